Context: an optimization exercise on an open-source flow, tuned for small area and a short achievable clock period. The choices shown serve that exercise and are no tape-out recipe.
Where RTL was checked, it was by simulation tests only, not by an equivalence proof against the original.
Runs are listed by start time; runs that overlapped did not see each other's results, and the first one shown may already differ from the original design.
Some runs may be left out. An edit can pass the tests and still lose a function that they never use.
For runs 5 to 15, 21, 22 and 25, only the layout was checked, not whether the RTL still works.

==> flow/design.v <==
module XORmessage(a,m,b);
input [63:0] a;
input [63:0] m;
output[63:0] b;
assign b = a ^ m;
endmodule
module GS(a3,a2,a1,a0,sbox_type,
          b3,b2,b1,b0);
input  a3,a2,a1,a0,sbox_type;
output b3,b2,b1,b0;
nand (a0_a2,a0,a2);
xnor (t1,a1,a0_a2);
nand (t1_a3,t1,a3);
xnor (t0,a0,t1_a3);
nor  (t0_t1,t0,t1);
xnor (t2,a2,t0_t1);
xnor (t3,a3,t2);
xnor (s1,t1,t3);
nand (t0_s1,t0,s1);
xnor (s2,t2,t0_s1);
buf  (b3,t0);
buf  (b1,s1);
buf  (b2,s2);
xor  (b0,t3,sbox_type);
endmodule
module SubCells(a0,a1,a2,a3,sbox_type,
                b0,b1,b2,b3);
input [15:0] a0,a1,a2,a3;
input        sbox_type;
output[15:0] b0,b1,b2,b3;
GS u15(a3[15],a2[15],a1[15],a0[15],sbox_type,b3[15],b2[15],b1[15],b0[15]);
GS u14(a3[14],a2[14],a1[14],a0[14],sbox_type,b3[14],b2[14],b1[14],b0[14]);
GS u13(a3[13],a2[13],a1[13],a0[13],sbox_type,b3[13],b2[13],b1[13],b0[13]);
GS u12(a3[12],a2[12],a1[12],a0[12],sbox_type,b3[12],b2[12],b1[12],b0[12]);
GS u11(a3[11],a2[11],a1[11],a0[11],sbox_type,b3[11],b2[11],b1[11],b0[11]);
GS u10(a3[10],a2[10],a1[10],a0[10],sbox_type,b3[10],b2[10],b1[10],b0[10]);
GS u09(a3[ 9],a2[ 9],a1[ 9],a0[ 9],sbox_type,b3[ 9],b2[ 9],b1[ 9],b0[ 9]);
GS u08(a3[ 8],a2[ 8],a1[ 8],a0[ 8],sbox_type,b3[ 8],b2[ 8],b1[ 8],b0[ 8]);
GS u07(a3[ 7],a2[ 7],a1[ 7],a0[ 7],sbox_type,b3[ 7],b2[ 7],b1[ 7],b0[ 7]);
GS u06(a3[ 6],a2[ 6],a1[ 6],a0[ 6],sbox_type,b3[ 6],b2[ 6],b1[ 6],b0[ 6]);
GS u05(a3[ 5],a2[ 5],a1[ 5],a0[ 5],sbox_type,b3[ 5],b2[ 5],b1[ 5],b0[ 5]);
GS u04(a3[ 4],a2[ 4],a1[ 4],a0[ 4],sbox_type,b3[ 4],b2[ 4],b1[ 4],b0[ 4]);
GS u03(a3[ 3],a2[ 3],a1[ 3],a0[ 3],sbox_type,b3[ 3],b2[ 3],b1[ 3],b0[ 3]);
GS u02(a3[ 2],a2[ 2],a1[ 2],a0[ 2],sbox_type,b3[ 2],b2[ 2],b1[ 2],b0[ 2]);
GS u01(a3[ 1],a2[ 1],a1[ 1],a0[ 1],sbox_type,b3[ 1],b2[ 1],b1[ 1],b0[ 1]);
GS u00(a3[ 0],a2[ 0],a1[ 0],a0[ 0],sbox_type,b3[ 0],b2[ 0],b1[ 0],b0[ 0]);
endmodule
module PermBits(a0,a1,a2,a3,
                b0,b1,b2,b3);
input [15:0] a0,a1,a2,a3;
output[15:0] b0,b1,b2,b3;
assign b0[0] = a0[0];
assign b0[12] = a0[1];
assign b0[8] = a0[2];
assign b0[4] = a0[3];
assign b0[1] = a0[4];
assign b0[13] = a0[5];
assign b0[9] = a0[6];
assign b0[5] = a0[7];
assign b0[2] = a0[8];
assign b0[14] = a0[9];
assign b0[10] = a0[10];
assign b0[6] = a0[11];
assign b0[3] = a0[12];
assign b0[15] = a0[13];
assign b0[11] = a0[14];
assign b0[7] = a0[15];
assign b1[4] = a1[0];
assign b1[0] = a1[1];
assign b1[12] = a1[2];
assign b1[8] = a1[3];
assign b1[5] = a1[4];
assign b1[1] = a1[5];
assign b1[13] = a1[6];
assign b1[9] = a1[7];
assign b1[6] = a1[8];
assign b1[2] = a1[9];
assign b1[14] = a1[10];
assign b1[10] = a1[11];
assign b1[7] = a1[12];
assign b1[3] = a1[13];
assign b1[15] = a1[14];
assign b1[11] = a1[15];
assign b2[8] = a2[0];
assign b2[4] = a2[1];
assign b2[0] = a2[2];
assign b2[12] = a2[3];
assign b2[9] = a2[4];
assign b2[5] = a2[5];
assign b2[1] = a2[6];
assign b2[13] = a2[7];
assign b2[10] = a2[8];
assign b2[6] = a2[9];
assign b2[2] = a2[10];
assign b2[14] = a2[11];
assign b2[11] = a2[12];
assign b2[7] = a2[13];
assign b2[3] = a2[14];
assign b2[15] = a2[15];
assign b3[12] = a3[0];
assign b3[8] = a3[1];
assign b3[4] = a3[2];
assign b3[0] = a3[3];
assign b3[13] = a3[4];
assign b3[9] = a3[5];
assign b3[5] = a3[6];
assign b3[1] = a3[7];
assign b3[14] = a3[8];
assign b3[10] = a3[9];
assign b3[6] = a3[10];
assign b3[2] = a3[11];
assign b3[15] = a3[12];
assign b3[11] = a3[13];
assign b3[7] = a3[14];
assign b3[3] = a3[15];
endmodule
module AddRoundKey(a0,a1,a2,a3,
                   key,
                   rc,
                   b0,b1,b2,b3);
input [15:0] a0,a1,a2,a3;
input [31:0] key;
input [5:0]  rc;
output[15:0] b0,b1,b2,b3;
assign b0 = a0 ^ key[15:0];
assign b1 = a1 ^ key[31:16];
assign b2 = a2;
assign b3[15]   = a3[15] ^ 1'b1;
assign b3[14:6] = a3[14:6];
assign b3[5:0]  = a3[5:0] ^ rc;
endmodule
module RoundFunction(a,
                     key,
                     rc,
                     sbox_type,
                     b);
input [63:0] a;
input [31:0] key;
input [5:0]  rc;
input        sbox_type;
output[63:0] b;
wire [15:0] a0,a1,a2,a3;
wire [15:0] s0,s1,s2,s3;
wire [15:0] p0,p1,p2,p3;
wire [15:0] b0,b1,b2,b3;
assign a0 = {a[60],a[56],a[52],a[48],a[44],a[40],a[36],a[32],a[28],a[24],a[20],a[16],a[12],a[8] ,a[4],a[0]};
assign a1 = {a[61],a[57],a[53],a[49],a[45],a[41],a[37],a[33],a[29],a[25],a[21],a[17],a[13],a[9] ,a[5],a[1]};
assign a2 = {a[62],a[58],a[54],a[50],a[46],a[42],a[38],a[34],a[30],a[26],a[22],a[18],a[14],a[10],a[6],a[2]};
assign a3 = {a[63],a[59],a[55],a[51],a[47],a[43],a[39],a[35],a[31],a[27],a[23],a[19],a[15],a[11],a[7],a[3]};
SubCells sc0(a0,a1,a2,a3,
             sbox_type,
             s0,s1,s2,s3);
PermBits pm0(s0,s1,s2,s3,
             p0,p1,p2,p3);
AddRoundKey ak0(p0,p1,p2,p3,
                key,
                rc,
                b0,b1,b2,b3);
assign b={b3[15],b2[15],b1[15],b0[15],
          b3[14],b2[14],b1[14],b0[14],
          b3[13],b2[13],b1[13],b0[13],
          b3[12],b2[12],b1[12],b0[12],
          b3[11],b2[11],b1[11],b0[11],
          b3[10],b2[10],b1[10],b0[10],
          b3[9] ,b2[9] ,b1[9] ,b0[9] ,
          b3[8] ,b2[8] ,b1[8] ,b0[8] ,
          b3[7] ,b2[7] ,b1[7] ,b0[7] ,
          b3[6] ,b2[6] ,b1[6] ,b0[6] ,
          b3[5] ,b2[5] ,b1[5] ,b0[5] ,
          b3[4] ,b2[4] ,b1[4] ,b0[4] ,
          b3[3] ,b2[3] ,b1[3] ,b0[3] ,
          b3[2] ,b2[2] ,b1[2] ,b0[2] ,
          b3[1] ,b2[1] ,b1[1] ,b0[1] ,
          b3[0] ,b2[0] ,b1[0] ,b0[0] };
endmodule
module LFSR(clk,rst,LFSR_out);
input        clk,rst;
output [5:0] LFSR_out;
reg  [5:0] LFSR_out_r;
wire [5:0] LFSR_out_w;
assign LFSR_out_w[5] = LFSR_out_r[4];
assign LFSR_out_w[4] = LFSR_out_r[3];
assign LFSR_out_w[3] = LFSR_out_r[2];
assign LFSR_out_w[2] = LFSR_out_r[1];
assign LFSR_out_w[1] = LFSR_out_r[0];
assign LFSR_out_w[0] = LFSR_out_r[5] ^ LFSR_out_r[4] ^ 1'b1;
always @(posedge clk) begin
    if(rst) begin
        LFSR_out_r[5] <= 0;
        LFSR_out_r[4] <= 0;
        LFSR_out_r[3] <= 0;
        LFSR_out_r[2] <= 0;
        LFSR_out_r[1] <= 0;
        LFSR_out_r[0] <= 0;
    end
    else begin
        LFSR_out_r[5] <= LFSR_out_w[5];
        LFSR_out_r[4] <= LFSR_out_w[4];
        LFSR_out_r[3] <= LFSR_out_w[3];
        LFSR_out_r[2] <= LFSR_out_w[2];
        LFSR_out_r[1] <= LFSR_out_w[1];
        LFSR_out_r[0] <= LFSR_out_w[0];
    end
end
assign LFSR_out = LFSR_out_w;
endmodule
module KeyUpdate(a,
                 b);
input [127:0] a;
output[127:0] b;
wire [31:0] a0,a1,a2,a3;
wire [31:0] b0,b1,b2,b3;
assign a0 = a[31:0];
assign a1 = a[63:32];
assign a2 = a[95:64];
assign a3 = a[127:96];
assign b3[0] = a0[12];
assign b3[1] = a0[13];
assign b3[2] = a0[14];
assign b3[3] = a0[15];
assign b3[4] = a0[0];
assign b3[5] = a0[1];
assign b3[6] = a0[2];
assign b3[7] = a0[3];
assign b3[8] = a0[4];
assign b3[9] = a0[5];
assign b3[10] = a0[6];
assign b3[11] = a0[7];
assign b3[12] = a0[8];
assign b3[13] = a0[9];
assign b3[14] = a0[10];
assign b3[15] = a0[11];
assign b3[16] = a0[18];
assign b3[17] = a0[19];
assign b3[18] = a0[20];
assign b3[19] = a0[21];
assign b3[20] = a0[22];
assign b3[21] = a0[23];
assign b3[22] = a0[24];
assign b3[23] = a0[25];
assign b3[24] = a0[26];
assign b3[25] = a0[27];
assign b3[26] = a0[28];
assign b3[27] = a0[29];
assign b3[28] = a0[30];
assign b3[29] = a0[31];
assign b3[30] = a0[16];
assign b3[31] = a0[17];
assign b0 = a1;
assign b1 = a2;
assign b2 = a3;
assign b = {b3,b2,b1,b0};
endmodule
module LDMAC(clk,rst,
             load_s1,load_s2,
             load_k,
             load_m,
             din,
             dout,
             dout_valid,
             done);
input            clk,rst;
input            load_s1,load_s2;
output reg       load_k;
output reg       load_m;
input     [63:0] din;
output reg[63:0] dout;
output reg       dout_valid;
output reg       done;
reg [63:0]  s1;
reg [63:0]  s2;
reg [127:0] k_enc;
reg         sbox_type;
reg  [63:0] xmi;
wire [63:0] xmo;
reg  [63:0] rfi;
wire [63:0] rfo;
reg         rst_lfsr;
wire [5:0]  LFSR_out;
wire [127:0] kuo;
reg [2:0] state;
reg [4:0] cntr,cntr_limit;
reg       cntr_up;
reg [2:0] blok;
reg       blok_up;
always @(posedge clk) begin 
    if(rst) begin
        state <= 0;
    end
    else begin
        case(state)
        3'd0: state <= 4;                   
        3'd1: state <= (cntr_up) ? 5 : 1;   
        3'd2: state <= (cntr_up) ? 3 : 2;   
        3'd3: state <= (cntr_up) ? 6 : 3;   
        3'd4: state <= (blok_up) ? 2 : 1;   
        3'd5: state <= (cntr_up) ? 0 : 5;   
        3'd6: state <= (cntr_up) ? 7 : 6;   
        3'd7: state <= (cntr_up) ? 0 : 7;   
        default: state <= state;
        endcase
    end
end
always @(*) begin
    case(state)
    3'd1,3'd5: cntr_limit=13;
    3'd3,3'd7: cntr_limit=27;
    default  : cntr_limit=1;
    endcase
end
always @(*) begin
    cntr_up = (cntr==cntr_limit);
end
always @(posedge clk) begin
    case(state)
    3'd0,3'd4: cntr <=0;
    default  : cntr <= (~cntr_up) ? cntr+1 : 0;
    endcase
end
always @(*) begin
    blok_up = (blok==7);
end
always @(posedge clk) begin
    blok <= (rst) ? 0 : blok + (state==3'd4);
end
always @(posedge clk) begin 
    load_m <= (state==3'd4);
end
always @(*) begin  
    case(state)
    3'd2,3'd6: load_k = 1;
    default:   load_k = 0;
    endcase
end
always @(*) begin
    done       = ((state==3'd7) && cntr_up); 
    dout       = rfo;
    dout_valid = ((state==3'd3 || state==3'd7) && cntr_up); 
end
always @(posedge clk) begin
    if(load_s1) begin
        s1 <= din;
    end
    else begin
        case(state)
        3'd0     : s1 <= xmo;
        3'd1,3'd3: s1 <= rfo;
        default  : s1 <= s1;
        endcase
    end
end
always @(posedge clk) begin
    if(load_s2) begin
        s2 <= din;
    end
    else begin
        case(state)
        3'd4     : s2 <= xmo;
        3'd5,3'd7: s2 <= rfo;
        default  : s2 <= s2;
        endcase
    end
end
always @(posedge clk) begin 
    case(state)
    3'd2,3'd6: k_enc <= {k_enc[63:0],din};
    default  : k_enc <= kuo;
    endcase
end
reg [63:0] s1_s2;
always @(*) begin
    s1_s2 = (state[2]==1'b0) ? s1 : s2;
end
always @(*) begin
    xmi = s1_s2;
    rfi = s1_s2;
end
always @(*) begin
    case(state)
    3'd3,3'd7: sbox_type = 0;
    default  : sbox_type = 1;
    endcase
end
always @(*) begin
    case(state)
    3'd4    : rst_lfsr = 1;
    default : rst_lfsr = (cntr_up);
    endcase  
end
XORmessage xm0(xmi,
               din,
               xmo);
RoundFunction rf0(rfi,
                  (k_enc[31:0] & {32{~sbox_type}}),
                  LFSR_out,
                  sbox_type,
                  rfo);
LFSR lf0(clk,rst_lfsr,
         LFSR_out);
KeyUpdate ku0(k_enc,
              kuo);
endmodule
==> flow/run.sh <==
#!/bin/bash
# synth_recipe.tcl (not shown) runs the flow's synth.tcl, then flattens the netlist and writes it again
# the make line also repeats each setting of config.mk as NAME=value (left out here)
make -C /OpenROAD-flow-scripts/flow DESIGN_CONFIG=/design/flow/config.mk WORK_HOME=/design/flow/orfs CLKGATE_MAP_FILE= SYNTH_SCRIPT=/design/flow/synth_recipe.tcl finish
==> flow/config.mk <==
export PLATFORM = sky130hd
export DESIGN_NAME = LDMAC
export DESIGN_NICKNAME = LDMAC
export VERILOG_FILES = /design/flow/design.v
export SDC_FILE = /design/flow/constraint.sdc
export NUM_CORES = 4
export LEC_CHECK = 0
export CAP_MARGIN = 20
export CORE_MARGIN = 2
export CORE_UTILIZATION = 40
export SLEW_MARGIN = 20
==> flow/constraint.sdc <==
create_clock -name core_clock -period 5.0 [get_ports {clk}]
set_input_delay 1.0000 -clock core_clock [delete_from_list [all_inputs] [get_ports {clk}]]
set_output_delay 1.0000 -clock core_clock [all_outputs]
set_load 0.01 [all_outputs]
==> flow_summary.html, run 1 <==
<table>
<tr><th>Metric</th><th>Value</th></tr>
<tr><th colspan="2">Synthesis</th></tr>
<tr><td>Cell area after synthesis</td><td>0.0155 mm²</td></tr>
<tr><td>Synthesis Warnings</td><td>12</td></tr>
<tr><td>Most used DFF post-synth</td><td>sky130_fd_sc_hd__dfxtp_1</td></tr>
<tr><td>Count of distinct cell types in the synthesized netlist</td><td>56</td></tr>
<tr><td>Synth async-reset ratio</td><td>0</td></tr>
<tr><td>Post-synthesis average cell area</td><td>8.91 µm²</td></tr>
<tr><td>Number of enable-type register cells in the synthesized netlist</td><td>128</td></tr>
<tr><td>#FFs+latches synth</td><td>274</td></tr>
<tr><td>Gate count after technology mapping</td><td>1735</td></tr>
<tr><td>Part of the Yosys area used for sequential elements</td><td>0.438</td></tr>
<tr><th colspan="2">Critical path</th></tr>
<tr><td>Category of the critical setup timing path</td><td>reg -&gt; out</td></tr>
<tr><td>Endpoint class of the critical path</td><td>primary output</td></tr>
<tr><td>Worst EP required</td><td>4.00 ns</td></tr>
<tr><td>Highest fanout seen on the critical path</td><td>28</td></tr>
<tr><td>Critical path data arrival time</td><td>3.79 ns</td></tr>
<tr><td>Startpoint Class</td><td>flop</td></tr>
<tr><th colspan="2">Cells and area</th></tr>
<tr><td>Reg area</td><td>~0.0068 mm²</td></tr>
<tr><td>Diodes inserted</td><td>0</td></tr>
<tr><td>Area of the multi-input gates</td><td>0.00778 mm²</td></tr>
<tr><td>Number of nets in the finished design</td><td>1876</td></tr>
<tr><td>Synthesis-to-finish area growth</td><td>17.6%</td></tr>
<tr><td>Layout fillers</td><td>about 3600</td></tr>
<tr><td>Fraction of layout cells with a size suffix above 1</td><td>0.0897</td></tr>
<tr><th colspan="2">STA</th></tr>
<tr><td>Tmin final</td><td>4.79 ns</td></tr>
<tr><td>Endpoints failing setup</td><td>0</td></tr>
<tr><td>Slew at the pin with the worst max-slew slack</td><td>~1.1 ns</td></tr>
<tr><td>Slew Viols, Final</td><td>0</td></tr>
<tr><td>Final hold vios</td><td>0</td></tr>
<tr><td>Final worst clock skew</td><td>~0.018 ns</td></tr>
<tr><td>Tightest slew margin relative to the limit</td><td>0.274</td></tr>
<tr><td>Fraction of the cycle the final worst path needs</td><td>0.959</td></tr>
<tr><td>Highest achievable clock rate</td><td>209 MHz</td></tr>
<tr><td>Total negative slack for setup checks</td><td>0 ns</td></tr>
<tr><td>Unrepaired setup endpoints after global routing</td><td>false</td></tr>
<tr><th colspan="2">Global route</th></tr>
<tr><td>Number of global-route vias before repair</td><td>12225</td></tr>
<tr><td>First-pass GRT wire length</td><td>76.6 mm</td></tr>
<tr><td>GRT Util Overall</td><td>0.248</td></tr>
<tr><td>Pin count of the biggest net entering global routing</td><td>70</td></tr>
<tr><td>Grt total ovfl</td><td>0</td></tr>
<tr><td>Antenna violations before repair</td><td>0</td></tr>
<tr><th colspan="2">Floorplan</th></tr>
<tr><td>X dimension of the die</td><td>201 µm</td></tr>
<tr><td>Floorplan core area</td><td>between 0.03 and 0.04 mm²</td></tr>
<tr><td>I/O pin total</td><td>between 100 and 150</td></tr>
<tr><td>Area of the die</td><td>0.0402 mm²</td></tr>
<tr><td>Number of placement rows</td><td>71</td></tr>
<tr><td>Die extent in y</td><td>201 µm</td></tr>
<tr><td>Starting Density</td><td>0.408</td></tr>
<tr><th colspan="2">Drt</th></tr>
<tr><td>Number of routed nets with antenna violations</td><td>0</td></tr>
<tr><td>Met2 wire len</td><td>23.4 mm</td></tr>
<tr><td>Highest metal layer with signal wires</td><td>met4</td></tr>
<tr><td>Total Wirelength</td><td>51.3 mm</td></tr>
<tr><td>WL per Instance</td><td>between 20 and 25 µm</td></tr>
<tr><td>Routed length on met1</td><td>22.6 mm</td></tr>
<tr><td>Number of design-rule violations left by the first detailed-router iteration</td><td>1532</td></tr>
<tr><td>DRC violation count after routing</td><td>0</td></tr>
<tr><td>WL met3</td><td>about 4.0 mm</td></tr>
<tr><td>Iteration count of the initial detailed-routing pass</td><td>6</td></tr>
<tr><td>Detail-routed via count per cell</td><td>approximately 5.7</td></tr>
<tr><td>DR vias</td><td>13300</td></tr>
<tr><th colspan="2">Clock tree</th></tr>
<tr><td>Source-to-sink clock delay at the later pin of the worst-skew pair</td><td>0.51 ns</td></tr>
<tr><td>Resize count post-CTS</td><td>0</td></tr>
<tr><td>Count of hold-fix buffers inserted at cts</td><td>0</td></tr>
<tr><td>Buffer type at the clock tree root</td><td>sky130_fd_sc_hd__clkbuf_16</td></tr>
<tr><td>Inserted Clock Buffers</td><td>34</td></tr>
<tr><td>Maximum level of the CTS H-tree</td><td>2</td></tr>
<tr><td>Clock transition at the register clock pins on the worst setup and hold paths after CTS</td><td>0.06 ns</td></tr>
<tr><td>TritonCTS Sinks</td><td>274</td></tr>
<tr><td>Setup Fix Bufs, Post-CTS</td><td>0</td></tr>
<tr><td>Clock tree from TritonCTS</td><td>done</td></tr>
<tr><td>Longest Clk Path Bufs</td><td>3</td></tr>
<tr><th colspan="2">Place</th></tr>
<tr><td>Half-perimeter wire length after detailed placement</td><td>34.4 mm</td></tr>
<tr><td># port buffers</td><td>135</td></tr>
<tr><td>Global placer's final weighted congestion</td><td>0.839</td></tr>
<tr><th colspan="2">Job</th></tr>
<tr><td>Total of max-cap violations</td><td>0</td></tr>
<tr><th colspan="2">Run status</th></tr>
<tr><td>Status</td><td>no timing/DRC/antenna violations</td></tr>
<tr><th colspan="2">Hold path</th></tr>
<tr><td>Type of the tightest min-delay check</td><td>reg -&gt; reg</td></tr>
</table>
-- critical path, cell delays in order (launching register included) --
cell and delay (ns):
sky130_fd_sc_hd__dfxtp_4 0.85, sky130_fd_sc_hd__buf_4 0.34, sky130_fd_sc_hd__mux2i_1 0.59, sky130_fd_sc_hd__nand2b_1 0.18, sky130_fd_sc_hd__o211ai_2 0.33, sky130_fd_sc_hd__xor2_1 0.39
sky130_fd_sc_hd__inv_1 0.07, sky130_fd_sc_hd__clkdlybuf4s50_1 0.49
-- layer usage --
layer | track usage | vias up
met2 | 0.393 | 571
li1 | - | 6151
met1 | 0.358 | 6497
met4 | 0.0693 | 0
met3 | 0.0260 | 81
met5 | 0 | -
-- registers in the layout, indices dropped and copies added (netlist names) --
register / flops
blok: 3
cntr: 5
k_enc: 128
lf0.LFSR_out_r: 6
load_m: 1
s1: 64
s2: 64
state: 3
-- cells in the mapped netlist (all sizes together), types with 2 or more instances --
cell type / n / share of area
a21oi: 26 / 0.0084
o311ai: 10 / 0.0057
or4b: 6 / 0.0039
nand3: 5 / 0.0016
nor2: 120 / 0.029
a22oi: 118 / 0.057
buf: 52 / 0.027
mux2: 11 / 0.0080
a221oi: 3 / 0.0017
nand4b: 11 / 0.0062
nand2: 434 / 0.11
o311a: 2 / 0.0013
nor2b: 3 / 0.0012
nand2b: 19 / 0.0077
mux2i: 73 / 0.068
a211oi: 13 / 0.0076
dfxtp: 146 / 0.19
nor4b: 2 / 0.0011
o22ai: 4 / 0.0016
o32ai: 2 / 0.0011
o32a: 4 / 0.0026
o21ai: 140 / 0.045
o211ai: 7 / 0.0050
a21o: 119 / 0.058
and2: 8 / 0.0032
nor4: 4 / 0.0016
xor2: 14 / 0.0079
clkbuf: 72 / 0.017
nor3: 4 / 0.0013
edfxtp: 128 / 0.25
ha: 3 / 0.0024
inv: 74 / 0.018
xnor2: 88 / 0.050
-- worst paths after layout --
check | slack (ns) | to | startpoint | cells after the start
worst max-delay path | 0.21 | dout[23] | state[2] | 7
worst min-delay path | 0.41 | k_enc[66] | k_enc[98] | 2
worst max register to register | 1.81 | s2[39] | state[2] | 6
worst min register to register | 0.41 | k_enc[66] | k_enc[98] | 2
-- kinds of logic (layout without fill, tap and decap cells) --
| kind of cell | count (synthesis) | in the layout | synth area share |
|---|---|---|---|
| AO/OA/AOI/OAI | 452 | 452 | 0.198 |
| XOR/XNOR | 102 | 102 | 0.0578 |
| adder cells (fa/ha/maj) | 3 | 3 | 0.00243 |
| buffers and inverters | 198 | 292 | 0.0623 |
| flip-flops | 274 | 274 | 0.438 |
| multiplexers | 84 | 84 | 0.0762 |
| AND/OR/NAND/NOR | 622 | 622 | 0.166 |
-- stage by stage --
step           hold slack [ns]  area [µm²]  setup slack, ns  cells  utilization
2_1_floorplan            0.399       15500            0.448   1735            -
5_1_grt                  0.432       18200           0.0531   2340        0.480
4_1_cts                  0.417       18200            0.265   2340        0.480
3_5_place_dp             0.406       17000            0.785   2280        0.450
6_report                 0.412       18200            0.206   2340        0.480
3_3_place_gp             0.402       17000            0.819   2280        0.450
-- placed cells by master, fill, tap and decap left out, types with 6 or more instances in the layout --
cell                              Yosys  final
sky130_fd_sc_hd__a211oi_1             9      9
sky130_fd_sc_hd__a21o_1             119    118
sky130_fd_sc_hd__a21oi_1             26     26
sky130_fd_sc_hd__a22oi_1            118    118
sky130_fd_sc_hd__and2_1               7      7
sky130_fd_sc_hd__buf_4               25     20
sky130_fd_sc_hd__clkbuf_16            0     36
sky130_fd_sc_hd__clkbuf_8             0      6
sky130_fd_sc_hd__clkdlybuf4s50_1      0    133
sky130_fd_sc_hd__clkinv_2             0      7
sky130_fd_sc_hd__dfxtp_1            146    145
sky130_fd_sc_hd__edfxtp_1           128    128
sky130_fd_sc_hd__inv_1               74     73
sky130_fd_sc_hd__mux2_2              11     11
sky130_fd_sc_hd__mux2i_1             22     22
sky130_fd_sc_hd__mux2i_2             36     36
sky130_fd_sc_hd__mux2i_4             15     15
sky130_fd_sc_hd__nand2_1            432    430
sky130_fd_sc_hd__nand2b_1            19     17
sky130_fd_sc_hd__nand4b_1            11     11
sky130_fd_sc_hd__nor2_1             120    118
sky130_fd_sc_hd__o21ai_0            109    109
sky130_fd_sc_hd__o21ai_1             31     31
sky130_fd_sc_hd__o311ai_0            10     10
sky130_fd_sc_hd__xnor2_1             88     88
sky130_fd_sc_hd__xor2_1              14     14
-- layout make-up --
class	instances	area share
clock inverter	13	0.00792
tap	511	0.0352
inverter	74	0.0154
sequential	274	0.373
timing repair buffer	158	0.0854
multi-input combinational	1263	0.428
clock buffer	47	0.0552
Power of run 1 is not shown: the default activity estimate is doubtful for this run.
==> run 2, diff against run 1 <==
==> flow/design.v (replaced) <==
module XORmessage(a,m,b);
input [63:0] a;
input [63:0] m;
output[63:0] b;
assign b = a ^ m;
endmodule
module GS(a3,a2,a1,a0,sbox_type,
          b3,b2,b1,b0);
input  a3,a2,a1,a0,sbox_type;
output b3,b2,b1,b0;
nand (a0_a2,a0,a2);
xnor (t1,a1,a0_a2);
nand (t1_a3,t1,a3);
xnor (t0,a0,t1_a3);
nor  (t0_t1,t0,t1);
xnor (t2,a2,t0_t1);
xnor (t3,a3,t2);
xnor (s1,t1,t3);
nand (t0_s1,t0,s1);
xnor (s2,t2,t0_s1);
buf  (b3,t0);
buf  (b1,s1);
buf  (b2,s2);
xor  (b0,t3,sbox_type);
endmodule
module SubCells(a0,a1,a2,a3,sbox_type,
                b0,b1,b2,b3);
input [15:0] a0,a1,a2,a3;
input        sbox_type;
output[15:0] b0,b1,b2,b3;
GS u15(a3[15],a2[15],a1[15],a0[15],sbox_type,b3[15],b2[15],b1[15],b0[15]);
GS u14(a3[14],a2[14],a1[14],a0[14],sbox_type,b3[14],b2[14],b1[14],b0[14]);
GS u13(a3[13],a2[13],a1[13],a0[13],sbox_type,b3[13],b2[13],b1[13],b0[13]);
GS u12(a3[12],a2[12],a1[12],a0[12],sbox_type,b3[12],b2[12],b1[12],b0[12]);
GS u11(a3[11],a2[11],a1[11],a0[11],sbox_type,b3[11],b2[11],b1[11],b0[11]);
GS u10(a3[10],a2[10],a1[10],a0[10],sbox_type,b3[10],b2[10],b1[10],b0[10]);
GS u09(a3[ 9],a2[ 9],a1[ 9],a0[ 9],sbox_type,b3[ 9],b2[ 9],b1[ 9],b0[ 9]);
GS u08(a3[ 8],a2[ 8],a1[ 8],a0[ 8],sbox_type,b3[ 8],b2[ 8],b1[ 8],b0[ 8]);
GS u07(a3[ 7],a2[ 7],a1[ 7],a0[ 7],sbox_type,b3[ 7],b2[ 7],b1[ 7],b0[ 7]);
GS u06(a3[ 6],a2[ 6],a1[ 6],a0[ 6],sbox_type,b3[ 6],b2[ 6],b1[ 6],b0[ 6]);
GS u05(a3[ 5],a2[ 5],a1[ 5],a0[ 5],sbox_type,b3[ 5],b2[ 5],b1[ 5],b0[ 5]);
GS u04(a3[ 4],a2[ 4],a1[ 4],a0[ 4],sbox_type,b3[ 4],b2[ 4],b1[ 4],b0[ 4]);
GS u03(a3[ 3],a2[ 3],a1[ 3],a0[ 3],sbox_type,b3[ 3],b2[ 3],b1[ 3],b0[ 3]);
GS u02(a3[ 2],a2[ 2],a1[ 2],a0[ 2],sbox_type,b3[ 2],b2[ 2],b1[ 2],b0[ 2]);
GS u01(a3[ 1],a2[ 1],a1[ 1],a0[ 1],sbox_type,b3[ 1],b2[ 1],b1[ 1],b0[ 1]);
GS u00(a3[ 0],a2[ 0],a1[ 0],a0[ 0],sbox_type,b3[ 0],b2[ 0],b1[ 0],b0[ 0]);
endmodule
module PermBits(a0,a1,a2,a3,
                b0,b1,b2,b3);
input [15:0] a0,a1,a2,a3;
output[15:0] b0,b1,b2,b3;
assign b0[0] = a0[0];
assign b0[12] = a0[1];
assign b0[8] = a0[2];
assign b0[4] = a0[3];
assign b0[1] = a0[4];
assign b0[13] = a0[5];
assign b0[9] = a0[6];
assign b0[5] = a0[7];
assign b0[2] = a0[8];
assign b0[14] = a0[9];
assign b0[10] = a0[10];
assign b0[6] = a0[11];
assign b0[3] = a0[12];
assign b0[15] = a0[13];
assign b0[11] = a0[14];
assign b0[7] = a0[15];
assign b1[4] = a1[0];
assign b1[0] = a1[1];
assign b1[12] = a1[2];
assign b1[8] = a1[3];
assign b1[5] = a1[4];
assign b1[1] = a1[5];
assign b1[13] = a1[6];
assign b1[9] = a1[7];
assign b1[6] = a1[8];
assign b1[2] = a1[9];
assign b1[14] = a1[10];
assign b1[10] = a1[11];
assign b1[7] = a1[12];
assign b1[3] = a1[13];
assign b1[15] = a1[14];
assign b1[11] = a1[15];
assign b2[8] = a2[0];
assign b2[4] = a2[1];
assign b2[0] = a2[2];
assign b2[12] = a2[3];
assign b2[9] = a2[4];
assign b2[5] = a2[5];
assign b2[1] = a2[6];
assign b2[13] = a2[7];
assign b2[10] = a2[8];
assign b2[6] = a2[9];
assign b2[2] = a2[10];
assign b2[14] = a2[11];
assign b2[11] = a2[12];
assign b2[7] = a2[13];
assign b2[3] = a2[14];
assign b2[15] = a2[15];
assign b3[12] = a3[0];
assign b3[8] = a3[1];
assign b3[4] = a3[2];
assign b3[0] = a3[3];
assign b3[13] = a3[4];
assign b3[9] = a3[5];
assign b3[5] = a3[6];
assign b3[1] = a3[7];
assign b3[14] = a3[8];
assign b3[10] = a3[9];
assign b3[6] = a3[10];
assign b3[2] = a3[11];
assign b3[15] = a3[12];
assign b3[11] = a3[13];
assign b3[7] = a3[14];
assign b3[3] = a3[15];
endmodule
module AddRoundKey(a0,a1,a2,a3,
                   c,
                   b0,b1,b2,b3);
input [15:0] a0,a1,a2,a3;
input [63:0] c;
output[15:0] b0,b1,b2,b3;
genvar j;
generate
    for (j = 0; j < 16; j = j + 1) begin : g
        assign b0[j] = a0[j] ^ c[4*j];
        assign b1[j] = a1[j] ^ c[4*j+1];
        assign b2[j] = a2[j] ^ c[4*j+2];
        assign b3[j] = a3[j] ^ c[4*j+3];
    end
endgenerate
endmodule
module RoundFunction(a,
                     c,
                     b);
input [63:0] a;
input [63:0] c;
output[63:0] b;
wire [15:0] a0,a1,a2,a3;
wire [15:0] s0,s1,s2,s3;
wire [15:0] p0,p1,p2,p3;
wire [15:0] b0,b1,b2,b3;
genvar j;
generate
    for (j = 0; j < 16; j = j + 1) begin : g
        assign a0[j] = a[4*j];
        assign a1[j] = a[4*j+1];
        assign a2[j] = a[4*j+2];
        assign a3[j] = a[4*j+3];
        assign b[4*j]   = b0[j];
        assign b[4*j+1] = b1[j];
        assign b[4*j+2] = b2[j];
        assign b[4*j+3] = b3[j];
    end
endgenerate
SubCells sc0(a0,a1,a2,a3,
             1'b0,
             s0,s1,s2,s3);
PermBits pm0(s0,s1,s2,s3,
             p0,p1,p2,p3);
AddRoundKey ak0(p0,p1,p2,p3,
                c,
                b0,b1,b2,b3);
endmodule
module LFSR(clk,clr,r,rc);
input        clk,clr;
output reg [5:0] r;
output     [5:0] rc;
assign rc = {r[4:0], ~(r[5] ^ r[4])};
always @(posedge clk) begin
    r <= clr ? 6'd0 : rc;
end
endmodule
module KeyUpdate(a,
                 b);
input [127:0] a;
output[127:0] b;
wire [31:0] a0,a1,a2,a3;
wire [31:0] b0,b1,b2,b3;
assign a0 = a[31:0];
assign a1 = a[63:32];
assign a2 = a[95:64];
assign a3 = a[127:96];
assign b3[0] = a0[12];
assign b3[1] = a0[13];
assign b3[2] = a0[14];
assign b3[3] = a0[15];
assign b3[4] = a0[0];
assign b3[5] = a0[1];
assign b3[6] = a0[2];
assign b3[7] = a0[3];
assign b3[8] = a0[4];
assign b3[9] = a0[5];
assign b3[10] = a0[6];
assign b3[11] = a0[7];
assign b3[12] = a0[8];
assign b3[13] = a0[9];
assign b3[14] = a0[10];
assign b3[15] = a0[11];
assign b3[16] = a0[18];
assign b3[17] = a0[19];
assign b3[18] = a0[20];
assign b3[19] = a0[21];
assign b3[20] = a0[22];
assign b3[21] = a0[23];
assign b3[22] = a0[24];
assign b3[23] = a0[25];
assign b3[24] = a0[26];
assign b3[25] = a0[27];
assign b3[26] = a0[28];
assign b3[27] = a0[29];
assign b3[28] = a0[30];
assign b3[29] = a0[31];
assign b3[30] = a0[16];
assign b3[31] = a0[17];
assign b0 = a1;
assign b1 = a2;
assign b2 = a3;
assign b = {b3,b2,b1,b0};
endmodule
module LDMAC(clk,rst,
             load_s1,load_s2,
             load_k,
             load_m,
             din,
             dout,
             dout_valid,
             done);
input            clk,rst;
input            load_s1,load_s2;
output reg       load_k;
output reg       load_m;
input     [63:0] din;
output    [63:0] dout;
output reg       dout_valid;
output reg       done;
localparam [5:0] F12 = 6'd60;
localparam [5:0] F27 = 6'd5;
reg X1,X2,P1,P2,KA1,KB1,E1,KA2,KB2,E2;
reg fin;             
reg [2:0] blok;
wire blok_up = (blok == 3'd7);
wire [5:0] r, rc;
wire lfsr_clr = X2 | KA1 | KA2 | fin;
always @(posedge clk) begin
    if (rst) begin
        X1 <= 1'b1; X2 <= 1'b0; P1 <= 1'b0; P2 <= 1'b0;
        KA1 <= 1'b0; KB1 <= 1'b0; E1 <= 1'b0;
        KA2 <= 1'b0; KB2 <= 1'b0; E2 <= 1'b0;
    end
    else begin
        X1  <= (P2 | E2) & fin;
        X2  <= X1;
        P1  <= (X2 & ~blok_up) | (P1 & ~fin);
        P2  <= (P1 & fin) | (P2 & ~fin);
        KA1 <= X2 & blok_up;
        KB1 <= KA1;
        E1  <= KB1 | (E1 & ~fin);
        KA2 <= E1 & fin;
        KB2 <= KA2;
        E2  <= KB2 | (E2 & ~fin);
    end
end
wire last_p = ~rst & ~fin & (P1 | P2) & (r == F12);
wire last_e = ~rst & ~fin & (E1 | E2) & (r == F27);
always @(posedge clk) begin
    fin        <= last_p | last_e;
    dout_valid <= last_e;
    done       <= last_e & E2;
    load_k     <= ~rst & (KA1 | KA2 | (X2 & blok_up) | (E1 & fin));
    load_m     <= X2;
    blok       <= rst ? 3'd0 : blok + {2'd0, X2};
end
LFSR lf0(clk, lfsr_clr, r, rc);
reg  [127:0] k;
wire [127:0] kuo;
KeyUpdate ku0(k, kuo);
always @(posedge clk) begin
    if (KA1 | KB1 | KA2 | KB2) k <= {k[63:0], din};
    else                       k <= kuo;
end
wire        kb  = KB1 | KB2;
wire        enc = kb | E1 | E2;
wire [31:0] kw  = kb ? din[31:0] : k[63:32];
reg  [63:0] c;
integer j;
always @(*) begin
    for (j = 0; j < 16; j = j + 1) begin
        c[4*j]   = ~enc | kw[j];
        c[4*j+1] = enc & kw[16+j];
        c[4*j+2] = 1'b0;
        c[4*j+3] = (j == 15) ? 1'b1 : (j < 6) ? rc[j] : 1'b0;
    end
end
reg  [63:0] A, B;
wire [63:0] rfi, rfo;
wire s2A    = P2 | KA2 | KB2 | E2;                
wire mode_e = ~rst & (kb | ((E1 | E2) & ~fin));   
wire mode_p = ~rst & (P1 | P2) & ~fin;            
wire swap   = ~rst & fin;
wire swap_p = swap & (P1 | P2);
wire swap_e = swap & (E1 | E2);
wire m      = ~rst & (s2A ^ fin);                 
wire ld_a   = m ? load_s2 : load_s1;
wire ld_b   = m ? load_s1 : load_s2;
wire ld_r   = mode_e & (s2A ? load_s2 : load_s1);
wire xor_a  = rst | X1;
wire xor_b  = ~rst & X2;
assign rfi = ld_r ? din : A;
RoundFunction rf0(rfi, c, rfo);
always @(posedge clk) begin
    if (mode_e)      A <= rfo;
    else if (ld_a)   A <= din;
    else if (mode_p) A <= rfo;
    else if (swap)   A <= B;
    else if (xor_a)  A <= A ^ din;
end
always @(posedge clk) begin
    if (ld_b)        B <= din;
    else if (swap_p) B <= rfo;
    else if (swap_e) B <= A;
    else if (xor_b)  B <= B ^ din;
end
assign dout = A;
endmodule
==> flow_summary.html, run 2 <==
<table>
<tr><th>Metric</th><th>Value</th></tr>
<tr><th colspan="2">Hold path</th></tr>
<tr><td>Worst Hold End</td><td>load_m</td></tr>
<tr><td>Hold Path Stages</td><td>0</td></tr>
<tr><td>Hold path startpoint</td><td>X2</td></tr>
<tr><td>Type of the tightest min-delay check</td><td>reg -&gt; reg</td></tr>
<tr><th colspan="2">Floorplan</th></tr>
<tr><td>I/O pin total</td><td>136</td></tr>
<tr><td>Die extent in y</td><td>217 µm</td></tr>
<tr><td>Number of placement rows</td><td>77</td></tr>
<tr><td>Floorplan core area</td><td>0.0444 mm²</td></tr>
<tr><td>X dimension of the die</td><td>217 µm</td></tr>
<tr><td>Area of the die</td><td>about 0.047 mm²</td></tr>
<tr><td>Starting Density</td><td>0.408</td></tr>
<tr><th colspan="2">Global route</th></tr>
<tr><td>Antenna violations before repair</td><td>2</td></tr>
<tr><td>Pin count of the biggest net entering global routing</td><td>approximately 130</td></tr>
<tr><td>Grt total ovfl</td><td>0</td></tr>
<tr><td>First-pass GRT wire length</td><td>105 mm</td></tr>
<tr><td>GRT Util Overall</td><td>0.296</td></tr>
<tr><td>Number of global-route vias before repair</td><td>between 15000 and 20000</td></tr>
<tr><th colspan="2">Synthesis</th></tr>
<tr><td>Count of distinct cell types in the synthesized netlist</td><td>60</td></tr>
<tr><td>#FFs+latches synth</td><td>280</td></tr>
<tr><td>Leading area contributor after synthesis</td><td>sky130_fd_sc_hd__edfxtp_1</td></tr>
<tr><td>Top cells by area, synth</td><td>sky130_fd_sc_hd__edfxtp_1, sky130_fd_sc_hd__dfxtp_1, sky130_fd_sc_hd__mux2_2</td></tr>
<tr><td>Number of enable-type register cells in the synthesized netlist</td><td>128</td></tr>
<tr><td>Gate count after technology mapping</td><td>2047</td></tr>
<tr><td>Post-synthesis average cell area</td><td>8.85 µm²</td></tr>
<tr><td>Synthesis Warnings</td><td>12</td></tr>
<tr><td>Cell area after synthesis</td><td>about 0.018 mm²</td></tr>
<tr><td>Synth cell count leaders</td><td>sky130_fd_sc_hd__a21oi_1, sky130_fd_sc_hd__clkbuf_1, sky130_fd_sc_hd__nor2_1</td></tr>
<tr><td>Share of Yosys cell area claimed by the top area cell type</td><td>0.212</td></tr>
<tr><td>Cell with the most instances after synthesis</td><td>sky130_fd_sc_hd__a21oi_1</td></tr>
<tr><td>Part of the Yosys area used for sequential elements</td><td>0.380</td></tr>
<tr><td>Synth async-reset ratio</td><td>0</td></tr>
<tr><td>Most used DFF post-synth</td><td>sky130_fd_sc_hd__dfxtp_1</td></tr>
<tr><th colspan="2">Cells and area</th></tr>
<tr><td>Fraction of layout cells with a size suffix above 1</td><td>0.138</td></tr>
<tr><td>Layout fillers</td><td>roughly 4200</td></tr>
<tr><td>Highest-count cells in the layout ignoring fill and taps</td><td>sky130_fd_sc_hd__a21oi_1, sky130_fd_sc_hd__nor2_1, sky130_fd_sc_hd__dfxtp_1</td></tr>
<tr><td>Synthesis-to-finish area growth</td><td>15.9%</td></tr>
<tr><td>Post-Layout Inst Area</td><td>0.0210 mm²</td></tr>
<tr><td>Biggest regs</td><td>k x128, A x64, B x64</td></tr>
<tr><td>Largest register by flop count</td><td>k</td></tr>
<tr><td>Flip-flop count of the largest register after layout</td><td>approximately 130</td></tr>
<tr><td>Number of nets in the finished design</td><td>2103</td></tr>
<tr><td>Most frequent standard cell in the layout excluding fill and tap cells</td><td>sky130_fd_sc_hd__a21oi_1</td></tr>
<tr><th colspan="2">Drt</th></tr>
<tr><td>WL per Instance</td><td>26.9 µm</td></tr>
<tr><td>Number of design-rule violations left by the first detailed-router iteration</td><td>2073</td></tr>
<tr><td>Total Wirelength</td><td>between 70 and 80 mm</td></tr>
<tr><td>Number of routed nets with antenna violations</td><td>0</td></tr>
<tr><td>DRC violation count after routing</td><td>0</td></tr>
<tr><td>Iteration count of the initial detailed-routing pass</td><td>7</td></tr>
<tr><td>Detail-routed via count per cell</td><td>between 6 and 7</td></tr>
<tr><td>DR vias</td><td>16882</td></tr>
<tr><th colspan="2">STA</th></tr>
<tr><td>Final hold vios</td><td>0</td></tr>
<tr><td>Tmin final</td><td>3.69 ns</td></tr>
<tr><td>Final worst clock skew</td><td>0.0231 ns</td></tr>
<tr><td>Unrepaired setup endpoints after global routing</td><td>false</td></tr>
<tr><td>Total negative slack for setup checks</td><td>0 ns</td></tr>
<tr><td>Tightest slew margin relative to the limit</td><td>0.152</td></tr>
<tr><td>Endpoints failing setup</td><td>0</td></tr>
<tr><td>Slew Viols, Final</td><td>0</td></tr>
<tr><td>WHS</td><td>0.421 ns</td></tr>
<tr><td>Highest achievable clock rate</td><td>271 MHz</td></tr>
<tr><td>Fraction of the cycle the final worst path needs</td><td>0.738</td></tr>
<tr><td>Slew at the pin with the worst max-slew slack</td><td>1.26 ns</td></tr>
<tr><th colspan="2">Critical path</th></tr>
<tr><td>Slowest stage cell on the critical path</td><td>sky130_fd_sc_hd__nand3_4</td></tr>
<tr><td>Highest fanout seen on the critical path</td><td>35</td></tr>
<tr><td>Cells along the critical path</td><td>clkdlybuf4s50_1, buf_4, nand2b_1, nor2_1, nor2_1, nand3_4, buf_4</td></tr>
<tr><td>Depth of the worst register-to-register path</td><td>7</td></tr>
<tr><td>FF-to-FF setup slack</td><td>between 1 and 1.5 ns</td></tr>
<tr><td>Worst EP required</td><td>5.25 ns</td></tr>
<tr><td>Category of the critical setup timing path</td><td>in -&gt; reg</td></tr>
<tr><td>Number of buffers and inverters on the critical path</td><td>3</td></tr>
<tr><td>Startpoint Class</td><td>input pin</td></tr>
<tr><td>Biggest cell delay along the critical path</td><td>0.62 ns</td></tr>
<tr><td>Critical path data arrival time</td><td>between 3 and 4 ns</td></tr>
<tr><td>Largest delay share family, worst path</td><td>simple AND/OR/NAND/NOR gates</td></tr>
<tr><td>R2R Path End</td><td>B[57]</td></tr>
<tr><td>Endpoint class of the critical path</td><td>flop</td></tr>
<tr><th colspan="2">Clock tree</th></tr>
<tr><td>Inserted Clock Buffers</td><td>34</td></tr>
<tr><td>Longest Clk Path Bufs</td><td>3</td></tr>
<tr><td>Clock transition at the register clock pins on the worst setup and hold paths after CTS</td><td>around 0.06 ns</td></tr>
<tr><td>Setup Fix Bufs, Post-CTS</td><td>0</td></tr>
<tr><td>Clock tree from TritonCTS</td><td>done</td></tr>
<tr><td>TritonCTS Sinks</td><td>280</td></tr>
<tr><td>Resize count post-CTS</td><td>0</td></tr>
<tr><td>Buffer type at the clock tree root</td><td>sky130_fd_sc_hd__clkbuf_16</td></tr>
<tr><td>Count of hold-fix buffers inserted at cts</td><td>0</td></tr>
<tr><td>Maximum level of the CTS H-tree</td><td>2</td></tr>
<tr><td>Source-to-sink clock delay at the later pin of the worst-skew pair</td><td>0.54 ns</td></tr>
<tr><th colspan="2">Run status</th></tr>
<tr><td>Status</td><td>no timing/DRC/antenna violations</td></tr>
<tr><th colspan="2">Place</th></tr>
<tr><td># port buffers</td><td>135</td></tr>
<tr><td>Global placer's final weighted congestion</td><td>0.914</td></tr>
<tr><td>Half-perimeter wire length after detailed placement</td><td>47.4 mm</td></tr>
<tr><td>DP Area</td><td>0.0198 mm²</td></tr>
<tr><th colspan="2">Job</th></tr>
<tr><td>Total of max-cap violations</td><td>0</td></tr>
</table>
[run 2: changes by cell type in the layout (fill, tap and decap cells not counted), moves of 80 or more]
cell,delta
sky130_fd_sc_hd__nand2_1,-349
sky130_fd_sc_hd__a21oi_1,+183
sky130_fd_sc_hd__mux2_2,+123
sky130_fd_sc_hd__a21o_1,-118
sky130_fd_sc_hd__nor3b_1,+110
sky130_fd_sc_hd__a22oi_1,-98
sky130_fd_sc_hd__o211ai_1,+94
sky130_fd_sc_hd__nor2_1,+80
[run 2: how the worst max path moves through the flow]
stage | depth (start not counted) | slack (ns) | startpoint | to
after floorplan | 5 | 0.91 | rst | B[0]
after global placement | 7 | 0.85 | rst | B[12]
after detailed placement | 7 | 0.83 | rst | B[12]
after CTS | 7 | 1.38 | rst | B[10]
after global routing | 7 | 1.23 | rst | B[10]
final | 7 | 1.31 | rst | B[10]
[run 2: kinds of logic after synthesis]
group	count (synthesis)	synth area share
DFF	280	0.380
buffers and inverters	251	0.0550
xor gates and xnor gates	135	0.0691
and+or+nand+nor	548	0.158
adders and majority gates	4	0.00276
muxes	181	0.110
AOI/OAI and AO/OA	648	0.226
[run 2: cell type report]
cell class | count | area [µm²] | area share
Multi-Input combinational cell | 1516 | 10400 | 0.493
Clock buffer | 49 | 1050 | 0.0499
Inverter | 13 | 48.8 | 0.00232
Timing Repair Buffer | 186 | 1810 | 0.0862
Tap cell | 592 | 741 | 0.0353
Sequential cell | 280 | 6890 | 0.328
Antenna cell | 3 | 7.51 | 0.000358
Clock inverter | 13 | 106 | 0.00506
[run 2: per-layer routing]
metal  vias up  global-route usage  part of all wire  wire (µm)
met5         -                   0           0.00018         13
met4         2               0.126             0.041       2950
met2      1063               0.462              0.45      32100
li1       7508                   -                 -          -
met1      8156               0.403              0.40      28300
met3       153              0.0552              0.11       7980
[run 2: through the flow]
stage	setup slack, ns	std cells	utilization
6_report	1.31	2652	0.473
5_1_grt	1.23	2649	0.473
4_1_cts	1.38	2649	0.473
3_5_place_dp	0.835	2587	0.447
3_3_place_gp	0.845	2587	0.447
2_1_floorplan	0.912	2047	-
Power of run 2 is not shown: the default activity estimate is doubtful for this run.
==> run 3, diff against run 2 <==
--- a/flow/config.mk
+++ b/flow/config.mk
@@ -6,6 +6,8 @@
 export NUM_CORES = 4
 export LEC_CHECK = 0
+export ABC_CLOCK_PERIOD_IN_PS = 2000
 export CAP_MARGIN = 20
 export CORE_MARGIN = 2
 export CORE_UTILIZATION = 40
+export SETUP_SLACK_MARGIN = 2.8
 export SLEW_MARGIN = 20
==> flow_summary.html, run 3 <==
<table>
<tr><th>Metric</th><th>Value</th></tr>
<tr><th colspan="2">Run status</th></tr>
<tr><td>Status</td><td>no timing/DRC/antenna violations</td></tr>
<tr><th colspan="2">Clock tree</th></tr>
<tr><td>Buffer type at the clock tree root</td><td>sky130_fd_sc_hd__clkbuf_16</td></tr>
<tr><td>Source-to-sink clock delay at the later pin of the worst-skew pair</td><td>just under 0.6 ns</td></tr>
<tr><td>Inserted Clock Buffers</td><td>34</td></tr>
<tr><td>Count of hold-fix buffers inserted at cts</td><td>0</td></tr>
<tr><td>TritonCTS Sinks</td><td>280</td></tr>
<tr><td>Clock tree from TritonCTS</td><td>done</td></tr>
<tr><td>Clock transition at the register clock pins on the worst setup and hold paths after CTS</td><td>roughly 0.060 ns</td></tr>
<tr><td>Longest Clk Path Bufs</td><td>3</td></tr>
<tr><td>Maximum level of the CTS H-tree</td><td>2</td></tr>
<tr><th colspan="2">Drt</th></tr>
<tr><td>Total Wirelength</td><td>94.1 mm</td></tr>
<tr><td>Number of routed nets with antenna violations</td><td>0</td></tr>
<tr><td>Iteration count of the initial detailed-routing pass</td><td>8</td></tr>
<tr><td>Number of design-rule violations left by the first detailed-router iteration</td><td>3490</td></tr>
<tr><td>Detail-routed via count per cell</td><td>slightly below 7</td></tr>
<tr><td>DR vias</td><td>19968</td></tr>
<tr><td>WL per Instance</td><td>32.6 µm</td></tr>
<tr><td>DRC violation count after routing</td><td>0</td></tr>
<tr><th colspan="2">Cells and area</th></tr>
<tr><td>Reg area</td><td>slightly below 0.007 mm²</td></tr>
<tr><td>Flip-flop count of the largest register after layout</td><td>about 130</td></tr>
<tr><td>Layout fillers</td><td>3534</td></tr>
<tr><td>Biggest regs</td><td>k x128, A x64, B x64</td></tr>
<tr><td>Synthesis-to-finish area growth</td><td>42.3%</td></tr>
<tr><td>Most frequent standard cell in the layout excluding fill and tap cells</td><td>sky130_fd_sc_hd__nor2_1</td></tr>
<tr><td>Highest-count cells in the layout ignoring fill and taps</td><td>sky130_fd_sc_hd__nor2_1, sky130_fd_sc_hd__a21oi_1, sky130_fd_sc_hd__dfxtp_1</td></tr>
<tr><td>Number of nets in the finished design</td><td>2337</td></tr>
<tr><td>Largest register by flop count</td><td>k</td></tr>
<tr><td>Area of the multi-input gates</td><td>~0.012 mm²</td></tr>
<tr><td>Fraction of layout cells with a size suffix above 1</td><td>0.348</td></tr>
<tr><th colspan="2">Global route</th></tr>
<tr><td>Met3 routing resource usage after global routing</td><td>0.123</td></tr>
<tr><td>Global-route layer with the greatest usage</td><td>met2</td></tr>
<tr><td>Number of global-route vias before repair</td><td>17992</td></tr>
<tr><td>GRT Util Overall</td><td>0.355</td></tr>
<tr><td>Met1 track demand over resource</td><td>0.434</td></tr>
<tr><td>Grt total ovfl</td><td>0</td></tr>
<tr><td>Antenna violations before repair</td><td>9</td></tr>
<tr><td>First-pass GRT wire length</td><td>~120 mm</td></tr>
<tr><td>Routing usage on met2</td><td>0.511</td></tr>
<tr><td>Pin count of the biggest net entering global routing</td><td>73</td></tr>
<tr><th colspan="2">Critical path</th></tr>
<tr><td>Startpoint Class</td><td>flop</td></tr>
<tr><td>Critical path data arrival time</td><td>~3.2 ns</td></tr>
<tr><td>Slowest stage cell on the critical path</td><td>sky130_fd_sc_hd__o31ai_2</td></tr>
<tr><td>Number of buffers and inverters on the critical path</td><td>0</td></tr>
<tr><td>Category of the critical setup timing path</td><td>reg -&gt; reg</td></tr>
<tr><td>Endpoint class of the critical path</td><td>flop</td></tr>
<tr><td>Biggest cell delay along the critical path</td><td>1.04 ns</td></tr>
<tr><td>Highest fanout seen on the critical path</td><td>11</td></tr>
<tr><td>Largest delay share family, worst path</td><td>compound AO/OA/AOI/OAI gates</td></tr>
<tr><td>Cells along the critical path</td><td>or2_4, o31ai_2, o211ai_1, o2111ai_2, xnor2_2, o221ai_1</td></tr>
<tr><td>Worst EP required</td><td>5.31 ns</td></tr>
<tr><th colspan="2">Synthesis</th></tr>
<tr><td>#FFs+latches synth</td><td>280</td></tr>
<tr><td>Synthesis Warnings</td><td>12</td></tr>
<tr><td>Cell with the most instances after synthesis</td><td>sky130_fd_sc_hd__a21oi_1</td></tr>
<tr><td>Most used DFF post-synth</td><td>sky130_fd_sc_hd__dfxtp_1</td></tr>
<tr><td>Part of the Yosys area used for sequential elements</td><td>0.380</td></tr>
<tr><td>Count of distinct cell types in the synthesized netlist</td><td>60</td></tr>
<tr><td>Synth cell count leaders</td><td>sky130_fd_sc_hd__a21oi_1, sky130_fd_sc_hd__clkbuf_1, sky130_fd_sc_hd__nor2_1</td></tr>
<tr><td>Share of Yosys cell area claimed by the top area cell type</td><td>0.212</td></tr>
<tr><td>Number of enable-type register cells in the synthesized netlist</td><td>128</td></tr>
<tr><td>Top cells by area, synth</td><td>sky130_fd_sc_hd__edfxtp_1, sky130_fd_sc_hd__dfxtp_1, sky130_fd_sc_hd__mux2_2</td></tr>
<tr><td>Synth async-reset ratio</td><td>0</td></tr>
<tr><td>Gate count after technology mapping</td><td>2047</td></tr>
<tr><td>Leading area contributor after synthesis</td><td>sky130_fd_sc_hd__edfxtp_1</td></tr>
<tr><td>Post-synthesis average cell area</td><td>between 8 and 9 µm²</td></tr>
<tr><td>Cell area after synthesis</td><td>roughly 0.018 mm²</td></tr>
<tr><th colspan="2">Floorplan</th></tr>
<tr><td>X dimension of the die</td><td>217 µm</td></tr>
<tr><td>Die extent in y</td><td>217 µm</td></tr>
<tr><td>I/O pin total</td><td>136</td></tr>
<tr><td>Area of the die</td><td>~0.047 mm²</td></tr>
<tr><td>Number of placement rows</td><td>77</td></tr>
<tr><td>Floorplan core area</td><td>0.0444 mm²</td></tr>
<tr><td>Starting Density</td><td>0.408</td></tr>
<tr><th colspan="2">Place</th></tr>
<tr><td># port buffers</td><td>135</td></tr>
<tr><td>Global placer's final weighted congestion</td><td>0.854</td></tr>
<tr><td>Half-perimeter wire length after detailed placement</td><td>45.6 mm</td></tr>
<tr><th colspan="2">STA</th></tr>
<tr><td>Tightest slew margin relative to the limit</td><td>0.177</td></tr>
<tr><td>Final hold vios</td><td>0</td></tr>
<tr><td>Fraction of the cycle the final worst path needs</td><td>0.574</td></tr>
<tr><td>Final worst clock skew</td><td>around 0.019 ns</td></tr>
<tr><td>Endpoints failing setup</td><td>0</td></tr>
<tr><td>Unrepaired setup endpoints after global routing</td><td>true</td></tr>
<tr><td>Slew at the pin with the worst max-slew slack</td><td>1.23 ns</td></tr>
<tr><td>Highest achievable clock rate</td><td>349 MHz</td></tr>
<tr><td>Slew Viols, Final</td><td>0</td></tr>
<tr><td>Total negative slack for setup checks</td><td>0 ns</td></tr>
<tr><td>Tmin final</td><td>2.87 ns</td></tr>
<tr><th colspan="2">Hold path</th></tr>
<tr><td>Type of the tightest min-delay check</td><td>reg -&gt; reg</td></tr>
<tr><th colspan="2">Job</th></tr>
<tr><td>Total of max-cap violations</td><td>0</td></tr>
</table>
[run 3: layout make-up]
cell class	instances	share of cell area
Antenna cell	4	0.000388
Clock inverter	14	0.00466
Sequential cell	280	0.268
Timing Repair Buffer	415	0.192
Multi-Input combinational cell	1521	0.468
Inverter	13	0.00189
Tap cell	592	0.0287
Clock buffer	48	0.0363
[run 3: cell families after synthesis]
logic type	count (synthesis)	share of synthesized area
fa+ha+maj	4	0.00276
flops	280	0.380
simple gates	548	0.158
compound gates	648	0.226
xor+xnor	135	0.0691
mux	181	0.110
buf+inv	251	0.0550
[run 3: routing by layer]
| metal | routed length, µm | vias to the layer above |
|---|---|---|
| li1 | - | 8028 |
| met1 | 30900 | 9362 |
| met2 | 37600 | 1926 |
| met3 | 16100 | 648 |
| met4 | 9450 | 4 |
| met5 | 25 | - |
[run 3: final timing paths]
path,from,to,slack (ns),depth (start not counted)
worst max register to register,KB2,A[20],2.13,6
worst min-delay path,X2,load_m,0.42,0
worst max-delay path,KB2,A[20],2.13,6
worst min register to register,X2,load_m,0.42,0
[run 3: through the flow]
stage / setup slack, ns / std cells / utilization / hold WS [ns] / cell area [µm²]
after floorplan: 2.44 / 2047 / - / 0.380 / 18700
after global placement: 0.884 / 2576 / 0.449 / 0.414 / 19900
after detailed placement: 0.855 / 2576 / 0.449 / 0.420 / 19900
after CTS: 2.52 / 2823 / 0.545 / 0.428 / 24200
after global routing: 2.14 / 2883 / 0.580 / 0.444 / 25800
final: 2.13 / 2887 / 0.580 / 0.422 / 25800
[run 3: timing repair]
| action | 4_1_cts | 5_1_grt |
|---|---|---|
| setup endpoints to repair | 454 | 381 |
| pin swaps | 59 | 69 |
| gates cloned | 34 | 19 |
| resized for setup | 619 | 161 |
| setup buffers | 151 | 41 |
Power of run 3 is not shown: the default activity estimate is doubtful for this run.
==> run 4, diff against run 3 <==
--- a/flow/config.mk
+++ b/flow/config.mk
@@ -6,5 +6,4 @@
 export NUM_CORES = 4
 export LEC_CHECK = 0
-export ABC_CLOCK_PERIOD_IN_PS = 2000
 export CAP_MARGIN = 20
 export CORE_MARGIN = 2
==> flow_summary.html, run 4 <==
<table>
<tr><th>Metric</th><th>Value</th></tr>
<tr><th colspan="2">Run status</th></tr>
<tr><td>Status</td><td>no timing/DRC/antenna violations</td></tr>
<tr><th colspan="2">STA</th></tr>
<tr><td>Endpoints failing setup</td><td>0</td></tr>
<tr><td>Highest achievable clock rate</td><td>349 MHz</td></tr>
<tr><td>Slew at the pin with the worst max-slew slack</td><td>approximately 1.2 ns</td></tr>
<tr><td>Unrepaired setup endpoints after global routing</td><td>true</td></tr>
<tr><td>Tightest slew margin relative to the limit</td><td>0.177</td></tr>
<tr><td>Total negative slack for setup checks</td><td>0 ns</td></tr>
<tr><td>WHS</td><td>0.422 ns</td></tr>
<tr><td>Slew Viols, Final</td><td>0</td></tr>
<tr><td>Final hold vios</td><td>0</td></tr>
<tr><td>Tmin final</td><td>approximately 2.9 ns</td></tr>
<tr><td>Final worst clock skew</td><td>0.0188 ns</td></tr>
<tr><td>Fraction of the cycle the final worst path needs</td><td>0.574</td></tr>
<tr><th colspan="2">Synthesis</th></tr>
<tr><td>Share of Yosys cell area claimed by the top area cell type</td><td>0.212</td></tr>
<tr><td>Post-synthesis average cell area</td><td>8.85 µm²</td></tr>
<tr><td>Xor-xnor portion of the synthesized cell area</td><td>0.0691</td></tr>
<tr><td>Leading area contributor after synthesis</td><td>sky130_fd_sc_hd__edfxtp_1</td></tr>
<tr><td>Part of the Yosys area used for sequential elements</td><td>0.380</td></tr>
<tr><td>Synth async-reset ratio</td><td>0</td></tr>
<tr><td>Cell with the most instances after synthesis</td><td>sky130_fd_sc_hd__a21oi_1</td></tr>
<tr><td>Share of the synthesized area in compound gates (AO/OA/AOI/OAI)</td><td>0.226</td></tr>
<tr><td>Gate count after technology mapping</td><td>2047</td></tr>
<tr><td>Main combinational cell family by area after synthesis</td><td>compound AO/OA/AOI/OAI gates</td></tr>
<tr><td>Synth cell count leaders</td><td>sky130_fd_sc_hd__a21oi_1, sky130_fd_sc_hd__clkbuf_1, sky130_fd_sc_hd__nor2_1</td></tr>
<tr><td>#FFs+latches synth</td><td>280</td></tr>
<tr><td>Basic-gate share of the synthesized area counting and, or, nand and nor cells</td><td>0.158</td></tr>
<tr><td>Multiplexer share of the synthesized area</td><td>0.110</td></tr>
<tr><td>Synthesis Warnings</td><td>12</td></tr>
<tr><td>Synth Area in Adders</td><td>0.00276</td></tr>
<tr><td>Number of enable-type register cells in the synthesized netlist</td><td>128</td></tr>
<tr><td>Top cells by area, synth</td><td>sky130_fd_sc_hd__edfxtp_1, sky130_fd_sc_hd__dfxtp_1, sky130_fd_sc_hd__mux2_2</td></tr>
<tr><td>Most used DFF post-synth</td><td>sky130_fd_sc_hd__dfxtp_1</td></tr>
<tr><td>Cell area after synthesis</td><td>0.0181 mm²</td></tr>
<tr><td>Count of distinct cell types in the synthesized netlist</td><td>60</td></tr>
<tr><th colspan="2">Cells and area</th></tr>
<tr><td>Biggest regs</td><td>k x128, A x64, B x64</td></tr>
<tr><td>Number of nets in the finished design</td><td>about 2300</td></tr>
<tr><td>Layout fillers</td><td>3534</td></tr>
<tr><td>Most frequent standard cell in the layout excluding fill and tap cells</td><td>sky130_fd_sc_hd__nor2_1</td></tr>
<tr><td>Area of the multi-input gates</td><td>0.0121 mm²</td></tr>
<tr><td>Highest-count cells in the layout ignoring fill and taps</td><td>sky130_fd_sc_hd__nor2_1, sky130_fd_sc_hd__a21oi_1, sky130_fd_sc_hd__dfxtp_1</td></tr>
<tr><td>Flip-flop count of the largest register after layout</td><td>128</td></tr>
<tr><td>Synthesis-to-finish area growth</td><td>42.3%</td></tr>
<tr><td>Number of standard cells in the layout, taps in and fillers out</td><td>2887</td></tr>
<tr><td>Fraction of layout cells with a size suffix above 1</td><td>0.348</td></tr>
<tr><td>Reg area</td><td>0.00690 mm²</td></tr>
<tr><td>Largest register by flop count</td><td>k</td></tr>
<tr><th colspan="2">Critical path</th></tr>
<tr><td>Worst EP required</td><td>5.31 ns</td></tr>
<tr><td>Startpoint Class</td><td>flop</td></tr>
<tr><td>Endpoint class of the critical path</td><td>flop</td></tr>
<tr><td>Category of the critical setup timing path</td><td>reg -&gt; reg</td></tr>
<tr><td>Highest fanout seen on the critical path</td><td>11</td></tr>
<tr><td>Critical path data arrival time</td><td>3.18 ns</td></tr>
<tr><td>Depth of the worst register-to-register path</td><td>6</td></tr>
<tr><th colspan="2">Drt</th></tr>
<tr><td>WL per Instance</td><td>roughly 33 µm</td></tr>
<tr><td>Number of routed nets with antenna violations</td><td>0</td></tr>
<tr><td>DRC violation count after routing</td><td>0</td></tr>
<tr><td>DR vias</td><td>19968</td></tr>
<tr><td>Detail-routed via count per cell</td><td>6.92</td></tr>
<tr><td>Number of design-rule violations left by the first detailed-router iteration</td><td>3490</td></tr>
<tr><td>Total Wirelength</td><td>94.1 mm</td></tr>
<tr><td>Iteration count of the initial detailed-routing pass</td><td>8</td></tr>
<tr><th colspan="2">Global route</th></tr>
<tr><td>Grt total ovfl</td><td>0</td></tr>
<tr><td>Pin count of the biggest net entering global routing</td><td>73</td></tr>
<tr><td>Antenna violations before repair</td><td>9</td></tr>
<tr><td>Number of global-route vias before repair</td><td>17992</td></tr>
<tr><td>First-pass GRT wire length</td><td>123 mm</td></tr>
<tr><td>GRT Util Overall</td><td>0.355</td></tr>
<tr><th colspan="2">Floorplan</th></tr>
<tr><td>Die extent in y</td><td>217 µm</td></tr>
<tr><td>Starting Density</td><td>0.408</td></tr>
<tr><td>Floorplan core area</td><td>0.0444 mm²</td></tr>
<tr><td>Area of the die</td><td>about 0.047 mm²</td></tr>
<tr><td>Number of placement rows</td><td>between 70 and 80</td></tr>
<tr><td>X dimension of the die</td><td>217 µm</td></tr>
<tr><td>I/O pin total</td><td>136</td></tr>
<tr><th colspan="2">Job</th></tr>
<tr><td>Total of max-cap violations</td><td>0</td></tr>
<tr><th colspan="2">Clock tree</th></tr>
<tr><td>Source-to-sink clock delay at the later pin of the worst-skew pair</td><td>between 0.5 and 0.6 ns</td></tr>
<tr><td>Clock tree from TritonCTS</td><td>done</td></tr>
<tr><td>Longest Clk Path Bufs</td><td>3</td></tr>
<tr><td>Buffer type at the clock tree root</td><td>sky130_fd_sc_hd__clkbuf_16</td></tr>
<tr><td>Maximum level of the CTS H-tree</td><td>2</td></tr>
<tr><td>TritonCTS Sinks</td><td>280</td></tr>
<tr><td>Clock transition at the register clock pins on the worst setup and hold paths after CTS</td><td>0.06 ns</td></tr>
<tr><td>Inserted Clock Buffers</td><td>34</td></tr>
<tr><th colspan="2">Place</th></tr>
<tr><td># port buffers</td><td>135</td></tr>
<tr><td>Half-perimeter wire length after detailed placement</td><td>45.6 mm</td></tr>
<tr><td>Placed instance count</td><td>2576</td></tr>
<tr><td>Global placer's final weighted congestion</td><td>0.854</td></tr>
<tr><th colspan="2">Hold path</th></tr>
<tr><td>Type of the tightest min-delay check</td><td>reg -&gt; reg</td></tr>
<tr><td>Hold Path Stages</td><td>0</td></tr>
</table>
## run 4: cell counts in the layout (fill, tap and decap cells not counted)
No cell type changed its count.
## run 4: logic make-up after synthesis
logic type	Yosys count
AOI/OAI and AO/OA	648
and+or+nand+nor	548
DFF	280
buffers and inverters	251
muxes	181
xor gates and xnor gates	135
adders and majority gates	4
## run 4: area by class of cell
| type | instances | share of cell area |
|---|---|---|
| inverters | 13 | 0.00189 |
| repair buffers | 415 | 0.192 |
| multi-input cells | 1521 | 0.468 |
| well taps | 592 | 0.0287 |
| clock buffers | 48 | 0.0363 |
| diodes | 4 | 0.000388 |
| flip-flops and latches | 280 | 0.268 |
| clock inverters | 14 | 0.00466 |
## run 4: final timing paths
| check | startpoint | endpoint | slack, ns |
|---|---|---|---|
| worst max register to register | KB2 | A[20] | 2.13 |
| worst max-delay path | KB2 | A[20] | 2.13 |
| worst min register to register | X2 | load_m | 0.42 |
| worst min-delay path | X2 | load_m | 0.42 |
## run 4: critical path, cell delays in order, from the launching register on
cell                        delay, ns
sky130_fd_sc_hd__dfxtp_2         0.42
sky130_fd_sc_hd__or2_4           0.39
sky130_fd_sc_hd__o31ai_2         1.04
sky130_fd_sc_hd__o211ai_1        0.27
sky130_fd_sc_hd__o2111ai_2       0.19
sky130_fd_sc_hd__xnor2_2         0.15
sky130_fd_sc_hd__o221ai_1        0.14
## run 4: through the flow
| stage | cell area, µm² | setup slack [ns] | util |
|---|---|---|---|
| 5_1_grt | 25800 | 2.14 | 0.580 |
| 2_1_floorplan | 18700 | 2.44 | - |
| 4_1_cts | 24200 | 2.52 | 0.545 |
| 3_5_place_dp | 19900 | 0.855 | 0.449 |
| 3_3_place_gp | 19900 | 0.884 | 0.449 |
| 6_report | 25800 | 2.13 | 0.580 |
## run 4: layer usage
metal | part of all wire | track usage
met5 | 0.00027 | 0
met2 | 0.40 | 0.511
met3 | 0.17 | 0.123
met4 | 0.10 | 0.274
met1 | 0.33 | 0.434
## run 4: timing repair
item                       CTS  global route
resized for setup          619           161
pin swaps                   59            69
cloned                      34            19
hold buffers                 0             0
setup endpoints to repair  454           381
buffers inserted           151            41
Power of run 4 is not shown: the default activity estimate is doubtful for this run.
==> run 5, diff against run 4 <==
--- a/flow/design.v
+++ b/flow/design.v
@@ -294,31 +294,24 @@
 end
 reg  [63:0] A, B;
-wire [63:0] rfi, rfo;
-wire s2A    = P2 | KA2 | KB2 | E2;                
-wire mode_e = ~rst & (kb | ((E1 | E2) & ~fin));   
-wire mode_p = ~rst & (P1 | P2) & ~fin;            
-wire swap   = ~rst & fin;
-wire swap_p = swap & (P1 | P2);
-wire swap_e = swap & (E1 | E2);
-wire m      = ~rst & (s2A ^ fin);                 
-wire ld_a   = m ? load_s2 : load_s1;
-wire ld_b   = m ? load_s1 : load_s2;
-wire ld_r   = mode_e & (s2A ? load_s2 : load_s1);
-wire xor_a  = rst | X1;
-wire xor_b  = ~rst & X2;
-assign rfi = ld_r ? din : A;
-RoundFunction rf0(rfi, c, rfo);
+wire [63:0] a, rfo;
+wire s2A  = ~rst & (X2 | P2 | KA2 | KB2 | E2);     
+wire ldc  = s2A ? load_s2 : load_s1;               
+wire ldo  = s2A ? load_s1 : load_s2;               
+wire dx   = rst | X1 | X2;                         
+wire swp  = ~rst & (X1 | X2 | fin);                
+wire rnd  = ~rst & (kb | ((E1 | E2 | ((P1 | P2) & ~ldc)) & ~fin));
+wire bx   = ~rst & (X1 | X2 | ((E1 | E2) & fin));  
+wire bp   = ~rst & (P1 | P2) & fin;                
+assign a = ldc ? din : (dx ? A ^ din : A);
+RoundFunction rf0(a, c, rfo);
 always @(posedge clk) begin
-    if (mode_e)      A <= rfo;
-    else if (ld_a)   A <= din;
-    else if (mode_p) A <= rfo;
-    else if (swap)   A <= B;
-    else if (xor_a)  A <= A ^ din;
+    if (swp)      A <= ldo ? din : B;
+    else if (rnd) A <= rfo;
+    else          A <= a;
 end
 always @(posedge clk) begin
-    if (ld_b)        B <= din;
-    else if (swap_p) B <= rfo;
-    else if (swap_e) B <= A;
-    else if (xor_b)  B <= B ^ din;
+    if (bx | (bp & ldc)) B <= a;
+    else if (bp)         B <= rfo;
+    else if (ldo)        B <= din;
 end
 assign dout = A;
--- a/flow/config.mk
+++ b/flow/config.mk
@@ -9,4 +9,3 @@
 export CORE_MARGIN = 2
 export CORE_UTILIZATION = 40
-export SETUP_SLACK_MARGIN = 2.8
 export SLEW_MARGIN = 20
==> flow_summary.html, run 5 <==
<table>
<tr><th>Metric</th><th>Value</th></tr>
<tr><th colspan="2">Run status</th></tr>
<tr><td>Status</td><td>no timing/DRC/antenna violations</td></tr>
<tr><th colspan="2">Floorplan</th></tr>
<tr><td>Floorplan core area</td><td>0.0367 mm²</td></tr>
<tr><td>Area of the die</td><td>0.0390 mm²</td></tr>
<tr><td>Starting Density</td><td>0.408</td></tr>
<tr><td>Number of placement rows</td><td>70</td></tr>
<tr><td>I/O pin total</td><td>136</td></tr>
<tr><td>X dimension of the die</td><td>between 150 and 200 µm</td></tr>
<tr><td>Die extent in y</td><td>197 µm</td></tr>
<tr><th colspan="2">Synthesis</th></tr>
<tr><td>Cell with the most instances after synthesis</td><td>sky130_fd_sc_hd__dfxtp_1</td></tr>
<tr><td>Main combinational cell family by area after synthesis</td><td>compound AO/OA/AOI/OAI gates</td></tr>
<tr><td>Basic-gate share of the synthesized area counting and, or, nand and nor cells</td><td>0.104</td></tr>
<tr><td>Share of the synthesized area in compound gates (AO/OA/AOI/OAI)</td><td>0.255</td></tr>
<tr><td>Leading area contributor after synthesis</td><td>sky130_fd_sc_hd__dfxtp_1</td></tr>
<tr><td>Post-synthesis average cell area</td><td>9.35 µm²</td></tr>
<tr><td>Part of the Yosys area used for sequential elements</td><td>0.374</td></tr>
<tr><td>Synth async-reset ratio</td><td>0</td></tr>
<tr><td>Count of distinct cell types in the synthesized netlist</td><td>66</td></tr>
<tr><td>Number of enable-type register cells in the synthesized netlist</td><td>0</td></tr>
<tr><td>Top cells by area, synth</td><td>sky130_fd_sc_hd__dfxtp_1, sky130_fd_sc_hd__mux2_2, sky130_fd_sc_hd__mux2i_1</td></tr>
<tr><td>#FFs+latches synth</td><td>280</td></tr>
<tr><td>Multiplexer share of the synthesized area</td><td>0.162</td></tr>
<tr><td>Share of Yosys cell area claimed by the top area cell type</td><td>0.374</td></tr>
<tr><td>Gate count after technology mapping</td><td>1601</td></tr>
<tr><td>Synth Area in Adders</td><td>0.00334</td></tr>
<tr><td>Xor-xnor portion of the synthesized cell area</td><td>0.0583</td></tr>
<tr><td>Cell area after synthesis</td><td>~0.015 mm²</td></tr>
<tr><td>Synthesis Warnings</td><td>12</td></tr>
<tr><td>Most used DFF post-synth</td><td>sky130_fd_sc_hd__dfxtp_1</td></tr>
<tr><td>Synth cell count leaders</td><td>sky130_fd_sc_hd__dfxtp_1, sky130_fd_sc_hd__mux2_2, sky130_fd_sc_hd__nor2_1</td></tr>
<tr><th colspan="2">Drt</th></tr>
<tr><td>Routed length on met1</td><td>about 23 mm</td></tr>
<tr><td>Total Wirelength</td><td>53.1 mm</td></tr>
<tr><td>Met2 wire len</td><td>23.5 mm</td></tr>
<tr><td>WL per Instance</td><td>approximately 24 µm</td></tr>
<tr><td>DR vias</td><td>13228</td></tr>
<tr><td>DRC violation count after routing</td><td>0</td></tr>
<tr><td>Highest metal layer with signal wires</td><td>met4</td></tr>
<tr><td>WL met3</td><td>approximately 4.4 mm</td></tr>
<tr><td>Iteration count of the initial detailed-routing pass</td><td>6</td></tr>
<tr><td>Number of routed nets with antenna violations</td><td>0</td></tr>
<tr><td>Number of design-rule violations left by the first detailed-router iteration</td><td>about 1300</td></tr>
<tr><td>Detail-routed via count per cell</td><td>6.08</td></tr>
<tr><th colspan="2">Critical path</th></tr>
<tr><td>Category of the critical setup timing path</td><td>in -&gt; reg</td></tr>
<tr><td>Startpoint Class</td><td>input pin</td></tr>
<tr><td>Slowest stage cell on the critical path</td><td>sky130_fd_sc_hd__or3_4</td></tr>
<tr><td>Biggest cell delay along the critical path</td><td>0.70 ns</td></tr>
<tr><td>Endpoint class of the critical path</td><td>flop</td></tr>
<tr><td>Cells along the critical path</td><td>clkdlybuf4s50_1, or3_4, buf_4, o21ai_2, a21oi_4, o21ai_1, a32oi_1, mux2i_1, o311a_1</td></tr>
<tr><td>Critical path data arrival time</td><td>4.44 ns</td></tr>
<tr><td>Worst EP required</td><td>5.52 ns</td></tr>
<tr><td>Highest fanout seen on the critical path</td><td>63</td></tr>
<tr><th colspan="2">STA</th></tr>
<tr><td>Slew at the pin with the worst max-slew slack</td><td>about 1.2 ns</td></tr>
<tr><td>Endpoints failing setup</td><td>0</td></tr>
<tr><td>Fraction of the cycle the final worst path needs</td><td>0.783</td></tr>
<tr><td>Tmin final</td><td>between 3 and 4 ns</td></tr>
<tr><td>Tightest slew margin relative to the limit</td><td>0.215</td></tr>
<tr><td>Slew Viols, Final</td><td>0</td></tr>
<tr><td>Highest achievable clock rate</td><td>255 MHz</td></tr>
<tr><td>Final worst clock skew</td><td>0.0321 ns</td></tr>
<tr><td>Unrepaired setup endpoints after global routing</td><td>false</td></tr>
<tr><td>Total negative slack for setup checks</td><td>0 ns</td></tr>
<tr><td>Final hold vios</td><td>0</td></tr>
<tr><th colspan="2">Cells and area</th></tr>
<tr><td>Largest register by flop count</td><td>k</td></tr>
<tr><td>Synthesis-to-finish area growth</td><td>18.7%</td></tr>
<tr><td>Number of nets in the finished design</td><td>1758</td></tr>
<tr><td>Biggest regs</td><td>k x128, A x64, B x64</td></tr>
<tr><td>Layout fillers</td><td>3459</td></tr>
<tr><td>Area of the multi-input gates</td><td>0.00881 mm²</td></tr>
<tr><td>Highest-count cells in the layout ignoring fill and taps</td><td>sky130_fd_sc_hd__dfxtp_1, sky130_fd_sc_hd__mux2_2, sky130_fd_sc_hd__clkdlybuf4s50_1</td></tr>
<tr><td>Reg area</td><td>0.00561 mm²</td></tr>
<tr><td>Diodes inserted</td><td>0</td></tr>
<tr><td>Most frequent standard cell in the layout excluding fill and tap cells</td><td>sky130_fd_sc_hd__dfxtp_1</td></tr>
<tr><td>Fraction of layout cells with a size suffix above 1</td><td>0.188</td></tr>
<tr><td>Flip-flop count of the largest register after layout</td><td>128</td></tr>
<tr><th colspan="2">Place</th></tr>
<tr><td>Half-perimeter wire length after detailed placement</td><td>37.6 mm</td></tr>
<tr><td># port buffers</td><td>135</td></tr>
<tr><td>Global placer's final weighted congestion</td><td>0.899</td></tr>
<tr><th colspan="2">Job</th></tr>
<tr><td>Total of max-cap violations</td><td>0</td></tr>
<tr><th colspan="2">Clock tree</th></tr>
<tr><td>Inserted Clock Buffers</td><td>31</td></tr>
<tr><td>TritonCTS Sinks</td><td>280</td></tr>
<tr><td>Source-to-sink clock delay at the later pin of the worst-skew pair</td><td>0.59 ns</td></tr>
<tr><td>Setup Fix Bufs, Post-CTS</td><td>0</td></tr>
<tr><td>Buffer type at the clock tree root</td><td>sky130_fd_sc_hd__clkbuf_16</td></tr>
<tr><td>Count of hold-fix buffers inserted at cts</td><td>0</td></tr>
<tr><td>Clock transition at the register clock pins on the worst setup and hold paths after CTS</td><td>0.06 ns</td></tr>
<tr><td>Resize count post-CTS</td><td>0</td></tr>
<tr><td>Longest Clk Path Bufs</td><td>3</td></tr>
<tr><td>Maximum level of the CTS H-tree</td><td>1</td></tr>
<tr><td>Clock tree from TritonCTS</td><td>done</td></tr>
<tr><th colspan="2">Global route</th></tr>
<tr><td>Grt total ovfl</td><td>0</td></tr>
<tr><td>First-pass GRT wire length</td><td>78.1 mm</td></tr>
<tr><td>Number of global-route vias before repair</td><td>approximately 12000</td></tr>
<tr><td>GRT Util Overall</td><td>0.266</td></tr>
<tr><td>Antenna violations before repair</td><td>2</td></tr>
<tr><td>Pin count of the biggest net entering global routing</td><td>roughly 130</td></tr>
<tr><th colspan="2">Hold path</th></tr>
<tr><td>Type of the tightest min-delay check</td><td>reg -&gt; reg</td></tr>
</table>
[run 5: cell count changes in the layout (fill, tap and decap cells not counted), sizes merged, moves of 88 or more]
| cell | previous run | this run |
|---|---|---|
| buf | 323 | 38 |
| clkdlybuf4s50 | 6 | 135 |
| dfxtp | 152 | 280 |
| edfxtp | 128 | 0 |
| nor3b | 111 | 4 |
| nor2 | 200 | 104 |
| a21oi | 212 | 124 |
[run 5: final timing paths]
path	endpoint	start	slack (ns)	cells past startpoint
hold / removal	k[37]	k[69]	0.45	1
hold reg to reg	k[37]	k[69]	0.45	1
setup / recovery	A[7]	rst	1.09	9
setup reg to reg	A[7]	X2	1.63	9
[run 5: kinds of logic after synthesis]
kind of cell / Yosys count
multiplexers: 225
adder cells (fa/ha/maj): 4
buffers and inverters: 125
flip-flops: 280
AO/OA/AOI/OAI: 548
AND/OR/NAND/NOR: 335
XOR/XNOR: 84
[run 5: area by class of cell]
type	instances	share of cell area
multi-input cells	1196	0.496
well taps	468	0.0329
inverters	4	0.000844
flip-flops and latches	280	0.315
clock buffers	36	0.0458
clock inverters	19	0.0126
repair buffers	173	0.0970
[run 5: per-stage QoR]
step | utilization | cell area (µm²) | std cells | hold slack (ns) | worst slack, ns
6_report | 0.485 | 17800 | 2176 | 0.450 | 1.09
4_1_cts | 0.485 | 17800 | 2176 | 0.453 | 1.19
2_1_floorplan | - | 15000 | 1601 | 0.427 | 1.85
3_3_place_gp | 0.456 | 16700 | 2121 | 0.434 | 0.627
5_1_grt | 0.485 | 17800 | 2176 | 0.458 | 0.951
3_5_place_dp | 0.456 | 16700 | 2121 | 0.439 | 0.598
[run 5: worst max-delay path: cells and delay by family]
kind / cells / cell delay (ns)
AND/OR/NAND/NOR: 1 / 0.70
multiplexers: 1 / 0.26
buffers and inverters: 2 / 1.10
AO/OA/AOI/OAI: 5 / 1.31
[run 5: routing by layer]
layer,global-route usage,vias up
met2,0.410,591
met5,0,-
met3,0.0534,112
met4,0.126,0
li1,-,6160
met1,0.355,6365
Power of run 5 is not shown: the default activity estimate is doubtful for this run.
==> run 6, diff against run 5 <==
--- a/flow/config.mk
+++ b/flow/config.mk
@@ -9,3 +9,4 @@
 export CORE_MARGIN = 2
 export CORE_UTILIZATION = 40
+export SETUP_SLACK_MARGIN = 2.6
 export SLEW_MARGIN = 20
==> flow_summary.html, run 6 <==
<table>
<tr><th>Metric</th><th>Value</th></tr>
<tr><th colspan="2">Run status</th></tr>
<tr><td>Status</td><td>no timing/DRC/antenna violations</td></tr>
<tr><th colspan="2">Drt</th></tr>
<tr><td>Number of design-rule violations left by the first detailed-router iteration</td><td>2520</td></tr>
<tr><td>DR vias</td><td>16707</td></tr>
<tr><td>Total Wirelength</td><td>74.1 mm</td></tr>
<tr><td>Number of routed nets with antenna violations</td><td>0</td></tr>
<tr><td>DRC violation count after routing</td><td>0</td></tr>
<tr><td>Detail-routed via count per cell</td><td>between 6 and 7</td></tr>
<tr><td>WL per Instance</td><td>29.7 µm</td></tr>
<tr><td>Iteration count of the initial detailed-routing pass</td><td>7</td></tr>
<tr><th colspan="2">Synthesis</th></tr>
<tr><td>Share of Yosys cell area claimed by the top area cell type</td><td>0.374</td></tr>
<tr><td>Post-synthesis average cell area</td><td>9.35 µm²</td></tr>
<tr><td>Synthesis Warnings</td><td>12</td></tr>
<tr><td>Cell area after synthesis</td><td>0.0150 mm²</td></tr>
<tr><td>Part of the Yosys area used for sequential elements</td><td>0.374</td></tr>
<tr><td>Number of enable-type register cells in the synthesized netlist</td><td>0</td></tr>
<tr><td>Gate count after technology mapping</td><td>1601</td></tr>
<tr><td>Top cells by area, synth</td><td>sky130_fd_sc_hd__dfxtp_1, sky130_fd_sc_hd__mux2_2, sky130_fd_sc_hd__mux2i_1</td></tr>
<tr><td>Synth async-reset ratio</td><td>0</td></tr>
<tr><td>Leading area contributor after synthesis</td><td>sky130_fd_sc_hd__dfxtp_1</td></tr>
<tr><td>Count of distinct cell types in the synthesized netlist</td><td>66</td></tr>
<tr><td>Synth cell count leaders</td><td>sky130_fd_sc_hd__dfxtp_1, sky130_fd_sc_hd__mux2_2, sky130_fd_sc_hd__nor2_1</td></tr>
<tr><td>#FFs+latches synth</td><td>280</td></tr>
<tr><td>Cell with the most instances after synthesis</td><td>sky130_fd_sc_hd__dfxtp_1</td></tr>
<tr><td>Most used DFF post-synth</td><td>sky130_fd_sc_hd__dfxtp_1</td></tr>
<tr><th colspan="2">Critical path</th></tr>
<tr><td>Startpoint Class</td><td>flop</td></tr>
<tr><td>Slowest stage cell on the critical path</td><td>sky130_fd_sc_hd__o211ai_1</td></tr>
<tr><td>Category of the critical setup timing path</td><td>reg -&gt; reg</td></tr>
<tr><td>Dominant cell type by count on the critical path</td><td>sky130_fd_sc_hd__buf_4</td></tr>
<tr><td>Biggest cell delay along the critical path</td><td>0.70 ns</td></tr>
<tr><td>Endpoint class of the critical path</td><td>flop</td></tr>
<tr><td>Highest fanout seen on the critical path</td><td>6</td></tr>
<tr><td>Worst EP required</td><td>approximately 5.5 ns</td></tr>
<tr><td>Critical path data arrival time</td><td>3.72 ns</td></tr>
<tr><td>Cells along the critical path</td><td>nor3_4, mux2i_4, and2_4, buf_6, buf_12, buf_16, a21oi_4, buf_4, buf_4, o211ai_1, nor2_1, a221oi_2</td></tr>
<tr><th colspan="2">STA</th></tr>
<tr><td>Unrepaired setup endpoints after global routing</td><td>true</td></tr>
<tr><td>Slew at the pin with the worst max-slew slack</td><td>1.07 ns</td></tr>
<tr><td>Fraction of the cycle the final worst path needs</td><td>0.648</td></tr>
<tr><td>Final worst clock skew</td><td>approximately 0.031 ns</td></tr>
<tr><td>Tmin final</td><td>about 3.2 ns</td></tr>
<tr><td>Total negative slack for setup checks</td><td>0 ns</td></tr>
<tr><td>Final hold vios</td><td>0</td></tr>
<tr><td>Tightest slew margin relative to the limit</td><td>0.290</td></tr>
<tr><td>Slew Viols, Final</td><td>0</td></tr>
<tr><td>Highest achievable clock rate</td><td>309 MHz</td></tr>
<tr><td>Endpoints failing setup</td><td>0</td></tr>
<tr><th colspan="2">Hold path</th></tr>
<tr><td>Type of the tightest min-delay check</td><td>reg -&gt; reg</td></tr>
<tr><th colspan="2">Clock tree</th></tr>
<tr><td>Clock tree from TritonCTS</td><td>done</td></tr>
<tr><td>Clock transition at the register clock pins on the worst setup and hold paths after CTS</td><td>0.06 ns</td></tr>
<tr><td>Maximum level of the CTS H-tree</td><td>2</td></tr>
<tr><td>Source-to-sink clock delay at the later pin of the worst-skew pair</td><td>0.58 ns</td></tr>
<tr><td>TritonCTS Sinks</td><td>280</td></tr>
<tr><td>Inserted Clock Buffers</td><td>34</td></tr>
<tr><td>Buffer type at the clock tree root</td><td>sky130_fd_sc_hd__clkbuf_16</td></tr>
<tr><td>Longest Clk Path Bufs</td><td>3</td></tr>
<tr><th colspan="2">Place</th></tr>
<tr><td>Global placer's final weighted congestion</td><td>0.883</td></tr>
<tr><td># port buffers</td><td>around 140</td></tr>
<tr><td>Half-perimeter wire length after detailed placement</td><td>38.2 mm</td></tr>
<tr><th colspan="2">Cells and area</th></tr>
<tr><td>Highest-count cells in the layout ignoring fill and taps</td><td>sky130_fd_sc_hd__dfxtp_1, sky130_fd_sc_hd__buf_4, sky130_fd_sc_hd__mux2_2</td></tr>
<tr><td>Flip-flop count of the largest register after layout</td><td>128</td></tr>
<tr><td>Synthesis-to-finish area growth</td><td>63.6%</td></tr>
<tr><td>Number of nets in the finished design</td><td>2076</td></tr>
<tr><td>Most frequent standard cell in the layout excluding fill and tap cells</td><td>sky130_fd_sc_hd__dfxtp_1</td></tr>
<tr><td>Biggest regs</td><td>k x128, A x64, B x64</td></tr>
<tr><td>Fraction of layout cells with a size suffix above 1</td><td>0.500</td></tr>
<tr><td>Largest register by flop count</td><td>k</td></tr>
<tr><th colspan="2">Floorplan</th></tr>
<tr><td>I/O pin total</td><td>136</td></tr>
<tr><td>Number of placement rows</td><td>70</td></tr>
<tr><td>Die extent in y</td><td>197 µm</td></tr>
<tr><td>Area of the die</td><td>0.0390 mm²</td></tr>
<tr><td>Floorplan core area</td><td>0.0367 mm²</td></tr>
<tr><td>X dimension of the die</td><td>about 200 µm</td></tr>
<tr><td>Starting Density</td><td>0.408</td></tr>
<tr><th colspan="2">Global route</th></tr>
<tr><td>Grt total ovfl</td><td>0</td></tr>
<tr><td>Pin count of the biggest net entering global routing</td><td>65</td></tr>
<tr><td>GRT Util Overall</td><td>0.328</td></tr>
<tr><td>First-pass GRT wire length</td><td>95.4 mm</td></tr>
<tr><td>Antenna violations before repair</td><td>0</td></tr>
<tr><td>Number of global-route vias before repair</td><td>~15000</td></tr>
<tr><th colspan="2">Job</th></tr>
<tr><td>Total of max-cap violations</td><td>0</td></tr>
</table>
[run 6: cell counts after synthesis]
No cell type changed its count.
[run 6: cell type report]
class                           instances  area, µm²
Inverter                                4       15.0
Tap cell                              468        586
Antenna cell                            1       2.50
Multi-Input combinational cell       1197      11500
Fill cell                            2526      12200
Clock buffer                           48       1010
Timing Repair Buffer                  487       5400
Sequential cell                       280       5700
Clock inverter                         14        249
[run 6: repair_timing]
action / CTS / global route
endpoints found under the setup margin: 195 / 259
buffers inserted: 188 / 95
pin swaps: 131 / 166
resized for setup: 453 / 242
hold buffers: 0 / 0
gates cloned: 18 / 11
[run 6: worst max-delay path: cells and delay by family (launching register included)]
family	cells	cell delay [ns]
mux	1	0.35
simple gates	3	0.66
compound gates	3	1.01
buf+inv	5	0.75
flops	1	0.36
[run 6: cells by family (layout without fill, tap and decap cells)]
kind of cell    count (synthesis)  in the layout  synth area share
fa+ha+maj                       4              4           0.00334
simple gates                  335            336             0.104
compound gates                548            548             0.255
xor+xnor                       84             84            0.0583
mux                           225            225             0.162
other cells                     0              1                 0
buf+inv                       125            553            0.0434
flops                         280            280             0.374
[run 6: worst paths after layout]
kind              slack [ns]   from    end  depth (start not counted)
setup / recovery        1.76    KA2  B[18]                         12
hold / removal          0.45  k[65]  k[33]                          1
setup reg to reg        1.76    KA2  B[18]                         12
hold reg to reg         0.45  k[65]  k[33]                          1
[run 6: metal layers]
metal	global-route usage	wire length [µm]	vias to the layer above
li1	-	-	6833
met3	0.0705	9530	456
met5	0	0	-
met2	0.502	31500	1450
met4	0.211	6290	0
met1	0.419	26800	7968
[run 6: through the flow]
stage,hold slack (ns),setup slack (ns),cell area (µm²),utilization,cells
6_report,0.450,1.76,24500,0.668,2499
5_1_grt,0.457,1.76,24500,0.668,2498
4_1_cts,0.453,2.21,22200,0.606,2392
3_5_place_dp,0.440,0.815,17300,0.470,2124
3_3_place_gp,0.435,0.822,17300,0.470,2124
2_1_floorplan,0.427,1.94,15500,-,1601
Power of run 6 is not shown: the default activity estimate is doubtful for this run.
==> run 7, diff against run 6 <==
--- a/flow/config.mk
+++ b/flow/config.mk
@@ -11,2 +11,3 @@
 export SETUP_SLACK_MARGIN = 2.6
 export SLEW_MARGIN = 20
+export TNS_END_PERCENT = 0
==> flow_summary.html, run 7 <==
<table>
<tr><th>Metric</th><th>Value</th></tr>
<tr><th colspan="2">Synthesis</th></tr>
<tr><td>Leading area contributor after synthesis</td><td>sky130_fd_sc_hd__dfxtp_1</td></tr>
<tr><td>Part of the Yosys area used for sequential elements</td><td>0.374</td></tr>
<tr><td>Post-synthesis average cell area</td><td>9.35 µm²</td></tr>
<tr><td>Share of Yosys cell area claimed by the top area cell type</td><td>0.374</td></tr>
<tr><td>Count of distinct cell types in the synthesized netlist</td><td>66</td></tr>
<tr><td>Most used DFF post-synth</td><td>sky130_fd_sc_hd__dfxtp_1</td></tr>
<tr><td>Synthesis Warnings</td><td>12</td></tr>
<tr><td>Top cells by area, synth</td><td>sky130_fd_sc_hd__dfxtp_1, sky130_fd_sc_hd__mux2_2, sky130_fd_sc_hd__mux2i_1</td></tr>
<tr><td>Synth cell count leaders</td><td>sky130_fd_sc_hd__dfxtp_1, sky130_fd_sc_hd__mux2_2, sky130_fd_sc_hd__nor2_1</td></tr>
<tr><td>Synth async-reset ratio</td><td>0</td></tr>
<tr><td>Number of enable-type register cells in the synthesized netlist</td><td>0</td></tr>
<tr><td>Cell with the most instances after synthesis</td><td>sky130_fd_sc_hd__dfxtp_1</td></tr>
<tr><td>Cell area after synthesis</td><td>about 0.015 mm²</td></tr>
<tr><td>Gate count after technology mapping</td><td>1601</td></tr>
<tr><td>#FFs+latches synth</td><td>280</td></tr>
<tr><th colspan="2">STA</th></tr>
<tr><td>Slew Viols, Final</td><td>0</td></tr>
<tr><td>Highest achievable clock rate</td><td>343 MHz</td></tr>
<tr><td>Final hold vios</td><td>0</td></tr>
<tr><td>Fraction of the cycle the final worst path needs</td><td>0.584</td></tr>
<tr><td>Tightest slew margin relative to the limit</td><td>0.373</td></tr>
<tr><td>Final worst clock skew</td><td>0.0198 ns</td></tr>
<tr><td>Endpoints failing setup</td><td>0</td></tr>
<tr><td>Unrepaired setup endpoints after global routing</td><td>true</td></tr>
<tr><td>Slew at the pin with the worst max-slew slack</td><td>between 0.9 and 1 ns</td></tr>
<tr><td>Total negative slack for setup checks</td><td>0 ns</td></tr>
<tr><td>Tmin final</td><td>2.92 ns</td></tr>
<tr><th colspan="2">Drt</th></tr>
<tr><td>Number of routed nets with antenna violations</td><td>0</td></tr>
<tr><td>Total Wirelength</td><td>56.9 mm</td></tr>
<tr><td>DRC violation count after routing</td><td>0</td></tr>
<tr><td>WL per Instance</td><td>between 20 and 30 µm</td></tr>
<tr><td>Iteration count of the initial detailed-routing pass</td><td>7</td></tr>
<tr><td>DR vias</td><td>14058</td></tr>
<tr><td>Detail-routed via count per cell</td><td>a little over 6</td></tr>
<tr><td>Number of design-rule violations left by the first detailed-router iteration</td><td>1844</td></tr>
<tr><th colspan="2">Clock tree</th></tr>
<tr><td>TritonCTS Sinks</td><td>280</td></tr>
<tr><td>Longest Clk Path Bufs</td><td>3</td></tr>
<tr><td>Clock tree from TritonCTS</td><td>done</td></tr>
<tr><td>Maximum level of the CTS H-tree</td><td>1</td></tr>
<tr><td>Count of hold-fix buffers inserted at cts</td><td>0</td></tr>
<tr><td>Inserted Clock Buffers</td><td>31</td></tr>
<tr><td>Source-to-sink clock delay at the later pin of the worst-skew pair</td><td>between 0.5 and 0.6 ns</td></tr>
<tr><td>Buffer type at the clock tree root</td><td>sky130_fd_sc_hd__clkbuf_16</td></tr>
<tr><td>Clock transition at the register clock pins on the worst setup and hold paths after CTS</td><td>0.06 ns</td></tr>
<tr><th colspan="2">Critical path</th></tr>
<tr><td>Critical path data arrival time</td><td>around 3.4 ns</td></tr>
<tr><td>Startpoint Class</td><td>input pin</td></tr>
<tr><td>Highest fanout seen on the critical path</td><td>8</td></tr>
<tr><td>Category of the critical setup timing path</td><td>in -&gt; reg</td></tr>
<tr><td>Beginning of the critical path</td><td>rst</td></tr>
<tr><td>Endpoint class of the critical path</td><td>flop</td></tr>
<tr><td>Startpoint of the worst-slack reg-to-reg timing path</td><td>KB2</td></tr>
<tr><td>Worst EP required</td><td>5.50 ns</td></tr>
<tr><th colspan="2">Cells and area</th></tr>
<tr><td>Layout fillers</td><td>3312</td></tr>
<tr><td>Synthesis-to-finish area growth</td><td>26.8%</td></tr>
<tr><td>Largest register by flop count</td><td>k</td></tr>
<tr><td>Fraction of layout cells with a size suffix above 1</td><td>0.249</td></tr>
<tr><td>Most frequent standard cell in the layout excluding fill and tap cells</td><td>sky130_fd_sc_hd__dfxtp_1</td></tr>
<tr><td>Number of nets in the finished design</td><td>1837</td></tr>
<tr><td>Biggest regs</td><td>k x128, A x64, B x64</td></tr>
<tr><td>Flip-flop count of the largest register after layout</td><td>128</td></tr>
<tr><td>Highest-count cells in the layout ignoring fill and taps</td><td>sky130_fd_sc_hd__dfxtp_1, sky130_fd_sc_hd__mux2_2, sky130_fd_sc_hd__clkdlybuf4s50_1</td></tr>
<tr><th colspan="2">Place</th></tr>
<tr><td># port buffers</td><td>135</td></tr>
<tr><td>Global placer's final weighted congestion</td><td>0.902</td></tr>
<tr><td>Half-perimeter wire length after detailed placement</td><td>~37 mm</td></tr>
<tr><th colspan="2">Run status</th></tr>
<tr><td>Status</td><td>no timing/DRC/antenna violations</td></tr>
<tr><th colspan="2">Global route</th></tr>
<tr><td>Antenna violations before repair</td><td>2</td></tr>
<tr><td>First-pass GRT wire length</td><td>83.6 mm</td></tr>
<tr><td>Grt total ovfl</td><td>0</td></tr>
<tr><td>Number of global-route vias before repair</td><td>12969</td></tr>
<tr><td>GRT Util Overall</td><td>0.283</td></tr>
<tr><td>Pin count of the biggest net entering global routing</td><td>65</td></tr>
<tr><th colspan="2">Floorplan</th></tr>
<tr><td>Area of the die</td><td>between 0.03 and 0.04 mm²</td></tr>
<tr><td>Die extent in y</td><td>~200 µm</td></tr>
<tr><td>Number of placement rows</td><td>70</td></tr>
<tr><td>I/O pin total</td><td>136</td></tr>
<tr><td>Starting Density</td><td>0.408</td></tr>
<tr><td>X dimension of the die</td><td>around 200 µm</td></tr>
<tr><td>Floorplan core area</td><td>0.0367 mm²</td></tr>
<tr><th colspan="2">Job</th></tr>
<tr><td>Total of max-cap violations</td><td>0</td></tr>
<tr><th colspan="2">Hold path</th></tr>
<tr><td>Type of the tightest min-delay check</td><td>reg -&gt; reg</td></tr>
<tr><td>Hold path startpoint</td><td>k[89]</td></tr>
</table>
run 7: cell count changes in the layout (fill, tap and decap cells not counted), moves of 29 or more:
cell	delta
sky130_fd_sc_hd__o21ai_2	-42
sky130_fd_sc_hd__o21ai_0	+64
sky130_fd_sc_hd__buf_12	-29
sky130_fd_sc_hd__buf_6	-77
sky130_fd_sc_hd__nand3_1	+31
sky130_fd_sc_hd__xnor2_1	+30
sky130_fd_sc_hd__a31oi_4	-35
sky130_fd_sc_hd__a31oi_1	+51
sky130_fd_sc_hd__nand3_2	-29
sky130_fd_sc_hd__clkdlybuf4s50_1	+68
sky130_fd_sc_hd__buf_4	-102
sky130_fd_sc_hd__dlygate4sd2_1	-65
sky130_fd_sc_hd__dfxtp_1	+55
sky130_fd_sc_hd__dfxtp_2	-48
run 7: cell type report:
cell class	instances	area [µm²]	share of cell area
Antenna cell	1	2.50	0.000132
Clock buffer	44	895	0.0471
Clock inverter	13	155	0.00817
Inverter	4	15.0	0.000791
Multi-Input combinational cell	1200	9160	0.482
Sequential cell	280	5610	0.296
Tap cell	468	586	0.0308
Timing Repair Buffer	248	2560	0.135
run 7: logic make-up (layout without fill, tap and decap cells):
logic type,after synthesis,count (layout),synth area share
XOR/XNOR,84,84,0.0583
adder cells (fa/ha/maj),4,4,0.00334
multiplexers,225,225,0.162
AND/OR/NAND/NOR,335,339,0.104
buffers and inverters,125,309,0.0434
other,0,1,0
AO/OA/AOI/OAI,548,548,0.255
flip-flops,280,280,0.374
run 7: critical path, stage by stage:
cell                      delay [ns]
sky130_fd_sc_hd__buf_12         0.11
sky130_fd_sc_hd__buf_8          0.12
sky130_fd_sc_hd__nor2b_4        0.14
sky130_fd_sc_hd__mux2i_4        0.09
sky130_fd_sc_hd__buf_12         0.16
sky130_fd_sc_hd__and2_4         0.24
sky130_fd_sc_hd__buf_4          0.17
sky130_fd_sc_hd__buf_16         0.15
sky130_fd_sc_hd__a21oi_4        0.31
sky130_fd_sc_hd__nand2_1        0.14
sky130_fd_sc_hd__a32oi_2        0.23
sky130_fd_sc_hd__buf_4          0.19
sky130_fd_sc_hd__mux2i_1        0.19
sky130_fd_sc_hd__o311a_1        0.16
run 7: final timing paths:
kind	depth (start not counted)	end	slack (ns)
hold reg to reg	1	k[57]	0.45
hold / removal	1	k[57]	0.45
setup / recovery	14	A[7]	2.08
setup reg to reg	11	B[46]	2.12
run 7: per-stage QoR:
step / worst slack [ns] / hold WS, ns / std cells / area, µm² / util
after floorplan: 1.92 / 0.427 / 1601 / 15000 / -
after global placement: 0.742 / 0.434 / 2119 / 16700 / 0.456
after detailed placement: 0.698 / 0.439 / 2119 / 16700 / 0.456
after CTS: 2.14 / 0.449 / 2240 / 18700 / 0.510
after global routing: 2.04 / 0.460 / 2257 / 19000 / 0.517
final: 2.08 / 0.452 / 2258 / 19000 / 0.517
run 7: what timing repair did:
action,CTS,global route
setup buffers,54,15
gates cloned,10,1
pin swaps,17,12
resized for setup,73,26
endpoints found under the setup margin,196,197
run 7: metal layers:
metal  global-route usage  up-vias  part of all wire
li1                     -     6328                 -
met1                0.385     6855              0.42
met2                0.444      738              0.44
met3               0.0403      137             0.091
met4                0.131        0             0.051
met5                    0        -                 0
Power of run 7 is not shown: the default activity estimate is doubtful for this run.
==> run 8, diff against run 7 <==
--- a/flow/config.mk
+++ b/flow/config.mk
@@ -9,5 +9,5 @@
 export CORE_MARGIN = 2
 export CORE_UTILIZATION = 40
-export SETUP_SLACK_MARGIN = 2.6
+export SETUP_SLACK_MARGIN = 3.2
 export SLEW_MARGIN = 20
 export TNS_END_PERCENT = 0
==> flow_summary.html, run 8 <==
<table>
<tr><th>Metric</th><th>Value</th></tr>
<tr><th colspan="2">Cells and area</th></tr>
<tr><td>Number of nets in the finished design</td><td>1837</td></tr>
<tr><td>Fraction of layout cells with a size suffix above 1</td><td>0.249</td></tr>
<tr><td>Largest register by flop count</td><td>k</td></tr>
<tr><td>Highest-count cells in the layout ignoring fill and taps</td><td>sky130_fd_sc_hd__dfxtp_1, sky130_fd_sc_hd__mux2_2, sky130_fd_sc_hd__clkdlybuf4s50_1</td></tr>
<tr><td>Flip-flop count of the largest register after layout</td><td>about 130</td></tr>
<tr><td>Biggest regs</td><td>k x128, A x64, B x64</td></tr>
<tr><td>Synthesis-to-finish area growth</td><td>26.8%</td></tr>
<tr><td>Most frequent standard cell in the layout excluding fill and tap cells</td><td>sky130_fd_sc_hd__dfxtp_1</td></tr>
<tr><th colspan="2">STA</th></tr>
<tr><td>Unrepaired setup endpoints after global routing</td><td>true</td></tr>
<tr><td>Final worst clock skew</td><td>0.0198 ns</td></tr>
<tr><td>Total negative slack for setup checks</td><td>0 ns</td></tr>
<tr><td>WHS</td><td>0.452 ns</td></tr>
<tr><td>Highest achievable clock rate</td><td>343 MHz</td></tr>
<tr><td>Tmin final</td><td>2.92 ns</td></tr>
<tr><td>Endpoints failing setup</td><td>0</td></tr>
<tr><td>Fraction of the cycle the final worst path needs</td><td>0.584</td></tr>
<tr><td>Slew Viols, Final</td><td>0</td></tr>
<tr><td>Final hold vios</td><td>0</td></tr>
<tr><td>Slew at the pin with the worst max-slew slack</td><td>0.938 ns</td></tr>
<tr><td>Tightest slew margin relative to the limit</td><td>0.373</td></tr>
<tr><th colspan="2">Critical path</th></tr>
<tr><td>Category of the critical setup timing path</td><td>in -&gt; reg</td></tr>
<tr><td>R2R Path End</td><td>B[46]</td></tr>
<tr><td>Critical path data arrival time</td><td>3.42 ns</td></tr>
<tr><td>FF-to-FF setup slack</td><td>2.12 ns</td></tr>
<tr><td>Cells along the critical path</td><td>buf_12, buf_8, nor2b_4, mux2i_4, buf_12, and2_4, buf_4, buf_16, a21oi_4, nand2_1, a32oi_2, buf_4, mux2i_1, o311a_1</td></tr>
<tr><td>Biggest cell delay along the critical path</td><td>0.31 ns</td></tr>
<tr><td>Worst EP required</td><td>5.50 ns</td></tr>
<tr><td>Endpoint class of the critical path</td><td>flop</td></tr>
<tr><td>Startpoint Class</td><td>input pin</td></tr>
<tr><td>Depth of the worst register-to-register path</td><td>11</td></tr>
<tr><td>Slowest stage cell on the critical path</td><td>sky130_fd_sc_hd__a21oi_4</td></tr>
<tr><td>Highest fanout seen on the critical path</td><td>8</td></tr>
<tr><td>Startpoint of the worst-slack reg-to-reg timing path</td><td>KB2</td></tr>
<tr><th colspan="2">Synthesis</th></tr>
<tr><td>Top cells by area, synth</td><td>sky130_fd_sc_hd__dfxtp_1, sky130_fd_sc_hd__mux2_2, sky130_fd_sc_hd__mux2i_1</td></tr>
<tr><td>Most used DFF post-synth</td><td>sky130_fd_sc_hd__dfxtp_1</td></tr>
<tr><td>Count of distinct cell types in the synthesized netlist</td><td>66</td></tr>
<tr><td>Gate count after technology mapping</td><td>~1600</td></tr>
<tr><td>Synth async-reset ratio</td><td>0</td></tr>
<tr><td>Synth cell count leaders</td><td>sky130_fd_sc_hd__dfxtp_1, sky130_fd_sc_hd__mux2_2, sky130_fd_sc_hd__nor2_1</td></tr>
<tr><td>Cell with the most instances after synthesis</td><td>sky130_fd_sc_hd__dfxtp_1</td></tr>
<tr><td>Part of the Yosys area used for sequential elements</td><td>0.374</td></tr>
<tr><td>#FFs+latches synth</td><td>280</td></tr>
<tr><td>Share of Yosys cell area claimed by the top area cell type</td><td>0.374</td></tr>
<tr><td>Number of enable-type register cells in the synthesized netlist</td><td>0</td></tr>
<tr><td>Cell area after synthesis</td><td>0.0150 mm²</td></tr>
<tr><td>Synthesis Warnings</td><td>12</td></tr>
<tr><td>Leading area contributor after synthesis</td><td>sky130_fd_sc_hd__dfxtp_1</td></tr>
<tr><td>Post-synthesis average cell area</td><td>9.35 µm²</td></tr>
<tr><th colspan="2">Drt</th></tr>
<tr><td>Total Wirelength</td><td>56.9 mm</td></tr>
<tr><td>DRC violation count after routing</td><td>0</td></tr>
<tr><td>Number of routed nets with antenna violations</td><td>0</td></tr>
<tr><td>DR vias</td><td>14058</td></tr>
<tr><td>Detail-routed via count per cell</td><td>6.23</td></tr>
<tr><td>Number of design-rule violations left by the first detailed-router iteration</td><td>1844</td></tr>
<tr><td>Iteration count of the initial detailed-routing pass</td><td>7</td></tr>
<tr><td>WL per Instance</td><td>25.2 µm</td></tr>
<tr><th colspan="2">Place</th></tr>
<tr><td># port buffers</td><td>between 100 and 150</td></tr>
<tr><td>Global placer's final weighted congestion</td><td>0.902</td></tr>
<tr><td>Half-perimeter wire length after detailed placement</td><td>37.0 mm</td></tr>
<tr><th colspan="2">Clock tree</th></tr>
<tr><td>Clock tree from TritonCTS</td><td>done</td></tr>
<tr><td>Source-to-sink clock delay at the later pin of the worst-skew pair</td><td>0.58 ns</td></tr>
<tr><td>Longest Clk Path Bufs</td><td>3</td></tr>
<tr><td>TritonCTS Sinks</td><td>280</td></tr>
<tr><td>Maximum level of the CTS H-tree</td><td>1</td></tr>
<tr><td>Clock transition at the register clock pins on the worst setup and hold paths after CTS</td><td>0.06 ns</td></tr>
<tr><td>Inserted Clock Buffers</td><td>31</td></tr>
<tr><td>Buffer type at the clock tree root</td><td>sky130_fd_sc_hd__clkbuf_16</td></tr>
<tr><th colspan="2">Hold path</th></tr>
<tr><td>Type of the tightest min-delay check</td><td>reg -&gt; reg</td></tr>
<tr><td>Hold Path Stages</td><td>1</td></tr>
<tr><td>Worst Hold End</td><td>k[57]</td></tr>
<tr><td>Hold path startpoint</td><td>k[89]</td></tr>
<tr><th colspan="2">Job</th></tr>
<tr><td>Total of max-cap violations</td><td>0</td></tr>
<tr><th colspan="2">Global route</th></tr>
<tr><td>Grt total ovfl</td><td>0</td></tr>
<tr><td>First-pass GRT wire length</td><td>approximately 84 mm</td></tr>
<tr><td>Pin count of the biggest net entering global routing</td><td>65</td></tr>
<tr><td>Antenna violations before repair</td><td>2</td></tr>
<tr><td>GRT Util Overall</td><td>0.283</td></tr>
<tr><td>Number of global-route vias before repair</td><td>12969</td></tr>
<tr><th colspan="2">Floorplan</th></tr>
<tr><td>Starting Density</td><td>0.408</td></tr>
<tr><td>I/O pin total</td><td>136</td></tr>
<tr><td>Number of placement rows</td><td>70</td></tr>
<tr><td>Area of the die</td><td>0.0390 mm²</td></tr>
<tr><td>Floorplan core area</td><td>0.0367 mm²</td></tr>
<tr><td>X dimension of the die</td><td>197 µm</td></tr>
<tr><td>Die extent in y</td><td>around 200 µm</td></tr>
<tr><th colspan="2">Run status</th></tr>
<tr><td>Status</td><td>no timing/DRC/antenna violations</td></tr>
</table>
[run 8: repair_timing]
item / CTS / global route
hold buffers: 0 / 0
cloned: 10 / 1
pin swaps: 17 / 12
setup buffers: 54 / 15
gates resized for setup: 73 / 26
endpoints found under the setup margin: 327 / 324
[run 8: critical path, delay by kind of cell]
kind	cells	cell delay, ns
AO/OA/AOI/OAI	3	0.70
AND/OR/NAND/NOR	3	0.52
multiplexers	2	0.28
buffers and inverters	6	0.90
[run 8: layout make-up]
cell class              count  area [µm²]
repair buffers            248        2560
inverters                   4        15.0
clock buffers              44         895
multi-input cells        1200        9160
flip-flops and latches    280        5610
fillers                  3312       17700
diodes                      1        2.50
clock inverters            13         155
well taps                 468         586
[run 8: logic make-up (layout without fill, tap and decap cells)]
| family | Yosys count | in the layout | synth area share |
|---|---|---|---|
| AOI/OAI and AO/OA | 548 | 548 | 0.255 |
| xor gates and xnor gates | 84 | 84 | 0.0583 |
| buffers and inverters | 125 | 309 | 0.0434 |
| and+or+nand+nor | 335 | 339 | 0.104 |
| other | 0 | 1 | 0 |
| DFF | 280 | 280 | 0.374 |
| adders and majority gates | 4 | 4 | 0.00334 |
| muxes | 225 | 225 | 0.162 |
[run 8: per-layer routing]
layer / up-vias / global-route usage / routed length, µm
met5: - / 0 / 0
met4: 0 / 0.131 / 2880
met3: 137 / 0.0403 / 5170
met2: 738 / 0.444 / 25200
met1: 6855 / 0.385 / 23600
li1: 6328 / - / -
[run 8: worst max path at each step]
stage	startpoint	endpoint	slack (ns)	depth (start not counted)
after global placement	load_s1	A[26]	0.74	10
after global routing	KB2	B[3]	2.04	10
final	rst	A[7]	2.08	14
after detailed placement	load_s1	A[26]	0.70	10
after CTS	KB2	A[12]	2.14	10
after floorplan	rst	A[15]	1.92	11
[run 8: stage by stage]
stage          worst slack (ns)  cells  utilization  cell area [µm²]
2_1_floorplan              1.92   1601            -            15000
3_3_place_gp              0.742   2119        0.456            16700
3_5_place_dp              0.698   2119        0.456            16700
4_1_cts                    2.14   2240        0.510            18700
5_1_grt                    2.04   2257        0.517            19000
6_report                   2.08   2258        0.517            19000
Power of run 8 is not shown: the default activity estimate is doubtful for this run.
==> run 9, diff against run 8 <==
--- a/flow/config.mk
+++ b/flow/config.mk
@@ -8,6 +8,6 @@
 export CAP_MARGIN = 20
 export CORE_MARGIN = 2
-export CORE_UTILIZATION = 40
-export SETUP_SLACK_MARGIN = 3.2
+export CORE_UTILIZATION = 60
+export SETUP_SLACK_MARGIN = 2.6
 export SLEW_MARGIN = 20
 export TNS_END_PERCENT = 0
==> flow_summary.html, run 9 <==
<table>
<tr><th>Metric</th><th>Value</th></tr>
<tr><th colspan="2">STA</th></tr>
<tr><td>Tightest slew margin relative to the limit</td><td>0.445</td></tr>
<tr><td>Final hold vios</td><td>0</td></tr>
<tr><td>Highest achievable clock rate</td><td>345 MHz</td></tr>
<tr><td>Endpoints failing setup</td><td>0</td></tr>
<tr><td>Slew Viols, Final</td><td>0</td></tr>
<tr><td>Unrepaired setup endpoints after global routing</td><td>true</td></tr>
<tr><td>Tmin final</td><td>2.90 ns</td></tr>
<tr><td>Total negative slack for setup checks</td><td>0 ns</td></tr>
<tr><td>Final worst clock skew</td><td>~0.014 ns</td></tr>
<tr><td>Slew at the pin with the worst max-slew slack</td><td>0.833 ns</td></tr>
<tr><td>Fraction of the cycle the final worst path needs</td><td>0.580</td></tr>
<tr><th colspan="2">Synthesis</th></tr>
<tr><td>Part of the Yosys area used for sequential elements</td><td>0.374</td></tr>
<tr><td>Synthesis Warnings</td><td>12</td></tr>
<tr><td>Synth Area in Adders</td><td>0.00334</td></tr>
<tr><td>Basic-gate share of the synthesized area counting and, or, nand and nor cells</td><td>0.104</td></tr>
<tr><td>Top cells by area, synth</td><td>sky130_fd_sc_hd__dfxtp_1, sky130_fd_sc_hd__mux2_2, sky130_fd_sc_hd__mux2i_1</td></tr>
<tr><td>Most used DFF post-synth</td><td>sky130_fd_sc_hd__dfxtp_1</td></tr>
<tr><td>Cell with the most instances after synthesis</td><td>sky130_fd_sc_hd__dfxtp_1</td></tr>
<tr><td>Post-synthesis average cell area</td><td>9.35 µm²</td></tr>
<tr><td>Share of Yosys cell area claimed by the top area cell type</td><td>0.374</td></tr>
<tr><td>Number of enable-type register cells in the synthesized netlist</td><td>0</td></tr>
<tr><td>Cell area after synthesis</td><td>0.0150 mm²</td></tr>
<tr><td>Synth async-reset ratio</td><td>0</td></tr>
<tr><td>Main combinational cell family by area after synthesis</td><td>compound AO/OA/AOI/OAI gates</td></tr>
<tr><td>Leading area contributor after synthesis</td><td>sky130_fd_sc_hd__dfxtp_1</td></tr>
<tr><td>#FFs+latches synth</td><td>280</td></tr>
<tr><td>Count of distinct cell types in the synthesized netlist</td><td>66</td></tr>
<tr><td>Xor-xnor portion of the synthesized cell area</td><td>0.0583</td></tr>
<tr><td>Multiplexer share of the synthesized area</td><td>0.162</td></tr>
<tr><td>Synth cell count leaders</td><td>sky130_fd_sc_hd__dfxtp_1, sky130_fd_sc_hd__mux2_2, sky130_fd_sc_hd__nor2_1</td></tr>
<tr><td>Gate count after technology mapping</td><td>1601</td></tr>
<tr><td>Share of the synthesized area in compound gates (AO/OA/AOI/OAI)</td><td>0.255</td></tr>
<tr><th colspan="2">Critical path</th></tr>
<tr><td>Beginning of the critical path</td><td>load_s2</td></tr>
<tr><td>Startpoint Class</td><td>input pin</td></tr>
<tr><td>Worst EP required</td><td>5.42 ns</td></tr>
<tr><td>Critical path data arrival time</td><td>3.32 ns</td></tr>
<tr><td>Endpoint class of the critical path</td><td>flop</td></tr>
<tr><td>Category of the critical setup timing path</td><td>in -&gt; reg</td></tr>
<tr><td>Startpoint of the worst-slack reg-to-reg timing path</td><td>X2</td></tr>
<tr><td>Highest fanout seen on the critical path</td><td>13</td></tr>
<tr><th colspan="2">Cells and area</th></tr>
<tr><td>Highest-count cells in the layout ignoring fill and taps</td><td>sky130_fd_sc_hd__dfxtp_1, sky130_fd_sc_hd__mux2_2, sky130_fd_sc_hd__clkdlybuf4s50_1</td></tr>
<tr><td>Number of standard cells in the layout, taps in and fillers out</td><td>2149</td></tr>
<tr><td>Flip-flop count of the largest register after layout</td><td>approximately 130</td></tr>
<tr><td>Largest register by flop count</td><td>k</td></tr>
<tr><td>Fraction of layout cells with a size suffix above 1</td><td>0.275</td></tr>
<tr><td>Number of nets in the finished design</td><td>1874</td></tr>
<tr><td>Synthesis-to-finish area growth</td><td>29.8%</td></tr>
<tr><td>Most frequent standard cell in the layout excluding fill and tap cells</td><td>sky130_fd_sc_hd__dfxtp_1</td></tr>
<tr><td>Biggest regs</td><td>k x128, A x64, B x64</td></tr>
<tr><td>Layout fillers</td><td>1611</td></tr>
<tr><th colspan="2">Drt</th></tr>
<tr><td>Highest metal layer with signal wires</td><td>met5</td></tr>
<tr><td>Total Wirelength</td><td>57.4 mm</td></tr>
<tr><td>Met2 wire len</td><td>24.2 mm</td></tr>
<tr><td>Number of routed nets with antenna violations</td><td>0</td></tr>
<tr><td>DR vias</td><td>14827</td></tr>
<tr><td>Number of design-rule violations left by the first detailed-router iteration</td><td>2277</td></tr>
<tr><td>DRC violation count after routing</td><td>0</td></tr>
<tr><td>Iteration count of the initial detailed-routing pass</td><td>6</td></tr>
<tr><td>Detail-routed via count per cell</td><td>6.90</td></tr>
<tr><td>Routed length on met1</td><td>21.1 mm</td></tr>
<tr><td>WL per Instance</td><td>roughly 27 µm</td></tr>
<tr><td>WL met3</td><td>7.58 mm</td></tr>
<tr><th colspan="2">Global route</th></tr>
<tr><td>First-pass GRT wire length</td><td>84.8 mm</td></tr>
<tr><td>Pin count of the biggest net entering global routing</td><td>65</td></tr>
<tr><td>GRT Util Overall</td><td>0.423</td></tr>
<tr><td>Antenna violations before repair</td><td>2</td></tr>
<tr><td>Grt total ovfl</td><td>0</td></tr>
<tr><td>Number of global-route vias before repair</td><td>13844</td></tr>
<tr><th colspan="2">Floorplan</th></tr>
<tr><td>Die extent in y</td><td>162 µm</td></tr>
<tr><td>Floorplan core area</td><td>0.0244 mm²</td></tr>
<tr><td>Number of placement rows</td><td>57</td></tr>
<tr><td>Starting Density</td><td>0.614</td></tr>
<tr><td>Area of the die</td><td>roughly 0.026 mm²</td></tr>
<tr><td>X dimension of the die</td><td>162 µm</td></tr>
<tr><td>I/O pin total</td><td>136</td></tr>
<tr><th colspan="2">Place</th></tr>
<tr><td>Half-perimeter wire length after detailed placement</td><td>34.6 mm</td></tr>
<tr><td>Placed instance count</td><td>1974</td></tr>
<tr><td># port buffers</td><td>135</td></tr>
<tr><td>Global placer's final weighted congestion</td><td>~0.93</td></tr>
<tr><th colspan="2">Hold path</th></tr>
<tr><td>Hold path startpoint</td><td>k[68]</td></tr>
<tr><td>Type of the tightest min-delay check</td><td>reg -&gt; reg</td></tr>
<tr><th colspan="2">Clock tree</th></tr>
<tr><td>Buffer type at the clock tree root</td><td>sky130_fd_sc_hd__clkbuf_16</td></tr>
<tr><td>Inserted Clock Buffers</td><td>29</td></tr>
<tr><td>Longest Clk Path Bufs</td><td>3</td></tr>
<tr><td>Clock tree from TritonCTS</td><td>done</td></tr>
<tr><td>Maximum level of the CTS H-tree</td><td>1</td></tr>
<tr><td>TritonCTS Sinks</td><td>280</td></tr>
<tr><td>Clock transition at the register clock pins on the worst setup and hold paths after CTS</td><td>0.06 ns</td></tr>
<tr><td>Source-to-sink clock delay at the later pin of the worst-skew pair</td><td>0.57 ns</td></tr>
<tr><th colspan="2">Run status</th></tr>
<tr><td>Status</td><td>no timing/DRC/antenna violations</td></tr>
<tr><th colspan="2">Job</th></tr>
<tr><td>Total of max-cap violations</td><td>0</td></tr>
</table>
[run 9: worst max-delay path, stage by stage]
cell and delay, ns:
sky130_fd_sc_hd__clkdlybuf4s15_2 0.21, sky130_fd_sc_hd__nor2b_4 0.14, sky130_fd_sc_hd__a22oi_2 0.14, sky130_fd_sc_hd__buf_4 0.18
sky130_fd_sc_hd__nand2_1 0.20, sky130_fd_sc_hd__a21oi_4 0.45, sky130_fd_sc_hd__nand2_1 0.58, sky130_fd_sc_hd__nor2_1 0.33
sky130_fd_sc_hd__a221oi_1 0.08
[run 9: path summary, 6_finish.rpt]
check	end	slack [ns]	cells after the start
setup / recovery	B[42]	2.10	9
hold / removal	k[36]	0.45	1
setup reg to reg	A[63]	2.12	13
hold reg to reg	k[36]	0.45	1
[run 9: cell type report]
cell class / instances / area, µm² / share of cell area
multi-input combinational: 1200 / 9300 / 0.479
tap: 324 / 405 / 0.0209
clock inverter: 13 / 199 / 0.0102
antenna: 1 / 2.50 / 0.000129
timing repair buffer: 287 / 3040 / 0.157
inverter: 4 / 15.0 / 0.000773
clock buffer: 40 / 857 / 0.0441
sequential: 280 / 5610 / 0.289
[run 9: logic make-up (layout without fill, tap and decap cells)]
logic type,count (synthesis),in the layout
compound gates,548,548
simple gates,335,339
flops,280,280
mux,225,225
buf+inv,125,344
xor+xnor,84,84
fa+ha+maj,4,4
other cells,0,1
[run 9: repair_timing]
action / in CTS / in global routing
hold buffers: 0 / 0
pin swaps: 46 / 16
resized for setup: 103 / 21
buffers inserted: 84 / 20
setup endpoints to repair: 195 / 221
gates cloned: 17 / 0
[run 9: per-stage QoR]
| step | util | setup WS [ns] | cell area (µm²) | hold WS, ns |
|---|---|---|---|---|
| after CTS | 0.786 | 2.16 | 19200 | 0.452 |
| after detailed placement | 0.680 | 0.876 | 16600 | 0.439 |
| after global placement | 0.680 | 0.945 | 16600 | 0.434 |
| after global routing | 0.797 | 2.04 | 19400 | 0.467 |
| final | 0.797 | 2.10 | 19400 | 0.449 |
| after floorplan | - | 1.92 | 15000 | 0.427 |
[run 9: per-layer routing]
| metal | up-vias | track usage |
|---|---|---|
| li1 | 6404 | - |
| met1 | 6981 | 0.554 |
| met2 | 1134 | 0.630 |
| met3 | 306 | 0.102 |
| met4 | 2 | 0.260 |
| met5 | - | 0 |
Power of run 9 is not shown: the default activity estimate is doubtful for this run.
==> run 10, diff against run 9 <==
==> flow/flow/run.sh (new file) <==
#!/bin/bash
set -euo pipefail
export BUFFER_PORTS_ARGS="-buffer_cell sky130_fd_sc_hd__buf_2"
bash standard.sh > standard_flow.log 2>&1
==> flow/standard.sh (new file) <==
#!/bin/bash
# synth_recipe.tcl (not shown) runs the flow's synth.tcl, then flattens the netlist and writes it again
# the make line also repeats each setting of config.mk as NAME=value (left out here)
make -C /OpenROAD-flow-scripts/flow DESIGN_CONFIG=/design/flow/config.mk WORK_HOME=/design/flow/orfs CLKGATE_MAP_FILE= SYNTH_SCRIPT=/design/flow/synth_recipe.tcl "${@:-finish}"
--- a/flow/config.mk
+++ b/flow/config.mk
@@ -8,5 +8,5 @@
 export CAP_MARGIN = 20
 export CORE_MARGIN = 2
-export CORE_UTILIZATION = 60
+export CORE_UTILIZATION = 40
 export SETUP_SLACK_MARGIN = 2.6
 export SLEW_MARGIN = 20
removed: flow/run.sh
==> flow_summary.html, run 10 <==
<table>
<tr><th>Metric</th><th>Value</th></tr>
<tr><th colspan="2">Synthesis</th></tr>
<tr><td>Post-synthesis average cell area</td><td>9.35 µm²</td></tr>
<tr><td>Leading area contributor after synthesis</td><td>sky130_fd_sc_hd__dfxtp_1</td></tr>
<tr><td>Part of the Yosys area used for sequential elements</td><td>0.374</td></tr>
<tr><td>Top cells by area, synth</td><td>sky130_fd_sc_hd__dfxtp_1, sky130_fd_sc_hd__mux2_2, sky130_fd_sc_hd__mux2i_1</td></tr>
<tr><td>Synth cell count leaders</td><td>sky130_fd_sc_hd__dfxtp_1, sky130_fd_sc_hd__mux2_2, sky130_fd_sc_hd__nor2_1</td></tr>
<tr><td>Most used DFF post-synth</td><td>sky130_fd_sc_hd__dfxtp_1</td></tr>
<tr><td>Cell area after synthesis</td><td>0.0150 mm²</td></tr>
<tr><td>#FFs+latches synth</td><td>280</td></tr>
<tr><td>Synthesis Warnings</td><td>12</td></tr>
<tr><td>Count of distinct cell types in the synthesized netlist</td><td>between 60 and 70</td></tr>
<tr><td>Cell with the most instances after synthesis</td><td>sky130_fd_sc_hd__dfxtp_1</td></tr>
<tr><td>Synth async-reset ratio</td><td>0</td></tr>
<tr><td>Number of enable-type register cells in the synthesized netlist</td><td>0</td></tr>
<tr><td>Share of Yosys cell area claimed by the top area cell type</td><td>0.374</td></tr>
<tr><td>Gate count after technology mapping</td><td>1601</td></tr>
<tr><th colspan="2">Job</th></tr>
<tr><td>Total of max-cap violations</td><td>0</td></tr>
<tr><th colspan="2">Hold path</th></tr>
<tr><td>Type of the tightest min-delay check</td><td>reg -&gt; reg</td></tr>
<tr><td>Worst Hold End</td><td>k[87]</td></tr>
<tr><td>Hold Path Stages</td><td>1</td></tr>
<tr><td>Hold path startpoint</td><td>k[119]</td></tr>
<tr><th colspan="2">Critical path</th></tr>
<tr><td>Biggest cell delay along the critical path</td><td>~0.49 ns</td></tr>
<tr><td>FF-to-FF setup slack</td><td>2.24 ns</td></tr>
<tr><td>Startpoint of the worst-slack reg-to-reg timing path</td><td>X2</td></tr>
<tr><td>Startpoint Class</td><td>input pin</td></tr>
<tr><td>Slowest stage cell on the critical path</td><td>sky130_fd_sc_hd__xnor3_2</td></tr>
<tr><td>Depth of the worst register-to-register path</td><td>10</td></tr>
<tr><td>Largest delay share family, worst path</td><td>compound AO/OA/AOI/OAI gates</td></tr>
<tr><td>R2R Path End</td><td>A[15]</td></tr>
<tr><td>Beginning of the critical path</td><td>load_s2</td></tr>
<tr><td>Cells along the critical path</td><td>buf_4, nor2b_4, a22oi_2, buf_6, buf_8, a31oi_1, a21oi_4, xor2_1, xnor3_2, o211ai_1, o21ai_1</td></tr>
<tr><td>Endpoint class of the critical path</td><td>flop</td></tr>
<tr><td>Number of buffers and inverters on the critical path</td><td>3</td></tr>
<tr><td>Category of the critical setup timing path</td><td>in -&gt; reg</td></tr>
<tr><td>Worst EP required</td><td>about 5.4 ns</td></tr>
<tr><td>Critical path data arrival time</td><td>3.23 ns</td></tr>
<tr><td>Highest fanout seen on the critical path</td><td>28</td></tr>
<tr><th colspan="2">Floorplan</th></tr>
<tr><td>Area of the die</td><td>0.0390 mm²</td></tr>
<tr><td>Starting Density</td><td>0.408</td></tr>
<tr><td>Die extent in y</td><td>197 µm</td></tr>
<tr><td>Floorplan core area</td><td>approximately 0.037 mm²</td></tr>
<tr><td>I/O pin total</td><td>136</td></tr>
<tr><td>Number of placement rows</td><td>70</td></tr>
<tr><td>X dimension of the die</td><td>roughly 200 µm</td></tr>
<tr><th colspan="2">STA</th></tr>
<tr><td>Fraction of the cycle the final worst path needs</td><td>0.564</td></tr>
<tr><td>Slew Viols, Final</td><td>0</td></tr>
<tr><td>Total negative slack for setup checks</td><td>0 ns</td></tr>
<tr><td>Tightest slew margin relative to the limit</td><td>0.322</td></tr>
<tr><td>Final worst clock skew</td><td>0.0188 ns</td></tr>
<tr><td>Unrepaired setup endpoints after global routing</td><td>true</td></tr>
<tr><td>Final hold vios</td><td>0</td></tr>
<tr><td>Tmin final</td><td>between 2 and 3 ns</td></tr>
<tr><td>Highest achievable clock rate</td><td>355 MHz</td></tr>
<tr><td>Minimum setup slack in the final design</td><td>2.18 ns</td></tr>
<tr><td>Endpoints failing setup</td><td>0</td></tr>
<tr><td>Slew at the pin with the worst max-slew slack</td><td>1.01 ns</td></tr>
<tr><th colspan="2">Global route</th></tr>
<tr><td>Met1 track demand over resource</td><td>0.386</td></tr>
<tr><td>Global-route layer with the greatest usage</td><td>met2</td></tr>
<tr><td>Number of global-route vias before repair</td><td>about 14000</td></tr>
<tr><td>Pin count of the biggest net entering global routing</td><td>129</td></tr>
<tr><td>Met3 routing resource usage after global routing</td><td>0.0618</td></tr>
<tr><td>First-pass GRT wire length</td><td>just under 90 mm</td></tr>
<tr><td>GRT Util Overall</td><td>0.297</td></tr>
<tr><td>Routing usage on met2</td><td>0.459</td></tr>
<tr><td>Grt total ovfl</td><td>0</td></tr>
<tr><td>Antenna violations before repair</td><td>1</td></tr>
<tr><th colspan="2">Drt</th></tr>
<tr><td>Detail-routed via count per cell</td><td>6.24</td></tr>
<tr><td>Number of routed nets with antenna violations</td><td>0</td></tr>
<tr><td>Number of design-rule violations left by the first detailed-router iteration</td><td>between 1500 and 2000</td></tr>
<tr><td>WL per Instance</td><td>around 26 µm</td></tr>
<tr><td>Iteration count of the initial detailed-routing pass</td><td>6</td></tr>
<tr><td>DRC violation count after routing</td><td>0</td></tr>
<tr><td>DR vias</td><td>14301</td></tr>
<tr><td>Total Wirelength</td><td>58.9 mm</td></tr>
<tr><th colspan="2">Cells and area</th></tr>
<tr><td>Final standard cell utilization of the core</td><td>0.517</td></tr>
<tr><td>Highest-count cells in the layout ignoring fill and taps</td><td>sky130_fd_sc_hd__dfxtp_1, sky130_fd_sc_hd__mux2_2, sky130_fd_sc_hd__buf_2</td></tr>
<tr><td>Largest register by flop count</td><td>k</td></tr>
<tr><td>Number of nets in the finished design</td><td>about 1900</td></tr>
<tr><td>Flip-flop count of the largest register after layout</td><td>roughly 130</td></tr>
<tr><td>Fraction of layout cells with a size suffix above 1</td><td>0.346</td></tr>
<tr><td>Synthesis-to-finish area growth</td><td>26.6%</td></tr>
<tr><td>Most frequent standard cell in the layout excluding fill and tap cells</td><td>sky130_fd_sc_hd__dfxtp_1</td></tr>
<tr><td>Biggest regs</td><td>k x128, A x64, B x64</td></tr>
<tr><td>Diodes inserted</td><td>0</td></tr>
<tr><th colspan="2">Clock tree</th></tr>
<tr><td>Clock tree from TritonCTS</td><td>done</td></tr>
<tr><td>Source-to-sink clock delay at the later pin of the worst-skew pair</td><td>about 0.55 ns</td></tr>
<tr><td>Clock transition at the register clock pins on the worst setup and hold paths after CTS</td><td>0.06 ns</td></tr>
<tr><td>Buffer type at the clock tree root</td><td>sky130_fd_sc_hd__clkbuf_16</td></tr>
<tr><td>TritonCTS Sinks</td><td>280</td></tr>
<tr><td>Inserted Clock Buffers</td><td>35</td></tr>
<tr><td>Maximum level of the CTS H-tree</td><td>2</td></tr>
<tr><td>Longest Clk Path Bufs</td><td>3</td></tr>
<tr><th colspan="2">Place</th></tr>
<tr><td>Global placer's final weighted congestion</td><td>~0.9</td></tr>
<tr><td>Post-placement worst setup slack</td><td>0.839 ns</td></tr>
<tr><td>Half-perimeter wire length after detailed placement</td><td>37.0 mm</td></tr>
<tr><td># port buffers</td><td>135</td></tr>
<tr><th colspan="2">Run status</th></tr>
<tr><td>Status</td><td>no timing/DRC/antenna violations</td></tr>
</table>
==> run 10: worst max-delay path by stage <==
stage,slack (ns),endpoint,cells past startpoint
floorplan,1.92,A[15],11
global placement,0.88,A[3],11
detailed placement,0.84,A[3],11
CTS,2.29,B[58],11
global route,2.16,A[7],12
finish,2.18,A[44],11
==> run 10: final cells by class <==
type / instances / area [µm²]
fill: 3284 / 17700
tap: 468 / 586
inverter: 4 / 15.0
multi-input combinational: 1203 / 9320
timing repair buffer: 277 / 2280
clock inverter: 14 / 164
clock buffer: 44 / 992
sequential: 280 / 5610
==> run 10: logic make-up after synthesis <==
family                     after synthesis  share of synthesized area
AOI/OAI and AO/OA                      548                      0.255
xor gates and xnor gates                84                     0.0583
adders and majority gates                4                    0.00334
buffers and inverters                  125                     0.0434
DFF                                    280                      0.374
muxes                                  225                      0.162
and+or+nand+nor                        335                      0.104
==> run 10: timing repair <==
item                                    CTS  global route
hold endpoints to repair                  0             0
endpoints found under the setup margin  128           128
cloned                                   15             3
gates resized for setup                 118            20
hold buffers                              0             0
pin swaps                                50            12
setup buffers                            85            11
==> run 10: per-stage QoR <==
stage,cells,instance area (µm²),hold WS (ns)
detailed placement,2118,16100,0.439
CTS,2276,18700,0.454
floorplan,1601,15000,0.427
global route,2290,19000,0.467
global placement,2117,16000,0.434
finish,2290,19000,0.451
==> run 10: per-layer routing <==
| metal | vias to the layer above | routed length, µm |
|---|---|---|
| met1 | 6928 | 23900 |
| li1 | 6404 | - |
| met4 | 2 | 3610 |
| met3 | 161 | 5670 |
| met5 | - | 13 |
| met2 | 806 | 25700 |
Power of run 10 is not shown: the default activity estimate is doubtful for this run.
==> run 11, diff against run 10 <==
==> flow/run.sh (new file) <==
#!/bin/bash
# synth_recipe.tcl (not shown) runs the flow's synth.tcl, then flattens the netlist and writes it again
# the make line also repeats each setting of config.mk as NAME=value (left out here)
make -C /OpenROAD-flow-scripts/flow DESIGN_CONFIG=/design/flow/config.mk WORK_HOME=/design/flow/orfs CLKGATE_MAP_FILE= SYNTH_SCRIPT=/design/flow/synth_recipe.tcl finish
--- a/flow/config.mk
+++ b/flow/config.mk
@@ -11,3 +11,3 @@
 export SETUP_SLACK_MARGIN = 2.6
 export SLEW_MARGIN = 20
-export TNS_END_PERCENT = 0
+export TNS_END_PERCENT = 5
removed: flow/flow/run.sh
removed: flow/standard.sh
==> flow_summary.html, run 11 <==
<table>
<tr><th>Metric</th><th>Value</th></tr>
<tr><th colspan="2">STA</th></tr>
<tr><td>Unrepaired setup endpoints after global routing</td><td>true</td></tr>
<tr><td>Final worst clock skew</td><td>0.0160 ns</td></tr>
<tr><td>Highest achievable clock rate</td><td>341 MHz</td></tr>
<tr><td>Tightest slew margin relative to the limit</td><td>0.291</td></tr>
<tr><td>Fraction of the cycle the final worst path needs</td><td>0.586</td></tr>
<tr><td>Minimum setup slack in the final design</td><td>2.07 ns</td></tr>
<tr><td>Slew at the pin with the worst max-slew slack</td><td>1.06 ns</td></tr>
<tr><td>Slew Viols, Final</td><td>0</td></tr>
<tr><td>Total negative slack for setup checks</td><td>0 ns</td></tr>
<tr><td>Tmin final</td><td>about 3 ns</td></tr>
<tr><td>Final hold vios</td><td>0</td></tr>
<tr><td>Endpoints failing setup</td><td>0</td></tr>
<tr><th colspan="2">Clock tree</th></tr>
<tr><td>Source-to-sink clock delay at the later pin of the worst-skew pair</td><td>0.53 ns</td></tr>
<tr><td>TritonCTS Sinks</td><td>between 200 and 300</td></tr>
<tr><td>Count of hold-fix buffers inserted at cts</td><td>0</td></tr>
<tr><td>Maximum level of the CTS H-tree</td><td>2</td></tr>
<tr><td>Clock transition at the register clock pins on the worst setup and hold paths after CTS</td><td>0.07 ns</td></tr>
<tr><td>Clock tree from TritonCTS</td><td>done</td></tr>
<tr><td>Longest Clk Path Bufs</td><td>3</td></tr>
<tr><td>Buffer type at the clock tree root</td><td>sky130_fd_sc_hd__clkbuf_16</td></tr>
<tr><td>Inserted Clock Buffers</td><td>34</td></tr>
<tr><th colspan="2">Critical path</th></tr>
<tr><td>Highest fanout seen on the critical path</td><td>8</td></tr>
<tr><td>Startpoint Class</td><td>input pin</td></tr>
<tr><td>Worst EP required</td><td>5.39 ns</td></tr>
<tr><td>Critical path data arrival time</td><td>3.32 ns</td></tr>
<tr><td>Category of the critical setup timing path</td><td>in -&gt; reg</td></tr>
<tr><td>Endpoint class of the critical path</td><td>flop</td></tr>
<tr><th colspan="2">Drt</th></tr>
<tr><td>WL per Instance</td><td>25.9 µm</td></tr>
<tr><td>Total Wirelength</td><td>59.8 mm</td></tr>
<tr><td>Number of routed nets with antenna violations</td><td>0</td></tr>
<tr><td>Detail-routed via count per cell</td><td>roughly 6.3</td></tr>
<tr><td>Iteration count of the initial detailed-routing pass</td><td>7</td></tr>
<tr><td>Number of design-rule violations left by the first detailed-router iteration</td><td>1576</td></tr>
<tr><td>DRC violation count after routing</td><td>0</td></tr>
<tr><td>DR vias</td><td>14634</td></tr>
<tr><th colspan="2">Cells and area</th></tr>
<tr><td>Highest-count cells in the layout ignoring fill and taps</td><td>sky130_fd_sc_hd__dfxtp_1, sky130_fd_sc_hd__mux2_2, sky130_fd_sc_hd__clkdlybuf4s50_1</td></tr>
<tr><td>Number of nets in the finished design</td><td>around 1900</td></tr>
<tr><td>Largest register by flop count</td><td>k</td></tr>
<tr><td>Most frequent standard cell in the layout excluding fill and tap cells</td><td>sky130_fd_sc_hd__dfxtp_1</td></tr>
<tr><td>Layout fillers</td><td>3212</td></tr>
<tr><td>Synthesis-to-finish area growth</td><td>34.0%</td></tr>
<tr><td>Fraction of layout cells with a size suffix above 1</td><td>0.307</td></tr>
<tr><td>Biggest regs</td><td>k x128, A x64, B x64</td></tr>
<tr><td>Diodes inserted</td><td>0</td></tr>
<tr><td>Flip-flop count of the largest register after layout</td><td>between 100 and 150</td></tr>
<tr><td>Number of standard cells in the layout, taps in and fillers out</td><td>around 2300</td></tr>
<tr><th colspan="2">Synthesis</th></tr>
<tr><td>Top cells by area, synth</td><td>sky130_fd_sc_hd__dfxtp_1, sky130_fd_sc_hd__mux2_2, sky130_fd_sc_hd__mux2i_1</td></tr>
<tr><td>Leading area contributor after synthesis</td><td>sky130_fd_sc_hd__dfxtp_1</td></tr>
<tr><td>Number of enable-type register cells in the synthesized netlist</td><td>0</td></tr>
<tr><td>Synthesis Warnings</td><td>12</td></tr>
<tr><td>Most used DFF post-synth</td><td>sky130_fd_sc_hd__dfxtp_1</td></tr>
<tr><td>Count of distinct cell types in the synthesized netlist</td><td>66</td></tr>
<tr><td>Gate count after technology mapping</td><td>1601</td></tr>
<tr><td>Post-synthesis average cell area</td><td>9.35 µm²</td></tr>
<tr><td>Share of Yosys cell area claimed by the top area cell type</td><td>0.374</td></tr>
<tr><td>Synth async-reset ratio</td><td>0</td></tr>
<tr><td>Synth cell count leaders</td><td>sky130_fd_sc_hd__dfxtp_1, sky130_fd_sc_hd__mux2_2, sky130_fd_sc_hd__nor2_1</td></tr>
<tr><td>Cell area after synthesis</td><td>0.0150 mm²</td></tr>
<tr><td>Part of the Yosys area used for sequential elements</td><td>0.374</td></tr>
<tr><td>Cell with the most instances after synthesis</td><td>sky130_fd_sc_hd__dfxtp_1</td></tr>
<tr><td>#FFs+latches synth</td><td>280</td></tr>
<tr><th colspan="2">Floorplan</th></tr>
<tr><td>Number of placement rows</td><td>70</td></tr>
<tr><td>Floorplan core area</td><td>between 0.03 and 0.04 mm²</td></tr>
<tr><td>Area of the die</td><td>0.0390 mm²</td></tr>
<tr><td>Starting Density</td><td>0.408</td></tr>
<tr><td>I/O pin total</td><td>136</td></tr>
<tr><td>Die extent in y</td><td>slightly below 200 µm</td></tr>
<tr><td>X dimension of the die</td><td>197 µm</td></tr>
<tr><th colspan="2">Job</th></tr>
<tr><td>Total of max-cap violations</td><td>0</td></tr>
<tr><th colspan="2">Global route</th></tr>
<tr><td>Pin count of the biggest net entering global routing</td><td>65</td></tr>
<tr><td>Antenna violations before repair</td><td>0</td></tr>
<tr><td>Number of global-route vias before repair</td><td>13420</td></tr>
<tr><td>First-pass GRT wire length</td><td>86.0 mm</td></tr>
<tr><td>GRT Util Overall</td><td>0.293</td></tr>
<tr><td>Grt total ovfl</td><td>0</td></tr>
<tr><th colspan="2">Place</th></tr>
<tr><td>Placed instance count</td><td>2117</td></tr>
<tr><td>Half-perimeter wire length after detailed placement</td><td>37.1 mm</td></tr>
<tr><td># port buffers</td><td>135</td></tr>
<tr><td>Global placer's final weighted congestion</td><td>between 0.9 and 1</td></tr>
<tr><td>Post-placement worst setup slack</td><td>0.808 ns</td></tr>
<tr><th colspan="2">Run status</th></tr>
<tr><td>Status</td><td>no timing/DRC/antenna violations</td></tr>
<tr><th colspan="2">Hold path</th></tr>
<tr><td>Type of the tightest min-delay check</td><td>reg -&gt; reg</td></tr>
</table>
run 11: layout make-up:
class                      count  area, µm²  area share
clock buffer                  46       1020      0.0508
clock inverter                15        118     0.00586
inverter                       4       15.0    0.000748
multi-input combinational   1201       9580       0.477
sequential                   280       5610       0.280
tap                          468        586      0.0292
timing repair buffer         294       3140       0.157
run 11: cells by family after synthesis:
logic type,after synthesis,share of synthesized area
muxes,225,0.162
adders and majority gates,4,0.00334
and+or+nand+nor,335,0.104
buffers and inverters,125,0.0434
DFF,280,0.374
AOI/OAI and AO/OA,548,0.255
xor gates and xnor gates,84,0.0583
run 11: what timing repair did:
action                     in CTS  in global routing
pin swaps                      51                 42
setup endpoints to repair     193                283
gates cloned                   14                  5
resized for setup             122                 84
setup buffers                  69                 42
hold endpoints to repair        0                  0
run 11: path summary, 6_finish.rpt:
kind / from / endpoint / slack, ns / cells past startpoint
max: rst / A[54] / 2.07 / 13
min: k[110] / k[78] / 0.45 / 1
max reg2reg: X2 / A[50] / 2.16 / 9
min reg2reg: k[110] / k[78] / 0.45 / 1
run 11: per-layer routing:
metal	part of all wire	up-vias	GRT usage
li1	-	6451	-
met1	0.41	7077	0.392
met2	0.44	896	0.460
met3	0.093	210	0.0500
met4	0.059	0	0.135
met5	0	-	0
run 11: through the flow:
step / instance area (µm²) / hold slack (ns) / utilization
floorplan: 15000 / 0.427 / -
global placement: 16800 / 0.434 / 0.457
detailed placement: 16800 / 0.440 / 0.457
CTS: 19300 / 0.450 / 0.525
global route: 20100 / 0.464 / 0.547
finish: 20100 / 0.448 / 0.547
run 11: critical path, stage by stage:
cell	delay, ns
sky130_fd_sc_hd__buf_6	0.10
sky130_fd_sc_hd__buf_8	0.13
sky130_fd_sc_hd__or3_4	0.44
sky130_fd_sc_hd__buf_6	0.18
sky130_fd_sc_hd__buf_16	0.14
sky130_fd_sc_hd__nand3_1	0.10
sky130_fd_sc_hd__o21ai_2	0.08
sky130_fd_sc_hd__a21o_1	0.23
sky130_fd_sc_hd__buf_4	0.17
sky130_fd_sc_hd__o211ai_1	0.18
sky130_fd_sc_hd__o211ai_1	0.18
sky130_fd_sc_hd__o21ai_0	0.26
sky130_fd_sc_hd__o21ai_0	0.12
Power of run 11 is not shown: the default activity estimate is doubtful for this run.
==> run 12, diff against run 11 <==
==> flow/design.v (replaced) <==
module Slice(A, B, din, rfo,
             nld, g,
             aD, aB, aR, aA,
             bD, bB, bR, bA,
             a, an, bn);
input  A, B, din, rfo;
input  nld, g;
input  aD, aB, aR, aA;
input  bD, bB, bR, bA;
output a, an, bn;
assign a  = (A & nld) ^ (din & g);
assign an = (din & aD) | (B & aB) | (rfo & aR) | (a & aA);
assign bn = (din & bD) | (B & bB) | (rfo & bR) | (a & bA);
endmodule
module GS(a3,a2,a1,a0,sbox_type,
          b3,b2,b1,b0);
input  a3,a2,a1,a0,sbox_type;
output b3,b2,b1,b0;
nand (a0_a2,a0,a2);
xnor (t1,a1,a0_a2);
nand (t1_a3,t1,a3);
xnor (t0,a0,t1_a3);
nor  (t0_t1,t0,t1);
xnor (t2,a2,t0_t1);
xnor (t3,a3,t2);
xnor (s1,t1,t3);
nand (t0_s1,t0,s1);
xnor (s2,t2,t0_s1);
buf  (b3,t0);
buf  (b1,s1);
buf  (b2,s2);
xor  (b0,t3,sbox_type);
endmodule
module RoundFunction(a,
                     c,
                     b);
input [63:0] a;
input [63:0] c;
output[63:0] b;
wire [15:0] s [0:3];
wire [15:0] p [0:3];
genvar i, m;
generate
    for (i = 0; i < 16; i = i + 1) begin : g
        GS sb(a[4*i+3], a[4*i+2], a[4*i+1], a[4*i], 1'b0,
              s[3][i], s[2][i], s[1][i], s[0][i]);
        for (m = 0; m < 4; m = m + 1) begin : h
            assign p[m][4*((m-i+16)%4) + i/4] = s[m][i];
            assign b[4*i+m] = p[m][i] ^ c[4*i+m];
        end
    end
endgenerate
endmodule
module LDMAC(clk,rst,
             load_s1,load_s2,
             load_k,
             load_m,
             din,
             dout,
             dout_valid,
             done);
input            clk,rst;
input            load_s1,load_s2;
output reg       load_k;
output reg       load_m;
input     [63:0] din;
output    [63:0] dout;
output reg       dout_valid;
output reg       done;
localparam [5:0] F12 = 6'd60;
localparam [5:0] F27 = 6'd5;
reg X1,X2,P1,P1F,P2,P2F,KA1,KB1,E1,E1F,KA2,KB2,E2,E2F;
reg [2:0] blok;
wire bu  = (blok == 3'd7);
wire [5:0] rc;
wire t12 = (r == F12);
wire t27 = (r == F27);
wire lfsr_clr = X2 | KA1 | KA2 | P1F | P2F | E1F | E2F;
always @(posedge clk) begin
    if (rst) begin
        X1 <= 1'b1; X2 <= 1'b0;
        P1 <= 1'b0; P1F <= 1'b0; P2 <= 1'b0; P2F <= 1'b0;
        KA1 <= 1'b0; KB1 <= 1'b0; E1 <= 1'b0; E1F <= 1'b0;
        KA2 <= 1'b0; KB2 <= 1'b0; E2 <= 1'b0; E2F <= 1'b0;
    end
    else begin
        X1  <= P2F | E2F;
        X2  <= X1;
        P1  <= (X2 & ~bu) | (P1 & ~t12);
        P1F <= P1 & t12;
        P2  <= P1F | (P2 & ~t12);
        P2F <= P2 & t12;
        KA1 <= X2 & bu;
        KB1 <= KA1;
        E1  <= KB1 | (E1 & ~t27);
        E1F <= E1 & t27;
        KA2 <= E1F;
        KB2 <= KA2;
        E2  <= KB2 | (E2 & ~t27);
        E2F <= E2 & t27;
    end
end
always @(posedge clk) begin
    dout_valid <= ~rst & (E1 | E2) & t27;
    done       <= ~rst & E2 & t27;
    load_k     <= ~rst & ((X2 & bu) | KA1 | E1F | KA2);
    load_m     <= X2;
    blok       <= rst ? 3'd0 : blok + {2'd0, X2};
end
reg [5:0] r;
assign rc = {r[4:0], ~(r[5] ^ r[4])};
always @(posedge clk) begin
    r <= lfsr_clr ? 6'd0 : rc;
end
reg  [127:0] k;
wire [127:0] kuo;
assign kuo = {k[17:16], k[31:18], k[11:0], k[15:12], k[127:32]};
always @(posedge clk) begin
    if (KA1 | KB1 | KA2 | KB2) k <= {k[63:0], din};
    else                       k <= kuo;
end
wire        kb  = KB1 | KB2;
wire        enc = kb | E1 | E2;
wire [31:0] kw  = kb ? din[31:0] : k[63:32];
reg  [63:0] c;
integer j;
always @(*) begin
    for (j = 0; j < 16; j = j + 1) begin
        c[4*j]   = ~enc | kw[j];
        c[4*j+1] = enc & kw[16+j];
        c[4*j+2] = 1'b0;
        c[4*j+3] = (j == 15) ? 1'b1 : (j < 6) ? rc[j] : 1'b0;
    end
end
wire s2A = X2 | P2 | P2F | KA2 | KB2 | E2 | E2F;   
wire em  = kb | E1 | E2;                           
wire pm  = P1 | P2;                                
wire ka  = KA1 | KA2;
wire xph = X1 | X2;
wire sw  = xph | P1F | P2F | E1F | E2F;            
wire pf  = P1F | P2F;                              
wire sel2 = s2A & ~rst;
wire ldc  = sel2 ? load_s2 : load_s1;              
wire ldo  = sel2 ? load_s1 : load_s2;              
wire dx   = rst | xph;                             
wire swp  = ~rst & sw;                             
wire rnd  = ~rst & (em | (pm & ~ldc));             
wire bx   = ~rst & sw & ~pf;                       
wire bp   = ~rst & pf;                             
reg  [63:0] A, B;
wire [63:0] a, an, bn, rfo;
wire bA_ = bx | (bp & ldc);
wire aD = swp & ldo;
wire aB = swp & ~ldo;
wire aR = ~swp & rnd;
wire aA = ~swp & ~rnd;
wire bA = bA_;
wire bR = ~bA_ & bp;
wire bD = ~bA_ & ~bp & ldo;
wire bB = ~bA_ & ~bp & ~ldo;
RoundFunction rf0(a, c, rfo);
genvar i;
generate
    for (i = 0; i < 64; i = i + 1) begin : g_bit
        Slice sl(A[i], B[i], din[i], rfo[i],
                 ~ldc, ldc | dx,
                 aD, aB, aR, aA,
                 bD, bB, bR, bA,
                 a[i], an[i], bn[i]);
    end
endgenerate
always @(posedge clk) begin
    A <= an;
    B <= bn;
end
assign dout = A;
endmodule
--- a/flow/config.mk
+++ b/flow/config.mk
@@ -11,3 +11,4 @@
 export SETUP_SLACK_MARGIN = 2.6
 export SLEW_MARGIN = 20
-export TNS_END_PERCENT = 5
+export SYNTH_HIERARCHICAL = 1
+export TNS_END_PERCENT = 0
==> flow_summary.html, run 12 <==
<table>
<tr><th>Metric</th><th>Value</th></tr>
<tr><th colspan="2">STA</th></tr>
<tr><td>Total negative slack for setup checks</td><td>0 ns</td></tr>
<tr><td>Endpoints failing setup</td><td>0</td></tr>
<tr><td>Highest achievable clock rate</td><td>277 MHz</td></tr>
<tr><td>Slew Viols, Final</td><td>0</td></tr>
<tr><td>Final hold vios</td><td>0</td></tr>
<tr><td>Tmin final</td><td>3.61 ns</td></tr>
<tr><td>Final worst clock skew</td><td>between 0.02 and 0.025 ns</td></tr>
<tr><td>Tightest slew margin relative to the limit</td><td>0.301</td></tr>
<tr><td>Slew at the pin with the worst max-slew slack</td><td>1.05 ns</td></tr>
<tr><td>Fraction of the cycle the final worst path needs</td><td>0.721</td></tr>
<tr><td>Unrepaired setup endpoints after global routing</td><td>true</td></tr>
<tr><th colspan="2">Critical path</th></tr>
<tr><td>Worst EP required</td><td>5.38 ns</td></tr>
<tr><td>Critical path data arrival time</td><td>3.98 ns</td></tr>
<tr><td>Category of the critical setup timing path</td><td>reg -&gt; reg</td></tr>
<tr><td>Endpoint class of the critical path</td><td>flop</td></tr>
<tr><td>Highest fanout seen on the critical path</td><td>7</td></tr>
<tr><td>Biggest cell delay along the critical path</td><td>~0.55 ns</td></tr>
<tr><td>Startpoint Class</td><td>flop</td></tr>
<tr><td>Depth of the worst register-to-register path</td><td>15</td></tr>
<tr><td>Cells along the critical path</td><td>nor4_4, a21o_1, mux2_4, or4_4, buf_6, buf_16, nand2_2, xnor2_2, inv_2, xor2_2, xnor2_1, xnor2_1, xor2_1, a222oi_1, o21ai_1</td></tr>
<tr><td>Dominant cell type by count on the critical path</td><td>sky130_fd_sc_hd__xnor2_1</td></tr>
<tr><td>FF-to-FF setup slack</td><td>1.39 ns</td></tr>
<tr><td>Slowest stage cell on the critical path</td><td>sky130_fd_sc_hd__or4_4</td></tr>
<tr><th colspan="2">Floorplan</th></tr>
<tr><td>Area of the die</td><td>0.0375 mm²</td></tr>
<tr><td>I/O pin total</td><td>around 140</td></tr>
<tr><td>Die extent in y</td><td>194 µm</td></tr>
<tr><td>Starting Density</td><td>0.405</td></tr>
<tr><td>Floorplan core area</td><td>0.0355 mm²</td></tr>
<tr><td>Number of placement rows</td><td>69</td></tr>
<tr><td>X dimension of the die</td><td>194 µm</td></tr>
<tr><th colspan="2">Clock tree</th></tr>
<tr><td>Clock tree from TritonCTS</td><td>done</td></tr>
<tr><td>Inserted Clock Buffers</td><td>34</td></tr>
<tr><td>Maximum level of the CTS H-tree</td><td>2</td></tr>
<tr><td>Source-to-sink clock delay at the later pin of the worst-skew pair</td><td>0.51 ns</td></tr>
<tr><td>Buffer type at the clock tree root</td><td>sky130_fd_sc_hd__clkbuf_16</td></tr>
<tr><td>Longest Clk Path Bufs</td><td>3</td></tr>
<tr><td>TritonCTS Sinks</td><td>between 200 and 300</td></tr>
<tr><td>Clock transition at the register clock pins on the worst setup and hold paths after CTS</td><td>0.06 ns</td></tr>
<tr><th colspan="2">Synthesis</th></tr>
<tr><td>Xor-xnor portion of the synthesized cell area</td><td>0.126</td></tr>
<tr><td>Share of Yosys cell area claimed by the top area cell type</td><td>0.394</td></tr>
<tr><td>Cell area after synthesis</td><td>0.0144 mm²</td></tr>
<tr><td>Part of the Yosys area used for sequential elements</td><td>0.394</td></tr>
<tr><td>Share of the synthesized area in compound gates (AO/OA/AOI/OAI)</td><td>0.170</td></tr>
<tr><td>Count of distinct cell types in the synthesized netlist</td><td>44</td></tr>
<tr><td>#FFs+latches synth</td><td>283</td></tr>
<tr><td>Top cells by area, synth</td><td>sky130_fd_sc_hd__dfxtp_1, sky130_fd_sc_hd__a222oi_1, sky130_fd_sc_hd__mux2_1</td></tr>
<tr><td>Leading area contributor after synthesis</td><td>sky130_fd_sc_hd__dfxtp_1</td></tr>
<tr><td>Multiplexer share of the synthesized area</td><td>0.124</td></tr>
<tr><td>Post-synthesis average cell area</td><td>9.14 µm²</td></tr>
<tr><td>Cell with the most instances after synthesis</td><td>sky130_fd_sc_hd__dfxtp_1</td></tr>
<tr><td>Main combinational cell family by area after synthesis</td><td>compound AO/OA/AOI/OAI gates</td></tr>
<tr><td>Gate count after technology mapping</td><td>~1600</td></tr>
<tr><td>Synthesis Warnings</td><td>18</td></tr>
<tr><td>Synth cell count leaders</td><td>sky130_fd_sc_hd__dfxtp_1, sky130_fd_sc_hd__nand2_1, sky130_fd_sc_hd__inv_1</td></tr>
<tr><td>Most used DFF post-synth</td><td>sky130_fd_sc_hd__dfxtp_1</td></tr>
<tr><td>Synth Area in Adders</td><td>0.00348</td></tr>
<tr><td>Basic-gate share of the synthesized area counting and, or, nand and nor cells</td><td>0.107</td></tr>
<tr><td>Synth async-reset ratio</td><td>0</td></tr>
<tr><td>Number of enable-type register cells in the synthesized netlist</td><td>0</td></tr>
<tr><th colspan="2">Cells and area</th></tr>
<tr><td>Flip-flop count of the largest register after layout</td><td>128</td></tr>
<tr><td>Diodes inserted</td><td>0</td></tr>
<tr><td>Layout fillers</td><td>3217</td></tr>
<tr><td>Area of the multi-input gates</td><td>about 0.0087 mm²</td></tr>
<tr><td>Number of nets in the finished design</td><td>around 1900</td></tr>
<tr><td>Synthesis-to-finish area growth</td><td>32.9%</td></tr>
<tr><td>Fraction of layout cells with a size suffix above 1</td><td>0.209</td></tr>
<tr><td>Most frequent standard cell in the layout excluding fill and tap cells</td><td>sky130_fd_sc_hd__dfxtp_1</td></tr>
<tr><td>Highest-count cells in the layout ignoring fill and taps</td><td>sky130_fd_sc_hd__dfxtp_1, sky130_fd_sc_hd__nand2_1, sky130_fd_sc_hd__o21ai_1</td></tr>
<tr><td>Largest register by flop count</td><td>k</td></tr>
<tr><td>Biggest regs</td><td>k x128, A x64, B x64</td></tr>
<tr><td>Reg area</td><td>0.00568 mm²</td></tr>
<tr><th colspan="2">Global route</th></tr>
<tr><td>GRT Util Overall</td><td>0.246</td></tr>
<tr><td>First-pass GRT wire length</td><td>72.3 mm</td></tr>
<tr><td>Number of global-route vias before repair</td><td>12374</td></tr>
<tr><td>Pin count of the biggest net entering global routing</td><td>81</td></tr>
<tr><td>Antenna violations before repair</td><td>0</td></tr>
<tr><td>Grt total ovfl</td><td>0</td></tr>
<tr><th colspan="2">Drt</th></tr>
<tr><td>Total Wirelength</td><td>between 40 and 50 mm</td></tr>
<tr><td>WL per Instance</td><td>20.6 µm</td></tr>
<tr><td>WL met3</td><td>3.94 mm</td></tr>
<tr><td>Highest metal layer with signal wires</td><td>met4</td></tr>
<tr><td>DRC violation count after routing</td><td>0</td></tr>
<tr><td>Routed length on met1</td><td>20.1 mm</td></tr>
<tr><td>Number of design-rule violations left by the first detailed-router iteration</td><td>between 1500 and 2000</td></tr>
<tr><td>Met2 wire len</td><td>22.0 mm</td></tr>
<tr><td>Number of routed nets with antenna violations</td><td>0</td></tr>
<tr><td>DR vias</td><td>12759</td></tr>
<tr><td>Detail-routed via count per cell</td><td>5.51</td></tr>
<tr><td>Iteration count of the initial detailed-routing pass</td><td>10</td></tr>
<tr><th colspan="2">Place</th></tr>
<tr><td>Global placer's final weighted congestion</td><td>0.809</td></tr>
<tr><td># port buffers</td><td>135</td></tr>
<tr><td>Half-perimeter wire length after detailed placement</td><td>29.3 mm</td></tr>
<tr><th colspan="2">Run status</th></tr>
<tr><td>Status</td><td>no timing/DRC/antenna violations</td></tr>
<tr><th colspan="2">Job</th></tr>
<tr><td>Total of max-cap violations</td><td>0</td></tr>
<tr><th colspan="2">Hold path</th></tr>
<tr><td>Type of the tightest min-delay check</td><td>reg -&gt; reg</td></tr>
<tr><td>Hold Path Stages</td><td>1</td></tr>
</table>
-- run 12: routing by layer --
layer / vias up / GRT usage
met4: 0 / 0.101
li1: 6017 / -
met3: 102 / 0.0349
met5: - / 0
met1: 6099 / 0.327
met2: 541 / 0.402
-- run 12: modules after synthesis, one instance, submodules excluded --
module         area, µm²  flops+latches  times used  cells inside
LDMAC               8160            283           1           612
RoundFunction        564              0           1            65
GS                   123              0          16            16
Slice               57.6              0          64            10
-- run 12: path summary, 6_finish.rpt --
kind                            start  endpoint
worst max-delay path               E2     A[28]
worst min-delay path            k[80]     k[48]
worst max register to register     E2     A[28]
worst min register to register  k[80]     k[48]
-- run 12: metrics by stage --
stage	cells	instance area [µm²]	hold WS, ns	setup WS [ns]	util
floorplan	1612	14600	0.396	1.26	-
global placement	2186	16400	0.419	0.374	0.463
detailed placement	2186	16400	0.426	0.339	0.463
CTS	2309	18800	0.436	1.44	0.530
global route	2317	19100	0.445	1.29	0.538
finish	2317	19100	0.435	1.39	0.538
-- run 12: area by class of cell --
type | count | share of cell area
clock buffers | 45 | 0.0489
clock inverters | 13 | 0.00917
inverters | 197 | 0.0392
multi-input cells | 1090 | 0.455
flip-flops and latches | 283 | 0.297
well taps | 461 | 0.0302
repair buffers | 228 | 0.120
-- run 12: critical path, delay by kind of cell (launching register included) --
family / cells / cell delay, ns
DFF: 1 / 0.36
and+or+nand+nor: 3 / 0.98
AOI/OAI and AO/OA: 3 / 0.58
xor gates and xnor gates: 5 / 0.83
muxes: 1 / 0.31
buffers and inverters: 3 / 0.42
-- run 12: timing repair --
action,4_1_cts,5_1_grt
hold buffers,0,0
setup buffers,60,7
gates cloned,5,0
pin swaps,117,24
gates resized for setup,202,32
setup endpoints to repair,251,265
-- run 12: cells by family after synthesis --
logic type,Yosys count
AOI/OAI and AO/OA,347
xor gates and xnor gates,193
adders and majority gates,4
buffers and inverters,239
DFF,283
muxes,162
other,3
and+or+nand+nor,342
Power of run 12 is not shown: the default activity estimate is doubtful for this run.
==> run 13, diff against run 12 <==
--- a/flow/design.v
+++ b/flow/design.v
@@ -13,28 +13,26 @@
 assign bn = (din & bD) | (B & bB) | (rfo & bR) | (a & bA);
 endmodule
-module GS(a3,a2,a1,a0,sbox_type,
+module GS(a3,a2,a1,a0,
           b3,b2,b1,b0);
-input  a3,a2,a1,a0,sbox_type;
+input  a3,a2,a1,a0;
 output b3,b2,b1,b0;
-nand (a0_a2,a0,a2);
-xnor (t1,a1,a0_a2);
-nand (t1_a3,t1,a3);
-xnor (t0,a0,t1_a3);
-nor  (t0_t1,t0,t1);
-xnor (t2,a2,t0_t1);
-xnor (t3,a3,t2);
-xnor (s1,t1,t3);
-nand (t0_s1,t0,s1);
-xnor (s2,t2,t0_s1);
-buf  (b3,t0);
-buf  (b1,s1);
-buf  (b2,s2);
-xor  (b0,t3,sbox_type);
+wire t1 = a1 ^ (a0 & a2);
+wire t0 = a0 ^ (t1 & a3);
+wire t2 = a2 ^ (t0 | t1);
+wire t3 = a3 ^ ~t2;
+wire s1 = t1 ^ ~t3;
+wire s2 = t2 ^ (t0 & s1);
+assign b3 = t0;
+assign b2 = s2;
+assign b1 = s1;
+assign b0 = t3;
 endmodule
 module RoundFunction(a,
-                     c,
+                     ck,
+                     rc,
                      b);
 input [63:0] a;
-input [63:0] c;
+input [31:0] ck;
+input [5:0]  rc;
 output[63:0] b;
 wire [15:0] s [0:3];
@@ -43,10 +41,18 @@
 generate
     for (i = 0; i < 16; i = i + 1) begin : g
-        GS sb(a[4*i+3], a[4*i+2], a[4*i+1], a[4*i], 1'b0,
+        GS sb(a[4*i+3], a[4*i+2], a[4*i+1], a[4*i],
               s[3][i], s[2][i], s[1][i], s[0][i]);
         for (m = 0; m < 4; m = m + 1) begin : h
             assign p[m][4*((m-i+16)%4) + i/4] = s[m][i];
-            assign b[4*i+m] = p[m][i] ^ c[4*i+m];
         end
+        assign b[4*i]   = p[0][i] ^ ck[i];
+        assign b[4*i+1] = p[1][i] ^ ck[16+i];
+        assign b[4*i+2] = p[2][i];
+        if (i < 6)
+            assign b[4*i+3] = p[3][i] ^ rc[i];
+        else if (i == 15)
+            assign b[4*i+3] = ~p[3][i];
+        else
+            assign b[4*i+3] = p[3][i];
     end
 endgenerate
@@ -123,14 +129,7 @@
 wire        enc = kb | E1 | E2;
 wire [31:0] kw  = kb ? din[31:0] : k[63:32];
-reg  [63:0] c;
-integer j;
-always @(*) begin
-    for (j = 0; j < 16; j = j + 1) begin
-        c[4*j]   = ~enc | kw[j];
-        c[4*j+1] = enc & kw[16+j];
-        c[4*j+2] = 1'b0;
-        c[4*j+3] = (j == 15) ? 1'b1 : (j < 6) ? rc[j] : 1'b0;
-    end
-end
+wire [31:0] ck;
+assign ck[15:0]  = {16{~enc}} | kw[15:0];
+assign ck[31:16] = {16{enc}} & kw[31:16];
 wire s2A = X2 | P2 | P2F | KA2 | KB2 | E2 | E2F;   
 wire em  = kb | E1 | E2;                           
@@ -159,5 +158,5 @@
 wire bD = ~bA_ & ~bp & ldo;
 wire bB = ~bA_ & ~bp & ~ldo;
-RoundFunction rf0(a, c, rfo);
+RoundFunction rf0(a, ck, rc, rfo);
 genvar i;
 generate
==> flow/flow/run.sh (new file) <==
#!/bin/bash
set -euo pipefail
export BUFFER_PORTS_ARGS="-buffer_cell sky130_fd_sc_hd__buf_2"
bash standard.sh > standard_flow.log 2>&1
==> flow/standard.sh (new file) <==
#!/bin/bash
# synth_recipe.tcl (not shown) runs the flow's synth.tcl, then flattens the netlist and writes it again
# the make line also repeats each setting of config.mk as NAME=value (left out here)
make -C /OpenROAD-flow-scripts/flow DESIGN_CONFIG=/design/flow/config.mk WORK_HOME=/design/flow/orfs CLKGATE_MAP_FILE= SYNTH_SCRIPT=/design/flow/synth_recipe.tcl "${@:-finish}"
removed: flow/run.sh
==> flow_summary.html, run 13 <==
<table>
<tr><th>Metric</th><th>Value</th></tr>
<tr><th colspan="2">Place</th></tr>
<tr><td>DP Area</td><td>approximately 0.015 mm²</td></tr>
<tr><td>Global placer's final weighted congestion</td><td>0.799</td></tr>
<tr><td>Half-perimeter wire length after detailed placement</td><td>28.6 mm</td></tr>
<tr><td># port buffers</td><td>135</td></tr>
<tr><th colspan="2">Synthesis</th></tr>
<tr><td>Share of Yosys cell area claimed by the top area cell type</td><td>0.409</td></tr>
<tr><td>Post-synthesis average cell area</td><td>9.00 µm²</td></tr>
<tr><td>Synth async-reset ratio</td><td>0</td></tr>
<tr><td>Part of the Yosys area used for sequential elements</td><td>0.409</td></tr>
<tr><td>Synthesis Warnings</td><td>8</td></tr>
<tr><td>Gate count after technology mapping</td><td>roughly 1500</td></tr>
<tr><td>#FFs+latches synth</td><td>283</td></tr>
<tr><td>Count of distinct cell types in the synthesized netlist</td><td>40</td></tr>
<tr><td>Leading area contributor after synthesis</td><td>sky130_fd_sc_hd__dfxtp_1</td></tr>
<tr><td>Synth cell count leaders</td><td>sky130_fd_sc_hd__dfxtp_1, sky130_fd_sc_hd__nand2_1, sky130_fd_sc_hd__inv_1</td></tr>
<tr><td>Cell area after synthesis</td><td>0.0138 mm²</td></tr>
<tr><td>Number of enable-type register cells in the synthesized netlist</td><td>0</td></tr>
<tr><td>Cell with the most instances after synthesis</td><td>sky130_fd_sc_hd__dfxtp_1</td></tr>
<tr><td>Top cells by area, synth</td><td>sky130_fd_sc_hd__dfxtp_1, sky130_fd_sc_hd__a222oi_1, sky130_fd_sc_hd__mux2_1</td></tr>
<tr><td>Most used DFF post-synth</td><td>sky130_fd_sc_hd__dfxtp_1</td></tr>
<tr><th colspan="2">Cells and area</th></tr>
<tr><td>Fraction of layout cells with a size suffix above 1</td><td>0.166</td></tr>
<tr><td>Biggest regs</td><td>k x128, A x64, B x64</td></tr>
<tr><td>Most frequent standard cell in the layout excluding fill and tap cells</td><td>sky130_fd_sc_hd__dfxtp_1</td></tr>
<tr><td>Post-Layout Inst Area</td><td>roughly 0.016 mm²</td></tr>
<tr><td>Highest-count cells in the layout ignoring fill and taps</td><td>sky130_fd_sc_hd__dfxtp_1, sky130_fd_sc_hd__nand2_1, sky130_fd_sc_hd__inv_1</td></tr>
<tr><td>Largest register by flop count</td><td>k</td></tr>
<tr><td>Flip-flop count of the largest register after layout</td><td>between 100 and 150</td></tr>
<tr><td>Number of nets in the finished design</td><td>1751</td></tr>
<tr><td>Synthesis-to-finish area growth</td><td>17.7%</td></tr>
<tr><th colspan="2">Critical path</th></tr>
<tr><td>Number of buffers and inverters on the critical path</td><td>2</td></tr>
<tr><td>Category of the critical setup timing path</td><td>reg -&gt; reg</td></tr>
<tr><td>Largest delay share family, worst path</td><td>simple AND/OR/NAND/NOR gates</td></tr>
<tr><td>Startpoint Class</td><td>flop</td></tr>
<tr><td>Beginning of the critical path</td><td>P2</td></tr>
<tr><td>FF-to-FF setup slack</td><td>1.33 ns</td></tr>
<tr><td>Critical path data arrival time</td><td>4.05 ns</td></tr>
<tr><td>Critical Path Sink</td><td>B[23]</td></tr>
<tr><td>Dominant cell type by count on the critical path</td><td>sky130_fd_sc_hd__nand2_1</td></tr>
<tr><td>Depth of the worst register-to-register path</td><td>14</td></tr>
<tr><td>Biggest cell delay along the critical path</td><td>0.52 ns</td></tr>
<tr><td>Highest fanout seen on the critical path</td><td>32</td></tr>
<tr><td>Slowest stage cell on the critical path</td><td>sky130_fd_sc_hd__or4_4</td></tr>
<tr><td>Startpoint of the worst-slack reg-to-reg timing path</td><td>P2</td></tr>
<tr><td>Cells along the critical path</td><td>nor4_2, a21o_1, mux2_4, or4_4, buf_16, nand2_1, xnor2_1, inv_1, nand2_1, mux2i_1, a21oi_1, xor2_1, a222oi_1, o21ai_1</td></tr>
<tr><td>Critical path depth</td><td>14</td></tr>
<tr><td>Endpoint class of the critical path</td><td>flop</td></tr>
<tr><td>R2R Path End</td><td>B[23]</td></tr>
<tr><td>Worst EP required</td><td>5.38 ns</td></tr>
<tr><th colspan="2">STA</th></tr>
<tr><td>Tmin final</td><td>3.67 ns</td></tr>
<tr><td>Total negative slack for setup checks</td><td>0 ns</td></tr>
<tr><td>Endpoints failing setup</td><td>0</td></tr>
<tr><td>Slew Viols, Final</td><td>0</td></tr>
<tr><td>Final hold vios</td><td>0</td></tr>
<tr><td>Fraction of the cycle the final worst path needs</td><td>0.733</td></tr>
<tr><td>Slew at the pin with the worst max-slew slack</td><td>1.09 ns</td></tr>
<tr><td>Tightest slew margin relative to the limit</td><td>0.271</td></tr>
<tr><td>Unrepaired setup endpoints after global routing</td><td>true</td></tr>
<tr><td>WHS</td><td>roughly 0.44 ns</td></tr>
<tr><td>Highest achievable clock rate</td><td>273 MHz</td></tr>
<tr><td>Final worst clock skew</td><td>~0.017 ns</td></tr>
<tr><th colspan="2">Run status</th></tr>
<tr><td>Status</td><td>no timing/DRC/antenna violations</td></tr>
<tr><th colspan="2">Floorplan</th></tr>
<tr><td>Die extent in y</td><td>190 µm</td></tr>
<tr><td>Area of the die</td><td>around 0.036 mm²</td></tr>
<tr><td>I/O pin total</td><td>136</td></tr>
<tr><td>X dimension of the die</td><td>190 µm</td></tr>
<tr><td>Floorplan core area</td><td>0.0343 mm²</td></tr>
<tr><td>Number of placement rows</td><td>68</td></tr>
<tr><td>Starting Density</td><td>0.404</td></tr>
<tr><th colspan="2">Global route</th></tr>
<tr><td>Number of global-route vias before repair</td><td>11351</td></tr>
<tr><td>Pin count of the biggest net entering global routing</td><td>96</td></tr>
<tr><td>First-pass GRT wire length</td><td>between 60 and 70 mm</td></tr>
<tr><td>Grt total ovfl</td><td>0</td></tr>
<tr><td>Antenna violations before repair</td><td>4</td></tr>
<tr><td>GRT Util Overall</td><td>0.243</td></tr>
<tr><th colspan="2">Hold path</th></tr>
<tr><td>Type of the tightest min-delay check</td><td>reg -&gt; reg</td></tr>
<tr><td>Hold path startpoint</td><td>k[107]</td></tr>
<tr><td>Hold Path Stages</td><td>1</td></tr>
<tr><th colspan="2">Drt</th></tr>
<tr><td>Detail-routed via count per cell</td><td>5.52</td></tr>
<tr><td>Number of design-rule violations left by the first detailed-router iteration</td><td>1601</td></tr>
<tr><td>Number of routed nets with antenna violations</td><td>0</td></tr>
<tr><td>Total Wirelength</td><td>approximately 45 mm</td></tr>
<tr><td>DR vias</td><td>between 10000 and 15000</td></tr>
<tr><td>DRC violation count after routing</td><td>0</td></tr>
<tr><td>Iteration count of the initial detailed-routing pass</td><td>10</td></tr>
<tr><td>WL per Instance</td><td>20.8 µm</td></tr>
<tr><th colspan="2">Clock tree</th></tr>
<tr><td>TritonCTS Sinks</td><td>between 200 and 300</td></tr>
<tr><td>Buffer type at the clock tree root</td><td>sky130_fd_sc_hd__clkbuf_16</td></tr>
<tr><td>Maximum level of the CTS H-tree</td><td>2</td></tr>
<tr><td>Longest Clk Path Bufs</td><td>3</td></tr>
<tr><td>Clock transition at the register clock pins on the worst setup and hold paths after CTS</td><td>roughly 0.06 ns</td></tr>
<tr><td>Source-to-sink clock delay at the later pin of the worst-skew pair</td><td>0.51 ns</td></tr>
<tr><td>Inserted Clock Buffers</td><td>34</td></tr>
<tr><td>Clock tree from TritonCTS</td><td>done</td></tr>
<tr><th colspan="2">Job</th></tr>
<tr><td>Total of max-cap violations</td><td>0</td></tr>
</table>
## run 13: cell type report
class                   count  area (µm²)
clock inverters            14         181
repair buffers            156         898
multi-input cells        1006        7240
well taps                 455         569
clock buffers              45         983
diodes                      3        7.51
fillers                  3223       18000
inverters                 198         747
flip-flops and latches    283        5670
## run 13: Yosys stat by module, one instance, submodules excluded
module,flops+latches,times used
GS,0,16
LDMAC,283,1
RoundFunction,0,1
Slice,0,64
## run 13: kinds of logic after synthesis
group,share of synthesized area
buffers and inverters,0.0783
AND/OR/NAND/NOR,0.108
multiplexers,0.129
AO/OA/AOI/OAI,0.176
XOR/XNOR,0.0955
flip-flops,0.409
adder cells (fa/ha/maj),0.00362
## run 13: repair_timing
action / 4_1_cts / 5_1_grt
hold buffers: 0 / 0
pin swaps: 10 / 6
gates cloned: 1 / 0
gates resized for setup: 35 / 3
endpoints found under the setup margin: 239 / 250
buffers inserted: 1 / 1
## run 13: per-layer routing
metal,up-vias,part of all wire,global-route usage,routed length [µm]
met3,81,0.080,0.0408,3590
met1,5663,0.44,0.332,19600
met4,4,0.029,0.0766,1280
li1,5712,-,-,-
met2,468,0.45,0.391,20400
met5,-,0.00062,0,28
## run 13: worst min-delay path by stage
| stage | end |
|---|---|
| 6_report | k[75] |
| 5_1_grt | k[58] |
| 4_1_cts | k[75] |
| 3_5_place_dp | k[94] |
| 3_3_place_gp | k[40] |
| 2_1_floorplan | load_m |
## run 13: through the flow
stage / util / instances / worst slack, ns
after floorplan: - / 1538 / 1.42
after global placement: 0.438 / 2095 / 0.902
after detailed placement: 0.438 / 2095 / 0.848
after CTS: 0.474 / 2156 / 1.38
after global routing: 0.475 / 2157 / 1.14
final: 0.475 / 2160 / 1.33
Power of run 13 is not shown: the default activity estimate is doubtful for this run.
==> run 14, diff against run 13 <==
--- a/flow/design.v
+++ b/flow/design.v
@@ -83,27 +83,39 @@
 wire t27 = (r == F27);
 wire lfsr_clr = X2 | KA1 | KA2 | P1F | P2F | E1F | E2F;
+wire nX1  = ~rst & (P2F | E2F) | rst;
+wire nX2  = ~rst & X1;
+wire nP1  = ~rst & ((X2 & ~bu) | (P1 & ~t12));
+wire nP1F = ~rst & P1 & t12;
+wire nP2  = ~rst & (P1F | (P2 & ~t12));
+wire nP2F = ~rst & P2 & t12;
+wire nKA1 = ~rst & X2 & bu;
+wire nKB1 = ~rst & KA1;
+wire nE1  = ~rst & (KB1 | (E1 & ~t27));
+wire nE1F = ~rst & E1 & t27;
+wire nKA2 = ~rst & E1F;
+wire nKB2 = ~rst & KA2;
+wire nE2  = ~rst & (KB2 | (E2 & ~t27));
+wire nE2F = ~rst & E2 & t27;
+reg s2A;     
+reg xph;     
+reg sw;      
+reg pf;      
+reg pm;      
+reg em;      
+reg kb;      
+reg kl;      
 always @(posedge clk) begin
-    if (rst) begin
-        X1 <= 1'b1; X2 <= 1'b0;
-        P1 <= 1'b0; P1F <= 1'b0; P2 <= 1'b0; P2F <= 1'b0;
-        KA1 <= 1'b0; KB1 <= 1'b0; E1 <= 1'b0; E1F <= 1'b0;
-        KA2 <= 1'b0; KB2 <= 1'b0; E2 <= 1'b0; E2F <= 1'b0;
-    end
-    else begin
-        X1  <= P2F | E2F;
-        X2  <= X1;
-        P1  <= (X2 & ~bu) | (P1 & ~t12);
-        P1F <= P1 & t12;
-        P2  <= P1F | (P2 & ~t12);
-        P2F <= P2 & t12;
-        KA1 <= X2 & bu;
-        KB1 <= KA1;
-        E1  <= KB1 | (E1 & ~t27);
-        E1F <= E1 & t27;
-        KA2 <= E1F;
-        KB2 <= KA2;
-        E2  <= KB2 | (E2 & ~t27);
-        E2F <= E2 & t27;
-    end
+    X1 <= nX1; X2 <= nX2;
+    P1 <= nP1; P1F <= nP1F; P2 <= nP2; P2F <= nP2F;
+    KA1 <= nKA1; KB1 <= nKB1; E1 <= nE1; E1F <= nE1F;
+    KA2 <= nKA2; KB2 <= nKB2; E2 <= nE2; E2F <= nE2F;
+    s2A <= nX2 | nP2 | nP2F | nKA2 | nKB2 | nE2 | nE2F;
+    xph <= nX1 | nX2;
+    sw  <= nX1 | nX2 | nP1F | nP2F | nE1F | nE2F;
+    pf  <= nP1F | nP2F;
+    pm  <= nP1 | nP2;
+    em  <= nKB1 | nKB2 | nE1 | nE2;
+    kb  <= nKB1 | nKB2;
+    kl  <= nKA1 | nKB1 | nKA2 | nKB2;
 end
 always @(posedge clk) begin
@@ -123,39 +135,25 @@
 assign kuo = {k[17:16], k[31:18], k[11:0], k[15:12], k[127:32]};
 always @(posedge clk) begin
-    if (KA1 | KB1 | KA2 | KB2) k <= {k[63:0], din};
+    if (kl) k <= {k[63:0], din};
     else                       k <= kuo;
 end
-wire        kb  = KB1 | KB2;
-wire        enc = kb | E1 | E2;
 wire [31:0] kw  = kb ? din[31:0] : k[63:32];
 wire [31:0] ck;
-assign ck[15:0]  = {16{~enc}} | kw[15:0];
-assign ck[31:16] = {16{enc}} & kw[31:16];
-wire s2A = X2 | P2 | P2F | KA2 | KB2 | E2 | E2F;   
-wire em  = kb | E1 | E2;                           
-wire pm  = P1 | P2;                                
-wire ka  = KA1 | KA2;
-wire xph = X1 | X2;
-wire sw  = xph | P1F | P2F | E1F | E2F;            
-wire pf  = P1F | P2F;                              
+assign ck[15:0]  = {16{~em}} | kw[15:0];
+assign ck[31:16] = {16{em}} & kw[31:16];
 wire sel2 = s2A & ~rst;
 wire ldc  = sel2 ? load_s2 : load_s1;              
 wire ldo  = sel2 ? load_s1 : load_s2;              
-wire dx   = rst | xph;                             
-wire swp  = ~rst & sw;                             
-wire rnd  = ~rst & (em | (pm & ~ldc));             
-wire bx   = ~rst & sw & ~pf;                       
-wire bp   = ~rst & pf;                             
+wire nrst = ~rst;
 reg  [63:0] A, B;
 wire [63:0] a, an, bn, rfo;
-wire bA_ = bx | (bp & ldc);
-wire aD = swp & ldo;
-wire aB = swp & ~ldo;
-wire aR = ~swp & rnd;
-wire aA = ~swp & ~rnd;
-wire bA = bA_;
-wire bR = ~bA_ & bp;
-wire bD = ~bA_ & ~bp & ldo;
-wire bB = ~bA_ & ~bp & ~ldo;
+wire aD = nrst & sw & ldo;                         
+wire aB = nrst & sw & ~ldo;                        
+wire aR = nrst & (em | (pm & ~ldc));               
+wire aA = ~(aD | aB | aR);                         
+wire bA = nrst & sw & (~pf | ldc);                 
+wire bR = nrst & pf & ~ldc;                        
+wire bD = (rst | ~sw) & ldo;                       
+wire bB = (rst | ~sw) & ~ldo;                      
 RoundFunction rf0(a, ck, rc, rfo);
 genvar i;
@@ -163,5 +161,5 @@
     for (i = 0; i < 64; i = i + 1) begin : g_bit
         Slice sl(A[i], B[i], din[i], rfo[i],
-                 ~ldc, ldc | dx,
+                 ~ldc, ldc | rst | xph,
                  aD, aB, aR, aA,
                  bD, bB, bR, bA,
==> flow_summary.html, run 14 <==
<table>
<tr><th>Metric</th><th>Value</th></tr>
<tr><th colspan="2">Cells and area</th></tr>
<tr><td>Layout fillers</td><td>3220</td></tr>
<tr><td>Number of nets in the finished design</td><td>1776</td></tr>
<tr><td>Largest register by flop count</td><td>k</td></tr>
<tr><td>Highest-count cells in the layout ignoring fill and taps</td><td>sky130_fd_sc_hd__dfxtp_1, sky130_fd_sc_hd__nand2_1, sky130_fd_sc_hd__inv_1</td></tr>
<tr><td>Number of standard cells in the layout, taps in and fillers out</td><td>between 2000 and 2500</td></tr>
<tr><td>Biggest regs</td><td>k x128, A x64, B x64</td></tr>
<tr><td>Diodes inserted</td><td>0</td></tr>
<tr><td>Area of the multi-input gates</td><td>0.00795 mm²</td></tr>
<tr><td>Synthesis-to-finish area growth</td><td>24.6%</td></tr>
<tr><td>Post-Layout Inst Area</td><td>approximately 0.018 mm²</td></tr>
<tr><td>Fraction of layout cells with a size suffix above 1</td><td>0.233</td></tr>
<tr><td>Most frequent standard cell in the layout excluding fill and tap cells</td><td>sky130_fd_sc_hd__dfxtp_1</td></tr>
<tr><td>Flip-flop count of the largest register after layout</td><td>about 130</td></tr>
<tr><td>Reg area</td><td>between 0.005 and 0.006 mm²</td></tr>
<tr><th colspan="2">Drt</th></tr>
<tr><td>DRC violation count after routing</td><td>0</td></tr>
<tr><td>Detail-routed via count per cell</td><td>5.70</td></tr>
<tr><td>DR vias</td><td>12436</td></tr>
<tr><td>WL per Instance</td><td>~22 µm</td></tr>
<tr><td>Iteration count of the initial detailed-routing pass</td><td>6</td></tr>
<tr><td>Total Wirelength</td><td>47.5 mm</td></tr>
<tr><td>Number of design-rule violations left by the first detailed-router iteration</td><td>1521</td></tr>
<tr><td>Number of routed nets with antenna violations</td><td>0</td></tr>
<tr><th colspan="2">Critical path</th></tr>
<tr><td>Highest fanout seen on the critical path</td><td>34</td></tr>
<tr><td>Critical path data arrival time</td><td>3.51 ns</td></tr>
<tr><td>Category of the critical setup timing path</td><td>in -&gt; reg</td></tr>
<tr><td>Endpoint class of the critical path</td><td>flop</td></tr>
<tr><td>Cells along the critical path</td><td>buf_2, nor2b_4, mux2i_4, buf_12, buf_16, nand2_1, xnor2_1, inv_1, xnor2_1, xnor2_1, xor2_1, a222oi_1, o21ai_1</td></tr>
<tr><td>Biggest cell delay along the critical path</td><td>0.29 ns</td></tr>
<tr><td>Worst EP required</td><td>5.39 ns</td></tr>
<tr><td>Startpoint Class</td><td>input pin</td></tr>
<tr><td>Dominant cell type by count on the critical path</td><td>sky130_fd_sc_hd__xnor2_1</td></tr>
<tr><td>Slowest stage cell on the critical path</td><td>sky130_fd_sc_hd__xnor2_1</td></tr>
<tr><th colspan="2">Floorplan</th></tr>
<tr><td>Die extent in y</td><td>about 190 µm</td></tr>
<tr><td>Starting Density</td><td>0.407</td></tr>
<tr><td>Floorplan core area</td><td>about 0.035 mm²</td></tr>
<tr><td>X dimension of the die</td><td>between 150 and 200 µm</td></tr>
<tr><td>Area of the die</td><td>0.0367 mm²</td></tr>
<tr><td>Number of placement rows</td><td>between 60 and 70</td></tr>
<tr><td>I/O pin total</td><td>136</td></tr>
<tr><th colspan="2">Global route</th></tr>
<tr><td>Grt total ovfl</td><td>0</td></tr>
<tr><td>First-pass GRT wire length</td><td>between 70 and 80 mm</td></tr>
<tr><td>GRT Util Overall</td><td>0.251</td></tr>
<tr><td>Pin count of the biggest net entering global routing</td><td>65</td></tr>
<tr><td>Number of global-route vias before repair</td><td>11788</td></tr>
<tr><td>Antenna violations before repair</td><td>2</td></tr>
<tr><th colspan="2">Synthesis</th></tr>
<tr><td>Synth async-reset ratio</td><td>0</td></tr>
<tr><td>Synth cell count leaders</td><td>sky130_fd_sc_hd__dfxtp_1, sky130_fd_sc_hd__inv_1, sky130_fd_sc_hd__nand2_1</td></tr>
<tr><td>Cell with the most instances after synthesis</td><td>sky130_fd_sc_hd__dfxtp_1</td></tr>
<tr><td>Gate count after technology mapping</td><td>about 1500</td></tr>
<tr><td>#FFs+latches synth</td><td>290</td></tr>
<tr><td>Main combinational cell family by area after synthesis</td><td>compound AO/OA/AOI/OAI gates</td></tr>
<tr><td>Number of enable-type register cells in the synthesized netlist</td><td>0</td></tr>
<tr><td>Share of Yosys cell area claimed by the top area cell type</td><td>0.412</td></tr>
<tr><td>Xor-xnor portion of the synthesized cell area</td><td>0.0939</td></tr>
<tr><td>Cell area after synthesis</td><td>0.0141 mm²</td></tr>
<tr><td>Count of distinct cell types in the synthesized netlist</td><td>41</td></tr>
<tr><td>Share of the synthesized area in compound gates (AO/OA/AOI/OAI)</td><td>0.170</td></tr>
<tr><td>Top cells by area, synth</td><td>sky130_fd_sc_hd__dfxtp_1, sky130_fd_sc_hd__mux2_1, sky130_fd_sc_hd__a222oi_1</td></tr>
<tr><td>Leading area contributor after synthesis</td><td>sky130_fd_sc_hd__dfxtp_1</td></tr>
<tr><td>Multiplexer share of the synthesized area</td><td>0.149</td></tr>
<tr><td>Post-synthesis average cell area</td><td>9.25 µm²</td></tr>
<tr><td>Synthesis Warnings</td><td>8</td></tr>
<tr><td>Most used DFF post-synth</td><td>sky130_fd_sc_hd__dfxtp_1</td></tr>
<tr><td>Synth Area in Adders</td><td>0.00355</td></tr>
<tr><td>Part of the Yosys area used for sequential elements</td><td>0.412</td></tr>
<tr><td>Basic-gate share of the synthesized area counting and, or, nand and nor cells</td><td>0.0967</td></tr>
<tr><th colspan="2">Place</th></tr>
<tr><td>DP Area</td><td>0.0153 mm²</td></tr>
<tr><td>Global placer's final weighted congestion</td><td>0.800</td></tr>
<tr><td>Placed instance count</td><td>2077</td></tr>
<tr><td># port buffers</td><td>135</td></tr>
<tr><td>Half-perimeter wire length after detailed placement</td><td>28.9 mm</td></tr>
<tr><th colspan="2">Run status</th></tr>
<tr><td>Status</td><td>no timing/DRC/antenna violations</td></tr>
<tr><th colspan="2">STA</th></tr>
<tr><td>Endpoints failing setup</td><td>0</td></tr>
<tr><td>Tightest slew margin relative to the limit</td><td>0.268</td></tr>
<tr><td>Final worst clock skew</td><td>0.0260 ns</td></tr>
<tr><td>Final hold vios</td><td>0</td></tr>
<tr><td>Fraction of the cycle the final worst path needs</td><td>0.623</td></tr>
<tr><td>Unrepaired setup endpoints after global routing</td><td>true</td></tr>
<tr><td>Total negative slack for setup checks</td><td>0 ns</td></tr>
<tr><td>Highest achievable clock rate</td><td>321 MHz</td></tr>
<tr><td>Slew Viols, Final</td><td>0</td></tr>
<tr><td>Slew at the pin with the worst max-slew slack</td><td>between 1 and 1.5 ns</td></tr>
<tr><td>Tmin final</td><td>approximately 3.1 ns</td></tr>
<tr><th colspan="2">Clock tree</th></tr>
<tr><td>TritonCTS Sinks</td><td>290</td></tr>
<tr><td>Clock tree from TritonCTS</td><td>done</td></tr>
<tr><td>Clock transition at the register clock pins on the worst setup and hold paths after CTS</td><td>about 0.06 ns</td></tr>
<tr><td>Count of hold-fix buffers inserted at cts</td><td>0</td></tr>
<tr><td>Maximum level of the CTS H-tree</td><td>2</td></tr>
<tr><td>Longest Clk Path Bufs</td><td>3</td></tr>
<tr><td>Buffer type at the clock tree root</td><td>sky130_fd_sc_hd__clkbuf_16</td></tr>
<tr><td>Source-to-sink clock delay at the later pin of the worst-skew pair</td><td>about 0.52 ns</td></tr>
<tr><td>Inserted Clock Buffers</td><td>34</td></tr>
<tr><th colspan="2">Hold path</th></tr>
<tr><td>Type of the tightest min-delay check</td><td>reg -&gt; reg</td></tr>
<tr><th colspan="2">Job</th></tr>
<tr><td>Total of max-cap violations</td><td>0</td></tr>
</table>
-- run 14: worst max-delay path, delay by kind of cell --
| kind | cells | cell delay (ns) |
|---|---|---|
| multiplexers | 1 | 0.27 |
| AND/OR/NAND/NOR | 2 | 0.26 |
| AO/OA/AOI/OAI | 2 | 0.37 |
| XOR/XNOR | 4 | 0.85 |
| buffers and inverters | 4 | 0.76 |
-- run 14: cell type report --
cell class,count,share of cell area
Timing Repair Buffer,196,0.0765
Clock inverter,9,0.00613
Tap cell,455,0.0324
Multi-Input combinational cell,982,0.453
Sequential cell,290,0.331
Inverter,200,0.0428
Clock buffer,50,0.0583
-- run 14: per-layer routing --
metal / part of all wire / vias up / GRT usage
li1: - / 5770 / -
met4: 0.028 / 4 / 0.0814
met3: 0.083 / 105 / 0.0426
met2: 0.47 / 554 / 0.414
met5: 0.00061 / - / 0
met1: 0.42 / 6003 / 0.332
-- run 14: logic make-up (layout without fill, tap and decap cells) --
group,after synthesis,in the layout
multiplexers,193,193
AND/OR/NAND/NOR,296,296
buffers and inverters,250,455
flip-flops,290,290
adder cells (fa/ha/maj),4,4
XOR/XNOR,151,151
AO/OA/AOI/OAI,338,338
-- run 14: through the flow --
stage	util	hold WS [ns]	setup WS (ns)
after floorplan	-	0.410	0.503
after CTS	0.497	0.430	1.94
after global placement	0.442	0.414	0.925
after detailed placement	0.442	0.416	0.926
final	0.507	0.425	1.88
after global routing	0.507	0.444	1.77
-- run 14: per-module statistics from Yosys, one instance, submodules excluded --
module         cell area [µm²]  flops+latches  times used  cells
GS                         100              0          16     15
RoundFunction              404              0           1     48
LDMAC                     8400            290           1    594
Slice                     57.6              0          64     10
-- run 14: worst paths after layout --
kind	from	cells after the start	slack, ns	endpoint
worst min-delay path	k[100]	1	0.42	k[68]
worst min register to register	k[100]	1	0.42	k[68]
worst max register to register	s2A	12	2.08	A[20]
worst max-delay path	rst	13	1.88	A[20]
-- run 14: what timing repair did --
item                                    4_1_cts  5_1_grt
buffers inserted                             23       17
gates cloned                                  5        1
resized for setup                           125       36
pin swaps                                    46       37
endpoints found under the setup margin      128      128
Power of run 14 is not shown: the default activity estimate is doubtful for this run.
==> run 15, diff against run 14 <==
--- a/flow/config.mk
+++ b/flow/config.mk
@@ -9,5 +9,5 @@
 export CORE_MARGIN = 2
 export CORE_UTILIZATION = 40
-export SETUP_SLACK_MARGIN = 2.6
+export SETUP_SLACK_MARGIN = 3.0
 export SLEW_MARGIN = 20
 export SYNTH_HIERARCHICAL = 1
==> flow_summary.html, run 15 <==
<table>
<tr><th>Metric</th><th>Value</th></tr>
<tr><th colspan="2">Drt</th></tr>
<tr><td>DR vias</td><td>12436</td></tr>
<tr><td>Total Wirelength</td><td>~47 mm</td></tr>
<tr><td>Detail-routed via count per cell</td><td>5.70</td></tr>
<tr><td>Iteration count of the initial detailed-routing pass</td><td>6</td></tr>
<tr><td>WL per Instance</td><td>roughly 22 µm</td></tr>
<tr><td>Number of design-rule violations left by the first detailed-router iteration</td><td>1521</td></tr>
<tr><td>DRC violation count after routing</td><td>0</td></tr>
<tr><td>Number of routed nets with antenna violations</td><td>0</td></tr>
<tr><th colspan="2">Hold path</th></tr>
<tr><td>Worst Hold End</td><td>k[68]</td></tr>
<tr><td>Hold Path Stages</td><td>1</td></tr>
<tr><td>Type of the tightest min-delay check</td><td>reg -&gt; reg</td></tr>
<tr><td>Hold path startpoint</td><td>k[100]</td></tr>
<tr><th colspan="2">Synthesis</th></tr>
<tr><td>Synth cell count leaders</td><td>sky130_fd_sc_hd__dfxtp_1, sky130_fd_sc_hd__inv_1, sky130_fd_sc_hd__nand2_1</td></tr>
<tr><td>Synth async-reset ratio</td><td>0</td></tr>
<tr><td>Cell with the most instances after synthesis</td><td>sky130_fd_sc_hd__dfxtp_1</td></tr>
<tr><td>Post-synthesis average cell area</td><td>between 9 and 10 µm²</td></tr>
<tr><td>Part of the Yosys area used for sequential elements</td><td>0.412</td></tr>
<tr><td>Basic-gate share of the synthesized area counting and, or, nand and nor cells</td><td>0.0967</td></tr>
<tr><td>Synth Area in Adders</td><td>0.00355</td></tr>
<tr><td>Gate count after technology mapping</td><td>between 1500 and 2000</td></tr>
<tr><td>Share of Yosys cell area claimed by the top area cell type</td><td>0.412</td></tr>
<tr><td>Share of the synthesized area in compound gates (AO/OA/AOI/OAI)</td><td>0.170</td></tr>
<tr><td>Cell area after synthesis</td><td>0.0141 mm²</td></tr>
<tr><td>Top cells by area, synth</td><td>sky130_fd_sc_hd__dfxtp_1, sky130_fd_sc_hd__mux2_1, sky130_fd_sc_hd__a222oi_1</td></tr>
<tr><td>Main combinational cell family by area after synthesis</td><td>compound AO/OA/AOI/OAI gates</td></tr>
<tr><td>Multiplexer share of the synthesized area</td><td>0.149</td></tr>
<tr><td>Xor-xnor portion of the synthesized cell area</td><td>0.0939</td></tr>
<tr><td>#FFs+latches synth</td><td>between 200 and 300</td></tr>
<tr><td>Number of enable-type register cells in the synthesized netlist</td><td>0</td></tr>
<tr><td>Most used DFF post-synth</td><td>sky130_fd_sc_hd__dfxtp_1</td></tr>
<tr><td>Synthesis Warnings</td><td>8</td></tr>
<tr><td>Count of distinct cell types in the synthesized netlist</td><td>41</td></tr>
<tr><td>Leading area contributor after synthesis</td><td>sky130_fd_sc_hd__dfxtp_1</td></tr>
<tr><th colspan="2">Critical path</th></tr>
<tr><td>Largest delay share family, worst path</td><td>XOR/XNOR gates</td></tr>
<tr><td>Worst EP required</td><td>between 5 and 6 ns</td></tr>
<tr><td>FF-to-FF setup slack</td><td>between 2 and 2.5 ns</td></tr>
<tr><td>Slowest stage cell on the critical path</td><td>sky130_fd_sc_hd__xnor2_1</td></tr>
<tr><td>Endpoint class of the critical path</td><td>flop</td></tr>
<tr><td>Number of buffers and inverters on the critical path</td><td>4</td></tr>
<tr><td>Category of the critical setup timing path</td><td>in -&gt; reg</td></tr>
<tr><td>Startpoint of the worst-slack reg-to-reg timing path</td><td>s2A</td></tr>
<tr><td>Critical path data arrival time</td><td>3.51 ns</td></tr>
<tr><td>Highest fanout seen on the critical path</td><td>34</td></tr>
<tr><td>Startpoint Class</td><td>input pin</td></tr>
<tr><td>Depth of the worst register-to-register path</td><td>12</td></tr>
<tr><td>R2R Path End</td><td>A[20]</td></tr>
<tr><td>Dominant cell type by count on the critical path</td><td>sky130_fd_sc_hd__xnor2_1</td></tr>
<tr><td>Biggest cell delay along the critical path</td><td>0.29 ns</td></tr>
<tr><td>Cells along the critical path</td><td>buf_2, nor2b_4, mux2i_4, buf_12, buf_16, nand2_1, xnor2_1, inv_1, xnor2_1, xnor2_1, xor2_1, a222oi_1, o21ai_1</td></tr>
<tr><th colspan="2">STA</th></tr>
<tr><td>Fraction of the cycle the final worst path needs</td><td>0.623</td></tr>
<tr><td>Tightest slew margin relative to the limit</td><td>0.268</td></tr>
<tr><td>Endpoints failing setup</td><td>0</td></tr>
<tr><td>Unrepaired setup endpoints after global routing</td><td>true</td></tr>
<tr><td>Slew at the pin with the worst max-slew slack</td><td>1.10 ns</td></tr>
<tr><td>Total negative slack for setup checks</td><td>0 ns</td></tr>
<tr><td>Final worst clock skew</td><td>0.0260 ns</td></tr>
<tr><td>Final hold vios</td><td>0</td></tr>
<tr><td>Slew Viols, Final</td><td>0</td></tr>
<tr><td>Highest achievable clock rate</td><td>around 320 MHz</td></tr>
<tr><td>Tmin final</td><td>3.12 ns</td></tr>
<tr><th colspan="2">Floorplan</th></tr>
<tr><td>Area of the die</td><td>0.0367 mm²</td></tr>
<tr><td>Floorplan core area</td><td>about 0.035 mm²</td></tr>
<tr><td>X dimension of the die</td><td>192 µm</td></tr>
<tr><td>Die extent in y</td><td>192 µm</td></tr>
<tr><td>Number of placement rows</td><td>68</td></tr>
<tr><td>Starting Density</td><td>0.407</td></tr>
<tr><td>I/O pin total</td><td>136</td></tr>
<tr><th colspan="2">Clock tree</th></tr>
<tr><td>TritonCTS Sinks</td><td>290</td></tr>
<tr><td>Maximum level of the CTS H-tree</td><td>2</td></tr>
<tr><td>Inserted Clock Buffers</td><td>34</td></tr>
<tr><td>Clock tree from TritonCTS</td><td>done</td></tr>
<tr><td>Clock transition at the register clock pins on the worst setup and hold paths after CTS</td><td>0.06 ns</td></tr>
<tr><td>Longest Clk Path Bufs</td><td>3</td></tr>
<tr><td>Count of hold-fix buffers inserted at cts</td><td>0</td></tr>
<tr><td>Source-to-sink clock delay at the later pin of the worst-skew pair</td><td>0.52 ns</td></tr>
<tr><td>Buffer type at the clock tree root</td><td>sky130_fd_sc_hd__clkbuf_16</td></tr>
<tr><th colspan="2">Global route</th></tr>
<tr><td>Met3 routing resource usage after global routing</td><td>0.0426</td></tr>
<tr><td>Routing usage on met2</td><td>0.414</td></tr>
<tr><td>Antenna violations before repair</td><td>2</td></tr>
<tr><td>First-pass GRT wire length</td><td>about 70 mm</td></tr>
<tr><td>Global-route layer with the greatest usage</td><td>met2</td></tr>
<tr><td>Number of global-route vias before repair</td><td>11788</td></tr>
<tr><td>Met1 track demand over resource</td><td>0.332</td></tr>
<tr><td>Pin count of the biggest net entering global routing</td><td>65</td></tr>
<tr><td>Grt total ovfl</td><td>0</td></tr>
<tr><td>GRT Util Overall</td><td>0.251</td></tr>
<tr><th colspan="2">Cells and area</th></tr>
<tr><td>Number of nets in the finished design</td><td>1776</td></tr>
<tr><td>Diodes inserted</td><td>0</td></tr>
<tr><td>Flip-flop count of the largest register after layout</td><td>128</td></tr>
<tr><td>Largest register by flop count</td><td>k</td></tr>
<tr><td>Synthesis-to-finish area growth</td><td>24.6%</td></tr>
<tr><td>Highest-count cells in the layout ignoring fill and taps</td><td>sky130_fd_sc_hd__dfxtp_1, sky130_fd_sc_hd__nand2_1, sky130_fd_sc_hd__inv_1</td></tr>
<tr><td>Most frequent standard cell in the layout excluding fill and tap cells</td><td>sky130_fd_sc_hd__dfxtp_1</td></tr>
<tr><td>Fraction of layout cells with a size suffix above 1</td><td>0.233</td></tr>
<tr><td>Biggest regs</td><td>k x128, A x64, B x64</td></tr>
<tr><th colspan="2">Job</th></tr>
<tr><td>Total of max-cap violations</td><td>0</td></tr>
<tr><th colspan="2">Place</th></tr>
<tr><td>Half-perimeter wire length after detailed placement</td><td>28.9 mm</td></tr>
<tr><td>Global placer's final weighted congestion</td><td>0.800</td></tr>
<tr><td># port buffers</td><td>135</td></tr>
<tr><th colspan="2">Run status</th></tr>
<tr><td>Status</td><td>no timing/DRC/antenna violations</td></tr>
</table>
[run 15: cell counts after synthesis]
Identical to the previous run, type by type.
[run 15: metrics by stage]
| stage | util | instance area (µm²) | hold WS, ns | cells | worst slack, ns |
|---|---|---|---|---|---|
| 2_1_floorplan | - | 14100 | 0.410 | 1522 | 0.503 |
| 3_3_place_gp | 0.442 | 15300 | 0.414 | 2077 | 0.925 |
| 3_5_place_dp | 0.442 | 15300 | 0.416 | 2077 | 0.926 |
| 4_1_cts | 0.497 | 17200 | 0.430 | 2164 | 1.94 |
| 5_1_grt | 0.507 | 17600 | 0.444 | 2182 | 1.77 |
| 6_report | 0.507 | 17600 | 0.425 | 2182 | 1.88 |
[run 15: layer usage]
layer / wire length, µm / share of wire
met2: 22100 / 0.47
met1: 20000 / 0.42
met3: 3960 / 0.083
met5: 29 / 0.00061
met4: 1330 / 0.028
[run 15: per-module statistics from Yosys (local to each module, per instance)]
module,cell area (µm²),flip-flops and latches,cells inside
RoundFunction,404,0,48
LDMAC,8400,290,594
GS,100,0,15
Slice,57.6,0,10
[run 15: how the worst max path moves through the flow]
stage	startpoint	slack, ns	to	cells after the start
2_1_floorplan	rst	0.50	B[0]	13
3_3_place_gp	rst	0.92	B[56]	13
3_5_place_dp	rst	0.93	A[56]	13
4_1_cts	rst	1.94	A[49]	15
5_1_grt	rst	1.77	A[61]	15
6_report	rst	1.88	A[20]	13
[run 15: area by class of cell]
type                       instances  area [µm²]
multi-input combinational        982        7950
inverter                         200         751
tap                              455         569
sequential                       290        5810
clock buffer                      50        1020
fill                            3220       17100
timing repair buffer             196        1340
clock inverter                     9         108
[run 15: timing repair]
| item | CTS | global route |
|---|---|---|
| buffers inserted | 23 | 17 |
| gates resized for setup | 125 | 36 |
| cloned | 5 | 1 |
| setup endpoints to repair | 163 | 233 |
| pin swaps | 46 | 37 |
[run 15: kinds of logic (layout without fill, tap and decap cells)]
kind of cell / after synthesis / after routing
buf+inv: 250 / 455
flops: 290 / 290
xor+xnor: 151 / 151
mux: 193 / 193
compound gates: 338 / 338
fa+ha+maj: 4 / 4
simple gates: 296 / 296
Power of run 15 is not shown: the default activity estimate is doubtful for this run.
==> run 16, diff against run 15 <==
--- a/flow/design.v
+++ b/flow/design.v
@@ -1,15 +1,15 @@
-module Slice(A, B, din, rfo,
+module Slice(A, B, din, rA, rD,
              nld, g,
-             aD, aB, aR, aA,
+             aD, aB, aR, aL, aA,
              bD, bB, bR, bA,
              a, an, bn);
-input  A, B, din, rfo;
+input  A, B, din, rA, rD;
 input  nld, g;
-input  aD, aB, aR, aA;
+input  aD, aB, aR, aL, aA;
 input  bD, bB, bR, bA;
 output a, an, bn;
 assign a  = (A & nld) ^ (din & g);
-assign an = (din & aD) | (B & aB) | (rfo & aR) | (a & aA);
-assign bn = (din & bD) | (B & bB) | (rfo & bR) | (a & bA);
+assign an = (din & aD) | (B & aB) | (rA & aR) | (rD & aL) | (a & aA);
+assign bn = (din & bD) | (B & bB) | (rA & bR) | (a & bA);
 endmodule
 module GS(a3,a2,a1,a0,
@@ -147,20 +147,22 @@
 wire nrst = ~rst;
 reg  [63:0] A, B;
-wire [63:0] a, an, bn, rfo;
+wire [63:0] a, an, bn, rA, rD;
 wire aD = nrst & sw & ldo;                         
 wire aB = nrst & sw & ~ldo;                        
-wire aR = nrst & (em | (pm & ~ldc));               
-wire aA = ~(aD | aB | aR);                         
+wire aR = nrst & (em | pm) & ~ldc;                 
+wire aL = nrst & em & ldc;                         
+wire aA = ~(aD | aB | aR | aL);                    
 wire bA = nrst & sw & (~pf | ldc);                 
 wire bR = nrst & pf & ~ldc;                        
 wire bD = (rst | ~sw) & ldo;                       
 wire bB = (rst | ~sw) & ~ldo;                      
-RoundFunction rf0(a, ck, rc, rfo);
+RoundFunction rf0(A,   ck, rc, rA);
+RoundFunction rf1(din, ck, rc, rD);
 genvar i;
 generate
     for (i = 0; i < 64; i = i + 1) begin : g_bit
-        Slice sl(A[i], B[i], din[i], rfo[i],
+        Slice sl(A[i], B[i], din[i], rA[i], rD[i],
                  ~ldc, ldc | rst | xph,
-                 aD, aB, aR, aA,
+                 aD, aB, aR, aL, aA,
                  bD, bB, bR, bA,
                  a[i], an[i], bn[i]);
==> flow_summary.html, run 16 <==
<table>
<tr><th>Metric</th><th>Value</th></tr>
<tr><th colspan="2">Clock tree</th></tr>
<tr><td>Inserted Clock Buffers</td><td>35</td></tr>
<tr><td>Buffer type at the clock tree root</td><td>sky130_fd_sc_hd__clkbuf_16</td></tr>
<tr><td>Clock transition at the register clock pins on the worst setup and hold paths after CTS</td><td>0.06 ns</td></tr>
<tr><td>Maximum level of the CTS H-tree</td><td>2</td></tr>
<tr><td>Clock tree from TritonCTS</td><td>done</td></tr>
<tr><td>Source-to-sink clock delay at the later pin of the worst-skew pair</td><td>0.53 ns</td></tr>
<tr><td>Count of hold-fix buffers inserted at cts</td><td>0</td></tr>
<tr><td>Longest Clk Path Bufs</td><td>3</td></tr>
<tr><td>TritonCTS Sinks</td><td>just under 300</td></tr>
<tr><th colspan="2">Critical path</th></tr>
<tr><td>Beginning of the critical path</td><td>rst</td></tr>
<tr><td>Worst EP required</td><td>5.40 ns</td></tr>
<tr><td>Critical path data arrival time</td><td>2.51 ns</td></tr>
<tr><td>Endpoint class of the critical path</td><td>flop</td></tr>
<tr><td>Startpoint Class</td><td>input pin</td></tr>
<tr><td>Category of the critical setup timing path</td><td>in -&gt; reg</td></tr>
<tr><td>Highest fanout seen on the critical path</td><td>27</td></tr>
<tr><td>Startpoint of the worst-slack reg-to-reg timing path</td><td>sw</td></tr>
<tr><td>Depth of the worst register-to-register path</td><td>7</td></tr>
<tr><th colspan="2">Cells and area</th></tr>
<tr><td>Post-Layout Inst Area</td><td>0.0206 mm²</td></tr>
<tr><td>Most frequent standard cell in the layout excluding fill and tap cells</td><td>sky130_fd_sc_hd__dfxtp_1</td></tr>
<tr><td>Largest register by flop count</td><td>k</td></tr>
<tr><td>Number of nets in the finished design</td><td>2066</td></tr>
<tr><td>Synthesis-to-finish area growth</td><td>22.8%</td></tr>
<tr><td>Fraction of layout cells with a size suffix above 1</td><td>0.223</td></tr>
<tr><td>Flip-flop count of the largest register after layout</td><td>128</td></tr>
<tr><td>Highest-count cells in the layout ignoring fill and taps</td><td>sky130_fd_sc_hd__dfxtp_1, sky130_fd_sc_hd__nand2_1, sky130_fd_sc_hd__xnor2_1</td></tr>
<tr><td>Number of standard cells in the layout, taps in and fillers out</td><td>2556</td></tr>
<tr><td>Biggest regs</td><td>k x128, A x64, B x64</td></tr>
<tr><th colspan="2">STA</th></tr>
<tr><td>Slew at the pin with the worst max-slew slack</td><td>between 0.9 and 1 ns</td></tr>
<tr><td>Slew Viols, Final</td><td>0</td></tr>
<tr><td>Fraction of the cycle the final worst path needs</td><td>0.422</td></tr>
<tr><td>Endpoints failing setup</td><td>0</td></tr>
<tr><td>Final hold vios</td><td>0</td></tr>
<tr><td>Tightest slew margin relative to the limit</td><td>0.384</td></tr>
<tr><td>Highest achievable clock rate</td><td>about 470 MHz</td></tr>
<tr><td>Tmin final</td><td>2.11 ns</td></tr>
<tr><td>Minimum setup slack in the final design</td><td>2.89 ns</td></tr>
<tr><td>Final worst clock skew</td><td>0.0270 ns</td></tr>
<tr><td>Unrepaired setup endpoints after global routing</td><td>true</td></tr>
<tr><td>Total negative slack for setup checks</td><td>0 ns</td></tr>
<tr><th colspan="2">Hold path</th></tr>
<tr><td>Type of the tightest min-delay check</td><td>reg -&gt; reg</td></tr>
<tr><td>Hold Path Stages</td><td>1</td></tr>
<tr><td>Hold path startpoint</td><td>k[71]</td></tr>
<tr><th colspan="2">Floorplan</th></tr>
<tr><td>I/O pin total</td><td>136</td></tr>
<tr><td>Die extent in y</td><td>209 µm</td></tr>
<tr><td>Number of placement rows</td><td>74</td></tr>
<tr><td>Floorplan core area</td><td>~0.041 mm²</td></tr>
<tr><td>Area of the die</td><td>0.0435 mm²</td></tr>
<tr><td>X dimension of the die</td><td>roughly 210 µm</td></tr>
<tr><td>Starting Density</td><td>0.407</td></tr>
<tr><th colspan="2">Synthesis</th></tr>
<tr><td>Gate count after technology mapping</td><td>between 1500 and 2000</td></tr>
<tr><td>Post-synthesis average cell area</td><td>just over 9 µm²</td></tr>
<tr><td>Synthesis Warnings</td><td>8</td></tr>
<tr><td>Cell area after synthesis</td><td>0.0167 mm²</td></tr>
<tr><th colspan="2">Drt</th></tr>
<tr><td>Number of design-rule violations left by the first detailed-router iteration</td><td>1680</td></tr>
<tr><td>Number of routed nets with antenna violations</td><td>0</td></tr>
<tr><td>Detail-routed via count per cell</td><td>5.97</td></tr>
<tr><td>WL per Instance</td><td>24.4 µm</td></tr>
<tr><td>Iteration count of the initial detailed-routing pass</td><td>9</td></tr>
<tr><td>DR vias</td><td>~15000</td></tr>
<tr><td>DRC violation count after routing</td><td>0</td></tr>
<tr><td>Total Wirelength</td><td>62.4 mm</td></tr>
<tr><th colspan="2">Job</th></tr>
<tr><td>Total of max-cap violations</td><td>0</td></tr>
<tr><th colspan="2">Place</th></tr>
<tr><td>Global placer's final weighted congestion</td><td>0.804</td></tr>
<tr><td>DP Area</td><td>0.0179 mm²</td></tr>
<tr><td># port buffers</td><td>135</td></tr>
<tr><td>Post-placement worst setup slack</td><td>1.46 ns</td></tr>
<tr><td>Placed instance count</td><td>2422</td></tr>
<tr><td>Half-perimeter wire length after detailed placement</td><td>34.5 mm</td></tr>
<tr><th colspan="2">Global route</th></tr>
<tr><td>Pin count of the biggest net entering global routing</td><td>65</td></tr>
<tr><td>First-pass GRT wire length</td><td>93.0 mm</td></tr>
<tr><td>Grt total ovfl</td><td>0</td></tr>
<tr><td>Antenna violations before repair</td><td>4</td></tr>
<tr><td>GRT Util Overall</td><td>0.281</td></tr>
<tr><td>Number of global-route vias before repair</td><td>14582</td></tr>
<tr><th colspan="2">Run status</th></tr>
<tr><td>Status</td><td>no timing/DRC/antenna violations</td></tr>
</table>
==> run 16: metrics by stage <==
stage                     hold WS, ns  utilization
after floorplan                 0.410            -
after global placement          0.413        0.435
after detailed placement        0.419        0.435
after CTS                       0.427        0.496
after global routing            0.433        0.500
final                           0.430        0.500
==> run 16: final cells by class <==
cell class	instances	area, µm²
Antenna cell	3	7.51
Clock buffer	48	976
Clock inverter	16	199
Fill cell	3786	20600
Inverter	136	518
Multi-Input combinational cell	1316	10400
Sequential cell	290	6060
Tap cell	532	666
Timing Repair Buffer	215	1770
==> run 16: worst paths after layout <==
path | to | slack [ns]
max | A[6] | 2.89
min | k[39] | 0.43
max reg2reg | A[4] | 2.91
min reg2reg | k[39] | 0.43
==> run 16: critical path: stages <==
cell and delay [ns]:
sky130_fd_sc_hd__buf_12 0.15, sky130_fd_sc_hd__nor2b_4 0.17, sky130_fd_sc_hd__mux2i_4 0.28, sky130_fd_sc_hd__buf_6 0.14, sky130_fd_sc_hd__nor3b_4 0.04, sky130_fd_sc_hd__buf_12 0.16
sky130_fd_sc_hd__buf_16 0.18, sky130_fd_sc_hd__a221oi_4 0.24, sky130_fd_sc_hd__o21ai_1 0.12
==> run 16: per-layer routing <==
| metal | vias to the layer above | GRT usage | share of wire |
|---|---|---|---|
| met2 | 726 | 0.443 | 0.45 |
| met3 | 127 | 0.0562 | 0.089 |
| met5 | - | 0 | 0.00021 |
| met1 | 7477 | 0.374 | 0.42 |
| li1 | 6936 | - | - |
| met4 | 2 | 0.117 | 0.039 |
==> run 16: what timing repair did <==
item                                    in CTS  in global routing
endpoints found under the setup margin     194                259
pin swaps                                   10                  1
buffers inserted                            51                  3
cloned                                      13                  0
gates resized for setup                    213                 16
Power of run 16 is not shown: the default activity estimate is doubtful for this run.
==> run 17, diff against run 16 <==
--- a/flow/config.mk
+++ b/flow/config.mk
@@ -9,4 +9,6 @@
 export CORE_MARGIN = 2
 export CORE_UTILIZATION = 40
+export CTS_BUF_LIST = sky130_fd_sc_hd__clkbuf_8
+export CTS_CLUSTER_SIZE = 30
 export SETUP_SLACK_MARGIN = 3.0
 export SLEW_MARGIN = 20
==> flow_summary.html, run 17 <==
<table>
<tr><th>Metric</th><th>Value</th></tr>
<tr><th colspan="2">Run status</th></tr>
<tr><td>Status</td><td>no timing/DRC/antenna violations</td></tr>
<tr><th colspan="2">Clock tree</th></tr>
<tr><td>Buffer type at the clock tree root</td><td>sky130_fd_sc_hd__clkbuf_8</td></tr>
<tr><td>TritonCTS Sinks</td><td>290</td></tr>
<tr><td>Clock tree from TritonCTS</td><td>done</td></tr>
<tr><td>Source-to-sink clock delay at the later pin of the worst-skew pair</td><td>0.62 ns</td></tr>
<tr><td>Longest Clk Path Bufs</td><td>3</td></tr>
<tr><td>Count of hold-fix buffers inserted at cts</td><td>0</td></tr>
<tr><td>Inserted Clock Buffers</td><td>54</td></tr>
<tr><td>Maximum level of the CTS H-tree</td><td>2</td></tr>
<tr><td>Clock transition at the register clock pins on the worst setup and hold paths after CTS</td><td>about 0.070 ns</td></tr>
<tr><th colspan="2">Job</th></tr>
<tr><td>Total of max-cap violations</td><td>0</td></tr>
<tr><th colspan="2">Place</th></tr>
<tr><td>Half-perimeter wire length after detailed placement</td><td>approximately 34 mm</td></tr>
<tr><td># port buffers</td><td>135</td></tr>
<tr><td>Global placer's final weighted congestion</td><td>0.804</td></tr>
<tr><th colspan="2">Floorplan</th></tr>
<tr><td>Starting Density</td><td>0.407</td></tr>
<tr><td>Die extent in y</td><td>209 µm</td></tr>
<tr><td>X dimension of the die</td><td>209 µm</td></tr>
<tr><td>Area of the die</td><td>between 0.04 and 0.05 mm²</td></tr>
<tr><td>Floorplan core area</td><td>slightly above 0.04 mm²</td></tr>
<tr><td>I/O pin total</td><td>136</td></tr>
<tr><td>Number of placement rows</td><td>74</td></tr>
<tr><th colspan="2">Synthesis</th></tr>
<tr><td>Cell area after synthesis</td><td>0.0167 mm²</td></tr>
<tr><td>Gate count after technology mapping</td><td>1813</td></tr>
<tr><td>Synthesis Warnings</td><td>8</td></tr>
<tr><td>Post-synthesis average cell area</td><td>9.23 µm²</td></tr>
<tr><th colspan="2">STA</th></tr>
<tr><td>Fraction of the cycle the final worst path needs</td><td>0.425</td></tr>
<tr><td>Slew at the pin with the worst max-slew slack</td><td>between 0.9 and 1 ns</td></tr>
<tr><td>Unrepaired setup endpoints after global routing</td><td>true</td></tr>
<tr><td>Highest achievable clock rate</td><td>470 MHz</td></tr>
<tr><td>Endpoints failing setup</td><td>0</td></tr>
<tr><td>Total negative slack for setup checks</td><td>0 ns</td></tr>
<tr><td>Tmin final</td><td>2.13 ns</td></tr>
<tr><td>Tightest slew margin relative to the limit</td><td>0.387</td></tr>
<tr><td>Final hold vios</td><td>0</td></tr>
<tr><td>Slew Viols, Final</td><td>0</td></tr>
<tr><td>Final worst clock skew</td><td>0.0286 ns</td></tr>
<tr><th colspan="2">Cells and area</th></tr>
<tr><td>Fraction of layout cells with a size suffix above 1</td><td>0.237</td></tr>
<tr><td>Layout fillers</td><td>3780</td></tr>
<tr><td>Largest register by flop count</td><td>k</td></tr>
<tr><td>Highest-count cells in the layout ignoring fill and taps</td><td>sky130_fd_sc_hd__dfxtp_1, sky130_fd_sc_hd__nand2_1, sky130_fd_sc_hd__xnor2_1</td></tr>
<tr><td>Most frequent standard cell in the layout excluding fill and tap cells</td><td>sky130_fd_sc_hd__dfxtp_1</td></tr>
<tr><td>Number of nets in the finished design</td><td>2117</td></tr>
<tr><td>Synthesis-to-finish area growth</td><td>22.2%</td></tr>
<tr><td>Biggest regs</td><td>k x128, A x64, B x64</td></tr>
<tr><td>Flip-flop count of the largest register after layout</td><td>128</td></tr>
<tr><th colspan="2">Critical path</th></tr>
<tr><td>Category of the critical setup timing path</td><td>reg -&gt; out</td></tr>
<tr><td>Largest delay share family, worst path</td><td>flip-flops</td></tr>
<tr><td>Endpoint class of the critical path</td><td>primary output</td></tr>
<tr><td>Biggest cell delay along the critical path</td><td>0.36 ns</td></tr>
<tr><td>Critical path data arrival time</td><td>1.13 ns</td></tr>
<tr><td>Number of buffers and inverters on the critical path</td><td>1</td></tr>
<tr><td>Slowest stage cell on the critical path</td><td>sky130_fd_sc_hd__dfxtp_4</td></tr>
<tr><td>Cells along the critical path</td><td>buf_4</td></tr>
<tr><td>Startpoint Class</td><td>flop</td></tr>
<tr><td>Highest fanout seen on the critical path</td><td>2</td></tr>
<tr><td>Worst EP required</td><td>4.00 ns</td></tr>
<tr><th colspan="2">Global route</th></tr>
<tr><td>Pin count of the biggest net entering global routing</td><td>65</td></tr>
<tr><td>GRT Util Overall</td><td>0.266</td></tr>
<tr><td>Antenna violations before repair</td><td>6</td></tr>
<tr><td>First-pass GRT wire length</td><td>around 90 mm</td></tr>
<tr><td>Grt total ovfl</td><td>0</td></tr>
<tr><td>Number of global-route vias before repair</td><td>14601</td></tr>
<tr><th colspan="2">Drt</th></tr>
<tr><td>WL per Instance</td><td>around 23 µm</td></tr>
<tr><td>Number of design-rule violations left by the first detailed-router iteration</td><td>1633</td></tr>
<tr><td>Iteration count of the initial detailed-routing pass</td><td>8</td></tr>
<tr><td>DRC violation count after routing</td><td>0</td></tr>
<tr><td>Total Wirelength</td><td>61.6 mm</td></tr>
<tr><td>Number of routed nets with antenna violations</td><td>0</td></tr>
<tr><td>Detail-routed via count per cell</td><td>5.86</td></tr>
<tr><td>DR vias</td><td>between 15000 and 20000</td></tr>
<tr><th colspan="2">Hold path</th></tr>
<tr><td>Type of the tightest min-delay check</td><td>reg -&gt; reg</td></tr>
</table>
-- run 17: cell types whose count changed in the layout (fill, tap and decap cells not counted), sizes merged --
cell / before / now
inv: 137 / 146
clkinvlp: 0 / 1
bufinv: 4 / 6
clkinv: 11 / 15
clkbuf: 48 / 70
buf: 215 / 244
-- run 17: worst paths after layout --
path,startpoint,to,slack (ns),depth (start not counted)
hold reg to reg,k[113],k[81],0.43,1
hold / removal,k[113],k[81],0.43,1
setup reg to reg,A[32],A[25],2.96,9
setup / recovery,A[50],dout[50],2.87,1
-- run 17: per-layer routing --
layer	up-vias	GRT usage	routed length, µm
li1	7018	-	-
met3	148	0.0546	5970
met5	-	0	28
met4	4	0.106	2350
met1	7381	0.355	25600
met2	808	0.423	27700
-- run 17: per-stage QoR --
step                      cells  hold slack, ns   util  cell area (µm²)  setup WS [ns]
final                      2623           0.426  0.498            20500           2.87
after global placement     2422           0.413  0.435            17900           1.46
after floorplan            1813           0.410      -            16800          0.818
after global routing       2621           0.430  0.498            20500           2.87
after detailed placement   2422           0.419  0.435            17900           1.46
after CTS                  2605           0.431  0.491            20200           2.86
-- run 17: layout make-up --
| cell class | instances | area (µm²) | share of cell area |
|---|---|---|---|
| diodes | 3 | 7.51 | 0.000367 |
| clock buffers | 67 | 922 | 0.0451 |
| clock inverters | 32 | 312 | 0.0152 |
| inverters | 136 | 513 | 0.0251 |
| multi-input cells | 1316 | 10100 | 0.496 |
| flip-flops and latches | 290 | 6060 | 0.296 |
| well taps | 532 | 666 | 0.0325 |
| repair buffers | 247 | 1840 | 0.0899 |
-- run 17: what timing repair did --
item / CTS / global route
setup endpoints to repair: 201 / 262
gates cloned: 5 / 4
buffers inserted: 79 / 11
resized for setup: 175 / 29
pin swaps: 3 / 1
Power of run 17 is not shown: the default activity estimate is doubtful for this run.
==> run 18, diff against run 17 <==
--- a/flow/config.mk
+++ b/flow/config.mk
@@ -9,6 +9,6 @@
 export CORE_MARGIN = 2
 export CORE_UTILIZATION = 40
-export CTS_BUF_LIST = sky130_fd_sc_hd__clkbuf_8
-export CTS_CLUSTER_SIZE = 30
+export CTS_CLUSTER_DIAMETER = 150
+export CTS_CLUSTER_SIZE = 25
 export SETUP_SLACK_MARGIN = 3.0
 export SLEW_MARGIN = 20
==> flow_summary.html, run 18 <==
<table>
<tr><th>Metric</th><th>Value</th></tr>
<tr><th colspan="2">Cells and area</th></tr>
<tr><td>Biggest regs</td><td>k x128, A x64, B x64</td></tr>
<tr><td>Synthesis-to-finish area growth</td><td>21.0%</td></tr>
<tr><td>Number of nets in the finished design</td><td>2091</td></tr>
<tr><td>Fraction of layout cells with a size suffix above 1</td><td>0.228</td></tr>
<tr><td>Most frequent standard cell in the layout excluding fill and tap cells</td><td>sky130_fd_sc_hd__dfxtp_1</td></tr>
<tr><td>Largest register by flop count</td><td>k</td></tr>
<tr><td>Flip-flop count of the largest register after layout</td><td>128</td></tr>
<tr><td>Highest-count cells in the layout ignoring fill and taps</td><td>sky130_fd_sc_hd__dfxtp_1, sky130_fd_sc_hd__nand2_1, sky130_fd_sc_hd__xnor2_1</td></tr>
<tr><th colspan="2">Drt</th></tr>
<tr><td>DRC violation count after routing</td><td>0</td></tr>
<tr><td>Number of design-rule violations left by the first detailed-router iteration</td><td>1763</td></tr>
<tr><td>Highest metal layer with signal wires</td><td>met5</td></tr>
<tr><td>DR vias</td><td>15278</td></tr>
<tr><td>Total Wirelength</td><td>62.7 mm</td></tr>
<tr><td>WL met3</td><td>5.72 mm</td></tr>
<tr><td>WL per Instance</td><td>24.5 µm</td></tr>
<tr><td>Iteration count of the initial detailed-routing pass</td><td>8</td></tr>
<tr><td>Number of routed nets with antenna violations</td><td>0</td></tr>
<tr><td>Detail-routed via count per cell</td><td>about 6</td></tr>
<tr><td>Met2 wire len</td><td>28.6 mm</td></tr>
<tr><td>Routed length on met1</td><td>~26 mm</td></tr>
<tr><th colspan="2">Critical path</th></tr>
<tr><td>Number of buffers and inverters on the critical path</td><td>2</td></tr>
<tr><td>Depth of the worst register-to-register path</td><td>7</td></tr>
<tr><td>Cells along the critical path</td><td>clkbuf_4, nor2b_4, a21oi_4, and3_4, buf_4, a22o_1, a221oi_2, o21ai_1</td></tr>
<tr><td>Worst EP required</td><td>5.43 ns</td></tr>
<tr><td>Endpoint class of the critical path</td><td>flop</td></tr>
<tr><td>Highest fanout seen on the critical path</td><td>13</td></tr>
<tr><td>Startpoint Class</td><td>input pin</td></tr>
<tr><td>Slowest stage cell on the critical path</td><td>sky130_fd_sc_hd__buf_4</td></tr>
<tr><td>Biggest cell delay along the critical path</td><td>0.29 ns</td></tr>
<tr><td>Critical path data arrival time</td><td>~2.5 ns</td></tr>
<tr><td>R2R Path End</td><td>A[9]</td></tr>
<tr><td>FF-to-FF setup slack</td><td>3.01 ns</td></tr>
<tr><td>Largest delay share family, worst path</td><td>compound AO/OA/AOI/OAI gates</td></tr>
<tr><td>Category of the critical setup timing path</td><td>in -&gt; reg</td></tr>
<tr><td>Startpoint of the worst-slack reg-to-reg timing path</td><td>kb</td></tr>
<tr><th colspan="2">Hold path</th></tr>
<tr><td>Hold path startpoint</td><td>k[75]</td></tr>
<tr><td>Hold Path Stages</td><td>1</td></tr>
<tr><td>Worst Hold End</td><td>k[43]</td></tr>
<tr><td>Type of the tightest min-delay check</td><td>reg -&gt; reg</td></tr>
<tr><th colspan="2">Clock tree</th></tr>
<tr><td>Maximum level of the CTS H-tree</td><td>1</td></tr>
<tr><td>Buffer type at the clock tree root</td><td>sky130_fd_sc_hd__clkbuf_16</td></tr>
<tr><td>Inserted Clock Buffers</td><td>15</td></tr>
<tr><td>TritonCTS Sinks</td><td>290</td></tr>
<tr><td>Source-to-sink clock delay at the later pin of the worst-skew pair</td><td>between 0.5 and 0.6 ns</td></tr>
<tr><td>Clock transition at the register clock pins on the worst setup and hold paths after CTS</td><td>0.12 ns</td></tr>
<tr><td>Count of hold-fix buffers inserted at cts</td><td>0</td></tr>
<tr><td>Longest Clk Path Bufs</td><td>3</td></tr>
<tr><td>Clock tree from TritonCTS</td><td>done</td></tr>
<tr><th colspan="2">Floorplan</th></tr>
<tr><td>Starting Density</td><td>0.407</td></tr>
<tr><td>X dimension of the die</td><td>209 µm</td></tr>
<tr><td>Area of the die</td><td>between 0.04 and 0.05 mm²</td></tr>
<tr><td>I/O pin total</td><td>between 100 and 150</td></tr>
<tr><td>Die extent in y</td><td>209 µm</td></tr>
<tr><td>Number of placement rows</td><td>74</td></tr>
<tr><td>Floorplan core area</td><td>0.0411 mm²</td></tr>
<tr><th colspan="2">STA</th></tr>
<tr><td>Final hold vios</td><td>0</td></tr>
<tr><td>Slew at the pin with the worst max-slew slack</td><td>0.722 ns</td></tr>
<tr><td>Final worst clock skew</td><td>between 0.03 and 0.04 ns</td></tr>
<tr><td>Slew Viols, Final</td><td>0</td></tr>
<tr><td>Unrepaired setup endpoints after global routing</td><td>true</td></tr>
<tr><td>Tmin final</td><td>around 2.1 ns</td></tr>
<tr><td>Tightest slew margin relative to the limit</td><td>0.518</td></tr>
<tr><td>Endpoints failing setup</td><td>0</td></tr>
<tr><td>Total negative slack for setup checks</td><td>0 ns</td></tr>
<tr><td>Fraction of the cycle the final worst path needs</td><td>0.422</td></tr>
<tr><td>Highest achievable clock rate</td><td>474 MHz</td></tr>
<tr><th colspan="2">Global route</th></tr>
<tr><td>Number of global-route vias before repair</td><td>14417</td></tr>
<tr><td>Pin count of the biggest net entering global routing</td><td>65</td></tr>
<tr><td>GRT Util Overall</td><td>0.279</td></tr>
<tr><td>First-pass GRT wire length</td><td>92.8 mm</td></tr>
<tr><td>Antenna violations before repair</td><td>4</td></tr>
<tr><td>Grt total ovfl</td><td>0</td></tr>
<tr><th colspan="2">Run status</th></tr>
<tr><td>Status</td><td>no timing/DRC/antenna violations</td></tr>
<tr><th colspan="2">Job</th></tr>
<tr><td>Total of max-cap violations</td><td>0</td></tr>
<tr><th colspan="2">Place</th></tr>
<tr><td>Global placer's final weighted congestion</td><td>roughly 0.80</td></tr>
<tr><td># port buffers</td><td>135</td></tr>
<tr><td>Half-perimeter wire length after detailed placement</td><td>34.5 mm</td></tr>
<tr><th colspan="2">Synthesis</th></tr>
<tr><td>Gate count after technology mapping</td><td>approximately 1800</td></tr>
<tr><td>Post-synthesis average cell area</td><td>9.23 µm²</td></tr>
<tr><td>Cell area after synthesis</td><td>0.0167 mm²</td></tr>
<tr><td>Synthesis Warnings</td><td>8</td></tr>
</table>
==> run 18: layout make-up <==
cell class,instances,area [µm²]
fillers,3796,20800
multi-input cells,1317,10400
flip-flops and latches,290,6060
repair buffers,259,2220
well taps,532,666
inverters,136,518
clock buffers,16,379
clock inverters,2,20.0
diodes,3,7.51
==> run 18: worst max-delay path by stage <==
stage               startpoint       to  slack, ns  depth (start not counted)
detailed placement         rst    B[11]       1.46                          8
global route           load_s2    A[40]       2.89                          8
CTS                       A[6]  dout[6]       2.95                          1
global placement           rst    A[63]       1.46                          8
finish                 load_s2    A[22]       2.89                          8
floorplan                  rst     A[0]       0.82                          6
==> run 18: metal layers <==
layer	vias to the layer above	global-route usage
met5	-	0
met4	2	0.0985
met3	121	0.0452
met2	758	0.454
met1	7446	0.376
li1	6951	-
==> run 18: repair_timing <==
item,in CTS,in global routing
endpoints found under the setup margin,227,258
pin swaps,11,0
gates resized for setup,231,10
gates cloned,19,0
buffers inserted,89,4
==> run 18: stage by stage <==
step                      hold WS [ns]  setup WS [ns]  utilization  instance area (µm²)  instances
after detailed placement         0.419           1.46        0.435                17900       2422
after floorplan                  0.410          0.818            -                16800       1813
after global placement           0.413           1.46        0.435                17900       2422
after CTS                        0.426           2.95        0.490                20200       2548
after global routing             0.429           2.89        0.493                20300       2554
final                            0.421           2.89        0.493                20300       2555
==> run 18: worst reg2reg max path, cell delays in order, from the launching register on <==
cell	delay (ns)
sky130_fd_sc_hd__dfxtp_4	0.42
sky130_fd_sc_hd__buf_4	0.20
sky130_fd_sc_hd__mux2i_1	0.44
sky130_fd_sc_hd__nor2b_1	0.16
sky130_fd_sc_hd__xor2_1	0.20
sky130_fd_sc_hd__a22o_1	0.22
sky130_fd_sc_hd__a221oi_2	0.16
sky130_fd_sc_hd__o21ai_1	0.08
Power of run 18 is not shown: the default activity estimate is doubtful for this run.
==> run 19, diff against run 18 <==
--- a/flow/design.v
+++ b/flow/design.v
@@ -9,7 +9,22 @@
 input  bD, bB, bR, bA;
 output a, an, bn;
-assign a  = (A & nld) ^ (din & g);
-assign an = (din & aD) | (B & aB) | (rA & aR) | (rD & aL) | (a & aA);
-assign bn = (din & bD) | (B & bB) | (rA & bR) | (a & bA);
+wire an1, an2, bn1, bn2;
+assign a = ~(A & nld) ^ ~(din & g);
+AOI222 u0(din, aD, B, aB, rA, aR, an1);
+AOI22  u1(rD, aL, a, aA, an2);
+assign an = ~(an1 & an2);
+AOI22  u2(din, bD, B, bB, bn1);
+AOI22  u3(rA, bR, a, bA, bn2);
+assign bn = ~(bn1 & bn2);
+endmodule
+module AOI222(a1, a2, b1, b2, c1, c2, y);
+input  a1, a2, b1, b2, c1, c2;
+output y;
+assign y = ~((a1 & a2) | (b1 & b2) | (c1 & c2));
+endmodule
+module AOI22(a1, a2, b1, b2, y);
+input  a1, a2, b1, b2;
+output y;
+assign y = ~((a1 & a2) | (b1 & b2));
 endmodule
 module GS(a3,a2,a1,a0,
@@ -76,5 +91,26 @@
 localparam [5:0] F12 = 6'd60;
 localparam [5:0] F27 = 6'd5;
-reg X1,X2,P1,P1F,P2,P2F,KA1,KB1,E1,E1F,KA2,KB2,E2,E2F;
+reg s2A;     
+reg xph;     
+reg sw;      
+reg pf;      
+reg pm;      
+reg em;      
+reg kb;      
+reg kl;      
+wire X1  = xph & ~s2A;
+wire X2  = xph & s2A;
+wire P1  = pm & ~s2A;
+wire P2  = pm & s2A;
+wire P1F = pf & ~s2A;
+wire P2F = pf & s2A;
+wire KA1 = kl & ~kb & ~s2A;
+wire KA2 = kl & ~kb & s2A;
+wire KB1 = kb & ~s2A;
+wire KB2 = kb & s2A;
+wire E1  = em & ~kb & ~s2A;
+wire E2  = em & ~kb & s2A;
+wire E1F = sw & ~xph & ~pf & ~s2A;
+wire E2F = sw & ~xph & ~pf & s2A;
 reg [2:0] blok;
 wire bu  = (blok == 3'd7);
@@ -97,17 +133,5 @@
 wire nE2  = ~rst & (KB2 | (E2 & ~t27));
 wire nE2F = ~rst & E2 & t27;
-reg s2A;     
-reg xph;     
-reg sw;      
-reg pf;      
-reg pm;      
-reg em;      
-reg kb;      
-reg kl;      
-always @(posedge clk) begin
-    X1 <= nX1; X2 <= nX2;
-    P1 <= nP1; P1F <= nP1F; P2 <= nP2; P2F <= nP2F;
-    KA1 <= nKA1; KB1 <= nKB1; E1 <= nE1; E1F <= nE1F;
-    KA2 <= nKA2; KB2 <= nKB2; E2 <= nE2; E2F <= nE2F;
+always @(posedge clk) begin
     s2A <= nX2 | nP2 | nP2F | nKA2 | nKB2 | nE2 | nE2F;
     xph <= nX1 | nX2;
==> flow/flow/run.sh (replaced) <==
#!/bin/bash
set -euo pipefail
export BUFFER_PORTS_ARGS="-buffer_cell sky130_fd_sc_hd__buf_2"
bash standard.sh ABC_LOAD_IN_FF=2 finish > standard_flow.log 2>&1
==> flow_summary.html, run 19 <==
<table>
<tr><th>Metric</th><th>Value</th></tr>
<tr><th colspan="2">Drt</th></tr>
<tr><td>DR vias</td><td>between 15000 and 20000</td></tr>
<tr><td>Iteration count of the initial detailed-routing pass</td><td>11</td></tr>
<tr><td>DRC violation count after routing</td><td>0</td></tr>
<tr><td>Detail-routed via count per cell</td><td>6.19</td></tr>
<tr><td>WL per Instance</td><td>25.2 µm</td></tr>
<tr><td>Number of routed nets with antenna violations</td><td>0</td></tr>
<tr><td>Total Wirelength</td><td>61.6 mm</td></tr>
<tr><td>Number of design-rule violations left by the first detailed-router iteration</td><td>2097</td></tr>
<tr><th colspan="2">Clock tree</th></tr>
<tr><td>Source-to-sink clock delay at the later pin of the worst-skew pair</td><td>0.51 ns</td></tr>
<tr><td>TritonCTS Sinks</td><td>277</td></tr>
<tr><td>Inserted Clock Buffers</td><td>15</td></tr>
<tr><td>Maximum level of the CTS H-tree</td><td>1</td></tr>
<tr><td>Longest Clk Path Bufs</td><td>3</td></tr>
<tr><td>Clock transition at the register clock pins on the worst setup and hold paths after CTS</td><td>about 0.10 ns</td></tr>
<tr><td>Buffer type at the clock tree root</td><td>sky130_fd_sc_hd__clkbuf_16</td></tr>
<tr><td>Count of hold-fix buffers inserted at cts</td><td>0</td></tr>
<tr><td>Clock tree from TritonCTS</td><td>done</td></tr>
<tr><th colspan="2">Synthesis</th></tr>
<tr><td>Leading area contributor after synthesis</td><td>sky130_fd_sc_hd__dfxtp_1</td></tr>
<tr><td>Synth async-reset ratio</td><td>0</td></tr>
<tr><td>Gate count after technology mapping</td><td>1718</td></tr>
<tr><td>Count of distinct cell types in the synthesized netlist</td><td>44</td></tr>
<tr><td>Cell with the most instances after synthesis</td><td>sky130_fd_sc_hd__nand2_1</td></tr>
<tr><td>Cell area after synthesis</td><td>0.0158 mm²</td></tr>
<tr><td>Synthesis Warnings</td><td>8</td></tr>
<tr><td>Most used DFF post-synth</td><td>sky130_fd_sc_hd__dfxtp_1</td></tr>
<tr><td>Part of the Yosys area used for sequential elements</td><td>0.351</td></tr>
<tr><td>Post-synthesis average cell area</td><td>about 9 µm²</td></tr>
<tr><td>Number of enable-type register cells in the synthesized netlist</td><td>0</td></tr>
<tr><td>Top cells by area, synth</td><td>sky130_fd_sc_hd__dfxtp_1, sky130_fd_sc_hd__a22oi_1, sky130_fd_sc_hd__nand2_1</td></tr>
<tr><td>#FFs+latches synth</td><td>between 200 and 300</td></tr>
<tr><td>Synth cell count leaders</td><td>sky130_fd_sc_hd__nand2_1, sky130_fd_sc_hd__dfxtp_1, sky130_fd_sc_hd__a22oi_1</td></tr>
<tr><td>Share of Yosys cell area claimed by the top area cell type</td><td>0.351</td></tr>
<tr><th colspan="2">Cells and area</th></tr>
<tr><td>Final standard cell utilization of the core</td><td>0.485</td></tr>
<tr><td>Highest-count cells in the layout ignoring fill and taps</td><td>sky130_fd_sc_hd__nand2_1, sky130_fd_sc_hd__dfxtp_1, sky130_fd_sc_hd__a22oi_1</td></tr>
<tr><td>Number of nets in the finished design</td><td>1996</td></tr>
<tr><td>Fraction of layout cells with a size suffix above 1</td><td>0.244</td></tr>
<tr><td>Synthesis-to-finish area growth</td><td>19.2%</td></tr>
<tr><td>Biggest regs</td><td>k x128, A x64, B x64</td></tr>
<tr><td>Most frequent standard cell in the layout excluding fill and tap cells</td><td>sky130_fd_sc_hd__nand2_1</td></tr>
<tr><td>Largest register by flop count</td><td>k</td></tr>
<tr><td>Diodes inserted</td><td>0</td></tr>
<tr><td>Flip-flop count of the largest register after layout</td><td>128</td></tr>
<tr><th colspan="2">Critical path</th></tr>
<tr><td>Endpoint class of the critical path</td><td>flop</td></tr>
<tr><td>Dominant cell type by count on the critical path</td><td>sky130_fd_sc_hd__buf_4</td></tr>
<tr><td>Slowest stage cell on the critical path</td><td>sky130_fd_sc_hd__a21oi_4</td></tr>
<tr><td>Startpoint Class</td><td>input pin</td></tr>
<tr><td>Worst EP required</td><td>5.45 ns</td></tr>
<tr><td>Cells along the critical path</td><td>buf_12, nand2b_4, mux2i_4, buf_4, buf_4, a21oi_4, a22oi_1, nand2_1</td></tr>
<tr><td>Biggest cell delay along the critical path</td><td>0.50 ns</td></tr>
<tr><td>Category of the critical setup timing path</td><td>in -&gt; reg</td></tr>
<tr><td>Critical path data arrival time</td><td>2.61 ns</td></tr>
<tr><td>Highest fanout seen on the critical path</td><td>12</td></tr>
<tr><th colspan="2">STA</th></tr>
<tr><td>Fraction of the cycle the final worst path needs</td><td>0.432</td></tr>
<tr><td>WHS</td><td>0.440 ns</td></tr>
<tr><td>Endpoints failing setup</td><td>0</td></tr>
<tr><td>Final worst clock skew</td><td>0.0324 ns</td></tr>
<tr><td>Tmin final</td><td>2.16 ns</td></tr>
<tr><td>Tightest slew margin relative to the limit</td><td>0.348</td></tr>
<tr><td>Unrepaired setup endpoints after global routing</td><td>true</td></tr>
<tr><td>Total negative slack for setup checks</td><td>0 ns</td></tr>
<tr><td>Final hold vios</td><td>0</td></tr>
<tr><td>Slew at the pin with the worst max-slew slack</td><td>about 1 ns</td></tr>
<tr><td>Slew Viols, Final</td><td>0</td></tr>
<tr><td>Highest achievable clock rate</td><td>between 400 and 500 MHz</td></tr>
<tr><th colspan="2">Place</th></tr>
<tr><td>Global placer's final weighted congestion</td><td>0.810</td></tr>
<tr><td>Half-perimeter wire length after detailed placement</td><td>34.3 mm</td></tr>
<tr><td># port buffers</td><td>135</td></tr>
<tr><th colspan="2">Job</th></tr>
<tr><td>Total of max-cap violations</td><td>0</td></tr>
<tr><th colspan="2">Global route</th></tr>
<tr><td>GRT Util Overall</td><td>0.289</td></tr>
<tr><td>Antenna violations before repair</td><td>0</td></tr>
<tr><td>First-pass GRT wire length</td><td>around 91 mm</td></tr>
<tr><td>Pin count of the biggest net entering global routing</td><td>69</td></tr>
<tr><td>Number of global-route vias before repair</td><td>14051</td></tr>
<tr><td>Grt total ovfl</td><td>0</td></tr>
<tr><th colspan="2">Hold path</th></tr>
<tr><td>Type of the tightest min-delay check</td><td>reg -&gt; reg</td></tr>
<tr><th colspan="2">Floorplan</th></tr>
<tr><td>Starting Density</td><td>0.407</td></tr>
<tr><td>I/O pin total</td><td>136</td></tr>
<tr><td>Floorplan core area</td><td>0.0388 mm²</td></tr>
<tr><td>Number of placement rows</td><td>72</td></tr>
<tr><td>X dimension of the die</td><td>203 µm</td></tr>
<tr><td>Area of the die</td><td>0.0411 mm²</td></tr>
<tr><td>Die extent in y</td><td>203 µm</td></tr>
<tr><th colspan="2">Run status</th></tr>
<tr><td>Status</td><td>no timing/DRC/antenna violations</td></tr>
</table>
[run 19: per-stage QoR]
stage          std cells  instance area, µm²  setup WS (ns)
2_1_floorplan       1718               15900           1.37
3_3_place_gp        2315               16800           1.36
3_5_place_dp        2315               16800           1.29
4_1_cts             2441               18800           2.94
5_1_grt             2442               18800           2.81
6_report            2442               18800           2.84
[run 19: cell type report]
type	count	area, µm²
fill	3700	20000
multi-input combinational	1362	9820
sequential	277	5800
timing repair buffer	261	2120
tap	518	648
clock buffer	16	379
clock inverter	1	30.0
inverter	7	26.3
[run 19: cells by family (layout without fill, tap and decap cells)]
kind of cell	after synthesis	count (layout)	synth area share
and+or+nand+nor	490	490	0.134
AOI/OAI and AO/OA	403	406	0.187
DFF	277	277	0.351
xor gates and xnor gates	237	237	0.131
muxes	225	225	0.153
buffers and inverters	82	285	0.0406
adders and majority gates	4	4	0.00317
[run 19: final timing paths]
check / start / to / slack [ns] / cells after the start
worst max-delay path: rst / B[54] / 2.84 / 8
worst min-delay path: k[74] / k[42] / 0.44 / 1
worst max register to register: em / A[13] / 2.92 / 8
worst min register to register: k[74] / k[42] / 0.44 / 1
[run 19: layer usage]
metal | wire length [µm] | vias up | part of all wire | GRT usage
met4 | 2380 | 0 | 0.039 | 0.106
met5 | 0 | - | 0 | 0
met3 | 6380 | 133 | 0.10 | 0.0539
met1 | 25000 | 7395 | 0.41 | 0.387
met2 | 27800 | 878 | 0.45 | 0.464
li1 | - | 6704 | - | -
[run 19: worst max-delay path: cells and delay by family]
family	cells	cell delay, ns
AO/OA/AOI/OAI	2	0.64
buffers and inverters	3	0.46
multiplexers	1	0.22
AND/OR/NAND/NOR	2	0.27
[run 19: modules after synthesis, one instance, submodules excluded]
module         flip-flops and latches  area [µm²]  copies in the design
LDMAC                             277        8060                     1
AOI22                               0        7.51                   192
GS                                  0         104                    32
RoundFunction                       0         404                     2
Slice                               0        23.8                    64
AOI222                              0        10.0                    64
[run 19: repair_timing]
item	CTS	global route
gates cloned	15	1
setup buffers	94	0
pin swaps	5	1
setup endpoints to repair	263	257
resized for setup	194	6
Power of run 19 is not shown: the default activity estimate is doubtful for this run.
==> run 20, diff against run 19 <==
--- a/flow/config.mk
+++ b/flow/config.mk
@@ -9,6 +9,6 @@
 export CORE_MARGIN = 2
 export CORE_UTILIZATION = 40
-export CTS_CLUSTER_DIAMETER = 150
-export CTS_CLUSTER_SIZE = 25
+export CTS_CLUSTER_DIAMETER = 100
+export CTS_CLUSTER_SIZE = 20
 export SETUP_SLACK_MARGIN = 3.0
 export SLEW_MARGIN = 20
==> flow_summary.html, run 20 <==
<table>
<tr><th>Metric</th><th>Value</th></tr>
<tr><th colspan="2">Floorplan</th></tr>
<tr><td>Floorplan core area</td><td>0.0388 mm²</td></tr>
<tr><td>Number of placement rows</td><td>72</td></tr>
<tr><td>X dimension of the die</td><td>between 200 and 250 µm</td></tr>
<tr><td>Die extent in y</td><td>203 µm</td></tr>
<tr><td>I/O pin total</td><td>136</td></tr>
<tr><td>Area of the die</td><td>0.0411 mm²</td></tr>
<tr><td>Starting Density</td><td>0.407</td></tr>
<tr><th colspan="2">Job</th></tr>
<tr><td>Total of max-cap violations</td><td>0</td></tr>
<tr><th colspan="2">Synthesis</th></tr>
<tr><td>Number of enable-type register cells in the synthesized netlist</td><td>0</td></tr>
<tr><td>Synth cell count leaders</td><td>sky130_fd_sc_hd__nand2_1, sky130_fd_sc_hd__dfxtp_1, sky130_fd_sc_hd__a22oi_1</td></tr>
<tr><td>Leading area contributor after synthesis</td><td>sky130_fd_sc_hd__dfxtp_1</td></tr>
<tr><td>Gate count after technology mapping</td><td>1718</td></tr>
<tr><td>Cell area after synthesis</td><td>~0.016 mm²</td></tr>
<tr><td>Synthesis Warnings</td><td>8</td></tr>
<tr><td>Share of Yosys cell area claimed by the top area cell type</td><td>0.351</td></tr>
<tr><td>Most used DFF post-synth</td><td>sky130_fd_sc_hd__dfxtp_1</td></tr>
<tr><td>#FFs+latches synth</td><td>277</td></tr>
<tr><td>Synth async-reset ratio</td><td>0</td></tr>
<tr><td>Top cells by area, synth</td><td>sky130_fd_sc_hd__dfxtp_1, sky130_fd_sc_hd__a22oi_1, sky130_fd_sc_hd__nand2_1</td></tr>
<tr><td>Part of the Yosys area used for sequential elements</td><td>0.351</td></tr>
<tr><td>Cell with the most instances after synthesis</td><td>sky130_fd_sc_hd__nand2_1</td></tr>
<tr><td>Post-synthesis average cell area</td><td>roughly 9.2 µm²</td></tr>
<tr><td>Count of distinct cell types in the synthesized netlist</td><td>44</td></tr>
<tr><th colspan="2">Global route</th></tr>
<tr><td>Met3 routing resource usage after global routing</td><td>0.0544</td></tr>
<tr><td>Routing usage on met2</td><td>0.432</td></tr>
<tr><td>Antenna violations before repair</td><td>1</td></tr>
<tr><td>Number of global-route vias before repair</td><td>around 13000</td></tr>
<tr><td>Met1 track demand over resource</td><td>0.369</td></tr>
<tr><td>First-pass GRT wire length</td><td>86.5 mm</td></tr>
<tr><td>Grt total ovfl</td><td>0</td></tr>
<tr><td>Global-route layer with the greatest usage</td><td>met2</td></tr>
<tr><td>GRT Util Overall</td><td>0.274</td></tr>
<tr><td>Pin count of the biggest net entering global routing</td><td>69</td></tr>
<tr><th colspan="2">Critical path</th></tr>
<tr><td>Depth of the worst register-to-register path</td><td>5</td></tr>
<tr><td>Endpoint class of the critical path</td><td>flop</td></tr>
<tr><td>Category of the critical setup timing path</td><td>reg -&gt; reg</td></tr>
<tr><td>Worst EP required</td><td>5.47 ns</td></tr>
<tr><td>Startpoint Class</td><td>flop</td></tr>
<tr><td>R2R Path End</td><td>A[36]</td></tr>
<tr><td>FF-to-FF setup slack</td><td>around 2.8 ns</td></tr>
<tr><td>Startpoint of the worst-slack reg-to-reg timing path</td><td>sw</td></tr>
<tr><td>Critical path data arrival time</td><td>2.65 ns</td></tr>
<tr><td>Highest fanout seen on the critical path</td><td>64</td></tr>
<tr><th colspan="2">Cells and area</th></tr>
<tr><td>Largest register by flop count</td><td>k</td></tr>
<tr><td>Biggest regs</td><td>k x128, A x64, B x64</td></tr>
<tr><td>Synthesis-to-finish area growth</td><td>16.2%</td></tr>
<tr><td>Fraction of layout cells with a size suffix above 1</td><td>0.225</td></tr>
<tr><td>Flip-flop count of the largest register after layout</td><td>128</td></tr>
<tr><td>Most frequent standard cell in the layout excluding fill and tap cells</td><td>sky130_fd_sc_hd__nand2_1</td></tr>
<tr><td>Number of nets in the finished design</td><td>1939</td></tr>
<tr><td>Final standard cell utilization of the core</td><td>0.473</td></tr>
<tr><td>Highest-count cells in the layout ignoring fill and taps</td><td>sky130_fd_sc_hd__nand2_1, sky130_fd_sc_hd__dfxtp_1, sky130_fd_sc_hd__a22oi_1</td></tr>
<tr><th colspan="2">Hold path</th></tr>
<tr><td>Hold path startpoint</td><td>k[125]</td></tr>
<tr><td>Hold Path Stages</td><td>1</td></tr>
<tr><td>Worst Hold End</td><td>k[93]</td></tr>
<tr><td>Type of the tightest min-delay check</td><td>reg -&gt; reg</td></tr>
<tr><th colspan="2">Drt</th></tr>
<tr><td>Total Wirelength</td><td>59.8 mm</td></tr>
<tr><td>Detail-routed via count per cell</td><td>6.16</td></tr>
<tr><td>WL per Instance</td><td>25.1 µm</td></tr>
<tr><td>DR vias</td><td>14696</td></tr>
<tr><td>Number of design-rule violations left by the first detailed-router iteration</td><td>2045</td></tr>
<tr><td>DRC violation count after routing</td><td>0</td></tr>
<tr><td>Iteration count of the initial detailed-routing pass</td><td>13</td></tr>
<tr><td>Number of routed nets with antenna violations</td><td>0</td></tr>
<tr><th colspan="2">STA</th></tr>
<tr><td>Endpoints failing setup</td><td>0</td></tr>
<tr><td>Unrepaired setup endpoints after global routing</td><td>true</td></tr>
<tr><td>Fraction of the cycle the final worst path needs</td><td>0.436</td></tr>
<tr><td>Slew at the pin with the worst max-slew slack</td><td>1.01 ns</td></tr>
<tr><td>Final hold vios</td><td>0</td></tr>
<tr><td>Slew Viols, Final</td><td>0</td></tr>
<tr><td>Tmin final</td><td>2.18 ns</td></tr>
<tr><td>Tightest slew margin relative to the limit</td><td>0.328</td></tr>
<tr><td>Highest achievable clock rate</td><td>~460 MHz</td></tr>
<tr><td>Final worst clock skew</td><td>0.0222 ns</td></tr>
<tr><td>Minimum setup slack in the final design</td><td>2.82 ns</td></tr>
<tr><td>Total negative slack for setup checks</td><td>0 ns</td></tr>
<tr><th colspan="2">Clock tree</th></tr>
<tr><td>Count of hold-fix buffers inserted at cts</td><td>0</td></tr>
<tr><td>TritonCTS Sinks</td><td>277</td></tr>
<tr><td>Maximum level of the CTS H-tree</td><td>1</td></tr>
<tr><td>Buffer type at the clock tree root</td><td>sky130_fd_sc_hd__clkbuf_16</td></tr>
<tr><td>Inserted Clock Buffers</td><td>17</td></tr>
<tr><td>Clock tree from TritonCTS</td><td>done</td></tr>
<tr><td>Clock transition at the register clock pins on the worst setup and hold paths after CTS</td><td>0.09 ns</td></tr>
<tr><td>Source-to-sink clock delay at the later pin of the worst-skew pair</td><td>0.53 ns</td></tr>
<tr><td>Longest Clk Path Bufs</td><td>3</td></tr>
<tr><th colspan="2">Place</th></tr>
<tr><td># port buffers</td><td>135</td></tr>
<tr><td>Post-placement worst setup slack</td><td>1.29 ns</td></tr>
<tr><td>Global placer's final weighted congestion</td><td>0.810</td></tr>
<tr><td>Half-perimeter wire length after detailed placement</td><td>34.3 mm</td></tr>
<tr><th colspan="2">Run status</th></tr>
<tr><td>Status</td><td>no timing/DRC/antenna violations</td></tr>
</table>
==> run 20: cell types whose count changed in the layout (fill, tap and decap cells not counted), moves of 4 or more <==
| cell | delta |
|---|---|
| sky130_fd_sc_hd__dfxtp_4 | -17 |
| sky130_fd_sc_hd__buf_6 | -4 |
| sky130_fd_sc_hd__buf_2 | +4 |
| sky130_fd_sc_hd__buf_16 | -5 |
| sky130_fd_sc_hd__a22oi_1 | -8 |
| sky130_fd_sc_hd__buf_4 | -56 |
| sky130_fd_sc_hd__a22oi_2 | +8 |
| sky130_fd_sc_hd__dfxtp_2 | +16 |
| sky130_fd_sc_hd__clkbuf_16 | +7 |
==> run 20: Yosys stat by module (local to each module, per instance) <==
module / copies in the design / cell area, µm²
AOI22: 192 / 7.51
AOI222: 64 / 10.0
GS: 32 / 104
LDMAC: 1 / 8060
RoundFunction: 2 / 404
Slice: 64 / 23.8
==> run 20: worst max-delay path by stage <==
stage | start | endpoint | slack (ns) | cells past startpoint
floorplan | rst | A[0] | 1.37 | 6
global placement | rst | A[42] | 1.36 | 8
detailed placement | rst | A[24] | 1.29 | 8
CTS | A[59] | dout[59] | 2.89 | 1
global route | load_s1 | B[21] | 2.81 | 9
finish | sw | A[36] | 2.82 | 5
==> run 20: critical path, stage by stage, from the launching register on <==
cell and delay (ns):
sky130_fd_sc_hd__dfxtp_1 0.68, sky130_fd_sc_hd__nand2b_2 0.34, sky130_fd_sc_hd__a21oi_4 0.21, sky130_fd_sc_hd__buf_8 0.46
sky130_fd_sc_hd__a222oi_1 0.25, sky130_fd_sc_hd__nand2_1 0.11
==> run 20: what timing repair did <==
| action | CTS | global route |
|---|---|---|
| setup endpoints to repair | 262 | 257 |
| resized for setup | 150 | 27 |
| cloned | 9 | 7 |
| endpoints found under the hold margin | 0 | 0 |
| buffers inserted | 28 | 7 |
| pin swaps | 4 | 5 |
==> run 20: layer usage <==
metal	up-vias	wire length, µm	part of all wire
met2	828	26700	0.45
met4	0	2610	0.044
met1	7132	24500	0.41
met5	-	0	0
li1	6587	-	-
met3	149	6050	0.10
==> run 20: kinds of logic after synthesis <==
family / after synthesis / synth area share
flip-flops: 277 / 0.351
AND/OR/NAND/NOR: 490 / 0.134
AO/OA/AOI/OAI: 403 / 0.187
multiplexers: 225 / 0.153
buffers and inverters: 82 / 0.0406
XOR/XNOR: 237 / 0.131
adder cells (fa/ha/maj): 4 / 0.00317
==> run 20: through the flow <==
step                hold WS (ns)  std cells  area [µm²]
floorplan                  0.410       1718       15900
global placement           0.412       2315       16800
detailed placement         0.420       2315       16800
CTS                        0.435       2372       18000
global route               0.446       2386       18300
finish                     0.431       2387       18300
==> run 20: area by class of cell <==
cell class                 instances  area, µm²
antenna                            1       2.50
clock buffer                      18        429
fill                            3717      20500
sequential                       277       5750
clock inverter                     2       13.8
timing repair buffer             202       1610
inverter                           7       26.3
multi-input combinational       1362       9870
tap                              518        648
Power of run 20 is not shown: the default activity estimate is doubtful for this run.
==> run 21, diff against run 20 <==
--- a/flow/design.v
+++ b/flow/design.v
@@ -159,6 +159,8 @@
 assign kuo = {k[17:16], k[31:18], k[11:0], k[15:12], k[127:32]};
 always @(posedge clk) begin
-    if (kl) k <= {k[63:0], din};
-    else                       k <= kuo;
+    if (kl) k[63:0] <= din;
+    else    k[63:0] <= kuo[63:0];
+    if (kb) k[127:64] <= k[63:0];
+    else    k[127:64] <= kuo[127:64];
 end
 wire [31:0] kw  = kb ? din[31:0] : k[63:32];
==> flow_summary.html, run 21 <==
<table>
<tr><th>Metric</th><th>Value</th></tr>
<tr><th colspan="2">Run status</th></tr>
<tr><td>Status</td><td>no timing/DRC/antenna violations</td></tr>
<tr><th colspan="2">Clock tree</th></tr>
<tr><td>Clock tree from TritonCTS</td><td>done</td></tr>
<tr><td>Longest Clk Path Bufs</td><td>3</td></tr>
<tr><td>Count of hold-fix buffers inserted at cts</td><td>0</td></tr>
<tr><td>Buffer type at the clock tree root</td><td>sky130_fd_sc_hd__clkbuf_16</td></tr>
<tr><td>Maximum level of the CTS H-tree</td><td>1</td></tr>
<tr><td>Clock transition at the register clock pins on the worst setup and hold paths after CTS</td><td>0.08 ns</td></tr>
<tr><td>Source-to-sink clock delay at the later pin of the worst-skew pair</td><td>0.52 ns</td></tr>
<tr><td>TritonCTS Sinks</td><td>277</td></tr>
<tr><td>Inserted Clock Buffers</td><td>18</td></tr>
<tr><th colspan="2">STA</th></tr>
<tr><td>Final hold vios</td><td>0</td></tr>
<tr><td>Slew Viols, Final</td><td>0</td></tr>
<tr><td>Endpoints failing setup</td><td>0</td></tr>
<tr><td>Highest achievable clock rate</td><td>458 MHz</td></tr>
<tr><td>Tightest slew margin relative to the limit</td><td>0.447</td></tr>
<tr><td>Slew at the pin with the worst max-slew slack</td><td>0.829 ns</td></tr>
<tr><td>Minimum setup slack in the final design</td><td>about 2.8 ns</td></tr>
<tr><td>Unrepaired setup endpoints after global routing</td><td>true</td></tr>
<tr><td>Total negative slack for setup checks</td><td>0 ns</td></tr>
<tr><td>Tmin final</td><td>between 2 and 2.5 ns</td></tr>
<tr><td>WHS</td><td>0.459 ns</td></tr>
<tr><td>Final worst clock skew</td><td>0.0204 ns</td></tr>
<tr><td>Fraction of the cycle the final worst path needs</td><td>0.437</td></tr>
<tr><th colspan="2">Global route</th></tr>
<tr><td>Pin count of the biggest net entering global routing</td><td>65</td></tr>
<tr><td>Grt total ovfl</td><td>0</td></tr>
<tr><td>GRT Util Overall</td><td>0.275</td></tr>
<tr><td>First-pass GRT wire length</td><td>87.5 mm</td></tr>
<tr><td>Number of global-route vias before repair</td><td>13759</td></tr>
<tr><td>Antenna violations before repair</td><td>1</td></tr>
<tr><th colspan="2">Synthesis</th></tr>
<tr><td>Basic-gate share of the synthesized area counting and, or, nand and nor cells</td><td>0.136</td></tr>
<tr><td>Share of Yosys cell area claimed by the top area cell type</td><td>0.349</td></tr>
<tr><td>Synthesis Warnings</td><td>8</td></tr>
<tr><td>Post-synthesis average cell area</td><td>between 9 and 10 µm²</td></tr>
<tr><td>Most used DFF post-synth</td><td>sky130_fd_sc_hd__dfxtp_1</td></tr>
<tr><td>Xor-xnor portion of the synthesized cell area</td><td>0.131</td></tr>
<tr><td>Synth async-reset ratio</td><td>0</td></tr>
<tr><td>Share of the synthesized area in compound gates (AO/OA/AOI/OAI)</td><td>0.184</td></tr>
<tr><td>Gate count after technology mapping</td><td>roughly 1700</td></tr>
<tr><td>Top cells by area, synth</td><td>sky130_fd_sc_hd__dfxtp_1, sky130_fd_sc_hd__a22oi_1, sky130_fd_sc_hd__mux2_2</td></tr>
<tr><td>#FFs+latches synth</td><td>277</td></tr>
<tr><td>Cell area after synthesis</td><td>0.0159 mm²</td></tr>
<tr><td>Synth cell count leaders</td><td>sky130_fd_sc_hd__nand2_1, sky130_fd_sc_hd__dfxtp_1, sky130_fd_sc_hd__a22oi_1</td></tr>
<tr><td>Cell with the most instances after synthesis</td><td>sky130_fd_sc_hd__nand2_1</td></tr>
<tr><td>Number of enable-type register cells in the synthesized netlist</td><td>0</td></tr>
<tr><td>Leading area contributor after synthesis</td><td>sky130_fd_sc_hd__dfxtp_1</td></tr>
<tr><td>Multiplexer share of the synthesized area</td><td>0.153</td></tr>
<tr><td>Main combinational cell family by area after synthesis</td><td>compound AO/OA/AOI/OAI gates</td></tr>
<tr><td>Part of the Yosys area used for sequential elements</td><td>0.349</td></tr>
<tr><td>Synth Area in Adders</td><td>0.00315</td></tr>
<tr><td>Count of distinct cell types in the synthesized netlist</td><td>slightly above 40</td></tr>
<tr><th colspan="2">Critical path</th></tr>
<tr><td>Depth of the worst register-to-register path</td><td>8</td></tr>
<tr><td>R2R Path End</td><td>A[22]</td></tr>
<tr><td>Dominant cell type by count on the critical path</td><td>sky130_fd_sc_hd__buf_12</td></tr>
<tr><td>Critical path depth</td><td>9</td></tr>
<tr><td>Biggest cell delay along the critical path</td><td>0.30 ns</td></tr>
<tr><td>Worst EP required</td><td>between 5 and 6 ns</td></tr>
<tr><td>Category of the critical setup timing path</td><td>in -&gt; reg</td></tr>
<tr><td>Critical path data arrival time</td><td>2.58 ns</td></tr>
<tr><td>Slowest stage cell on the critical path</td><td>sky130_fd_sc_hd__mux2i_4</td></tr>
<tr><td>Largest delay share family, worst path</td><td>buffers and inverters</td></tr>
<tr><td>Cells along the critical path</td><td>buf_16, nor2b_4, mux2i_4, buf_12, buf_12, a31oi_4, clkbuf_16, a22oi_1, nand2_1</td></tr>
<tr><td>Number of buffers and inverters on the critical path</td><td>4</td></tr>
<tr><td>Critical Path Sink</td><td>A[22]</td></tr>
<tr><td>Beginning of the critical path</td><td>rst</td></tr>
<tr><td>Highest fanout seen on the critical path</td><td>16</td></tr>
<tr><td>Endpoint class of the critical path</td><td>flop</td></tr>
<tr><td>FF-to-FF setup slack</td><td>around 2.8 ns</td></tr>
<tr><td>Startpoint Class</td><td>input pin</td></tr>
<tr><td>Startpoint of the worst-slack reg-to-reg timing path</td><td>s2A</td></tr>
<tr><th colspan="2">Drt</th></tr>
<tr><td>Detail-routed via count per cell</td><td>6.12</td></tr>
<tr><td>WL met3</td><td>approximately 5.6 mm</td></tr>
<tr><td>Number of routed nets with antenna violations</td><td>0</td></tr>
<tr><td>Iteration count of the initial detailed-routing pass</td><td>9</td></tr>
<tr><td>Met2 wire len</td><td>about 27 mm</td></tr>
<tr><td>Routed length on met1</td><td>25.1 mm</td></tr>
<tr><td>Number of design-rule violations left by the first detailed-router iteration</td><td>1846</td></tr>
<tr><td>WL per Instance</td><td>25.3 µm</td></tr>
<tr><td>Highest metal layer with signal wires</td><td>met4</td></tr>
<tr><td>DRC violation count after routing</td><td>0</td></tr>
<tr><td>DR vias</td><td>14640</td></tr>
<tr><td>Total Wirelength</td><td>just over 60 mm</td></tr>
<tr><th colspan="2">Cells and area</th></tr>
<tr><td>Largest register by flop count</td><td>k</td></tr>
<tr><td>Number of nets in the finished design</td><td>1941</td></tr>
<tr><td>Most frequent standard cell in the layout excluding fill and tap cells</td><td>sky130_fd_sc_hd__nand2_1</td></tr>
<tr><td>Fraction of layout cells with a size suffix above 1</td><td>0.239</td></tr>
<tr><td>Biggest regs</td><td>k x128, A x64, B x64</td></tr>
<tr><td>Highest-count cells in the layout ignoring fill and taps</td><td>sky130_fd_sc_hd__nand2_1, sky130_fd_sc_hd__dfxtp_1, sky130_fd_sc_hd__a22oi_1</td></tr>
<tr><td>Synthesis-to-finish area growth</td><td>16.0%</td></tr>
<tr><td>Flip-flop count of the largest register after layout</td><td>128</td></tr>
<tr><td>Layout fillers</td><td>3780</td></tr>
<tr><th colspan="2">Floorplan</th></tr>
<tr><td>Starting Density</td><td>0.408</td></tr>
<tr><td>Area of the die</td><td>slightly above 0.04 mm²</td></tr>
<tr><td>Number of placement rows</td><td>72</td></tr>
<tr><td>X dimension of the die</td><td>approximately 200 µm</td></tr>
<tr><td>Floorplan core area</td><td>between 0.03 and 0.04 mm²</td></tr>
<tr><td>Die extent in y</td><td>203 µm</td></tr>
<tr><td>I/O pin total</td><td>136</td></tr>
<tr><th colspan="2">Job</th></tr>
<tr><td>Total of max-cap violations</td><td>0</td></tr>
<tr><th colspan="2">Place</th></tr>
<tr><td># port buffers</td><td>135</td></tr>
<tr><td>Post-placement worst setup slack</td><td>1.53 ns</td></tr>
<tr><td>Half-perimeter wire length after detailed placement</td><td>34.6 mm</td></tr>
<tr><td>Global placer's final weighted congestion</td><td>0.820</td></tr>
<tr><th colspan="2">Hold path</th></tr>
<tr><td>Hold Path Stages</td><td>1</td></tr>
<tr><td>Hold path startpoint</td><td>k[117]</td></tr>
<tr><td>Type of the tightest min-delay check</td><td>reg -&gt; reg</td></tr>
</table>
-- run 21: changes by cell type after synthesis, sizes merged, moves of 2 or more --
cell    change
a31oi       +3
clkbuf      -2
nand2       +4
nand4       +2
nor3        +2
nor4        +2
or3         -2
-- run 21: how the worst min path moves through the flow --
stage / end / slack [ns]
floorplan: k[59] / 0.43
global placement: k[63] / 0.44
detailed placement: k[63] / 0.44
CTS: k[52] / 0.46
global route: k[63] / 0.46
finish: k[85] / 0.46
-- run 21: kinds of logic (layout without fill, tap and decap cells) --
family | after synthesis | count (layout)
other | 0 | 1
AOI/OAI and AO/OA | 401 | 403
muxes | 225 | 225
DFF | 277 | 277
buffers and inverters | 82 | 231
and+or+nand+nor | 494 | 495
adders and majority gates | 4 | 4
xor gates and xnor gates | 237 | 237
-- run 21: through the flow --
stage | utilization | cells | area, µm²
after CTS | 0.467 | 2379 | 18200
after floorplan | - | 1720 | 15900
after global routing | 0.473 | 2391 | 18400
final | 0.473 | 2391 | 18400
after detailed placement | 0.432 | 2319 | 16800
after global placement | 0.432 | 2319 | 16800
-- run 21: what timing repair did --
item / 4_1_cts / 5_1_grt
cloned: 9 / 5
setup endpoints to repair: 192 / 192
setup buffers: 28 / 6
pin swaps: 3 / 3
resized for setup: 151 / 18
-- run 21: layout make-up --
type,instances,area (µm²),share of cell area
diodes,1,2.50,0.000136
multi-input cells,1364,9820,0.533
clock inverters,2,27.5,0.00150
well taps,518,648,0.0352
flip-flops and latches,277,5730,0.311
clock buffers,21,493,0.0268
inverters,8,33.8,0.00183
repair buffers,200,1660,0.0900
-- run 21: per-module statistics from Yosys (local to each module, per instance) --
module / cell area [µm²] / flops+latches
Slice: 23.8 / 0
RoundFunction: 404 / 0
LDMAC: 8130 / 277
AOI222: 10.0 / 0
AOI22: 7.51 / 0
GS: 104 / 0
-- run 21: per-layer routing --
| metal | GRT usage | vias to the layer above |
|---|---|---|
| li1 | - | 6595 |
| met1 | 0.376 | 7082 |
| met2 | 0.440 | 814 |
| met3 | 0.0425 | 149 |
| met4 | 0.0998 | 0 |
| met5 | 0 | - |
Power of run 21 is not shown: the default activity estimate is doubtful for this run.
==> run 22, diff against run 21 <==
--- a/flow/design.v
+++ b/flow/design.v
@@ -32,44 +32,9 @@
 input  a3,a2,a1,a0;
 output b3,b2,b1,b0;
-wire t1 = a1 ^ (a0 & a2);
-wire t0 = a0 ^ (t1 & a3);
-wire t2 = a2 ^ (t0 | t1);
-wire t3 = a3 ^ ~t2;
-wire s1 = t1 ^ ~t3;
-wire s2 = t2 ^ (t0 & s1);
-assign b3 = t0;
-assign b2 = s2;
-assign b1 = s1;
-assign b0 = t3;
-endmodule
-module RoundFunction(a,
-                     ck,
-                     rc,
-                     b);
-input [63:0] a;
-input [31:0] ck;
-input [5:0]  rc;
-output[63:0] b;
-wire [15:0] s [0:3];
-wire [15:0] p [0:3];
-genvar i, m;
-generate
-    for (i = 0; i < 16; i = i + 1) begin : g
-        GS sb(a[4*i+3], a[4*i+2], a[4*i+1], a[4*i],
-              s[3][i], s[2][i], s[1][i], s[0][i]);
-        for (m = 0; m < 4; m = m + 1) begin : h
-            assign p[m][4*((m-i+16)%4) + i/4] = s[m][i];
-        end
-        assign b[4*i]   = p[0][i] ^ ck[i];
-        assign b[4*i+1] = p[1][i] ^ ck[16+i];
-        assign b[4*i+2] = p[2][i];
-        if (i < 6)
-            assign b[4*i+3] = p[3][i] ^ rc[i];
-        else if (i == 15)
-            assign b[4*i+3] = ~p[3][i];
-        else
-            assign b[4*i+3] = p[3][i];
-    end
-endgenerate
+wire x23 = a2 ^ a3;
+assign b0 = ~(a0 | a1) ^ x23;
+assign b1 = (a0 & ~(a1 ^ a2)) ^ x23;
+assign b2 = a1 ^ a2 ^ (a3 & (a0 ^ (a1 & ~a2)));
+assign b3 = a0 ^ (a3 & (a1 ^ (a0 & a2)));
 endmodule
 module LDMAC(clk,rst,
@@ -99,4 +64,7 @@
 reg kb;      
 reg kl;      
+reg ef;      
+reg rp;      
+reg sx;      
 wire X1  = xph & ~s2A;
 wire X2  = xph & s2A;
@@ -111,6 +79,6 @@
 wire E1  = em & ~kb & ~s2A;
 wire E2  = em & ~kb & s2A;
-wire E1F = sw & ~xph & ~pf & ~s2A;
-wire E2F = sw & ~xph & ~pf & s2A;
+wire E1F = ef & ~s2A;
+wire E2F = ef & s2A;
 reg [2:0] blok;
 wire bu  = (blok == 3'd7);
@@ -142,4 +110,7 @@
     kb  <= nKB1 | nKB2;
     kl  <= nKA1 | nKB1 | nKA2 | nKB2;
+    ef  <= nE1F | nE2F;
+    rp  <= nP1 | nP2 | nKB1 | nKB2 | nE1 | nE2;
+    sx  <= nX1 | nX2 | nE1F | nE2F;
 end
 always @(posedge clk) begin
@@ -176,14 +147,35 @@
 wire aD = nrst & sw & ldo;                         
 wire aB = nrst & sw & ~ldo;                        
-wire aR = nrst & (em | pm) & ~ldc;                 
+wire aR = nrst & rp & ~ldc;                        
 wire aL = nrst & em & ldc;                         
 wire aA = ~(aD | aB | aR | aL);                    
-wire bA = nrst & sw & (~pf | ldc);                 
+wire bA = nrst & (sx | (pf & ldc));                 
 wire bR = nrst & pf & ~ldc;                        
 wire bD = (rst | ~sw) & ldo;                       
 wire bB = (rst | ~sw) & ~ldo;                      
-RoundFunction rf0(A,   ck, rc, rA);
-RoundFunction rf1(din, ck, rc, rD);
-genvar i;
+wire [63:0] pA, pD;
+genvar i, m;
+generate
+    for (i = 0; i < 16; i = i + 1) begin : g_sb
+        wire [3:0] sa, sd;
+        GS sbA(A[4*i+3],   A[4*i+2],   A[4*i+1],   A[4*i],   sa[3], sa[2], sa[1], sa[0]);
+        GS sbD(din[4*i+3], din[4*i+2], din[4*i+1], din[4*i], sd[3], sd[2], sd[1], sd[0]);
+        for (m = 0; m < 4; m = m + 1) begin : g_pm
+            assign pA[4*(4*((m-i+16)%4) + i/4) + m] = sa[m];
+            assign pD[4*(4*((m-i+16)%4) + i/4) + m] = sd[m];
+        end
+    end
+endgenerate
+wire [63:0] cv;
+generate
+    for (i = 0; i < 16; i = i + 1) begin : g_cv
+        assign cv[4*i]   = ck[i];
+        assign cv[4*i+1] = ck[16+i];
+        assign cv[4*i+2] = 1'b0;
+        assign cv[4*i+3] = (i < 6) ? rc[i] : (i == 15);
+    end
+endgenerate
+assign rA = pA ^ cv;
+assign rD = pD ^ cv;
 generate
     for (i = 0; i < 64; i = i + 1) begin : g_bit
==> flow_summary.html, run 22 <==
<table>
<tr><th>Metric</th><th>Value</th></tr>
<tr><th colspan="2">Critical path</th></tr>
<tr><td>FF-to-FF setup slack</td><td>just under 3 ns</td></tr>
<tr><td>Depth of the worst register-to-register path</td><td>8</td></tr>
<tr><td>Critical Path Sink</td><td>A[24]</td></tr>
<tr><td>Beginning of the critical path</td><td>rst</td></tr>
<tr><td>Critical path data arrival time</td><td>around 2.6 ns</td></tr>
<tr><td>Startpoint Class</td><td>input pin</td></tr>
<tr><td>Category of the critical setup timing path</td><td>in -&gt; reg</td></tr>
<tr><td>Worst EP required</td><td>5.47 ns</td></tr>
<tr><td>Highest fanout seen on the critical path</td><td>8</td></tr>
<tr><td>Endpoint class of the critical path</td><td>flop</td></tr>
<tr><td>Startpoint of the worst-slack reg-to-reg timing path</td><td>s2A</td></tr>
<tr><td>R2R Path End</td><td>A[24]</td></tr>
<tr><th colspan="2">Synthesis</th></tr>
<tr><td>Part of the Yosys area used for sequential elements</td><td>0.361</td></tr>
<tr><td>Number of enable-type register cells in the synthesized netlist</td><td>0</td></tr>
<tr><td>Cell area after synthesis</td><td>0.0155 mm²</td></tr>
<tr><td>Leading area contributor after synthesis</td><td>sky130_fd_sc_hd__dfxtp_1</td></tr>
<tr><td>Count of distinct cell types in the synthesized netlist</td><td>41</td></tr>
<tr><td>Most used DFF post-synth</td><td>sky130_fd_sc_hd__dfxtp_1</td></tr>
<tr><td>Synth async-reset ratio</td><td>0</td></tr>
<tr><td>Share of Yosys cell area claimed by the top area cell type</td><td>0.361</td></tr>
<tr><td>Cell with the most instances after synthesis</td><td>sky130_fd_sc_hd__nand2_1</td></tr>
<tr><td>Top cells by area, synth</td><td>sky130_fd_sc_hd__dfxtp_1, sky130_fd_sc_hd__mux2_2, sky130_fd_sc_hd__xor2_1</td></tr>
<tr><td>Synth cell count leaders</td><td>sky130_fd_sc_hd__nand2_1, sky130_fd_sc_hd__dfxtp_1, sky130_fd_sc_hd__xor2_1</td></tr>
<tr><td>Post-synthesis average cell area</td><td>9.42 µm²</td></tr>
<tr><td>Gate count after technology mapping</td><td>~1600</td></tr>
<tr><td>#FFs+latches synth</td><td>280</td></tr>
<tr><td>Synthesis Warnings</td><td>7</td></tr>
<tr><th colspan="2">Floorplan</th></tr>
<tr><td>Area of the die</td><td>between 0.04 and 0.05 mm²</td></tr>
<tr><td>Number of placement rows</td><td>between 70 and 80</td></tr>
<tr><td>Floorplan core area</td><td>a little under 0.04 mm²</td></tr>
<tr><td>I/O pin total</td><td>136</td></tr>
<tr><td>Die extent in y</td><td>201 µm</td></tr>
<tr><td>Starting Density</td><td>0.403</td></tr>
<tr><td>X dimension of the die</td><td>201 µm</td></tr>
<tr><th colspan="2">STA</th></tr>
<tr><td>Unrepaired setup endpoints after global routing</td><td>true</td></tr>
<tr><td>Final worst clock skew</td><td>about 0.020 ns</td></tr>
<tr><td>Tightest slew margin relative to the limit</td><td>0.471</td></tr>
<tr><td>Slew at the pin with the worst max-slew slack</td><td>0.794 ns</td></tr>
<tr><td>Highest achievable clock rate</td><td>460 MHz</td></tr>
<tr><td>Fraction of the cycle the final worst path needs</td><td>0.434</td></tr>
<tr><td>Endpoints failing setup</td><td>0</td></tr>
<tr><td>Total negative slack for setup checks</td><td>0 ns</td></tr>
<tr><td>Final hold vios</td><td>0</td></tr>
<tr><td>Tmin final</td><td>2.17 ns</td></tr>
<tr><td>Slew Viols, Final</td><td>0</td></tr>
<tr><th colspan="2">Cells and area</th></tr>
<tr><td>Highest-count cells in the layout ignoring fill and taps</td><td>sky130_fd_sc_hd__nand2_1, sky130_fd_sc_hd__dfxtp_1, sky130_fd_sc_hd__xor2_1</td></tr>
<tr><td>Number of nets in the finished design</td><td>approximately 1900</td></tr>
<tr><td>Fraction of layout cells with a size suffix above 1</td><td>0.268</td></tr>
<tr><td>Post-Layout Inst Area</td><td>0.0184 mm²</td></tr>
<tr><td>Most frequent standard cell in the layout excluding fill and tap cells</td><td>sky130_fd_sc_hd__nand2_1</td></tr>
<tr><td>Largest register by flop count</td><td>k</td></tr>
<tr><td>Biggest regs</td><td>k x128, A x64, B x64</td></tr>
<tr><td>Flip-flop count of the largest register after layout</td><td>128</td></tr>
<tr><td>Synthesis-to-finish area growth</td><td>18.4%</td></tr>
<tr><th colspan="2">Clock tree</th></tr>
<tr><td>Longest Clk Path Bufs</td><td>3</td></tr>
<tr><td>Clock transition at the register clock pins on the worst setup and hold paths after CTS</td><td>0.09 ns</td></tr>
<tr><td>Maximum level of the CTS H-tree</td><td>1</td></tr>
<tr><td>Inserted Clock Buffers</td><td>18</td></tr>
<tr><td>Source-to-sink clock delay at the later pin of the worst-skew pair</td><td>0.52 ns</td></tr>
<tr><td>Buffer type at the clock tree root</td><td>sky130_fd_sc_hd__clkbuf_16</td></tr>
<tr><td>Clock tree from TritonCTS</td><td>done</td></tr>
<tr><td>TritonCTS Sinks</td><td>280</td></tr>
<tr><th colspan="2">Job</th></tr>
<tr><td>Total of max-cap violations</td><td>0</td></tr>
<tr><th colspan="2">Drt</th></tr>
<tr><td>DR vias</td><td>13999</td></tr>
<tr><td>Detail-routed via count per cell</td><td>a little under 6</td></tr>
<tr><td>WL per Instance</td><td>24.4 µm</td></tr>
<tr><td>Number of design-rule violations left by the first detailed-router iteration</td><td>1627</td></tr>
<tr><td>DRC violation count after routing</td><td>0</td></tr>
<tr><td>Total Wirelength</td><td>roughly 58 mm</td></tr>
<tr><td>Number of routed nets with antenna violations</td><td>0</td></tr>
<tr><td>Iteration count of the initial detailed-routing pass</td><td>9</td></tr>
<tr><th colspan="2">Run status</th></tr>
<tr><td>Status</td><td>no timing/DRC/antenna violations</td></tr>
<tr><th colspan="2">Place</th></tr>
<tr><td># port buffers</td><td>135</td></tr>
<tr><td>Global placer's final weighted congestion</td><td>0.854</td></tr>
<tr><td>DP Area</td><td>0.0169 mm²</td></tr>
<tr><td>Half-perimeter wire length after detailed placement</td><td>34.8 mm</td></tr>
<tr><th colspan="2">Global route</th></tr>
<tr><td>Number of global-route vias before repair</td><td>13391</td></tr>
<tr><td>Pin count of the biggest net entering global routing</td><td>65</td></tr>
<tr><td>Grt total ovfl</td><td>0</td></tr>
<tr><td>First-pass GRT wire length</td><td>84.2 mm</td></tr>
<tr><td>GRT Util Overall</td><td>0.270</td></tr>
<tr><td>Antenna violations before repair</td><td>1</td></tr>
<tr><th colspan="2">Hold path</th></tr>
<tr><td>Hold Path Stages</td><td>1</td></tr>
<tr><td>Type of the tightest min-delay check</td><td>reg -&gt; reg</td></tr>
</table>
## run 22: cell types whose count changed after synthesis, sizes merged, moves of 30 or more
cell | before | now
buf | 69 | 20
mux2 | 128 | 177
xor2 | 140 | 202
inv | 8 | 41
ha | 4 | 36
a22o | 0 | 32
nand3 | 32 | 2
nand3b | 32 | 0
mux2i | 97 | 17
a21oi | 67 | 8
o211ai | 32 | 0
## run 22: cell families after synthesis
kind of cell,Yosys count,share of synthesized area
simple gates,431,0.110
flops,280,0.361
mux,194,0.140
xor+xnor,301,0.170
compound gates,339,0.170
fa+ha+maj,36,0.0290
buf+inv,65,0.0193
## run 22: what timing repair did
item                                    CTS  global route
setup buffers                            16            15
hold buffers                              0             0
gates resized for setup                  88            36
pin swaps                                12             4
endpoints found under the setup margin  222           230
gates cloned                             10             5
## run 22: layout make-up
cell class,instances,area [µm²]
Inverter,41,158
Clock buffer,20,479
Antenna cell,2,5.00
Tap cell,518,648
Sequential cell,280,5690
Timing Repair Buffer,195,1510
Multi-Input combinational cell,1307,9850
Fill cell,3682,20100
Clock inverter,3,25.0
## run 22: worst min-delay path by stage
stage | startpoint | endpoint | slack (ns)
after floorplan | k[96] | k[64] | 0.43
after global placement | k[120] | k[88] | 0.44
after detailed placement | k[105] | k[73] | 0.44
after CTS | k[74] | k[42] | 0.46
after global routing | k[120] | k[88] | 0.47
final | k[74] | k[42] | 0.46
## run 22: worst max-delay path, cell delays in order
cell	delay [ns]
sky130_fd_sc_hd__buf_12	0.11
sky130_fd_sc_hd__nor2b_4	0.14
sky130_fd_sc_hd__mux2i_4	0.28
sky130_fd_sc_hd__mux2_4	0.33
sky130_fd_sc_hd__o21ai_4	0.22
sky130_fd_sc_hd__buf_6	0.18
sky130_fd_sc_hd__clkbuf_16	0.20
sky130_fd_sc_hd__a22oi_1	0.09
sky130_fd_sc_hd__nand2_1	0.09
## run 22: per-module statistics from Yosys, one instance, submodules excluded
module	cells inside	area [µm²]	times used	flops+latches
AOI22	1	7.51	192	0
AOI222	1	10.0	64	0
GS	13	96.3	32	0
LDMAC	654	8820	1	280
Slice	5	23.8	64	0
## run 22: metrics by stage
| stage | utilization | instances | hold slack, ns | setup WS, ns |
|---|---|---|---|---|
| CTS | 0.468 | 2344 | 0.461 | 2.83 |
| global route | 0.477 | 2365 | 0.467 | 2.82 |
| global placement | 0.441 | 2295 | 0.436 | 1.52 |
| finish | 0.477 | 2366 | 0.457 | 2.83 |
| floorplan | - | 1646 | 0.434 | 1.37 |
| detailed placement | 0.441 | 2295 | 0.441 | 1.47 |
## run 22: layer usage
metal	wire length, µm	track usage	up-vias
li1	-	-	6352
met1	23900	0.353	6863
met2	27000	0.448	663
met3	4460	0.0416	121
met4	2360	0.108	0
met5	0	0	-
Power of run 22 is not shown: the default activity estimate is doubtful for this run.
==> run 23, diff against run 22 <==
--- a/flow/design.v
+++ b/flow/design.v
@@ -64,7 +64,4 @@
 reg kb;      
 reg kl;      
-reg ef;      
-reg rp;      
-reg sx;      
 wire X1  = xph & ~s2A;
 wire X2  = xph & s2A;
@@ -79,6 +76,6 @@
 wire E1  = em & ~kb & ~s2A;
 wire E2  = em & ~kb & s2A;
-wire E1F = ef & ~s2A;
-wire E2F = ef & s2A;
+wire E1F = sw & ~xph & ~pf & ~s2A;
+wire E2F = sw & ~xph & ~pf & s2A;
 reg [2:0] blok;
 wire bu  = (blok == 3'd7);
@@ -110,7 +107,4 @@
     kb  <= nKB1 | nKB2;
     kl  <= nKA1 | nKB1 | nKA2 | nKB2;
-    ef  <= nE1F | nE2F;
-    rp  <= nP1 | nP2 | nKB1 | nKB2 | nE1 | nE2;
-    sx  <= nX1 | nX2 | nE1F | nE2F;
 end
 always @(posedge clk) begin
@@ -147,8 +141,8 @@
 wire aD = nrst & sw & ldo;                         
 wire aB = nrst & sw & ~ldo;                        
-wire aR = nrst & rp & ~ldc;                        
+wire aR = nrst & (em | pm) & ~ldc;                 
 wire aL = nrst & em & ldc;                         
 wire aA = ~(aD | aB | aR | aL);                    
-wire bA = nrst & (sx | (pf & ldc));                 
+wire bA = nrst & sw & (~pf | ldc);                 
 wire bR = nrst & pf & ~ldc;                        
 wire bD = (rst | ~sw) & ldo;                       
--- a/flow/config.mk
+++ b/flow/config.mk
@@ -8,5 +8,5 @@
 export CAP_MARGIN = 20
 export CORE_MARGIN = 2
-export CORE_UTILIZATION = 40
+export CORE_UTILIZATION = 50
 export CTS_CLUSTER_DIAMETER = 100
 export CTS_CLUSTER_SIZE = 20
==> flow_summary.html, run 23 <==
<table>
<tr><th>Metric</th><th>Value</th></tr>
<tr><th colspan="2">STA</th></tr>
<tr><td>Fraction of the cycle the final worst path needs</td><td>0.426</td></tr>
<tr><td>Total negative slack for setup checks</td><td>0 ns</td></tr>
<tr><td>Slew at the pin with the worst max-slew slack</td><td>1.07 ns</td></tr>
<tr><td>Endpoints failing setup</td><td>0</td></tr>
<tr><td>Final hold vios</td><td>0</td></tr>
<tr><td>Final worst clock skew</td><td>0.0158 ns</td></tr>
<tr><td>Tmin final</td><td>around 2.1 ns</td></tr>
<tr><td>Highest achievable clock rate</td><td>around 470 MHz</td></tr>
<tr><td>Tightest slew margin relative to the limit</td><td>0.285</td></tr>
<tr><td>Slew Viols, Final</td><td>0</td></tr>
<tr><td>Unrepaired setup endpoints after global routing</td><td>true</td></tr>
<tr><th colspan="2">Clock tree</th></tr>
<tr><td>Longest Clk Path Bufs</td><td>3</td></tr>
<tr><td>TritonCTS Sinks</td><td>277</td></tr>
<tr><td>Clock tree from TritonCTS</td><td>done</td></tr>
<tr><td>Clock transition at the register clock pins on the worst setup and hold paths after CTS</td><td>0.09 ns</td></tr>
<tr><td>Inserted Clock Buffers</td><td>17</td></tr>
<tr><td>Maximum level of the CTS H-tree</td><td>1</td></tr>
<tr><td>Buffer type at the clock tree root</td><td>sky130_fd_sc_hd__clkbuf_16</td></tr>
<tr><td>Source-to-sink clock delay at the later pin of the worst-skew pair</td><td>0.51 ns</td></tr>
<tr><th colspan="2">Synthesis</th></tr>
<tr><td>Most used DFF post-synth</td><td>sky130_fd_sc_hd__dfxtp_1</td></tr>
<tr><td>Share of Yosys cell area claimed by the top area cell type</td><td>0.360</td></tr>
<tr><td>Main combinational cell family by area after synthesis</td><td>compound AO/OA/AOI/OAI gates</td></tr>
<tr><td>Xor-xnor portion of the synthesized cell area</td><td>0.171</td></tr>
<tr><td>Multiplexer share of the synthesized area</td><td>0.140</td></tr>
<tr><td>#FFs+latches synth</td><td>277</td></tr>
<tr><td>Number of enable-type register cells in the synthesized netlist</td><td>0</td></tr>
<tr><td>Part of the Yosys area used for sequential elements</td><td>0.360</td></tr>
<tr><td>Top cells by area, synth</td><td>sky130_fd_sc_hd__dfxtp_1, sky130_fd_sc_hd__xor2_1, sky130_fd_sc_hd__a22oi_1</td></tr>
<tr><td>Basic-gate share of the synthesized area counting and, or, nand and nor cells</td><td>0.110</td></tr>
<tr><td>Count of distinct cell types in the synthesized netlist</td><td>45</td></tr>
<tr><td>Synthesis Warnings</td><td>7</td></tr>
<tr><td>Synth async-reset ratio</td><td>0</td></tr>
<tr><td>Leading area contributor after synthesis</td><td>sky130_fd_sc_hd__dfxtp_1</td></tr>
<tr><td>Synth cell count leaders</td><td>sky130_fd_sc_hd__nand2_1, sky130_fd_sc_hd__dfxtp_1, sky130_fd_sc_hd__xor2_1</td></tr>
<tr><td>Cell area after synthesis</td><td>0.0154 mm²</td></tr>
<tr><td>Cell with the most instances after synthesis</td><td>sky130_fd_sc_hd__nand2_1</td></tr>
<tr><td>Synth Area in Adders</td><td>0.0292</td></tr>
<tr><td>Gate count after technology mapping</td><td>1635</td></tr>
<tr><td>Post-synthesis average cell area</td><td>9.43 µm²</td></tr>
<tr><td>Share of the synthesized area in compound gates (AO/OA/AOI/OAI)</td><td>0.173</td></tr>
<tr><th colspan="2">Critical path</th></tr>
<tr><td>Critical path data arrival time</td><td>2.57 ns</td></tr>
<tr><td>Cells along the critical path</td><td>buf_12, buf_4, nand2b_2, a21oi_4, buf_12, a222oi_1, nand2_1</td></tr>
<tr><td>Startpoint of the worst-slack reg-to-reg timing path</td><td>kb</td></tr>
<tr><td>Beginning of the critical path</td><td>rst</td></tr>
<tr><td>Startpoint Class</td><td>input pin</td></tr>
<tr><td>Dominant cell type by count on the critical path</td><td>sky130_fd_sc_hd__buf_12</td></tr>
<tr><td>Category of the critical setup timing path</td><td>in -&gt; reg</td></tr>
<tr><td>Worst EP required</td><td>5.44 ns</td></tr>
<tr><td>Biggest cell delay along the critical path</td><td>between 0.3 and 0.4 ns</td></tr>
<tr><td>Highest fanout seen on the critical path</td><td>64</td></tr>
<tr><td>Endpoint class of the critical path</td><td>flop</td></tr>
<tr><td>Number of buffers and inverters on the critical path</td><td>3</td></tr>
<tr><td>Slowest stage cell on the critical path</td><td>sky130_fd_sc_hd__nand2b_2</td></tr>
<tr><td>Largest delay share family, worst path</td><td>buffers and inverters</td></tr>
<tr><th colspan="2">Place</th></tr>
<tr><td>Global placer's final weighted congestion</td><td>around 0.8</td></tr>
<tr><td># port buffers</td><td>about 140</td></tr>
<tr><td>Half-perimeter wire length after detailed placement</td><td>32.6 mm</td></tr>
<tr><th colspan="2">Drt</th></tr>
<tr><td>WL met3</td><td>6.12 mm</td></tr>
<tr><td>DRC violation count after routing</td><td>0</td></tr>
<tr><td>Highest metal layer with signal wires</td><td>met4</td></tr>
<tr><td>Routed length on met1</td><td>23.5 mm</td></tr>
<tr><td>Detail-routed via count per cell</td><td>6.41</td></tr>
<tr><td>Iteration count of the initial detailed-routing pass</td><td>8</td></tr>
<tr><td>Total Wirelength</td><td>58.6 mm</td></tr>
<tr><td>DR vias</td><td>14287</td></tr>
<tr><td>Met2 wire len</td><td>25.9 mm</td></tr>
<tr><td>Number of routed nets with antenna violations</td><td>0</td></tr>
<tr><td>WL per Instance</td><td>26.3 µm</td></tr>
<tr><td>Number of design-rule violations left by the first detailed-router iteration</td><td>between 1500 and 2000</td></tr>
<tr><th colspan="2">Floorplan</th></tr>
<tr><td>Number of placement rows</td><td>64</td></tr>
<tr><td>I/O pin total</td><td>136</td></tr>
<tr><td>X dimension of the die</td><td>between 150 and 200 µm</td></tr>
<tr><td>Starting Density</td><td>0.505</td></tr>
<tr><td>Floorplan core area</td><td>a little over 0.03 mm²</td></tr>
<tr><td>Die extent in y</td><td>180 µm</td></tr>
<tr><td>Area of the die</td><td>0.0322 mm²</td></tr>
<tr><th colspan="2">Global route</th></tr>
<tr><td>Grt total ovfl</td><td>0</td></tr>
<tr><td>GRT Util Overall</td><td>0.337</td></tr>
<tr><td>Number of global-route vias before repair</td><td>13318</td></tr>
<tr><td>First-pass GRT wire length</td><td>between 80 and 90 mm</td></tr>
<tr><td>Pin count of the biggest net entering global routing</td><td>just under 70</td></tr>
<tr><td>Antenna violations before repair</td><td>0</td></tr>
<tr><th colspan="2">Hold path</th></tr>
<tr><td>Hold path startpoint</td><td>k[105]</td></tr>
<tr><td>Type of the tightest min-delay check</td><td>reg -&gt; reg</td></tr>
<tr><th colspan="2">Cells and area</th></tr>
<tr><td>Largest register by flop count</td><td>k</td></tr>
<tr><td>Flip-flop count of the largest register after layout</td><td>between 100 and 150</td></tr>
<tr><td>Biggest regs</td><td>k x128, A x64, B x64</td></tr>
<tr><td>Synthesis-to-finish area growth</td><td>20.6%</td></tr>
<tr><td>Diodes inserted</td><td>0</td></tr>
<tr><td>Most frequent standard cell in the layout excluding fill and tap cells</td><td>sky130_fd_sc_hd__nand2_1</td></tr>
<tr><td>Highest-count cells in the layout ignoring fill and taps</td><td>sky130_fd_sc_hd__nand2_1, sky130_fd_sc_hd__dfxtp_1, sky130_fd_sc_hd__xor2_1</td></tr>
<tr><td>Number of nets in the finished design</td><td>1938</td></tr>
<tr><td>Fraction of layout cells with a size suffix above 1</td><td>0.246</td></tr>
<tr><th colspan="2">Run status</th></tr>
<tr><td>Status</td><td>no timing/DRC/antenna violations</td></tr>
<tr><th colspan="2">Job</th></tr>
<tr><td>Total of max-cap violations</td><td>0</td></tr>
</table>
-- run 23: changes by cell type after synthesis, sizes merged, moves of 3 or more --
cell and change:
nor2 -7, a21oi -3, dfxtp -3, inv -3, nand2 -3, o21ai -3
nand2b +4
-- run 23: final cells by class --
| type | instances | area, µm² |
|---|---|---|
| fillers | 2649 | 11900 |
| clock inverters | 1 | 5.00 |
| clock buffers | 18 | 429 |
| inverters | 38 | 143 |
| flip-flops and latches | 277 | 5680 |
| well taps | 396 | 495 |
| repair buffers | 199 | 1810 |
| multi-input cells | 1301 | 10000 |
-- run 23: cells by family after synthesis --
kind of cell / count (synthesis)
and+or+nand+nor: 426
AOI/OAI and AO/OA: 339
DFF: 277
muxes: 193
adders and majority gates: 36
buffers and inverters: 63
xor gates and xnor gates: 301
-- run 23: routing by layer --
layer  vias to the layer above  GRT usage
met5                         -          0
met4                         0      0.152
met3                       175     0.0502
met2                       889      0.530
met1                      6896      0.458
li1                       6327          -
-- run 23: repair_timing --
| action | CTS | global route |
|---|---|---|
| setup buffers | 22 | 3 |
| cloned | 15 | 11 |
| hold buffers | 0 | 0 |
| hold endpoints to repair | 0 | 0 |
| pin swaps | 6 | 6 |
| setup endpoints to repair | 192 | 192 |
| gates resized for setup | 140 | 49 |
-- run 23: worst paths after layout --
check,end,slack [ns],depth (start not counted)
setup / recovery,A[27],2.87,7
hold / removal,k[73],0.44,1
setup reg to reg,A[52],2.92,6
hold reg to reg,k[73],0.44,1
-- run 23: through the flow --
step	hold slack (ns)	util	cell area [µm²]	worst slack, ns	cells
3_5_place_dp	0.418	0.548	16700	1.33	2160
2_1_floorplan	0.410	-	15500	1.37	1635
6_report	0.437	0.609	18600	2.87	2230
4_1_cts	0.436	0.591	18000	2.92	2216
3_3_place_gp	0.416	0.548	16700	1.38	2160
5_1_grt	0.455	0.609	18600	2.86	2230
-- run 23: Yosys stat by module (local to each module, per instance) --
module | flops+latches | area [µm²] | times used | cells
LDMAC | 277 | 8720 | 1 | 643
GS | 0 | 96.3 | 32 | 13
Slice | 0 | 23.8 | 64 | 5
AOI222 | 0 | 10.0 | 64 | 1
AOI22 | 0 | 7.51 | 192 | 1
Power of run 23 is not shown: the default activity estimate is doubtful for this run.
==> run 24, diff against run 23 <==
--- a/flow/config.mk
+++ b/flow/config.mk
@@ -8,5 +8,5 @@
 export CAP_MARGIN = 20
 export CORE_MARGIN = 2
-export CORE_UTILIZATION = 50
+export CORE_UTILIZATION = 40
 export CTS_CLUSTER_DIAMETER = 100
 export CTS_CLUSTER_SIZE = 20
==> flow_summary.html, run 24 <==
<table>
<tr><th>Metric</th><th>Value</th></tr>
<tr><th colspan="2">Run status</th></tr>
<tr><td>Status</td><td>no timing/DRC/antenna violations</td></tr>
<tr><th colspan="2">Global route</th></tr>
<tr><td>First-pass GRT wire length</td><td>around 84 mm</td></tr>
<tr><td>Pin count of the biggest net entering global routing</td><td>68</td></tr>
<tr><td>Antenna violations before repair</td><td>1</td></tr>
<tr><td>Grt total ovfl</td><td>0</td></tr>
<tr><td>GRT Util Overall</td><td>0.269</td></tr>
<tr><td>Number of global-route vias before repair</td><td>13394</td></tr>
<tr><th colspan="2">Critical path</th></tr>
<tr><td>Worst EP required</td><td>5.40 ns</td></tr>
<tr><td>Biggest cell delay along the critical path</td><td>roughly 0.3 ns</td></tr>
<tr><td>Largest delay share family, worst path</td><td>buffers and inverters</td></tr>
<tr><td>Slowest stage cell on the critical path</td><td>sky130_fd_sc_hd__mux2i_4</td></tr>
<tr><td>Cells along the critical path</td><td>buf_16, nand2b_4, mux2i_4, buf_12, buf_12, clkbuf_16, nand2_1, xor2_1, a22oi_1, nand2_1</td></tr>
<tr><td>Startpoint Class</td><td>input pin</td></tr>
<tr><td>Category of the critical setup timing path</td><td>in -&gt; reg</td></tr>
<tr><td>Number of buffers and inverters on the critical path</td><td>4</td></tr>
<tr><td>Endpoint class of the critical path</td><td>flop</td></tr>
<tr><td>Critical path data arrival time</td><td>about 2.5 ns</td></tr>
<tr><td>Highest fanout seen on the critical path</td><td>8</td></tr>
<tr><th colspan="2">Cells and area</th></tr>
<tr><td>Synthesis-to-finish area growth</td><td>18.7%</td></tr>
<tr><td>Biggest regs</td><td>k x128, A x64, B x64</td></tr>
<tr><td>Fraction of layout cells with a size suffix above 1</td><td>0.224</td></tr>
<tr><td>Highest-count cells in the layout ignoring fill and taps</td><td>sky130_fd_sc_hd__nand2_1, sky130_fd_sc_hd__dfxtp_1, sky130_fd_sc_hd__xor2_1</td></tr>
<tr><td>Reg area</td><td>0.00565 mm²</td></tr>
<tr><td>Area of the multi-input gates</td><td>0.00981 mm²</td></tr>
<tr><td>Largest register by flop count</td><td>k</td></tr>
<tr><td>Most frequent standard cell in the layout excluding fill and tap cells</td><td>sky130_fd_sc_hd__nand2_1</td></tr>
<tr><td>Layout fillers</td><td>3629</td></tr>
<tr><td>Number of nets in the finished design</td><td>approximately 1900</td></tr>
<tr><td>Flip-flop count of the largest register after layout</td><td>approximately 130</td></tr>
<tr><th colspan="2">Synthesis</th></tr>
<tr><td>Top cells by area, synth</td><td>sky130_fd_sc_hd__dfxtp_1, sky130_fd_sc_hd__xor2_1, sky130_fd_sc_hd__a22oi_1</td></tr>
<tr><td>Post-synthesis average cell area</td><td>9.43 µm²</td></tr>
<tr><td>Share of Yosys cell area claimed by the top area cell type</td><td>0.360</td></tr>
<tr><td>Synth async-reset ratio</td><td>0</td></tr>
<tr><td>Cell area after synthesis</td><td>0.0154 mm²</td></tr>
<tr><td>#FFs+latches synth</td><td>approximately 280</td></tr>
<tr><td>Synthesis Warnings</td><td>7</td></tr>
<tr><td>Most used DFF post-synth</td><td>sky130_fd_sc_hd__dfxtp_1</td></tr>
<tr><td>Cell with the most instances after synthesis</td><td>sky130_fd_sc_hd__nand2_1</td></tr>
<tr><td>Leading area contributor after synthesis</td><td>sky130_fd_sc_hd__dfxtp_1</td></tr>
<tr><td>Part of the Yosys area used for sequential elements</td><td>0.360</td></tr>
<tr><td>Count of distinct cell types in the synthesized netlist</td><td>45</td></tr>
<tr><td>Number of enable-type register cells in the synthesized netlist</td><td>0</td></tr>
<tr><td>Synth cell count leaders</td><td>sky130_fd_sc_hd__nand2_1, sky130_fd_sc_hd__dfxtp_1, sky130_fd_sc_hd__xor2_1</td></tr>
<tr><td>Gate count after technology mapping</td><td>about 1600</td></tr>
<tr><th colspan="2">Clock tree</th></tr>
<tr><td>Longest Clk Path Bufs</td><td>3</td></tr>
<tr><td>Inserted Clock Buffers</td><td>17</td></tr>
<tr><td>TritonCTS Sinks</td><td>277</td></tr>
<tr><td>Buffer type at the clock tree root</td><td>sky130_fd_sc_hd__clkbuf_16</td></tr>
<tr><td>Count of hold-fix buffers inserted at cts</td><td>0</td></tr>
<tr><td>Maximum level of the CTS H-tree</td><td>1</td></tr>
<tr><td>Source-to-sink clock delay at the later pin of the worst-skew pair</td><td>0.51 ns</td></tr>
<tr><td>Clock transition at the register clock pins on the worst setup and hold paths after CTS</td><td>approximately 0.09 ns</td></tr>
<tr><td>Clock tree from TritonCTS</td><td>done</td></tr>
<tr><th colspan="2">STA</th></tr>
<tr><td>Tmin final</td><td>2.13 ns</td></tr>
<tr><td>Endpoints failing setup</td><td>0</td></tr>
<tr><td>Slew at the pin with the worst max-slew slack</td><td>1.01 ns</td></tr>
<tr><td>Unrepaired setup endpoints after global routing</td><td>true</td></tr>
<tr><td>Total negative slack for setup checks</td><td>0 ns</td></tr>
<tr><td>Fraction of the cycle the final worst path needs</td><td>0.426</td></tr>
<tr><td>Slew Viols, Final</td><td>0</td></tr>
<tr><td>Highest achievable clock rate</td><td>470 MHz</td></tr>
<tr><td>Final worst clock skew</td><td>0.0118 ns</td></tr>
<tr><td>Tightest slew margin relative to the limit</td><td>0.328</td></tr>
<tr><td>Final hold vios</td><td>0</td></tr>
<tr><th colspan="2">Place</th></tr>
<tr><td># port buffers</td><td>135</td></tr>
<tr><td>Global placer's final weighted congestion</td><td>0.828</td></tr>
<tr><td>Half-perimeter wire length after detailed placement</td><td>34.0 mm</td></tr>
<tr><th colspan="2">Floorplan</th></tr>
<tr><td>Area of the die</td><td>between 0.04 and 0.05 mm²</td></tr>
<tr><td>X dimension of the die</td><td>200 µm</td></tr>
<tr><td>I/O pin total</td><td>136</td></tr>
<tr><td>Starting Density</td><td>0.407</td></tr>
<tr><td>Floorplan core area</td><td>0.0378 mm²</td></tr>
<tr><td>Die extent in y</td><td>200 µm</td></tr>
<tr><td>Number of placement rows</td><td>71</td></tr>
<tr><th colspan="2">Drt</th></tr>
<tr><td>Detail-routed via count per cell</td><td>5.98</td></tr>
<tr><td>Iteration count of the initial detailed-routing pass</td><td>8</td></tr>
<tr><td>Number of routed nets with antenna violations</td><td>0</td></tr>
<tr><td>Total Wirelength</td><td>57.0 mm</td></tr>
<tr><td>DR vias</td><td>13962</td></tr>
<tr><td>Number of design-rule violations left by the first detailed-router iteration</td><td>1731</td></tr>
<tr><td>WL per Instance</td><td>roughly 24 µm</td></tr>
<tr><td>DRC violation count after routing</td><td>0</td></tr>
<tr><th colspan="2">Hold path</th></tr>
<tr><td>Type of the tightest min-delay check</td><td>reg -&gt; reg</td></tr>
<tr><th colspan="2">Job</th></tr>
<tr><td>Total of max-cap violations</td><td>0</td></tr>
</table>
run 24: cell types whose count changed in the layout (fill, tap and decap cells not counted), moves of 2 or more:
cell and delta:
sky130_fd_sc_hd__a22oi_2 -31, sky130_fd_sc_hd__a22oi_1 +31, sky130_fd_sc_hd__mux2i_2 +2, sky130_fd_sc_hd__buf_4 -3, sky130_fd_sc_hd__buf_16 -6, sky130_fd_sc_hd__clkbuf_16 -6
sky130_fd_sc_hd__xor2_1 +2, sky130_fd_sc_hd__mux2i_1 -2, sky130_fd_sc_hd__dfxtp_4 -10, sky130_fd_sc_hd__xor2_2 -2, sky130_fd_sc_hd__buf_6 +2, sky130_fd_sc_hd__dfxtp_2 +9
sky130_fd_sc_hd__buf_12 +4
run 24: per-stage QoR:
stage	cell area (µm²)	utilization	instances	setup slack [ns]	hold slack, ns
final	18300	0.483	2336	2.87	0.424
after global routing	18300	0.483	2335	2.85	0.432
after CTS	18000	0.476	2325	2.87	0.428
after detailed placement	16900	0.446	2276	1.40	0.420
after global placement	16900	0.446	2276	1.53	0.414
after floorplan	15500	-	1635	1.37	0.410
run 24: kinds of logic (layout without fill, tap and decap cells):
group                    count (synthesis)  after routing  synth area share
XOR/XNOR                               301            301             0.171
adder cells (fa/ha/maj)                 36             36            0.0292
multiplexers                           193            193             0.140
AND/OR/NAND/NOR                        426            427             0.110
AO/OA/AOI/OAI                          339            341             0.173
flip-flops                             277            277             0.360
buffers and inverters                   63            249            0.0175
other                                    0              1                 0
run 24: cell type report:
class | count | area share
Multi-Input combinational cell | 1298 | 0.537
Sequential cell | 277 | 0.309
Antenna cell | 1 | 0.000137
Timing Repair Buffer | 191 | 0.0870
Clock buffer | 20 | 0.0244
Inverter | 38 | 0.00780
Tap cell | 511 | 0.0350
run 24: metal layers:
layer,vias to the layer above,global-route usage,part of all wire
li1,6286,-,-
met1,6830,0.359,0.42
met2,724,0.441,0.46
met3,120,0.0428,0.088
met4,2,0.0905,0.033
met5,-,0,0.00023
run 24: modules after synthesis (local to each module, per instance):
module	cells	area (µm²)
GS	13	96.3
Slice	5	23.8
AOI222	1	10.0
AOI22	1	7.51
LDMAC	643	8720
run 24: path summary, 6_finish.rpt:
check / start / to / slack [ns] / cells past startpoint
worst min-delay path: k[103] / k[71] / 0.42 / 1
worst max-delay path: rst / A[29] / 2.87 / 10
worst max register to register: kb / A[60] / 2.98 / 6
worst min register to register: k[103] / k[71] / 0.42 / 1
run 24: repair_timing:
| action | 4_1_cts | 5_1_grt |
|---|---|---|
| cloned | 7 | 5 |
| pin swaps | 4 | 13 |
| setup buffers | 22 | 5 |
| endpoints found under the setup margin | 192 | 192 |
| resized for setup | 127 | 16 |
Power of run 24 is not shown: the default activity estimate is doubtful for this run.
==> run 25, diff against run 24 <==
--- a/flow/design.v
+++ b/flow/design.v
@@ -1,14 +1,14 @@
 module Slice(A, B, din, rA, rD,
-             nld, g,
+             dx,
              aD, aB, aR, aL, aA,
              bD, bB, bR, bA,
              a, an, bn);
 input  A, B, din, rA, rD;
-input  nld, g;
+input  dx;
 input  aD, aB, aR, aL, aA;
 input  bD, bB, bR, bA;
 output a, an, bn;
 wire an1, an2, bn1, bn2;
-assign a = ~(A & nld) ^ ~(din & g);
+assign a = A ^ (din & dx);
 AOI222 u0(din, aD, B, aB, rA, aR, an1);
 AOI22  u1(rD, aL, a, aA, an2);
@@ -139,12 +139,14 @@
 reg  [63:0] A, B;
 wire [63:0] a, an, bn, rA, rD;
-wire aD = nrst & sw & ldo;                         
+wire ka = kl & ~kb;                                
+wire dx = rst | xph;                               
+wire aD = rst ? ldc : ((sw & ldo) | ((pm | ka) & ldc));    
 wire aB = nrst & sw & ~ldo;                        
 wire aR = nrst & (em | pm) & ~ldc;                 
 wire aL = nrst & em & ldc;                         
 wire aA = ~(aD | aB | aR | aL);                    
-wire bA = nrst & sw & (~pf | ldc);                 
+wire bD = (nrst & sw) ? ldc : ldo;                 
+wire bA = nrst & sw & ~pf & ~ldc;                  
 wire bR = nrst & pf & ~ldc;                        
-wire bD = (rst | ~sw) & ldo;                       
 wire bB = (rst | ~sw) & ~ldo;                      
 wire [63:0] pA, pD;
@@ -175,5 +177,5 @@
     for (i = 0; i < 64; i = i + 1) begin : g_bit
         Slice sl(A[i], B[i], din[i], rA[i], rD[i],
-                 ~ldc, ldc | rst | xph,
+                 dx,
                  aD, aB, aR, aL, aA,
                  bD, bB, bR, bA,
==> flow_summary.html, run 25 <==
<table>
<tr><th>Metric</th><th>Value</th></tr>
<tr><th colspan="2">Global route</th></tr>
<tr><td>Grt total ovfl</td><td>0</td></tr>
<tr><td>Number of global-route vias before repair</td><td>12641</td></tr>
<tr><td>Pin count of the biggest net entering global routing</td><td>68</td></tr>
<tr><td>First-pass GRT wire length</td><td>79.7 mm</td></tr>
<tr><td>Antenna violations before repair</td><td>2</td></tr>
<tr><td>GRT Util Overall</td><td>0.263</td></tr>
<tr><th colspan="2">Floorplan</th></tr>
<tr><td>Area of the die</td><td>0.0400 mm²</td></tr>
<tr><td>Number of placement rows</td><td>between 70 and 80</td></tr>
<tr><td>I/O pin total</td><td>136</td></tr>
<tr><td>Floorplan core area</td><td>0.0378 mm²</td></tr>
<tr><td>Starting Density</td><td>0.407</td></tr>
<tr><td>Die extent in y</td><td>roughly 200 µm</td></tr>
<tr><td>X dimension of the die</td><td>200 µm</td></tr>
<tr><th colspan="2">Cells and area</th></tr>
<tr><td>Diodes inserted</td><td>0</td></tr>
<tr><td>Area of the multi-input gates</td><td>about 0.0096 mm²</td></tr>
<tr><td>Biggest regs</td><td>k x128, A x64, B x64</td></tr>
<tr><td>Largest register by flop count</td><td>k</td></tr>
<tr><td>Flip-flop count of the largest register after layout</td><td>128</td></tr>
<tr><td>Highest-count cells in the layout ignoring fill and taps</td><td>sky130_fd_sc_hd__nand2_1, sky130_fd_sc_hd__dfxtp_1, sky130_fd_sc_hd__a22oi_1</td></tr>
<tr><td>Synthesis-to-finish area growth</td><td>14.9%</td></tr>
<tr><td>Layout fillers</td><td>3632</td></tr>
<tr><td>Most frequent standard cell in the layout excluding fill and tap cells</td><td>sky130_fd_sc_hd__nand2_1</td></tr>
<tr><td>Number of standard cells in the layout, taps in and fillers out</td><td>2253</td></tr>
<tr><td>Fraction of layout cells with a size suffix above 1</td><td>0.263</td></tr>
<tr><td>Number of nets in the finished design</td><td>around 1800</td></tr>
<tr><td>Reg area</td><td>0.00564 mm²</td></tr>
<tr><th colspan="2">Critical path</th></tr>
<tr><td>Worst EP required</td><td>5.37 ns</td></tr>
<tr><td>Startpoint Class</td><td>input pin</td></tr>
<tr><td>Category of the critical setup timing path</td><td>in -&gt; reg</td></tr>
<tr><td>Highest fanout seen on the critical path</td><td>8</td></tr>
<tr><td>Endpoint class of the critical path</td><td>flop</td></tr>
<tr><td>Critical path data arrival time</td><td>2.63 ns</td></tr>
<tr><th colspan="2">Drt</th></tr>
<tr><td>DR vias</td><td>13337</td></tr>
<tr><td>WL met3</td><td>4.64 mm</td></tr>
<tr><td>Met2 wire len</td><td>~25 mm</td></tr>
<tr><td>Routed length on met1</td><td>23.1 mm</td></tr>
<tr><td>Number of routed nets with antenna violations</td><td>0</td></tr>
<tr><td>DRC violation count after routing</td><td>0</td></tr>
<tr><td>Number of design-rule violations left by the first detailed-router iteration</td><td>1538</td></tr>
<tr><td>WL per Instance</td><td>23.8 µm</td></tr>
<tr><td>Highest metal layer with signal wires</td><td>met5</td></tr>
<tr><td>Detail-routed via count per cell</td><td>~6</td></tr>
<tr><td>Total Wirelength</td><td>53.7 mm</td></tr>
<tr><td>Iteration count of the initial detailed-routing pass</td><td>8</td></tr>
<tr><th colspan="2">Hold path</th></tr>
<tr><td>Type of the tightest min-delay check</td><td>reg -&gt; reg</td></tr>
<tr><th colspan="2">STA</th></tr>
<tr><td>Final worst clock skew</td><td>0.0221 ns</td></tr>
<tr><td>Endpoints failing setup</td><td>0</td></tr>
<tr><td>Minimum setup slack in the final design</td><td>~2.7 ns</td></tr>
<tr><td>WHS</td><td>0.450 ns</td></tr>
<tr><td>Slew at the pin with the worst max-slew slack</td><td>between 1 and 1.5 ns</td></tr>
<tr><td>Tmin final</td><td>between 2 and 2.5 ns</td></tr>
<tr><td>Highest achievable clock rate</td><td>443 MHz</td></tr>
<tr><td>Fraction of the cycle the final worst path needs</td><td>0.452</td></tr>
<tr><td>Unrepaired setup endpoints after global routing</td><td>true</td></tr>
<tr><td>Slew Viols, Final</td><td>0</td></tr>
<tr><td>Total negative slack for setup checks</td><td>0 ns</td></tr>
<tr><td>Final hold vios</td><td>0</td></tr>
<tr><td>Tightest slew margin relative to the limit</td><td>0.302</td></tr>
<tr><th colspan="2">Place</th></tr>
<tr><td>Global placer's final weighted congestion</td><td>0.812</td></tr>
<tr><td>Placed instance count</td><td>about 2200</td></tr>
<tr><td>Half-perimeter wire length after detailed placement</td><td>~33 mm</td></tr>
<tr><td>Post-placement worst setup slack</td><td>1.64 ns</td></tr>
<tr><td># port buffers</td><td>~140</td></tr>
<tr><th colspan="2">Clock tree</th></tr>
<tr><td>TritonCTS Sinks</td><td>277</td></tr>
<tr><td>Longest Clk Path Bufs</td><td>3</td></tr>
<tr><td>Buffer type at the clock tree root</td><td>sky130_fd_sc_hd__clkbuf_16</td></tr>
<tr><td>Clock transition at the register clock pins on the worst setup and hold paths after CTS</td><td>0.09 ns</td></tr>
<tr><td>Source-to-sink clock delay at the later pin of the worst-skew pair</td><td>0.51 ns</td></tr>
<tr><td>Maximum level of the CTS H-tree</td><td>1</td></tr>
<tr><td>Clock tree from TritonCTS</td><td>done</td></tr>
<tr><td>Inserted Clock Buffers</td><td>17</td></tr>
<tr><th colspan="2">Synthesis</th></tr>
<tr><td>Most used DFF post-synth</td><td>sky130_fd_sc_hd__dfxtp_1</td></tr>
<tr><td>Leading area contributor after synthesis</td><td>sky130_fd_sc_hd__dfxtp_1</td></tr>
<tr><td>Number of enable-type register cells in the synthesized netlist</td><td>0</td></tr>
<tr><td>Count of distinct cell types in the synthesized netlist</td><td>42</td></tr>
<tr><td>Synth cell count leaders</td><td>sky130_fd_sc_hd__nand2_1, sky130_fd_sc_hd__dfxtp_1, sky130_fd_sc_hd__a22oi_1</td></tr>
<tr><td>Share of Yosys cell area claimed by the top area cell type</td><td>0.361</td></tr>
<tr><td>Post-synthesis average cell area</td><td>9.79 µm²</td></tr>
<tr><td>Cell area after synthesis</td><td>0.0154 mm²</td></tr>
<tr><td>Gate count after technology mapping</td><td>1571</td></tr>
<tr><td>Synthesis Warnings</td><td>7</td></tr>
<tr><td>Part of the Yosys area used for sequential elements</td><td>0.361</td></tr>
<tr><td>Top cells by area, synth</td><td>sky130_fd_sc_hd__dfxtp_1, sky130_fd_sc_hd__mux2_2, sky130_fd_sc_hd__a22oi_1</td></tr>
<tr><td>Synth async-reset ratio</td><td>0</td></tr>
<tr><td>Cell with the most instances after synthesis</td><td>sky130_fd_sc_hd__nand2_1</td></tr>
<tr><td>#FFs+latches synth</td><td>277</td></tr>
<tr><th colspan="2">Run status</th></tr>
<tr><td>Status</td><td>no timing/DRC/antenna violations</td></tr>
<tr><th colspan="2">Job</th></tr>
<tr><td>Total of max-cap violations</td><td>0</td></tr>
</table>
[run 25: cell types whose count changed in the layout (fill, tap and decap cells not counted), sizes merged, moves of 4 or more]
cell and change:
nor3 +5, xnor2 +64, clkbuf -6, xor2 -64, buf -11, nand2 -65
nand2b -4
[run 25: path summary, 6_finish.rpt]
kind               from     to  slack [ns]  cells after the start
setup / recovery    rst  A[22]        2.74                      8
setup reg to reg    s2A  A[22]        2.80                      7
hold / removal    k[94]  k[62]        0.45                      1
hold reg to reg   k[94]  k[62]        0.45                      1
[run 25: per-module statistics from Yosys, one instance, submodules excluded]
module | flops+latches | times used | area, µm² | cells
AOI222 | 0 | 64 | 10.0 | 1
LDMAC | 277 | 1 | 8930 | 643
GS | 0 | 32 | 96.3 | 13
AOI22 | 0 | 192 | 7.51 | 1
Slice | 0 | 64 | 20.0 | 4
[run 25: cell type report]
cell class / count / share of cell area
multi-input cells: 1231 / 0.542
flip-flops and latches: 277 / 0.319
repair buffers: 176 / 0.0693
well taps: 511 / 0.0362
clock buffers: 18 / 0.0243
inverters: 39 / 0.00850
clock inverters: 1 / 0.000283
[run 25: routing by layer]
metal	global-route usage	vias to the layer above
li1	-	6066
met1	0.373	6535
met2	0.420	656
met3	0.0324	78
met4	0.0760	2
met5	0	-
[run 25: what timing repair did]
item,in CTS,in global routing
hold endpoints to repair,0,0
setup endpoints to repair,192,192
setup buffers,16,5
hold buffers,0,0
pin swaps,5,4
resized for setup,93,2
cloned,6,1
[run 25: cells by family (layout without fill, tap and decap cells)]
group	after synthesis	count (layout)	synth area share
XOR/XNOR	301	301	0.171
flip-flops	277	277	0.361
AO/OA/AOI/OAI	334	335	0.170
adder cells (fa/ha/maj)	36	36	0.0293
multiplexers	194	194	0.144
buffers and inverters	65	234	0.0231
AND/OR/NAND/NOR	364	365	0.102
[run 25: worst max-delay path, cell delays in order]
cell	delay, ns
sky130_fd_sc_hd__buf_16	0.11
sky130_fd_sc_hd__nor2b_4	0.14
sky130_fd_sc_hd__mux2i_4	0.36
sky130_fd_sc_hd__o22ai_4	0.21
sky130_fd_sc_hd__buf_4	0.19
sky130_fd_sc_hd__buf_12	0.15
sky130_fd_sc_hd__a222oi_1	0.36
sky130_fd_sc_hd__nand2_1	0.10
[run 25: stage by stage]
| stage | cell area [µm²] | util |
|---|---|---|
| 2_1_floorplan | 15400 | - |
| 5_1_grt | 17700 | 0.468 |
| 4_1_cts | 17600 | 0.466 |
| 6_report | 17700 | 0.468 |
| 3_5_place_dp | 16700 | 0.442 |
| 3_3_place_gp | 16700 | 0.442 |
Power of run 25 is not shown: the default activity estimate is doubtful for this run.
==> run 26, diff against run 25 <==
--- a/flow/design.v
+++ b/flow/design.v
@@ -98,4 +98,30 @@
 wire nE2  = ~rst & (KB2 | (E2 & ~t27));
 wire nE2F = ~rst & E2 & t27;
+wire n2  = nX2 | nP2 | nP2F | nKA2 | nKB2 | nE2 | nE2F;    
+wire nsw = nX1 | nX2 | nP1F | nP2F | nE1F | nE2F;          
+wire npk = nP1 | nP2 | nKA1 | nKA2;                        
+wire nrp = nP1 | nP2 | nKB1 | nKB2 | nE1 | nE2;            
+wire nem = nKB1 | nKB2 | nE1 | nE2;                        
+wire nsx = nX1 | nX2 | nE1F | nE2F;                        
+wire npf = nP1F | nP2F;                                    
+reg d1, d2;      
+reg w1, w2;      
+reg r1, r2;      
+reg e1, e2;      
+reg h1;          
+reg x1, x2;      
+reg f1, f2;      
+reg q1, q2;      
+always @(posedge clk) begin
+    d1 <= (nsw & n2) | (npk & ~n2);
+    d2 <= (nsw & ~n2) | (npk & n2);
+    w1 <= nsw & ~n2;  w2 <= nsw & n2;
+    r1 <= nrp & ~n2;  r2 <= nrp & n2;
+    e1 <= nem & ~n2;  e2 <= nem & n2;
+    h1 <= nsw ^ n2;
+    x1 <= nsx & ~n2;  x2 <= nsx & n2;
+    f1 <= npf & ~n2;  f2 <= npf & n2;
+    q1 <= ~nsw & n2;  q2 <= ~nsw & ~n2;
+end
 always @(posedge clk) begin
     s2A <= nX2 | nP2 | nP2F | nKA2 | nKB2 | nE2 | nE2F;
@@ -133,21 +159,17 @@
 assign ck[15:0]  = {16{~em}} | kw[15:0];
 assign ck[31:16] = {16{em}} & kw[31:16];
-wire sel2 = s2A & ~rst;
-wire ldc  = sel2 ? load_s2 : load_s1;              
-wire ldo  = sel2 ? load_s1 : load_s2;              
 wire nrst = ~rst;
 reg  [63:0] A, B;
 wire [63:0] a, an, bn, rA, rD;
-wire ka = kl & ~kb;                                
 wire dx = rst | xph;                               
-wire aD = rst ? ldc : ((sw & ldo) | ((pm | ka) & ldc));    
-wire aB = nrst & sw & ~ldo;                        
-wire aR = nrst & (em | pm) & ~ldc;                 
-wire aL = nrst & em & ldc;                         
-wire aA = ~(aD | aB | aR | aL);                    
-wire bD = (nrst & sw) ? ldc : ldo;                 
-wire bA = nrst & sw & ~pf & ~ldc;                  
-wire bR = nrst & pf & ~ldc;                        
-wire bB = (rst | ~sw) & ~ldo;                      
+wire aD = rst ? load_s1 : ((load_s1 & d1) | (load_s2 & d2));    
+wire aB = nrst & ((w2 & ~load_s1) | (w1 & ~load_s2));        
+wire aR = nrst & ((r1 & ~load_s1) | (r2 & ~load_s2));        
+wire aL = nrst & ((e1 & load_s1) | (e2 & load_s2));          
+wire aA = ~(aD | aB | aR | aL);                              
+wire bD = (nrst & h1) ? load_s1 : load_s2;                   
+wire bA = nrst & ((x1 & ~load_s1) | (x2 & ~load_s2));        
+wire bR = nrst & ((f1 & ~load_s1) | (f2 & ~load_s2));        
+wire bB = rst ? ~load_s2 : ((q1 & ~load_s1) | (q2 & ~load_s2));    
 wire [63:0] pA, pD;
 genvar i, m;
==> flow_summary.html, run 26 <==
<table>
<tr><th>Metric</th><th>Value</th></tr>
<tr><th colspan="2">Clock tree</th></tr>
<tr><td>Maximum level of the CTS H-tree</td><td>1</td></tr>
<tr><td>Buffer type at the clock tree root</td><td>sky130_fd_sc_hd__clkbuf_16</td></tr>
<tr><td>Clock transition at the register clock pins on the worst setup and hold paths after CTS</td><td>0.09 ns</td></tr>
<tr><td>Clock tree from TritonCTS</td><td>done</td></tr>
<tr><td>Longest Clk Path Bufs</td><td>3</td></tr>
<tr><td>TritonCTS Sinks</td><td>292</td></tr>
<tr><td>Source-to-sink clock delay at the later pin of the worst-skew pair</td><td>roughly 0.53 ns</td></tr>
<tr><td>Inserted Clock Buffers</td><td>18</td></tr>
<tr><td>Count of hold-fix buffers inserted at cts</td><td>0</td></tr>
<tr><th colspan="2">Place</th></tr>
<tr><td>Global placer's final weighted congestion</td><td>0.852</td></tr>
<tr><td>Placed instance count</td><td>2264</td></tr>
<tr><td>Half-perimeter wire length after detailed placement</td><td>35.3 mm</td></tr>
<tr><td># port buffers</td><td>135</td></tr>
<tr><th colspan="2">Critical path</th></tr>
<tr><td>Startpoint Class</td><td>flop</td></tr>
<tr><td>Cells along the critical path</td><td>buf_2</td></tr>
<tr><td>Slowest stage cell on the critical path</td><td>sky130_fd_sc_hd__dfxtp_4</td></tr>
<tr><td>Depth of the worst register-to-register path</td><td>6</td></tr>
<tr><td>Highest fanout seen on the critical path</td><td>6</td></tr>
<tr><td>Critical path depth</td><td>1</td></tr>
<tr><td>Endpoint class of the critical path</td><td>primary output</td></tr>
<tr><td>Biggest cell delay along the critical path</td><td>approximately 0.4 ns</td></tr>
<tr><td>Number of buffers and inverters on the critical path</td><td>1</td></tr>
<tr><td>Worst EP required</td><td>about 4.0 ns</td></tr>
<tr><td>Category of the critical setup timing path</td><td>reg -&gt; out</td></tr>
<tr><td>Largest delay share family, worst path</td><td>flip-flops</td></tr>
<tr><td>Critical path data arrival time</td><td>1.07 ns</td></tr>
<tr><th colspan="2">Synthesis</th></tr>
<tr><td>Synthesis Warnings</td><td>7</td></tr>
<tr><td>Part of the Yosys area used for sequential elements</td><td>0.374</td></tr>
<tr><td>Number of enable-type register cells in the synthesized netlist</td><td>0</td></tr>
<tr><td>Top cells by area, synth</td><td>sky130_fd_sc_hd__dfxtp_1, sky130_fd_sc_hd__mux2_2, sky130_fd_sc_hd__a22oi_1</td></tr>
<tr><td>Synth cell count leaders</td><td>sky130_fd_sc_hd__nand2_1, sky130_fd_sc_hd__dfxtp_1, sky130_fd_sc_hd__a22oi_1</td></tr>
<tr><td>Cell area after synthesis</td><td>0.0156 mm²</td></tr>
<tr><td>Share of Yosys cell area claimed by the top area cell type</td><td>0.374</td></tr>
<tr><td>Cell with the most instances after synthesis</td><td>sky130_fd_sc_hd__nand2_1</td></tr>
<tr><td>Leading area contributor after synthesis</td><td>sky130_fd_sc_hd__dfxtp_1</td></tr>
<tr><td>Post-synthesis average cell area</td><td>9.67 µm²</td></tr>
<tr><td>Most used DFF post-synth</td><td>sky130_fd_sc_hd__dfxtp_1</td></tr>
<tr><td>#FFs+latches synth</td><td>around 290</td></tr>
<tr><td>Gate count after technology mapping</td><td>roughly 1600</td></tr>
<tr><td>Count of distinct cell types in the synthesized netlist</td><td>43</td></tr>
<tr><td>Synth async-reset ratio</td><td>0</td></tr>
<tr><th colspan="2">Global route</th></tr>
<tr><td>First-pass GRT wire length</td><td>83.3 mm</td></tr>
<tr><td>GRT Util Overall</td><td>0.266</td></tr>
<tr><td>Number of global-route vias before repair</td><td>13033</td></tr>
<tr><td>Pin count of the biggest net entering global routing</td><td>65</td></tr>
<tr><td>Grt total ovfl</td><td>0</td></tr>
<tr><td>Antenna violations before repair</td><td>1</td></tr>
<tr><th colspan="2">STA</th></tr>
<tr><td>Final hold vios</td><td>0</td></tr>
<tr><td>Tmin final</td><td>2.07 ns</td></tr>
<tr><td>Final worst clock skew</td><td>0.0331 ns</td></tr>
<tr><td>Tightest slew margin relative to the limit</td><td>0.500</td></tr>
<tr><td>Unrepaired setup endpoints after global routing</td><td>true</td></tr>
<tr><td>WHS</td><td>0.443 ns</td></tr>
<tr><td>Total negative slack for setup checks</td><td>0 ns</td></tr>
<tr><td>Slew Viols, Final</td><td>0</td></tr>
<tr><td>Highest achievable clock rate</td><td>482 MHz</td></tr>
<tr><td>Fraction of the cycle the final worst path needs</td><td>0.415</td></tr>
<tr><td>Endpoints failing setup</td><td>0</td></tr>
<tr><td>Slew at the pin with the worst max-slew slack</td><td>0.750 ns</td></tr>
<tr><th colspan="2">Floorplan</th></tr>
<tr><td>Starting Density</td><td>0.404</td></tr>
<tr><td>X dimension of the die</td><td>roughly 200 µm</td></tr>
<tr><td>Floorplan core area</td><td>0.0386 mm²</td></tr>
<tr><td>Number of placement rows</td><td>72</td></tr>
<tr><td>Die extent in y</td><td>202 µm</td></tr>
<tr><td>I/O pin total</td><td>roughly 140</td></tr>
<tr><td>Area of the die</td><td>between 0.04 and 0.05 mm²</td></tr>
<tr><th colspan="2">Cells and area</th></tr>
<tr><td>Most frequent standard cell in the layout excluding fill and tap cells</td><td>sky130_fd_sc_hd__nand2_1</td></tr>
<tr><td>Synthesis-to-finish area growth</td><td>22.1%</td></tr>
<tr><td>Fraction of layout cells with a size suffix above 1</td><td>0.294</td></tr>
<tr><td>Layout fillers</td><td>3574</td></tr>
<tr><td>Flip-flop count of the largest register after layout</td><td>128</td></tr>
<tr><td>Number of nets in the finished design</td><td>1983</td></tr>
<tr><td>Highest-count cells in the layout ignoring fill and taps</td><td>sky130_fd_sc_hd__nand2_1, sky130_fd_sc_hd__dfxtp_1, sky130_fd_sc_hd__a22oi_1</td></tr>
<tr><td>Final standard cell utilization of the core</td><td>0.494</td></tr>
<tr><td>Reg area</td><td>0.00610 mm²</td></tr>
<tr><td>Number of standard cells in the layout, taps in and fillers out</td><td>around 2400</td></tr>
<tr><td>Biggest regs</td><td>k x128, A x64, B x64</td></tr>
<tr><td>Largest register by flop count</td><td>k</td></tr>
<tr><td>Area of the multi-input gates</td><td>~0.0097 mm²</td></tr>
<tr><th colspan="2">Drt</th></tr>
<tr><td>WL met3</td><td>roughly 4.7 mm</td></tr>
<tr><td>Highest metal layer with signal wires</td><td>met4</td></tr>
<tr><td>DR vias</td><td>14122</td></tr>
<tr><td>Iteration count of the initial detailed-routing pass</td><td>9</td></tr>
<tr><td>WL per Instance</td><td>24.0 µm</td></tr>
<tr><td>Number of routed nets with antenna violations</td><td>0</td></tr>
<tr><td>Number of design-rule violations left by the first detailed-router iteration</td><td>1813</td></tr>
<tr><td>Routed length on met1</td><td>24.6 mm</td></tr>
<tr><td>Met2 wire len</td><td>26.6 mm</td></tr>
<tr><td>Detail-routed via count per cell</td><td>5.89</td></tr>
<tr><td>DRC violation count after routing</td><td>0</td></tr>
<tr><td>Total Wirelength</td><td>57.6 mm</td></tr>
<tr><th colspan="2">Run status</th></tr>
<tr><td>Status</td><td>no timing/DRC/antenna violations</td></tr>
<tr><th colspan="2">Hold path</th></tr>
<tr><td>Type of the tightest min-delay check</td><td>reg -&gt; reg</td></tr>
<tr><td>Hold Path Stages</td><td>1</td></tr>
<tr><th colspan="2">Job</th></tr>
<tr><td>Total of max-cap violations</td><td>0</td></tr>
</table>
run 26: cell types whose count changed in the layout (fill, tap and decap cells not counted), moves of 13 or more:
cell | before | now
sky130_fd_sc_hd__buf_2 | 134 | 118
sky130_fd_sc_hd__buf_4 | 24 | 111
sky130_fd_sc_hd__dfxtp_2 | 54 | 0
sky130_fd_sc_hd__dfxtp_4 | 6 | 67
sky130_fd_sc_hd__nand2_1 | 280 | 293
run 26: worst paths after layout:
check / start / endpoint / slack [ns]
worst max register to register: kb / A[28] / 2.95
worst min register to register: k[96] / k[64] / 0.44
worst max-delay path: A[7] / dout[7] / 2.93
worst min-delay path: k[96] / k[64] / 0.44
run 26: cells by family (layout without fill, tap and decap cells):
family	after synthesis	after routing	share of synthesized area
buffers and inverters	73	330	0.0198
AOI/OAI and AO/OA	341	345	0.172
xor gates and xnor gates	301	301	0.169
DFF	292	292	0.374
muxes	192	192	0.137
adders and majority gates	38	38	0.0304
other	0	1	0
and+or+nand+nor	380	381	0.0977
run 26: metal layers:
| layer | global-route usage | vias to the layer above |
|---|---|---|
| met5 | 0 | - |
| met4 | 0.0693 | 0 |
| met3 | 0.0366 | 96 |
| met2 | 0.434 | 738 |
| met1 | 0.370 | 6892 |
| li1 | - | 6396 |
run 26: cell type report:
class / count / share of cell area
timing repair buffer: 261 / 0.103
antenna: 1 / 0.000131
clock buffer: 21 / 0.0253
sequential: 292 / 0.319
clock inverter: 1 / 0.000459
tap: 518 / 0.0340
inverter: 47 / 0.00924
multi-input combinational: 1257 / 0.509
run 26: through the flow:
stage          setup WS, ns  area (µm²)
2_1_floorplan          1.44       15700
3_3_place_gp           1.61       17100
3_5_place_dp           1.56       17100
4_1_cts                2.80       18000
5_1_grt                2.91       19100
6_report               2.93       19100
run 26: per-module statistics from Yosys, one instance, submodules excluded:
| module | cells | times used |
|---|---|---|
| LDMAC | 689 | 1 |
| Slice | 4 | 64 |
| AOI222 | 1 | 64 |
| AOI22 | 1 | 192 |
| GS | 13 | 32 |
run 26: timing repair:
action,CTS,global route
pin swaps,6,6
gates cloned,7,2
setup buffers,16,86
endpoints found under the setup margin,203,195
gates resized for setup,62,127
Power of run 26 is not shown: the default activity estimate is doubtful for this run.
==> run 27, diff against run 26 <==
--- a/flow/config.mk
+++ b/flow/config.mk
@@ -11,5 +11,5 @@
 export CTS_CLUSTER_DIAMETER = 100
 export CTS_CLUSTER_SIZE = 20
-export SETUP_SLACK_MARGIN = 3.0
+export SETUP_SLACK_MARGIN = 2.8
 export SLEW_MARGIN = 20
 export SYNTH_HIERARCHICAL = 1
==> flow_summary.html, run 27 <==
<table>
<tr><th>Metric</th><th>Value</th></tr>
<tr><th colspan="2">Clock tree</th></tr>
<tr><td>Longest Clk Path Bufs</td><td>3</td></tr>
<tr><td>Clock transition at the register clock pins on the worst setup and hold paths after CTS</td><td>0.09 ns</td></tr>
<tr><td>Count of hold-fix buffers inserted at cts</td><td>0</td></tr>
<tr><td>Clock tree from TritonCTS</td><td>done</td></tr>
<tr><td>Inserted Clock Buffers</td><td>18</td></tr>
<tr><td>Buffer type at the clock tree root</td><td>sky130_fd_sc_hd__clkbuf_16</td></tr>
<tr><td>Maximum level of the CTS H-tree</td><td>1</td></tr>
<tr><td>Source-to-sink clock delay at the later pin of the worst-skew pair</td><td>approximately 0.53 ns</td></tr>
<tr><td>TritonCTS Sinks</td><td>292</td></tr>
<tr><th colspan="2">Drt</th></tr>
<tr><td>Iteration count of the initial detailed-routing pass</td><td>14</td></tr>
<tr><td>WL per Instance</td><td>about 24 µm</td></tr>
<tr><td>Number of routed nets with antenna violations</td><td>0</td></tr>
<tr><td>DR vias</td><td>13558</td></tr>
<tr><td>DRC violation count after routing</td><td>0</td></tr>
<tr><td>Total Wirelength</td><td>between 50 and 60 mm</td></tr>
<tr><td>Number of design-rule violations left by the first detailed-router iteration</td><td>1665</td></tr>
<tr><td>Detail-routed via count per cell</td><td>5.88</td></tr>
<tr><th colspan="2">STA</th></tr>
<tr><td>Tightest slew margin relative to the limit</td><td>0.289</td></tr>
<tr><td>Final hold vios</td><td>0</td></tr>
<tr><td>Final worst clock skew</td><td>0.0318 ns</td></tr>
<tr><td>Total negative slack for setup checks</td><td>0 ns</td></tr>
<tr><td>Highest achievable clock rate</td><td>between 400 and 500 MHz</td></tr>
<tr><td>Slew Viols, Final</td><td>0</td></tr>
<tr><td>Tmin final</td><td>2.34 ns</td></tr>
<tr><td>Endpoints failing setup</td><td>0</td></tr>
<tr><td>Unrepaired setup endpoints after global routing</td><td>true</td></tr>
<tr><td>Slew at the pin with the worst max-slew slack</td><td>~1.1 ns</td></tr>
<tr><td>Fraction of the cycle the final worst path needs</td><td>0.467</td></tr>
<tr><th colspan="2">Synthesis</th></tr>
<tr><td>Synthesis Warnings</td><td>7</td></tr>
<tr><td>Post-synthesis average cell area</td><td>just under 10 µm²</td></tr>
<tr><td>Gate count after technology mapping</td><td>1617</td></tr>
<tr><td>Number of enable-type register cells in the synthesized netlist</td><td>0</td></tr>
<tr><td>Top cells by area, synth</td><td>sky130_fd_sc_hd__dfxtp_1, sky130_fd_sc_hd__mux2_2, sky130_fd_sc_hd__a22oi_1</td></tr>
<tr><td>Count of distinct cell types in the synthesized netlist</td><td>43</td></tr>
<tr><td>Synth cell count leaders</td><td>sky130_fd_sc_hd__nand2_1, sky130_fd_sc_hd__dfxtp_1, sky130_fd_sc_hd__a22oi_1</td></tr>
<tr><td>Leading area contributor after synthesis</td><td>sky130_fd_sc_hd__dfxtp_1</td></tr>
<tr><td>#FFs+latches synth</td><td>292</td></tr>
<tr><td>Cell with the most instances after synthesis</td><td>sky130_fd_sc_hd__nand2_1</td></tr>
<tr><td>Most used DFF post-synth</td><td>sky130_fd_sc_hd__dfxtp_1</td></tr>
<tr><td>Synth async-reset ratio</td><td>0</td></tr>
<tr><td>Part of the Yosys area used for sequential elements</td><td>0.374</td></tr>
<tr><td>Share of Yosys cell area claimed by the top area cell type</td><td>0.374</td></tr>
<tr><td>Cell area after synthesis</td><td>0.0156 mm²</td></tr>
<tr><th colspan="2">Run status</th></tr>
<tr><td>Status</td><td>no timing/DRC/antenna violations</td></tr>
<tr><th colspan="2">Cells and area</th></tr>
<tr><td>Largest register by flop count</td><td>k</td></tr>
<tr><td>Post-Layout Inst Area</td><td>~0.018 mm²</td></tr>
<tr><td>Biggest regs</td><td>k x128, A x64, B x64</td></tr>
<tr><td>Flip-flop count of the largest register after layout</td><td>128</td></tr>
<tr><td>Number of nets in the finished design</td><td>1892</td></tr>
<tr><td>Fraction of layout cells with a size suffix above 1</td><td>0.219</td></tr>
<tr><td>Most frequent standard cell in the layout excluding fill and tap cells</td><td>sky130_fd_sc_hd__nand2_1</td></tr>
<tr><td>Highest-count cells in the layout ignoring fill and taps</td><td>sky130_fd_sc_hd__nand2_1, sky130_fd_sc_hd__dfxtp_1, sky130_fd_sc_hd__a22oi_1</td></tr>
<tr><td>Synthesis-to-finish area growth</td><td>14.5%</td></tr>
<tr><th colspan="2">Hold path</th></tr>
<tr><td>Hold path startpoint</td><td>k[96]</td></tr>
<tr><td>Hold Path Stages</td><td>1</td></tr>
<tr><td>Type of the tightest min-delay check</td><td>reg -&gt; reg</td></tr>
<tr><td>Worst Hold End</td><td>k[64]</td></tr>
<tr><th colspan="2">Critical path</th></tr>
<tr><td>Startpoint of the worst-slack reg-to-reg timing path</td><td>kb</td></tr>
<tr><td>Number of buffers and inverters on the critical path</td><td>1</td></tr>
<tr><td>Cells along the critical path</td><td>buf_2</td></tr>
<tr><td>Critical path depth</td><td>1</td></tr>
<tr><td>FF-to-FF setup slack</td><td>2.83 ns</td></tr>
<tr><td>Highest fanout seen on the critical path</td><td>6</td></tr>
<tr><td>Largest delay share family, worst path</td><td>flip-flops</td></tr>
<tr><td>Critical path data arrival time</td><td>1.34 ns</td></tr>
<tr><td>Biggest cell delay along the critical path</td><td>0.59 ns</td></tr>
<tr><td>Depth of the worst register-to-register path</td><td>6</td></tr>
<tr><td>Slowest stage cell on the critical path</td><td>sky130_fd_sc_hd__dfxtp_1</td></tr>
<tr><td>Endpoint class of the critical path</td><td>primary output</td></tr>
<tr><td>Worst EP required</td><td>4.00 ns</td></tr>
<tr><td>R2R Path End</td><td>A[28]</td></tr>
<tr><td>Startpoint Class</td><td>flop</td></tr>
<tr><td>Category of the critical setup timing path</td><td>reg -&gt; out</td></tr>
<tr><th colspan="2">Global route</th></tr>
<tr><td>Number of global-route vias before repair</td><td>13014</td></tr>
<tr><td>Antenna violations before repair</td><td>1</td></tr>
<tr><td>GRT Util Overall</td><td>0.261</td></tr>
<tr><td>Grt total ovfl</td><td>0</td></tr>
<tr><td>Pin count of the biggest net entering global routing</td><td>68</td></tr>
<tr><td>First-pass GRT wire length</td><td>82.1 mm</td></tr>
<tr><th colspan="2">Floorplan</th></tr>
<tr><td>Number of placement rows</td><td>72</td></tr>
<tr><td>I/O pin total</td><td>136</td></tr>
<tr><td>Starting Density</td><td>0.404</td></tr>
<tr><td>Area of the die</td><td>a little over 0.04 mm²</td></tr>
<tr><td>Die extent in y</td><td>202 µm</td></tr>
<tr><td>X dimension of the die</td><td>202 µm</td></tr>
<tr><td>Floorplan core area</td><td>0.0386 mm²</td></tr>
<tr><th colspan="2">Place</th></tr>
<tr><td>Global placer's final weighted congestion</td><td>0.852</td></tr>
<tr><td>Half-perimeter wire length after detailed placement</td><td>35.3 mm</td></tr>
<tr><td>DP Area</td><td>0.0171 mm²</td></tr>
<tr><td># port buffers</td><td>135</td></tr>
<tr><th colspan="2">Job</th></tr>
<tr><td>Total of max-cap violations</td><td>0</td></tr>
</table>
==> run 27: stage by stage <==
stage	util	hold WS, ns	worst slack, ns	std cells
final	0.463	0.440	2.66	2307
after global routing	0.463	0.457	2.63	2307
after CTS	0.460	0.451	2.66	2300
after detailed placement	0.443	0.441	1.56	2264
after global placement	0.443	0.435	1.61	2264
after floorplan	-	0.434	1.44	1617
==> run 27: cell type report <==
type / instances / area [µm²]
fill: 3655 / 20700
multi-input combinational: 1257 / 9620
sequential: 292 / 5860
timing repair buffer: 170 / 1110
tap: 518 / 648
clock buffer: 21 / 483
inverter: 47 / 176
clock inverter: 1 / 8.76
antenna: 1 / 2.50
==> run 27: repair_timing <==
action,in CTS,in global routing
pin swaps,4,3
endpoints found under the setup margin,177,192
setup buffers,10,5
resized for setup,7,7
cloned,4,1
endpoints found under the hold margin,0,0
==> run 27: worst max-delay path by stage <==
stage | start | to
2_1_floorplan | rst | A[0]
6_report | A[46] | dout[46]
4_1_cts | A[51] | dout[51]
3_3_place_gp | rst | B[8]
3_5_place_dp | rst | B[3]
5_1_grt | rst | B[39]
==> run 27: routing by layer <==
layer  GRT usage  wire [µm]  vias up
met4      0.0848       2030        0
met5           0          0        -
met3      0.0377       4670      108
met1       0.361      23900     6584
met2       0.418      24900      661
li1            -          -     6205
==> run 27: Yosys stat by module, one instance, submodules excluded <==
module,cell area (µm²),cells inside,flip-flops and latches,times used
LDMAC,9180,689,292,1
GS,96.3,13,0,32
Slice,20.0,4,0,64
AOI222,10.0,1,0,64
AOI22,7.51,1,0,192
==> run 27: logic make-up (layout without fill, tap and decap cells) <==
family / Yosys count / after routing / share of synthesized area
AND/OR/NAND/NOR: 380 / 381 / 0.0977
AO/OA/AOI/OAI: 341 / 345 / 0.172
XOR/XNOR: 301 / 301 / 0.169
flip-flops: 292 / 292 / 0.374
multiplexers: 192 / 192 / 0.137
buffers and inverters: 73 / 239 / 0.0198
adder cells (fa/ha/maj): 38 / 38 / 0.0304
other: 0 / 1 / 0
Power of run 27 is not shown: the default activity estimate is doubtful for this run.
==> run 28, diff against run 27 <==
--- a/flow/config.mk
+++ b/flow/config.mk
@@ -8,8 +8,8 @@
 export CAP_MARGIN = 20
 export CORE_MARGIN = 2
-export CORE_UTILIZATION = 40
+export CORE_UTILIZATION = 30
 export CTS_CLUSTER_DIAMETER = 100
 export CTS_CLUSTER_SIZE = 20
-export SETUP_SLACK_MARGIN = 2.8
+export SETUP_SLACK_MARGIN = 3.0
 export SLEW_MARGIN = 20
 export SYNTH_HIERARCHICAL = 1
==> flow_summary.html, run 28 <==
<table>
<tr><th>Metric</th><th>Value</th></tr>
<tr><th colspan="2">Global route</th></tr>
<tr><td>Number of global-route vias before repair</td><td>13411</td></tr>
<tr><td>Antenna violations before repair</td><td>6</td></tr>
<tr><td>Grt total ovfl</td><td>0</td></tr>
<tr><td>GRT Util Overall</td><td>0.204</td></tr>
<tr><td>First-pass GRT wire length</td><td>~85 mm</td></tr>
<tr><td>Pin count of the biggest net entering global routing</td><td>a little under 70</td></tr>
<tr><th colspan="2">Cells and area</th></tr>
<tr><td>Synthesis-to-finish area growth</td><td>22.2%</td></tr>
<tr><td>Fraction of layout cells with a size suffix above 1</td><td>0.285</td></tr>
<tr><td>Most frequent standard cell in the layout excluding fill and tap cells</td><td>sky130_fd_sc_hd__nand2_1</td></tr>
<tr><td>Flip-flop count of the largest register after layout</td><td>between 100 and 150</td></tr>
<tr><td>Number of nets in the finished design</td><td>1954</td></tr>
<tr><td>Highest-count cells in the layout ignoring fill and taps</td><td>sky130_fd_sc_hd__nand2_1, sky130_fd_sc_hd__dfxtp_1, sky130_fd_sc_hd__a22oi_1</td></tr>
<tr><td>Biggest regs</td><td>k x128, A x64, B x64</td></tr>
<tr><td>Layout fillers</td><td>5151</td></tr>
<tr><td>Largest register by flop count</td><td>k</td></tr>
<tr><td>Final standard cell utilization of the core</td><td>0.371</td></tr>
<tr><th colspan="2">STA</th></tr>
<tr><td>Slew Viols, Final</td><td>0</td></tr>
<tr><td>Unrepaired setup endpoints after global routing</td><td>true</td></tr>
<tr><td>Tmin final</td><td>2.04 ns</td></tr>
<tr><td>Total negative slack for setup checks</td><td>0 ns</td></tr>
<tr><td>WHS</td><td>0.456 ns</td></tr>
<tr><td>Highest achievable clock rate</td><td>approximately 490 MHz</td></tr>
<tr><td>Fraction of the cycle the final worst path needs</td><td>0.407</td></tr>
<tr><td>Slew at the pin with the worst max-slew slack</td><td>about 0.76 ns</td></tr>
<tr><td>Endpoints failing setup</td><td>0</td></tr>
<tr><td>Minimum setup slack in the final design</td><td>around 3.0 ns</td></tr>
<tr><td>Final worst clock skew</td><td>0.0202 ns</td></tr>
<tr><td>Tightest slew margin relative to the limit</td><td>0.494</td></tr>
<tr><td>Final hold vios</td><td>0</td></tr>
<tr><th colspan="2">Critical path</th></tr>
<tr><td>Depth of the worst register-to-register path</td><td>7</td></tr>
<tr><td>Category of the critical setup timing path</td><td>in -&gt; reg</td></tr>
<tr><td>Worst EP required</td><td>~5.5 ns</td></tr>
<tr><td>Biggest cell delay along the critical path</td><td>0.50 ns</td></tr>
<tr><td>Beginning of the critical path</td><td>load_s2</td></tr>
<tr><td>Slowest stage cell on the critical path</td><td>sky130_fd_sc_hd__buf_8</td></tr>
<tr><td>Startpoint Class</td><td>input pin</td></tr>
<tr><td>Critical path data arrival time</td><td>2.50 ns</td></tr>
<tr><td>R2R Path End</td><td>A[37]</td></tr>
<tr><td>Highest fanout seen on the critical path</td><td>64</td></tr>
<tr><td>Startpoint of the worst-slack reg-to-reg timing path</td><td>A[29]</td></tr>
<tr><td>FF-to-FF setup slack</td><td>3.01 ns</td></tr>
<tr><td>Endpoint class of the critical path</td><td>flop</td></tr>
<tr><td>Cells along the critical path</td><td>buf_2, nand2b_1, a21oi_4, buf_8, a222oi_1, nand2_1</td></tr>
<tr><th colspan="2">Synthesis</th></tr>
<tr><td>Synth async-reset ratio</td><td>0</td></tr>
<tr><td>Cell area after synthesis</td><td>0.0156 mm²</td></tr>
<tr><td>Leading area contributor after synthesis</td><td>sky130_fd_sc_hd__dfxtp_1</td></tr>
<tr><td>Gate count after technology mapping</td><td>1617</td></tr>
<tr><td>Synth cell count leaders</td><td>sky130_fd_sc_hd__nand2_1, sky130_fd_sc_hd__dfxtp_1, sky130_fd_sc_hd__a22oi_1</td></tr>
<tr><td>Number of enable-type register cells in the synthesized netlist</td><td>0</td></tr>
<tr><td>Count of distinct cell types in the synthesized netlist</td><td>43</td></tr>
<tr><td>Part of the Yosys area used for sequential elements</td><td>0.374</td></tr>
<tr><td>#FFs+latches synth</td><td>292</td></tr>
<tr><td>Top cells by area, synth</td><td>sky130_fd_sc_hd__dfxtp_1, sky130_fd_sc_hd__mux2_2, sky130_fd_sc_hd__a22oi_1</td></tr>
<tr><td>Post-synthesis average cell area</td><td>roughly 9.7 µm²</td></tr>
<tr><td>Most used DFF post-synth</td><td>sky130_fd_sc_hd__dfxtp_1</td></tr>
<tr><td>Share of Yosys cell area claimed by the top area cell type</td><td>0.374</td></tr>
<tr><td>Synthesis Warnings</td><td>7</td></tr>
<tr><td>Cell with the most instances after synthesis</td><td>sky130_fd_sc_hd__nand2_1</td></tr>
<tr><th colspan="2">Hold path</th></tr>
<tr><td>Type of the tightest min-delay check</td><td>reg -&gt; reg</td></tr>
<tr><td>Worst Hold End</td><td>k[38]</td></tr>
<tr><td>Hold Path Stages</td><td>1</td></tr>
<tr><td>Hold path startpoint</td><td>k[70]</td></tr>
<tr><th colspan="2">Clock tree</th></tr>
<tr><td>Source-to-sink clock delay at the later pin of the worst-skew pair</td><td>0.52 ns</td></tr>
<tr><td>Clock transition at the register clock pins on the worst setup and hold paths after CTS</td><td>0.09 ns</td></tr>
<tr><td>TritonCTS Sinks</td><td>292</td></tr>
<tr><td>Maximum level of the CTS H-tree</td><td>1</td></tr>
<tr><td>Longest Clk Path Bufs</td><td>3</td></tr>
<tr><td>Inserted Clock Buffers</td><td>18</td></tr>
<tr><td>Buffer type at the clock tree root</td><td>sky130_fd_sc_hd__clkbuf_16</td></tr>
<tr><td>Clock tree from TritonCTS</td><td>done</td></tr>
<tr><th colspan="2">Drt</th></tr>
<tr><td>Detail-routed via count per cell</td><td>5.52</td></tr>
<tr><td>WL per Instance</td><td>23.1 µm</td></tr>
<tr><td>Number of routed nets with antenna violations</td><td>0</td></tr>
<tr><td>Number of design-rule violations left by the first detailed-router iteration</td><td>1734</td></tr>
<tr><td>Iteration count of the initial detailed-routing pass</td><td>9</td></tr>
<tr><td>DRC violation count after routing</td><td>0</td></tr>
<tr><td>DR vias</td><td>13968</td></tr>
<tr><td>Total Wirelength</td><td>58.5 mm</td></tr>
<tr><th colspan="2">Floorplan</th></tr>
<tr><td>Die extent in y</td><td>between 200 and 250 µm</td></tr>
<tr><td>Number of placement rows</td><td>83</td></tr>
<tr><td>X dimension of the die</td><td>~230 µm</td></tr>
<tr><td>Floorplan core area</td><td>0.0514 mm²</td></tr>
<tr><td>Area of the die</td><td>0.0539 mm²</td></tr>
<tr><td>Starting Density</td><td>0.304</td></tr>
<tr><td>I/O pin total</td><td>136</td></tr>
<tr><th colspan="2">Place</th></tr>
<tr><td># port buffers</td><td>~140</td></tr>
<tr><td>Post-placement worst setup slack</td><td>1.78 ns</td></tr>
<tr><td>Global placer's final weighted congestion</td><td>between 0.8 and 0.9</td></tr>
<tr><td>Half-perimeter wire length after detailed placement</td><td>35.9 mm</td></tr>
<tr><th colspan="2">Job</th></tr>
<tr><td>Total of max-cap violations</td><td>0</td></tr>
<tr><th colspan="2">Run status</th></tr>
<tr><td>Status</td><td>no timing/DRC/antenna violations</td></tr>
</table>
## run 28: cells by family (layout without fill, tap and decap cells)
kind of cell    Yosys count  count (layout)  synth area share
compound gates          341             341             0.172
fa+ha+maj                38              38            0.0304
xor+xnor                301             301             0.169
simple gates            380             382            0.0977
mux                     192             192             0.137
other cells               0               1                 0
buf+inv                  73             305            0.0198
flops                   292             292             0.374
## run 28: worst max path at each step
stage,endpoint,slack [ns],depth (start not counted)
after global routing,A[32],2.91,7
after global placement,A[11],1.84,7
final,A[40],2.96,6
after detailed placement,A[32],1.78,7
after CTS,dout[58],2.93,1
after floorplan,A[0],1.44,6
## run 28: critical path: cells and delay by family
| kind | cells | cell delay (ns) |
|---|---|---|
| buffers and inverters | 2 | 0.66 |
| AO/OA/AOI/OAI | 2 | 0.44 |
| AND/OR/NAND/NOR | 2 | 0.33 |
## run 28: area by class of cell
cell class	instances	area [µm²]	share of cell area
inverter	47	176	0.00924
timing repair buffer	235	1780	0.0934
sequential	292	6090	0.319
antenna	1	2.50	0.000131
clock inverter	1	30.0	0.00157
multi-input combinational	1254	9660	0.506
clock buffer	22	507	0.0265
tap	680	851	0.0446
## run 28: per-module statistics from Yosys, one instance, submodules excluded
| module | cells | flops+latches | area, µm² | times used |
|---|---|---|---|---|
| LDMAC | 689 | 292 | 9180 | 1 |
| GS | 13 | 0 | 96.3 | 32 |
| Slice | 4 | 0 | 20.0 | 64 |
| AOI222 | 1 | 0 | 10.0 | 64 |
| AOI22 | 1 | 0 | 7.51 | 192 |
## run 28: timing repair
action | CTS | global route
endpoints found under the setup margin | 216 | 200
pin swaps | 1 | 2
setup buffers | 53 | 29
hold buffers | 0 | 0
cloned | 1 | 3
gates resized for setup | 165 | 57
## run 28: per-layer routing
layer,global-route usage,share of wire,up-vias
li1,-,-,6317
met1,0.276,0.43,6900
met2,0.334,0.46,653
met3,0.0341,0.080,90
met4,0.0585,0.031,8
met5,0,0.00082,-
## run 28: metrics by stage
step,area (µm²),std cells
2_1_floorplan,15700,1617
3_3_place_gp,17200,2422
3_5_place_dp,17200,2422
4_1_cts,18600,2499
5_1_grt,19100,2532
6_report,19100,2532
Power of run 28 is not shown: the default activity estimate is doubtful for this run.
==> run 29, diff against run 28 <==
--- a/flow/config.mk
+++ b/flow/config.mk
@@ -8,5 +8,5 @@
 export CAP_MARGIN = 20
 export CORE_MARGIN = 2
-export CORE_UTILIZATION = 30
+export CORE_UTILIZATION = 35
 export CTS_CLUSTER_DIAMETER = 100
 export CTS_CLUSTER_SIZE = 20
==> flow_summary.html, run 29 <==
<table>
<tr><th>Metric</th><th>Value</th></tr>
<tr><th colspan="2">Drt</th></tr>
<tr><td>WL met3</td><td>4.26 mm</td></tr>
<tr><td>Iteration count of the initial detailed-routing pass</td><td>10</td></tr>
<tr><td>Number of design-rule violations left by the first detailed-router iteration</td><td>1664</td></tr>
<tr><td>Detail-routed via count per cell</td><td>5.66</td></tr>
<tr><td>Routed length on met1</td><td>23.6 mm</td></tr>
<tr><td>DRC violation count after routing</td><td>0</td></tr>
<tr><td>Met2 wire len</td><td>24.9 mm</td></tr>
<tr><td>Highest metal layer with signal wires</td><td>met5</td></tr>
<tr><td>WL per Instance</td><td>22.9 µm</td></tr>
<tr><td>Number of routed nets with antenna violations</td><td>0</td></tr>
<tr><td>Total Wirelength</td><td>54.4 mm</td></tr>
<tr><td>DR vias</td><td>13460</td></tr>
<tr><th colspan="2">STA</th></tr>
<tr><td>Final worst clock skew</td><td>0.0275 ns</td></tr>
<tr><td>Tightest slew margin relative to the limit</td><td>0.358</td></tr>
<tr><td>Unrepaired setup endpoints after global routing</td><td>true</td></tr>
<tr><td>Highest achievable clock rate</td><td>between 400 and 500 MHz</td></tr>
<tr><td>Slew at the pin with the worst max-slew slack</td><td>0.963 ns</td></tr>
<tr><td>Tmin final</td><td>2.12 ns</td></tr>
<tr><td>Endpoints failing setup</td><td>0</td></tr>
<tr><td>Final hold vios</td><td>0</td></tr>
<tr><td>Slew Viols, Final</td><td>0</td></tr>
<tr><td>Minimum setup slack in the final design</td><td>2.88 ns</td></tr>
<tr><td>Total negative slack for setup checks</td><td>0 ns</td></tr>
<tr><td>Fraction of the cycle the final worst path needs</td><td>0.424</td></tr>
<tr><th colspan="2">Floorplan</th></tr>
<tr><td>Number of placement rows</td><td>just under 80</td></tr>
<tr><td>Floorplan core area</td><td>0.0441 mm²</td></tr>
<tr><td>Starting Density</td><td>0.354</td></tr>
<tr><td>X dimension of the die</td><td>215 µm</td></tr>
<tr><td>Die extent in y</td><td>215 µm</td></tr>
<tr><td>I/O pin total</td><td>136</td></tr>
<tr><td>Area of the die</td><td>0.0464 mm²</td></tr>
<tr><th colspan="2">Synthesis</th></tr>
<tr><td>Most used DFF post-synth</td><td>sky130_fd_sc_hd__dfxtp_1</td></tr>
<tr><td>Share of Yosys cell area claimed by the top area cell type</td><td>0.374</td></tr>
<tr><td>Leading area contributor after synthesis</td><td>sky130_fd_sc_hd__dfxtp_1</td></tr>
<tr><td>Cell with the most instances after synthesis</td><td>sky130_fd_sc_hd__nand2_1</td></tr>
<tr><td>Top cells by area, synth</td><td>sky130_fd_sc_hd__dfxtp_1, sky130_fd_sc_hd__mux2_2, sky130_fd_sc_hd__a22oi_1</td></tr>
<tr><td>Gate count after technology mapping</td><td>1617</td></tr>
<tr><td>#FFs+latches synth</td><td>a little under 300</td></tr>
<tr><td>Part of the Yosys area used for sequential elements</td><td>0.374</td></tr>
<tr><td>Number of enable-type register cells in the synthesized netlist</td><td>0</td></tr>
<tr><td>Synth cell count leaders</td><td>sky130_fd_sc_hd__nand2_1, sky130_fd_sc_hd__dfxtp_1, sky130_fd_sc_hd__a22oi_1</td></tr>
<tr><td>Synth async-reset ratio</td><td>0</td></tr>
<tr><td>Count of distinct cell types in the synthesized netlist</td><td>43</td></tr>
<tr><td>Synthesis Warnings</td><td>7</td></tr>
<tr><td>Cell area after synthesis</td><td>0.0156 mm²</td></tr>
<tr><td>Post-synthesis average cell area</td><td>9.67 µm²</td></tr>
<tr><th colspan="2">Run status</th></tr>
<tr><td>Status</td><td>no timing/DRC/antenna violations</td></tr>
<tr><th colspan="2">Cells and area</th></tr>
<tr><td>Synthesis-to-finish area growth</td><td>15.8%</td></tr>
<tr><td>Layout fillers</td><td>4421</td></tr>
<tr><td>Fraction of layout cells with a size suffix above 1</td><td>0.253</td></tr>
<tr><td>Number of nets in the finished design</td><td>1886</td></tr>
<tr><td>Largest register by flop count</td><td>k</td></tr>
<tr><td>Biggest regs</td><td>k x128, A x64, B x64</td></tr>
<tr><td>Flip-flop count of the largest register after layout</td><td>128</td></tr>
<tr><td>Highest-count cells in the layout ignoring fill and taps</td><td>sky130_fd_sc_hd__nand2_1, sky130_fd_sc_hd__dfxtp_1, sky130_fd_sc_hd__a22oi_1</td></tr>
<tr><td>Most frequent standard cell in the layout excluding fill and tap cells</td><td>sky130_fd_sc_hd__nand2_1</td></tr>
<tr><th colspan="2">Clock tree</th></tr>
<tr><td>Inserted Clock Buffers</td><td>18</td></tr>
<tr><td>Count of hold-fix buffers inserted at cts</td><td>0</td></tr>
<tr><td>Clock transition at the register clock pins on the worst setup and hold paths after CTS</td><td>0.09 ns</td></tr>
<tr><td>Longest Clk Path Bufs</td><td>3</td></tr>
<tr><td>Clock tree from TritonCTS</td><td>done</td></tr>
<tr><td>Buffer type at the clock tree root</td><td>sky130_fd_sc_hd__clkbuf_16</td></tr>
<tr><td>Maximum level of the CTS H-tree</td><td>1</td></tr>
<tr><td>TritonCTS Sinks</td><td>292</td></tr>
<tr><td>Source-to-sink clock delay at the later pin of the worst-skew pair</td><td>around 0.54 ns</td></tr>
<tr><th colspan="2">Global route</th></tr>
<tr><td>First-pass GRT wire length</td><td>81.6 mm</td></tr>
<tr><td>Grt total ovfl</td><td>0</td></tr>
<tr><td>Number of global-route vias before repair</td><td>between 10000 and 15000</td></tr>
<tr><td>GRT Util Overall</td><td>0.226</td></tr>
<tr><td>Antenna violations before repair</td><td>4</td></tr>
<tr><td>Pin count of the biggest net entering global routing</td><td>65</td></tr>
<tr><th colspan="2">Job</th></tr>
<tr><td>Total of max-cap violations</td><td>0</td></tr>
<tr><th colspan="2">Critical path</th></tr>
<tr><td>Cells along the critical path</td><td>buf_8, mux2i_1, nand2_1, xor2_1, a222oi_1, nand2_1</td></tr>
<tr><td>Slowest stage cell on the critical path</td><td>sky130_fd_sc_hd__dfxtp_4</td></tr>
<tr><td>Largest delay share family, worst path</td><td>flip-flops</td></tr>
<tr><td>Endpoint class of the critical path</td><td>flop</td></tr>
<tr><td>Critical path data arrival time</td><td>around 2.5 ns</td></tr>
<tr><td>Biggest cell delay along the critical path</td><td>0.51 ns</td></tr>
<tr><td>Category of the critical setup timing path</td><td>reg -&gt; reg</td></tr>
<tr><td>Number of buffers and inverters on the critical path</td><td>1</td></tr>
<tr><td>Highest fanout seen on the critical path</td><td>27</td></tr>
<tr><td>Dominant cell type by count on the critical path</td><td>sky130_fd_sc_hd__nand2_1</td></tr>
<tr><td>Startpoint Class</td><td>flop</td></tr>
<tr><td>Worst EP required</td><td>roughly 5.4 ns</td></tr>
<tr><th colspan="2">Place</th></tr>
<tr><td>Half-perimeter wire length after detailed placement</td><td>34.4 mm</td></tr>
<tr><td># port buffers</td><td>135</td></tr>
<tr><td>Global placer's final weighted congestion</td><td>0.830</td></tr>
<tr><td>Post-placement worst setup slack</td><td>1.75 ns</td></tr>
<tr><th colspan="2">Hold path</th></tr>
<tr><td>Type of the tightest min-delay check</td><td>reg -&gt; reg</td></tr>
</table>
[run 29: cell counts after synthesis]
No cell type changed its count.
[run 29: worst paths after layout]
path	startpoint	cells after the start	slack (ns)	endpoint
setup / recovery	kb	6	2.88	A[52]
hold / removal	k[71]	1	0.44	k[39]
setup reg to reg	kb	6	2.88	A[52]
hold reg to reg	k[71]	1	0.44	k[39]
[run 29: cell families (layout without fill, tap and decap cells)]
| kind of cell | after synthesis | in the layout | synth area share |
|---|---|---|---|
| compound gates | 341 | 342 | 0.172 |
| xor+xnor | 301 | 301 | 0.169 |
| fa+ha+maj | 38 | 38 | 0.0304 |
| buf+inv | 73 | 237 | 0.0198 |
| flops | 292 | 292 | 0.374 |
| mux | 192 | 192 | 0.137 |
| other cells | 0 | 2 | 0 |
| simple gates | 380 | 380 | 0.0977 |
[run 29: Yosys stat by module (local to each module, per instance)]
module | flops+latches | times used
GS | 0 | 32
AOI222 | 0 | 64
Slice | 0 | 64
LDMAC | 292 | 1
AOI22 | 0 | 192
[run 29: routing by layer]
metal  track usage  up-vias
met5             0        -
met2         0.364      625
met4        0.0818        4
li1              -     6194
met3        0.0412       82
met1         0.302     6555
[run 29: area by class of cell]
cell class,instances,area [µm²],share of cell area
clock inverters,3,28.8,0.00159
inverters,47,176,0.00974
well taps,592,741,0.0409
multi-input cells,1253,9600,0.530
flip-flops and latches,292,6020,0.332
repair buffers,168,1080,0.0599
clock buffers,19,454,0.0251
diodes,2,5.00,0.000276
[run 29: worst reg2reg max path: stages (launching register included)]
cell                       delay (ns)
sky130_fd_sc_hd__dfxtp_4         0.51
sky130_fd_sc_hd__buf_8           0.29
sky130_fd_sc_hd__mux2i_1         0.42
sky130_fd_sc_hd__nand2_1         0.17
sky130_fd_sc_hd__xor2_1          0.20
sky130_fd_sc_hd__a222oi_1        0.32
sky130_fd_sc_hd__nand2_1         0.08
[run 29: repair_timing]
action / in CTS / in global routing
buffers inserted: 13 / 3
cloned: 1 / 1
gates resized for setup: 118 / 8
setup endpoints to repair: 196 / 198
pin swaps: 1 / 1
[run 29: stage by stage]
step | util | hold slack, ns | std cells | cell area (µm²)
2_1_floorplan | - | 0.434 | 1617 | 15700
3_3_place_gp | 0.389 | 0.436 | 2333 | 17200
3_5_place_dp | 0.389 | 0.441 | 2334 | 17200
4_1_cts | 0.409 | 0.451 | 2370 | 18000
5_1_grt | 0.410 | 0.457 | 2376 | 18100
6_report | 0.410 | 0.443 | 2376 | 18100
Power of run 29 is not shown: the default activity estimate is doubtful for this run.
==> run 30, diff against run 29 <==
==> flow/flow/run.sh (replaced) <==
#!/bin/bash
set -euo pipefail
export BUFFER_PORTS_ARGS="-buffer_cell sky130_fd_sc_hd__buf_2"
bash standard.sh ABC_LOAD_IN_FF=3 finish > standard_flow.log 2>&1
==> flow_summary.html, run 30 <==
<table>
<tr><th>Metric</th><th>Value</th></tr>
<tr><th colspan="2">Run status</th></tr>
<tr><td>Status</td><td>no timing/DRC/antenna violations</td></tr>
<tr><th colspan="2">Critical path</th></tr>
<tr><td>Depth of the worst register-to-register path</td><td>7</td></tr>
<tr><td>Worst EP required</td><td>5.45 ns</td></tr>
<tr><td>Endpoint class of the critical path</td><td>flop</td></tr>
<tr><td>Number of buffers and inverters on the critical path</td><td>2</td></tr>
<tr><td>Cells along the critical path</td><td>clkbuf_4, nand2b_1, a21oi_4, clkbuf_8, a222oi_1, nand2_1</td></tr>
<tr><td>Startpoint Class</td><td>input pin</td></tr>
<tr><td>FF-to-FF setup slack</td><td>2.97 ns</td></tr>
<tr><td>Critical path data arrival time</td><td>2.51 ns</td></tr>
<tr><td>Category of the critical setup timing path</td><td>in -&gt; reg</td></tr>
<tr><td>Biggest cell delay along the critical path</td><td>0.50 ns</td></tr>
<tr><td>Slowest stage cell on the critical path</td><td>sky130_fd_sc_hd__clkbuf_8</td></tr>
<tr><td>Highest fanout seen on the critical path</td><td>64</td></tr>
<tr><td>R2R Path End</td><td>A[41]</td></tr>
<tr><td>Critical path depth</td><td>6</td></tr>
<tr><td>Largest delay share family, worst path</td><td>buffers and inverters</td></tr>
<tr><td>Startpoint of the worst-slack reg-to-reg timing path</td><td>kb</td></tr>
<tr><th colspan="2">Synthesis</th></tr>
<tr><td>Part of the Yosys area used for sequential elements</td><td>0.374</td></tr>
<tr><td>Synthesis Warnings</td><td>7</td></tr>
<tr><td>Leading area contributor after synthesis</td><td>sky130_fd_sc_hd__dfxtp_1</td></tr>
<tr><td>#FFs+latches synth</td><td>292</td></tr>
<tr><td>Gate count after technology mapping</td><td>1617</td></tr>
<tr><td>Count of distinct cell types in the synthesized netlist</td><td>41</td></tr>
<tr><td>Top cells by area, synth</td><td>sky130_fd_sc_hd__dfxtp_1, sky130_fd_sc_hd__mux2_2, sky130_fd_sc_hd__a22oi_1</td></tr>
<tr><td>Number of enable-type register cells in the synthesized netlist</td><td>0</td></tr>
<tr><td>Synth async-reset ratio</td><td>0</td></tr>
<tr><td>Share of Yosys cell area claimed by the top area cell type</td><td>0.374</td></tr>
<tr><td>Post-synthesis average cell area</td><td>9.67 µm²</td></tr>
<tr><td>Most used DFF post-synth</td><td>sky130_fd_sc_hd__dfxtp_1</td></tr>
<tr><td>Synth cell count leaders</td><td>sky130_fd_sc_hd__nand2_1, sky130_fd_sc_hd__dfxtp_1, sky130_fd_sc_hd__a22oi_1</td></tr>
<tr><td>Cell area after synthesis</td><td>0.0156 mm²</td></tr>
<tr><td>Cell with the most instances after synthesis</td><td>sky130_fd_sc_hd__nand2_1</td></tr>
<tr><th colspan="2">Drt</th></tr>
<tr><td>Total Wirelength</td><td>58.5 mm</td></tr>
<tr><td>WL per Instance</td><td>23.7 µm</td></tr>
<tr><td>Detail-routed via count per cell</td><td>5.72</td></tr>
<tr><td>Iteration count of the initial detailed-routing pass</td><td>9</td></tr>
<tr><td>Number of routed nets with antenna violations</td><td>0</td></tr>
<tr><td>Number of design-rule violations left by the first detailed-router iteration</td><td>1760</td></tr>
<tr><td>DR vias</td><td>14105</td></tr>
<tr><td>DRC violation count after routing</td><td>0</td></tr>
<tr><th colspan="2">Cells and area</th></tr>
<tr><td>Largest register by flop count</td><td>k</td></tr>
<tr><td>Fraction of layout cells with a size suffix above 1</td><td>0.295</td></tr>
<tr><td>Diodes inserted</td><td>0</td></tr>
<tr><td>Flip-flop count of the largest register after layout</td><td>128</td></tr>
<tr><td>Biggest regs</td><td>k x128, A x64, B x64</td></tr>
<tr><td>Layout fillers</td><td>~4300</td></tr>
<tr><td>Number of nets in the finished design</td><td>1981</td></tr>
<tr><td>Synthesis-to-finish area growth</td><td>22.9%</td></tr>
<tr><td>Most frequent standard cell in the layout excluding fill and tap cells</td><td>sky130_fd_sc_hd__nand2_1</td></tr>
<tr><td>Highest-count cells in the layout ignoring fill and taps</td><td>sky130_fd_sc_hd__nand2_1, sky130_fd_sc_hd__dfxtp_1, sky130_fd_sc_hd__a22oi_1</td></tr>
<tr><th colspan="2">STA</th></tr>
<tr><td>Tmin final</td><td>2.06 ns</td></tr>
<tr><td>Final hold vios</td><td>0</td></tr>
<tr><td>Highest achievable clock rate</td><td>486 MHz</td></tr>
<tr><td>Slew at the pin with the worst max-slew slack</td><td>about 0.72 ns</td></tr>
<tr><td>Fraction of the cycle the final worst path needs</td><td>0.411</td></tr>
<tr><td>Tightest slew margin relative to the limit</td><td>0.517</td></tr>
<tr><td>Final worst clock skew</td><td>approximately 0.025 ns</td></tr>
<tr><td>Unrepaired setup endpoints after global routing</td><td>true</td></tr>
<tr><td>Endpoints failing setup</td><td>0</td></tr>
<tr><td>Total negative slack for setup checks</td><td>0 ns</td></tr>
<tr><td>Slew Viols, Final</td><td>0</td></tr>
<tr><th colspan="2">Job</th></tr>
<tr><td>Total of max-cap violations</td><td>0</td></tr>
<tr><th colspan="2">Global route</th></tr>
<tr><td>Met3 routing resource usage after global routing</td><td>0.0463</td></tr>
<tr><td>Grt total ovfl</td><td>0</td></tr>
<tr><td>First-pass GRT wire length</td><td>roughly 85 mm</td></tr>
<tr><td>Met1 track demand over resource</td><td>0.321</td></tr>
<tr><td>GRT Util Overall</td><td>0.237</td></tr>
<tr><td>Number of global-route vias before repair</td><td>13203</td></tr>
<tr><td>Global-route layer with the greatest usage</td><td>met2</td></tr>
<tr><td>Pin count of the biggest net entering global routing</td><td>65</td></tr>
<tr><td>Antenna violations before repair</td><td>1</td></tr>
<tr><td>Routing usage on met2</td><td>0.381</td></tr>
<tr><th colspan="2">Clock tree</th></tr>
<tr><td>TritonCTS Sinks</td><td>292</td></tr>
<tr><td>Buffer type at the clock tree root</td><td>sky130_fd_sc_hd__clkbuf_16</td></tr>
<tr><td>Clock transition at the register clock pins on the worst setup and hold paths after CTS</td><td>0.09 ns</td></tr>
<tr><td>Count of hold-fix buffers inserted at cts</td><td>0</td></tr>
<tr><td>Inserted Clock Buffers</td><td>18</td></tr>
<tr><td>Maximum level of the CTS H-tree</td><td>1</td></tr>
<tr><td>Source-to-sink clock delay at the later pin of the worst-skew pair</td><td>~0.53 ns</td></tr>
<tr><td>Longest Clk Path Bufs</td><td>3</td></tr>
<tr><td>Clock tree from TritonCTS</td><td>done</td></tr>
<tr><th colspan="2">Floorplan</th></tr>
<tr><td>Floorplan core area</td><td>0.0441 mm²</td></tr>
<tr><td>Area of the die</td><td>0.0464 mm²</td></tr>
<tr><td>Starting Density</td><td>0.354</td></tr>
<tr><td>Number of placement rows</td><td>77</td></tr>
<tr><td>I/O pin total</td><td>roughly 140</td></tr>
<tr><td>X dimension of the die</td><td>215 µm</td></tr>
<tr><td>Die extent in y</td><td>~220 µm</td></tr>
<tr><th colspan="2">Hold path</th></tr>
<tr><td>Hold Path Stages</td><td>1</td></tr>
<tr><td>Hold path startpoint</td><td>k[76]</td></tr>
<tr><td>Type of the tightest min-delay check</td><td>reg -&gt; reg</td></tr>
<tr><td>Worst Hold End</td><td>k[44]</td></tr>
<tr><th colspan="2">Place</th></tr>
<tr><td>Global placer's final weighted congestion</td><td>a little over 0.8</td></tr>
<tr><td>Half-perimeter wire length after detailed placement</td><td>35.7 mm</td></tr>
<tr><td># port buffers</td><td>between 100 and 150</td></tr>
</table>
run 30: cell count changes after synthesis:
cell                       change
sky130_fd_sc_hd__or2_2         +1
sky130_fd_sc_hd__or2_0         -1
sky130_fd_sc_hd__and2_0        -1
sky130_fd_sc_hd__clkbuf_1      +1
sky130_fd_sc_hd__and2_1        +1
sky130_fd_sc_hd__buf_1         -1
run 30: logic make-up after synthesis:
kind of cell    Yosys count  synth area share
fa+ha+maj                38            0.0304
xor+xnor                301             0.169
mux                     192             0.137
simple gates            380            0.0977
buf+inv                  73            0.0198
flops                   292             0.374
compound gates          341             0.172
run 30: how the worst max path moves through the flow:
stage             from  slack [ns]        to
6_report       load_s1        2.94     A[26]
5_1_grt             kb        2.91     A[36]
4_1_cts          A[58]        2.91  dout[58]
3_5_place_dp       rst        1.78     B[61]
3_3_place_gp       rst        1.84     A[24]
2_1_floorplan      rst        1.44      A[0]
run 30: per-module statistics from Yosys, one instance, submodules excluded:
module | copies in the design | flip-flops and latches
AOI22 | 192 | 0
LDMAC | 1 | 292
GS | 32 | 0
AOI222 | 64 | 0
Slice | 64 | 0
run 30: area by class of cell:
cell class | instances | area (µm²) | area share
inverter | 47 | 176 | 0.00919
multi-input combinational | 1253 | 9650 | 0.503
tap | 592 | 741 | 0.0386
clock buffer | 19 | 454 | 0.0237
clock inverter | 2 | 25.0 | 0.00130
sequential | 292 | 6090 | 0.317
timing repair buffer | 263 | 2060 | 0.107
run 30: what timing repair did:
item / in CTS / in global routing
gates cloned: 3 / 6
endpoints found under the setup margin: 251 / 178
hold endpoints to repair: 0 / 0
pin swaps: 5 / 6
resized for setup: 157 / 39
buffers inserted: 40 / 60
run 30: routing by layer:
layer,wire length (µm),vias up
li1,-,6370
met2,26400,755
met3,5480,106
met4,1980,2
met1,24600,6872
met5,16,-
run 30: per-stage QoR:
stage | setup slack, ns | area [µm²] | util | hold WS (ns) | cells
3_3_place_gp | 1.84 | 17200 | 0.389 | 0.436 | 2337
6_report | 2.94 | 19200 | 0.435 | 0.456 | 2468
3_5_place_dp | 1.78 | 17200 | 0.390 | 0.442 | 2338
2_1_floorplan | 1.44 | 15700 | - | 0.434 | 1617
4_1_cts | 2.91 | 18400 | 0.418 | 0.457 | 2402
5_1_grt | 2.91 | 19200 | 0.435 | 0.460 | 2468
Power of run 30 is not shown: the default activity estimate is doubtful for this run.
==> run 31, diff against run 30 <==
==> flow/flow/run.sh (replaced) <==
#!/bin/bash
set -euo pipefail
export BUFFER_PORTS_ARGS="-buffer_cell sky130_fd_sc_hd__buf_2"
bash standard.sh ABC_LOAD_IN_FF=2 finish > standard_flow.log 2>&1
--- a/flow/config.mk
+++ b/flow/config.mk
@@ -9,6 +9,6 @@
 export CORE_MARGIN = 2
 export CORE_UTILIZATION = 35
-export CTS_CLUSTER_DIAMETER = 100
-export CTS_CLUSTER_SIZE = 20
+export CTS_CLUSTER_DIAMETER = 150
+export CTS_CLUSTER_SIZE = 25
 export SETUP_SLACK_MARGIN = 3.0
 export SLEW_MARGIN = 20
==> flow_summary.html, run 31 <==
<table>
<tr><th>Metric</th><th>Value</th></tr>
<tr><th colspan="2">Run status</th></tr>
<tr><td>Status</td><td>no timing/DRC/antenna violations</td></tr>
<tr><th colspan="2">Critical path</th></tr>
<tr><td>Cells along the critical path</td><td>buf_6, clkinvlp_4, a21boi_2, a31o_4, buf_12, a22oi_1, nand2_1</td></tr>
<tr><td>Highest fanout seen on the critical path</td><td>a little over 40</td></tr>
<tr><td>Startpoint Class</td><td>input pin</td></tr>
<tr><td>Largest delay share family, worst path</td><td>buffers and inverters</td></tr>
<tr><td>Biggest cell delay along the critical path</td><td>0.29 ns</td></tr>
<tr><td>Category of the critical setup timing path</td><td>in -&gt; reg</td></tr>
<tr><td>Slowest stage cell on the critical path</td><td>sky130_fd_sc_hd__a21boi_2</td></tr>
<tr><td>Critical path data arrival time</td><td>2.55 ns</td></tr>
<tr><td>Worst EP required</td><td>5.44 ns</td></tr>
<tr><td>Number of buffers and inverters on the critical path</td><td>3</td></tr>
<tr><td>Endpoint class of the critical path</td><td>flop</td></tr>
<tr><th colspan="2">Clock tree</th></tr>
<tr><td>Maximum level of the CTS H-tree</td><td>1</td></tr>
<tr><td>Clock tree from TritonCTS</td><td>done</td></tr>
<tr><td>TritonCTS Sinks</td><td>292</td></tr>
<tr><td>Clock transition at the register clock pins on the worst setup and hold paths after CTS</td><td>approximately 0.11 ns</td></tr>
<tr><td>Buffer type at the clock tree root</td><td>sky130_fd_sc_hd__clkbuf_16</td></tr>
<tr><td>Longest Clk Path Bufs</td><td>3</td></tr>
<tr><td>Inserted Clock Buffers</td><td>15</td></tr>
<tr><td>Count of hold-fix buffers inserted at cts</td><td>0</td></tr>
<tr><td>Source-to-sink clock delay at the later pin of the worst-skew pair</td><td>between 0.5 and 0.6 ns</td></tr>
<tr><th colspan="2">Synthesis</th></tr>
<tr><td>Main combinational cell family by area after synthesis</td><td>compound AO/OA/AOI/OAI gates</td></tr>
<tr><td>Synth cell count leaders</td><td>sky130_fd_sc_hd__nand2_1, sky130_fd_sc_hd__dfxtp_1, sky130_fd_sc_hd__a22oi_1</td></tr>
<tr><td>Part of the Yosys area used for sequential elements</td><td>0.374</td></tr>
<tr><td>Count of distinct cell types in the synthesized netlist</td><td>43</td></tr>
<tr><td>Synth async-reset ratio</td><td>0</td></tr>
<tr><td>Cell with the most instances after synthesis</td><td>sky130_fd_sc_hd__nand2_1</td></tr>
<tr><td>Synth Area in Adders</td><td>0.0304</td></tr>
<tr><td>Multiplexer share of the synthesized area</td><td>0.137</td></tr>
<tr><td>Synthesis Warnings</td><td>7</td></tr>
<tr><td>Leading area contributor after synthesis</td><td>sky130_fd_sc_hd__dfxtp_1</td></tr>
<tr><td>Post-synthesis average cell area</td><td>9.67 µm²</td></tr>
<tr><td>#FFs+latches synth</td><td>292</td></tr>
<tr><td>Number of enable-type register cells in the synthesized netlist</td><td>0</td></tr>
<tr><td>Share of Yosys cell area claimed by the top area cell type</td><td>0.374</td></tr>
<tr><td>Most used DFF post-synth</td><td>sky130_fd_sc_hd__dfxtp_1</td></tr>
<tr><td>Gate count after technology mapping</td><td>1617</td></tr>
<tr><td>Top cells by area, synth</td><td>sky130_fd_sc_hd__dfxtp_1, sky130_fd_sc_hd__mux2_2, sky130_fd_sc_hd__a22oi_1</td></tr>
<tr><td>Basic-gate share of the synthesized area counting and, or, nand and nor cells</td><td>0.0977</td></tr>
<tr><td>Cell area after synthesis</td><td>0.0156 mm²</td></tr>
<tr><td>Xor-xnor portion of the synthesized cell area</td><td>0.169</td></tr>
<tr><td>Share of the synthesized area in compound gates (AO/OA/AOI/OAI)</td><td>0.172</td></tr>
<tr><th colspan="2">Cells and area</th></tr>
<tr><td>Biggest regs</td><td>k x128, A x64, B x64</td></tr>
<tr><td>Synthesis-to-finish area growth</td><td>17.4%</td></tr>
<tr><td>Largest register by flop count</td><td>k</td></tr>
<tr><td>Fraction of layout cells with a size suffix above 1</td><td>0.263</td></tr>
<tr><td>Number of nets in the finished design</td><td>around 1900</td></tr>
<tr><td>Highest-count cells in the layout ignoring fill and taps</td><td>sky130_fd_sc_hd__nand2_1, sky130_fd_sc_hd__dfxtp_1, sky130_fd_sc_hd__a22oi_1</td></tr>
<tr><td>Flip-flop count of the largest register after layout</td><td>128</td></tr>
<tr><td>Most frequent standard cell in the layout excluding fill and tap cells</td><td>sky130_fd_sc_hd__nand2_1</td></tr>
<tr><th colspan="2">Floorplan</th></tr>
<tr><td>Area of the die</td><td>between 0.04 and 0.05 mm²</td></tr>
<tr><td>I/O pin total</td><td>about 140</td></tr>
<tr><td>Die extent in y</td><td>215 µm</td></tr>
<tr><td>X dimension of the die</td><td>215 µm</td></tr>
<tr><td>Starting Density</td><td>0.354</td></tr>
<tr><td>Number of placement rows</td><td>77</td></tr>
<tr><td>Floorplan core area</td><td>about 0.044 mm²</td></tr>
<tr><th colspan="2">STA</th></tr>
<tr><td>Highest achievable clock rate</td><td>about 480 MHz</td></tr>
<tr><td>Fraction of the cycle the final worst path needs</td><td>0.421</td></tr>
<tr><td>Slew at the pin with the worst max-slew slack</td><td>0.971 ns</td></tr>
<tr><td>Final hold vios</td><td>0</td></tr>
<tr><td>Total negative slack for setup checks</td><td>0 ns</td></tr>
<tr><td>Tightest slew margin relative to the limit</td><td>0.353</td></tr>
<tr><td>Unrepaired setup endpoints after global routing</td><td>true</td></tr>
<tr><td>Endpoints failing setup</td><td>0</td></tr>
<tr><td>Minimum setup slack in the final design</td><td>~2.9 ns</td></tr>
<tr><td>Tmin final</td><td>between 2 and 2.5 ns</td></tr>
<tr><td>Final worst clock skew</td><td>0.0457 ns</td></tr>
<tr><td>Slew Viols, Final</td><td>0</td></tr>
<tr><th colspan="2">Global route</th></tr>
<tr><td>First-pass GRT wire length</td><td>80.7 mm</td></tr>
<tr><td>Grt total ovfl</td><td>0</td></tr>
<tr><td>Pin count of the biggest net entering global routing</td><td>65</td></tr>
<tr><td>Antenna violations before repair</td><td>3</td></tr>
<tr><td>Number of global-route vias before repair</td><td>13140</td></tr>
<tr><td>GRT Util Overall</td><td>0.223</td></tr>
<tr><th colspan="2">Drt</th></tr>
<tr><td>Number of design-rule violations left by the first detailed-router iteration</td><td>1506</td></tr>
<tr><td>DR vias</td><td>approximately 14000</td></tr>
<tr><td>Number of routed nets with antenna violations</td><td>0</td></tr>
<tr><td>Total Wirelength</td><td>~54 mm</td></tr>
<tr><td>Detail-routed via count per cell</td><td>around 5.7</td></tr>
<tr><td>Iteration count of the initial detailed-routing pass</td><td>13</td></tr>
<tr><td>WL per Instance</td><td>22.7 µm</td></tr>
<tr><td>DRC violation count after routing</td><td>0</td></tr>
<tr><th colspan="2">Place</th></tr>
<tr><td>Post-placement worst setup slack</td><td>~1.8 ns</td></tr>
<tr><td>Global placer's final weighted congestion</td><td>0.830</td></tr>
<tr><td># port buffers</td><td>~140</td></tr>
<tr><td>Half-perimeter wire length after detailed placement</td><td>between 30 and 40 mm</td></tr>
<tr><th colspan="2">Job</th></tr>
<tr><td>Total of max-cap violations</td><td>0</td></tr>
<tr><th colspan="2">Hold path</th></tr>
<tr><td>Type of the tightest min-delay check</td><td>reg -&gt; reg</td></tr>
</table>
## run 31: kinds of logic (layout without fill, tap and decap cells)
group,Yosys count,in the layout
buffers and inverters,73,256
AOI/OAI and AO/OA,341,342
muxes,192,192
adders and majority gates,38,38
other,0,1
DFF,292,292
and+or+nand+nor,380,380
xor gates and xnor gates,301,301
## run 31: path summary, 6_finish.rpt
check                           slack, ns  cells after the start   from    end
worst max register to register       2.94                      7  A[13]  A[33]
worst min register to register       0.43                      1  k[71]  k[39]
worst min-delay path                 0.43                      1  k[71]  k[39]
worst max-delay path                 2.90                      7    rst  B[37]
## run 31: layout make-up
class	count	area, µm²
diodes	1	2.50
fillers	4408	25800
clock buffers	16	379
inverters	47	180
well taps	592	741
clock inverters	2	17.5
multi-input cells	1253	9620
repair buffers	191	1320
flip-flops and latches	292	6090
## run 31: through the flow
stage | hold slack, ns | util | area [µm²] | std cells
after floorplan | 0.434 | - | 15700 | 1617
after global placement | 0.436 | 0.389 | 17200 | 2333
after detailed placement | 0.441 | 0.389 | 17200 | 2334
after CTS | 0.438 | 0.404 | 17800 | 2358
after global routing | 0.446 | 0.416 | 18300 | 2394
final | 0.431 | 0.416 | 18300 | 2394
## run 31: routing by layer
layer	wire length, µm	up-vias	track usage
met5	30	-	0
met4	1680	4	0.0793
met3	4390	77	0.0386
met2	25100	641	0.361
met1	23100	6666	0.299
li1	-	6234	-
## run 31: repair_timing
action	CTS	global route
setup buffers	5	34
cloned	1	1
gates resized for setup	83	92
pin swaps	1	1
setup endpoints to repair	197	196
endpoints found under the hold margin	0	0
## run 31: per-module statistics from Yosys (local to each module, per instance)
module  cell area [µm²]  cells inside  copies in the design  flip-flops and latches
AOI22              7.51             1                   192                       0
LDMAC              9180           689                     1                     292
Slice              20.0             4                    64                       0
AOI222             10.0             1                    64                       0
GS                 96.3            13                    32                       0
Power of run 31 is not shown: the default activity estimate is doubtful for this run.
==> run 32, diff against run 31 <==
--- a/flow/config.mk
+++ b/flow/config.mk
@@ -9,6 +9,7 @@
 export CORE_MARGIN = 2
 export CORE_UTILIZATION = 35
-export CTS_CLUSTER_DIAMETER = 150
-export CTS_CLUSTER_SIZE = 25
+export CTS_CLUSTER_DIAMETER = 100
+export CTS_CLUSTER_SIZE = 20
+export PLACE_DENSITY = 0.5
 export SETUP_SLACK_MARGIN = 3.0
 export SLEW_MARGIN = 20
==> flow_summary.html, run 32 <==
<table>
<tr><th>Metric</th><th>Value</th></tr>
<tr><th colspan="2">Run status</th></tr>
<tr><td>Status</td><td>no timing/DRC/antenna violations</td></tr>
<tr><th colspan="2">STA</th></tr>
<tr><td>Total negative slack for setup checks</td><td>0 ns</td></tr>
<tr><td>Tmin final</td><td>2.09 ns</td></tr>
<tr><td>Slew at the pin with the worst max-slew slack</td><td>0.759 ns</td></tr>
<tr><td>Minimum setup slack in the final design</td><td>2.91 ns</td></tr>
<tr><td>Tightest slew margin relative to the limit</td><td>0.494</td></tr>
<tr><td>Fraction of the cycle the final worst path needs</td><td>0.417</td></tr>
<tr><td>Unrepaired setup endpoints after global routing</td><td>true</td></tr>
<tr><td>Slew Viols, Final</td><td>0</td></tr>
<tr><td>Final worst clock skew</td><td>0.0300 ns</td></tr>
<tr><td>Endpoints failing setup</td><td>0</td></tr>
<tr><td>Highest achievable clock rate</td><td>roughly 480 MHz</td></tr>
<tr><td>Final hold vios</td><td>0</td></tr>
<tr><th colspan="2">Floorplan</th></tr>
<tr><td>Die extent in y</td><td>~220 µm</td></tr>
<tr><td>Area of the die</td><td>0.0464 mm²</td></tr>
<tr><td>I/O pin total</td><td>136</td></tr>
<tr><td>Number of placement rows</td><td>77</td></tr>
<tr><td>X dimension of the die</td><td>215 µm</td></tr>
<tr><td>Floorplan core area</td><td>0.0441 mm²</td></tr>
<tr><td>Starting Density</td><td>0.354</td></tr>
<tr><th colspan="2">Synthesis</th></tr>
<tr><td>Number of enable-type register cells in the synthesized netlist</td><td>0</td></tr>
<tr><td>Gate count after technology mapping</td><td>1617</td></tr>
<tr><td>Part of the Yosys area used for sequential elements</td><td>0.374</td></tr>
<tr><td>Leading area contributor after synthesis</td><td>sky130_fd_sc_hd__dfxtp_1</td></tr>
<tr><td>Top cells by area, synth</td><td>sky130_fd_sc_hd__dfxtp_1, sky130_fd_sc_hd__mux2_2, sky130_fd_sc_hd__a22oi_1</td></tr>
<tr><td>Cell area after synthesis</td><td>0.0156 mm²</td></tr>
<tr><td>Cell with the most instances after synthesis</td><td>sky130_fd_sc_hd__nand2_1</td></tr>
<tr><td>Synth cell count leaders</td><td>sky130_fd_sc_hd__nand2_1, sky130_fd_sc_hd__dfxtp_1, sky130_fd_sc_hd__a22oi_1</td></tr>
<tr><td>Count of distinct cell types in the synthesized netlist</td><td>43</td></tr>
<tr><td>Share of Yosys cell area claimed by the top area cell type</td><td>0.374</td></tr>
<tr><td>Synthesis Warnings</td><td>7</td></tr>
<tr><td>Post-synthesis average cell area</td><td>9.67 µm²</td></tr>
<tr><td>#FFs+latches synth</td><td>292</td></tr>
<tr><td>Most used DFF post-synth</td><td>sky130_fd_sc_hd__dfxtp_1</td></tr>
<tr><td>Synth async-reset ratio</td><td>0</td></tr>
<tr><th colspan="2">Global route</th></tr>
<tr><td>First-pass GRT wire length</td><td>between 80 and 90 mm</td></tr>
<tr><td>Pin count of the biggest net entering global routing</td><td>65</td></tr>
<tr><td>Number of global-route vias before repair</td><td>13203</td></tr>
<tr><td>Grt total ovfl</td><td>0</td></tr>
<tr><td>GRT Util Overall</td><td>0.240</td></tr>
<tr><td>Antenna violations before repair</td><td>0</td></tr>
<tr><th colspan="2">Critical path</th></tr>
<tr><td>Number of buffers and inverters on the critical path</td><td>1</td></tr>
<tr><td>Slowest stage cell on the critical path</td><td>sky130_fd_sc_hd__dfxtp_4</td></tr>
<tr><td>Worst EP required</td><td>about 4.0 ns</td></tr>
<tr><td>Highest fanout seen on the critical path</td><td>6</td></tr>
<tr><td>Category of the critical setup timing path</td><td>reg -&gt; out</td></tr>
<tr><td>Cells along the critical path</td><td>buf_2</td></tr>
<tr><td>Startpoint Class</td><td>flop</td></tr>
<tr><td>Critical path data arrival time</td><td>1.09 ns</td></tr>
<tr><td>Largest delay share family, worst path</td><td>flip-flops</td></tr>
<tr><td>Biggest cell delay along the critical path</td><td>0.42 ns</td></tr>
<tr><td>Endpoint class of the critical path</td><td>primary output</td></tr>
<tr><th colspan="2">Cells and area</th></tr>
<tr><td>Fraction of layout cells with a size suffix above 1</td><td>0.284</td></tr>
<tr><td>Number of standard cells in the layout, taps in and fillers out</td><td>2445</td></tr>
<tr><td>Largest register by flop count</td><td>k</td></tr>
<tr><td>Biggest regs</td><td>k x128, A x64, B x64</td></tr>
<tr><td>Number of nets in the finished design</td><td>1957</td></tr>
<tr><td>Area of the multi-input gates</td><td>a little under 0.01 mm²</td></tr>
<tr><td>Layout fillers</td><td>about 4400</td></tr>
<tr><td>Synthesis-to-finish area growth</td><td>21.3%</td></tr>
<tr><td>Diodes inserted</td><td>0</td></tr>
<tr><td>Highest-count cells in the layout ignoring fill and taps</td><td>sky130_fd_sc_hd__nand2_1, sky130_fd_sc_hd__dfxtp_1, sky130_fd_sc_hd__a22oi_1</td></tr>
<tr><td>Flip-flop count of the largest register after layout</td><td>128</td></tr>
<tr><td>Reg area</td><td>0.00609 mm²</td></tr>
<tr><td>Most frequent standard cell in the layout excluding fill and tap cells</td><td>sky130_fd_sc_hd__nand2_1</td></tr>
<tr><th colspan="2">Place</th></tr>
<tr><td># port buffers</td><td>135</td></tr>
<tr><td>Global placer's final weighted congestion</td><td>0.820</td></tr>
<tr><td>Half-perimeter wire length after detailed placement</td><td>36.7 mm</td></tr>
<tr><td>Post-placement worst setup slack</td><td>around 1.7 ns</td></tr>
<tr><td>Placed instance count</td><td>2338</td></tr>
<tr><th colspan="2">Hold path</th></tr>
<tr><td>Type of the tightest min-delay check</td><td>reg -&gt; reg</td></tr>
<tr><th colspan="2">Drt</th></tr>
<tr><td>DR vias</td><td>about 14000</td></tr>
<tr><td>Detail-routed via count per cell</td><td>between 5 and 6</td></tr>
<tr><td>Total Wirelength</td><td>approximately 59 mm</td></tr>
<tr><td>DRC violation count after routing</td><td>0</td></tr>
<tr><td>Iteration count of the initial detailed-routing pass</td><td>9</td></tr>
<tr><td>WL per Instance</td><td>around 24 µm</td></tr>
<tr><td>Number of design-rule violations left by the first detailed-router iteration</td><td>between 1500 and 2000</td></tr>
<tr><td>Number of routed nets with antenna violations</td><td>0</td></tr>
<tr><th colspan="2">Clock tree</th></tr>
<tr><td>Inserted Clock Buffers</td><td>18</td></tr>
<tr><td>Buffer type at the clock tree root</td><td>sky130_fd_sc_hd__clkbuf_16</td></tr>
<tr><td>Maximum level of the CTS H-tree</td><td>1</td></tr>
<tr><td>Source-to-sink clock delay at the later pin of the worst-skew pair</td><td>0.54 ns</td></tr>
<tr><td>Longest Clk Path Bufs</td><td>3</td></tr>
<tr><td>Clock transition at the register clock pins on the worst setup and hold paths after CTS</td><td>0.10 ns</td></tr>
<tr><td>TritonCTS Sinks</td><td>292</td></tr>
<tr><td>Clock tree from TritonCTS</td><td>done</td></tr>
<tr><th colspan="2">Job</th></tr>
<tr><td>Total of max-cap violations</td><td>0</td></tr>
</table>
run 32: cell counts after synthesis:
Identical to the previous run, type by type.
run 32: per-stage QoR:
| stage | area [µm²] | util | hold WS [ns] |
|---|---|---|---|
| after floorplan | 15700 | - | 0.434 |
| after global placement | 17200 | 0.390 | 0.438 |
| after detailed placement | 17200 | 0.390 | 0.442 |
| after CTS | 18000 | 0.408 | 0.445 |
| after global routing | 19000 | 0.430 | 0.456 |
| final | 19000 | 0.430 | 0.445 |
run 32: modules after synthesis (local to each module, per instance):
module | cell area [µm²] | cells inside
AOI222 | 10.0 | 1
AOI22 | 7.51 | 1
GS | 96.3 | 13
LDMAC | 9180 | 689
Slice | 20.0 | 4
run 32: path summary, 6_finish.rpt:
path,start,endpoint,slack (ns),cells past startpoint
max reg2reg,kb,A[52],2.96,6
min,k[115],k[83],0.44,1
min reg2reg,k[115],k[83],0.44,1
max,A[57],dout[57],2.91,1
run 32: cell families after synthesis:
group,after synthesis,share of synthesized area
and+or+nand+nor,380,0.0977
AOI/OAI and AO/OA,341,0.172
xor gates and xnor gates,301,0.169
DFF,292,0.374
muxes,192,0.137
buffers and inverters,73,0.0198
adders and majority gates,38,0.0304
run 32: per-layer routing:
| metal | wire, µm | part of all wire | track usage | vias to the layer above |
|---|---|---|---|---|
| li1 | - | - | - | 6332 |
| met1 | 26800 | 0.45 | 0.329 | 6802 |
| met2 | 27600 | 0.47 | 0.396 | 526 |
| met3 | 3350 | 0.056 | 0.0292 | 77 |
| met4 | 1550 | 0.026 | 0.0699 | 0 |
| met5 | 0 | 0 | 0 | - |
run 32: timing repair:
action                     CTS  global route
gates cloned                 3             5
buffers inserted            10            67
hold buffers                 0             0
pin swaps                    4             5
setup endpoints to repair  207           200
resized for setup           76            98
run 32: cell type report:
type	count	area share
multi-input combinational	1254	0.508
sequential	292	0.321
timing repair buffer	238	0.0956
tap	592	0.0391
clock buffer	21	0.0260
inverter	47	0.00931
clock inverter	1	0.000462
Power of run 32 is not shown: the default activity estimate is doubtful for this run.
==> run 33, diff against run 32 <==
--- a/flow/config.mk
+++ b/flow/config.mk
@@ -11,7 +11,6 @@
 export CTS_CLUSTER_DIAMETER = 100
 export CTS_CLUSTER_SIZE = 20
-export PLACE_DENSITY = 0.5
 export SETUP_SLACK_MARGIN = 3.0
 export SLEW_MARGIN = 20
 export SYNTH_HIERARCHICAL = 1
-export TNS_END_PERCENT = 0
+export TNS_END_PERCENT = 2
==> flow_summary.html, run 33 <==
<table>
<tr><th>Metric</th><th>Value</th></tr>
<tr><th colspan="2">Place</th></tr>
<tr><td>Post-placement worst setup slack</td><td>1.77 ns</td></tr>
<tr><td>Half-perimeter wire length after detailed placement</td><td>36.4 mm</td></tr>
<tr><td># port buffers</td><td>135</td></tr>
<tr><td>Global placer's final weighted congestion</td><td>0.831</td></tr>
<tr><th colspan="2">Synthesis</th></tr>
<tr><td>#FFs+latches synth</td><td>~290</td></tr>
<tr><td>Gate count after technology mapping</td><td>1617</td></tr>
<tr><td>Synth async-reset ratio</td><td>0</td></tr>
<tr><td>Count of distinct cell types in the synthesized netlist</td><td>43</td></tr>
<tr><td>Synthesis Warnings</td><td>7</td></tr>
<tr><td>Post-synthesis average cell area</td><td>9.67 µm²</td></tr>
<tr><td>Most used DFF post-synth</td><td>sky130_fd_sc_hd__dfxtp_1</td></tr>
<tr><td>Part of the Yosys area used for sequential elements</td><td>0.374</td></tr>
<tr><td>Cell area after synthesis</td><td>0.0156 mm²</td></tr>
<tr><td>Top cells by area, synth</td><td>sky130_fd_sc_hd__dfxtp_1, sky130_fd_sc_hd__mux2_2, sky130_fd_sc_hd__a22oi_1</td></tr>
<tr><td>Leading area contributor after synthesis</td><td>sky130_fd_sc_hd__dfxtp_1</td></tr>
<tr><td>Synth cell count leaders</td><td>sky130_fd_sc_hd__nand2_1, sky130_fd_sc_hd__dfxtp_1, sky130_fd_sc_hd__a22oi_1</td></tr>
<tr><td>Share of Yosys cell area claimed by the top area cell type</td><td>0.374</td></tr>
<tr><td>Cell with the most instances after synthesis</td><td>sky130_fd_sc_hd__nand2_1</td></tr>
<tr><td>Number of enable-type register cells in the synthesized netlist</td><td>0</td></tr>
<tr><th colspan="2">Floorplan</th></tr>
<tr><td>Number of placement rows</td><td>77</td></tr>
<tr><td>Floorplan core area</td><td>0.0441 mm²</td></tr>
<tr><td>Die extent in y</td><td>215 µm</td></tr>
<tr><td>X dimension of the die</td><td>215 µm</td></tr>
<tr><td>I/O pin total</td><td>~140</td></tr>
<tr><td>Starting Density</td><td>0.354</td></tr>
<tr><td>Area of the die</td><td>0.0464 mm²</td></tr>
<tr><th colspan="2">STA</th></tr>
<tr><td>Unrepaired setup endpoints after global routing</td><td>true</td></tr>
<tr><td>Fraction of the cycle the final worst path needs</td><td>0.424</td></tr>
<tr><td>Final worst clock skew</td><td>0.0343 ns</td></tr>
<tr><td>Tmin final</td><td>approximately 2.1 ns</td></tr>
<tr><td>Final hold vios</td><td>0</td></tr>
<tr><td>Minimum setup slack in the final design</td><td>between 2 and 3 ns</td></tr>
<tr><td>Endpoints failing setup</td><td>0</td></tr>
<tr><td>Tightest slew margin relative to the limit</td><td>0.321</td></tr>
<tr><td>Slew Viols, Final</td><td>0</td></tr>
<tr><td>Slew at the pin with the worst max-slew slack</td><td>1.02 ns</td></tr>
<tr><td>Total negative slack for setup checks</td><td>0 ns</td></tr>
<tr><td>Highest achievable clock rate</td><td>472 MHz</td></tr>
<tr><th colspan="2">Global route</th></tr>
<tr><td>Pin count of the biggest net entering global routing</td><td>67</td></tr>
<tr><td>First-pass GRT wire length</td><td>about 83 mm</td></tr>
<tr><td>Number of global-route vias before repair</td><td>13274</td></tr>
<tr><td>GRT Util Overall</td><td>0.231</td></tr>
<tr><td>Antenna violations before repair</td><td>1</td></tr>
<tr><td>Grt total ovfl</td><td>0</td></tr>
<tr><th colspan="2">Drt</th></tr>
<tr><td>DR vias</td><td>13771</td></tr>
<tr><td>Iteration count of the initial detailed-routing pass</td><td>12</td></tr>
<tr><td>Total Wirelength</td><td>around 56 mm</td></tr>
<tr><td>Detail-routed via count per cell</td><td>5.70</td></tr>
<tr><td>Number of routed nets with antenna violations</td><td>0</td></tr>
<tr><td>Number of design-rule violations left by the first detailed-router iteration</td><td>1638</td></tr>
<tr><td>DRC violation count after routing</td><td>0</td></tr>
<tr><td>WL per Instance</td><td>approximately 23 µm</td></tr>
<tr><th colspan="2">Run status</th></tr>
<tr><td>Status</td><td>no timing/DRC/antenna violations</td></tr>
<tr><th colspan="2">Clock tree</th></tr>
<tr><td>Buffer type at the clock tree root</td><td>sky130_fd_sc_hd__clkbuf_16</td></tr>
<tr><td>TritonCTS Sinks</td><td>~290</td></tr>
<tr><td>Source-to-sink clock delay at the later pin of the worst-skew pair</td><td>0.54 ns</td></tr>
<tr><td>Count of hold-fix buffers inserted at cts</td><td>0</td></tr>
<tr><td>Inserted Clock Buffers</td><td>18</td></tr>
<tr><td>Clock transition at the register clock pins on the worst setup and hold paths after CTS</td><td>0.09 ns</td></tr>
<tr><td>Clock tree from TritonCTS</td><td>done</td></tr>
<tr><td>Maximum level of the CTS H-tree</td><td>1</td></tr>
<tr><td>Longest Clk Path Bufs</td><td>3</td></tr>
<tr><th colspan="2">Critical path</th></tr>
<tr><td>Highest fanout seen on the critical path</td><td>14</td></tr>
<tr><td>Startpoint Class</td><td>input pin</td></tr>
<tr><td>Startpoint of the worst-slack reg-to-reg timing path</td><td>kb</td></tr>
<tr><td>Worst EP required</td><td>between 5 and 6 ns</td></tr>
<tr><td>Category of the critical setup timing path</td><td>in -&gt; reg</td></tr>
<tr><td>Depth of the worst register-to-register path</td><td>6</td></tr>
<tr><td>Critical path data arrival time</td><td>around 2.6 ns</td></tr>
<tr><td>Endpoint class of the critical path</td><td>flop</td></tr>
<tr><td>Beginning of the critical path</td><td>load_s2</td></tr>
<tr><th colspan="2">Cells and area</th></tr>
<tr><td>Fraction of layout cells with a size suffix above 1</td><td>0.272</td></tr>
<tr><td>Number of nets in the finished design</td><td>1927</td></tr>
<tr><td>Biggest regs</td><td>k x128, A x64, B x64</td></tr>
<tr><td>Diodes inserted</td><td>0</td></tr>
<tr><td>Synthesis-to-finish area growth</td><td>19.3%</td></tr>
<tr><td>Most frequent standard cell in the layout excluding fill and tap cells</td><td>sky130_fd_sc_hd__nand2_1</td></tr>
<tr><td>Flip-flop count of the largest register after layout</td><td>128</td></tr>
<tr><td>Highest-count cells in the layout ignoring fill and taps</td><td>sky130_fd_sc_hd__nand2_1, sky130_fd_sc_hd__dfxtp_1, sky130_fd_sc_hd__a22oi_1</td></tr>
<tr><td>Largest register by flop count</td><td>k</td></tr>
<tr><th colspan="2">Hold path</th></tr>
<tr><td>Hold Path Stages</td><td>1</td></tr>
<tr><td>Hold path startpoint</td><td>k[64]</td></tr>
<tr><td>Type of the tightest min-delay check</td><td>reg -&gt; reg</td></tr>
<tr><th colspan="2">Job</th></tr>
<tr><td>Total of max-cap violations</td><td>0</td></tr>
</table>
## run 33: changes by cell type in the layout (fill, tap and decap cells not counted), moves of 2 or more
cell                        previous run  this run
sky130_fd_sc_hd__buf_6                12         7
sky130_fd_sc_hd__buf_4                80        63
sky130_fd_sc_hd__buf_8                 3         5
sky130_fd_sc_hd__buf_12               11         4
sky130_fd_sc_hd__dfxtp_2               0         5
sky130_fd_sc_hd__xor2_2                2         4
sky130_fd_sc_hd__bufinv_16             0         2
sky130_fd_sc_hd__xor2_1              136       134
sky130_fd_sc_hd__buf_2               123       121
sky130_fd_sc_hd__clkbuf_16            24        21
sky130_fd_sc_hd__dfxtp_4              66        61
## run 33: final timing paths
check        slack (ns)    end
max reg2reg        3.01  A[16]
min reg2reg        0.45  k[32]
max                2.88  B[45]
min                0.45  k[32]
## run 33: area by class of cell
type,count,area [µm²]
fillers,4397,25500
multi-input cells,1253,9630
flip-flops and latches,292,6080
repair buffers,209,1480
well taps,592,741
clock buffers,19,454
inverters,47,176
clock inverters,3,76.3
## run 33: per-module statistics from Yosys, one instance, submodules excluded
module / flops+latches / area [µm²]
LDMAC: 292 / 9180
GS: 0 / 96.3
Slice: 0 / 20.0
AOI222: 0 / 10.0
AOI22: 0 / 7.51
## run 33: kinds of logic after synthesis
group | Yosys count | synth area share
AND/OR/NAND/NOR | 380 | 0.0977
AO/OA/AOI/OAI | 341 | 0.172
XOR/XNOR | 301 | 0.169
flip-flops | 292 | 0.374
multiplexers | 192 | 0.137
buffers and inverters | 73 | 0.0198
adder cells (fa/ha/maj) | 38 | 0.0304
## run 33: through the flow
step / instance area [µm²] / std cells / util / hold slack (ns)
floorplan: 15700 / 1617 / - / 0.434
global placement: 17200 / 2338 / 0.389 / 0.435
CTS: 18000 / 2370 / 0.408 / 0.452
detailed placement: 17200 / 2338 / 0.389 / 0.441
global route: 18600 / 2415 / 0.422 / 0.461
finish: 18600 / 2415 / 0.422 / 0.449
## run 33: what timing repair did
action,4_1_cts,5_1_grt
endpoints found under the setup margin,198,197
gates cloned,1,3
pin swaps,4,6
gates resized for setup,97,77
setup buffers,9,42
## run 33: routing by layer
layer,vias up,wire length [µm],track usage
li1,6265,-,-
met1,6816,23900,0.309
met2,615,26000,0.380
met3,75,4360,0.0402
met4,0,1690,0.0683
met5,-,0,0
## run 33: worst max-delay path, cell delays in order
cell and delay (ns):
sky130_fd_sc_hd__clkbuf_4 0.17, sky130_fd_sc_hd__nand2b_1 0.26, sky130_fd_sc_hd__a21oi_2 0.85, sky130_fd_sc_hd__a22oi_1 0.21, sky130_fd_sc_hd__nand2_1 0.10
Power of run 33 is not shown: the default activity estimate is doubtful for this run.
==> run 34, diff against run 33 <==
--- a/flow/config.mk
+++ b/flow/config.mk
@@ -11,6 +11,6 @@
 export CTS_CLUSTER_DIAMETER = 100
 export CTS_CLUSTER_SIZE = 20
-export SETUP_SLACK_MARGIN = 3.0
+export SETUP_SLACK_MARGIN = 2.9
 export SLEW_MARGIN = 20
 export SYNTH_HIERARCHICAL = 1
-export TNS_END_PERCENT = 2
+export TNS_END_PERCENT = 0
==> flow_summary.html, run 34 <==
<table>
<tr><th>Metric</th><th>Value</th></tr>
<tr><th colspan="2">Floorplan</th></tr>
<tr><td>I/O pin total</td><td>136</td></tr>
<tr><td>Area of the die</td><td>0.0464 mm²</td></tr>
<tr><td>Floorplan core area</td><td>0.0441 mm²</td></tr>
<tr><td>Die extent in y</td><td>~220 µm</td></tr>
<tr><td>X dimension of the die</td><td>around 220 µm</td></tr>
<tr><td>Starting Density</td><td>0.354</td></tr>
<tr><td>Number of placement rows</td><td>77</td></tr>
<tr><th colspan="2">Critical path</th></tr>
<tr><td>Category of the critical setup timing path</td><td>in -&gt; reg</td></tr>
<tr><td>Worst EP required</td><td>5.47 ns</td></tr>
<tr><td>Startpoint Class</td><td>input pin</td></tr>
<tr><td>FF-to-FF setup slack</td><td>2.90 ns</td></tr>
<tr><td>Critical path data arrival time</td><td>2.61 ns</td></tr>
<tr><td>Beginning of the critical path</td><td>rst</td></tr>
<tr><td>Startpoint of the worst-slack reg-to-reg timing path</td><td>kb</td></tr>
<tr><td>Endpoint class of the critical path</td><td>flop</td></tr>
<tr><td>Highest fanout seen on the critical path</td><td>41</td></tr>
<tr><th colspan="2">Synthesis</th></tr>
<tr><td>Top cells by area, synth</td><td>sky130_fd_sc_hd__dfxtp_1, sky130_fd_sc_hd__mux2_2, sky130_fd_sc_hd__a22oi_1</td></tr>
<tr><td>Synth cell count leaders</td><td>sky130_fd_sc_hd__nand2_1, sky130_fd_sc_hd__dfxtp_1, sky130_fd_sc_hd__a22oi_1</td></tr>
<tr><td>Most used DFF post-synth</td><td>sky130_fd_sc_hd__dfxtp_1</td></tr>
<tr><td>Cell area after synthesis</td><td>0.0156 mm²</td></tr>
<tr><td>#FFs+latches synth</td><td>292</td></tr>
<tr><td>Count of distinct cell types in the synthesized netlist</td><td>43</td></tr>
<tr><td>Post-synthesis average cell area</td><td>9.67 µm²</td></tr>
<tr><td>Gate count after technology mapping</td><td>around 1600</td></tr>
<tr><td>Part of the Yosys area used for sequential elements</td><td>0.374</td></tr>
<tr><td>Leading area contributor after synthesis</td><td>sky130_fd_sc_hd__dfxtp_1</td></tr>
<tr><td>Synth async-reset ratio</td><td>0</td></tr>
<tr><td>Number of enable-type register cells in the synthesized netlist</td><td>0</td></tr>
<tr><td>Synthesis Warnings</td><td>7</td></tr>
<tr><td>Share of Yosys cell area claimed by the top area cell type</td><td>0.374</td></tr>
<tr><td>Cell with the most instances after synthesis</td><td>sky130_fd_sc_hd__nand2_1</td></tr>
<tr><th colspan="2">Global route</th></tr>
<tr><td>First-pass GRT wire length</td><td>81.0 mm</td></tr>
<tr><td>GRT Util Overall</td><td>0.223</td></tr>
<tr><td>Antenna violations before repair</td><td>3</td></tr>
<tr><td>Grt total ovfl</td><td>0</td></tr>
<tr><td>Pin count of the biggest net entering global routing</td><td>65</td></tr>
<tr><td>Number of global-route vias before repair</td><td>roughly 13000</td></tr>
<tr><th colspan="2">Cells and area</th></tr>
<tr><td>Biggest regs</td><td>k x128, A x64, B x64</td></tr>
<tr><td>Largest register by flop count</td><td>k</td></tr>
<tr><td>Final standard cell utilization of the core</td><td>0.408</td></tr>
<tr><td>Highest-count cells in the layout ignoring fill and taps</td><td>sky130_fd_sc_hd__nand2_1, sky130_fd_sc_hd__dfxtp_1, sky130_fd_sc_hd__a22oi_1</td></tr>
<tr><td>Fraction of layout cells with a size suffix above 1</td><td>0.249</td></tr>
<tr><td>Synthesis-to-finish area growth</td><td>15.2%</td></tr>
<tr><td>Flip-flop count of the largest register after layout</td><td>about 130</td></tr>
<tr><td>Number of nets in the finished design</td><td>~1900</td></tr>
<tr><td>Most frequent standard cell in the layout excluding fill and tap cells</td><td>sky130_fd_sc_hd__nand2_1</td></tr>
<tr><th colspan="2">Clock tree</th></tr>
<tr><td>Source-to-sink clock delay at the later pin of the worst-skew pair</td><td>0.55 ns</td></tr>
<tr><td>Inserted Clock Buffers</td><td>18</td></tr>
<tr><td>Buffer type at the clock tree root</td><td>sky130_fd_sc_hd__clkbuf_16</td></tr>
<tr><td>Clock tree from TritonCTS</td><td>done</td></tr>
<tr><td>Count of hold-fix buffers inserted at cts</td><td>0</td></tr>
<tr><td>Maximum level of the CTS H-tree</td><td>1</td></tr>
<tr><td>TritonCTS Sinks</td><td>292</td></tr>
<tr><td>Longest Clk Path Bufs</td><td>3</td></tr>
<tr><td>Clock transition at the register clock pins on the worst setup and hold paths after CTS</td><td>0.09 ns</td></tr>
<tr><th colspan="2">STA</th></tr>
<tr><td>Total negative slack for setup checks</td><td>0 ns</td></tr>
<tr><td>Final worst clock skew</td><td>0.0346 ns</td></tr>
<tr><td>Unrepaired setup endpoints after global routing</td><td>true</td></tr>
<tr><td>WHS</td><td>0.443 ns</td></tr>
<tr><td>Highest achievable clock rate</td><td>467 MHz</td></tr>
<tr><td>Tightest slew margin relative to the limit</td><td>0.356</td></tr>
<tr><td>Endpoints failing setup</td><td>0</td></tr>
<tr><td>Fraction of the cycle the final worst path needs</td><td>0.428</td></tr>
<tr><td>Tmin final</td><td>2.14 ns</td></tr>
<tr><td>Minimum setup slack in the final design</td><td>2.86 ns</td></tr>
<tr><td>Final hold vios</td><td>0</td></tr>
<tr><td>Slew at the pin with the worst max-slew slack</td><td>0.966 ns</td></tr>
<tr><td>Slew Viols, Final</td><td>0</td></tr>
<tr><th colspan="2">Place</th></tr>
<tr><td>Global placer's final weighted congestion</td><td>roughly 0.83</td></tr>
<tr><td>Post-placement worst setup slack</td><td>1.75 ns</td></tr>
<tr><td>Half-perimeter wire length after detailed placement</td><td>34.4 mm</td></tr>
<tr><td># port buffers</td><td>between 100 and 150</td></tr>
<tr><th colspan="2">Drt</th></tr>
<tr><td>Number of design-rule violations left by the first detailed-router iteration</td><td>1613</td></tr>
<tr><td>DR vias</td><td>13467</td></tr>
<tr><td>Detail-routed via count per cell</td><td>5.69</td></tr>
<tr><td>Number of routed nets with antenna violations</td><td>0</td></tr>
<tr><td>DRC violation count after routing</td><td>0</td></tr>
<tr><td>Iteration count of the initial detailed-routing pass</td><td>10</td></tr>
<tr><td>WL per Instance</td><td>22.8 µm</td></tr>
<tr><td>Total Wirelength</td><td>54.1 mm</td></tr>
<tr><th colspan="2">Hold path</th></tr>
<tr><td>Type of the tightest min-delay check</td><td>reg -&gt; reg</td></tr>
<tr><td>Hold path startpoint</td><td>k[71]</td></tr>
<tr><th colspan="2">Job</th></tr>
<tr><td>Total of max-cap violations</td><td>0</td></tr>
<tr><th colspan="2">Run status</th></tr>
<tr><td>Status</td><td>no timing/DRC/antenna violations</td></tr>
</table>
run 34: cell counts after synthesis:
Identical to the previous run, type by type.
run 34: worst paths after layout:
kind / to / depth (start not counted)
worst max register to register: A[52] / 6
worst min-delay path: k[39] / 1
worst min register to register: k[39] / 1
worst max-delay path: B[20] / 7
run 34: layout make-up:
type	count	area, µm²
repair buffers	159	1010
well taps	592	741
diodes	1	2.50
multi-input cells	1253	9610
clock inverters	3	28.8
inverters	47	176
clock buffers	19	454
fillers	4424	26100
flip-flops and latches	292	5980
run 34: modules after synthesis, one instance, submodules excluded:
module,times used,flip-flops and latches
AOI222,64,0
AOI22,192,0
LDMAC,1,292
Slice,64,0
GS,32,0
run 34: timing repair:
action                                  in CTS  in global routing
gates cloned                                 1                  1
hold endpoints to repair                     0                  0
pin swaps                                    1                  1
gates resized for setup                     72                 39
buffers inserted                             4                  3
endpoints found under the setup margin     194                193
run 34: routing by layer:
layer / GRT usage / routed length, µm
met4: 0.0814 / 1720
met3: 0.0408 / 4620
met2: 0.360 / 24600
met5: 0 / 30
met1: 0.299 / 23100
run 34: cells by family after synthesis:
kind of cell,Yosys count,synth area share
AOI/OAI and AO/OA,341,0.172
xor gates and xnor gates,301,0.169
adders and majority gates,38,0.0304
buffers and inverters,73,0.0198
DFF,292,0.374
muxes,192,0.137
and+or+nand+nor,380,0.0977
run 34: critical path: stages:
cell and delay [ns]:
sky130_fd_sc_hd__buf_6 0.24, sky130_fd_sc_hd__inv_1 0.22, sky130_fd_sc_hd__a21boi_2 0.25, sky130_fd_sc_hd__a31o_4 0.29, sky130_fd_sc_hd__buf_12 0.28, sky130_fd_sc_hd__a22oi_1 0.17, sky130_fd_sc_hd__nand2_1 0.10
run 34: per-stage QoR:
step,instance area [µm²],cells
finish,18000,2366
global placement,17200,2333
global route,18000,2366
floorplan,15700,1617
detailed placement,17200,2334
CTS,17900,2361
Power of run 34 is not shown: the default activity estimate is doubtful for this run.

-- static timing again, ports no longer ideal --
The results above use ideal ports. As a check the final layouts listed here were re-extracted and re-timed, cells and wires unchanged.
Step 1 assumes that a clkbuf_16 drives the clock port and a buf_2 every other input.
Step 2 also shifts input and output timing later by t, the mid clock arrival at the registers, as if the neighbouring blocks saw the same clock.
Slacks: ideal / step 1 / step 2; pairs: ideal / step 1.
run | shift t [ns] | slack for setup (ns) | latest minus earliest clock arrival (ns) | worst data-port slew with drivers (ns)
run 1 | 0.557 | 0.206 / 0.153 / 0.710 | 0.020 / 0.020 | 0.06
run 2 | 0.579 | 1.310 / 1.343 / 0.764 | 0.027 / 0.027 | 0.08
run 3 | 0.621 | 2.132 / 2.132 / 1.736 | 0.023 / 0.023 | 0.08
run 4 | 0.621 | 2.132 / 2.132 / 1.736 | 0.023 / 0.023 | 0.08
run 5 | 0.625 | 1.085 / 1.117 / 0.491 | 0.035 / 0.035 | 0.05
run 6 | 0.623 | 1.762 / 1.762 / 1.192 | 0.031 / 0.032 | 0.06
run 7 | 0.621 | 2.082 / 2.090 / 1.469 | 0.021 / 0.021 | 0.06
run 8 | 0.621 | 2.082 / 2.090 / 1.469 | 0.021 / 0.021 | 0.06
run 9 | 0.614 | 2.098 / 2.119 / 1.509 | 0.017 / 0.016 | 0.06
run 10 | 0.593 | 2.181 / 2.200 / 1.607 | 0.019 / 0.020 | 0.10
run 11 | 0.571 | 2.071 / 2.090 / 1.519 | 0.016 / 0.016 | 0.05
run 12 | 0.550 | 1.393 / 1.393 / 0.967 | 0.023 / 0.022 | 0.04
run 13 | 0.548 | 1.333 / 1.333 / 0.910 | 0.017 / 0.017 | 0.07
run 14 | 0.559 | 1.883 / 1.917 / 1.357 | 0.026 / 0.027 | 0.07
run 15 | 0.559 | 1.883 / 1.917 / 1.357 | 0.026 / 0.027 | 0.07
run 16 | 0.574 | 2.889 / 2.867 / 2.323 | 0.028 / 0.027 | 0.09
run 17 | 0.655 | 2.875 / 2.824 / 2.245 | 0.028 / 0.029 | 0.09
run 18 | 0.564 | 2.888 / 2.899 / 2.335 | 0.038 / 0.038 | 0.11
run 19 | 0.547 | 2.840 / 2.840 / 2.293 | 0.034 / 0.033 | 0.06
run 20 | 0.570 | 2.821 / 2.820 / 2.272 | 0.025 / 0.025 | 0.11
run 21 | 0.568 | 2.816 / 2.786 / 2.218 | 0.022 / 0.021 | 0.13
run 22 | 0.565 | 2.828 / 2.804 / 2.271 | 0.024 / 0.024 | 0.08
run 23 | 0.551 | 2.871 / 2.859 / 2.327 | 0.016 / 0.016 | 0.06
run 24 | 0.552 | 2.872 / 2.834 / 2.282 | 0.012 / 0.013 | 0.08
run 25 | 0.554 | 2.742 / 2.736 / 2.182 | 0.022 / 0.022 | 0.08
run 26 | 0.570 | 2.925 / 2.869 / 2.393 | 0.036 / 0.035 | 0.06
run 27 | 0.570 | 2.664 / 2.608 / 2.149 | 0.035 / 0.035 | 0.06
run 28 | 0.572 | 2.963 / 2.908 / 2.416 | 0.020 / 0.021 | 0.09
run 29 | 0.583 | 2.879 / 2.833 / 2.340 | 0.029 / 0.028 | 0.07
run 30 | 0.573 | 2.943 / 2.890 / 2.399 | 0.026 / 0.026 | 0.07
run 31 | 0.558 | 2.897 / 2.859 / 2.357 | 0.046 / 0.046 | 0.07
run 32 | 0.577 | 2.914 / 2.859 / 2.395 | 0.033 / 0.033 | 0.06
run 33 | 0.575 | 2.881 / 2.857 / 2.339 | 0.036 / 0.035 | 0.06
run 34 | 0.583 | 2.860 / 2.814 / 2.296 | 0.035 / 0.035 | 0.07
After both steps every run listed still meets setup and hold. For run 17, which loses most, drivers alone change the setup slack by -0.051 ns; drivers and shift together by -0.630 ns.
